Source: an optimization exercise on an open RTL-to-GDS flow (aim: small area and a short achievable clock period). Production flows keep margins and buffers that such runs may drop. RTL that was checked went through simulation tests only; none was proved equivalent to the original. Order is by start time. A run may have started before the one above it ended, and the first run may already hold edits. The series may have gaps, and a smaller design here may also do less where the tests do not look. For runs 2 to 5, 12 to 18, 21, 22, 28, 29, 33, 36, 37, 39 and 49, only the layout was checked, not whether the RTL still works.

## config.mk

```make
export PLATFORM = sky130hd
export DESIGN_NAME = ham
export DESIGN_NICKNAME = ham
export VERILOG_FILES = /design/flow/design.v
export SDC_FILE = /design/flow/constraint.sdc
export NUM_CORES = 4
export LEC_CHECK = 0
export CAP_MARGIN = 20
export CORE_MARGIN = 2
export CORE_UTILIZATION = 40
export SLEW_MARGIN = 20
```

## constraint.sdc

```tcl
create_clock -name core_clock -period 12.5 [get_ports {clk}]
set_input_delay 2.5000 -clock core_clock [delete_from_list [all_inputs] [get_ports {clk}]]
set_output_delay 2.5000 -clock core_clock [all_outputs]
set_load 0.01 [all_outputs]
```

## design.v

```verilog
`timescale 1ns / 1ps
module hd_calcu_4m(input [33:0] a,
                   output reg [5:0] hd
                  );
  always @(a)
  begin
   hd <= (a[33]+a[32]+a[31]+a[30]+a[29]+a[28]+a[27]+
	a[26]+a[25]+a[24]+a[23]+a[22]+a[21]+a[20]+a[19]+a[18]
	+a[17]+a[16]+a[15]+a[14]+a[13]+a[12]+a[11]+a[10]+a[9]+
	a[8]+a[7]+a[6]+a[5]+a[4]+a[3]+a[2]+a[1]+a[0]);
  end
endmodule
`timescale 1ns / 1ps
module ham(data_in, data_out,clk,resetn);
input [31:0] data_in;
input clk,resetn;
reg [33:0] temp; 
output reg [33:0] data_out;
reg [33:0] invert,swap,i_e_l,i_o_l;
reg [33:0] invert_xor,swap_xor,i_e_l_xor,i_o_l_xor;
wire [5:0] hd_invert,hd_swap,hd_i_e_l,hd_i_o_l;
reg [5:0] hd_sel_i_s,hd_sel_el_ol;
reg [5:0] hd_sel1;
parameter Invert = 2'b00;
parameter Swap = 2'b01;
parameter Invert_even_line = 2'b10;
parameter Invert_odd_line = 2'b11;
always @(posedge clk,negedge resetn)
begin
if(!resetn)
 data_out<=0;
 else 
 data_out<=temp;
end 
always @(*)
 begin
 invert={~(data_in),Invert};
 swap ={data_in[30],data_in[31],data_in[28],data_in[29],data_in[26],data_in[27],data_in[24],data_in[25],data_in[22],
       data_in[23],data_in[20],data_in[21],data_in[18],data_in[19],data_in[16],data_in[17],data_in[14],
       data_in[15],data_in[12],data_in[13],data_in[10],data_in[11],data_in[8],data_in[9],data_in[6],
       data_in[7],data_in[4],data_in[5],data_in[2],data_in[3],data_in[0],data_in[1],Swap};
 i_e_l={data_in[31],~data_in[30],data_in[29],~data_in[28],
       data_in[27],~data_in[26],data_in[25],~data_in[24],data_in[23],~data_in[22],data_in[21],~data_in[20],
       data_in[19],~data_in[18],data_in[17],~data_in[16],data_in[15],~data_in[14],data_in[13],~data_in[12],
       data_in[11],~data_in[10],data_in[9],~data_in[8],data_in[7],~data_in[6],data_in[5],~data_in[4],
       data_in[3],~data_in[2],data_in[1],~data_in[0],Invert_even_line};
 i_o_l={~data_in[31],data_in[30],~data_in[29],data_in[28],
       ~data_in[27],data_in[26],~data_in[25],data_in[24],~data_in[23],data_in[22],~data_in[21],data_in[20],
       ~data_in[19],data_in[18],~data_in[17],data_in[16],~data_in[15],data_in[14],~data_in[13],data_in[12],
       ~data_in[11],data_in[10],~data_in[9],data_in[8],~data_in[7],data_in[6],~data_in[5],data_in[4],
       ~data_in[3],data_in[2],~data_in[1],data_in[0],Invert_odd_line};
invert_xor= invert^data_out;
 swap_xor = swap^data_out;
 i_e_l_xor= i_e_l^data_out;
 i_o_l_xor= i_o_l^data_out;
end
 hd_calcu_4m h1(invert_xor, hd_invert);
 hd_calcu_4m h2(swap_xor, hd_swap);
 hd_calcu_4m h3(i_e_l_xor, hd_i_e_l);
 hd_calcu_4m h4(i_o_l_xor, hd_i_o_l); 
always @(*)
 begin
   if(hd_invert<hd_swap)
      hd_sel_i_s=hd_invert;
   else if(hd_invert>hd_swap)
      hd_sel_i_s=hd_swap;
	else
	hd_sel_i_s=hd_invert;
	if(hd_i_e_l<hd_i_o_l)
      hd_sel_el_ol=hd_i_e_l;
   else if(hd_i_e_l>hd_i_o_l)
      hd_sel_el_ol=hd_i_o_l;
	else
	hd_sel_el_ol=hd_i_e_l;
end
always @(*)
	begin
		if(hd_sel_i_s<hd_sel_el_ol)
		      hd_sel1=hd_sel_i_s;
		else if (hd_sel_i_s>hd_sel_el_ol)
		      hd_sel1=hd_sel_el_ol;
		else
		hd_sel1=hd_sel_el_ol;
		end
	always@(*)		
			begin
			case(hd_sel1)
			 hd_invert:temp<=invert;
			 hd_swap:temp<=swap;
			 hd_i_e_l:temp<=i_e_l;
          hd_i_o_l:temp<=i_o_l;		
          default: temp<=~invert;
			 endcase
		end
		endmodule
```

## run.sh

```bash
#!/bin/bash
# synth_recipe.tcl (not shown) runs the flow's synth.tcl, then flattens the netlist and writes it again
# the make line also repeats each setting of config.mk as NAME=value (left out here)
make -C /OpenROAD-flow-scripts/flow DESIGN_CONFIG=/design/flow/config.mk WORK_HOME=/design/flow/orfs CLKGATE_MAP_FILE= SYNTH_SCRIPT=/design/flow/synth_recipe.tcl finish
```

==> results.toml, run 1 <==
[run_status]
status = "timing/DRC/antenna clean"

[finish]
area.growth.synth_to_final_pct = 27.70
fillers = 1550
antenna_cells = 0
regMostFlops = "data_out"
nNetsFinal = 1019
top_regs = "data_out (34)"
fin_area_um2 = 8682
largest_reg_flops = 34
drive_above_1_share_pct = 15.93

[timing]
fmax_mhz = 82.58
hold_viol = 0
finalClockSkew_ns = 0.004383
maxSlewHeadroom_pct = 42.57
setup_viol_count_final = 0
fin_crit_ns = 12.11
fin_ws_ns = 0.3908
tns_ns = 0
fin_crit_sh_pct = 96.87
worst_pin_slew_ns = 0.8614
drv_slew = 0

[detailed_routing]
wl_per_cell_um = 17.99
drc = 0
drt_first_iter_violations = 225
totalWireLength_um = 19090
via_count = 5303
firstDrtPassIters = 5
postRouteAntennaNets = 0
avgViaCountPerCell = 4.998

[job]
max_cap_viol_count = 0

[critical_path]
cpMostUsedCell = "fa_1"
cp_max_fo = 24
slowest_stage = "clkdlybuf4s50_1"
path_delay_family = "adder cells"
rrSetupSlack_ns = 2.39
cpPeakStageDelay_ns = 0.53
start_kind = "input port"
crit_start = "data_in[18]"
critical_path_buf_inv_count = 10
r2r-start = "data_out[32]"
arrival_ns = 12.28
cp_data_required_time_ns = 12.67
crit_type = "input port to flop"
endpoint_kind = "flop"

[hold_path]
hp-start = "data_out[1]"
hold_class = "flop to flop"

[synthesis]
syn_inst = 719
synth_area_um2 = 6799
ys_seq_elements = 34
async_reset_ff_share_pct = 100.0
syn_nets = 897
synthFlopType = "dfrtp_1"
synth.yosys.warnings = 2
ys_types = 51
ys_seq_area_share_pct = 12.51
synth_edf_count = 0
avgSynthCellArea_um2 = 9.456

[clock_network]
clockRootBuffer = "clkbuf_16"
cts_tree = "done"
cts_buffers = 5
cts_buffer_depth = 2
ctsHoldBuffers = 0
clkSinkCount = 34
htree_levels = 2
clkLatencyLatePin_ns = 0.28
clkSlewWorstSetupHoldPaths_ns = 0.06

[place]
place_area_um2 = 8215
gp_congestion = 0.8555
preCtsSetupSlack_ns = -0.3259
dp.final_hpwl_um = 15540
portBuffers = 67

[global_route]
grt_max_degree = 49
grt_pass1_vias = 5732
overflow = 0
antenna_found_initial = 0
grt_pass1_wl_um = 30000
grt_use_total_pct = 21.65

[die]
io_pins = 68
die_w_um = 134.4
dieArea_um2 = 18060
row_count = 47
start_util_pct = 41.00
coreArea_um2 = 16580
dieHeight_um = 134.4
==> tightest hold or removal path, cell delays in order, from the launching register on <==
cell and delay, ns:
dfrtp_1 0.60, fa_1 0.30, xnor2_1 0.21, o31ai_1 0.10, buf_4 0.14, inv_1 0.04
==> path summary, 6_finish.rpt <==
| check | to | cells after the start |
|---|---|---|
| min in group asynchronous | data_out[16] | 1 |
| min | data_out[1] | 5 |
| max in group asynchronous | data_out[4] | 1 |
| max reg2reg | data_out[10] | 39 |
| min reg2reg | data_out[1] | 5 |
| max | data_out[10] | 39 |
==> cells in the final DEF (no fill, tap or decap), drive strengths merged <==
cell           count
bufbuf             1
a211oi            18
nand3              3
nand4             21
nor3              35
o211a             16
nor2              22
xnor2             77
a22o               2
nand2              6
inv              173
a31oi              3
fa               100
a21oi             13
dfrtp             34
o31ai              2
nor2b              5
mux2i             31
a311oi             1
nand3b             1
and2               2
a221oi             1
o21ai              7
a311o              1
and3               2
and4               3
or3                2
bufinv             1
a21o              15
a21boi             1
ha                44
clkbuf             7
o41ai              1
xor2              37
o21bai             1
buf               85
dlymetal6s2s       6
clkdlybuf4s50     59
a211o              2
==> kinds of logic (layout without fill, tap and decap cells) <==
family          after synthesis  count (layout)  synth area share [%]
compound gates               84              84                 9.956
fa+ha+maj                   144             144                 37.54
buf+inv                     210             332                 12.18
flops                        34              34                 12.51
mux                          31              31                 4.987
simple gates                102             102                 8.134
xor+xnor                    114             114                 14.69
==> layer usage <==
metal	up-vias	part of all wire (%)	track usage [%]
met1	2659	44	28.86
li1	2504	-	-
met3	19	3.5	2.116
met4	0	2.1	5.906
met2	121	50	37.64
met5	-	0	0
==> cell usage after synthesis, drive strengths merged, types with 5 or more instances <==
cell,count,area share (%)
a21o,15,1.8
fa,100,29
a21oi,13,1.0
dfrtp,34,13
nor3,35,2.7
inv,173,9.6
ha,44,8.1
xor2,37,4.8
xnor2,77,9.9
mux2i,31,5.0
nor2,22,1.2
clkbuf,24,1.3
nand2,6,0.33
o21ai,7,0.52
a211oi,18,2.1
nand4,21,2.0
o211a,16,2.4
buf,13,1.3
nor2b,5,0.46
==> repair_timing <==
action,CTS,global route
gates resized for setup,1,37
endpoints found under the setup margin,21,34
cloned,1,0
pin swaps,2,13
setup buffers,1,5
==> final cells by class <==
class	instances	area, um^2	area share (%)
clock buffer	6	138.9	1.600
clock inverter	1	30.03	0.3459
inverter	173	649.4	7.479
multi-input combinational	475	5320	61.28
sequential	34	850.8	9.800
tap	220	275.3	3.170
timing repair buffer	152	1418	16.33
==> through the flow <==
| stage | hold WS [ns] | cells | utilization (%) |
|---|---|---|---|
| 2_1_floorplan | 1.068 | 719 | - |
| 3_3_place_gp | 1.449 | 1047 | 49.54 |
| 3_5_place_dp | 1.418 | 1047 | 49.54 |
| 4_1_cts | 1.454 | 1056 | 50.92 |
| 5_1_grt | 1.506 | 1061 | 52.35 |
| 6_report | 1.429 | 1061 | 52.35 |
Power of run 1 is left out: the tool's default activity adds up to more than one toggle a clock period on the data nets, which glitch-free logic cannot reach.
==> inputs of run 2 (changes only) <==
==> design.v (replaced) <==
module hd_calcu_4m(input [15:0] a,
                   output [4:0] hd
                  );
  assign hd = a[0] + a[1] + a[2] + a[3] + a[4] + a[5] + a[6] + a[7] +
              a[8] + a[9] + a[10] + a[11] + a[12] + a[13] + a[14] + a[15];
endmodule
module ham(data_in, data_out, clk, resetn);
input [31:0] data_in;
input clk, resetn;
output reg [33:0] data_out;
wire p1 = data_out[1];
wire p0 = data_out[0];
wire [15:0] va, vb, vw;
genvar k;
generate
  for (k = 0; k < 16; k = k + 1) begin : pr
    wire d1 = data_in[2*k+1];
    wire d0 = data_in[2*k];
    wire q1 = data_out[2*k+3];
    wire q0 = data_out[2*k+2];
    wire x  = d1 ^ d0;
    assign va[k] = d1 ^ q1;
    assign vb[k] = d0 ^ q0;
    assign vw[k] = x ? ~va[k] : vb[k];
  end
endgenerate
wire [4:0] A, B, W;
hd_calcu_4m ca(va, A);
hd_calcu_4m cb(vb, B);
hd_calcu_4m cw(vw, W);
wire [5:0] M = A + W;
wire ie = A >= 5'd8 + p1;
wire io = B >= 5'd7 + p1 + p0;
wire is = M >= 6'd16 + p0;
wire se = W <= 5'd8 - p1 + p0;
wire so = M <= B + 6'd8 - p1;
wire eo = A + p0 <= B;
wire sel_i = ie & io & is;
wire sel_s = ~is & se & so;
wire sel_e = ~ie & ~se & eo;
wire c1 = ~sel_i & ~sel_s;
wire c0 = ~sel_i & ~sel_e;
wire inv1 = ~(c1 & ~c0);    
wire inv0 = ~(c1 & c0);     
reg [33:0] nxt;
integer i;
always @(*) begin
  nxt[1:0] = {c1, c0};
  for (i = 0; i < 16; i = i + 1) begin
    nxt[2*i+3] = sel_s ? data_in[2*i]   : data_in[2*i+1] ^ inv1;
    nxt[2*i+2] = sel_s ? data_in[2*i+1] : data_in[2*i]   ^ inv0;
  end
end
always @(posedge clk, negedge resetn)
begin
  if (!resetn)
    data_out <= 34'd0;
  else
    data_out <= nxt;
end
endmodule
==> results.toml, run 2 <==
[die]
io_pins = 68
dieArea_um2 = 12730
dieHeight_um = 112.8
coreArea_um2 = 11470
row_count = 39
start_util_pct = 41.30
die_w_um = 112.8

[global_route]
grt_pass1_vias = 3484
antenna_found_initial = 0
grt_max_degree = 35
overflow = 0
grt_pass1_wl_um = 16790
grt_use_total_pct = 16.55

[critical_path]
reg2reg_depth = 21
r2r-start = "data_out[3]"
crit_start = "data_in[1]"
endpoint_kind = "flop"
endpoint = "data_out[23]"
crit_type = "input port to flop"
cp_max_fo = 33
arrival_ns = 10.44
start_kind = "input port"
rrSetupSlack_ns = 4.55
reg2reg_to = "data_out[23]"
cp_data_required_time_ns = 12.66

[timing]
maxSlewHeadroom_pct = 28.86
fin_crit_sh_pct = 82.23
hold_viol = 0
fmax_mhz = 97.29
fin_crit_ns = 10.28
setup_viol_count_final = 0
rsz0062_at_grt = "false"
drv_slew = 0
worst_pin_slew_ns = 1.067
finalClockSkew_ns = 0.003551
tns_ns = 0

[finish]
final_cell_mix = "clkdlybuf4s50_1, inv_1, ha_1"
fin_area_um2 = 5401
nNetsFinal = 625
layout_commonest_cell = "clkdlybuf4s50_1"
largest_reg_flops = 34
area.growth.synth_to_final_pct = 14.06
fillers = 1072
top_regs = "data_out (34)"
antenna_cells = 0
drive_above_1_share_pct = 9.180
regMostFlops = "data_out"

[synthesis]
syn_nets = 590
synth.yosys.warnings = 1
syn_inst = 476
yosys-top-cells-area = "dfrtp_1, fa_1, ha_1"
synth_common_cells = "inv_1, ha_1, xnor2_1"
yosys.area.top_type_share_pct = 17.97
ys_seq_elements = 34
ys_seq_area_share_pct = 17.97
yosysMostFrequentCell = "inv_1"
async_reset_ff_share_pct = 100.0
synthFlopType = "dfrtp_1"
avgSynthCellArea_um2 = 9.949
synth_edf_count = 0
synth_area_leader_cell = "dfrtp_1"
synth_area_um2 = 4736
ys_types = 44

[detailed_routing]
drt_first_iter_violations = 56
firstDrtPassIters = 4
via_count = 3211
wl_per_cell_um = 15.27
avgViaCountPerCell = 4.902
postRouteAntennaNets = 0
drc = 0
totalWireLength_um = 9999

[clock_network]
post_cts_resize_count = 0
cts_buffer_depth = 2
ctsHoldBuffers = 0
htree_levels = 2
clkLatencyLatePin_ns = 0.28
clkSinkCount = 34
cts_buffers = 5
clockRootBuffer = "clkbuf_16"
post_cts_buffers = 0
clkSlewWorstSetupHoldPaths_ns = 0.06
cts_tree = "done"

[place]
place_area_um2 = 5254
dp.final_hpwl_um = 8165
portBuffers = 67
gp_congestion = 0.8885

[run_status]
status = "timing/DRC/antenna clean"

[job]
max_cap_viol_count = 0

[hold_path]
hold_class = "flop to flop"
## run 2: cell count changes in the layout (fill, tap and decap cells not counted), sizes merged, moves of 28 or more
| cell | delta |
|---|---|
| buf | -83 |
| fa | -68 |
| inv | -110 |
| mux2 | +28 |
| nor3 | -34 |
| xnor2 | -36 |
## run 2: worst max-delay path, stage by stage
cell and delay, ns:
clkdlybuf4s50_1 0.58, mux2i_1 0.10, o21ai_0 0.23, ha_1 0.29
fa_1 0.57, fa_1 0.45, fa_1 0.55, inv_1 0.06
fa_1 0.51, fa_1 0.47, fa_1 0.42, xnor2_1 0.35
ha_1 0.38, a21oi_1 0.24, xnor2_1 0.17, ha_1 0.27
a21o_1 0.18, a2111oi_0 0.40, o21ai_0 0.15, or4_2 1.07
mux2_4 0.47
## run 2: per-layer routing
layer	global-route usage [%]	wire [um]	up-vias
met4	4.553	144	0
li1	-	-	1601
met2	30.94	5245	45
met1	19.76	4297	1554
met3	2.303	311	11
met5	0	0	-
## run 2: stage by stage
step | setup slack [ns] | util (%) | hold slack (ns) | instances
finish | 2.222 | 47.10 | 1.264 | 655
global route | 1.890 | 47.10 | 1.394 | 655
CTS | 2.196 | 47.10 | 1.266 | 655
detailed placement | 1.937 | 45.82 | 1.241 | 647
global placement | 1.962 | 45.82 | 1.242 | 647
floorplan | 3.591 | - | 1.076 | 476
## run 2: final cells by class
type	count	area, um^2	area share (%)
multi-input cells	338	3302	61.13
flip-flops and latches	34	850.8	15.75
repair buffers	69	685.7	12.69
inverters	63	236.5	4.378
well taps	143	178.9	3.312
clock buffers	7	142.6	2.641
clock inverters	1	5.005	0.09266
## run 2: how the worst min path moves through the flow
stage,cells past startpoint,end,from
floorplan,6,data_out[1],data_out[1]
global placement,6,data_out[1],data_out[1]
detailed placement,6,data_out[1],data_out[1]
CTS,6,data_out[1],data_out[1]
global route,6,data_out[1],data_out[1]
finish,6,data_out[1],data_out[1]
## run 2: cells by family (layout without fill, tap and decap cells)
logic type | after synthesis | in the layout | share of synthesized area (%)
compound gates | 65 | 65 | 8.507
flops | 34 | 34 | 17.97
fa+ha+maj | 80 | 80 | 26.21
xor+xnor | 76 | 76 | 14.21
simple gates | 62 | 62 | 6.420
buf+inv | 104 | 140 | 12.34
mux | 55 | 55 | 14.35
Power of run 2 is left out for the same reason.
==> inputs of run 3 (changes only) <==
--- a/config.mk
+++ b/config.mk
@@ -5,6 +5,7 @@
 export SDC_FILE = /design/flow/constraint.sdc
 export NUM_CORES = 4
 export LEC_CHECK = 0
+export ABC_AREA = 1
 export CAP_MARGIN = 20
 export CORE_MARGIN = 2
 export CORE_UTILIZATION = 40
==> results.toml, run 3 <==
[synthesis]
syn_nets = 710
synth_area_leader_cell = "dfrtp_1"
synth_edf_count = 0
synth.yosys.warnings = 1
yosys-top-cells-area = "dfrtp_1, fa_1, ha_1"
synth_common_cells = "nand2_1, inv_1, ha_1"
async_reset_ff_share_pct = 100.0
ys_seq_elements = 34
ys_seq_area_share_pct = 18.23
yosysMostFrequentCell = "nand2_1"
ys_types = 32
synth_area_um2 = 4667
synthFlopType = "dfrtp_1"
yosys.area.top_type_share_pct = 18.23
avgSynthCellArea_um2 = 7.830
syn_inst = 596

[clock_network]
ctsHoldBuffers = 0
clkSinkCount = 34
cts_buffer_depth = 2
clockRootBuffer = "clkbuf_16"
post_cts_buffers = 0
clkSlewWorstSetupHoldPaths_ns = 0.06
post_cts_resize_count = 0
cts_tree = "done"
cts_buffers = 5
clkLatencyLatePin_ns = 0.29
htree_levels = 2

[critical_path]
path_delay_family = "adder cells"
cp_max_fo = 33
critical_path_depth = 28
cpPeakStageDelay_ns = 0.79
cpMostUsedCell = "fa_1"
critical_path_buf_inv_count = 4
reg2reg_depth = 27
slowest_stage = "inv_2"
endpoint_kind = "flop"
crit_type = "input port to flop"
start_kind = "input port"
arrival_ns = 10.59
cp_data_required_time_ns = 12.70

[global_route]
antenna_found_initial = 0
grt_pass1_vias = 3669
overflow = 0
grt_max_degree = 50
grt_pass1_wl_um = 17750
grt_use_total_pct = 17.39

[detailed_routing]
avgViaCountPerCell = 4.692
drc = 0
drt_first_iter_violations = 149
firstDrtPassIters = 5
wl_per_cell_um = 13.71
postRouteAntennaNets = 0
totalWireLength_um = 10520
via_count = 3599

[timing]
fmax_mhz = 96.22
drv_slew = 0
fin_crit_ns = 10.39
rsz0062_at_grt = "false"
hold_viol = 0
maxSlewHeadroom_pct = 42.70
whs_ns = 1.095
finalClockSkew_ns = 0.008127
fin_crit_sh_pct = 83.14
worst_pin_slew_ns = 0.8595
setup_viol_count_final = 0
tns_ns = 0

[finish]
final_cell_mix = "nand2_1, inv_1, clkdlybuf4s50_1"
post-route-util_pct = 46.43
largest_reg_flops = 34
regMostFlops = "data_out"
layout_commonest_cell = "nand2_1"
antenna_cells = 0
top_regs = "data_out (34)"
stdcell_count = 767
nNetsFinal = 737
drive_above_1_share_pct = 5.288
area.growth.synth_to_final_pct = 13.59

[hold_path]
min_path_cells = 8
hold_class = "flop to flop"

[die]
io_pins = 68
die_w_um = 112.0
coreArea_um2 = 11420
dieHeight_um = 112.0
row_count = 39
dieArea_um2 = 12550
start_util_pct = 40.87

[place]
dp.final_hpwl_um = 8170
post-place-cells = 759
gp_congestion = 0.8670
portBuffers = 67

[run_status]
status = "timing/DRC/antenna clean"

[job]
max_cap_viol_count = 0
[run 3: cell types whose count changed after synthesis, sizes merged, moves of 4 or more]
cell,change
a21o,-7
buf,+6
inv,+30
mux2,-25
mux2i,-23
nand2,+124
nand3,+37
nor2,+21
nor2b,-4
xor2,-19
[run 3: per-stage QoR]
step	instance area (um^2)	worst slack, ns
after floorplan	4667	3.930
after global placement	5154	1.999
after global routing	5301	1.633
after CTS	5301	2.091
after detailed placement	5154	1.797
final	5301	2.107
[run 3: cell type report]
class,count,area (um^2)
well taps,143,178.9
repair buffers,67,665.6
clock buffers,7,142.6
inverters,93,349.1
multi-input cells,422,3109
fillers,1141,6117
flip-flops and latches,34,850.8
clock inverters,1,5.005
[run 3: final timing paths]
kind | start | to | slack, ns
setup / recovery | data_in[0] | data_out[5] | 2.11
hold / removal | data_out[0] | data_out[1] | 1.09
setup reg to reg | data_out[3] | data_out[5] | 4.56
hold reg to reg | data_out[0] | data_out[1] | 1.09
max in group asynchronous | resetn | data_out[2] | 9.63
min in group asynchronous | resetn | data_out[26] | 2.31
[run 3: cell families after synthesis]
logic type,after synthesis,share of synthesized area (%)
simple gates,231,22.06
buf+inv,140,15.15
fa+ha+maj,80,26.60
xor+xnor,59,11.23
compound gates,45,5.147
flops,34,18.23
mux,7,1.582
[run 3: metal layers]
layer | routed length [um] | global-route usage (%) | share of wire [%]
met1 | 4698 | 21.56 | 45
met2 | 5325 | 31.43 | 51
met3 | 259 | 2.430 | 2.5
met4 | 233 | 5.366 | 2.2
met5 | 0 | 0 | 0
[run 3: worst reg2reg max path: stages (launching register included)]
cell and delay (ns):
dfrtp_1 0.39, xnor2_1 0.18, mux2_2 0.29, ha_1 0.33, fa_1 0.57, fa_1 0.45, fa_1 0.55, inv_1 0.05
fa_1 0.51, fa_1 0.48, fa_1 0.43, xnor2_1 0.22, ha_1 0.34, a21oi_2 0.20, o21ai_0 0.12, nor2_2 0.20
inv_1 0.08, ha_1 0.30, nand2_1 0.07, nor2_1 0.13, nand2_1 0.06, nor2_1 0.08, a31oi_1 0.05, nor2_1 0.12
nand3_2 0.62, inv_2 0.79, nand2_1 0.12, o21ai_1 0.12
Power of run 3 is left out for the same reason.
==> inputs of run 4 (changes only) <==
--- a/config.mk
+++ b/config.mk
@@ -5,8 +5,8 @@
 export SDC_FILE = /design/flow/constraint.sdc
 export NUM_CORES = 4
 export LEC_CHECK = 0
-export ABC_AREA = 1
 export CAP_MARGIN = 20
 export CORE_MARGIN = 2
 export CORE_UTILIZATION = 40
+export SETUP_SLACK_MARGIN = 3
 export SLEW_MARGIN = 20
==> results.toml, run 4 <==
[synthesis]
yosys-top-cells-area = "dfrtp_1, fa_1, ha_1"
synth_common_cells = "inv_1, ha_1, xnor2_1"
synth.yosys.warnings = 1
ys_seq_area_share_pct = 17.97
ys_types = 44
syn_nets = 590
avgSynthCellArea_um2 = 9.949
synth_area_leader_cell = "dfrtp_1"
synth_area_um2 = 4736
synth_edf_count = 0
ys_seq_elements = 34
synthFlopType = "dfrtp_1"
async_reset_ff_share_pct = 100.0
yosysMostFrequentCell = "inv_1"
syn_inst = 476
yosys.area.top_type_share_pct = 17.97

[die]
dieArea_um2 = 12730
start_util_pct = 41.30
io_pins = 68
dieHeight_um = 112.8
coreArea_um2 = 11470
die_w_um = 112.8
row_count = 39

[finish]
area.growth.synth_to_final_pct = 17.94
top_regs = "data_out (34)"
post-route-util_pct = 48.71
final_cell_mix = "inv_1, clkdlybuf4s50_1, ha_1"
regMostFlops = "data_out"
layout_commonest_cell = "inv_1"
antenna_cells = 0
drive_above_1_share_pct = 14.31
fillers = 1059
largest_reg_flops = 34
nNetsFinal = 630

[timing]
fin_crit_sh_pct = 74.39
rsz0062_at_grt = "false"
setup_viol_count_final = 0
fin_ws_ns = 3.202
worst_pin_slew_ns = 0.7928
drv_slew = 0
fmax_mhz = 107.5
maxSlewHeadroom_pct = 46.59
finalClockSkew_ns = 0.004869
hold_viol = 0
tns_ns = 0
fin_crit_ns = 9.298

[clock_network]
cts_buffer_depth = 2
cts_buffers = 5
clkSlewWorstSetupHoldPaths_ns = 0.05
clkLatencyLatePin_ns = 0.28
cts_tree = "done"
clockRootBuffer = "clkbuf_16"
clkSinkCount = 34
ctsHoldBuffers = 0
htree_levels = 2

[place]
preCtsSetupSlack_ns = 1.937
dp.final_hpwl_um = 8165
gp_congestion = 0.8885
portBuffers = 67

[global_route]
overflow = 0
antenna_found_initial = 0
grt_use_met2_pct = 31.66
grt_max_degree = 35
top_usage_layer = "met2"
grt_pass1_vias = 3503
grt.met1_usage_pct = 20.50
grt_util_met3_pct = 2.303
grt_use_total_pct = 16.98
grt_pass1_wl_um = 17130

[detailed_routing]
totalWireLength_um = 10510
postRouteAntennaNets = 0
drt_first_iter_violations = 70
firstDrtPassIters = 4
wl_per_cell_um = 15.92
via_count = 3298
avgViaCountPerCell = 4.997
drc = 0

[critical_path]
crit_start = "data_in[3]"
cpMostUsedCell = "fa_1"
slowest_stage = "or4_4"
rrSetupSlack_ns = 5.24
arrival_ns = 9.46
crit_type = "input port to flop"
start_kind = "input port"
path_delay_family = "adder cells"
r2r-start = "data_out[3]"
cp_data_required_time_ns = 12.66
cp_cell_sequence = "clkdlybuf4s15_1 > xnor2_2 > xor2_1 > fa_1 > inv_1 > fa_1 > fa_1 > fa_1 > fa_1 > fa_2 > inv_1 > ha_1 > a21o_1 > a21oi_2 > xnor2_1 > ha_1 > a21o_1 > a2111oi_2 > o21ai_1 > buf_4 > or4_4 > mux2_4"
critical_path_buf_inv_count = 4
cp_max_fo = 16
endpoint_kind = "flop"
cpPeakStageDelay_ns = 0.61

[job]
max_cap_viol_count = 0

[hold_path]
hold_class = "flop to flop"
hp-start = "data_out[1]"

[run_status]
status = "timing/DRC/antenna clean"
## run 4: changes by cell type in the layout (fill, tap and decap cells not counted), sizes merged, moves of 11 or more
cell / previous run / this run
nand2: 148 / 24
mux2: 3 / 28
nand3: 44 / 7
nor2: 34 / 13
inv: 93 / 63
mux2i: 4 / 27
clkdlybuf4s50: 66 / 55
xor2: 16 / 35
## run 4: kinds of logic (layout without fill, tap and decap cells)
| kind of cell | count (synthesis) | after routing | share of synthesized area [%] |
|---|---|---|---|
| buf+inv | 104 | 144 | 12.34 |
| fa+ha+maj | 80 | 80 | 26.21 |
| xor+xnor | 76 | 76 | 14.21 |
| compound gates | 65 | 65 | 8.507 |
| simple gates | 62 | 63 | 6.420 |
| mux | 55 | 55 | 14.35 |
| flops | 34 | 34 | 17.97 |
## run 4: worst min-delay path: stages (launching register included)
cell and delay, ns:
dfrtp_1 0.43, ha_1 0.18, nand2_1 0.05, nor3_1 0.19, o31ai_2 0.13, o311ai_2 0.09, and2_1 0.15
## run 4: repair_timing
| item | CTS | global route |
|---|---|---|
| resized for setup | 15 | 30 |
| setup buffers | 1 | 2 |
| pin swaps | 2 | 4 |
| endpoints found under the setup margin | 33 | 33 |
| endpoints found under the hold margin | 0 | 0 |
| gates cloned | 1 | 1 |
## run 4: routing by layer
layer	part of all wire, %	up-vias
li1	-	1610
met1	43	1620
met2	52	56
met3	3.4	12
met4	1.4	0
met5	0	-
## run 4: final timing paths
kind / cells past startpoint / to
worst max-delay path: 22 / data_out[20]
worst min-delay path: 6 / data_out[1]
worst max register to register: 23 / data_out[20]
worst min register to register: 6 / data_out[1]
max in group asynchronous: 2 / data_out[1]
min in group asynchronous: 2 / data_out[22]
## run 4: cell type report
class,instances,area [um^2],share of cell area (%)
Clock buffer,7,142.6,2.554
Clock inverter,1,5.005,0.08961
Inverter,63,236.5,4.234
Multi-Input combinational cell,339,3417,61.18
Sequential cell,34,850.8,15.23
Tap cell,143,178.9,3.203
Timing Repair Buffer,73,754.5,13.51
## run 4: through the flow
step / std cells / hold WS [ns] / area [um^2]
after floorplan: 476 / 1.076 / 4736
after global placement: 647 / 1.242 / 5254
after detailed placement: 647 / 1.241 / 5254
after CTS: 657 / 1.266 / 5451
after global routing: 660 / 1.394 / 5585
final: 660 / 1.273 / 5585
Power of run 4 is left out for the same reason.
==> inputs of run 5 (changes only) <==
--- a/config.mk
+++ b/config.mk
@@ -8,5 +8,5 @@
 export CAP_MARGIN = 20
 export CORE_MARGIN = 2
 export CORE_UTILIZATION = 40
-export SETUP_SLACK_MARGIN = 3
+export SETUP_SLACK_MARGIN = 5
 export SLEW_MARGIN = 20
==> results.toml, run 5 <==
[critical_path]
crit_start = "data_in[0]"
cp_data_required_time_ns = 12.67
crit_type = "input port to flop"
arrival_ns = 8.89
start_kind = "input port"
r2r-start = "data_out[3]"
rrSetupSlack_ns = 5.52
endpoint_kind = "flop"
cp_max_fo = 6
reg2reg_to = "data_out[4]"
reg2reg_depth = 25

[finish]
top_regs = "data_out (34)"
area.growth.synth_to_final_pct = 27.87
layout_commonest_cell = "inv_1"
final_cell_mix = "inv_1, clkdlybuf4s50_1, ha_1"
nNetsFinal = 659
antenna_cells = 0
drive_above_1_share_pct = 24.18
fillers = 1022
regMostFlops = "data_out"
largest_reg_flops = 34

[synthesis]
synthFlopType = "dfrtp_1"
synth_common_cells = "inv_1, ha_1, xnor2_1"
synth.yosys.warnings = 1
syn_inst = 476
syn_nets = 590
yosys.area.top_type_share_pct = 17.97
ys_types = 44
synth_area_um2 = 4736
avgSynthCellArea_um2 = 9.949
synth_area_leader_cell = "dfrtp_1"
async_reset_ff_share_pct = 100.0
yosys-top-cells-area = "dfrtp_1, fa_1, ha_1"
synth_edf_count = 0
ys_seq_area_share_pct = 17.97
ys_seq_elements = 34
yosysMostFrequentCell = "inv_1"

[detailed_routing]
drc = 0
wl_per_cell_um = 16.42
totalWireLength_um = 11310
drt_first_iter_violations = 86
firstDrtPassIters = 4
via_count = 3427
avgViaCountPerCell = 4.974
postRouteAntennaNets = 0

[die]
dieHeight_um = 112.8
coreArea_um2 = 11470
dieArea_um2 = 12730
die_w_um = 112.8
start_util_pct = 41.30
row_count = 39
io_pins = 68

[global_route]
top_usage_layer = "met2"
grt_pass1_wl_um = 18080
grt.met1_usage_pct = 22.38
grt_use_total_pct = 18.10
antenna_found_initial = 0
grt_util_met3_pct = 2.410
grt_max_degree = 35
overflow = 0
grt_pass1_vias = 3627
grt_use_met2_pct = 31.98

[hold_path]
hp-start = "data_out[1]"
hold_class = "flop to flop"
min_path_cells = 7
hold_path_end = "data_out[1]"

[clock_network]
ctsHoldBuffers = 0
cts_buffers = 5
cts_tree = "done"
htree_levels = 2
clockRootBuffer = "clkbuf_16"
clkSinkCount = 34
clkSlewWorstSetupHoldPaths_ns = 0.06
clkLatencyLatePin_ns = 0.28
cts_buffer_depth = 2

[timing]
fmax_mhz = 114.6
worst_pin_slew_ns = 0.6572
fin_crit_ns = 8.728
rsz0062_at_grt = "true"
finalClockSkew_ns = 0.005839
hold_viol = 0
setup_viol_count_final = 0
fin_crit_sh_pct = 69.83
drv_slew = 0
tns_ns = 0
maxSlewHeadroom_pct = 55.72

[place]
gp_congestion = 0.8513
dp.final_hpwl_um = 8034
portBuffers = 67

[run_status]
status = "timing/DRC/antenna clean"

[job]
max_cap_viol_count = 0
[run 5: logic make-up after synthesis]
group	Yosys count	share of synthesized area, %
mux	55	14.35
compound gates	65	8.507
simple gates	62	6.420
flops	34	17.97
xor+xnor	76	14.21
fa+ha+maj	80	26.21
buf+inv	104	12.34
[run 5: repair_timing]
item	CTS	global route
resized for setup	66	32
setup buffers	19	13
pin swaps	25	21
gates cloned	3	0
endpoints found under the setup margin	34	34
[run 5: layout make-up]
class	instances	area [um^2]	share of cell area [%]
timing repair buffer	102	1051	17.36
inverter	63	239.0	3.946
clock buffer	7	142.6	2.355
clock inverter	1	5.005	0.08264
multi-input combinational	339	3588	59.26
sequential	34	850.8	14.05
tap	143	178.9	2.955
[run 5: routing by layer]
layer / vias to the layer above / wire length, um
li1: 1679 / -
met1: 1669 / 4964
met2: 62 / 5765
met3: 17 / 281
met4: 0 / 303
met5: - / 0
[run 5: critical path: stages]
cell and delay, ns:
buf_8 0.10, buf_4 0.13, xor2_1 0.14, ha_1 0.29, inv_2 0.04, fa_1 0.52
inv_1 0.05, fa_1 0.47, inv_1 0.05, fa_1 0.50, fa_1 0.42, inv_1 0.10
fa_2 0.21, inv_2 0.04, fa_2 0.38, xnor2_2 0.25, inv_2 0.09, ha_1 0.28
a21o_1 0.17, a21oi_2 0.14, xnor2_1 0.10, ha_1 0.40, a2111oi_4 0.38, o21ai_2 0.12
or4_4 0.54, buf_8 0.18, mux2_4 0.29
[run 5: how the worst max path moves through the flow]
| stage | endpoint | cells past startpoint | slack (ns) |
|---|---|---|---|
| 6_report | data_out[4] | 27 | 3.77 |
| 5_1_grt | data_out[4] | 26 | 3.50 |
| 4_1_cts | data_out[8] | 24 | 3.51 |
| 3_5_place_dp | data_out[19] | 24 | 2.22 |
| 3_3_place_gp | data_out[7] | 24 | 2.29 |
| 2_1_floorplan | data_out[10] | 23 | 3.89 |
[run 5: through the flow]
step	worst slack [ns]	cell area [um^2]	instances	hold WS, ns	utilization, %
4_1_cts	3.511	5832	676	1.399	50.86
5_1_grt	3.502	6056	689	1.483	52.81
3_3_place_gp	2.291	5341	646	1.290	46.58
6_report	3.772	6056	689	1.419	52.81
3_5_place_dp	2.219	5341	646	1.301	46.58
2_1_floorplan	3.891	4831	476	1.118	-
Power of run 5 is left out for the same reason.
==> inputs of run 6 (changes only) <==
--- a/design.v
+++ b/design.v
@@ -1,8 +1,32 @@
 module hd_calcu_4m(input [15:0] a,
                    output [4:0] hd
                   );
-  assign hd = a[0] + a[1] + a[2] + a[3] + a[4] + a[5] + a[6] + a[7] +
-              a[8] + a[9] + a[10] + a[11] + a[12] + a[13] + a[14] + a[15];
+  wire [4:0] s1, c1;
+  wire [1:0] s2, c2;
+  wire t, u, t2, u2, t3, u3, u4, h, v, y, y2;
+  ham_fa f0 (a[0],  a[1],  a[2],  c1[0], s1[0]);
+  ham_fa f1 (a[3],  a[4],  a[5],  c1[1], s1[1]);
+  ham_fa f2 (a[6],  a[7],  a[8],  c1[2], s1[2]);
+  ham_fa f3 (a[9],  a[10], a[11], c1[3], s1[3]);
+  ham_fa f4 (a[12], a[13], a[14], c1[4], s1[4]);
+  ham_fa f5 (s1[0], s1[1], s1[2], c2[0], s2[0]);
+  ham_fa f6 (s1[3], s1[4], a[15], c2[1], s2[1]);
+  ham_ha h0 (s2[0], s2[1], h, hd[0]);
+  ham_fa f7 (c1[0], c1[1], c1[2], u,  t);
+  ham_fa f8 (t,     c1[3], c1[4], u2, t2);
+  ham_fa f9 (t2,    c2[0], c2[1], u3, t3);
+  ham_ha h1 (t3,    h,            u4, hd[1]);
+  ham_fa f10 (u, u2, u3, y, v);
+  ham_ha h2 (v, u4, y2, hd[2]);
+  ham_ha h3 (y, y2, hd[4], hd[3]);
+endmodule
+module ham_fa(input a, input b, input c, output co, output s);
+  assign s  = a ^ b ^ c;
+  assign co = (a & b) | (a & c) | (b & c);
+endmodule
+module ham_ha(input a, input b, output co, output s);
+  assign s  = a ^ b;
+  assign co = a & b;
 endmodule
 module ham(data_in, data_out, clk, resetn);
 input [31:0] data_in;
@@ -10,7 +34,7 @@
 output reg [33:0] data_out;
 wire p1 = data_out[1];
 wire p0 = data_out[0];
-wire [15:0] va, vb, vw;
+wire [15:0] va, vb, vn, vz;
 genvar k;
 generate
   for (k = 0; k < 16; k = k + 1) begin : pr
@@ -21,20 +45,35 @@
     wire x  = d1 ^ d0;
     assign va[k] = d1 ^ q1;
     assign vb[k] = d0 ^ q0;
-    assign vw[k] = x ? ~va[k] : vb[k];
+    assign vn[k] = x ? va[k] : ~vb[k];
+    assign vz[k] = x ? ~vb[k] : va[k];
   end
 endgenerate
-wire [4:0] A, B, W;
+wire [4:0] A, B, N, Z;
 hd_calcu_4m ca(va, A);
 hd_calcu_4m cb(vb, B);
-hd_calcu_4m cw(vw, W);
-wire [5:0] M = A + W;
-wire ie = A >= 5'd8 + p1;
-wire io = B >= 5'd7 + p1 + p0;
-wire is = M >= 6'd16 + p0;
-wire se = W <= 5'd8 - p1 + p0;
-wire so = M <= B + 6'd8 - p1;
-wire eo = A + p0 <= B;
+hd_calcu_4m cn(vn, N);
+hd_calcu_4m cz(vz, Z);
+function geq;
+  input [4:0] u, v;
+  input c;
+  reg cy;
+  integer j;
+  begin
+    cy = ~c;
+    for (j = 0; j < 5; j = j + 1)
+      cy = (u[j] & ~v[j]) | (u[j] & cy) | (~v[j] & cy);
+    geq = cy;
+  end
+endfunction
+wire ie = A[4] | (A[3] & (~p1 | A[2] | A[1] | A[0]));
+wire io = B[4] | (B[3] & (~(p1 & p0) | B[2] | B[1] | B[0])) |
+          (~p1 & ~p0 & B[2] & B[1] & B[0]);
+wire se = N[4] | (N[3] & (p0 | ~p1 | N[2] | N[1] | N[0])) |
+          (p0 & ~p1 & N[2] & N[1] & N[0]);
+wire so = ~Z[4] & (~Z[3] | (~p1 & ~Z[2] & ~Z[1] & ~Z[0]));
+wire is = geq(A, N, p0);
+wire eo = geq(B, A, p0);
 wire sel_i = ie & io & is;
 wire sel_s = ~is & se & so;
 wire sel_e = ~ie & ~se & eo;
--- a/config.mk
+++ b/config.mk
@@ -8,5 +8,5 @@
 export CAP_MARGIN = 20
 export CORE_MARGIN = 2
 export CORE_UTILIZATION = 40
-export SETUP_SLACK_MARGIN = 5
+export SETUP_SLACK_MARGIN = 3
 export SLEW_MARGIN = 20
==> results.toml, run 6 <==
[run_status]
status = "timing/DRC/antenna clean"

[hold_path]
hold_class = "flop to flop"

[timing]
whs_ns = 1.442
rsz0062_at_grt = "false"
fin_crit_ns = 8.624
tns_ns = 0
drv_slew = 0
fin_ws_ns = 3.876
finalClockSkew_ns = 0.003744
worst_pin_slew_ns = 0.8389
maxSlewHeadroom_pct = 44.01
fin_crit_sh_pct = 68.99
setup_viol_count_final = 0
fmax_mhz = 116.0
hold_viol = 0

[critical_path]
cp_max_fo = 18
start_kind = "input port"
crit_type = "input port to flop"
arrival_ns = 8.79
endpoint_kind = "flop"
cp_data_required_time_ns = 12.66

[synthesis]
syn_nets = 643
synth_area_um2 = 4743
synth_edf_count = 0
synth.yosys.warnings = 1
async_reset_ff_share_pct = 100.0
synth_common_cells = "a21oi_1, inv_1, clkbuf_1"
synthFlopType = "dfrtp_1"
synth_area_leader_cell = "dfrtp_1"
yosys-top-cells-area = "dfrtp_1, fa_1, a21oi_1"
ys_types = 49
avgSynthCellArea_um2 = 8.624
syn_inst = 550
yosys.area.top_type_share_pct = 17.94
ys_seq_area_share_pct = 17.94
ys_seq_elements = 34
yosysMostFrequentCell = "a21oi_1"

[clock_network]
htree_levels = 2
cts_tree = "done"
clkSinkCount = 34
ctsHoldBuffers = 0
post_cts_resize_count = 0
clkLatencyLatePin_ns = 0.28
cts_buffers = 5
clkSlewWorstSetupHoldPaths_ns = 0.06
clockRootBuffer = "clkbuf_16"
post_cts_buffers = 0
cts_buffer_depth = 2

[global_route]
grt_use_total_pct = 18.22
antenna_found_initial = 0
overflow = 0
grt_max_degree = 35
grt_pass1_wl_um = 18770
grt_pass1_vias = 3727

[detailed_routing]
drc = 0
routed.top_layer = "met4"
drt-met1-wl_um = 5169
firstDrtPassIters = 15
met2_length_um = 5284
postRouteAntennaNets = 0
drt_first_iter_violations = 201
dr_wl_met3_um = 395
avgViaCountPerCell = 5.386
wl_per_cell_um = 16.15
via_count = 3695
totalWireLength_um = 11080

[finish]
drive_above_1_share_pct = 5.525
antenna_cells = 0
largest_reg_flops = 34
nNetsFinal = 635
layout_commonest_cell = "clkdlybuf4s50_1"
area.growth.synth_to_final_pct = 11.34
final_cell_mix = "clkdlybuf4s50_1, a21oi_1, inv_1"
post-route-util_pct = 45.86
regMostFlops = "data_out"
top_regs = "data_out (34)"

[place]
dp.final_hpwl_um = 8432
preCtsSetupSlack_ns = 3.593
gp_congestion = 0.8341
portBuffers = 67

[die]
coreArea_um2 = 11520
die_w_um = 112.9
dieArea_um2 = 12750
row_count = 39
start_util_pct = 41.19
io_pins = 68
dieHeight_um = 112.9

[job]
max_cap_viol_count = 0
[run 6: changes by cell type in the layout (fill, tap and decap cells not counted), sizes merged, moves of 15 or more]
cell    change
a21oi      +37
buf        -37
ha         -30
a211oi     +27
nor3       +27
nor2       +18
o21a       +15
[run 6: final timing paths]
kind | depth (start not counted) | slack, ns | start | endpoint
max | 18 | 3.88 | data_in[0] | data_out[33]
min in group asynchronous | 1 | 2.32 | resetn | data_out[19]
max in group asynchronous | 1 | 9.64 | resetn | data_out[32]
min reg2reg | 3 | 1.44 | data_out[1] | data_out[1]
min | 3 | 1.44 | data_out[1] | data_out[1]
max reg2reg | 17 | 6.32 | data_out[9] | data_out[33]
[run 6: critical path, stage by stage]
cell	delay (ns)
clkdlybuf4s50_1	0.67
nor2_1	0.09
a211oi_1	0.24
a21oi_1	0.10
fa_1	0.46
fa_1	0.54
inv_1	0.05
fa_1	0.50
fa_1	0.43
inv_1	0.08
fa_1	0.42
ha_1	0.22
ha_1	0.35
a41oi_1	0.06
o211ai_1	0.37
and3b_1	0.77
nand2_2	0.50
mux2_2	0.42
[run 6: area by class of cell]
type	instances	area (um^2)
repair buffers	68	673.1
well taps	143	178.9
flip-flops and latches	34	850.8
clock buffers	7	142.6
fillers	1130	6235
inverters	52	195.2
multi-input cells	381	3236
clock inverters	1	5.005
[run 6: layer usage]
metal	up-vias	GRT usage [%]
met5	-	0
met4	0	4.797
met3	24	2.464
met2	86	30.04
met1	1792	25.40
li1	1793	-
[run 6: cells by family after synthesis]
family	share of synthesized area, %
AND/OR/NAND/NOR	10.95
adder cells (fa/ha/maj)	22.47
XOR/XNOR	9.602
AO/OA/AOI/OAI	18.02
multiplexers	7.175
buffers and inverters	13.85
flip-flops	17.94
[run 6: through the flow]
step                      cell area (um^2)  instances
final                                 5281        686
after global routing                  5281        686
after CTS                             5281        686
after detailed placement              5134        678
after global placement                5134        678
after floorplan                       4743        550
Power of run 6 is left out for the same reason.
==> inputs of run 7 (changes only) <==
--- a/config.mk
+++ b/config.mk
@@ -8,5 +8,5 @@
 export CAP_MARGIN = 20
 export CORE_MARGIN = 2
 export CORE_UTILIZATION = 40
-export SETUP_SLACK_MARGIN = 3
+export SETUP_SLACK_MARGIN = 0
 export SLEW_MARGIN = 20
==> results.toml, run 7 <==
[timing]
maxSlewHeadroom_pct = 44.01
worst_pin_slew_ns = 0.8389
fmax_mhz = 116.0
rsz0062_at_grt = "false"
fin_crit_sh_pct = 68.99
drv_slew = 0
fin_crit_ns = 8.624
finalClockSkew_ns = 0.003744
tns_ns = 0
fin_ws_ns = 3.876
setup_viol_count_final = 0
hold_viol = 0

[detailed_routing]
via_count = 3695
firstDrtPassIters = 15
totalWireLength_um = 11080
avgViaCountPerCell = 5.386
drt_first_iter_violations = 201
drc = 0
postRouteAntennaNets = 0
wl_per_cell_um = 16.15

[die]
start_util_pct = 41.19
die_w_um = 112.9
dieHeight_um = 112.9
row_count = 39
dieArea_um2 = 12750
io_pins = 68
coreArea_um2 = 11520

[synthesis]
synth_compound_area_share_pct = 18.02
async_reset_ff_share_pct = 100.0
synthFlopType = "dfrtp_1"
syn_inst = 550
synthXorXnorAreaFrac_pct = 9.602
synth_common_cells = "a21oi_1, inv_1, clkbuf_1"
ys_seq_area_share_pct = 17.94
yosys-top-cells-area = "dfrtp_1, fa_1, a21oi_1"
synthAdderAreaFrac_pct = 22.47
ys_types = 49
synth-simple-area-share_pct = 10.95
syn_nets = 643
synth_area_um2 = 4743
synth_top_family_by_area = "adder cells"
synth_mux_area_share_pct = 7.175
yosysMostFrequentCell = "a21oi_1"
synth.yosys.warnings = 1
yosys.area.top_type_share_pct = 17.94
synth_area_leader_cell = "dfrtp_1"
synth_edf_count = 0
avgSynthCellArea_um2 = 8.624
ys_seq_elements = 34

[finish]
fillers = 1130
antenna_cells = 0
top_regs = "data_out (34)"
largest_reg_flops = 34
layout_commonest_cell = "clkdlybuf4s50_1"
drive_above_1_share_pct = 5.525
area.growth.synth_to_final_pct = 11.34
nNetsFinal = 635
final_cell_mix = "clkdlybuf4s50_1, a21oi_1, inv_1"
regMostFlops = "data_out"

[global_route]
grt_max_degree = 35
grt_use_total_pct = 18.22
antenna_found_initial = 0
overflow = 0
grt_pass1_vias = 3727
grt_pass1_wl_um = 18770

[clock_network]
clkSinkCount = 34
htree_levels = 2
cts_buffers = 5
post_cts_buffers = 0
clkSlewWorstSetupHoldPaths_ns = 0.06
clockRootBuffer = "clkbuf_16"
cts_tree = "done"
cts_buffer_depth = 2
clkLatencyLatePin_ns = 0.28
post_cts_resize_count = 0
ctsHoldBuffers = 0

[run_status]
status = "timing/DRC/antenna clean"

[critical_path]
endpoint_kind = "flop"
cp_cell_sequence = "clkdlybuf4s50_1 > nor2_1 > a211oi_1 > a21oi_1 > fa_1 > fa_1 > inv_1 > fa_1 > fa_1 > inv_1 > fa_1 > ha_1 > ha_1 > a41oi_1 > o211ai_1 > and3b_1 > nand2_2 > mux2_2"
crit_type = "input port to flop"
arrival_ns = 8.79
start_kind = "input port"
slowest_stage = "and3b_1"
cp_data_required_time_ns = 12.66
cpMostUsedCell = "fa_1"
cpPeakStageDelay_ns = 0.77
cp_max_fo = 18

[hold_path]
hold_class = "flop to flop"

[place]
portBuffers = 67
dp.final_hpwl_um = 8432
gp_congestion = 0.8341
preCtsSetupSlack_ns = 3.593

[job]
max_cap_viol_count = 0
## run 7: cell counts in the layout (fill, tap and decap cells not counted)
No cell type changed its count.
## run 7: layout make-up
class / count / area [um^2] / area share (%)
clock inverters: 1 / 5.005 / 0.09476
clock buffers: 7 / 142.6 / 2.701
flip-flops and latches: 34 / 850.8 / 16.11
well taps: 143 / 178.9 / 3.388
repair buffers: 68 / 673.1 / 12.75
inverters: 52 / 195.2 / 3.696
multi-input cells: 381 / 3236 / 61.26
## run 7: logic make-up (layout without fill, tap and decap cells)
logic type      count (synthesis)  in the layout
compound gates                134            134
xor+xnor                       52             52
fa+ha+maj                      61             61
buf+inv                       135            128
flops                          34             34
mux                            32             32
simple gates                  102            102
## run 7: critical path: cells and delay by family
| family | cells | cell delay, ns |
|---|---|---|
| AO/OA/AOI/OAI | 4 | 0.77 |
| adder cells (fa/ha/maj) | 7 | 2.92 |
| buffers and inverters | 3 | 0.80 |
| multiplexers | 1 | 0.42 |
| AND/OR/NAND/NOR | 3 | 1.36 |
## run 7: stage by stage
| step | std cells | hold WS (ns) | util [%] | area (um^2) |
|---|---|---|---|---|
| 2_1_floorplan | 550 | 0.9722 | - | 4743 |
| 3_3_place_gp | 678 | 1.397 | 44.58 | 5134 |
| 3_5_place_dp | 678 | 1.390 | 44.58 | 5134 |
| 4_1_cts | 686 | 1.414 | 45.86 | 5281 |
| 5_1_grt | 686 | 1.500 | 45.86 | 5281 |
| 6_report | 686 | 1.442 | 45.86 | 5281 |
## run 7: per-layer routing
metal	GRT usage (%)	routed length [um]	vias to the layer above
li1	-	-	1793
met5	0	0	-
met2	30.04	5284	86
met4	4.797	226	0
met1	25.40	5169	1792
met3	2.464	395	24
## run 7: final timing paths
path                             start            to  slack, ns  cells after the start
setup / recovery            data_in[0]  data_out[33]       3.88                     18
setup reg to reg           data_out[9]  data_out[33]       6.32                     17
min in group asynchronous       resetn  data_out[19]       2.32                      1
max in group asynchronous       resetn  data_out[32]       9.64                      1
hold reg to reg            data_out[1]   data_out[1]       1.44                      3
hold / removal             data_out[1]   data_out[1]       1.44                      3
Power of run 7 is left out for the same reason.
==> inputs of run 8 (changes only) <==
==> flow/run.sh (new file) <==
#!/bin/bash
set -euo pipefail
export BUFFER_PORTS_ARGS="-buffer_cell sky130_fd_sc_hd__buf_1"
bash standard.sh > standard.log 2>&1
==> standard.sh (new file) <==
#!/bin/bash
# synth_recipe.tcl (not shown) runs the flow's synth.tcl, then flattens the netlist and writes it again
# the make line also repeats each setting of config.mk as NAME=value (left out here)
make -C /OpenROAD-flow-scripts/flow DESIGN_CONFIG=/design/flow/config.mk WORK_HOME=/design/flow/orfs CLKGATE_MAP_FILE= SYNTH_SCRIPT=/design/flow/synth_recipe.tcl "${@:-finish}"
removed: run.sh
==> results.toml, run 8 <==
[synthesis]
syn_nets = 643
avgSynthCellArea_um2 = 8.624
yosys.area.top_type_share_pct = 17.94
async_reset_ff_share_pct = 100.0
ys_seq_elements = 34
ys_seq_area_share_pct = 17.94
synth-simple-area-share_pct = 10.95
synth_area_um2 = 4743
synth_common_cells = "a21oi_1, inv_1, clkbuf_1"
synthAdderAreaFrac_pct = 22.47
synthXorXnorAreaFrac_pct = 9.602
synth_compound_area_share_pct = 18.02
synth_top_family_by_area = "adder cells"
ys_types = 49
synth_mux_area_share_pct = 7.175
syn_inst = 550
yosys-top-cells-area = "dfrtp_1, fa_1, a21oi_1"
synth.yosys.warnings = 1
synthFlopType = "dfrtp_1"
yosysMostFrequentCell = "a21oi_1"
synth_edf_count = 0
synth_area_leader_cell = "dfrtp_1"

[job]
max_cap_viol_count = 0

[critical_path]
start_kind = "input port"
crit_type = "input port to flop"
cp_max_fo = 18
endpoint_kind = "flop"
cp_data_required_time_ns = 12.66
arrival_ns = 8.44

[detailed_routing]
firstDrtPassIters = 15
wl_per_cell_um = 16.35
drt_first_iter_violations = 179
avgViaCountPerCell = 5.417
totalWireLength_um = 11220
drt-met1-wl_um = 5237
routed.top_layer = "met4"
drc = 0
postRouteAntennaNets = 0
via_count = 3716
met2_length_um = 5176
dr_wl_met3_um = 489

[place]
place_area_um2 = 4721
portBuffers = 67
gp_congestion = 0.8237
dp.final_hpwl_um = 8520

[clock_network]
clkSinkCount = 34
cts_tree = "done"
cts_buffer_depth = 2
clkSlewWorstSetupHoldPaths_ns = 0.05
post_cts_buffers = 0
cts_buffers = 5
clkLatencyLatePin_ns = 0.28
post_cts_resize_count = 0
htree_levels = 2
ctsHoldBuffers = 0
clockRootBuffer = "clkbuf_16"

[finish]
area.growth.synth_to_final_pct = 2.638
nNetsFinal = 635
layout_commonest_cell = "buf_1"
largest_reg_flops = 34
fin_area_um2 = 4868
drive_above_1_share_pct = 5.525
final_cell_mix = "buf_1, a21oi_1, inv_1"
regMostFlops = "data_out"
antenna_cells = 0
top_regs = "data_out (34)"

[die]
row_count = 39
dieArea_um2 = 12750
dieHeight_um = 112.9
die_w_um = 112.9
io_pins = 68
coreArea_um2 = 11520
start_util_pct = 41.19

[timing]
fin_crit_sh_pct = 66.24
fmax_mhz = 120.8
fin_crit_ns = 8.280
drv_slew = 0
finalClockSkew_ns = 0.004484
worst_pin_slew_ns = 0.9387
whs_ns = 1.431
maxSlewHeadroom_pct = 37.42
setup_viol_count_final = 0
tns_ns = 0
hold_viol = 0
rsz0062_at_grt = "false"

[hold_path]
hold_class = "flop to flop"

[global_route]
grt_pass1_vias = 3623
overflow = 0
grt_use_total_pct = 18.04
grt_pass1_wl_um = 18370
grt_max_degree = 35
antenna_found_initial = 0

[run_status]
status = "timing/DRC/antenna clean"
## run 8: worst paths after layout
| kind | from | cells past startpoint | end | slack (ns) |
|---|---|---|---|---|
| min in group asynchronous | resetn | 1 | data_out[19] | 2.35 |
| max in group asynchronous | resetn | 1 | data_out[33] | 9.56 |
| worst min-delay path | data_out[1] | 3 | data_out[1] | 1.43 |
| worst min register to register | data_out[1] | 3 | data_out[1] | 1.43 |
| worst max-delay path | data_in[2] | 18 | data_out[19] | 4.22 |
| worst max register to register | data_out[9] | 17 | data_out[19] | 6.32 |
## run 8: kinds of logic (layout without fill, tap and decap cells)
logic type | Yosys count | in the layout
xor+xnor | 52 | 52
fa+ha+maj | 61 | 61
flops | 34 | 34
compound gates | 134 | 134
mux | 32 | 32
simple gates | 102 | 102
buf+inv | 135 | 128
## run 8: metrics by stage
stage	util [%]	std cells	setup slack, ns
2_1_floorplan	-	550	4.965
3_3_place_gp	40.99	678	4.097
3_5_place_dp	40.99	678	3.949
4_1_cts	42.28	686	4.220
5_1_grt	42.28	686	3.764
6_report	42.28	686	4.220
## run 8: area by class of cell
type / count / area (um^2)
Inverter: 52 / 195.2
Timing Repair Buffer: 68 / 260.3
Clock buffer: 7 / 142.6
Clock inverter: 1 / 5.005
Sequential cell: 34 / 850.8
Tap cell: 143 / 178.9
Multi-Input combinational cell: 381 / 3236
Fill cell: 1161 / 6648
## run 8: per-layer routing
metal  track usage [%]  vias up
met5                 0        -
met4             6.179        0
met3             2.410       21
met2             29.12      104
met1             25.11     1796
li1                  -     1795
## run 8: worst max-delay path, stage by stage
cell and delay (ns):
buf_1 0.33, nor2_1 0.10, a211oi_1 0.26, a21oi_1 0.10
fa_1 0.44, fa_1 0.54, inv_1 0.06, fa_1 0.51
fa_1 0.42, inv_1 0.08, fa_1 0.42, ha_1 0.22
ha_1 0.35, a41oi_1 0.06, o211ai_1 0.36, and3b_1 0.76
nand2_2 0.50, mux2_2 0.42
Power of run 8 is left out for the same reason.
==> inputs of run 9 (changes only) <==
--- a/config.mk
+++ b/config.mk
@@ -8,5 +8,5 @@
 export CAP_MARGIN = 20
 export CORE_MARGIN = 2
 export CORE_UTILIZATION = 40
-export SETUP_SLACK_MARGIN = 0
+export SETUP_SLACK_MARGIN = 5
 export SLEW_MARGIN = 20
==> results.toml, run 9 <==
[clock_network]
htree_levels = 2
clockRootBuffer = "clkbuf_16"
cts_buffers = 5
clkLatencyLatePin_ns = 0.29
cts_buffer_depth = 2
cts_tree = "done"
clkSinkCount = 34
clkSlewWorstSetupHoldPaths_ns = 0.06

[finish]
largest_reg_flops = 34
fillers = 1132
final_cell_mix = "buf_1, a21oi_1, inv_1"
layout_commonest_cell = "buf_1"
antenna_cells = 0
regMostFlops = "data_out"
nNetsFinal = 659
area.growth.synth_to_final_pct = 10.31
top_regs = "data_out (34)"
drive_above_1_share_pct = 13.23

[synthesis]
avgSynthCellArea_um2 = 8.624
synth-simple-area-share_pct = 10.95
synth_top_family_by_area = "adder cells"
synth_compound_area_share_pct = 18.02
yosys-top-cells-area = "dfrtp_1, fa_1, a21oi_1"
synthFlopType = "dfrtp_1"
synth_common_cells = "a21oi_1, inv_1, clkbuf_1"
synth_area_um2 = 4743
yosys.area.top_type_share_pct = 17.94
synth.yosys.warnings = 1
synth_mux_area_share_pct = 7.175
ys_types = 49
ys_seq_elements = 34
ys_seq_area_share_pct = 17.94
yosysMostFrequentCell = "a21oi_1"
async_reset_ff_share_pct = 100.0
synth_edf_count = 0
syn_inst = 550
synthXorXnorAreaFrac_pct = 9.602
syn_nets = 643
synthAdderAreaFrac_pct = 22.47
synth_area_leader_cell = "dfrtp_1"

[detailed_routing]
drt_first_iter_violations = 184
dr_wl_met3_um = 560
avgViaCountPerCell = 5.432
met2_length_um = 5758
postRouteAntennaNets = 0
wl_per_cell_um = 17.11
via_count = 3857
totalWireLength_um = 12150
drc = 0
routed.top_layer = "met4"
drt-met1-wl_um = 5544
firstDrtPassIters = 15

[timing]
whs_ns = 1.221
worst_pin_slew_ns = 0.9430
maxSlewHeadroom_pct = 37.13
tns_ns = 0
drv_slew = 0
fin_crit_ns = 7.339
rsz0062_at_grt = "true"
setup_viol_count_final = 0
finalClockSkew_ns = 0.006412
hold_viol = 0
fin_crit_sh_pct = 58.72
fmax_mhz = 136.2

[die]
coreArea_um2 = 11520
io_pins = 68
start_util_pct = 41.19
die_w_um = 112.9
row_count = 39
dieHeight_um = 112.9
dieArea_um2 = 12750

[hold_path]
hold_class = "flop to flop"
hp-start = "data_out[1]"
min_path_cells = 4
hold_path_end = "data_out[28]"

[critical_path]
arrival_ns = 7.51
reg2reg_depth = 18
rrSetupSlack_ns = 7.03
reg2reg_to = "data_out[13]"
cp_max_fo = 10
cp_data_required_time_ns = 12.67
crit_type = "input port to flop"
endpoint_kind = "flop"
start_kind = "input port"
r2r-start = "data_out[9]"

[run_status]
status = "timing/DRC/antenna clean"

[global_route]
grt_use_total_pct = 18.49
grt_max_degree = 35
antenna_found_initial = 0
grt_pass1_vias = 3735
grt_pass1_wl_um = 18870
overflow = 0

[place]
dp.final_hpwl_um = 8470
portBuffers = 67
gp_congestion = 0.8279

[job]
max_cap_viol_count = 0
==> run 9: cell types whose count changed in the layout (fill, tap and decap cells not counted), moves of 2 or more <==
cell	delta
buf_4	+17
buf_2	+2
buf_12	+5
buf_1	-10
clkbuf_2	+7
==> run 9: cell families after synthesis <==
logic type	after synthesis
DFF	34
muxes	32
adders and majority gates	61
AOI/OAI and AO/OA	134
xor gates and xnor gates	52
and+or+nand+nor	102
buffers and inverters	135
==> run 9: area by class of cell <==
cell class	count	area, um^2	share of cell area (%)
Multi-Input combinational cell	382	3337	63.77
Tap cell	143	178.9	3.419
Sequential cell	34	850.8	16.26
Clock inverter	2	13.76	0.2630
Clock buffer	6	128.9	2.463
Timing Repair Buffer	91	528.0	10.09
Inverter	52	195.2	3.730
==> run 9: per-layer routing <==
metal / vias to the layer above / track usage, %
met5: - / 0
met4: 0 / 5.610
met3: 29 / 2.839
met2: 114 / 30.36
met1: 1871 / 25.37
li1: 1843 / -
==> run 9: worst max path at each step <==
| stage | slack (ns) | cells past startpoint | to | startpoint |
|---|---|---|---|---|
| 2_1_floorplan | 5.07 | 20 | data_out[11] | data_in[10] |
| 3_3_place_gp | 4.06 | 18 | data_out[7] | data_in[0] |
| 3_5_place_dp | 3.88 | 18 | data_out[13] | data_in[0] |
| 4_1_cts | 5.02 | 18 | data_out[8] | data_in[6] |
| 5_1_grt | 4.98 | 19 | data_out[32] | data_in[6] |
| 6_report | 5.16 | 19 | data_out[13] | data_in[9] |
==> run 9: timing repair <==
action,CTS,global route
pin swaps,3,4
resized for setup,17,18
gates cloned,0,2
setup endpoints to repair,34,34
hold buffers,0,0
setup buffers,10,12
==> run 9: worst max-delay path, cell delays in order <==
cell and delay, ns:
buf_1 0.26, nor2b_1 0.08, nor3_1 0.13, a21oi_1 0.09
fa_1 0.47, fa_1 0.53, inv_1 0.06, fa_1 0.51
fa_1 0.45, inv_1 0.08, fa_1 0.41, ha_1 0.37
o41ai_2 0.36, o211ai_1 0.25, a211oi_4 0.29, buf_12 0.19
buf_12 0.13, xnor2_1 0.06, mux2_2 0.27
==> run 9: stage by stage <==
stage	setup WS (ns)	util (%)	std cells	area, um^2
after global placement	4.064	40.99	678	4721
final	5.161	45.44	710	5233
after global routing	4.980	45.44	710	5233
after floorplan	5.072	-	550	4747
after CTS	5.023	43.46	696	5005
after detailed placement	3.879	40.99	678	4721
Power of run 9 is left out for the same reason.
==> inputs of run 10 (changes only) <==
==> flow/run.sh (replaced) <==
#!/bin/bash
set -euo pipefail
export BUFFER_PORTS_ARGS="-buffer_cell sky130_fd_sc_hd__buf_1"
bash standard.sh SETUP_SLACK_MARGIN=6 finish > standard.log 2>&1
--- a/config.mk
+++ b/config.mk
@@ -8,5 +8,4 @@
 export CAP_MARGIN = 20
 export CORE_MARGIN = 2
 export CORE_UTILIZATION = 40
-export SETUP_SLACK_MARGIN = 5
 export SLEW_MARGIN = 20
==> results.toml, run 10 <==
[finish]
seqCellArea_um2 = 850.8
final_cell_mix = "a21oi_1, inv_1, buf_1"
largest_reg_flops = 34
multiInputGateArea_um2 = 3881
drive_above_1_share_pct = 33.73
area.growth.synth_to_final_pct = 29.86
fillers = 1005
layout_commonest_cell = "a21oi_1"
antenna_cells = 0
top_regs = "data_out (34)"
nNetsFinal = 673
fin_area_um2 = 6160
regMostFlops = "data_out"

[timing]
worst_pin_slew_ns = 0.9642
hold_viol = 0
drv_slew = 0
setup_viol_count_final = 0
tns_ns = 0
fin_crit_sh_pct = 54.73
fmax_mhz = 146.2
finalClockSkew_ns = 0.003892
fin_crit_ns = 6.841
maxSlewHeadroom_pct = 35.72
rsz0062_at_grt = "true"

[detailed_routing]
drt_first_iter_violations = 159
avgViaCountPerCell = 5.532
wl_per_cell_um = 19.00
drc = 0
firstDrtPassIters = 15
postRouteAntennaNets = 0
via_count = 4005
totalWireLength_um = 13750

[critical_path]
cp_data_required_time_ns = 12.68
start_kind = "input port"
crit_type = "input port to flop"
arrival_ns = 7.02
cpPeakStageDelay_ns = 0.53
cp_max_fo = 7
reg2reg_to = "data_out[22]"
crit_start = "data_in[9]"
endpoint = "data_out[22]"
cp_cell_sequence = "buf_12 > nor2b_4 > nor3_2 > a21oi_2 > fa_2 > fa_1 > inv_2 > fa_1 > fa_2 > inv_2 > fa_1 > ha_4 > ha_4 > a41oi_2 > o211ai_1 > buf_4 > a211oi_4 > buf_6 > buf_6 > buf_16 > buf_6 > o21a_1 > a211oi_2"
rrSetupSlack_ns = 7.26
reg2reg_depth = 21
r2r-start = "data_out[11]"
slowest_stage = "fa_1"
endpoint_kind = "flop"

[place]
portBuffers = 67
dp.final_hpwl_um = 8722
gp_congestion = 0.8097
place_area_um2 = 4938

[synthesis]
synthAdderAreaFrac_pct = 22.47
synth_edf_count = 0
synth_top_family_by_area = "adder cells"
synthFlopType = "dfrtp_1"
synthXorXnorAreaFrac_pct = 9.602
avgSynthCellArea_um2 = 8.624
synth_mux_area_share_pct = 7.175
yosys.area.top_type_share_pct = 17.94
syn_nets = 643
ys_seq_area_share_pct = 17.94
synth_common_cells = "a21oi_1, inv_1, clkbuf_1"
synth.yosys.warnings = 1
async_reset_ff_share_pct = 100.0
yosys-top-cells-area = "dfrtp_1, fa_1, a21oi_1"
ys_types = 49
syn_inst = 550
yosysMostFrequentCell = "a21oi_1"
synth_area_leader_cell = "dfrtp_1"
synth-simple-area-share_pct = 10.95
ys_seq_elements = 34
synth_compound_area_share_pct = 18.02
synth_area_um2 = 4743

[global_route]
antenna_found_initial = 0
grt_pass1_vias = 3962
grt_use_total_pct = 21.26
grt_pass1_wl_um = 20980
overflow = 0
grt_max_degree = 35

[clock_network]
clkLatencyLatePin_ns = 0.29
ctsHoldBuffers = 0
cts_buffers = 5
clkSlewWorstSetupHoldPaths_ns = 0.06
clkSinkCount = 34
clockRootBuffer = "clkbuf_16"
htree_levels = 2
cts_tree = "done"
cts_buffer_depth = 2

[die]
start_util_pct = 41.19
dieHeight_um = 112.9
io_pins = 68
dieArea_um2 = 12750
coreArea_um2 = 11520
die_w_um = 112.9
row_count = 39

[job]
max_cap_viol_count = 0

[run_status]
status = "timing/DRC/antenna clean"

[hold_path]
hold_class = "flop to flop"
run 10: cell counts after synthesis:
No cell type changed its count.
run 10: stage by stage:
| step | hold slack, ns | util (%) | instances | setup slack (ns) |
|---|---|---|---|---|
| final | 1.272 | 53.49 | 724 | 5.659 |
| after global routing | 1.313 | 53.49 | 724 | 5.528 |
| after detailed placement | 1.237 | 42.88 | 680 | 4.225 |
| after global placement | 1.239 | 42.88 | 680 | 4.343 |
| after CTS | 1.192 | 51.26 | 716 | 5.698 |
| after floorplan | 0.9724 | - | 550 | 5.496 |
run 10: final cells by class:
type	instances	share of cell area (%)
Multi-Input combinational cell	383	63.01
Timing Repair Buffer	104	14.65
Sequential cell	34	13.81
Inverter	52	3.169
Tap cell	143	2.905
Clock buffer	6	2.255
Clock inverter	2	0.2031
run 10: worst min path at each step:
stage	end	start	cells after the start	slack, ns
after floorplan	data_out[22]	data_out[1]	4	0.97
after global placement	data_out[1]	data_out[1]	4	1.24
after detailed placement	data_out[1]	data_out[1]	4	1.24
after CTS	data_out[30]	data_out[1]	5	1.19
after global routing	data_out[8]	data_out[1]	5	1.31
final	data_out[8]	data_out[1]	5	1.27
run 10: cells by family after synthesis:
group | after synthesis
buffers and inverters | 135
AO/OA/AOI/OAI | 134
AND/OR/NAND/NOR | 102
adder cells (fa/ha/maj) | 61
XOR/XNOR | 52
flip-flops | 34
multiplexers | 32
run 10: metal layers:
layer	GRT usage [%]	up-vias	part of all wire, %
met5	0	-	0
met4	6.341	0	2.4
met3	3.107	22	5.6
met2	36.06	138	49
met1	28.35	1970	43
li1	-	1875	-
run 10: worst max-delay path, delay by kind of cell:
family,cells,cell delay (ns)
adders and majority gates,7,2.68
AOI/OAI and AO/OA,6,0.74
buffers and inverters,8,0.88
and+or+nand+nor,2,0.20
run 10: timing repair:
item,4_1_cts,5_1_grt
buffers inserted,25,6
cloned,3,2
resized for setup,141,42
setup endpoints to repair,34,34
pin swaps,29,16
Power of run 10 is left out for the same reason.
==> inputs of run 11 (changes only) <==
==> flow/run.sh (replaced) <==
#!/bin/bash
set -euo pipefail
export BUFFER_PORTS_ARGS="-buffer_cell sky130_fd_sc_hd__buf_1"
bash standard.sh SETUP_SLACK_MARGIN=7 finish > standard.log 2>&1
==> results.toml, run 11 <==
[synthesis]
synth_mux_area_share_pct = 7.175
synth-simple-area-share_pct = 10.95
synth_area_leader_cell = "dfrtp_1"
ys_seq_elements = 34
synth_area_um2 = 4743
synth_edf_count = 0
ys_types = 49
yosys-top-cells-area = "dfrtp_1, fa_1, a21oi_1"
syn_inst = 550
synthFlopType = "dfrtp_1"
syn_nets = 643
yosys.area.top_type_share_pct = 17.94
synth_common_cells = "a21oi_1, inv_1, clkbuf_1"
ys_seq_area_share_pct = 17.94
synth.yosys.warnings = 1
yosysMostFrequentCell = "a21oi_1"
synth_top_family_by_area = "adder cells"
async_reset_ff_share_pct = 100.0
synthAdderAreaFrac_pct = 22.47
synthXorXnorAreaFrac_pct = 9.602
avgSynthCellArea_um2 = 8.624
synth_compound_area_share_pct = 18.02

[clock_network]
clkSlewWorstSetupHoldPaths_ns = 0.06
clkLatencyLatePin_ns = 0.29
cts_tree = "done"
cts_buffers = 5
cts_buffer_depth = 2
clkSinkCount = 34
clockRootBuffer = "clkbuf_16"
htree_levels = 2

[run_status]
status = "timing/DRC/antenna clean"

[critical_path]
arrival_ns = 7.02
cpPeakStageDelay_ns = 0.53
rrSetupSlack_ns = 7.26
cp_data_required_time_ns = 12.68
start_kind = "input port"
critical_path_buf_inv_count = 8
endpoint_kind = "flop"
reg2reg_depth = 21
cp_cell_sequence = "buf_12 > nor2b_4 > nor3_2 > a21oi_2 > fa_2 > fa_1 > inv_2 > fa_1 > fa_2 > inv_2 > fa_1 > ha_4 > ha_4 > a41oi_2 > o211ai_1 > buf_4 > a211oi_4 > buf_6 > buf_6 > buf_16 > buf_6 > o21a_1 > a211oi_2"
r2r-start = "data_out[11]"
slowest_stage = "fa_1"
reg2reg_to = "data_out[22]"
path_delay_family = "adder cells"
crit_type = "input port to flop"
cp_max_fo = 7

[global_route]
overflow = 0
grt_max_degree = 35
grt_pass1_vias = 3964
antenna_found_initial = 0
grt_use_total_pct = 21.26
grt_pass1_wl_um = 20980

[die]
start_util_pct = 41.19
dieArea_um2 = 12750
io_pins = 68
die_w_um = 112.9
dieHeight_um = 112.9
row_count = 39
coreArea_um2 = 11520

[detailed_routing]
wl_per_cell_um = 19.04
firstDrtPassIters = 17
drt_first_iter_violations = 176
drc = 0
via_count = 3977
avgViaCountPerCell = 5.493
totalWireLength_um = 13790
postRouteAntennaNets = 0

[place]
dp.final_hpwl_um = 8722
gp_congestion = 0.8097
portBuffers = 67

[timing]
worst_pin_slew_ns = 0.9798
setup_viol_count_final = 0
rsz0062_at_grt = "true"
fmax_mhz = 146.3
tns_ns = 0
finalClockSkew_ns = 0.003356
drv_slew = 0
hold_viol = 0
maxSlewHeadroom_pct = 34.68
fin_crit_sh_pct = 54.68
fin_crit_ns = 6.835

[hold_path]
hp-start = "data_out[1]"
hold_path_end = "data_out[8]"
min_path_cells = 5
hold_class = "flop to flop"

[finish]
regMostFlops = "data_out"
seqCellArea_um2 = 850.8
fillers = 1005
area.growth.synth_to_final_pct = 29.86
nNetsFinal = 673
largest_reg_flops = 34
drive_above_1_share_pct = 33.73
final_cell_mix = "a21oi_1, inv_1, buf_1"
top_regs = "data_out (34)"
antenna_cells = 0
multiInputGateArea_um2 = 3881
layout_commonest_cell = "a21oi_1"

[job]
max_cap_viol_count = 0
[run 11: cell counts after synthesis]
Identical to the previous run, type by type.
[run 11: layer usage]
layer,routed length [um],GRT usage (%),share of wire [%]
met5,0,0,0
met4,348,6.341,2.5
met3,637,3.107,4.6
met2,6842,36.06,50
met1,5960,28.35,43
[run 11: cell families (layout without fill, tap and decap cells)]
| group | Yosys count | count (layout) |
|---|---|---|
| AO/OA/AOI/OAI | 134 | 134 |
| XOR/XNOR | 52 | 52 |
| AND/OR/NAND/NOR | 102 | 104 |
| adder cells (fa/ha/maj) | 61 | 61 |
| flip-flops | 34 | 34 |
| multiplexers | 32 | 32 |
| buffers and inverters | 135 | 164 |
[run 11: what timing repair did]
| item | in CTS | in global routing |
|---|---|---|
| hold buffers | 0 | 0 |
| setup endpoints to repair | 34 | 34 |
| resized for setup | 141 | 42 |
| cloned | 3 | 2 |
| pin swaps | 29 | 16 |
| buffers inserted | 25 | 6 |
[run 11: final cells by class]
cell class              instances  share of cell area, %
multi-input cells             383                  63.01
repair buffers                104                  14.65
flip-flops and latches         34                  13.81
inverters                      52                  3.169
well taps                     143                  2.905
clock buffers                   6                  2.255
clock inverters                 2                 0.2031
[run 11: worst max path at each step]
| stage | start | end | cells after the start |
|---|---|---|---|
| finish | data_in[9] | data_out[22] | 23 |
| detailed placement | data_in[10] | data_out[26] | 19 |
| floorplan | data_in[7] | data_out[27] | 18 |
| global placement | data_in[10] | data_out[16] | 18 |
| global route | data_in[6] | data_out[12] | 21 |
| CTS | data_in[1] | data_out[17] | 21 |
[run 11: per-stage QoR]
| step | util [%] | hold slack, ns | worst slack (ns) | cell area [um^2] | cells |
|---|---|---|---|---|---|
| detailed placement | 42.88 | 1.237 | 4.225 | 4938 | 680 |
| global placement | 42.88 | 1.239 | 4.343 | 4938 | 680 |
| finish | 53.49 | 1.272 | 5.665 | 6160 | 724 |
| global route | 53.49 | 1.313 | 5.528 | 6160 | 724 |
| CTS | 51.26 | 1.192 | 5.698 | 5903 | 716 |
| floorplan | - | 0.9724 | 5.496 | 5161 | 550 |
[run 11: worst register-to-register path: stages (launching register included)]
cell	delay, ns
dfrtp_1	0.59
mux2i_4	0.30
a21oi_2	0.09
fa_2	0.42
fa_1	0.53
inv_2	0.04
fa_1	0.45
fa_2	0.35
inv_2	0.06
fa_1	0.44
ha_4	0.18
ha_4	0.31
a41oi_2	0.05
o211ai_1	0.17
buf_4	0.17
a211oi_4	0.04
buf_6	0.14
buf_6	0.12
buf_16	0.13
buf_6	0.11
o21a_1	0.17
a211oi_2	0.25
Power of run 11 is left out for the same reason.
==> inputs of run 12 (changes only) <==
--- a/design.v
+++ b/design.v
@@ -1,24 +1,27 @@
 module hd_calcu_4m(input [15:0] a,
                    output [4:0] hd
                   );
-  wire [4:0] s1, c1;
-  wire [1:0] s2, c2;
-  wire t, u, t2, u2, t3, u3, u4, h, v, y, y2;
-  ham_fa f0 (a[0],  a[1],  a[2],  c1[0], s1[0]);
-  ham_fa f1 (a[3],  a[4],  a[5],  c1[1], s1[1]);
-  ham_fa f2 (a[6],  a[7],  a[8],  c1[2], s1[2]);
-  ham_fa f3 (a[9],  a[10], a[11], c1[3], s1[3]);
-  ham_fa f4 (a[12], a[13], a[14], c1[4], s1[4]);
-  ham_fa f5 (s1[0], s1[1], s1[2], c2[0], s2[0]);
-  ham_fa f6 (s1[3], s1[4], a[15], c2[1], s2[1]);
-  ham_ha h0 (s2[0], s2[1], h, hd[0]);
-  ham_fa f7 (c1[0], c1[1], c1[2], u,  t);
-  ham_fa f8 (t,     c1[3], c1[4], u2, t2);
-  ham_fa f9 (t2,    c2[0], c2[1], u3, t3);
-  ham_ha h1 (t3,    h,            u4, hd[1]);
-  ham_fa f10 (u, u2, u3, y, v);
-  ham_ha h2 (v, u4, y2, hd[2]);
-  ham_ha h3 (y, y2, hd[4], hd[3]);
+  wire c0, s0, c1, s1, c2, s2, c3, s3, c4, s4, c5, s5, c6, s6, c7, s7, c8, s8, c9, s9, c10, s10, c11, s11, c12, s12, c13, s13, c14, s14;
+  ham_fa f0 (a[0], a[10], a[11], c0, s0);
+  ham_fa f1 (a[12], a[13], a[14], c1, s1);
+  ham_fa f2 (a[15], a[1], a[2], c2, s2);
+  ham_fa f3 (a[3], a[4], a[5], c3, s3);
+  ham_fa f4 (a[6], a[7], a[8], c4, s4);
+  ham_fa f5 (a[9], s0, s1, c5, s5);
+  ham_fa f6 (s2, s3, s4, c6, s6);
+  ham_ha h7 (s5, s6, c7, s7);
+  ham_fa f8 (c0, c1, c2, c8, s8);
+  ham_fa f9 (c3, c4, c5, c9, s9);
+  ham_fa f10 (c6, s8, c7, c10, s10);
+  ham_ha h11 (s9, s10, c11, s11);
+  ham_fa f12 (c8, c9, c10, c12, s12);
+  ham_ha h13 (c11, s12, c13, s13);
+  ham_ha h14 (c12, c13, c14, s14);
+  assign hd[0] = s7;
+  assign hd[1] = s11;
+  assign hd[2] = s13;
+  assign hd[3] = s14;
+  assign hd[4] = c14;
 endmodule
 module ham_fa(input a, input b, input c, output co, output s);
   assign s  = a ^ b ^ c;
==> flow/run.sh (replaced) <==
#!/bin/bash
set -euo pipefail
export BUFFER_PORTS_ARGS="-buffer_cell sky130_fd_sc_hd__buf_1"
bash standard.sh > standard.log 2>&1
--- a/config.mk
+++ b/config.mk
@@ -8,4 +8,5 @@
 export CAP_MARGIN = 20
 export CORE_MARGIN = 2
 export CORE_UTILIZATION = 40
+export SETUP_SLACK_MARGIN = 4
 export SLEW_MARGIN = 20
==> results.toml, run 12 <==
[global_route]
grt_pass1_wl_um = 17330
grt_use_total_pct = 17.34
overflow = 0
grt_max_degree = 49
antenna_found_initial = 0
grt_pass1_vias = 3384

[clock_network]
post_cts_buffers = 0
clkSlewWorstSetupHoldPaths_ns = 0.06
cts_buffers = 5
clkSinkCount = 34
cts_buffer_depth = 2
cts_tree = "done"
htree_levels = 2
ctsHoldBuffers = 0
clockRootBuffer = "clkbuf_16"
post_cts_resize_count = 0
clkLatencyLatePin_ns = 0.28

[detailed_routing]
avgViaCountPerCell = 5.307
drc = 0
drt_first_iter_violations = 174
postRouteAntennaNets = 0
wl_per_cell_um = 15.77
totalWireLength_um = 10670
via_count = 3593
firstDrtPassIters = 4

[finish]
area.growth.synth_to_final_pct = 2.914
seqCellArea_um2 = 850.8
antenna_cells = 0
final_cell_mix = "buf_1, a21oi_1, inv_1"
top_regs = "data_out (34)"
drive_above_1_share_pct = 3.558
nNetsFinal = 624
multiInputGateArea_um2 = 3088
regMostFlops = "data_out"
layout_commonest_cell = "buf_1"
largest_reg_flops = 34
fin_area_um2 = 4728
fillers = 1144

[synthesis]
syn_nets = 631
ys_seq_elements = 34
ys_seq_area_share_pct = 18.52
synth_area_leader_cell = "dfrtp_1"
synth.yosys.warnings = 1
synthFlopType = "dfrtp_1"
avgSynthCellArea_um2 = 8.508
syn_inst = 540
ys_types = 48
yosys.area.top_type_share_pct = 18.52
yosys-top-cells-area = "dfrtp_1, fa_1, xnor2_1"
synth_common_cells = "a21oi_1, inv_1, nor2_1"
async_reset_ff_share_pct = 100.0
synth_area_um2 = 4594
yosysMostFrequentCell = "a21oi_1"
synth_edf_count = 0

[critical_path]
start_kind = "input port"
cp_max_fo = 16
crit_type = "input port to flop"
cp_data_required_time_ns = 12.62
endpoint_kind = "flop"
arrival_ns = 8.02

[timing]
fin_crit_ns = 7.896
fmax_mhz = 126.6
worst_pin_slew_ns = 1.120
finalClockSkew_ns = 0.007559
rsz0062_at_grt = "false"
setup_viol_count_final = 0
fin_crit_sh_pct = 63.17
drv_slew = 0
maxSlewHeadroom_pct = 25.17
hold_viol = 0
tns_ns = 0

[run_status]
status = "timing/DRC/antenna clean"

[die]
start_util_pct = 40.58
dieHeight_um = 111.2
io_pins = 68
coreArea_um2 = 11320
die_w_um = 111.2
row_count = 39
dieArea_um2 = 12360

[job]
max_cap_viol_count = 0

[place]
dp.final_hpwl_um = 8163
place_area_um2 = 4581
portBuffers = 67
gp_congestion = 0.8867

[hold_path]
hold_class = "flop to flop"
-- run 12: changes by cell type after synthesis, moves of 4 or more --
cell,before,now
o21ai_0,13,24
a211oi_1,28,14
xnor2_1,28,40
o221a_1,0,16
xor2_1,24,16
nor3_1,28,9
mux2_2,16,0
o21a_1,16,0
nand2_1,9,15
nor2_1,30,49
nand2b_1,9,5
-- run 12: critical path, stage by stage --
cell      delay, ns
buf_1          0.34
nor2_1         0.10
a211oi_1       0.23
a21oi_1        0.10
fa_1           0.55
fa_1           0.54
ha_1           0.15
inv_1          0.05
fa_1           0.35
inv_1          0.07
fa_1           0.41
ha_1           0.34
or4_4          0.53
a221oi_2       0.32
and2_2         0.20
nand2_1        0.65
xnor2_1        0.45
a21oi_1        0.12
-- run 12: cell type report --
type,instances,area share (%)
clock buffers,7,3.017
clock inverters,1,0.1058
repair buffers,68,5.504
flip-flops and latches,34,17.99
well taps,143,3.784
inverters,54,4.287
multi-input cells,370,65.31
-- run 12: final timing paths --
kind                        startpoint      endpoint  slack (ns)  cells past startpoint
hold reg to reg            data_out[1]   data_out[1]        1.01                      4
hold / removal             data_out[1]   data_out[1]        1.01                      4
max in group asynchronous       resetn  data_out[31]        9.57                      1
setup / recovery            data_in[6]  data_out[17]        4.60                     18
min in group asynchronous       resetn  data_out[13]        2.34                      1
setup reg to reg           data_out[3]  data_out[17]        6.60                     19
-- run 12: cell families (layout without fill, tap and decap cells) --
family / Yosys count / count (layout) / share of synthesized area [%]
AND/OR/NAND/NOR: 105 / 105 / 11.19
AO/OA/AOI/OAI: 133 / 133 / 19.20
multiplexers: 16 / 16 / 3.486
flip-flops: 34 / 34 / 18.52
buffers and inverters: 136 / 130 / 14.38
XOR/XNOR: 56 / 56 / 10.68
adder cells (fa/ha/maj): 60 / 60 / 22.55
-- run 12: routing by layer --
metal	track usage (%)	up-vias	part of all wire, %
met5	0	-	0
met4	3.621	0	1.1
met3	2.788	16	3.8
met2	28.82	85	47
met1	24.00	1740	48
li1	-	1752	-
-- run 12: metrics by stage --
stage,instances,utilization [%],hold WS [ns],setup slack [ns]
CTS,677,41.77,1.003,4.605
detailed placement,669,40.46,0.9862,4.306
global placement,669,40.46,0.9448,4.399
finish,677,41.77,1.009,4.604
floorplan,540,-,0.8080,4.991
global route,677,41.77,1.059,4.308
Power of run 12 is left out for the same reason.
==> inputs of run 13 (changes only) <==
--- a/config.mk
+++ b/config.mk
@@ -8,5 +8,5 @@
 export CAP_MARGIN = 20
 export CORE_MARGIN = 2
 export CORE_UTILIZATION = 40
-export SETUP_SLACK_MARGIN = 4
+export SETUP_SLACK_MARGIN = 5
 export SLEW_MARGIN = 20
==> results.toml, run 13 <==
[run_status]
status = "timing/DRC/antenna clean"

[place]
gp_congestion = 0.8422
place_area_um2 = 4579
dp.final_hpwl_um = 8142
portBuffers = 67

[detailed_routing]
firstDrtPassIters = 5
met2_length_um = 5254
totalWireLength_um = 10880
drc = 0
avgViaCountPerCell = 5.331
drt-met1-wl_um = 5043
via_count = 3620
routed.top_layer = "met4"
wl_per_cell_um = 16.02
dr_wl_met3_um = 462
drt_first_iter_violations = 183
postRouteAntennaNets = 0

[critical_path]
path_delay_family = "adder cells"
slowest_stage = "fa_1"
critical_path_depth = 18
endpoint_kind = "flop"
cp_max_fo = 10
reg2reg_depth = 19
start_kind = "input port"
cpMostUsedCell = "fa_1"
critical_path_buf_inv_count = 3
rrSetupSlack_ns = 7.05
cp_cell_sequence = "buf_2 > nor2_1 > a211oi_1 > a21oi_1 > fa_1 > fa_1 > ha_1 > inv_1 > fa_1 > inv_1 > fa_1 > ha_1 > or4_4 > a221oi_4 > a211oi_2 > and3_4 > or3_4 > o221a_1"
reg2reg_to = "data_out[30]"
crit_type = "input port to flop"
cpPeakStageDelay_ns = 0.57
arrival_ns = 7.49
r2r-start = "data_out[3]"
endpoint = "data_out[30]"
crit_start = "data_in[2]"
cp_data_required_time_ns = 12.67

[synthesis]
ys_types = 48
synth.yosys.warnings = 1
yosys-top-cells-area = "dfrtp_1, fa_1, xnor2_1"
synth_edf_count = 0
syn_nets = 631
syn_inst = 540
yosys.area.top_type_share_pct = 18.52
avgSynthCellArea_um2 = 8.508
ys_seq_elements = 34
async_reset_ff_share_pct = 100.0
synth_area_um2 = 4594
yosysMostFrequentCell = "a21oi_1"
synth_area_leader_cell = "dfrtp_1"
ys_seq_area_share_pct = 18.52
synth_common_cells = "a21oi_1, inv_1, nor2_1"
synthFlopType = "dfrtp_1"

[finish]
drive_above_1_share_pct = 8.769
nNetsFinal = 626
regMostFlops = "data_out"
multiInputGateArea_um2 = 3162
seqCellArea_um2 = 850.8
antenna_cells = 0
final_cell_mix = "inv_1, a21oi_1, nor2_1"
layout_commonest_cell = "inv_1"
fillers = 1132
top_regs = "data_out (34)"
area.growth.synth_to_final_pct = 5.065
fin_area_um2 = 4827
largest_reg_flops = 34

[die]
die_w_um = 111.2
row_count = 39
coreArea_um2 = 11320
start_util_pct = 40.58
dieArea_um2 = 12360
io_pins = 68
dieHeight_um = 111.2

[global_route]
grt_pass1_vias = 3455
grt_pass1_wl_um = 17500
grt_use_total_pct = 17.55
antenna_found_initial = 0
overflow = 0
grt_max_degree = 35

[hold_path]
hold_class = "flop to flop"

[clock_network]
htree_levels = 2
cts_tree = "done"
clkLatencyLatePin_ns = 0.28
clkSlewWorstSetupHoldPaths_ns = 0.06
clkSinkCount = 34
cts_buffer_depth = 2
post_cts_buffers = 0
clockRootBuffer = "clkbuf_16"
cts_buffers = 5

[timing]
tns_ns = 0
maxSlewHeadroom_pct = 40.36
setup_viol_count_final = 0
finalClockSkew_ns = 0.006757
rsz0062_at_grt = "false"
fin_crit_ns = 7.321
drv_slew = 0
hold_viol = 0
fin_crit_sh_pct = 58.57
worst_pin_slew_ns = 0.8946
fmax_mhz = 136.6

[job]
max_cap_viol_count = 0
run 13: cells by family after synthesis:
logic type,count (synthesis),share of synthesized area (%)
fa+ha+maj,60,22.55
xor+xnor,56,10.68
simple gates,105,11.19
flops,34,18.52
compound gates,133,19.20
mux,16,3.486
buf+inv,136,14.38
run 13: per-stage QoR:
step	util (%)	hold slack, ns	cells	setup WS [ns]
after detailed placement	40.45	1.002	669	4.359
after CTS	42.08	1.061	677	5.004
after floorplan	-	0.8080	540	5.015
after global routing	42.64	1.126	679	4.993
final	42.64	1.070	679	5.179
after global placement	40.45	0.9756	669	4.419
run 13: worst register-to-register path, cell delays in order, from the launching register on:
cell and delay, ns:
dfrtp_1 0.46, nor2b_1 0.17, nor3_1 0.17, a21oi_1 0.09, fa_1 0.56, inv_1 0.06
fa_1 0.44, inv_1 0.08, ha_1 0.15, inv_1 0.05, fa_1 0.36, inv_1 0.07
fa_1 0.44, ha_1 0.35, or4_4 0.54, a221oi_4 0.34, a211oi_2 0.11, and3_4 0.21
or3_4 0.43, o221a_1 0.26
run 13: layout make-up:
class	instances	area share (%)
sequential	34	17.63
timing repair buffer	68	5.910
tap	143	3.707
multi-input combinational	372	65.50
clock buffer	7	2.955
inverter	54	4.199
clock inverter	1	0.1037
run 13: repair_timing:
item	CTS	global route
resized for setup	15	17
hold buffers	0	0
pin swaps	0	1
cloned	0	2
setup endpoints to repair	32	32
run 13: how the worst min path moves through the flow:
stage,start,to,cells past startpoint
after floorplan,data_out[1],data_out[1],4
after global placement,data_out[1],data_out[1],4
after detailed placement,data_out[1],data_out[1],4
after CTS,data_out[1],data_out[1],4
after global routing,data_out[1],data_out[1],4
final,data_out[1],data_out[1],4
run 13: metal layers:
metal / track usage, % / up-vias
met1: 24.29 / 1765
met5: 0 / -
li1: - / 1752
met3: 2.570 / 13
met4: 3.457 / 0
met2: 29.43 / 90
Power of run 13 is left out for the same reason.
==> inputs of run 14 (changes only) <==
--- a/config.mk
+++ b/config.mk
@@ -10,3 +10,5 @@
 export CORE_UTILIZATION = 40
 export SETUP_SLACK_MARGIN = 5
 export SLEW_MARGIN = 20
+export SYNTH_HIERARCHICAL = 1
+export SYNTH_MINIMUM_KEEP_SIZE = 0
==> results.toml, run 14 <==
[synthesis]
ys_seq_elements = 34
syn_inst = 528
yosysMostFrequentCell = "buf_4"
synth_area_um2 = 4633
synth.yosys.warnings = 7
ys_seq_area_share_pct = 18.36
async_reset_ff_share_pct = 100.0
synth_area_leader_cell = "fa_1"
synth_edf_count = 0
yosys-top-cells-area = "fa_1, dfrtp_1, buf_4"
syn_nets = 622
synthFlopType = "dfrtp_1"
yosys.area.top_type_share_pct = 19.01
ys_types = 41
avgSynthCellArea_um2 = 8.775
synth_common_cells = "buf_4, clkbuf_1, nor2_1"

[timing]
fmax_mhz = 137.6
fin_crit_sh_pct = 58.13
tns_ns = 0
maxSlewHeadroom_pct = 37.01
rsz0062_at_grt = "false"
setup_viol_count_final = 0
drv_slew = 0
finalClockSkew_ns = 0.004943
fin_ws_ns = 5.234
worst_pin_slew_ns = 0.9448
hold_viol = 0
fin_crit_ns = 7.266

[place]
gp_congestion = 0.9123
portBuffers = 67
preCtsSetupSlack_ns = 4.163
dp.final_hpwl_um = 8154

[detailed_routing]
avgViaCountPerCell = 5.495
met2_length_um = 5215
totalWireLength_um = 10970
drt_first_iter_violations = 189
wl_per_cell_um = 17.17
drt-met1-wl_um = 5133
drc = 0
postRouteAntennaNets = 0
firstDrtPassIters = 5
dr_wl_met3_um = 476
via_count = 3511
routed.top_layer = "met4"

[finish]
nNetsFinal = 589
top_regs = "data_out (34)"
post-route-util_pct = 40.87
fillers = 1121
final_cell_mix = "buf_1, nor2_1, xor2_1"
largest_reg_flops = 34
area.growth.synth_to_final_pct = 0.2971
antenna_cells = 0
regMostFlops = "data_out"
drive_above_1_share_pct = 8.065
layout_commonest_cell = "buf_1"

[clock_network]
cts_tree = "done"
clockRootBuffer = "clkbuf_16"
htree_levels = 2
clkSinkCount = 34
cts_buffer_depth = 2
cts_buffers = 5
clkLatencyLatePin_ns = 0.28
clkSlewWorstSetupHoldPaths_ns = 0.06

[die]
die_w_um = 111.6
coreArea_um2 = 11370
io_pins = 68
row_count = 39
dieArea_um2 = 12460
dieHeight_um = 111.6
start_util_pct = 40.75

[critical_path]
cpMostUsedCell = "fa_1"
path_delay_family = "adder cells"
start_kind = "input port"
critical_path_buf_inv_count = 1
cp_cell_sequence = "buf_1 > nand2b_1 > a31oi_1 > fa_1 > fa_1 > ha_1 > fa_1 > fa_1 > ha_1 > ha_1 > nand2b_1 > nand2_1 > o31ai_2 > o21a_4 > or2_4 > a211oi_1"
cpPeakStageDelay_ns = 0.64
cp_data_required_time_ns = 12.64
slowest_stage = "o31ai_2"
cp_max_fo = 19
endpoint_kind = "flop"
arrival_ns = 7.41
crit_type = "input port to flop"

[global_route]
grt_use_total_pct = 17.20
grt_pass1_wl_um = 17190
grt_max_degree = 35
overflow = 0
antenna_found_initial = 0
grt_pass1_vias = 3254

[job]
max_cap_viol_count = 0

[run_status]
status = "timing/DRC/antenna clean"

[hold_path]
hold_class = "flop to flop"
run 14: changes by cell type in the layout (fill, tap and decap cells not counted), sizes merged, moves of 14 or more:
cell and change:
inv -47, xor2 +32, o221a -16, nor2b -14
xnor2 -40, nor4 +16, nand2 +21, a21oi -37
a31oi +14
run 14: kinds of logic after synthesis:
| family | synth area share [%] |
|---|---|
| DFF | 18.36 |
| AOI/OAI and AO/OA | 16.42 |
| adders and majority gates | 23.55 |
| and+or+nand+nor | 13.50 |
| muxes | 3.457 |
| buffers and inverters | 15.64 |
| xor gates and xnor gates | 9.074 |
run 14: modules after synthesis, one instance, submodules excluded:
module       cell area, um^2  flip-flops and latches  times used  cells
ham                     3402                      34           1    448
ham_fa                 20.02                       0          44      1
ham_ha                 12.51                       0          16      1
hd_calcu_4m            37.54                       0           4      5
run 14: metrics by stage:
stage                     instance area, um^2  hold WS, ns  std cells
after floorplan                          4633       0.9385        528
after global placement                   4389        1.015        625
after detailed placement                 4389        1.018        625
after CTS                                4553        1.037        633
after global routing                     4647        1.172        639
final                                    4647        1.089        639
run 14: routing by layer:
metal | up-vias | GRT usage, %
met5 | - | 0
met4 | 0 | 4.033
li1 | 1676 | -
met1 | 1726 | 24.38
met2 | 98 | 28.16
met3 | 11 | 2.232
run 14: final cells by class:
class                      instances  area, um^2  area share (%)
tap                              143       178.9           3.850
timing repair buffer              74       319.1           6.866
multi-input combinational        373        3120           67.15
inverter                           7       26.28          0.5654
clock inverter                     2       12.51          0.2693
clock buffer                       6       138.9           2.989
sequential                        34       850.8           18.31
run 14: worst min-delay path: cells and delay by family, from the launching register on:
kind	cells	cell delay, ns
and+or+nand+nor	1	0.11
buffers and inverters	1	0.10
DFF	1	0.44
AOI/OAI and AO/OA	3	0.39
run 14: worst paths after layout:
kind	startpoint	to	slack, ns	cells past startpoint
min reg2reg	data_out[1]	data_out[1]	1.09	5
max reg2reg	data_out[5]	data_out[22]	7.10	16
max in group asynchronous	resetn	data_out[20]	9.55	1
min	data_out[1]	data_out[1]	1.09	5
min in group asynchronous	resetn	data_out[11]	2.35	1
max	data_in[3]	data_out[22]	5.23	16
run 14: repair_timing:
item                       4_1_cts  5_1_grt
setup endpoints to repair       26       26
hold buffers                     0        0
cloned                           0        2
pin swaps                        0        4
gates resized for setup          6       13
buffers inserted                 0        4
Power of run 14 is left out for the same reason.
==> inputs of run 15 (changes only) <==
--- a/config.mk
+++ b/config.mk
@@ -8,7 +8,6 @@
 export CAP_MARGIN = 20
 export CORE_MARGIN = 2
 export CORE_UTILIZATION = 40
+export CTS_BUF_LIST = sky130_fd_sc_hd__clkbuf_4
 export SETUP_SLACK_MARGIN = 5
 export SLEW_MARGIN = 20
-export SYNTH_HIERARCHICAL = 1
-export SYNTH_MINIMUM_KEEP_SIZE = 0
==> results.toml, run 15 <==
[finish]
regMostFlops = "data_out"
top_regs = "data_out (34)"
area.growth.synth_to_final_pct = 2.151
stdcell_count = 678
final_cell_mix = "buf_1, inv_1, a21oi_1"
antenna_cells = 0
largest_reg_flops = 34
drive_above_1_share_pct = 6.542
nNetsFinal = 625
layout_commonest_cell = "buf_1"

[global_route]
grt_use_total_pct = 17.38
antenna_found_initial = 0
overflow = 0
grt_pass1_vias = 3456
grt_max_degree = 35
grt_pass1_wl_um = 17360

[place]
gp_congestion = 0.8422
post-place-cells = 669
dp.final_hpwl_um = 8142
preCtsSetupSlack_ns = 4.359
portBuffers = 67

[timing]
fin_ws_ns = 5.172
worst_pin_slew_ns = 0.8873
rsz0062_at_grt = "true"
drv_slew = 0
finalClockSkew_ns = 0.01113
setup_viol_count_final = 0
hold_viol = 0
tns_ns = 0
maxSlewHeadroom_pct = 40.85
fin_crit_sh_pct = 58.62
fmax_mhz = 136.5
fin_crit_ns = 7.328

[die]
dieArea_um2 = 12360
io_pins = 68
coreArea_um2 = 11320
dieHeight_um = 111.2
die_w_um = 111.2
row_count = 39
start_util_pct = 40.58

[detailed_routing]
via_count = 3626
totalWireLength_um = 10680
postRouteAntennaNets = 0
avgViaCountPerCell = 5.348
drt_first_iter_violations = 175
wl_per_cell_um = 15.74
drc = 0
firstDrtPassIters = 4

[synthesis]
syn_inst = 540
synth_area_leader_cell = "dfrtp_1"
yosys-top-cells-area = "dfrtp_1, fa_1, xnor2_1"
ys_seq_area_share_pct = 18.52
ys_types = 48
yosysMostFrequentCell = "a21oi_1"
synthFlopType = "dfrtp_1"
yosys.area.top_type_share_pct = 18.52
synth_common_cells = "a21oi_1, inv_1, nor2_1"
async_reset_ff_share_pct = 100.0
synth.yosys.warnings = 1
ys_seq_elements = 34
avgSynthCellArea_um2 = 8.508
synth_edf_count = 0
synth_area_um2 = 4594
syn_nets = 631

[clock_network]
cts_buffer_depth = 2
clockRootBuffer = "clkbuf_4"
ctsHoldBuffers = 0
htree_levels = 2
cts_tree = "done"
clkLatencyLatePin_ns = 0.34
cts_buffers = 5
post_cts_buffers = 0
clkSinkCount = 34
clkSlewWorstSetupHoldPaths_ns = 0.12

[critical_path]
r2r-start = "data_out[3]"
reg2reg_depth = 19
crit_type = "input port to flop"
cp_data_required_time_ns = 12.73
cpPeakStageDelay_ns = 0.56
start_kind = "input port"
arrival_ns = 7.56
reg2reg_to = "data_out[32]"
path_delay_family = "adder cells"
cp_max_fo = 8
slowest_stage = "fa_1"
critical_path_buf_inv_count = 5
rrSetupSlack_ns = 7.03
critical_path_depth = 20
endpoint_kind = "flop"
cp_cell_sequence = "buf_1 > nor2_1 > nor3_1 > a21oi_1 > fa_1 > inv_1 > fa_1 > inv_1 > ha_1 > inv_1 > fa_1 > inv_1 > fa_1 > ha_1 > or4_4 > a221oi_2 > a211oi_2 > and3_4 > or3_4 > o221a_1"

[hold_path]
hp-start = "data_out[1]"
hold_path_end = "data_out[1]"
hold_class = "flop to flop"
min_path_cells = 4

[job]
max_cap_viol_count = 0

[run_status]
status = "timing/DRC/antenna clean"
## run 15: cell count changes after synthesis, moves of 10 or more
cell      change
a21oi_1      +36
a31oi_1      -14
buf_4        -25
inv_1        +47
nand2_1      -21
nand2b_1     -13
nor2b_1      +14
nor4_1       -16
o211ai_1     -13
o21ai_0      -10
o221a_1      +16
xnor2_1      +40
xor2_1       -32
## run 15: worst reg2reg max path: cells and delay by family, from the launching register on
| family | cells | cell delay (ns) |
|---|---|---|
| and+or+nand+nor | 5 | 1.52 |
| adders and majority gates | 6 | 2.27 |
| AOI/OAI and AO/OA | 4 | 0.85 |
| buffers and inverters | 4 | 0.26 |
| DFF | 1 | 0.48 |
## run 15: worst max-delay path by stage
stage                              end        start
after global routing      data_out[24]  data_in[30]
after floorplan           data_out[10]   data_in[2]
final                     data_out[32]   data_in[0]
after global placement    data_out[32]  data_in[30]
after detailed placement  data_out[24]   data_in[2]
after CTS                 data_out[24]  data_in[30]
## run 15: logic make-up after synthesis
kind of cell / synth area share (%)
adders and majority gates: 22.55
buffers and inverters: 14.38
muxes: 3.486
xor gates and xnor gates: 10.68
and+or+nand+nor: 11.19
DFF: 18.52
AOI/OAI and AO/OA: 19.20
## run 15: area by class of cell
class | instances | area, um^2
clock buffer | 6 | 45.04
sequential | 34 | 850.8
timing repair buffer | 68 | 274.0
inverter | 54 | 202.7
multi-input combinational | 371 | 3133
clock inverter | 2 | 8.758
tap | 143 | 178.9
fill | 1157 | 6628
## run 15: routing by layer
| layer | wire (um) | GRT usage, % | vias up |
|---|---|---|---|
| li1 | - | - | 1754 |
| met5 | 0 | 0 | - |
| met1 | 5030 | 24.15 | 1781 |
| met2 | 5142 | 29.19 | 87 |
| met4 | 76 | 3.292 | 0 |
| met3 | 425 | 2.406 | 4 |
## run 15: repair_timing
item,in CTS,in global routing
gates resized for setup,5,15
setup endpoints to repair,32,32
gates cloned,0,1
pin swaps,0,1
hold endpoints to repair,0,0
## run 15: metrics by stage
stage | hold WS, ns | instance area (um^2) | util, %
3_3_place_gp | 0.9756 | 4579 | 40.45
4_1_cts | 1.050 | 4651 | 41.08
2_1_floorplan | 0.8080 | 4596 | -
3_5_place_dp | 1.002 | 4579 | 40.45
6_report | 1.075 | 4693 | 41.46
5_1_grt | 1.143 | 4693 | 41.46
Power of run 15 is left out for the same reason.
==> inputs of run 16 (changes only) <==
--- a/config.mk
+++ b/config.mk
@@ -8,6 +8,8 @@
 export CAP_MARGIN = 20
 export CORE_MARGIN = 2
 export CORE_UTILIZATION = 40
-export CTS_BUF_LIST = sky130_fd_sc_hd__clkbuf_4
+export CTS_BUF_LIST = sky130_fd_sc_hd__clkbuf_8
 export SETUP_SLACK_MARGIN = 5
 export SLEW_MARGIN = 20
+export SYNTH_HIERARCHICAL = 1
+export SYNTH_MINIMUM_KEEP_SIZE = 0
==> results.toml, run 16 <==
[clock_network]
cts_tree = "done"
clkSlewWorstSetupHoldPaths_ns = 0.08
htree_levels = 2
clockRootBuffer = "clkbuf_8"
clkSinkCount = 34
cts_buffer_depth = 2
clkLatencyLatePin_ns = 0.30
cts_buffers = 5
ctsHoldBuffers = 0

[detailed_routing]
drt_first_iter_violations = 156
wl_per_cell_um = 16.92
drc = 0
via_count = 3471
totalWireLength_um = 10780
firstDrtPassIters = 5
avgViaCountPerCell = 5.449
postRouteAntennaNets = 0

[finish]
top_regs = "data_out (34)"
fillers = 1135
post-route-util_pct = 40.31
area.growth.synth_to_final_pct = -1.080
final_cell_mix = "buf_1, nor2_1, xor2_1"
antenna_cells = 0
drive_above_1_share_pct = 7.085
layout_commonest_cell = "buf_1"
stdcell_count = 637
largest_reg_flops = 34
regMostFlops = "data_out"
nNetsFinal = 587

[timing]
fin_crit_sh_pct = 58.18
drv_slew = 0
setup_viol_count_final = 0
fin_ws_ns = 5.228
tns_ns = 0
fin_crit_ns = 7.272
hold_viol = 0
fmax_mhz = 137.5
worst_pin_slew_ns = 0.9441
rsz0062_at_grt = "false"
maxSlewHeadroom_pct = 37.06
finalClockSkew_ns = 0.009529

[global_route]
grt_pass1_wl_um = 17010
grt_pass1_vias = 3233
antenna_found_initial = 0
overflow = 0
grt_max_degree = 35
grt_use_total_pct = 17.06

[job]
max_cap_viol_count = 0

[synthesis]
synth.yosys.warnings = 7
yosysMostFrequentCell = "buf_4"
synth_area_leader_cell = "fa_1"
ys_seq_area_share_pct = 18.36
synth_edf_count = 0
synth_common_cells = "buf_4, clkbuf_1, nor2_1"
yosys-top-cells-area = "fa_1, dfrtp_1, buf_4"
synthFlopType = "dfrtp_1"
synth_area_um2 = 4633
syn_inst = 528
async_reset_ff_share_pct = 100.0
avgSynthCellArea_um2 = 8.775
yosys.area.top_type_share_pct = 19.01
ys_types = 41
ys_seq_elements = 34
syn_nets = 622

[critical_path]
critical_path_buf_inv_count = 3
cp_max_fo = 33
endpoint_kind = "flop"
cp_cell_sequence = "buf_1 > nand2b_1 > a31oi_1 > fa_1 > fa_1 > ha_1 > fa_1 > fa_1 > ha_1 > or4_1 > a221oi_2 > o311a_1 > buf_6 > or2_4 > buf_12 > a211oi_1"
cpMostUsedCell = "fa_1"
crit_type = "input port to flop"
cp_data_required_time_ns = 12.66
slowest_stage = "or4_1"
path_delay_family = "adder cells"
cpPeakStageDelay_ns = 0.54
reg2reg_depth = 16
arrival_ns = 7.44
critical_path_depth = 16
start_kind = "input port"

[die]
start_util_pct = 40.75
dieHeight_um = 111.6
row_count = 39
io_pins = 68
dieArea_um2 = 12460
coreArea_um2 = 11370
die_w_um = 111.6

[place]
preCtsSetupSlack_ns = 4.163
post-place-cells = 625
portBuffers = 67
gp_congestion = 0.9123
dp.final_hpwl_um = 8154

[run_status]
status = "timing/DRC/antenna clean"

[hold_path]
min_path_cells = 5
hold_class = "flop to flop"
[run 16: cell count changes after synthesis, sizes merged, moves of 21 or more]
cell and delta:
xor2 +32, xnor2 -40, buf +25, inv -47, nand2 +21, a21oi -36
[run 16: per-stage QoR]
stage / area (um^2) / hold slack, ns
finish: 4583 / 1.090
global route: 4583 / 1.168
CTS: 4493 / 1.038
detailed placement: 4389 / 1.018
global placement: 4389 / 1.015
floorplan: 4633 / 0.9385
[run 16: repair_timing]
action                                  4_1_cts  5_1_grt
resized for setup                             5       11
pin swaps                                     0        2
endpoints found under the hold margin         0        0
gates cloned                                  0        1
buffers inserted                              0        3
endpoints found under the setup margin       26       29
[run 16: per-layer routing]
metal | track usage [%] | up-vias | share of wire, %
met5 | 0 | - | 0
met4 | 4.774 | 0 | 2.1
met3 | 2.395 | 19 | 4.1
met2 | 27.39 | 101 | 47
met1 | 24.20 | 1689 | 47
li1 | - | 1662 | -
[run 16: worst paths after layout]
check / startpoint / end / slack, ns
setup / recovery: data_in[3] / data_out[30] / 5.23
max in group asynchronous: resetn / data_out[23] / 9.57
setup reg to reg: data_out[5] / data_out[30] / 7.08
hold / removal: data_out[1] / data_out[1] / 1.09
hold reg to reg: data_out[1] / data_out[1] / 1.09
min in group asynchronous: resetn / data_out[15] / 2.32
[run 16: worst min-delay path, delay by kind of cell (launching register included)]
kind	cells	cell delay (ns)
buf+inv	1	0.10
simple gates	1	0.11
flops	1	0.44
compound gates	3	0.39
[run 16: area by class of cell]
class | count | area [um^2] | area share [%]
multi-input cells | 372 | 3112 | 67.90
flip-flops and latches | 34 | 850.8 | 18.56
repair buffers | 73 | 320.3 | 6.989
well taps | 143 | 178.9 | 3.904
clock buffers | 6 | 82.58 | 1.802
inverters | 7 | 26.28 | 0.5733
clock inverters | 2 | 12.51 | 0.2730
[run 16: per-module statistics from Yosys, one instance, submodules excluded]
module | cells inside | flops+latches | times used
ham_fa | 1 | 0 | 44
ham_ha | 1 | 0 | 16
hd_calcu_4m | 5 | 0 | 4
ham | 448 | 34 | 1
[run 16: cells by family after synthesis]
| group | Yosys count | synth area share (%) |
|---|---|---|
| adders and majority gates | 61 | 23.55 |
| xor gates and xnor gates | 48 | 9.074 |
| and+or+nand+nor | 132 | 13.50 |
| muxes | 16 | 3.457 |
| AOI/OAI and AO/OA | 114 | 16.42 |
| buffers and inverters | 123 | 15.64 |
| DFF | 34 | 18.36 |
Power of run 16 is left out for the same reason.
==> inputs of run 17 (changes only) <==
--- a/config.mk
+++ b/config.mk
@@ -7,8 +7,7 @@
 export LEC_CHECK = 0
 export CAP_MARGIN = 20
 export CORE_MARGIN = 2
-export CORE_UTILIZATION = 40
-export CTS_BUF_LIST = sky130_fd_sc_hd__clkbuf_8
+export CORE_UTILIZATION = 60
 export SETUP_SLACK_MARGIN = 5
 export SLEW_MARGIN = 20
 export SYNTH_HIERARCHICAL = 1
==> results.toml, run 17 <==
[detailed_routing]
postRouteAntennaNets = 0
avgViaCountPerCell = 5.744
wl_per_cell_um = 17.69
drc = 0
totalWireLength_um = 10490
drt_first_iter_violations = 177
via_count = 3406
firstDrtPassIters = 4

[global_route]
grt_use_total_pct = 25.65
overflow = 0
grt_pass1_vias = 3248
grt_pass1_wl_um = 16960
grt_max_degree = 35
antenna_found_initial = 0

[synthesis]
yosys.area.top_type_share_pct = 19.01
async_reset_ff_share_pct = 100.0
ys_seq_elements = 34
ys_seq_area_share_pct = 18.36
synth.yosys.warnings = 7
synth_area_leader_cell = "fa_1"
yosys-top-cells-area = "fa_1, dfrtp_1, buf_4"
syn_inst = 528
avgSynthCellArea_um2 = 8.775
syn_nets = 622
synth_edf_count = 0
yosysMostFrequentCell = "buf_4"
synth_common_cells = "buf_4, clkbuf_1, nor2_1"
synth_area_um2 = 4633
synthFlopType = "dfrtp_1"
ys_types = 41

[place]
portBuffers = 67
dp.final_hpwl_um = 7804
gp_congestion = 0.9556
place_area_um2 = 4338

[timing]
hold_viol = 0
finalClockSkew_ns = 0.009878
fin_crit_ns = 7.328
maxSlewHeadroom_pct = 36.76
fmax_mhz = 136.5
tns_ns = 0
drv_slew = 0
fin_crit_sh_pct = 58.63
worst_pin_slew_ns = 0.9485
rsz0062_at_grt = "true"
setup_viol_count_final = 0

[die]
start_util_pct = 60.90
dieArea_um2 = 8441
row_count = 32
io_pins = 68
die_w_um = 91.88
dieHeight_um = 91.88
coreArea_um2 = 7607

[critical_path]
cp_data_required_time_ns = 12.65
endpoint_kind = "flop"
slowest_stage = "o31ai_2"
cp_max_fo = 18
cpPeakStageDelay_ns = 0.59
cpMostUsedCell = "fa_1"
start_kind = "input port"
path_delay_family = "adder cells"
cp_cell_sequence = "buf_1 > nand2_1 > a31oi_1 > fa_1 > fa_1 > ha_1 > fa_1 > fa_1 > ha_1 > ha_1 > nand2b_1 > nand2_1 > o31ai_2 > o21a_4 > or2_4 > a211oi_1"
critical_path_buf_inv_count = 1
crit_type = "input port to flop"
arrival_ns = 7.48

[job]
max_cap_viol_count = 0

[clock_network]
clkSinkCount = 34
cts_buffer_depth = 2
cts_buffers = 5
ctsHoldBuffers = 0
htree_levels = 2
post_cts_buffers = 0
clockRootBuffer = "clkbuf_8"
clkSlewWorstSetupHoldPaths_ns = 0.07
clkLatencyLatePin_ns = 0.29
cts_tree = "done"

[finish]
fin_area_um2 = 4499
drive_above_1_share_pct = 6.314
layout_commonest_cell = "buf_1"
area.growth.synth_to_final_pct = -2.889
top_regs = "data_out (34)"
final_cell_mix = "buf_1, nor2_1, xor2_1"
antenna_cells = 0
largest_reg_flops = 34
regMostFlops = "data_out"
nNetsFinal = 584

[hold_path]
hold_class = "flop to flop"

[run_status]
status = "timing/DRC/antenna clean"
run 17: cell counts after synthesis:
Identical to the previous run, type by type.
run 17: area by class of cell:
class / count / area (um^2)
clock buffers: 7 / 76.32
inverters: 7 / 26.28
multi-input cells: 372 / 3105
clock inverters: 1 / 30.03
fillers: 709 / 3108
well taps: 102 / 127.6
repair buffers: 70 / 282.8
flip-flops and latches: 34 / 850.8
run 17: modules after synthesis (local to each module, per instance):
module / cell area, um^2 / cells inside / times used / flip-flops and latches
hd_calcu_4m: 37.54 / 5 / 4 / 0
ham: 3402 / 448 / 1 / 34
ham_fa: 20.02 / 1 / 44 / 0
ham_ha: 12.51 / 1 / 16 / 0
run 17: cell families (layout without fill, tap and decap cells):
| group | after synthesis | after routing | share of synthesized area, % |
|---|---|---|---|
| AOI/OAI and AO/OA | 114 | 114 | 16.42 |
| DFF | 34 | 34 | 18.36 |
| and+or+nand+nor | 132 | 133 | 13.50 |
| muxes | 16 | 16 | 3.457 |
| buffers and inverters | 123 | 85 | 15.64 |
| adders and majority gates | 61 | 61 | 23.55 |
| xor gates and xnor gates | 48 | 48 | 9.074 |
run 17: per-layer routing:
metal	vias to the layer above	GRT usage, %	wire [um]	part of all wire [%]
met5	-	0	0	0
li1	1670	-	-	-
met4	0	4.726	112	1.1
met3	8	2.794	448	4.3
met1	1648	37.90	4906	47
met2	80	41.54	5024	48
run 17: path summary, 6_finish.rpt:
| check | start | endpoint | slack [ns] | depth (start not counted) |
|---|---|---|---|---|
| max in group asynchronous | resetn | data_out[0] | 9.56 | 1 |
| hold / removal | data_out[1] | data_out[1] | 1.07 | 5 |
| setup / recovery | data_in[4] | data_out[20] | 5.17 | 16 |
| hold reg to reg | data_out[1] | data_out[1] | 1.07 | 5 |
| min in group asynchronous | resetn | data_out[11] | 2.34 | 1 |
| setup reg to reg | data_out[5] | data_out[20] | 7.04 | 16 |
run 17: worst min-delay path, cell delays in order, from the launching register on:
cell and delay (ns):
dfrtp_1 0.43, inv_1 0.09, o21ai_0 0.08, a21oi_1 0.10, o21a_4 0.21, nor2_1 0.11
run 17: what timing repair did:
item	in CTS	in global routing
setup endpoints to repair	26	33
cloned	0	1
gates resized for setup	4	10
run 17: per-stage QoR:
stage | hold slack (ns) | instances | util, % | worst slack (ns)
final | 1.066 | 593 | 59.14 | 5.172
after global routing | 1.142 | 593 | 59.14 | 4.975
after CTS | 1.127 | 592 | 58.50 | 5.065
after detailed placement | 1.121 | 584 | 57.02 | 4.232
after global placement | 1.104 | 584 | 57.02 | 4.367
after floorplan | 0.9385 | 528 | - | 5.391
Power of run 17 is left out for the same reason.
==> inputs of run 18 (changes only) <==
--- a/config.mk
+++ b/config.mk
@@ -5,9 +5,11 @@
 export SDC_FILE = /design/flow/constraint.sdc
 export NUM_CORES = 4
 export LEC_CHECK = 0
+export ABC_AREA = 1
 export CAP_MARGIN = 20
 export CORE_MARGIN = 2
 export CORE_UTILIZATION = 60
+export CTS_BUF_LIST = sky130_fd_sc_hd__clkbuf_8
 export SETUP_SLACK_MARGIN = 5
 export SLEW_MARGIN = 20
 export SYNTH_HIERARCHICAL = 1
==> results.toml, run 18 <==
[run_status]
status = "timing/DRC/antenna clean"

[finish]
nNetsFinal = 626
fillers = 648
final_cell_mix = "nand2_1, buf_1, fa_1"
layout_commonest_cell = "nand2_1"
fin_area_um2 = 4215
antenna_cells = 0
top_regs = "data_out (34)"
largest_reg_flops = 34
drive_above_1_share_pct = 4.128
stdcell_count = 629
area.growth.synth_to_final_pct = -1.173
regMostFlops = "data_out"

[timing]
rsz0062_at_grt = "false"
maxSlewHeadroom_pct = 37.19
drv_slew = 0
fmax_mhz = 140.5
fin_crit_sh_pct = 56.93
tns_ns = 0
fin_crit_ns = 7.117
setup_viol_count_final = 0
worst_pin_slew_ns = 0.9421
whs_ns = 1.194
finalClockSkew_ns = 0.008712
hold_viol = 0

[synthesis]
synth.yosys.warnings = 7
syn_inst = 525
yosys-top-cells-area = "fa_1, dfrtp_1, nand2_1"
synth_common_cells = "nand2_1, buf_4, fa_1"
ys_seq_area_share_pct = 19.95
ys_seq_elements = 34
yosys.area.top_type_share_pct = 20.65
syn_nets = 619
yosysMostFrequentCell = "nand2_1"
ys_types = 26
synthFlopType = "dfrtp_1"
synth_area_um2 = 4265
synth_area_leader_cell = "fa_1"
synth_edf_count = 0
async_reset_ff_share_pct = 100.0
avgSynthCellArea_um2 = 8.124

[detailed_routing]
firstDrtPassIters = 6
totalWireLength_um = 9144
via_count = 3238
avgViaCountPerCell = 5.148
routed.top_layer = "met4"
postRouteAntennaNets = 0
met2_length_um = 4222
dr_wl_met3_um = 446
drt-met1-wl_um = 4291
wl_per_cell_um = 14.54
drt_first_iter_violations = 115
drc = 0

[clock_network]
cts_buffers = 5
post_cts_buffers = 0
post_cts_resize_count = 0
ctsHoldBuffers = 0
cts_buffer_depth = 2
clockRootBuffer = "clkbuf_8"
cts_tree = "done"
htree_levels = 2
clkLatencyLatePin_ns = 0.29
clkSinkCount = 34
clkSlewWorstSetupHoldPaths_ns = 0.08

[hold_path]
min_path_cells = 6
hold_class = "flop to flop"

[critical_path]
rrSetupSlack_ns = 7.41
arrival_ns = 7.33
cp_data_required_time_ns = 12.72
cp_max_fo = 34
start_kind = "input port"
reg2reg_depth = 22
crit_type = "input port to flop"
endpoint_kind = "flop"

[die]
coreArea_um2 = 6832
dieHeight_um = 88.32
start_util_pct = 62.44
row_count = 30
die_w_um = 88.32
io_pins = 68
dieArea_um2 = 7800

[global_route]
overflow = 0
grt_pass1_vias = 3020
grt_pass1_wl_um = 14960
grt_use_total_pct = 25.29
grt_max_degree = 50
antenna_found_initial = 0

[place]
dp.final_hpwl_um = 7084
post-place-cells = 621
portBuffers = 67
gp_congestion = 0.8856
place_area_um2 = 4120

[job]
max_cap_viol_count = 0
==> run 18: worst max-delay path: stages <==
cell	delay [ns]
buf_1	0.20
xor2_1	0.37
nor2_1	0.07
a21oi_1	0.23
fa_1	0.51
fa_1	0.50
ha_1	0.20
fa_1	0.39
fa_1	0.44
ha_1	0.19
ha_1	0.30
inv_1	0.07
nand2_1	0.06
o21ai_0	0.08
inv_1	0.06
nand2_1	0.05
nand2_1	0.06
nand2_1	0.09
inv_1	0.11
nand2_4	0.24
inv_4	0.40
nand2_1	0.09
o21ai_1	0.10
==> run 18: per-module statistics from Yosys (local to each module, per instance) <==
module / flip-flops and latches / cell area, um^2 / copies in the design
ham: 34 / 3034 / 1
hd_calcu_4m: 0 / 37.54 / 4
ham_fa: 0 / 20.02 / 44
ham_ha: 0 / 12.51 / 16
==> run 18: per-layer routing <==
metal	vias to the layer above	GRT usage [%]
li1	1614	-
met1	1508	36.40
met2	101	39.37
met3	15	4.851
met4	0	7.025
met5	-	0
==> run 18: path summary, 6_finish.rpt <==
path | startpoint | end
worst max-delay path | data_in[3] | data_out[5]
worst min-delay path | data_out[1] | data_out[1]
worst min register to register | data_out[1] | data_out[1]
worst max register to register | data_out[5] | data_out[5]
min in group asynchronous | resetn | data_out[0]
max in group asynchronous | resetn | data_out[23]
==> run 18: cell type report <==
type | count | area (um^2) | share of cell area [%]
multi-input cells | 384 | 2744 | 65.09
repair buffers | 67 | 252.7 | 5.996
inverters | 40 | 152.6 | 3.621
clock buffers | 6 | 82.58 | 1.959
clock inverters | 2 | 12.51 | 0.2968
well taps | 96 | 120.1 | 2.850
flip-flops and latches | 34 | 850.8 | 20.18
==> run 18: cells by family after synthesis <==
group / Yosys count / share of synthesized area (%)
flops: 34 / 19.95
fa+ha+maj: 60 / 25.34
simple gates: 216 / 21.88
buf+inv: 107 / 15.72
xor+xnor: 48 / 9.856
compound gates: 60 / 7.246
==> run 18: metrics by stage <==
stage | util [%] | worst slack (ns)
2_1_floorplan | - | 6.011
3_3_place_gp | 60.31 | 5.213
3_5_place_dp | 60.31 | 5.033
4_1_cts | 61.70 | 5.363
5_1_grt | 61.70 | 5.023
6_report | 61.70 | 5.383
Power of run 18 is left out for the same reason.
==> inputs of run 19 (changes only) <==
--- a/design.v
+++ b/design.v
@@ -37,7 +37,7 @@
 output reg [33:0] data_out;
 wire p1 = data_out[1];
 wire p0 = data_out[0];
-wire [15:0] va, vb, vn, vz;
+wire [15:0] va, vb, vn;
 genvar k;
 generate
   for (k = 0; k < 16; k = k + 1) begin : pr
@@ -45,38 +45,44 @@
     wire d0 = data_in[2*k];
     wire q1 = data_out[2*k+3];
     wire q0 = data_out[2*k+2];
-    wire x  = d1 ^ d0;
+    wire y  = q1 ^ q0;
     assign va[k] = d1 ^ q1;
     assign vb[k] = d0 ^ q0;
-    assign vn[k] = x ? va[k] : ~vb[k];
-    assign vz[k] = x ? ~vb[k] : va[k];
+    assign vn[k] = y ? va[k] : ~vb[k];
   end
 endgenerate
-wire [4:0] A, B, N, Z;
+wire [4:0] A, B, N;
 hd_calcu_4m ca(va, A);
 hd_calcu_4m cb(vb, B);
 hd_calcu_4m cn(vn, N);
-hd_calcu_4m cz(vz, Z);
-function geq;
+function cout5;
   input [4:0] u, v;
   input c;
   reg cy;
   integer j;
   begin
-    cy = ~c;
+    cy = c;
     for (j = 0; j < 5; j = j + 1)
-      cy = (u[j] & ~v[j]) | (u[j] & cy) | (~v[j] & cy);
-    geq = cy;
+      cy = (u[j] & v[j]) | (u[j] & cy) | (v[j] & cy);
+    cout5 = cy;
   end
 endfunction
+wire [4:0] a8n = ~{A[4] | A[3], ~A[3], A[2:0]};
+wire [4:0] rs, rc;
+genvar m;
+generate
+  for (m = 0; m < 5; m = m + 1) begin : rw
+    ham_fa f(B[m], N[m], a8n[m], rc[m], rs[m]);
+  end
+endgenerate
 wire ie = A[4] | (A[3] & (~p1 | A[2] | A[1] | A[0]));
 wire io = B[4] | (B[3] & (~(p1 & p0) | B[2] | B[1] | B[0])) |
           (~p1 & ~p0 & B[2] & B[1] & B[0]);
 wire se = N[4] | (N[3] & (p0 | ~p1 | N[2] | N[1] | N[0])) |
           (p0 & ~p1 & N[2] & N[1] & N[0]);
-wire so = ~Z[4] & (~Z[3] | (~p1 & ~Z[2] & ~Z[1] & ~Z[0]));
-wire is = geq(A, N, p0);
-wire eo = geq(B, A, p0);
+wire so = rc[4] | cout5(rs, {rc[3:0], 1'b0}, ~p1);
+wire is = cout5(A, ~N, ~p0);
+wire eo = cout5(B, ~A, ~p0);
 wire sel_i = ie & io & is;
 wire sel_s = ~is & se & so;
 wire sel_e = ~ie & ~se & eo;
--- a/config.mk
+++ b/config.mk
@@ -5,7 +5,6 @@
 export SDC_FILE = /design/flow/constraint.sdc
 export NUM_CORES = 4
 export LEC_CHECK = 0
-export ABC_AREA = 1
 export CAP_MARGIN = 20
 export CORE_MARGIN = 2
 export CORE_UTILIZATION = 60
==> results.toml, run 19 <==
[finish]
area.growth.synth_to_final_pct = 2.373
top_regs = "data_out (34)"
final_cell_mix = "fa_1, buf_1, dfrtp_1"
drive_above_1_share_pct = 20.24
antenna_cells = 0
nNetsFinal = 493
regMostFlops = "data_out"
largest_reg_flops = 34

[hold_path]
hold_class = "flop to flop"
hp-start = "data_out[1]"

[critical_path]
arrival_ns = 7.46
cp_max_fo = 18
start_kind = "input port"
endpoint_kind = "flop"
cp_data_required_time_ns = 12.70
crit_type = "input port to flop"
r2r-start = "data_out[13]"
crit_start = "data_in[29]"

[global_route]
grt_pass1_wl_um = 14860
grt_use_total_pct = 25.96
overflow = 0
antenna_found_initial = 0
grt_max_degree = 50
grt_pass1_vias = 2768

[detailed_routing]
firstDrtPassIters = 4
wl_per_cell_um = 18.54
drt_first_iter_violations = 91
drc = 0
postRouteAntennaNets = 0
totalWireLength_um = 9083
avgViaCountPerCell = 5.859
via_count = 2871

[timing]
finalClockSkew_ns = 0.008185
setup_viol_count_final = 0
fin_crit_ns = 7.260
maxSlewHeadroom_pct = 35.05
tns_ns = 0
worst_pin_slew_ns = 0.9742
fin_crit_sh_pct = 58.08
hold_viol = 0
rsz0062_at_grt = "false"
fmax_mhz = 137.7
drv_slew = 0

[synthesis]
synth_area_leader_cell = "dfrtp_1"
avgSynthCellArea_um2 = 10.39
ys_types = 47
synth_edf_count = 0
synth.yosys.warnings = 7
syn_nets = 480
ys_seq_area_share_pct = 20.69
syn_inst = 396
ys_seq_elements = 34
synthFlopType = "dfrtp_1"
synth_common_cells = "buf_4, fa_1, dfrtp_1"
async_reset_ff_share_pct = 100.0
synth_area_um2 = 4113
yosysMostFrequentCell = "buf_4"
yosys-top-cells-area = "dfrtp_1, fa_1, buf_4"
yosys.area.top_type_share_pct = 20.69

[clock_network]
clkLatencyLatePin_ns = 0.29
cts_buffers = 5
clkSinkCount = 34
clockRootBuffer = "clkbuf_8"
post_cts_buffers = 0
cts_buffer_depth = 2
htree_levels = 2
ctsHoldBuffers = 0
cts_tree = "done"
clkSlewWorstSetupHoldPaths_ns = 0.08

[job]
max_cap_viol_count = 0

[die]
start_util_pct = 61.21
dieArea_um2 = 7533
row_count = 30
coreArea_um2 = 6719
die_w_um = 86.79
dieHeight_um = 86.79
io_pins = 68

[run_status]
status = "timing/DRC/antenna clean"

[place]
gp_congestion = 0.8494
dp.final_hpwl_um = 6655
portBuffers = 67
-- run 19: cell types whose count changed after synthesis, moves of 6 or more --
cell / delta
nand2_1: -130
mux2i_1: +32
inv_1: -30
o21ai_1: -18
o21a_1: +17
mux2_2: +16
nor3_1: +16
o21ai_0: -15
nand3_1: -14
nor2_1: -14
o31ai_2: +9
o31ai_1: +8
buf_4: -7
fa_1: -6
-- run 19: critical path, stage by stage --
cell and delay [ns]:
clkbuf_2 0.14, xor2_1 0.24, fa_1 0.50, fa_1 0.47, ha_1 0.23, fa_1 0.37
fa_1 0.46, ha_1 0.20, ha_1 0.41, fa_1 0.47, or2_1 0.22, maj3_1 0.36
nor2_2 0.10, a211oi_2 0.07, buf_6 0.19, and2_4 0.23, o31ai_1 0.28
-- run 19: per-layer routing --
layer  wire length [um]  share of wire [%]  GRT usage [%]
met5                  0                  0              0
met4                127                1.4          5.824
met3                364                4.0          3.524
met2               4369                 48          40.74
met1               4221                 46          38.36
-- run 19: cells by family (layout without fill, tap and decap cells) --
logic type,count (synthesis),in the layout,synth area share (%)
AO/OA/AOI/OAI,73,73,13.72
XOR/XNOR,48,48,10.22
adder cells (fa/ha/maj),51,51,22.39
buffers and inverters,73,86,12.66
flip-flops,34,34,20.69
multiplexers,48,48,12.17
AND/OR/NAND/NOR,69,70,8.154
-- run 19: metrics by stage --
| stage | setup slack (ns) | instances | util (%) | hold slack, ns | cell area [um^2] |
|---|---|---|---|---|---|
| global route | 5.023 | 490 | 62.66 | 1.133 | 4210 |
| floorplan | 5.085 | 396 | - | 0.8173 | 4113 |
| CTS | 5.005 | 490 | 61.28 | 1.135 | 4118 |
| global placement | 4.406 | 481 | 59.46 | 1.094 | 3995 |
| finish | 5.240 | 490 | 62.66 | 1.046 | 4210 |
| detailed placement | 4.281 | 481 | 59.46 | 1.114 | 3995 |
-- run 19: area by class of cell --
cell class | instances | area (um^2)
Sequential cell | 34 | 850.8
Inverter | 9 | 33.78
Tap cell | 80 | 100.1
Clock buffer | 6 | 82.58
Multi-Input combinational cell | 290 | 2824
Clock inverter | 2 | 12.51
Fill cell | 562 | 2509
Timing Repair Buffer | 69 | 306.5
-- run 19: timing repair --
action                     CTS  global route
gates resized for setup     10            37
setup endpoints to repair   33            33
gates cloned                 1             0
pin swaps                    0             2
-- run 19: final timing paths --
path                                end  slack [ns]  depth (start not counted)
min                         data_out[1]        1.05                          4
max reg2reg                data_out[26]        7.08                         18
max in group asynchronous  data_out[18]        9.54                          1
max                        data_out[26]        5.24                         17
min in group asynchronous  data_out[28]        2.35                          1
min reg2reg                 data_out[1]        1.05                          4
Power of run 19 is left out for the same reason.
==> inputs of run 20 (changes only) <==
--- a/config.mk
+++ b/config.mk
@@ -5,6 +5,7 @@
 export SDC_FILE = /design/flow/constraint.sdc
 export NUM_CORES = 4
 export LEC_CHECK = 0
+export ABC_AREA = 1
 export CAP_MARGIN = 20
 export CORE_MARGIN = 2
 export CORE_UTILIZATION = 60
==> results.toml, run 20 <==
[clock_network]
htree_levels = 2
clkLatencyLatePin_ns = 0.29
cts_buffers = 5
clkSinkCount = 34
clkSlewWorstSetupHoldPaths_ns = 0.08
clockRootBuffer = "clkbuf_8"
cts_tree = "done"
cts_buffer_depth = 2

[global_route]
antenna_found_initial = 0
grt_use_total_pct = 25.75
grt_max_degree = 50
overflow = 0
grt_pass1_vias = 2994
grt_pass1_wl_um = 14920

[timing]
tns_ns = 0
worst_pin_slew_ns = 0.9628
maxSlewHeadroom_pct = 35.81
hold_viol = 0
finalClockSkew_ns = 0.005470
drv_slew = 0
fin_crit_ns = 7.194
fmax_mhz = 139.0
rsz0062_at_grt = "false"
fin_crit_sh_pct = 57.55
setup_viol_count_final = 0

[run_status]
status = "timing/DRC/antenna clean"

[synthesis]
synth_area_um2 = 4114
yosys.area.top_type_share_pct = 20.68
syn_nets = 594
synth_area_leader_cell = "dfrtp_1"
ys_seq_elements = 34
synth_common_cells = "nand2_1, inv_1, buf_4"
ys_seq_area_share_pct = 20.68
async_reset_ff_share_pct = 100.0
synthFlopType = "dfrtp_1"
yosys-top-cells-area = "dfrtp_1, fa_1, nand2_1"
yosysMostFrequentCell = "nand2_1"
synth.yosys.warnings = 7
synth_edf_count = 0
avgSynthCellArea_um2 = 8.067
ys_types = 27
syn_inst = 510

[finish]
multiInputGateArea_um2 = 2535
largest_reg_flops = 34
layout_commonest_cell = "nand2_1"
area.growth.synth_to_final_pct = 0.9731
drive_above_1_share_pct = 7.780
final_cell_mix = "nand2_1, inv_1, buf_1"
top_regs = "data_out (34)"
seqCellArea_um2 = 850.8
nNetsFinal = 610
regMostFlops = "data_out"
antenna_cells = 0
fillers = 629

[die]
row_count = 30
io_pins = 68
die_w_um = 86.81
dieHeight_um = 86.81
coreArea_um2 = 6719
dieArea_um2 = 7535
start_util_pct = 61.23

[detailed_routing]
met2_length_um = 4500
totalWireLength_um = 9173
avgViaCountPerCell = 5.114
wl_per_cell_um = 15.11
drt_first_iter_violations = 144
via_count = 3104
postRouteAntennaNets = 0
drc = 0
drt-met1-wl_um = 4198
routed.top_layer = "met4"
firstDrtPassIters = 4
dr_wl_met3_um = 431

[critical_path]
cp_data_required_time_ns = 12.73
endpoint_kind = "flop"
crit_type = "input port to flop"
cp_max_fo = 49
start_kind = "input port"
arrival_ns = 7.43

[place]
dp.final_hpwl_um = 6703
gp_congestion = 0.8902
portBuffers = 67

[hold_path]
hold_class = "flop to flop"

[job]
max_cap_viol_count = 0
-- run 20: cell count changes in the layout (fill, tap and decap cells not counted), sizes merged, moves of 17 or more --
cell and change:
o21ai +18, clkbuf -22, nand2 +124, o31ai -17, nand3 +36, inv +67
mux2i -32, buf +24, o21a -17
-- run 20: worst paths after layout --
path | cells after the start | start | to | slack (ns)
max | 19 | data_in[31] | data_out[22] | 5.31
min | 6 | data_out[1] | data_out[1] | 0.90
max reg2reg | 18 | data_out[6] | data_out[22] | 7.13
min reg2reg | 6 | data_out[1] | data_out[1] | 0.90
max in group asynchronous | 1 | resetn | data_out[2] | 9.56
min in group asynchronous | 1 | resetn | data_out[1] | 2.32
-- run 20: through the flow --
step	hold slack, ns	area [um^2]	util, %	std cells	setup WS (ns)
after CTS	0.9145	4113	61.21	603	5.181
final	0.8978	4154	61.82	607	5.306
after global placement	0.8884	4010	59.68	595	4.559
after floorplan	0.8210	4114	-	510	5.573
after global routing	1.024	4154	61.82	607	5.032
after detailed placement	0.8888	4010	59.68	595	4.470
-- run 20: critical path: stages --
cell	delay (ns)
buf_1	0.12
xor2_1	0.18
mux2_2	0.30
fa_1	0.53
fa_1	0.52
ha_1	0.21
fa_1	0.39
fa_1	0.44
ha_1	0.20
ha_1	0.35
fa_1	0.55
nand2_1	0.06
nand3_1	0.07
nand2_1	0.07
a21boi_2	0.26
nand2_8	0.24
inv_6	0.25
nand2_1	0.07
nand2_1	0.07
-- run 20: per-layer routing --
metal / vias to the layer above / track usage (%)
met5: - / 0
met4: 0 / 5.256
met3: 4 / 4.571
met2: 71 / 42.68
met1: 1472 / 35.54
li1: 1557 / -
-- run 20: Yosys stat by module, one instance, submodules excluded --
module | times used | cell area, um^2
ham | 1 | 3090
hd_calcu_4m | 3 | 37.54
ham_fa | 38 | 20.02
ham_ha | 12 | 12.51
-- run 20: logic make-up after synthesis --
| group | share of synthesized area (%) |
|---|---|
| buffers and inverters | 18.04 |
| AO/OA/AOI/OAI | 4.319 |
| AND/OR/NAND/NOR | 20.22 |
| adder cells (fa/ha/maj) | 22.14 |
| flip-flops | 20.68 |
| XOR/XNOR | 10.22 |
| multiplexers | 4.379 |
-- run 20: timing repair --
| item | in CTS | in global routing |
|---|---|---|
| endpoints found under the setup margin | 17 | 17 |
| hold buffers | 0 | 0 |
| endpoints found under the hold margin | 0 | 0 |
| pin swaps | 0 | 1 |
| gates resized for setup | 2 | 2 |
| buffers inserted | 0 | 4 |
-- run 20: cell type report --
cell class / instances / area share, %
clock buffer: 6 / 1.988
sequential: 34 / 20.48
clock inverter: 2 / 0.3012
timing repair buffer: 71 / 6.807
inverter: 76 / 6.988
multi-input combinational: 338 / 61.02
tap: 80 / 2.410
Power of run 20 is left out for the same reason.
==> inputs of run 21 (changes only) <==
--- a/design.v
+++ b/design.v
@@ -90,15 +90,14 @@
 wire c0 = ~sel_i & ~sel_e;
 wire inv1 = ~(c1 & ~c0);    
 wire inv0 = ~(c1 & c0);     
-reg [33:0] nxt;
-integer i;
-always @(*) begin
-  nxt[1:0] = {c1, c0};
-  for (i = 0; i < 16; i = i + 1) begin
-    nxt[2*i+3] = sel_s ? data_in[2*i]   : data_in[2*i+1] ^ inv1;
-    nxt[2*i+2] = sel_s ? data_in[2*i+1] : data_in[2*i]   ^ inv0;
+wire [33:0] nxt;
+assign nxt[1:0] = {c1, c0};
+generate
+  for (k = 0; k < 16; k = k + 1) begin : ob
+    ham_obit o1(sel_s, data_in[2*k],   data_in[2*k+1], inv1, nxt[2*k+3]);
+    ham_obit o0(sel_s, data_in[2*k+1], data_in[2*k],   inv0, nxt[2*k+2]);
   end
-end
+endgenerate
 always @(posedge clk, negedge resetn)
 begin
   if (!resetn)
@@ -107,3 +106,6 @@
     data_out <= nxt;
 end
 endmodule
+module ham_obit(input s, input u, input v, input inv, output o);
+  assign o = s ? u : v ^ inv;
+endmodule
--- a/config.mk
+++ b/config.mk
@@ -5,7 +5,6 @@
 export SDC_FILE = /design/flow/constraint.sdc
 export NUM_CORES = 4
 export LEC_CHECK = 0
-export ABC_AREA = 1
 export CAP_MARGIN = 20
 export CORE_MARGIN = 2
 export CORE_UTILIZATION = 60
==> results.toml, run 21 <==
[synthesis]
synthXorXnorAreaFrac_pct = 14.67
synth_edf_count = 0
yosys-top-cells-area = "dfrtp_1, fa_1, buf_4"
syn_inst = 381
avgSynthCellArea_um2 = 10.03
synth_area_um2 = 3821
yosysMostFrequentCell = "buf_4"
yosys.area.top_type_share_pct = 22.27
synth_compound_area_share_pct = 11.62
synth_common_cells = "buf_4, fa_1, dfrtp_1, nand2_1, mux2i_1"
synthFlopType = "dfrtp_1"
ys_seq_area_share_pct = 22.27
synth_mux_area_share_pct = 8.644
async_reset_ff_share_pct = 100.0
synth_top_family_by_area = "adder cells"
ys_types = 38
ys_seq_elements = 34
synthAdderAreaFrac_pct = 24.36
synth_area_leader_cell = "dfrtp_1"
synth-simple-area-share_pct = 7.924
synth.yosys.warnings = 7
syn_nets = 465

[finish]
final_cell_mix = "buf_1, fa_1, dfrtp_1"
antenna_cells = 0
largest_reg_flops = 34
layout_commonest_cell = "buf_1"
nNetsFinal = 503
regMostFlops = "data_out"
top_regs = "data_out (34)"
drive_above_1_share_pct = 14.05
area.growth.synth_to_final_pct = 8.743

[die]
coreArea_um2 = 6241
row_count = 29
die_w_um = 83.81
io_pins = 68
dieHeight_um = 83.81
start_util_pct = 61.23
dieArea_um2 = 7023

[critical_path]
start_kind = "input port"
arrival_ns = 7.49
cp_data_required_time_ns = 12.68
endpoint_kind = "flop"
cp_max_fo = 9
crit_type = "input port to flop"

[global_route]
grt_pass1_wl_um = 14500
overflow = 0
grt_use_total_pct = 26.60
grt_max_degree = 35
grt_pass1_vias = 2752
antenna_found_initial = 0

[place]
dp.final_hpwl_um = 5877
gp_congestion = 0.8773
portBuffers = 67

[timing]
maxSlewHeadroom_pct = 36.06
hold_viol = 0
setup_viol_count_final = 0
drv_slew = 0
worst_pin_slew_ns = 0.9591
fin_crit_ns = 7.310
fin_crit_sh_pct = 58.48
tns_ns = 0
rsz0062_at_grt = "false"
fmax_mhz = 136.8
finalClockSkew_ns = 0.009131

[clock_network]
cts_buffers = 5
htree_levels = 2
cts_buffer_depth = 2
clkSlewWorstSetupHoldPaths_ns = 0.08
clkLatencyLatePin_ns = 0.30
clockRootBuffer = "clkbuf_8"
clkSinkCount = 34
cts_tree = "done"
ctsHoldBuffers = 0

[detailed_routing]
drt_first_iter_violations = 132
postRouteAntennaNets = 0
via_count = 2795
totalWireLength_um = 9294
firstDrtPassIters = 4
drc = 0
wl_per_cell_um = 18.70
avgViaCountPerCell = 5.624

[job]
max_cap_viol_count = 0

[hold_path]
hold_class = "flop to flop"

[run_status]
status = "timing/DRC/antenna clean"
-- run 21: cell types whose count changed after synthesis, moves of 16 or more --
| cell | delta |
|---|---|
| inv_1 | -65 |
| mux2i_1 | +33 |
| mux2_2 | -16 |
| nand2_1 | -89 |
| nor2_1 | +16 |
| nand3_1 | -52 |
| xor2_1 | +16 |
-- run 21: critical path: stages --
cell and delay (ns):
buf_2 0.15, xor2_1 0.23, fa_1 0.51, fa_1 0.51, ha_1 0.21, fa_1 0.38, fa_1 0.45, ha_1 0.21
ha_1 0.44, nor2_1 0.09, fa_1 0.54, o22ai_1 0.09, or3_4 0.35, a32oi_4 0.28, a21bo_4 0.20, buf_12 0.15
xnor2_1 0.13, o21ai_1 0.07
-- run 21: path summary, 6_finish.rpt --
path	slack, ns	depth (start not counted)	startpoint	to
setup / recovery	5.19	18	data_in[3]	data_out[18]
hold / removal	0.90	3	data_out[0]	data_out[1]
setup reg to reg	7.13	17	data_out[5]	data_out[18]
hold reg to reg	0.90	3	data_out[0]	data_out[1]
max in group asynchronous	9.56	1	resetn	data_out[22]
min in group asynchronous	2.34	1	resetn	data_out[9]
-- run 21: layout make-up --
class,count,area [um^2]
clock inverter,2,12.51
inverter,9,33.78
timing repair buffer,73,352.8
clock buffer,6,82.58
fill,533,2086
tap,77,96.34
sequential,34,850.8
multi-input combinational,296,2726
-- run 21: modules after synthesis (local to each module, per instance) --
module	flip-flops and latches	cells	copies in the design	cell area, um^2
hd_calcu_4m	0	5	3	37.54
ham	34	220	1	2237
ham_fa	0	1	38	20.02
ham_obit	0	3	32	17.52
ham_ha	0	1	12	12.51
-- run 21: cell families after synthesis --
family                   count (synthesis)
adder cells (fa/ha/maj)                 52
flip-flops                              34
multiplexers                            33
AND/OR/NAND/NOR                         68
AO/OA/AOI/OAI                           72
buffers and inverters                   58
XOR/XNOR                                64
-- run 21: metrics by stage --
stage               hold WS (ns)  cells  util [%]  instance area [um^2]  setup WS (ns)
global placement          0.8597    476     60.97                  3805          4.229
CTS                       0.8905    492     64.43                  4021          5.010
floorplan                 0.7452    381         -                  3824          5.001
finish                    0.9031    497     66.58                  4155          5.190
global route              0.9606    497     66.58                  4155          4.959
detailed placement        0.8694    476     60.97                  3805          4.180
-- run 21: metal layers --
layer / GRT usage, % / share of wire (%) / vias to the layer above
met1: 38.42 / 47 / 1379
met4: 5.425 / 0.86 / 0
met5: 0 / 0 / -
li1: - / - / 1326
met2: 44.00 / 48 / 84
met3: 2.770 / 4.6 / 6
-- run 21: repair_timing --
item | 4_1_cts | 5_1_grt
cloned | 4 | 3
setup endpoints to repair | 32 | 32
resized for setup | 12 | 37
pin swaps | 4 | 8
setup buffers | 4 | 2
Power of run 21 is left out for the same reason.
==> inputs of run 22 (changes only) <==
--- a/design.v
+++ b/design.v
@@ -41,14 +41,8 @@
 genvar k;
 generate
   for (k = 0; k < 16; k = k + 1) begin : pr
-    wire d1 = data_in[2*k+1];
-    wire d0 = data_in[2*k];
-    wire q1 = data_out[2*k+3];
-    wire q0 = data_out[2*k+2];
-    wire y  = q1 ^ q0;
-    assign va[k] = d1 ^ q1;
-    assign vb[k] = d0 ^ q0;
-    assign vn[k] = y ? va[k] : ~vb[k];
+    ham_pair pp(data_in[2*k+1], data_in[2*k], data_out[2*k+3], data_out[2*k+2],
+                va[k], vb[k], vn[k]);
   end
 endgenerate
 wire [4:0] A, B, N;
@@ -109,3 +103,17 @@
 module ham_obit(input s, input u, input v, input inv, output o);
   assign o = s ? u : v ^ inv;
 endmodule
+module ham_pair(input d1, input d0, input q1, input q0,
+                output a, output b, output n);
+  wire y;
+  ham_xor xa(d1, q1, a);
+  ham_xor xb(d0, q0, b);
+  ham_xor xy(q1, q0, y);
+  ham_mxn mn(y, a, b, n);
+endmodule
+module ham_xor(input u, input v, output o);
+  assign o = u ^ v;
+endmodule
+module ham_mxn(input s, input u, input v, output o);
+  assign o = s ? u : ~v;
+endmodule
==> results.toml, run 22 <==
[global_route]
grt_max_degree = 35
grt_pass1_wl_um = 13110
grt_use_total_pct = 27.57
overflow = 0
grt_pass1_vias = 2682
antenna_found_initial = 0

[synthesis]
synth_common_cells = "nand2_1, o21ai_1, xor2_1"
synth_area_leader_cell = "dfrtp_1"
yosys.area.top_type_share_pct = 25.02
yosysMostFrequentCell = "nand2_1"
synth_edf_count = 0
avgSynthCellArea_um2 = 10.21
syn_nets = 417
async_reset_ff_share_pct = 100.0
synthFlopType = "dfrtp_1"
syn_inst = 333
ys_seq_elements = 34
yosys-top-cells-area = "dfrtp_1, fa_1, xor2_1"
synth.yosys.warnings = 7
ys_seq_area_share_pct = 25.02
ys_types = 38
synth_area_um2 = 3401

[die]
dieArea_um2 = 6286
io_pins = 68
start_util_pct = 61.76
die_w_um = 79.29
coreArea_um2 = 5507
row_count = 27
dieHeight_um = 79.29

[place]
preCtsSetupSlack_ns = 4.454
dp.final_hpwl_um = 5607
portBuffers = 67
gp_congestion = 0.8973

[critical_path]
cpMostUsedCell = "fa_1"
arrival_ns = 7.60
slowest_stage = "fa_1"
cp_max_fo = 8
start_kind = "input port"
cp_cell_sequence = "clkbuf_2 > xor2_2 > buf_4 > fa_1 > fa_1 > ha_1 > fa_1 > fa_1 > ha_1 > ha_4 > nor2_1 > fa_1 > o22ai_1 > or3_1 > a32oi_4 > buf_12 > and2_2 > nand2_1 > o21ai_1"
critical_path_buf_inv_count = 3
crit_type = "input port to flop"
cpPeakStageDelay_ns = 0.57
path_delay_family = "adder cells"
endpoint_kind = "flop"
cp_data_required_time_ns = 12.72

[clock_network]
cts_buffers = 5
cts_buffer_depth = 2
ctsHoldBuffers = 0
clkLatencyLatePin_ns = 0.30
htree_levels = 2
clockRootBuffer = "clkbuf_8"
clkSlewWorstSetupHoldPaths_ns = 0.08
cts_tree = "done"
clkSinkCount = 34

[detailed_routing]
firstDrtPassIters = 7
drc = 0
postRouteAntennaNets = 0
avgViaCountPerCell = 5.483
totalWireLength_um = 8388
drt_first_iter_violations = 113
wl_per_cell_um = 17.77
via_count = 2588

[timing]
maxSlewHeadroom_pct = 39.66
worst_pin_slew_ns = 0.9051
tns_ns = 0
fin_crit_sh_pct = 59.00
finalClockSkew_ns = 0.008843
rsz0062_at_grt = "false"
fin_crit_ns = 7.376
setup_viol_count_final = 0
fmax_mhz = 135.6
fin_ws_ns = 5.124
drv_slew = 0
hold_viol = 0

[finish]
post-route-util_pct = 74.46
multiInputGateArea_um2 = 2685
layout_commonest_cell = "nand2_1"
nNetsFinal = 483
top_regs = "data_out (34)"
final_cell_mix = "nand2_1, o21ai_1, buf_1"
regMostFlops = "data_out"
drive_above_1_share_pct = 19.00
fillers = 411
seqCellArea_um2 = 850.8
largest_reg_flops = 34
area.growth.synth_to_final_pct = 20.57
antenna_cells = 0

[hold_path]
hold_class = "flop to flop"

[run_status]
status = "timing/DRC/antenna clean"

[job]
max_cap_viol_count = 0
[run 22: cell count changes after synthesis]
cell,previous run,this run
a21oi_1,18,2
nand2_1,34,50
xor2_1,32,48
o21ai_1,32,48
buf_4,49,17
mux2i_1,33,1
nor2_1,22,6
[run 22: worst reg2reg max path: stages (launching register included)]
cell and delay (ns):
dfrtp_1 0.43, xor2_2 0.17, buf_4 0.15, fa_1 0.57, fa_1 0.44, ha_1 0.21, fa_1 0.39, fa_1 0.48
ha_1 0.23, ha_4 0.33, nor2_1 0.07, fa_1 0.54, o22ai_1 0.10, or3_1 0.36, a32oi_4 0.32, buf_12 0.16
and2_2 0.30, nand2_1 0.08, o21ai_1 0.07
[run 22: modules after synthesis (local to each module, per instance), a selection]
| module | copies in the design | cells inside |
|---|---|---|
| ham | 1 | 92 |
| hd_calcu_4m | 3 | 5 |
| ham_fa | 38 | 1 |
| ham_obit | 32 | 3 |
| ham_ha | 12 | 1 |
| ham_mxn | 16 | 2 |
| ham_xor | 48 | 1 |
[run 22: what timing repair did]
action                                  CTS  global route
pin swaps                                 3             3
setup buffers                             2             2
cloned                                    3             2
endpoints found under the setup margin   32            32
resized for setup                         8            50
[run 22: worst paths after layout]
kind	from	to	slack [ns]	cells past startpoint
setup / recovery	data_in[7]	data_out[6]	5.12	19
hold / removal	data_out[0]	data_out[1]	0.88	3
setup reg to reg	data_out[9]	data_out[6]	7.05	18
hold reg to reg	data_out[0]	data_out[1]	0.88	3
max in group asynchronous	resetn	data_out[15]	9.62	1
min in group asynchronous	resetn	data_out[23]	2.32	1
[run 22: per-stage QoR]
step | area [um^2] | cells | hold slack, ns
after floorplan | 3403 | 333 | 0.7452
after global placement | 3618 | 455 | 0.8652
after detailed placement | 3618 | 455 | 0.8525
after CTS | 3820 | 468 | 0.8817
after global routing | 4100 | 472 | 0.9689
final | 4100 | 472 | 0.8810
[run 22: layout make-up]
| cell class | instances | share of cell area [%] |
|---|---|---|
| well taps | 72 | 2.197 |
| clock buffers | 6 | 2.014 |
| clock inverters | 2 | 0.3052 |
| repair buffers | 71 | 8.422 |
| multi-input cells | 278 | 65.49 |
| flip-flops and latches | 34 | 20.75 |
| inverters | 9 | 0.8239 |
[run 22: cell families after synthesis]
kind of cell / after synthesis / synth area share (%)
muxes: 1 / 0.2943
buffers and inverters: 26 / 4.746
DFF: 34 / 25.02
xor gates and xnor gates: 80 / 20.60
AOI/OAI and AO/OA: 72 / 13.06
adders and majority gates: 52 / 27.37
and+or+nand+nor: 68 / 8.904
[run 22: per-layer routing]
| metal | routed length (um) | GRT usage (%) |
|---|---|---|
| met1 | 3649 | 37.91 |
| met2 | 4326 | 46.10 |
| met3 | 337 | 3.068 |
| met4 | 75 | 8.621 |
| met5 | 0 | 0 |
Power of run 22 is left out for the same reason.
==> inputs of run 23 (changes only) <==
--- a/design.v
+++ b/design.v
@@ -82,8 +82,8 @@
 wire sel_e = ~ie & ~se & eo;
 wire c1 = ~sel_i & ~sel_s;
 wire c0 = ~sel_i & ~sel_e;
-wire inv1 = ~(c1 & ~c0);    
-wire inv0 = ~(c1 & c0);     
+wire inv1 = ~sel_e;           
+wire inv0 = sel_i | sel_e;    
 wire [33:0] nxt;
 assign nxt[1:0] = {c1, c0};
 generate
==> results.toml, run 23 <==
[run_status]
status = "timing/DRC/antenna clean"

[timing]
fin_crit_ns = 7.340
maxSlewHeadroom_pct = 39.57
drv_slew = 0
rsz0062_at_grt = "false"
fmax_mhz = 136.2
finalClockSkew_ns = 0.003887
fin_ws_ns = 5.160
worst_pin_slew_ns = 0.9065
setup_viol_count_final = 0
tns_ns = 0
whs_ns = 0.9348
fin_crit_sh_pct = 58.72
hold_viol = 0

[global_route]
grt_pass1_wl_um = 13230
grt_pass1_vias = 2668
grt_max_degree = 35
antenna_found_initial = 0
overflow = 0
grt_use_total_pct = 28.11

[synthesis]
async_reset_ff_share_pct = 100.0
syn_inst = 331
synthFlopType = "dfrtp_1"
ys_types = 35
yosys.area.top_type_share_pct = 25.37
synth_common_cells = "nand2_1, o21ai_1, xor2_1"
synth_area_um2 = 3353
syn_nets = 415
yosysMostFrequentCell = "nand2_1"
ys_seq_area_share_pct = 25.37
avgSynthCellArea_um2 = 10.13
yosys-top-cells-area = "dfrtp_1, fa_1, xor2_1"
synth.yosys.warnings = 7
synth_area_leader_cell = "dfrtp_1"
ys_seq_elements = 34
synth_edf_count = 0

[detailed_routing]
totalWireLength_um = 8501
wl_per_cell_um = 18.01
firstDrtPassIters = 5
via_count = 2588
drc = 0
postRouteAntennaNets = 0
drt_first_iter_violations = 113
avgViaCountPerCell = 5.483

[hold_path]
min_path_cells = 3
hold_path_end = "data_out[0]"
hold_class = "flop to flop"
hp-start = "data_out[0]"

[place]
post-place-cells = 454
place_area_um2 = 3596
dp.final_hpwl_um = 5544
gp_congestion = 0.9102
portBuffers = 67
preCtsSetupSlack_ns = 4.441

[clock_network]
cts_buffer_depth = 2
clkSlewWorstSetupHoldPaths_ns = 0.07
cts_buffers = 5
clkLatencyLatePin_ns = 0.29
clockRootBuffer = "clkbuf_8"
htree_levels = 2
clkSinkCount = 34
cts_tree = "done"

[finish]
seqCellArea_um2 = 850.8
area.growth.synth_to_final_pct = 19.96
largest_reg_flops = 34
stdcell_count = 472
post-route-util_pct = 73.96
final_cell_mix = "nand2_1, o21ai_1, buf_1"
drive_above_1_share_pct = 17.00
layout_commonest_cell = "nand2_1"
antenna_cells = 0
fin_area_um2 = 4023
fillers = 431
nNetsFinal = 483
regMostFlops = "data_out"
multiInputGateArea_um2 = 2640
top_regs = "data_out (34)"

[critical_path]
cpMostUsedCell = "fa_1"
cp_data_required_time_ns = 12.67
crit_type = "input port to flop"
path_delay_family = "adder cells"
arrival_ns = 7.51
start_kind = "input port"
cp_cell_sequence = "buf_1 > xor2_2 > nand2_1 > o21ai_1 > fa_1 > fa_1 > ha_1 > fa_1 > fa_1 > ha_1 > ha_1 > fa_1 > o22ai_1 > or3_1 > a31oi_4 > clkbuf_2 > and2_4 > o21ai_1"
reg2reg_to = "data_out[31]"
rrSetupSlack_ns = 7.06
endpoint_kind = "flop"
slowest_stage = "fa_1"
critical_path_buf_inv_count = 2
reg2reg_depth = 17
r2r-start = "data_out[8]"
cpPeakStageDelay_ns = 0.58
cp_max_fo = 8

[die]
start_util_pct = 61.65
coreArea_um2 = 5439
die_w_um = 78.76
dieArea_um2 = 6202
dieHeight_um = 78.76
io_pins = 68
row_count = 27

[job]
max_cap_viol_count = 0
[run 23: cell count changes in the layout (fill, tap and decap cells not counted), sizes merged, moves of 2 or more]
cell	change
buf	+2
inv	+2
nor2	-2
a32oi	-2
clkbuf	-3
and2	+3
[run 23: repair_timing]
action | 4_1_cts | 5_1_grt
buffers inserted | 0 | 3
pin swaps | 2 | 3
hold endpoints to repair | 0 | 0
hold buffers | 0 | 0
setup endpoints to repair | 32 | 32
gates resized for setup | 7 | 47
gates cloned | 4 | 3
[run 23: per-module statistics from Yosys (local to each module, per instance), excerpt]
module       cell area (um^2)  cells inside  copies in the design  flip-flops and latches
ham                      1209            90                     1                      34
hd_calcu_4m             37.54             5                     3                       0
ham_fa                  20.02             1                    38                       0
ham_obit                17.52             3                    32                       0
ham_ha                  12.51             1                    12                       0
ham_mxn                 8.758             2                    16                       0
ham_xor                 8.758             1                    48                       0
[run 23: cell families (layout without fill, tap and decap cells)]
group | after synthesis | count (layout) | share of synthesized area, %
xor+xnor | 80 | 80 | 20.90
compound gates | 70 | 70 | 12.09
simple gates | 68 | 75 | 8.731
fa+ha+maj | 53 | 53 | 28.10
flops | 34 | 34 | 25.37
buf+inv | 26 | 88 | 4.813
[run 23: per-layer routing]
layer	GRT usage, %	vias up	part of all wire, %
met3	3.977	12	5.7
met1	38.96	1281	41
met4	7.719	0	1.7
met2	46.75	82	51
li1	-	1213	-
met5	0	-	0
[run 23: worst max path at each step]
stage | depth (start not counted) | slack, ns | start | to
2_1_floorplan | 15 | 5.03 | data_in[3] | data_out[10]
3_3_place_gp | 16 | 4.60 | data_in[8] | data_out[23]
3_5_place_dp | 18 | 4.44 | data_in[9] | data_out[6]
4_1_cts | 17 | 5.01 | data_in[9] | data_out[8]
5_1_grt | 19 | 4.97 | data_in[1] | data_out[28]
6_report | 18 | 5.16 | data_in[1] | data_out[31]
[run 23: worst register-to-register path, cell delays in order, from the launching register on]
cell      delay (ns)
dfrtp_1         0.44
xor2_1          0.25
nand2_1         0.09
o21ai_1         0.13
fa_1            0.46
fa_1            0.50
ha_1            0.22
fa_1            0.41
fa_1            0.46
ha_1            0.20
ha_1            0.38
fa_1            0.58
o22ai_1         0.08
or3_1           0.40
a31oi_4         0.20
clkbuf_2        0.20
and2_4          0.25
o21ai_1         0.09
[run 23: cell type report]
type	instances	area share (%)
sequential	34	21.15
inverter	9	0.8398
timing repair buffer	71	7.496
clock inverter	3	0.9331
tap	72	2.240
multi-input combinational	278	65.63
clock buffer	5	1.711
Power of run 23 is left out for the same reason.
==> inputs of run 24 (changes only) <==
--- a/config.mk
+++ b/config.mk
@@ -9,7 +9,7 @@
 export CORE_MARGIN = 2
 export CORE_UTILIZATION = 60
 export CTS_BUF_LIST = sky130_fd_sc_hd__clkbuf_8
-export SETUP_SLACK_MARGIN = 5
+export SETUP_SLACK_MARGIN = 4
 export SLEW_MARGIN = 20
 export SYNTH_HIERARCHICAL = 1
 export SYNTH_MINIMUM_KEEP_SIZE = 0
==> results.toml, run 24 <==
[detailed_routing]
totalWireLength_um = 6786
postRouteAntennaNets = 0
via_count = 2424
avgViaCountPerCell = 5.258
drc = 0
firstDrtPassIters = 4
wl_per_cell_um = 14.72
drt_first_iter_violations = 83

[global_route]
antenna_found_initial = 0
overflow = 0
grt_pass1_wl_um = 11770
grt_max_degree = 65
grt_use_total_pct = 24.75
grt_pass1_vias = 2497

[finish]
drive_above_1_share_pct = 3.599
top_regs = "data_out (34)"
regMostFlops = "data_out"
final_cell_mix = "buf_1, nand2_1, o21ai_1"
antenna_cells = 0
layout_commonest_cell = "buf_1"
area.growth.synth_to_final_pct = 10.60
nNetsFinal = 473
stdcell_count = 461
largest_reg_flops = 34

[critical_path]
crit_type = "input port to flop"
cp_data_required_time_ns = 12.66
cpPeakStageDelay_ns = 0.79
endpoint_kind = "flop"
start_kind = "input port"
cp_cell_sequence = "buf_1 > xor2_1 > nand2_1 > o21ai_1 > fa_1 > fa_1 > ha_1 > fa_1 > fa_1 > ha_1 > ha_1 > a41o_1 > a221oi_2 > o311ai_4 > buf_4 > nand2_1 > xnor2_1 > o21ai_1"
cp_max_fo = 18
cpMostUsedCell = "fa_1"
arrival_ns = 7.91
slowest_stage = "nand2_1"

[clock_network]
cts_buffer_depth = 2
post_cts_resize_count = 0
cts_tree = "done"
clkLatencyLatePin_ns = 0.29
htree_levels = 2
clkSlewWorstSetupHoldPaths_ns = 0.07
ctsHoldBuffers = 0
clockRootBuffer = "clkbuf_8"
clkSinkCount = 34
cts_buffers = 5
post_cts_buffers = 0

[place]
preCtsSetupSlack_ns = 4.258
portBuffers = 67
dp.final_hpwl_um = 5361
gp_congestion = 0.8732
post-place-cells = 454

[timing]
fmax_mhz = 128.9
whs_ns = 0.8731
setup_viol_count_final = 0
tns_ns = 0
finalClockSkew_ns = 0.003537
fin_crit_ns = 7.757
fin_crit_sh_pct = 62.05
worst_pin_slew_ns = 1.012
hold_viol = 0
fin_ws_ns = 4.743
maxSlewHeadroom_pct = 32.35
rsz0062_at_grt = "false"
drv_slew = 0

[run_status]
status = "timing/DRC/antenna clean"

[synthesis]
syn_nets = 415
synth_area_um2 = 3353
avgSynthCellArea_um2 = 10.13
async_reset_ff_share_pct = 100.0
synth_edf_count = 0
ys_seq_elements = 34
synthFlopType = "dfrtp_1"
synth_common_cells = "nand2_1, o21ai_1, xor2_1"
synth.yosys.warnings = 7
synth_area_leader_cell = "dfrtp_1"
ys_seq_area_share_pct = 25.37
yosys.area.top_type_share_pct = 25.37
yosys-top-cells-area = "dfrtp_1, fa_1, xor2_1"
ys_types = 35
syn_inst = 331
yosysMostFrequentCell = "nand2_1"

[die]
start_util_pct = 61.65
die_w_um = 78.76
dieArea_um2 = 6202
coreArea_um2 = 5439
io_pins = 68
dieHeight_um = 78.76
row_count = 27

[hold_path]
hold_class = "flop to flop"

[job]
max_cap_viol_count = 0
## run 24: cell count changes in the layout (fill, tap and decap cells not counted)
cell | before | now
a31oi_4 | 1 | 0
and2_4 | 8 | 1
nand2_1 | 50 | 51
a31oi_1 | 1 | 2
nand2_4 | 1 | 0
buf_1 | 49 | 66
clkbuf_8 | 5 | 6
xor2_1 | 22 | 48
inv_1 | 11 | 9
xor2_2 | 26 | 0
buf_4 | 3 | 1
clkbuf_2 | 19 | 1
## run 24: routing by layer
layer / GRT usage (%) / share of wire [%]
met2: 41.11 / 49
met1: 33.82 / 46
met3: 3.977 / 3.8
met4: 7.193 / 1.4
met5: 0 / 0
## run 24: path summary, 6_finish.rpt
kind                       slack, ns   startpoint           end  cells after the start
min reg2reg                     0.87  data_out[0]   data_out[0]                      3
min in group asynchronous       2.30       resetn   data_out[1]                      1
max in group asynchronous       9.65       resetn  data_out[14]                      1
max                             4.74   data_in[7]  data_out[24]                     18
max reg2reg                     6.72  data_out[8]  data_out[24]                     16
min                             0.87  data_out[0]   data_out[0]                      3
## run 24: kinds of logic (layout without fill, tap and decap cells)
kind of cell / count (synthesis) / in the layout / synth area share, %
compound gates: 70 / 70 / 12.09
simple gates: 68 / 68 / 8.731
xor+xnor: 80 / 80 / 20.90
flops: 34 / 34 / 25.37
buf+inv: 26 / 84 / 4.813
fa+ha+maj: 53 / 53 / 28.10
## run 24: worst max-delay path: cells and delay by family
family	cells	cell delay, ns
AOI/OAI and AO/OA	5	1.00
xor gates and xnor gates	2	0.51
adders and majority gates	7	2.57
buffers and inverters	2	0.45
and+or+nand+nor	2	0.87
## run 24: per-module statistics from Yosys (local to each module, per instance), excerpt
module       area, um^2  cells inside  copies in the design  flops+latches
ham_obit          17.52             3                    32              0
ham_xor           8.758             1                    48              0
ham_fa            20.02             1                    38              0
hd_calcu_4m       37.54             5                     3              0
ham                1209            90                     1             34
ham_mxn           8.758             2                    16              0
ham_ha            12.51             1                    12              0
## run 24: layout make-up
| type | count | area [um^2] |
|---|---|---|
| timing repair buffer | 68 | 260.3 |
| inverter | 9 | 33.78 |
| sequential | 34 | 850.8 |
| clock buffer | 6 | 82.58 |
| clock inverter | 1 | 30.03 |
| fill | 452 | 1730 |
| multi-input combinational | 271 | 2361 |
| tap | 72 | 90.09 |
## run 24: metrics by stage
step	utilization, %	cell area (um^2)
final	68.19	3709
after global routing	68.19	3709
after floorplan	-	3361
after CTS	68.16	3707
after detailed placement	66.09	3595
after global placement	66.09	3595
Power of run 24 is left out for the same reason.
==> inputs of run 25 (changes only) <==
--- a/config.mk
+++ b/config.mk
@@ -9,7 +9,7 @@
 export CORE_MARGIN = 2
 export CORE_UTILIZATION = 60
 export CTS_BUF_LIST = sky130_fd_sc_hd__clkbuf_8
-export SETUP_SLACK_MARGIN = 4
+export SETUP_SLACK_MARGIN = 3
 export SLEW_MARGIN = 20
 export SYNTH_HIERARCHICAL = 1
 export SYNTH_MINIMUM_KEEP_SIZE = 0
==> results.toml, run 25 <==
[critical_path]
arrival_ns = 7.88
endpoint_kind = "flop"
cp_data_required_time_ns = 12.64
crit_type = "input port to flop"
cp_max_fo = 18
start_kind = "input port"

[timing]
worst_pin_slew_ns = 1.005
fmax_mhz = 129.2
maxSlewHeadroom_pct = 32.86
fin_crit_ns = 7.739
rsz0062_at_grt = "false"
finalClockSkew_ns = 0.008284
tns_ns = 0
hold_viol = 0
drv_slew = 0
fin_crit_sh_pct = 61.91
setup_viol_count_final = 0

[place]
dp.final_hpwl_um = 5583
gp_congestion = 0.8880
portBuffers = 67

[detailed_routing]
wl_per_cell_um = 15.34
totalWireLength_um = 7089
avgViaCountPerCell = 5.372
postRouteAntennaNets = 0
drt_first_iter_violations = 91
firstDrtPassIters = 4
via_count = 2482
drc = 0

[synthesis]
yosys-top-cells-area = "dfrtp_1, fa_1, xor2_1"
syn_nets = 415
synthXorXnorAreaFrac_pct = 20.90
avgSynthCellArea_um2 = 10.13
synth-simple-area-share_pct = 8.731
synthAdderAreaFrac_pct = 28.10
synth_mux_area_share_pct = 0
ys_seq_elements = 34
synth_common_cells = "nand2_1, o21ai_1, xor2_1"
synth_area_um2 = 3353
synth_top_family_by_area = "adder cells"
synth_edf_count = 0
yosys.area.top_type_share_pct = 25.37
syn_inst = 331
ys_seq_area_share_pct = 25.37
synthFlopType = "dfrtp_1"
yosysMostFrequentCell = "nand2_1"
synth_compound_area_share_pct = 12.09
synth.yosys.warnings = 7
ys_types = 35
async_reset_ff_share_pct = 100.0
synth_area_leader_cell = "dfrtp_1"

[global_route]
grt_max_degree = 65
antenna_found_initial = 0
grt_pass1_vias = 2569
overflow = 0
grt_pass1_wl_um = 12270
grt_use_total_pct = 25.80

[clock_network]
cts_tree = "done"
post_cts_buffers = 0
cts_buffers = 5
ctsHoldBuffers = 0
cts_buffer_depth = 2
htree_levels = 2
post_cts_resize_count = 0
clkSlewWorstSetupHoldPaths_ns = 0.08
clkSinkCount = 34
clockRootBuffer = "clkbuf_8"
clkLatencyLatePin_ns = 0.29

[finish]
drive_above_1_share_pct = 3.846
fillers = 463
antenna_cells = 0
nNetsFinal = 473
top_regs = "data_out (34)"
largest_reg_flops = 34
area.growth.synth_to_final_pct = 10.07
final_cell_mix = "buf_1, nand2_1, o21ai_1"
seqCellArea_um2 = 850.8
layout_commonest_cell = "buf_1"
regMostFlops = "data_out"
multiInputGateArea_um2 = 2361

[run_status]
status = "timing/DRC/antenna clean"

[die]
start_util_pct = 61.65
coreArea_um2 = 5439
die_w_um = 78.76
dieHeight_um = 78.76
io_pins = 68
dieArea_um2 = 6202
row_count = 27

[job]
max_cap_viol_count = 0

[hold_path]
hold_class = "flop to flop"
## run 25: changes by cell type in the layout (fill, tap and decap cells not counted), sizes merged
cell / before / now
bufinv: 1 / 0
clkinvlp: 0 / 1
clkinv: 0 / 1
## run 25: cell families after synthesis
| logic type | after synthesis |
|---|---|
| buf+inv | 26 |
| xor+xnor | 80 |
| compound gates | 70 |
| simple gates | 68 |
| flops | 34 |
| fa+ha+maj | 53 |
## run 25: cell type report
type | count | share of cell area, %
flip-flops and latches | 34 | 23.05
inverters | 9 | 0.9153
clock inverters | 2 | 0.3390
well taps | 72 | 2.441
multi-input cells | 271 | 63.97
clock buffers | 6 | 2.237
repair buffers | 68 | 7.051
## run 25: metal layers
metal | GRT usage, % | vias to the layer above | share of wire (%)
met1 | 34.59 | 1199 | 44
li1 | - | 1209 | -
met3 | 5.341 | 10 | 4.5
met5 | 0 | - | 0
met2 | 42.56 | 64 | 50
met4 | 7.895 | 0 | 1.7
## run 25: final timing paths
path                         startpoint           end  slack, ns  cells past startpoint
max                         data_in[30]   data_out[4]       4.76                     17
max in group asynchronous        resetn  data_out[33]       9.64                      1
min                         data_out[0]   data_out[0]       0.91                      3
min reg2reg                 data_out[0]   data_out[0]       0.91                      3
max reg2reg                data_out[32]   data_out[4]       6.69                     16
min in group asynchronous        resetn   data_out[1]       2.31                      1
## run 25: Yosys stat by module, one instance, submodules excluded, excerpt
module,cells inside,cell area (um^2),flip-flops and latches,times used
ham_obit,3,17.52,0,32
ham,90,1209,34,1
ham_ha,1,12.51,0,12
hd_calcu_4m,5,37.54,0,3
ham_fa,1,20.02,0,38
ham_mxn,2,8.758,0,16
ham_xor,1,8.758,0,48
## run 25: critical path: stages
cell	delay, ns
buf_1	0.14
xor2_1	0.30
o21ai_1	0.15
fa_1	0.55
fa_1	0.52
ha_1	0.21
fa_1	0.39
fa_1	0.45
ha_1	0.19
ha_1	0.37
a41o_1	0.24
a221oi_2	0.36
o311ai_4	0.15
buf_4	0.26
nand2_1	0.78
xnor2_1	0.19
o21ai_1	0.09
## run 25: per-stage QoR
step | cells | cell area, um^2 | hold slack (ns) | setup slack (ns) | util, %
6_report | 462 | 3691 | 0.9140 | 4.761 | 67.86
4_1_cts | 462 | 3690 | 0.9058 | 4.522 | 67.84
5_1_grt | 462 | 3691 | 0.9861 | 4.425 | 67.86
3_5_place_dp | 454 | 3595 | 0.8841 | 4.200 | 66.09
3_3_place_gp | 454 | 3595 | 0.8841 | 4.336 | 66.09
2_1_floorplan | 331 | 3353 | 0.7106 | 3.437 | -
Power of run 25 is left out for the same reason.
==> inputs of run 26 (changes only) <==
--- a/config.mk
+++ b/config.mk
@@ -9,7 +9,7 @@
 export CORE_MARGIN = 2
 export CORE_UTILIZATION = 60
 export CTS_BUF_LIST = sky130_fd_sc_hd__clkbuf_8
-export SETUP_SLACK_MARGIN = 3
+export SETUP_SLACK_MARGIN = 4.5
 export SLEW_MARGIN = 20
 export SYNTH_HIERARCHICAL = 1
 export SYNTH_MINIMUM_KEEP_SIZE = 0
==> results.toml, run 26 <==
[hold_path]
hold_class = "flop to flop"
hold_path_end = "data_out[0]"
hp-start = "data_out[0]"
min_path_cells = 3

[critical_path]
reg2reg_depth = 15
r2r-start = "data_out[32]"
cpMostUsedCell = "fa_1"
crit_start = "data_in[9]"
arrival_ns = 7.78
cpPeakStageDelay_ns = 0.57
endpoint_kind = "flop"
slowest_stage = "fa_1"
crit_type = "input port to flop"
cp_max_fo = 64
reg2reg_to = "data_out[9]"
rrSetupSlack_ns = 6.82
start_kind = "input port"
cp_data_required_time_ns = 12.65
cp_cell_sequence = "buf_1 > xor2_1 > nand2_1 > o21ai_1 > fa_1 > fa_1 > ha_1 > fa_1 > fa_1 > ha_1 > ha_1 > fa_1 > o22ai_1 > or3_1 > a31oi_1 > and2_4 > o21ai_1"

[finish]
regMostFlops = "data_out"
area.growth.synth_to_final_pct = 10.15
antenna_cells = 0
fin_area_um2 = 3694
layout_commonest_cell = "buf_1"
final_cell_mix = "buf_1, nand2_1, o21ai_1"
stdcell_count = 462
top_regs = "data_out (34)"
largest_reg_flops = 34
drive_above_1_share_pct = 4.103
nNetsFinal = 473

[clock_network]
post_cts_buffers = 0
clockRootBuffer = "clkbuf_8"
htree_levels = 2
clkLatencyLatePin_ns = 0.29
cts_buffers = 5
cts_buffer_depth = 2
clkSinkCount = 34
clkSlewWorstSetupHoldPaths_ns = 0.07
cts_tree = "done"

[global_route]
overflow = 0
grt_pass1_wl_um = 11660
grt_use_total_pct = 24.47
antenna_found_initial = 0
grt_max_degree = 65
grt_pass1_vias = 2408

[synthesis]
synth.yosys.warnings = 7
yosys.area.top_type_share_pct = 25.37
synthXorXnorAreaFrac_pct = 20.90
synthAdderAreaFrac_pct = 28.10
yosys-top-cells-area = "dfrtp_1, fa_1, xor2_1"
synth-simple-area-share_pct = 8.731
synth_area_leader_cell = "dfrtp_1"
synth_compound_area_share_pct = 12.09
async_reset_ff_share_pct = 100.0
synthFlopType = "dfrtp_1"
yosysMostFrequentCell = "nand2_1"
avgSynthCellArea_um2 = 10.13
syn_inst = 331
synth_mux_area_share_pct = 0
ys_seq_area_share_pct = 25.37
ys_types = 35
synth_common_cells = "nand2_1, o21ai_1, xor2_1"
ys_seq_elements = 34
synth_edf_count = 0
synth_area_um2 = 3353
syn_nets = 415
synth_top_family_by_area = "adder cells"

[detailed_routing]
postRouteAntennaNets = 0
avgViaCountPerCell = 5.234
drc = 0
drt_first_iter_violations = 90
firstDrtPassIters = 4
wl_per_cell_um = 14.98
via_count = 2418
totalWireLength_um = 6922

[place]
dp.final_hpwl_um = 5550
post-place-cells = 454
portBuffers = 67
gp_congestion = 0.8773
place_area_um2 = 3595

[timing]
hold_viol = 0
rsz0062_at_grt = "false"
finalClockSkew_ns = 0.003749
worst_pin_slew_ns = 0.8705
fmax_mhz = 131.1
maxSlewHeadroom_pct = 41.96
tns_ns = 0
setup_viol_count_final = 0
drv_slew = 0
fin_crit_sh_pct = 61.02
fin_crit_ns = 7.627

[die]
die_w_um = 78.76
dieHeight_um = 78.76
io_pins = 68
dieArea_um2 = 6202
start_util_pct = 61.65
coreArea_um2 = 5439
row_count = 27

[run_status]
status = "timing/DRC/antenna clean"

[job]
max_cap_viol_count = 0
run 26: worst max path at each step:
stage,depth (start not counted),slack [ns],to
after floorplan,16,4.93,data_out[10]
after global placement,17,4.34,data_out[20]
after detailed placement,17,4.20,data_out[9]
after CTS,18,4.72,data_out[8]
after global routing,18,4.54,data_out[33]
final,17,4.87,data_out[9]
run 26: metrics by stage:
stage	hold WS [ns]	util, %	setup WS (ns)
after floorplan	0.7109	-	4.933
after global placement	0.8644	66.09	4.343
after detailed placement	0.8554	66.09	4.200
after CTS	0.8788	67.86	4.716
after global routing	0.9787	67.91	4.544
final	0.8986	67.91	4.873
run 26: layer usage:
| metal | track usage (%) | vias up | share of wire [%] |
|---|---|---|---|
| met5 | 0 | - | 0 |
| met4 | 6.842 | 0 | 1.1 |
| met3 | 2.727 | 7 | 3.0 |
| met2 | 40.34 | 52 | 49 |
| met1 | 34.66 | 1152 | 47 |
| li1 | - | 1207 | - |
run 26: cell families (layout without fill, tap and decap cells):
logic type / count (synthesis) / count (layout)
AND/OR/NAND/NOR: 68 / 68
adder cells (fa/ha/maj): 53 / 53
flip-flops: 34 / 34
AO/OA/AOI/OAI: 70 / 70
XOR/XNOR: 80 / 80
buffers and inverters: 26 / 85
run 26: worst max-delay path, delay by kind of cell:
family | cells | cell delay (ns)
compound gates | 4 | 0.66
xor+xnor | 1 | 0.27
fa+ha+maj | 8 | 3.15
buf+inv | 1 | 0.17
simple gates | 3 | 0.98
run 26: modules after synthesis (local to each module, per instance), excerpt:
module / cell area (um^2) / flops+latches / times used / cells
ham_obit: 17.52 / 0 / 32 / 3
ham_xor: 8.758 / 0 / 48 / 1
hd_calcu_4m: 37.54 / 0 / 3 / 5
ham_fa: 20.02 / 0 / 38 / 1
ham_mxn: 8.758 / 0 / 16 / 2
ham: 1209 / 34 / 1 / 90
ham_ha: 12.51 / 0 / 12 / 1
run 26: timing repair:
| action | in CTS | in global routing |
|---|---|---|
| pin swaps | 0 | 0 |
| hold buffers | 0 | 0 |
| resized for setup | 1 | 1 |
| setup endpoints to repair | 1 | 1 |
| gates cloned | 0 | 0 |
run 26: cell type report:
type                            instances  area (um^2)
Multi-Input combinational cell        271         2364
Fill cell                             467         1745
Sequential cell                        34        850.8
Timing Repair Buffer                   68        260.3
Tap cell                               72        90.09
Clock buffer                            6        82.58
Inverter                                9        33.78
Clock inverter                          2        12.51
Power of run 26 is left out for the same reason.
==> inputs of run 27 (changes only) <==
--- a/config.mk
+++ b/config.mk
@@ -8,7 +8,7 @@
 export CAP_MARGIN = 20
 export CORE_MARGIN = 2
 export CORE_UTILIZATION = 60
-export CTS_BUF_LIST = sky130_fd_sc_hd__clkbuf_8
+export CTS_BUF_LIST = sky130_fd_sc_hd__clkbuf_4
 export SETUP_SLACK_MARGIN = 4.5
 export SLEW_MARGIN = 20
 export SYNTH_HIERARCHICAL = 1
==> results.toml, run 27 <==
[run_status]
status = "timing/DRC/antenna clean"

[die]
row_count = 27
die_w_um = 78.76
io_pins = 68
coreArea_um2 = 5439
start_util_pct = 61.65
dieHeight_um = 78.76
dieArea_um2 = 6202

[detailed_routing]
firstDrtPassIters = 4
wl_per_cell_um = 15.01
totalWireLength_um = 6933
avgViaCountPerCell = 5.297
postRouteAntennaNets = 0
drt_first_iter_violations = 109
drc = 0
via_count = 2447

[clock_network]
cts_buffers = 5
post_cts_resize_count = 0
cts_buffer_depth = 2
clockRootBuffer = "clkbuf_4"
ctsHoldBuffers = 0
clkSlewWorstSetupHoldPaths_ns = 0.11
post_cts_buffers = 0
cts_tree = "done"
clkLatencyLatePin_ns = 0.35
htree_levels = 2
clkSinkCount = 34

[timing]
drv_slew = 0
fin_ws_ns = 4.821
setup_viol_count_final = 0
rsz0062_at_grt = "false"
fmax_mhz = 130.2
tns_ns = 0
fin_crit_ns = 7.679
finalClockSkew_ns = 0.006592
hold_viol = 0
fin_crit_sh_pct = 61.43
worst_pin_slew_ns = 1.048
maxSlewHeadroom_pct = 29.98

[synthesis]
avgSynthCellArea_um2 = 10.13
ys_types = 35
synthFlopType = "dfrtp_1"
ys_seq_area_share_pct = 25.37
yosys.area.top_type_share_pct = 25.37
yosys-top-cells-area = "dfrtp_1, fa_1, xor2_1"
synth_area_um2 = 3353
async_reset_ff_share_pct = 100.0
synth_edf_count = 0
synth_common_cells = "nand2_1, o21ai_1, xor2_1"
synth_area_leader_cell = "dfrtp_1"
synth.yosys.warnings = 7
syn_nets = 415
ys_seq_elements = 34
syn_inst = 331
yosysMostFrequentCell = "nand2_1"

[global_route]
overflow = 0
grt_pass1_wl_um = 11630
grt_max_degree = 65
grt_use_total_pct = 24.39
antenna_found_initial = 0
grt_pass1_vias = 2406

[finish]
fillers = 472
area.growth.synth_to_final_pct = 8.843
regMostFlops = "data_out"
top_regs = "data_out (34)"
drive_above_1_share_pct = 3.590
largest_reg_flops = 34
antenna_cells = 0
nNetsFinal = 473
layout_commonest_cell = "buf_1"
stdcell_count = 462
final_cell_mix = "buf_1, nand2_1, o21ai_1"
post-route-util_pct = 67.10

[critical_path]
crit_type = "input port to flop"
start_kind = "input port"
endpoint_kind = "flop"
rrSetupSlack_ns = 6.69
cp_data_required_time_ns = 12.72
crit_start = "data_in[30]"
arrival_ns = 7.90
cp_max_fo = 18
r2r-start = "data_out[32]"

[hold_path]
hold_class = "flop to flop"
hp-start = "data_out[0]"

[place]
dp.final_hpwl_um = 5550
portBuffers = 67
preCtsSetupSlack_ns = 4.200
post-place-cells = 454
gp_congestion = 0.8773

[job]
max_cap_viol_count = 0
[run 27: cell types whose count changed in the layout (fill, tap and decap cells not counted)]
cell / before / now
clkbuf_4: 0 / 5
clkinv_1: 0 / 1
nand2_1: 50 / 51
clkbuf_8: 6 / 0
nand2_2: 1 / 0
[run 27: cell type report]
type | instances | area, um^2 | area share, %
Sequential cell | 34 | 850.8 | 23.31
Inverter | 9 | 33.78 | 0.9256
Tap cell | 72 | 90.09 | 2.468
Multi-Input combinational cell | 271 | 2361 | 64.69
Timing Repair Buffer | 68 | 260.3 | 7.131
Clock buffer | 5 | 37.54 | 1.028
Clock inverter | 3 | 16.27 | 0.4457
[run 27: per-stage QoR]
stage          cell area [um^2]  hold WS [ns]
2_1_floorplan              3372        0.7109
3_3_place_gp               3595        0.8644
3_5_place_dp               3595        0.8554
4_1_cts                    3649        0.8884
5_1_grt                    3650        0.9682
6_report                   3650        0.8838
[run 27: routing by layer]
layer,share of wire [%],GRT usage [%],up-vias
met5,0,0,-
met1,45,34.20,1175
met4,0.94,6.316,0
li1,-,-,1211
met2,50,40.60,56
met3,3.8,3.068,5
[run 27: cell families (layout without fill, tap and decap cells)]
family | after synthesis | count (layout) | synth area share (%)
xor+xnor | 80 | 80 | 20.90
compound gates | 70 | 70 | 12.09
simple gates | 68 | 68 | 8.731
fa+ha+maj | 53 | 53 | 28.10
flops | 34 | 34 | 25.37
buf+inv | 26 | 85 | 4.813
[run 27: per-module statistics from Yosys, one instance, submodules excluded, a selection]
module | cells inside | flip-flops and latches
hd_calcu_4m | 5 | 0
ham_fa | 1 | 0
ham_obit | 3 | 0
ham_ha | 1 | 0
ham_mxn | 2 | 0
ham_xor | 1 | 0
[run 27: worst paths after layout]
path | to | depth (start not counted)
max in group asynchronous | data_out[28] | 1
worst max-delay path | data_out[8] | 17
worst max register to register | data_out[8] | 16
worst min-delay path | data_out[0] | 3
min in group asynchronous | data_out[1] | 1
worst min register to register | data_out[0] | 3
[run 27: critical path, cell delays in order]
cell	delay [ns]
buf_1	0.15
xor2_1	0.29
o21ai_1	0.15
fa_1	0.54
fa_1	0.51
ha_1	0.21
fa_1	0.38
fa_1	0.44
ha_1	0.19
ha_1	0.38
a41o_1	0.25
a221oi_2	0.38
o311ai_4	0.15
buf_4	0.26
nand2_1	0.81
xnor2_1	0.21
o21ai_1	0.08
Power of run 27 is left out for the same reason.
==> inputs of run 28 (changes only) <==
--- a/design.v
+++ b/design.v
@@ -37,18 +37,19 @@
 output reg [33:0] data_out;
 wire p1 = data_out[1];
 wire p0 = data_out[0];
-wire [15:0] va, vb, vn;
+wire [15:0] va, vb, vn, vz;
 genvar k;
 generate
   for (k = 0; k < 16; k = k + 1) begin : pr
     ham_pair pp(data_in[2*k+1], data_in[2*k], data_out[2*k+3], data_out[2*k+2],
-                va[k], vb[k], vn[k]);
+                va[k], vb[k], vn[k], vz[k]);
   end
 endgenerate
-wire [4:0] A, B, N;
+wire [4:0] A, B, N, Z;
 hd_calcu_4m ca(va, A);
 hd_calcu_4m cb(vb, B);
 hd_calcu_4m cn(vn, N);
+hd_calcu_4m cz(vz, Z);
 function cout5;
   input [4:0] u, v;
   input c;
@@ -61,20 +62,12 @@
     cout5 = cy;
   end
 endfunction
-wire [4:0] a8n = ~{A[4] | A[3], ~A[3], A[2:0]};
-wire [4:0] rs, rc;
-genvar m;
-generate
-  for (m = 0; m < 5; m = m + 1) begin : rw
-    ham_fa f(B[m], N[m], a8n[m], rc[m], rs[m]);
-  end
-endgenerate
 wire ie = A[4] | (A[3] & (~p1 | A[2] | A[1] | A[0]));
 wire io = B[4] | (B[3] & (~(p1 & p0) | B[2] | B[1] | B[0])) |
           (~p1 & ~p0 & B[2] & B[1] & B[0]);
 wire se = N[4] | (N[3] & (p0 | ~p1 | N[2] | N[1] | N[0])) |
           (p0 & ~p1 & N[2] & N[1] & N[0]);
-wire so = rc[4] | cout5(rs, {rc[3:0], 1'b0}, ~p1);
+wire so = Z[4] | (Z[3] & (~p1 | Z[2] | Z[1] | Z[0]));
 wire is = cout5(A, ~N, ~p0);
 wire eo = cout5(B, ~A, ~p0);
 wire sel_i = ie & io & is;
@@ -104,12 +97,13 @@
   assign o = s ? u : v ^ inv;
 endmodule
 module ham_pair(input d1, input d0, input q1, input q0,
-                output a, output b, output n);
+                output a, output b, output n, output z);
   wire y;
   ham_xor xa(d1, q1, a);
   ham_xor xb(d0, q0, b);
   ham_xor xy(q1, q0, y);
   ham_mxn mn(y, a, b, n);
+  ham_mxn mz(y, b, a, z);
 endmodule
 module ham_xor(input u, input v, output o);
   assign o = u ^ v;
--- a/config.mk
+++ b/config.mk
@@ -8,7 +8,7 @@
 export CAP_MARGIN = 20
 export CORE_MARGIN = 2
 export CORE_UTILIZATION = 60
-export CTS_BUF_LIST = sky130_fd_sc_hd__clkbuf_4
+export CTS_BUF_LIST = sky130_fd_sc_hd__clkbuf_8
 export SETUP_SLACK_MARGIN = 4.5
 export SLEW_MARGIN = 20
 export SYNTH_HIERARCHICAL = 1
==> results.toml, run 28 <==
[run_status]
status = "timing/DRC/antenna clean"

[synthesis]
yosys.area.top_type_share_pct = 24.06
ys_types = 36
synth.yosys.warnings = 7
synth_area_leader_cell = "fa_1"
synth_edf_count = 0
async_reset_ff_share_pct = 100.0
synthFlopType = "dfrtp_1"
syn_nets = 465
synth_common_cells = "nand2_1, o21ai_1, xor2_1"
ys_seq_area_share_pct = 23.24
avgSynthCellArea_um2 = 9.868
yosys-top-cells-area = "fa_1, dfrtp_1, xor2_1"
syn_inst = 371
ys_seq_elements = 34
synth_area_um2 = 3661

[finish]
fin_area_um2 = 3959
layout_commonest_cell = "buf_1"
largest_reg_flops = 34
area.growth.synth_to_final_pct = 8.134
antenna_cells = 0
stdcell_count = 500
final_cell_mix = "buf_1, nand2_1, o21ai_1"
regMostFlops = "data_out"
top_regs = "data_out (34)"
drive_above_1_share_pct = 3.059
nNetsFinal = 518
fillers = 500

[timing]
rsz0062_at_grt = "false"
drv_slew = 0
fin_crit_sh_pct = 60.78
setup_viol_count_final = 0
hold_viol = 0
tns_ns = 0
fin_crit_ns = 7.598
maxSlewHeadroom_pct = 31.41
fmax_mhz = 131.6
finalClockSkew_ns = 0.003733
worst_pin_slew_ns = 1.029

[detailed_routing]
drt_first_iter_violations = 96
postRouteAntennaNets = 0
firstDrtPassIters = 5
totalWireLength_um = 7577
avgViaCountPerCell = 5.348
wl_per_cell_um = 15.15
via_count = 2674
drc = 0

[clock_network]
post_cts_buffers = 0
cts_tree = "done"
post_cts_resize_count = 0
cts_buffers = 5
clkSinkCount = 34
htree_levels = 2
clockRootBuffer = "clkbuf_8"
clkSlewWorstSetupHoldPaths_ns = 0.08
ctsHoldBuffers = 0
clkLatencyLatePin_ns = 0.29
cts_buffer_depth = 2

[critical_path]
cpMostUsedCell = "fa_1"
cp_max_fo = 16
cpPeakStageDelay_ns = 0.83
cp_cell_sequence = "buf_1 > xor2_1 > nand2_1 > o21ai_1 > fa_1 > fa_1 > ha_1 > fa_1 > fa_1 > ha_1 > ha_1 > a41o_1 > a221o_1 > a211oi_2 > or2_1 > xnor2_1 > o21ai_1"
slowest_stage = "or2_1"
start_kind = "input port"
crit_type = "input port to flop"
cp_data_required_time_ns = 12.66
arrival_ns = 7.76
endpoint_kind = "flop"

[global_route]
grt_use_total_pct = 24.04
antenna_found_initial = 0
grt_max_degree = 65
grt_use_met2_pct = 39.27
grt.met1_usage_pct = 34.10
grt_pass1_vias = 2479
grt_pass1_wl_um = 12010
overflow = 0
grt_util_met3_pct = 3.913
top_usage_layer = "met2"

[die]
dieHeight_um = 82.12
dieArea_um2 = 6743
coreArea_um2 = 5921
io_pins = 68
start_util_pct = 61.83
die_w_um = 82.12
row_count = 28

[place]
gp_congestion = 0.9067
place_area_um2 = 3844
dp.final_hpwl_um = 6067
portBuffers = 67
post-place-cells = 491

[job]
max_cap_viol_count = 0

[hold_path]
hold_class = "flop to flop"
-- run 28: cell types whose count changed after synthesis, moves of 3 or more --
cell,previous run,this run
ha_1,12,16
o21ai_1,49,65
nand2_1,51,65
buf_4,17,22
and2_1,3,0
fa_1,38,44
-- run 28: cell type report --
cell class	count	area [um^2]	share of cell area, %
Timing Repair Buffer	68	272.8	6.890
Inverter	8	30.03	0.7585
Sequential cell	34	850.8	21.49
Multi-Input combinational cell	307	2616	66.09
Clock inverter	2	12.51	0.3161
Tap cell	75	93.84	2.370
Clock buffer	6	82.58	2.086
-- run 28: worst max-delay path: cells and delay by family --
family / cells / cell delay (ns)
xor gates and xnor gates: 2 / 0.51
buffers and inverters: 1 / 0.16
AOI/OAI and AO/OA: 5 / 1.10
and+or+nand+nor: 2 / 0.91
adders and majority gates: 7 / 2.57
-- run 28: logic make-up after synthesis --
logic type / share of synthesized area [%]
xor+xnor: 19.14
compound gates: 12.78
flops: 23.24
simple gates: 9.706
buf+inv: 5.332
fa+ha+maj: 29.80
-- run 28: through the flow --
step           util (%)  worst slack (ns)  hold slack [ns]
2_1_floorplan         -             5.156           0.7313
3_3_place_gp      64.92             4.651           0.8325
3_5_place_dp      64.92             4.546           0.8492
4_1_cts           66.53             4.840           0.8609
5_1_grt           66.86             4.547           0.9139
6_report          66.86             4.902           0.8600
-- run 28: metal layers --
layer | part of all wire, % | wire length [um] | vias up
met1 | 45 | 3438 | 1268
li1 | - | - | 1328
met2 | 49 | 3745 | 69
met4 | 1.2 | 92 | 0
met3 | 4.0 | 301 | 9
met5 | 0 | 0 | -
-- run 28: worst paths after layout --
path,start,endpoint,slack [ns],cells after the start
worst max-delay path,data_in[5],data_out[8],4.90,17
worst min-delay path,data_out[1],data_out[1],0.86,3
worst max register to register,data_out[10],data_out[8],6.86,16
worst min register to register,data_out[1],data_out[1],0.86,3
max in group asynchronous,resetn,data_out[30],9.64,1
min in group asynchronous,resetn,data_out[1],2.32,1
-- run 28: modules after synthesis, one instance, submodules excluded, excerpt --
module       cells inside  cell area, um^2  flip-flops and latches
ham                    83             1169                      34
hd_calcu_4m             5            37.54                       0
ham_fa                  1            20.02                       0
ham_obit                3            17.52                       0
ham_ha                  1            12.51                       0
ham_mxn                 2            8.758                       0
ham_xor                 1            8.758                       0
Power of run 28 is left out for the same reason.
==> inputs of run 29 (changes only) <==
--- a/config.mk
+++ b/config.mk
@@ -9,7 +9,7 @@
 export CORE_MARGIN = 2
 export CORE_UTILIZATION = 60
 export CTS_BUF_LIST = sky130_fd_sc_hd__clkbuf_8
-export SETUP_SLACK_MARGIN = 4.5
+export SETUP_SLACK_MARGIN = 5
 export SLEW_MARGIN = 20
 export SYNTH_HIERARCHICAL = 1
 export SYNTH_MINIMUM_KEEP_SIZE = 0
==> results.toml, run 29 <==
[synthesis]
synth_mux_area_share_pct = 0
synth_common_cells = "nand2_1, o21ai_1, xor2_1"
synth.yosys.warnings = 7
synthFlopType = "dfrtp_1"
ys_seq_area_share_pct = 23.24
async_reset_ff_share_pct = 100.0
synth_compound_area_share_pct = 12.78
synth_area_um2 = 3661
synthXorXnorAreaFrac_pct = 19.14
yosys-top-cells-area = "fa_1, dfrtp_1, xor2_1"
synth_area_leader_cell = "fa_1"
synth-simple-area-share_pct = 9.706
synthAdderAreaFrac_pct = 29.80
synth_top_family_by_area = "adder cells"
ys_types = 36
avgSynthCellArea_um2 = 9.868
yosys.area.top_type_share_pct = 24.06
syn_inst = 371
syn_nets = 465
ys_seq_elements = 34
synth_edf_count = 0

[clock_network]
cts_buffers = 5
clkLatencyLatePin_ns = 0.29
clkSlewWorstSetupHoldPaths_ns = 0.08
clkSinkCount = 34
clockRootBuffer = "clkbuf_8"
htree_levels = 2
cts_tree = "done"
cts_buffer_depth = 2

[hold_path]
hold_path_end = "data_out[1]"
min_path_cells = 3
hold_class = "flop to flop"
hp-start = "data_out[1]"

[timing]
worst_pin_slew_ns = 0.8921
finalClockSkew_ns = 0.003477
hold_viol = 0
whs_ns = 0.8530
tns_ns = 0
fmax_mhz = 139.3
setup_viol_count_final = 0
fin_crit_sh_pct = 57.42
maxSlewHeadroom_pct = 40.53
rsz0062_at_grt = "false"
drv_slew = 0
fin_crit_ns = 7.178

[global_route]
grt_pass1_vias = 2479
antenna_found_initial = 0
grt_max_degree = 65
grt_use_total_pct = 24.04
grt_pass1_wl_um = 12010
overflow = 0

[detailed_routing]
totalWireLength_um = 7635
drc = 0
via_count = 2670
postRouteAntennaNets = 0
firstDrtPassIters = 5
drt_first_iter_violations = 55
wl_per_cell_um = 15.15
avgViaCountPerCell = 5.298

[critical_path]
reg2reg_depth = 17
endpoint_kind = "flop"
rrSetupSlack_ns = 7.28
crit_type = "input port to flop"
start_kind = "input port"
cp_max_fo = 7
cp_data_required_time_ns = 12.65
reg2reg_to = "data_out[9]"
arrival_ns = 7.33
r2r-start = "data_out[10]"

[place]
gp_congestion = 0.9067
dp.final_hpwl_um = 6067
portBuffers = 67

[finish]
layout_commonest_cell = "buf_1"
largest_reg_flops = 34
top_regs = "data_out (34)"
drive_above_1_share_pct = 4.429
nNetsFinal = 522
antenna_cells = 0
regMostFlops = "data_out"
area.growth.synth_to_final_pct = 9.809
final_cell_mix = "buf_1, nand2_1, o21ai_1"

[die]
dieArea_um2 = 6743
die_w_um = 82.12
dieHeight_um = 82.12
start_util_pct = 61.83
io_pins = 68
row_count = 28
coreArea_um2 = 5921

[job]
max_cap_viol_count = 0

[run_status]
status = "timing/DRC/antenna clean"
run 29: cell families after synthesis:
| family | Yosys count |
|---|---|
| AO/OA/AOI/OAI | 83 |
| XOR/XNOR | 80 |
| adder cells (fa/ha/maj) | 61 |
| buffers and inverters | 30 |
| flip-flops | 34 |
| AND/OR/NAND/NOR | 83 |
run 29: modules after synthesis (local to each module, per instance), excerpt:
module,cell area [um^2],cells
ham_mxn,8.758,2
ham_xor,8.758,1
ham_ha,12.51,1
ham_fa,20.02,1
hd_calcu_4m,37.54,5
ham,1169,83
ham_obit,17.52,3
run 29: cell type report:
class | count | area (um^2)
repair buffers | 72 | 327.8
fillers | 495 | 1901
clock inverters | 2 | 12.51
inverters | 8 | 33.78
clock buffers | 6 | 82.58
flip-flops and latches | 34 | 850.8
multi-input cells | 307 | 2619
well taps | 75 | 93.84
run 29: worst max-delay path by stage:
stage	to	cells after the start	start	slack, ns
finish	data_out[9]	18	data_in[5]	5.32
global placement	data_out[10]	16	data_in[12]	4.65
CTS	data_out[9]	17	data_in[3]	5.07
floorplan	data_out[10]	16	data_in[0]	5.16
global route	data_out[17]	18	data_in[3]	5.00
detailed placement	data_out[10]	17	data_in[3]	4.55
run 29: what timing repair did:
action | in CTS | in global routing
hold buffers | 0 | 0
pin swaps | 0 | 1
endpoints found under the setup margin | 16 | 32
gates resized for setup | 1 | 2
setup buffers | 0 | 4
run 29: metrics by stage:
step | worst slack [ns] | utilization [%] | area (um^2) | std cells
detailed placement | 4.546 | 64.92 | 3844 | 491
finish | 5.322 | 67.90 | 4020 | 504
global placement | 4.651 | 64.92 | 3844 | 491
floorplan | 5.156 | - | 3661 | 371
CTS | 5.072 | 66.53 | 3939 | 499
global route | 5.003 | 67.90 | 4020 | 504
run 29: critical path, cell delays in order:
cell        delay (ns)
buf_1             0.16
xor2_1            0.31
nand2_1           0.08
o21ai_1           0.14
fa_1              0.49
fa_1              0.53
ha_1              0.22
fa_1              0.38
fa_1              0.44
ha_1              0.19
ha_1              0.32
a41o_1            0.21
a221o_1           0.39
a211oi_2          0.36
clkinvlp_4        0.15
buf_4             0.20
xnor2_1           0.17
o21ai_1           0.09
run 29: metal layers:
metal	up-vias	wire [um]	GRT usage, %
met5	-	0	0
met1	1266	3454	34.10
li1	1336	-	-
met2	61	3745	39.27
met4	0	84	5.167
met3	7	351	3.913
Power of run 29 is left out for the same reason.
==> inputs of run 30 (changes only) <==
--- a/design.v
+++ b/design.v
@@ -37,19 +37,18 @@
 output reg [33:0] data_out;
 wire p1 = data_out[1];
 wire p0 = data_out[0];
-wire [15:0] va, vb, vn, vz;
+wire [15:0] va, vb, vn;
 genvar k;
 generate
   for (k = 0; k < 16; k = k + 1) begin : pr
     ham_pair pp(data_in[2*k+1], data_in[2*k], data_out[2*k+3], data_out[2*k+2],
-                va[k], vb[k], vn[k], vz[k]);
+                va[k], vb[k], vn[k]);
   end
 endgenerate
-wire [4:0] A, B, N, Z;
+wire [4:0] A, B, N;
 hd_calcu_4m ca(va, A);
 hd_calcu_4m cb(vb, B);
 hd_calcu_4m cn(vn, N);
-hd_calcu_4m cz(vz, Z);
 function cout5;
   input [4:0] u, v;
   input c;
@@ -62,12 +61,20 @@
     cout5 = cy;
   end
 endfunction
+wire [4:0] a8n = ~{A[4] | A[3], ~A[3], A[2:0]};
+wire [4:0] rs, rc;
+genvar m;
+generate
+  for (m = 0; m < 5; m = m + 1) begin : rw
+    ham_fa f(B[m], N[m], a8n[m], rc[m], rs[m]);
+  end
+endgenerate
 wire ie = A[4] | (A[3] & (~p1 | A[2] | A[1] | A[0]));
 wire io = B[4] | (B[3] & (~(p1 & p0) | B[2] | B[1] | B[0])) |
           (~p1 & ~p0 & B[2] & B[1] & B[0]);
 wire se = N[4] | (N[3] & (p0 | ~p1 | N[2] | N[1] | N[0])) |
           (p0 & ~p1 & N[2] & N[1] & N[0]);
-wire so = Z[4] | (Z[3] & (~p1 | Z[2] | Z[1] | Z[0]));
+wire so = rc[4] | cout5(rs, {rc[3:0], 1'b0}, ~p1);
 wire is = cout5(A, ~N, ~p0);
 wire eo = cout5(B, ~A, ~p0);
 wire sel_i = ie & io & is;
@@ -97,13 +104,12 @@
   assign o = s ? u : v ^ inv;
 endmodule
 module ham_pair(input d1, input d0, input q1, input q0,
-                output a, output b, output n, output z);
+                output a, output b, output n);
   wire y;
   ham_xor xa(d1, q1, a);
   ham_xor xb(d0, q0, b);
   ham_xor xy(q1, q0, y);
   ham_mxn mn(y, a, b, n);
-  ham_mxn mz(y, b, a, z);
 endmodule
 module ham_xor(input u, input v, output o);
   assign o = u ^ v;
--- a/config.mk
+++ b/config.mk
@@ -9,7 +9,8 @@
 export CORE_MARGIN = 2
 export CORE_UTILIZATION = 60
 export CTS_BUF_LIST = sky130_fd_sc_hd__clkbuf_8
-export SETUP_SLACK_MARGIN = 5
+export GPL_TIMING_DRIVEN = 1
+export SETUP_SLACK_MARGIN = 4.5
 export SLEW_MARGIN = 20
 export SYNTH_HIERARCHICAL = 1
 export SYNTH_MINIMUM_KEEP_SIZE = 0
==> results.toml, run 30 <==
[run_status]
status = "timing/DRC/antenna clean"

[clock_network]
htree_levels = 2
clkSlewWorstSetupHoldPaths_ns = 0.07
cts_buffers = 5
clockRootBuffer = "clkbuf_8"
post_cts_buffers = 0
ctsHoldBuffers = 0
cts_tree = "done"
clkSinkCount = 34
cts_buffer_depth = 2
clkLatencyLatePin_ns = 0.29

[place]
dp.final_hpwl_um = 5550
gp_congestion = 0.8773
portBuffers = 67

[synthesis]
syn_nets = 415
synth_common_cells = "nand2_1, o21ai_1, xor2_1"
yosys-top-cells-area = "dfrtp_1, fa_1, xor2_1"
synth_area_um2 = 3353
synth.yosys.warnings = 7
ys_seq_elements = 34
ys_seq_area_share_pct = 25.37
yosysMostFrequentCell = "nand2_1"
synth_area_leader_cell = "dfrtp_1"
syn_inst = 331
yosys.area.top_type_share_pct = 25.37
synth_edf_count = 0
ys_types = 35
avgSynthCellArea_um2 = 10.13
async_reset_ff_share_pct = 100.0
synthFlopType = "dfrtp_1"

[hold_path]
min_path_cells = 3
hold_class = "flop to flop"
hold_path_end = "data_out[0]"
hp-start = "data_out[0]"

[detailed_routing]
drt_first_iter_violations = 90
wl_per_cell_um = 14.98
via_count = 2418
postRouteAntennaNets = 0
firstDrtPassIters = 4
drc = 0
totalWireLength_um = 6922
avgViaCountPerCell = 5.234

[die]
die_w_um = 78.76
dieHeight_um = 78.76
io_pins = 68
row_count = 27
coreArea_um2 = 5439
dieArea_um2 = 6202
start_util_pct = 61.65

[finish]
seqCellArea_um2 = 850.8
layout_commonest_cell = "buf_1"
multiInputGateArea_um2 = 2364
largest_reg_flops = 34
final_cell_mix = "buf_1, nand2_1, o21ai_1"
fillers = 467
drive_above_1_share_pct = 4.103
top_regs = "data_out (34)"
nNetsFinal = 473
regMostFlops = "data_out"
antenna_cells = 0
area.growth.synth_to_final_pct = 10.15

[timing]
rsz0062_at_grt = "false"
drv_slew = 0
fin_crit_ns = 7.627
fin_crit_sh_pct = 61.02
finalClockSkew_ns = 0.003749
hold_viol = 0
worst_pin_slew_ns = 0.8705
maxSlewHeadroom_pct = 41.96
fmax_mhz = 131.1
setup_viol_count_final = 0
tns_ns = 0

[critical_path]
start_kind = "input port"
reg2reg_depth = 15
reg2reg_to = "data_out[9]"
cp_data_required_time_ns = 12.65
crit_type = "input port to flop"
cp_max_fo = 64
endpoint_kind = "flop"
r2r-start = "data_out[32]"
rrSetupSlack_ns = 6.82
arrival_ns = 7.78
crit_start = "data_in[9]"

[global_route]
grt_max_degree = 65
grt_pass1_wl_um = 11660
antenna_found_initial = 0
overflow = 0
grt_pass1_vias = 2408
grt_use_total_pct = 24.47

[job]
max_cap_viol_count = 0
[run 30: area by class of cell]
cell class	instances	share of cell area [%]
multi-input cells	271	63.99
flip-flops and latches	34	23.04
repair buffers	68	7.046
well taps	72	2.439
clock buffers	6	2.236
inverters	9	0.9146
clock inverters	2	0.3388
[run 30: cells by family (layout without fill, tap and decap cells)]
logic type	after synthesis	count (layout)	synth area share, %
and+or+nand+nor	68	68	8.731
DFF	34	34	25.37
adders and majority gates	53	53	28.10
AOI/OAI and AO/OA	70	70	12.09
xor gates and xnor gates	80	80	20.90
buffers and inverters	26	85	4.813
[run 30: how the worst max path moves through the flow]
stage                        end  slack [ns]  cells after the start
floorplan           data_out[10]        4.93                     16
global placement    data_out[20]        4.34                     17
detailed placement   data_out[9]        4.20                     17
CTS                  data_out[8]        4.72                     18
global route        data_out[33]        4.54                     18
finish               data_out[9]        4.87                     17
[run 30: through the flow]
stage	setup slack [ns]	utilization (%)	instance area [um^2]	std cells	hold slack, ns
after floorplan	4.933	-	3372	331	0.7109
after global placement	4.343	66.09	3595	454	0.8644
after detailed placement	4.200	66.09	3595	454	0.8554
after CTS	4.716	67.86	3691	462	0.8788
after global routing	4.544	67.91	3694	462	0.9787
final	4.873	67.91	3694	462	0.8986
[run 30: repair_timing]
action | 4_1_cts | 5_1_grt
gates resized for setup | 1 | 1
setup endpoints to repair | 1 | 1
pin swaps | 0 | 0
[run 30: metal layers]
| metal | part of all wire, % | global-route usage [%] | vias up |
|---|---|---|---|
| met3 | 3.0 | 2.727 | 7 |
| met4 | 1.1 | 6.842 | 0 |
| met1 | 47 | 34.66 | 1152 |
| met5 | 0 | 0 | - |
| li1 | - | - | 1207 |
| met2 | 49 | 40.34 | 52 |
[run 30: per-module statistics from Yosys, one instance, submodules excluded, excerpt]
module	cell area (um^2)	cells	times used	flip-flops and latches
ham_mxn	8.758	2	16	0
ham_ha	12.51	1	12	0
ham	1209	90	1	34
hd_calcu_4m	37.54	5	3	0
ham_fa	20.02	1	38	0
ham_obit	17.52	3	32	0
ham_xor	8.758	1	48	0
[run 30: worst max-delay path, stage by stage]
cell and delay [ns]:
buf_1 0.17, xor2_1 0.27, nand2_1 0.07, o21ai_1 0.15
fa_1 0.49, fa_1 0.49, ha_1 0.21, fa_1 0.38
fa_1 0.44, ha_1 0.19, ha_1 0.38, fa_1 0.57
o22ai_1 0.09, or3_1 0.34, a31oi_1 0.26, and2_4 0.57
o21ai_1 0.16
Power of run 30 is left out for the same reason.
==> inputs of run 31 (changes only) <==
--- a/config.mk
+++ b/config.mk
@@ -7,9 +7,9 @@
 export LEC_CHECK = 0
 export CAP_MARGIN = 20
 export CORE_MARGIN = 2
-export CORE_UTILIZATION = 60
+export CORE_UTILIZATION = 75
 export CTS_BUF_LIST = sky130_fd_sc_hd__clkbuf_8
-export GPL_TIMING_DRIVEN = 1
+export PLACE_DENSITY = 0.8
 export SETUP_SLACK_MARGIN = 4.5
 export SLEW_MARGIN = 20
 export SYNTH_HIERARCHICAL = 1
==> results.toml, run 31 <==
[clock_network]
htree_levels = 2
clkSlewWorstSetupHoldPaths_ns = 0.07
post_cts_buffers = 0
cts_tree = "done"
clockRootBuffer = "clkbuf_8"
cts_buffers = 5
cts_buffer_depth = 2
clkLatencyLatePin_ns = 0.29
clkSinkCount = 34

[finish]
multiInputGateArea_um2 = 2361
nNetsFinal = 473
seqCellArea_um2 = 850.8
fillers = 270
final_cell_mix = "buf_1, nand2_1, o21ai_1"
layout_commonest_cell = "buf_1"
area.growth.synth_to_final_pct = 8.881
antenna_cells = 0
drive_above_1_share_pct = 3.342
stdcell_count = 441
largest_reg_flops = 34
regMostFlops = "data_out"
top_regs = "data_out (34)"

[place]
portBuffers = 67
post-place-cells = 434
dp.final_hpwl_um = 5712
gp_congestion = 0.8742

[hold_path]
min_path_cells = 3
hp-start = "data_out[0]"
hold_class = "flop to flop"
hold_path_end = "data_out[0]"

[timing]
setup_viol_count_final = 0
fin_crit_ns = 7.746
finalClockSkew_ns = 0.008397
worst_pin_slew_ns = 1.005
fin_crit_sh_pct = 61.97
drv_slew = 0
hold_viol = 0
rsz0062_at_grt = "false"
fmax_mhz = 129.1
tns_ns = 0
whs_ns = 0.9051
maxSlewHeadroom_pct = 32.83

[critical_path]
start_kind = "input port"
cp_data_required_time_ns = 12.71
slowest_stage = "and2_4"
reg2reg_depth = 17
rrSetupSlack_ns = 6.72
cpPeakStageDelay_ns = 0.58
arrival_ns = 7.95
endpoint_kind = "flop"
cp_cell_sequence = "buf_1 > xor2_1 > nand2_1 > o21ai_1 > fa_1 > fa_1 > ha_1 > fa_1 > fa_1 > ha_1 > ha_1 > fa_1 > o22ai_1 > or3_1 > a31oi_1 > and2_4 > nand2_1 > o21ai_1"
crit_type = "input port to flop"
r2r-start = "data_out[23]"
reg2reg_to = "data_out[13]"
cp_max_fo = 64
cpMostUsedCell = "fa_1"

[global_route]
grt.met1_usage_pct = 42.91
grt_use_met2_pct = 52.54
antenna_found_initial = 0
grt_util_met3_pct = 5.128
overflow = 0
grt_use_total_pct = 31.83
top_usage_layer = "met2"
grt_pass1_vias = 2682
grt_max_degree = 65
grt_pass1_wl_um = 12320

[die]
dieArea_um2 = 5022
io_pins = 68
row_count = 24
start_util_pct = 77.55
coreArea_um2 = 4324
dieHeight_um = 70.87
die_w_um = 70.87

[synthesis]
avgSynthCellArea_um2 = 10.13
ys_seq_elements = 34
syn_inst = 331
synth_area_leader_cell = "dfrtp_1"
yosys.area.top_type_share_pct = 25.37
yosysMostFrequentCell = "nand2_1"
async_reset_ff_share_pct = 100.0
synth_area_um2 = 3353
synth.yosys.warnings = 7
yosys-top-cells-area = "dfrtp_1, fa_1, xor2_1"
ys_seq_area_share_pct = 25.37
synth_edf_count = 0
synth_common_cells = "nand2_1, o21ai_1, xor2_1"
ys_types = 35
syn_nets = 415
synthFlopType = "dfrtp_1"

[detailed_routing]
firstDrtPassIters = 4
via_count = 2551
avgViaCountPerCell = 5.785
drc = 0
totalWireLength_um = 7140
postRouteAntennaNets = 0
wl_per_cell_um = 16.19
drt_first_iter_violations = 175

[run_status]
status = "timing/DRC/antenna clean"

[job]
max_cap_viol_count = 0
-- run 31: cell counts after synthesis --
Identical to the previous run, type by type.
-- run 31: per-layer routing --
layer	part of all wire (%)	vias up
met5	0	-
met3	5.1	16
met4	2.5	0
met1	42	1241
met2	50	88
li1	-	1206
-- run 31: area by class of cell --
cell class / instances / area share, %
Inverter: 9 / 0.9253
Tap cell: 52 / 1.782
Sequential cell: 34 / 23.30
Clock inverter: 2 / 0.3084
Timing Repair Buffer: 68 / 7.128
Clock buffer: 5 / 1.885
Multi-Input combinational cell: 271 / 64.67
-- run 31: cell families after synthesis --
group                    synth area share [%]
XOR/XNOR                                20.90
AND/OR/NAND/NOR                         8.731
buffers and inverters                   4.813
flip-flops                              25.37
adder cells (fa/ha/maj)                 28.10
AO/OA/AOI/OAI                           12.09
-- run 31: worst max-delay path: cells and delay by family --
kind | cells | cell delay, ns
and+or+nand+nor | 4 | 1.14
adders and majority gates | 8 | 3.17
AOI/OAI and AO/OA | 4 | 0.64
xor gates and xnor gates | 1 | 0.29
buffers and inverters | 1 | 0.16
-- run 31: what timing repair did --
item                       in CTS  in global routing
hold buffers                    0                  0
resized for setup               1                  0
setup endpoints to repair       1                  0
-- run 31: Yosys stat by module (local to each module, per instance), excerpt --
| module | times used | cell area [um^2] |
|---|---|---|
| ham_xor | 48 | 8.758 |
| hd_calcu_4m | 3 | 37.54 |
| ham | 1 | 1209 |
| ham_fa | 38 | 20.02 |
| ham_obit | 32 | 17.52 |
| ham_mxn | 16 | 8.758 |
| ham_ha | 12 | 12.51 |
-- run 31: through the flow --
stage          worst slack, ns  instance area, um^2  util [%]
6_report                 4.754                 3651     84.43
5_1_grt                  4.525                 3651     84.43
4_1_cts                  4.822                 3651     84.43
3_5_place_dp             4.171                 3570     82.55
3_3_place_gp             4.418                 3570     82.55
2_1_floorplan            4.933                 3372         -
-- run 31: how the worst max path moves through the flow --
stage	slack (ns)	endpoint	start	cells after the start
after detailed placement	4.17	data_out[13]	data_in[21]	18
after CTS	4.82	data_out[13]	data_in[12]	17
final	4.75	data_out[13]	data_in[21]	18
after global routing	4.53	data_out[22]	data_in[21]	18
after global placement	4.42	data_out[21]	data_in[6]	16
after floorplan	4.93	data_out[10]	data_in[0]	16
Power of run 31 is left out for the same reason.
==> inputs of run 32 (changes only) <==
--- a/config.mk
+++ b/config.mk
@@ -7,9 +7,10 @@
 export LEC_CHECK = 0
 export CAP_MARGIN = 20
 export CORE_MARGIN = 2
-export CORE_UTILIZATION = 75
+export CORE_UTILIZATION = 60
 export CTS_BUF_LIST = sky130_fd_sc_hd__clkbuf_8
-export PLACE_DENSITY = 0.8
+export CTS_CLUSTER_DIAMETER = 500
+export CTS_CLUSTER_SIZE = 50
 export SETUP_SLACK_MARGIN = 4.5
 export SLEW_MARGIN = 20
 export SYNTH_HIERARCHICAL = 1
==> results.toml, run 32 <==
[run_status]
status = "timing/DRC/antenna clean"

[synthesis]
synth_common_cells = "nand2_1, o21ai_1, xor2_1"
synth_mux_area_share_pct = 0
avgSynthCellArea_um2 = 10.13
synth_area_um2 = 3353
syn_inst = 331
synth_edf_count = 0
synth_compound_area_share_pct = 12.09
ys_types = 35
synth_top_family_by_area = "adder cells"
async_reset_ff_share_pct = 100.0
synthFlopType = "dfrtp_1"
yosys-top-cells-area = "dfrtp_1, fa_1, xor2_1"
synth.yosys.warnings = 7
yosys.area.top_type_share_pct = 25.37
yosysMostFrequentCell = "nand2_1"
synthXorXnorAreaFrac_pct = 20.90
ys_seq_elements = 34
synth-simple-area-share_pct = 8.731
ys_seq_area_share_pct = 25.37
synth_area_leader_cell = "dfrtp_1"
synthAdderAreaFrac_pct = 28.10
syn_nets = 415

[clock_network]
htree_levels = 2
cts_tree = "done"
cts_buffers = 5
post_cts_buffers = 0
cts_buffer_depth = 2
clockRootBuffer = "clkbuf_8"
clkSlewWorstSetupHoldPaths_ns = 0.07
clkLatencyLatePin_ns = 0.29
clkSinkCount = 34

[job]
max_cap_viol_count = 0

[place]
dp.final_hpwl_um = 5550
portBuffers = 67
gp_congestion = 0.8773

[timing]
tns_ns = 0
fmax_mhz = 131.1
finalClockSkew_ns = 0.003749
drv_slew = 0
setup_viol_count_final = 0
worst_pin_slew_ns = 0.8705
fin_crit_sh_pct = 61.02
maxSlewHeadroom_pct = 41.96
rsz0062_at_grt = "false"
hold_viol = 0
fin_crit_ns = 7.627

[detailed_routing]
drt-met1-wl_um = 3220
met2_length_um = 3417
drc = 0
dr_wl_met3_um = 211
totalWireLength_um = 6922
firstDrtPassIters = 4
postRouteAntennaNets = 0
wl_per_cell_um = 14.98
avgViaCountPerCell = 5.234
routed.top_layer = "met4"
via_count = 2418
drt_first_iter_violations = 90

[global_route]
grt_pass1_wl_um = 11660
overflow = 0
antenna_found_initial = 0
grt_pass1_vias = 2408
grt_max_degree = 65
grt_use_total_pct = 24.47

[critical_path]
arrival_ns = 7.78
cp_data_required_time_ns = 12.65
start_kind = "input port"
crit_type = "input port to flop"
cp_max_fo = 64
endpoint_kind = "flop"

[finish]
nNetsFinal = 473
layout_commonest_cell = "buf_1"
largest_reg_flops = 34
drive_above_1_share_pct = 4.103
top_regs = "data_out (34)"
fillers = 467
final_cell_mix = "buf_1, nand2_1, o21ai_1"
antenna_cells = 0
multiInputGateArea_um2 = 2364
regMostFlops = "data_out"
area.growth.synth_to_final_pct = 10.15
seqCellArea_um2 = 850.8
post-route-util_pct = 67.91

[die]
row_count = 27
coreArea_um2 = 5439
start_util_pct = 61.65
die_w_um = 78.76
dieArea_um2 = 6202
dieHeight_um = 78.76
io_pins = 68

[hold_path]
hold_class = "flop to flop"
## run 32: layout make-up
class | count | area share [%]
Clock inverter | 2 | 0.3388
Tap cell | 72 | 2.439
Timing Repair Buffer | 68 | 7.046
Sequential cell | 34 | 23.04
Multi-Input combinational cell | 271 | 63.99
Clock buffer | 6 | 2.236
Inverter | 9 | 0.9146
## run 32: stage by stage
stage | area, um^2 | hold slack, ns | cells | worst slack [ns]
after floorplan | 3372 | 0.7109 | 331 | 4.933
after global placement | 3595 | 0.8644 | 454 | 4.343
after detailed placement | 3595 | 0.8554 | 454 | 4.200
after CTS | 3691 | 0.8788 | 462 | 4.716
after global routing | 3694 | 0.9787 | 462 | 4.544
final | 3694 | 0.8986 | 462 | 4.873
## run 32: path summary, 6_finish.rpt
path                              start           end  slack [ns]  cells after the start
max                          data_in[9]   data_out[9]        4.87                     17
min                         data_out[0]   data_out[0]        0.90                      3
max reg2reg                data_out[32]   data_out[9]        6.82                     15
min reg2reg                 data_out[0]   data_out[0]        0.90                      3
max in group asynchronous        resetn  data_out[28]        9.65                      1
min in group asynchronous        resetn   data_out[1]        2.31                      1
## run 32: kinds of logic (layout without fill, tap and decap cells)
group           Yosys count  in the layout
xor+xnor                 80             80
simple gates             68             68
buf+inv                  26             85
fa+ha+maj                53             53
flops                    34             34
compound gates           70             70
## run 32: per-layer routing
metal	vias to the layer above	global-route usage (%)
met1	1152	34.66
met4	0	6.842
met2	52	40.34
met5	-	0
li1	1207	-
met3	7	2.727
## run 32: per-module statistics from Yosys, one instance, submodules excluded, a selection
module | times used | area, um^2 | cells
ham_mxn | 16 | 8.758 | 2
ham_fa | 38 | 20.02 | 1
hd_calcu_4m | 3 | 37.54 | 5
ham_obit | 32 | 17.52 | 3
ham | 1 | 1209 | 90
ham_xor | 48 | 8.758 | 1
ham_ha | 12 | 12.51 | 1
## run 32: what timing repair did
item	4_1_cts	5_1_grt
hold buffers	0	0
pin swaps	0	0
endpoints found under the setup margin	1	1
gates resized for setup	1	1
## run 32: worst max-delay path: stages
cell,delay [ns]
buf_1,0.17
xor2_1,0.27
nand2_1,0.07
o21ai_1,0.15
fa_1,0.49
fa_1,0.49
ha_1,0.21
fa_1,0.38
fa_1,0.44
ha_1,0.19
ha_1,0.38
fa_1,0.57
o22ai_1,0.09
or3_1,0.34
a31oi_1,0.26
and2_4,0.57
o21ai_1,0.16
Power of run 32 is left out for the same reason.
==> inputs of run 33 (changes only) <==
--- a/design.v
+++ b/design.v
@@ -82,14 +82,17 @@
 wire sel_e = ~ie & ~se & eo;
 wire c1 = ~sel_i & ~sel_s;
 wire c0 = ~sel_i & ~sel_e;
-wire inv1 = ~sel_e;           
-wire inv0 = sel_i | sel_e;    
 wire [33:0] nxt;
 assign nxt[1:0] = {c1, c0};
+genvar g;
 generate
-  for (k = 0; k < 16; k = k + 1) begin : ob
-    ham_obit o1(sel_s, data_in[2*k],   data_in[2*k+1], inv1, nxt[2*k+3]);
-    ham_obit o0(sel_s, data_in[2*k+1], data_in[2*k],   inv0, nxt[2*k+2]);
+  for (g = 0; g < 4; g = g + 1) begin : og
+    wire gs, gi1, gi0;
+    ham_ctl ct(ie, io, is, se, so, eo, gs, gi1, gi0);
+    for (k = 4*g; k < 4*g + 4; k = k + 1) begin : ob
+      ham_obit o1(gs, data_in[2*k],   data_in[2*k+1], gi1, nxt[2*k+3]);
+      ham_obit o0(gs, data_in[2*k+1], data_in[2*k],   gi0, nxt[2*k+2]);
+    end
   end
 endgenerate
 always @(posedge clk, negedge resetn)
@@ -99,6 +102,14 @@
   else
     data_out <= nxt;
 end
+endmodule
+module ham_ctl(input ie, input io, input is, input se, input so, input eo,
+               output s, output inv1, output inv0);
+  wire sel_i = ie & io & is;
+  wire sel_e = ~ie & ~se & eo;
+  assign s    = ~is & se & so;
+  assign inv1 = ~sel_e;
+  assign inv0 = sel_i | sel_e;
 endmodule
 module ham_obit(input s, input u, input v, input inv, output o);
   assign o = s ? u : v ^ inv;
--- a/config.mk
+++ b/config.mk
@@ -9,8 +9,6 @@
 export CORE_MARGIN = 2
 export CORE_UTILIZATION = 60
 export CTS_BUF_LIST = sky130_fd_sc_hd__clkbuf_8
-export CTS_CLUSTER_DIAMETER = 500
-export CTS_CLUSTER_SIZE = 50
 export SETUP_SLACK_MARGIN = 4.5
 export SLEW_MARGIN = 20
 export SYNTH_HIERARCHICAL = 1
==> results.toml, run 33 <==
[critical_path]
critical_path_depth = 18
cpMostUsedCell = "fa_1"
crit_type = "input port to flop"
cpPeakStageDelay_ns = 0.57
path_delay_family = "adder cells"
critical_path_buf_inv_count = 1
reg2reg_depth = 17
cp_data_required_time_ns = 12.65
cp_cell_sequence = "buf_1 > xor2_1 > nand2_1 > o21ai_1 > fa_1 > fa_1 > ha_1 > fa_1 > fa_1 > ha_1 > ha_1 > fa_1 > o22ai_1 > o31ai_1 > or2_2 > nand2_1 > nor2_2 > o21ai_1"
rrSetupSlack_ns = 6.97
endpoint_kind = "flop"
start_kind = "input port"
slowest_stage = "fa_1"
cp_max_fo = 16
arrival_ns = 7.64

[finish]
largest_reg_flops = 34
fillers = 465
regMostFlops = "data_out"
area.growth.synth_to_final_pct = 9.640
nNetsFinal = 499
final_cell_mix = "buf_1, nand2_1, o21ai_1"
stdcell_count = 487
layout_commonest_cell = "buf_1"
top_regs = "data_out (34)"
post-route-util_pct = 68.93
drive_above_1_share_pct = 5.060
antenna_cells = 0

[die]
dieArea_um2 = 6468
coreArea_um2 = 5574
dieHeight_um = 80.43
row_count = 27
die_w_um = 80.43
start_util_pct = 62.87
io_pins = 68

[timing]
fmax_mhz = 133.6
fin_ws_ns = 5.014
hold_viol = 0
maxSlewHeadroom_pct = 39.31
worst_pin_slew_ns = 0.9089
drv_slew = 0
setup_viol_count_final = 0
rsz0062_at_grt = "false"
finalClockSkew_ns = 0.01086
fin_crit_sh_pct = 59.89
tns_ns = 0
fin_crit_ns = 7.486

[clock_network]
clkLatencyLatePin_ns = 0.29
post_cts_buffers = 0
cts_tree = "done"
clkSinkCount = 34
clkSlewWorstSetupHoldPaths_ns = 0.08
clockRootBuffer = "clkbuf_8"
cts_buffers = 5
cts_buffer_depth = 2
htree_levels = 2

[place]
dp.final_hpwl_um = 6425
portBuffers = 67
preCtsSetupSlack_ns = 4.478
post-place-cells = 480
gp_congestion = 0.9185

[synthesis]
syn_inst = 358
synth.yosys.warnings = 7
synthFlopType = "dfrtp_1"
async_reset_ff_share_pct = 100.0
synth_area_leader_cell = "dfrtp_1"
ys_seq_area_share_pct = 24.28
ys_types = 41
synth_edf_count = 0
avgSynthCellArea_um2 = 9.789
syn_nets = 442
yosys-top-cells-area = "dfrtp_1, fa_1, xor2_1"
ys_seq_elements = 34
yosysMostFrequentCell = "nand2_1"
synth_common_cells = "nand2_1, o21ai_1, xor2_1"
synth_area_um2 = 3505
yosys.area.top_type_share_pct = 24.28

[hold_path]
hold_class = "flop to flop"
min_path_cells = 2

[detailed_routing]
avgViaCountPerCell = 5.559
drc = 0
wl_per_cell_um = 16.49
totalWireLength_um = 8031
postRouteAntennaNets = 0
via_count = 2707
firstDrtPassIters = 5
drt_first_iter_violations = 195

[global_route]
grt_max_degree = 35
grt_pass1_vias = 2656
antenna_found_initial = 0
overflow = 0
grt_use_total_pct = 27.35
grt_pass1_wl_um = 13030

[run_status]
status = "timing/DRC/antenna clean"

[job]
max_cap_viol_count = 0
==> run 33: path summary, 6_finish.rpt <==
check	from	to
max	data_in[5]	data_out[29]
min	data_out[1]	data_out[0]
max reg2reg	data_out[7]	data_out[29]
min reg2reg	data_out[1]	data_out[0]
max in group asynchronous	resetn	data_out[31]
min in group asynchronous	resetn	data_out[1]
==> run 33: final cells by class <==
type / count / area [um^2] / share of cell area [%]
repair buffers: 67 / 252.7 / 6.578
clock buffers: 6 / 82.58 / 2.149
multi-input cells: 297 / 2499 / 65.03
inverters: 10 / 37.54 / 0.9769
clock inverters: 1 / 30.03 / 0.7815
well taps: 72 / 90.09 / 2.345
flip-flops and latches: 34 / 850.8 / 22.14
==> run 33: stage by stage <==
stage	instance area [um^2]	hold slack, ns
after floorplan	3505	0.6771
final	3842	0.9043
after CTS	3832	0.9078
after global placement	3720	0.8939
after detailed placement	3720	0.8902
after global routing	3842	0.9792
==> run 33: metal layers <==
layer  vias up  global-route usage [%]  share of wire (%)
met2       101                   46.25                 49
met3         6                   4.382                6.2
met5         -                       0                  0
met1      1302                   36.59                 44
li1       1298                       -                  -
met4         0                   7.458                1.1
==> run 33: logic make-up (layout without fill, tap and decap cells) <==
| kind of cell | after synthesis | count (layout) | share of synthesized area (%) |
|---|---|---|---|
| AOI/OAI and AO/OA | 79 | 79 | 13.67 |
| xor gates and xnor gates | 80 | 80 | 19.99 |
| adders and majority gates | 53 | 53 | 26.92 |
| buffers and inverters | 27 | 84 | 4.713 |
| DFF | 34 | 34 | 24.28 |
| muxes | 1 | 1 | 0.4283 |
| and+or+nand+nor | 84 | 84 | 9.997 |
==> run 33: timing repair <==
action / 4_1_cts / 5_1_grt
gates resized for setup: 0 / 4
hold buffers: 0 / 0
setup endpoints to repair: 0 / 32
hold endpoints to repair: 0 / 0
==> run 33: tightest hold or removal path, cell delays in order (launching register included) <==
cell	delay, ns
dfrtp_1	0.42
o21ai_1	0.23
a31oi_1	0.21
==> run 33: per-module statistics from Yosys (local to each module, per instance), a selection <==
module	flip-flops and latches	cells	cell area (um^2)	times used
hd_calcu_4m	0	5	37.54	3
ham_xor	0	1	8.758	48
ham	34	93	1245	1
ham_mxn	0	2	8.758	16
ham_ctl	0	6	28.78	4
ham_fa	0	1	20.02	38
ham_obit	0	3	17.52	32
ham_ha	0	1	12.51	12
Power of run 33 is left out for the same reason.
==> inputs of run 34 (changes only) <==
--- a/design.v
+++ b/design.v
@@ -8,14 +8,14 @@
   ham_fa f3 (a[3], a[4], a[5], c3, s3);
   ham_fa f4 (a[6], a[7], a[8], c4, s4);
   ham_fa f5 (a[9], s0, s1, c5, s5);
-  ham_fa f6 (s2, s3, s4, c6, s6);
-  ham_ha h7 (s5, s6, c7, s7);
+  ham_ha h6 (s2, s3, c6, s6);
+  ham_fa f7 (s4, s6, s5, c7, s7);
   ham_fa f8 (c0, c1, c2, c8, s8);
-  ham_fa f9 (c3, c4, c5, c9, s9);
-  ham_fa f10 (c6, s8, c7, c10, s10);
-  ham_ha h11 (s9, s10, c11, s11);
-  ham_fa f12 (c8, c9, c10, c12, s12);
-  ham_ha h13 (c11, s12, c13, s13);
+  ham_fa f9 (c3, c4, c6, c9, s9);
+  ham_ha h10 (c5, s8, c10, s10);
+  ham_fa f11 (s9, s10, c7, c11, s11);
+  ham_fa f12 (c8, c10, c9, c12, s12);
+  ham_ha h13 (s12, c11, c13, s13);
   ham_ha h14 (c12, c13, c14, s14);
   assign hd[0] = s7;
   assign hd[1] = s11;
@@ -82,17 +82,14 @@
 wire sel_e = ~ie & ~se & eo;
 wire c1 = ~sel_i & ~sel_s;
 wire c0 = ~sel_i & ~sel_e;
+wire inv1 = ~sel_e;           
+wire inv0 = sel_i | sel_e;    
 wire [33:0] nxt;
 assign nxt[1:0] = {c1, c0};
-genvar g;
 generate
-  for (g = 0; g < 4; g = g + 1) begin : og
-    wire gs, gi1, gi0;
-    ham_ctl ct(ie, io, is, se, so, eo, gs, gi1, gi0);
-    for (k = 4*g; k < 4*g + 4; k = k + 1) begin : ob
-      ham_obit o1(gs, data_in[2*k],   data_in[2*k+1], gi1, nxt[2*k+3]);
-      ham_obit o0(gs, data_in[2*k+1], data_in[2*k],   gi0, nxt[2*k+2]);
-    end
+  for (k = 0; k < 16; k = k + 1) begin : ob
+    ham_obit o1(sel_s, data_in[2*k],   data_in[2*k+1], inv1, nxt[2*k+3]);
+    ham_obit o0(sel_s, data_in[2*k+1], data_in[2*k],   inv0, nxt[2*k+2]);
   end
 endgenerate
 always @(posedge clk, negedge resetn)
@@ -102,14 +99,6 @@
   else
     data_out <= nxt;
 end
-endmodule
-module ham_ctl(input ie, input io, input is, input se, input so, input eo,
-               output s, output inv1, output inv0);
-  wire sel_i = ie & io & is;
-  wire sel_e = ~ie & ~se & eo;
-  assign s    = ~is & se & so;
-  assign inv1 = ~sel_e;
-  assign inv0 = sel_i | sel_e;
 endmodule
 module ham_obit(input s, input u, input v, input inv, output o);
   assign o = s ? u : v ^ inv;
--- a/config.mk
+++ b/config.mk
@@ -9,7 +9,7 @@
 export CORE_MARGIN = 2
 export CORE_UTILIZATION = 60
 export CTS_BUF_LIST = sky130_fd_sc_hd__clkbuf_8
-export SETUP_SLACK_MARGIN = 4.5
+export SETUP_SLACK_MARGIN = 5
 export SLEW_MARGIN = 20
 export SYNTH_HIERARCHICAL = 1
 export SYNTH_MINIMUM_KEEP_SIZE = 0
==> results.toml, run 34 <==
[finish]
drive_above_1_share_pct = 4.592
regMostFlops = "data_out"
area.growth.synth_to_final_pct = 10.71
largest_reg_flops = 34
seqCellArea_um2 = 850.8
top_regs = "data_out (34)"
antenna_cells = 0
layout_commonest_cell = "buf_1"
final_cell_mix = "buf_1, nand2_1, o21ai_1"
fillers = 460
nNetsFinal = 475
multiInputGateArea_um2 = 2386
stdcell_count = 464
post-route-util_pct = 68.25
fin_area_um2 = 3712

[synthesis]
synth.yosys.warnings = 7
syn_nets = 415
ys_seq_area_share_pct = 25.37
syn_inst = 331
synth_common_cells = "nand2_1, o21ai_1, xor2_1"
synth_area_leader_cell = "dfrtp_1"
ys_types = 35
avgSynthCellArea_um2 = 10.13
async_reset_ff_share_pct = 100.0
ys_seq_elements = 34
yosysMostFrequentCell = "nand2_1"
synth_edf_count = 0
yosys-top-cells-area = "dfrtp_1, fa_1, xor2_1"
synthFlopType = "dfrtp_1"
synth_area_um2 = 3353
yosys.area.top_type_share_pct = 25.37

[global_route]
grt_pass1_wl_um = 11990
antenna_found_initial = 0
grt_pass1_vias = 2547
grt_max_degree = 65
overflow = 0
grt_use_total_pct = 25.31

[timing]
hold_viol = 0
finalClockSkew_ns = 0.006757
tns_ns = 0
worst_pin_slew_ns = 0.8847
rsz0062_at_grt = "false"
drv_slew = 0
fin_crit_sh_pct = 58.39
fmax_mhz = 137.0
maxSlewHeadroom_pct = 41.02
fin_crit_ns = 7.299
setup_viol_count_final = 0

[detailed_routing]
avgViaCountPerCell = 5.386
drt_first_iter_violations = 115
totalWireLength_um = 7440
firstDrtPassIters = 4
drc = 0
postRouteAntennaNets = 0
via_count = 2499
wl_per_cell_um = 16.03

[critical_path]
cp_data_required_time_ns = 12.66
endpoint_kind = "flop"
crit_type = "input port to flop"
cp_max_fo = 32
arrival_ns = 7.46
start_kind = "input port"

[clock_network]
htree_levels = 2
clkSinkCount = 34
cts_buffer_depth = 2
ctsHoldBuffers = 0
cts_tree = "done"
clkLatencyLatePin_ns = 0.29
post_cts_buffers = 0
cts_buffers = 5
clkSlewWorstSetupHoldPaths_ns = 0.07
clockRootBuffer = "clkbuf_8"

[die]
start_util_pct = 61.65
io_pins = 68
dieHeight_um = 78.76
coreArea_um2 = 5439
die_w_um = 78.76
dieArea_um2 = 6202
row_count = 27

[place]
place_area_um2 = 3595
dp.final_hpwl_um = 5578
gp_congestion = 0.8799
portBuffers = 67
post-place-cells = 454

[run_status]
status = "timing/DRC/antenna clean"

[hold_path]
hold_class = "flop to flop"

[job]
max_cap_viol_count = 0
[run 34: critical path, cell delays in order]
cell and delay, ns:
buf_1 0.15, xor2_1 0.28, o21ai_1 0.15, fa_1 0.57, fa_1 0.45, fa_1 0.40
fa_1 0.37, ha_1 0.19, ha_1 0.37, fa_1 0.56, o22ai_1 0.07, or3_1 0.36
a31oi_2 0.42, and2_4 0.48, o21ai_1 0.13
[run 34: cells by family after synthesis]
family / after synthesis / synth area share [%]
simple gates: 68 / 8.731
xor+xnor: 80 / 20.90
fa+ha+maj: 53 / 28.10
compound gates: 70 / 12.09
buf+inv: 26 / 4.813
flops: 34 / 25.37
[run 34: path summary, 6_finish.rpt]
| path | startpoint | endpoint | slack [ns] | depth (start not counted) |
|---|---|---|---|---|
| setup reg to reg | data_out[27] | data_out[12] | 7.15 | 15 |
| setup / recovery | data_in[0] | data_out[12] | 5.20 | 15 |
| max in group asynchronous | resetn | data_out[8] | 9.63 | 1 |
| min in group asynchronous | resetn | data_out[14] | 2.32 | 1 |
| hold / removal | data_out[0] | data_out[0] | 0.89 | 3 |
| hold reg to reg | data_out[0] | data_out[0] | 0.89 | 3 |
[run 34: metrics by stage]
step,setup slack [ns],hold WS (ns)
after detailed placement,4.531,0.8480
after floorplan,5.193,0.7109
after global placement,4.639,0.8409
after CTS,5.087,0.8643
final,5.201,0.8885
after global routing,4.977,0.9783
[run 34: layer usage]
metal / wire, um / part of all wire, % / vias up / GRT usage (%)
met5: 0 / 0 / - / 0
li1: - / - / 1211 / -
met4: 99 / 1.3 / 0 / 6.667
met1: 3438 / 46 / 1213 / 34.33
met3: 255 / 3.4 / 8 / 4.205
met2: 3646 / 49 / 67 / 42.56
[run 34: per-module statistics from Yosys, one instance, submodules excluded, a selection]
module / flip-flops and latches / cells
ham: 34 / 90
ham_fa: 0 / 1
ham_ha: 0 / 1
ham_mxn: 0 / 2
ham_obit: 0 / 3
ham_xor: 0 / 1
hd_calcu_4m: 0 / 5
[run 34: repair_timing]
action | 4_1_cts | 5_1_grt
endpoints found under the hold margin | 0 | 0
cloned | 0 | 2
pin swaps | 0 | 1
resized for setup | 1 | 3
setup endpoints to repair | 32 | 32
[run 34: cell type report]
class                      count  area share (%)
clock buffer                   6           2.224
clock inverter                 2          0.2359
inverter                       9          0.9100
multi-input combinational    273           64.27
sequential                    34           22.92
tap                           72           2.427
timing repair buffer          68           7.010
Power of run 34 is left out for the same reason.
==> inputs of run 35 (changes only) <==
--- a/config.mk
+++ b/config.mk
@@ -9,7 +9,7 @@
 export CORE_MARGIN = 2
 export CORE_UTILIZATION = 60
 export CTS_BUF_LIST = sky130_fd_sc_hd__clkbuf_8
-export SETUP_SLACK_MARGIN = 5
+export SETUP_SLACK_MARGIN = 4.5
 export SLEW_MARGIN = 20
 export SYNTH_HIERARCHICAL = 1
 export SYNTH_MINIMUM_KEEP_SIZE = 0
==> results.toml, run 35 <==
[critical_path]
cpPeakStageDelay_ns = 0.58
endpoint_kind = "flop"
start_kind = "input port"
crit_type = "input port to flop"
arrival_ns = 7.52
cp_data_required_time_ns = 12.71
cp_max_fo = 64
cp_cell_sequence = "buf_1 > xor2_1 > nand2_1 > o21ai_1 > fa_1 > fa_1 > fa_1 > fa_1 > ha_1 > ha_1 > fa_1 > o22ai_1 > or3_1 > a31oi_1 > and2_4 > nand2_1 > o21ai_1"
cpMostUsedCell = "fa_1"
slowest_stage = "and2_4"

[synthesis]
synth_edf_count = 0
avgSynthCellArea_um2 = 10.13
yosys.area.top_type_share_pct = 25.37
syn_inst = 331
ys_types = 35
yosysMostFrequentCell = "nand2_1"
synth_area_leader_cell = "dfrtp_1"
ys_seq_area_share_pct = 25.37
synthFlopType = "dfrtp_1"
syn_nets = 415
ys_seq_elements = 34
yosys-top-cells-area = "dfrtp_1, fa_1, xor2_1"
async_reset_ff_share_pct = 100.0
synth_area_um2 = 3353
synth_common_cells = "nand2_1, o21ai_1, xor2_1"
synth.yosys.warnings = 7

[die]
dieArea_um2 = 6202
io_pins = 68
dieHeight_um = 78.76
start_util_pct = 61.65
coreArea_um2 = 5439
die_w_um = 78.76
row_count = 27

[finish]
drive_above_1_share_pct = 3.846
stdcell_count = 462
final_cell_mix = "buf_1, nand2_1, o21ai_1"
area.growth.synth_to_final_pct = 10.07
antenna_cells = 0
layout_commonest_cell = "buf_1"
multiInputGateArea_um2 = 2361
seqCellArea_um2 = 850.8
nNetsFinal = 473
top_regs = "data_out (34)"
fillers = 457
largest_reg_flops = 34
regMostFlops = "data_out"

[clock_network]
clkSlewWorstSetupHoldPaths_ns = 0.08
clkLatencyLatePin_ns = 0.29
cts_tree = "done"
cts_buffer_depth = 2
post_cts_resize_count = 0
clockRootBuffer = "clkbuf_8"
ctsHoldBuffers = 0
htree_levels = 2
cts_buffers = 5
post_cts_buffers = 0
clkSinkCount = 34

[detailed_routing]
totalWireLength_um = 6668
wl_per_cell_um = 14.43
drt_first_iter_violations = 63
dr_wl_met3_um = 244
routed.top_layer = "met4"
firstDrtPassIters = 4
postRouteAntennaNets = 0
met2_length_um = 3182
drt-met1-wl_um = 3116
via_count = 2390
avgViaCountPerCell = 5.173
drc = 0

[timing]
finalClockSkew_ns = 0.006922
worst_pin_slew_ns = 0.9998
hold_viol = 0
fmax_mhz = 136.9
fin_crit_sh_pct = 58.43
rsz0062_at_grt = "false"
setup_viol_count_final = 0
fin_crit_ns = 7.304
tns_ns = 0
maxSlewHeadroom_pct = 33.19
drv_slew = 0

[global_route]
antenna_found_initial = 0
grt_use_total_pct = 23.99
grt_max_degree = 65
grt_pass1_vias = 2355
overflow = 0
grt_pass1_wl_um = 11350

[run_status]
status = "timing/DRC/antenna clean"

[place]
post-place-cells = 454
dp.final_hpwl_um = 5353
gp_congestion = 0.9344
portBuffers = 67

[hold_path]
hold_class = "flop to flop"

[job]
max_cap_viol_count = 0
-- run 35: worst max-delay path: cells and delay by family --
family	cells	cell delay [ns]
buffers and inverters	1	0.16
AND/OR/NAND/NOR	4	1.12
XOR/XNOR	1	0.28
adder cells (fa/ha/maj)	7	2.84
AO/OA/AOI/OAI	4	0.57
-- run 35: worst paths after layout --
check	startpoint	to	slack, ns	cells past startpoint
max	data_in[23]	data_out[25]	5.20	17
min	data_out[0]	data_out[0]	0.85	3
max reg2reg	data_out[25]	data_out[25]	7.16	16
min reg2reg	data_out[0]	data_out[0]	0.85	3
max in group asynchronous	resetn	data_out[8]	9.62	1
min in group asynchronous	resetn	data_out[19]	2.32	1
-- run 35: Yosys stat by module (local to each module, per instance), excerpt --
module,flops+latches,times used
ham,34,1
ham_fa,0,38
ham_ha,0,12
ham_mxn,0,16
ham_obit,0,32
ham_xor,0,48
hd_calcu_4m,0,3
-- run 35: layer usage --
layer	GRT usage, %	vias to the layer above
li1	-	1206
met3	3.750	9
met5	0	-
met2	38.80	60
met4	7.544	0
met1	33.51	1115
-- run 35: cell families (layout without fill, tap and decap cells) --
kind of cell | count (synthesis) | in the layout | share of synthesized area (%)
xor gates and xnor gates | 80 | 80 | 20.90
and+or+nand+nor | 68 | 68 | 8.731
DFF | 34 | 34 | 25.37
AOI/OAI and AO/OA | 70 | 70 | 12.09
adders and majority gates | 53 | 53 | 28.10
buffers and inverters | 26 | 85 | 4.813
-- run 35: cell type report --
class                           count  share of cell area [%]
Timing Repair Buffer               68                   7.051
Clock buffer                        6                   2.237
Tap cell                           72                   2.441
Sequential cell                    34                   23.05
Inverter                            9                  0.9153
Clock inverter                      2                  0.3390
Multi-Input combinational cell    271                   63.97
-- run 35: through the flow --
step	worst slack [ns]	util (%)	hold WS (ns)	instance area, um^2
5_1_grt	4.826	67.86	0.9230	3691
2_1_floorplan	4.695	-	0.7107	3361
3_3_place_gp	4.700	66.09	0.8392	3595
6_report	5.196	67.86	0.8534	3691
4_1_cts	4.870	67.84	0.8371	3690
3_5_place_dp	4.536	66.09	0.8217	3595
Power of run 35 is left out for the same reason.
==> inputs of run 36 (changes only) <==
--- a/design.v
+++ b/design.v
@@ -66,7 +66,7 @@
 genvar m;
 generate
   for (m = 0; m < 5; m = m + 1) begin : rw
-    ham_fa f(B[m], N[m], a8n[m], rc[m], rs[m]);
+    ham_fa f(B[m], a8n[m], N[m], rc[m], rs[m]);
   end
 endgenerate
 wire ie = A[4] | (A[3] & (~p1 | A[2] | A[1] | A[0]));
==> results.toml, run 36 <==
[global_route]
antenna_found_initial = 0
overflow = 0
grt_pass1_vias = 2531
grt_max_degree = 65
grt_pass1_wl_um = 11840
grt_use_total_pct = 24.59

[clock_network]
ctsHoldBuffers = 0
clkSlewWorstSetupHoldPaths_ns = 0.06
post_cts_buffers = 0
post_cts_resize_count = 0
clkSinkCount = 34
cts_buffer_depth = 2
cts_buffers = 5
cts_tree = "done"
clockRootBuffer = "clkbuf_8"
htree_levels = 2
clkLatencyLatePin_ns = 0.28

[place]
preCtsSetupSlack_ns = 4.510
gp_congestion = 0.9400
dp.final_hpwl_um = 5484
portBuffers = 67

[hold_path]
hold_class = "flop to flop"
min_path_cells = 3

[die]
row_count = 27
die_w_um = 78.76
dieHeight_um = 78.76
dieArea_um2 = 6202
io_pins = 68
coreArea_um2 = 5439
start_util_pct = 61.65

[timing]
fin_crit_sh_pct = 58.41
setup_viol_count_final = 0
drv_slew = 0
fin_crit_ns = 7.302
rsz0062_at_grt = "false"
fmax_mhz = 137.0
fin_ws_ns = 5.198
worst_pin_slew_ns = 0.9927
maxSlewHeadroom_pct = 33.66
tns_ns = 0
finalClockSkew_ns = 0.003053
hold_viol = 0

[detailed_routing]
firstDrtPassIters = 4
postRouteAntennaNets = 0
totalWireLength_um = 6827
routed.top_layer = "met4"
wl_per_cell_um = 14.84
drt-met1-wl_um = 3173
drt_first_iter_violations = 146
dr_wl_met3_um = 249
drc = 0
met2_length_um = 3275
via_count = 2408
avgViaCountPerCell = 5.235

[finish]
seqCellArea_um2 = 850.8
multiInputGateArea_um2 = 2361
largest_reg_flops = 34
post-route-util_pct = 67.63
area.growth.synth_to_final_pct = 9.702
nNetsFinal = 473
antenna_cells = 0
layout_commonest_cell = "buf_1"
fillers = 459
drive_above_1_share_pct = 3.351
regMostFlops = "data_out"
final_cell_mix = "buf_1, nand2_1, o21ai_1"
top_regs = "data_out (34)"

[synthesis]
yosys-top-cells-area = "dfrtp_1, fa_1, xor2_1"
synth_area_um2 = 3353
syn_inst = 331
yosysMostFrequentCell = "nand2_1"
async_reset_ff_share_pct = 100.0
ys_types = 35
synth_common_cells = "nand2_1, o21ai_1, xor2_1"
avgSynthCellArea_um2 = 10.13
yosys.area.top_type_share_pct = 25.37
synth.yosys.warnings = 7
ys_seq_area_share_pct = 25.37
synth_area_leader_cell = "dfrtp_1"
syn_nets = 415
synth_edf_count = 0
synthFlopType = "dfrtp_1"
ys_seq_elements = 34

[critical_path]
crit_type = "input port to flop"
cp_max_fo = 64
critical_path_buf_inv_count = 1
cpMostUsedCell = "fa_1"
cp_data_required_time_ns = 12.63
critical_path_depth = 15
cpPeakStageDelay_ns = 0.58
arrival_ns = 7.44
endpoint_kind = "flop"
path_delay_family = "adder cells"
slowest_stage = "fa_1"
reg2reg_depth = 14
start_kind = "input port"
cp_cell_sequence = "buf_1 > xor2_1 > o21ai_1 > fa_1 > fa_1 > fa_1 > fa_1 > ha_1 > ha_1 > fa_1 > o22ai_1 > or3_1 > a31oi_1 > and2_4 > o21ai_1"

[job]
max_cap_viol_count = 0

[run_status]
status = "timing/DRC/antenna clean"
==> run 36: cell counts after synthesis <==
Identical to the previous run, type by type.
==> run 36: layout make-up <==
cell class | count | area share (%)
Inverter | 9 | 0.9184
Tap cell | 72 | 2.449
Clock buffer | 6 | 2.245
Multi-Input combinational cell | 271 | 64.18
Timing Repair Buffer | 68 | 7.075
Sequential cell | 34 | 23.13
==> run 36: worst min-delay path, stage by stage, from the launching register on <==
cell and delay [ns]:
dfrtp_1 0.47, o21ai_1 0.14, nand4b_1 0.13, and2_1 0.13
==> run 36: worst paths after layout <==
kind / startpoint / to / slack (ns)
worst max-delay path: data_in[24] / data_out[8] / 5.20
worst min-delay path: data_out[0] / data_out[0] / 0.91
worst max register to register: data_out[26] / data_out[8] / 7.16
worst min register to register: data_out[0] / data_out[0] / 0.91
max in group asynchronous: resetn / data_out[1] / 9.63
min in group asynchronous: resetn / data_out[15] / 2.32
==> run 36: Yosys stat by module (local to each module, per instance), excerpt <==
module | copies in the design | cells inside | flops+latches | area [um^2]
ham | 1 | 90 | 34 | 1209
hd_calcu_4m | 3 | 5 | 0 | 37.54
ham_fa | 38 | 1 | 0 | 20.02
ham_obit | 32 | 3 | 0 | 17.52
ham_ha | 12 | 1 | 0 | 12.51
ham_mxn | 16 | 2 | 0 | 8.758
ham_xor | 48 | 1 | 0 | 8.758
==> run 36: through the flow <==
step	cells	hold WS, ns	cell area [um^2]
after detailed placement	454	0.8678	3595
after global placement	454	0.8752	3595
after floorplan	331	0.7107	3361
final	460	0.9061	3679
after global routing	460	0.9976	3679
after CTS	460	0.8847	3677
==> run 36: layer usage <==
layer,global-route usage (%),up-vias
li1,-,1200
met3,3.182,14
met1,34.98,1140
met5,0,-
met2,39.66,54
met4,7.544,0
==> run 36: kinds of logic after synthesis <==
group	after synthesis	share of synthesized area, %
flip-flops	34	25.37
adder cells (fa/ha/maj)	53	28.10
buffers and inverters	26	4.813
AND/OR/NAND/NOR	68	8.731
AO/OA/AOI/OAI	70	12.09
XOR/XNOR	80	20.90
Power of run 36 is left out for the same reason.
==> inputs of run 37 (changes only) <==
--- a/config.mk
+++ b/config.mk
@@ -8,7 +8,7 @@
 export CAP_MARGIN = 20
 export CORE_MARGIN = 2
 export CORE_UTILIZATION = 60
-export CTS_BUF_LIST = sky130_fd_sc_hd__clkbuf_8
+export CTS_BUF_LIST = sky130_fd_sc_hd__clkbuf_4 sky130_fd_sc_hd__clkbuf_8
 export SETUP_SLACK_MARGIN = 4.5
 export SLEW_MARGIN = 20
 export SYNTH_HIERARCHICAL = 1
==> results.toml, run 37 <==
[run_status]
status = "timing/DRC/antenna clean"

[finish]
seqCellArea_um2 = 850.8
drive_above_1_share_pct = 3.351
fillers = 459
nNetsFinal = 473
layout_commonest_cell = "buf_1"
top_regs = "data_out (34)"
regMostFlops = "data_out"
antenna_cells = 0
multiInputGateArea_um2 = 2361
area.growth.synth_to_final_pct = 9.702
largest_reg_flops = 34
final_cell_mix = "buf_1, nand2_1, o21ai_1"

[global_route]
grt_use_total_pct = 24.59
grt_pass1_wl_um = 11840
grt_pass1_vias = 2531
antenna_found_initial = 0
grt_max_degree = 65
overflow = 0

[clock_network]
cts_buffers = 5
htree_levels = 2
clockRootBuffer = "clkbuf_8"
post_cts_resize_count = 0
cts_tree = "done"
clkSinkCount = 34
cts_buffer_depth = 2
clkLatencyLatePin_ns = 0.28
clkSlewWorstSetupHoldPaths_ns = 0.06
post_cts_buffers = 0
ctsHoldBuffers = 0

[critical_path]
slowest_stage = "fa_1"
endpoint_kind = "flop"
path_delay_family = "adder cells"
cpMostUsedCell = "fa_1"
cp_max_fo = 64
cp_data_required_time_ns = 12.63
cpPeakStageDelay_ns = 0.58
critical_path_buf_inv_count = 1
start_kind = "input port"
arrival_ns = 7.44
cp_cell_sequence = "buf_1 > xor2_1 > o21ai_1 > fa_1 > fa_1 > fa_1 > fa_1 > ha_1 > ha_1 > fa_1 > o22ai_1 > or3_1 > a31oi_1 > and2_4 > o21ai_1"
crit_type = "input port to flop"

[synthesis]
async_reset_ff_share_pct = 100.0
synth_area_um2 = 3353
yosys-top-cells-area = "dfrtp_1, fa_1, xor2_1"
synth_common_cells = "nand2_1, o21ai_1, xor2_1"
synth_edf_count = 0
synth.yosys.warnings = 7
ys_seq_area_share_pct = 25.37
ys_seq_elements = 34
syn_nets = 415
yosysMostFrequentCell = "nand2_1"
synth_area_leader_cell = "dfrtp_1"
avgSynthCellArea_um2 = 10.13
yosys.area.top_type_share_pct = 25.37
synthFlopType = "dfrtp_1"
syn_inst = 331
ys_types = 35

[timing]
tns_ns = 0
finalClockSkew_ns = 0.003053
fin_crit_ns = 7.302
rsz0062_at_grt = "false"
fmax_mhz = 137.0
drv_slew = 0
fin_crit_sh_pct = 58.41
worst_pin_slew_ns = 0.9927
maxSlewHeadroom_pct = 33.66
setup_viol_count_final = 0
hold_viol = 0

[detailed_routing]
totalWireLength_um = 6827
drc = 0
avgViaCountPerCell = 5.235
wl_per_cell_um = 14.84
drt_first_iter_violations = 146
postRouteAntennaNets = 0
via_count = 2408
firstDrtPassIters = 4

[die]
row_count = 27
dieArea_um2 = 6202
die_w_um = 78.76
io_pins = 68
dieHeight_um = 78.76
start_util_pct = 61.65
coreArea_um2 = 5439

[job]
max_cap_viol_count = 0

[place]
gp_congestion = 0.9400
dp.final_hpwl_um = 5484
portBuffers = 67

[hold_path]
hold_class = "flop to flop"
## run 37: cell counts in the layout (fill, tap and decap cells not counted)
No cell type changed its count.
## run 37: per-module statistics from Yosys (local to each module, per instance), excerpt
module       copies in the design  cells inside
ham_mxn                        16             2
ham_ha                         12             1
ham                             1            90
ham_fa                         38             1
hd_calcu_4m                     3             5
ham_obit                       32             3
ham_xor                        48             1
## run 37: worst min-delay path: stages, from the launching register on
cell and delay [ns]:
dfrtp_1 0.47, o21ai_1 0.14, nand4b_1 0.13, and2_1 0.13
## run 37: metrics by stage
step	instances	hold slack [ns]	setup slack, ns	util [%]	area [um^2]
global route	460	0.9976	4.896	67.63	3679
CTS	460	0.8847	4.835	67.61	3677
global placement	454	0.8752	4.712	66.09	3595
detailed placement	454	0.8678	4.510	66.09	3595
finish	460	0.9061	5.198	67.63	3679
floorplan	331	0.7107	4.716	-	3361
## run 37: layer usage
| layer | track usage [%] | wire length [um] |
|---|---|---|
| met5 | 0 | 0 |
| met4 | 7.544 | 129 |
| met3 | 3.182 | 249 |
| met2 | 39.66 | 3275 |
| met1 | 34.98 | 3173 |
## run 37: kinds of logic after synthesis
logic type / count (synthesis) / share of synthesized area (%)
XOR/XNOR: 80 / 20.90
flip-flops: 34 / 25.37
AND/OR/NAND/NOR: 68 / 8.731
adder cells (fa/ha/maj): 53 / 28.10
buffers and inverters: 26 / 4.813
AO/OA/AOI/OAI: 70 / 12.09
## run 37: worst paths after layout
check,endpoint,start,slack [ns],depth (start not counted)
min reg2reg,data_out[0],data_out[0],0.91,3
min in group asynchronous,data_out[15],resetn,2.32,1
max,data_out[8],data_in[24],5.20,15
max reg2reg,data_out[8],data_out[26],7.16,14
min,data_out[0],data_out[0],0.91,3
max in group asynchronous,data_out[1],resetn,9.63,1
## run 37: layout make-up
class / count / area share (%)
clock buffers: 6 / 2.245
inverters: 9 / 0.9184
multi-input cells: 271 / 64.18
flip-flops and latches: 34 / 23.13
well taps: 72 / 2.449
repair buffers: 68 / 7.075
Power of run 37 is left out for the same reason.
==> inputs of run 38 (changes only) <==
--- a/design.v
+++ b/design.v
@@ -79,6 +79,9 @@
 wire eo = cout5(B, ~A, ~p0);
 wire sel_i = ie & io & is;
 wire sel_s = ~is & se & so;
+wire sel_s1, sel_s0;
+ham_sel ss1(is, se, so, sel_s1);
+ham_sel ss0(is, se, so, sel_s0);
 wire sel_e = ~ie & ~se & eo;
 wire c1 = ~sel_i & ~sel_s;
 wire c0 = ~sel_i & ~sel_e;
@@ -88,8 +91,8 @@
 assign nxt[1:0] = {c1, c0};
 generate
   for (k = 0; k < 16; k = k + 1) begin : ob
-    ham_obit o1(sel_s, data_in[2*k],   data_in[2*k+1], inv1, nxt[2*k+3]);
-    ham_obit o0(sel_s, data_in[2*k+1], data_in[2*k],   inv0, nxt[2*k+2]);
+    ham_obit o1(sel_s1, data_in[2*k],   data_in[2*k+1], inv1, nxt[2*k+3]);
+    ham_obit o0(sel_s0, data_in[2*k+1], data_in[2*k],   inv0, nxt[2*k+2]);
   end
 endgenerate
 always @(posedge clk, negedge resetn)
@@ -99,6 +102,9 @@
   else
     data_out <= nxt;
 end
+endmodule
+module ham_sel(input is, input se, input so, output s);
+  assign s = ~is & se & so;
 endmodule
 module ham_obit(input s, input u, input v, input inv, output o);
   assign o = s ? u : v ^ inv;
--- a/config.mk
+++ b/config.mk
@@ -8,7 +8,7 @@
 export CAP_MARGIN = 20
 export CORE_MARGIN = 2
 export CORE_UTILIZATION = 60
-export CTS_BUF_LIST = sky130_fd_sc_hd__clkbuf_4 sky130_fd_sc_hd__clkbuf_8
+export CTS_BUF_LIST = sky130_fd_sc_hd__clkbuf_8
 export SETUP_SLACK_MARGIN = 4.5
 export SLEW_MARGIN = 20
 export SYNTH_HIERARCHICAL = 1
==> results.toml, run 38 <==
[run_status]
status = "timing/DRC/antenna clean"

[timing]
hold_viol = 0
fin_crit_sh_pct = 57.01
drv_slew = 0
fin_crit_ns = 7.126
setup_viol_count_final = 0
finalClockSkew_ns = 0.01268
worst_pin_slew_ns = 0.9549
fmax_mhz = 140.3
tns_ns = 0
maxSlewHeadroom_pct = 36.18
rsz0062_at_grt = "false"

[critical_path]
cp_cell_sequence = "buf_1 > xor2_1 > o21ai_1 > fa_1 > fa_1 > fa_1 > fa_1 > ha_1 > ha_1 > a41o_1 > a221oi_4 > o311ai_4 > nand2_1 > xnor2_1 > o21ai_1"
endpoint_kind = "flop"
start_kind = "input port"
arrival_ns = 7.27
cp_max_fo = 16
cp_data_required_time_ns = 12.65
crit_type = "input port to flop"
cpMostUsedCell = "fa_1"
cpPeakStageDelay_ns = 0.72
slowest_stage = "nand2_1"
path_delay_family = "adder cells"
critical_path_buf_inv_count = 1

[synthesis]
synth_area_um2 = 3408
synth_common_cells = "nand2_1, o21ai_1, xor2_1"
syn_nets = 419
ys_seq_elements = 34
synth_edf_count = 0
yosysMostFrequentCell = "nand2_1"
synth_area_leader_cell = "dfrtp_1"
syn_inst = 335
avgSynthCellArea_um2 = 10.17
yosys.area.top_type_share_pct = 24.96
synthFlopType = "dfrtp_1"
yosys-top-cells-area = "dfrtp_1, fa_1, xor2_1"
async_reset_ff_share_pct = 100.0
ys_seq_area_share_pct = 24.96
ys_types = 37
synth.yosys.warnings = 7

[global_route]
grt_pass1_vias = 2389
antenna_found_initial = 0
grt_pass1_wl_um = 11920
grt_max_degree = 35
overflow = 0
grt_use_total_pct = 25.04

[die]
dieArea_um2 = 6300
die_w_um = 79.37
coreArea_um2 = 5507
dieHeight_um = 79.37
io_pins = 68
start_util_pct = 61.90
row_count = 27

[clock_network]
clkSinkCount = 34
clkSlewWorstSetupHoldPaths_ns = 0.08
post_cts_resize_count = 0
cts_buffers = 5
clockRootBuffer = "clkbuf_8"
htree_levels = 2
cts_tree = "done"
post_cts_buffers = 0
cts_buffer_depth = 2
clkLatencyLatePin_ns = 0.29
ctsHoldBuffers = 0

[detailed_routing]
avgViaCountPerCell = 5.228
met2_length_um = 3381
firstDrtPassIters = 5
totalWireLength_um = 6990
drt-met1-wl_um = 3327
via_count = 2431
drt_first_iter_violations = 94
wl_per_cell_um = 15.03
dr_wl_met3_um = 246
drc = 0
routed.top_layer = "met4"
postRouteAntennaNets = 0

[finish]
top_regs = "data_out (34)"
drive_above_1_share_pct = 4.071
fillers = 461
largest_reg_flops = 34
area.growth.synth_to_final_pct = 10.21
antenna_cells = 0
regMostFlops = "data_out"
fin_area_um2 = 3756
nNetsFinal = 477
multiInputGateArea_um2 = 2401
seqCellArea_um2 = 850.8
layout_commonest_cell = "buf_1"
final_cell_mix = "buf_1, nand2_1, o21ai_1, xor2_1, fa_1"

[place]
place_area_um2 = 3641
gp_congestion = 0.9402
dp.final_hpwl_um = 5629
portBuffers = 67

[hold_path]
hold_class = "flop to flop"

[job]
max_cap_viol_count = 0
run 38: kinds of logic (layout without fill, tap and decap cells):
kind of cell | Yosys count | in the layout | share of synthesized area [%]
xor gates and xnor gates | 80 | 80 | 20.56
AOI/OAI and AO/OA | 70 | 70 | 12.56
and+or+nand+nor | 69 | 69 | 9.031
adders and majority gates | 53 | 53 | 27.64
DFF | 34 | 34 | 24.96
buffers and inverters | 28 | 86 | 4.956
muxes | 1 | 1 | 0.2937
run 38: cell type report:
type | instances | area share, %
well taps | 72 | 2.398
clock buffers | 6 | 2.199
clock inverters | 1 | 0.7995
inverters | 11 | 1.099
repair buffers | 68 | 6.929
multi-input cells | 273 | 63.92
flip-flops and latches | 34 | 22.65
run 38: final timing paths:
path	slack [ns]	cells after the start	to	startpoint
hold / removal	0.88	3	data_out[1]	data_out[0]
min in group asynchronous	2.31	1	data_out[0]	resetn
hold reg to reg	0.88	3	data_out[1]	data_out[0]
setup reg to reg	7.33	14	data_out[32]	data_out[2]
max in group asynchronous	9.64	1	data_out[33]	resetn
setup / recovery	5.37	15	data_out[32]	data_in[0]
run 38: metrics by stage:
stage | instances | worst slack [ns] | utilization (%) | hold WS, ns
finish | 465 | 5.374 | 68.21 | 0.8811
floorplan | 335 | 4.736 | - | 0.7449
global placement | 458 | 4.838 | 66.12 | 0.8729
CTS | 465 | 5.036 | 68.17 | 0.8893
detailed placement | 458 | 4.741 | 66.12 | 0.8593
global route | 465 | 5.057 | 68.21 | 0.9539
run 38: Yosys stat by module (local to each module, per instance), a selection:
module	times used	cells inside	cell area, um^2	flip-flops and latches
ham	1	92	1246	34
ham_fa	38	1	20.02	0
ham_mxn	16	2	8.758	0
ham_obit	32	3	17.52	0
ham_xor	48	1	8.758	0
hd_calcu_4m	3	5	37.54	0
run 38: tightest hold or removal path, stage by stage (launching register included):
cell and delay [ns]:
dfrtp_1 0.44, o21bai_1 0.14, a31oi_1 0.12, mux2i_1 0.14
run 38: layer usage:
layer | up-vias | track usage (%)
met4 | 0 | 5.690
met2 | 50 | 39.24
met3 | 2 | 4.072
met5 | - | 0
met1 | 1165 | 36.90
li1 | 1214 | -
Power of run 38 is left out for the same reason.
==> inputs of run 39 (changes only) <==
--- a/design.v
+++ b/design.v
@@ -79,20 +79,20 @@
 wire eo = cout5(B, ~A, ~p0);
 wire sel_i = ie & io & is;
 wire sel_s = ~is & se & so;
-wire sel_s1, sel_s0;
-ham_sel ss1(is, se, so, sel_s1);
-ham_sel ss0(is, se, so, sel_s0);
 wire sel_e = ~ie & ~se & eo;
 wire c1 = ~sel_i & ~sel_s;
 wire c0 = ~sel_i & ~sel_e;
-wire inv1 = ~sel_e;           
-wire inv0 = sel_i | sel_e;    
 wire [33:0] nxt;
 assign nxt[1:0] = {c1, c0};
+genvar g;
 generate
-  for (k = 0; k < 16; k = k + 1) begin : ob
-    ham_obit o1(sel_s1, data_in[2*k],   data_in[2*k+1], inv1, nxt[2*k+3]);
-    ham_obit o0(sel_s0, data_in[2*k+1], data_in[2*k],   inv0, nxt[2*k+2]);
+  for (g = 0; g < 2; g = g + 1) begin : og
+    wire gs, gi1, gi0;
+    ham_ctl ct(ie, io, is, se, so, eo, gs, gi1, gi0);
+    for (k = 8*g; k < 8*g + 8; k = k + 1) begin : ob
+      ham_obit o1(gs, data_in[2*k],   data_in[2*k+1], gi1, nxt[2*k+3]);
+      ham_obit o0(gs, data_in[2*k+1], data_in[2*k],   gi0, nxt[2*k+2]);
+    end
   end
 endgenerate
 always @(posedge clk, negedge resetn)
@@ -103,8 +103,13 @@
     data_out <= nxt;
 end
 endmodule
-module ham_sel(input is, input se, input so, output s);
-  assign s = ~is & se & so;
+module ham_ctl(input ie, input io, input is, input se, input so, input eo,
+               output s, output inv1, output inv0);
+  wire sel_i = ie & io & is;
+  wire sel_e = ~ie & ~se & eo;
+  assign s    = ~is & se & so;
+  assign inv1 = ~sel_e;
+  assign inv0 = sel_i | sel_e;
 endmodule
 module ham_obit(input s, input u, input v, input inv, output o);
   assign o = s ? u : v ^ inv;
==> results.toml, run 39 <==
[die]
coreArea_um2 = 5540
dieArea_um2 = 6367
die_w_um = 79.80
dieHeight_um = 79.80
io_pins = 68
row_count = 27
start_util_pct = 62.22

[finish]
regMostFlops = "data_out"
top_regs = "data_out (34)"
layout_commonest_cell = "buf_1"
fillers = 462
seqCellArea_um2 = 850.8
largest_reg_flops = 34
final_cell_mix = "buf_1, nand2_1, o21ai_1"
area.growth.synth_to_final_pct = 9.945
antenna_cells = 0
nNetsFinal = 487
drive_above_1_share_pct = 4.715
multiInputGateArea_um2 = 2446

[timing]
maxSlewHeadroom_pct = 41.74
tns_ns = 0
fmax_mhz = 139.3
rsz0062_at_grt = "false"
finalClockSkew_ns = 0.005374
drv_slew = 0
setup_viol_count_final = 0
fin_crit_ns = 7.178
worst_pin_slew_ns = 0.8739
fin_crit_sh_pct = 57.43
hold_viol = 0

[critical_path]
cpMostUsedCell = "fa_1"
cp_max_fo = 32
arrival_ns = 7.32
cp_data_required_time_ns = 12.64
crit_type = "input port to flop"
path_delay_family = "adder cells"
endpoint_kind = "flop"
reg2reg_depth = 15
critical_path_buf_inv_count = 1
cp_cell_sequence = "buf_1 > xor2_1 > o21ai_1 > fa_1 > fa_1 > fa_1 > fa_1 > ha_1 > ha_1 > fa_1 > o22ai_1 > o31ai_1 > or2_2 > nand2_1 > nor2_4 > o21ai_1"
start_kind = "input port"
cpPeakStageDelay_ns = 0.58
critical_path_depth = 16
slowest_stage = "fa_1"

[synthesis]
syn_nets = 430
synth.yosys.warnings = 7
synth_area_leader_cell = "dfrtp_1"
avgSynthCellArea_um2 = 9.963
ys_seq_area_share_pct = 24.68
syn_inst = 346
ys_types = 41
synthFlopType = "dfrtp_1"
synth_area_um2 = 3447
yosysMostFrequentCell = "nand2_1"
synth_common_cells = "nand2_1, o21ai_1, xor2_1"
yosys.area.top_type_share_pct = 24.68
ys_seq_elements = 34
synth_edf_count = 0
yosys-top-cells-area = "dfrtp_1, fa_1, xor2_1"
async_reset_ff_share_pct = 100.0

[detailed_routing]
wl_per_cell_um = 15.89
postRouteAntennaNets = 0
totalWireLength_um = 7547
avgViaCountPerCell = 5.518
via_count = 2621
firstDrtPassIters = 4
drt_first_iter_violations = 91
drc = 0

[clock_network]
clkSinkCount = 34
clockRootBuffer = "clkbuf_8"
clkSlewWorstSetupHoldPaths_ns = 0.07
post_cts_resize_count = 0
cts_buffers = 5
clkLatencyLatePin_ns = 0.28
htree_levels = 2
post_cts_buffers = 0
cts_buffer_depth = 2
cts_tree = "done"
ctsHoldBuffers = 0

[global_route]
overflow = 0
grt_pass1_wl_um = 12650
antenna_found_initial = 0
grt_use_total_pct = 26.06
grt_max_degree = 35
grt_pass1_vias = 2639

[job]
max_cap_viol_count = 0

[place]
portBuffers = 67
gp_congestion = 0.9954
dp.final_hpwl_um = 6103

[hold_path]
hold_class = "flop to flop"
min_path_cells = 2

[run_status]
status = "timing/DRC/antenna clean"
## run 39: layout make-up
class	instances	area share, %
Sequential cell	34	22.45
Clock buffer	6	2.179
Inverter	10	0.9904
Tap cell	72	2.377
Timing Repair Buffer	67	6.669
Multi-Input combinational cell	285	64.54
Clock inverter	1	0.7923
## run 39: modules after synthesis (local to each module, per instance), a selection
module,cell area (um^2),flip-flops and latches,times used
ham_obit,17.52,0,32
ham_xor,8.758,0,48
ham_fa,20.02,0,38
ham_ha,12.51,0,12
ham_mxn,8.758,0,16
hd_calcu_4m,37.54,0,3
ham_ctl,28.78,0,2
ham,1245,34,1
## run 39: metrics by stage
stage / utilization (%) / setup WS, ns / cells / hold slack, ns / instance area [um^2]
finish: 68.41 / 5.322 / 475 / 0.7928 / 3790
global route: 68.41 / 4.965 / 475 / 0.8456 / 3790
CTS: 68.22 / 5.017 / 475 / 0.7903 / 3780
detailed placement: 66.19 / 4.677 / 468 / 0.7724 / 3667
global placement: 66.19 / 4.802 / 468 / 0.7532 / 3667
floorplan: - / 5.013 / 346 / 0.6508 / 3447
## run 39: worst paths after layout
check | startpoint | end | slack [ns]
worst min register to register | data_out[1] | data_out[0] | 0.79
min in group asynchronous | resetn | data_out[27] | 2.32
worst min-delay path | data_out[1] | data_out[0] | 0.79
max in group asynchronous | resetn | data_out[17] | 9.64
worst max register to register | data_out[26] | data_out[31] | 7.30
worst max-delay path | data_in[24] | data_out[31] | 5.32
## run 39: worst register-to-register path, cell delays in order, from the launching register on
cell     delay [ns]
dfrtp_1        0.41
xor2_1         0.29
o21ai_1        0.15
fa_1           0.58
fa_1           0.43
fa_1           0.39
fa_1           0.38
ha_1           0.19
ha_1           0.35
fa_1           0.53
o22ai_1        0.08
o31ai_1        0.28
or2_2          0.18
nand2_1        0.08
nor2_4         0.56
o21ai_1        0.19
## run 39: routing by layer
layer | global-route usage (%) | part of all wire [%] | routed length, um
met2 | 44.45 | 49 | 3709
met3 | 2.941 | 4.2 | 319
met1 | 34.98 | 44 | 3357
met5 | 0 | 0 | 0
met4 | 8.305 | 2.1 | 161
## run 39: kinds of logic (layout without fill, tap and decap cells)
family	after synthesis	after routing	synth area share [%]
xor+xnor	80	80	20.33
flops	34	34	24.68
fa+ha+maj	53	53	27.37
buf+inv	27	84	4.791
compound gates	77	77	13.47
simple gates	74	74	8.930
mux	1	1	0.4354
Power of run 39 is left out for the same reason.
==> inputs of run 40 (changes only) <==
--- a/design.v
+++ b/design.v
@@ -79,20 +79,20 @@
 wire eo = cout5(B, ~A, ~p0);
 wire sel_i = ie & io & is;
 wire sel_s = ~is & se & so;
+wire sel_s1, sel_s0;
+ham_sel ss1(is, se, so, sel_s1);
+ham_sel ss0(is, se, so, sel_s0);
 wire sel_e = ~ie & ~se & eo;
 wire c1 = ~sel_i & ~sel_s;
 wire c0 = ~sel_i & ~sel_e;
+wire inv1 = ~sel_e;           
+wire inv0 = sel_i | sel_e;    
 wire [33:0] nxt;
 assign nxt[1:0] = {c1, c0};
-genvar g;
 generate
-  for (g = 0; g < 2; g = g + 1) begin : og
-    wire gs, gi1, gi0;
-    ham_ctl ct(ie, io, is, se, so, eo, gs, gi1, gi0);
-    for (k = 8*g; k < 8*g + 8; k = k + 1) begin : ob
-      ham_obit o1(gs, data_in[2*k],   data_in[2*k+1], gi1, nxt[2*k+3]);
-      ham_obit o0(gs, data_in[2*k+1], data_in[2*k],   gi0, nxt[2*k+2]);
-    end
+  for (k = 0; k < 16; k = k + 1) begin : ob
+    ham_obit o1(sel_s1, data_in[2*k],   data_in[2*k+1], inv1, nxt[2*k+3]);
+    ham_obit o0(sel_s0, data_in[2*k+1], data_in[2*k],   inv0, nxt[2*k+2]);
   end
 endgenerate
 always @(posedge clk, negedge resetn)
@@ -103,13 +103,8 @@
     data_out <= nxt;
 end
 endmodule
-module ham_ctl(input ie, input io, input is, input se, input so, input eo,
-               output s, output inv1, output inv0);
-  wire sel_i = ie & io & is;
-  wire sel_e = ~ie & ~se & eo;
-  assign s    = ~is & se & so;
-  assign inv1 = ~sel_e;
-  assign inv0 = sel_i | sel_e;
+module ham_sel(input is, input se, input so, output s);
+  assign s = ~is & se & so;
 endmodule
 module ham_obit(input s, input u, input v, input inv, output o);
   assign o = s ? u : v ^ inv;
--- a/config.mk
+++ b/config.mk
@@ -9,7 +9,7 @@
 export CORE_MARGIN = 2
 export CORE_UTILIZATION = 60
 export CTS_BUF_LIST = sky130_fd_sc_hd__clkbuf_8
-export SETUP_SLACK_MARGIN = 4.5
+export SETUP_SLACK_MARGIN = 5
 export SLEW_MARGIN = 20
 export SYNTH_HIERARCHICAL = 1
 export SYNTH_MINIMUM_KEEP_SIZE = 0
==> results.toml, run 40 <==
[clock_network]
post_cts_resize_count = 0
clkSinkCount = 34
cts_buffers = 5
post_cts_buffers = 0
clkSlewWorstSetupHoldPaths_ns = 0.07
cts_tree = "done"
cts_buffer_depth = 2
clkLatencyLatePin_ns = 0.29
ctsHoldBuffers = 0
clockRootBuffer = "clkbuf_8"
htree_levels = 2

[timing]
maxSlewHeadroom_pct = 32.82
tns_ns = 0
worst_pin_slew_ns = 1.005
hold_viol = 0
setup_viol_count_final = 0
drv_slew = 0
finalClockSkew_ns = 0.002889
rsz0062_at_grt = "false"
fin_crit_sh_pct = 56.94
fin_crit_ns = 7.118
fmax_mhz = 140.5

[place]
dp.final_hpwl_um = 5819
gp_congestion = 0.8954
portBuffers = 67

[hold_path]
hold_class = "flop to flop"
min_path_cells = 3

[die]
start_util_pct = 61.90
die_w_um = 79.37
dieHeight_um = 79.37
coreArea_um2 = 5507
io_pins = 68
row_count = 27
dieArea_um2 = 6300

[synthesis]
synthFlopType = "dfrtp_1"
avgSynthCellArea_um2 = 10.17
ys_seq_area_share_pct = 24.96
synth_edf_count = 0
synth_common_cells = "nand2_1, o21ai_1, xor2_1"
synth_area_leader_cell = "dfrtp_1"
syn_inst = 335
synth.yosys.warnings = 7
ys_types = 37
async_reset_ff_share_pct = 100.0
yosysMostFrequentCell = "nand2_1"
syn_nets = 419
yosys-top-cells-area = "dfrtp_1, fa_1, xor2_1"
ys_seq_elements = 34
yosys.area.top_type_share_pct = 24.96
synth_area_um2 = 3408

[detailed_routing]
via_count = 2508
drc = 0
wl_per_cell_um = 15.85
firstDrtPassIters = 7
postRouteAntennaNets = 0
totalWireLength_um = 7384
avgViaCountPerCell = 5.382
drt_first_iter_violations = 63

[finish]
seqCellArea_um2 = 850.8
largest_reg_flops = 34
post-route-util_pct = 67.83
top_regs = "data_out (34)"
drive_above_1_share_pct = 4.061
nNetsFinal = 477
final_cell_mix = "buf_1, nand2_1, o21ai_1, xor2_1, fa_1"
fillers = 485
multiInputGateArea_um2 = 2401
antenna_cells = 0
layout_commonest_cell = "buf_1"
area.growth.synth_to_final_pct = 9.581
regMostFlops = "data_out"

[global_route]
grt_use_total_pct = 25.83
grt_pass1_wl_um = 12320
grt_max_degree = 35
grt_pass1_vias = 2595
overflow = 0
antenna_found_initial = 0

[job]
max_cap_viol_count = 0

[critical_path]
cp_max_fo = 16
endpoint_kind = "flop"
reg2reg_depth = 15
cp_data_required_time_ns = 12.65
start_kind = "input port"
crit_type = "input port to flop"
arrival_ns = 7.27

[run_status]
status = "timing/DRC/antenna clean"
==> run 40: cell type report <==
cell class | instances | share of cell area, %
clock buffer | 6 | 2.211
clock inverter | 2 | 0.2345
inverter | 11 | 1.106
multi-input combinational | 273 | 64.29
sequential | 34 | 22.78
tap | 72 | 2.412
timing repair buffer | 68 | 6.968
==> run 40: routing by layer <==
| layer | wire length (um) | up-vias | GRT usage (%) |
|---|---|---|---|
| met5 | 0 | - | 0 |
| met4 | 157 | 0 | 8.448 |
| met3 | 239 | 13 | 4.299 |
| met2 | 3651 | 58 | 44.75 |
| met1 | 3336 | 1211 | 33.06 |
| li1 | - | 1226 | - |
==> run 40: final timing paths <==
path | from | end | slack (ns)
worst max-delay path | data_in[29] | data_out[32] | 5.38
min in group asynchronous | resetn | data_out[15] | 2.31
worst min register to register | data_out[0] | data_out[1] | 0.91
worst max register to register | data_out[31] | data_out[32] | 7.34
max in group asynchronous | resetn | data_out[11] | 9.63
worst min-delay path | data_out[0] | data_out[1] | 0.91
==> run 40: per-module statistics from Yosys (local to each module, per instance), excerpt <==
module,cell area (um^2),cells inside
ham,1246,92
ham_fa,20.02,1
ham_ha,12.51,1
ham_mxn,8.758,2
ham_obit,17.52,3
ham_sel,8.758,1
ham_xor,8.758,1
hd_calcu_4m,37.54,5
==> run 40: logic make-up (layout without fill, tap and decap cells) <==
| kind of cell | Yosys count | count (layout) | share of synthesized area, % |
|---|---|---|---|
| compound gates | 70 | 70 | 12.56 |
| xor+xnor | 80 | 80 | 20.56 |
| fa+ha+maj | 53 | 53 | 27.64 |
| buf+inv | 28 | 87 | 4.956 |
| flops | 34 | 34 | 24.96 |
| mux | 1 | 1 | 0.2937 |
| simple gates | 69 | 69 | 9.031 |
==> run 40: critical path, stage by stage <==
cell      delay (ns)
buf_1           0.16
xor2_1          0.31
nand2_1         0.09
o21ai_1         0.13
fa_1            0.48
fa_1            0.47
fa_1            0.40
fa_1            0.37
ha_1            0.19
ha_1            0.38
a41o_1          0.27
a221oi_4        0.33
o311ai_4        0.15
nand2_1         0.75
xnor2_1         0.21
o21ai_1         0.08
==> run 40: per-stage QoR <==
stage / hold slack (ns) / area (um^2) / setup WS (ns) / cells
2_1_floorplan: 0.7484 / 3418 / 5.272 / 335
5_1_grt: 0.9462 / 3735 / 5.051 / 466
6_report: 0.9065 / 3735 / 5.382 / 466
4_1_cts: 0.8953 / 3732 / 5.056 / 466
3_5_place_dp: 0.8696 / 3641 / 4.722 / 458
3_3_place_gp: 0.8900 / 3641 / 4.834 / 458
Power of run 40 is left out for the same reason.
==> inputs of run 41 (changes only) <==
==> flow/run.sh (replaced) <==
#!/bin/bash
set -euo pipefail
export BUFFER_PORTS_ARGS="-buffer_cell sky130_fd_sc_hd__buf_1"
bash standard.sh RECOVER_POWER=100 finish > standard.log 2>&1
==> results.toml, run 41 <==
[clock_network]
post_cts_resize_count = 0
clkLatencyLatePin_ns = 0.29
clkSinkCount = 34
cts_buffers = 5
htree_levels = 2
ctsHoldBuffers = 0
post_cts_buffers = 0
cts_tree = "done"
cts_buffer_depth = 2
clockRootBuffer = "clkbuf_8"
clkSlewWorstSetupHoldPaths_ns = 0.07

[critical_path]
slowest_stage = "and3b_1"
arrival_ns = 7.58
endpoint_kind = "flop"
cp_max_fo = 32
start_kind = "input port"
crit_type = "input port to flop"
cpPeakStageDelay_ns = 0.89
cp_data_required_time_ns = 12.63
cpMostUsedCell = "fa_1"
cp_cell_sequence = "buf_1 > xor2_1 > nand2_1 > o21ai_0 > fa_1 > fa_1 > fa_1 > fa_1 > ha_1 > ha_1 > fa_1 > o22ai_1 > o31a_1 > nand2_1 > and3b_1 > o21ai_0"

[finish]
final_cell_mix = "buf_1, nand2_1, xor2_1"
nNetsFinal = 477
area.growth.synth_to_final_pct = 8.480
layout_commonest_cell = "buf_1"
stdcell_count = 466
top_regs = "data_out (34)"
regMostFlops = "data_out"
drive_above_1_share_pct = 3.046
antenna_cells = 0
largest_reg_flops = 34

[synthesis]
yosysMostFrequentCell = "nand2_1"
async_reset_ff_share_pct = 100.0
syn_nets = 419
ys_seq_elements = 34
syn_inst = 335
yosys-top-cells-area = "dfrtp_1, fa_1, xor2_1"
synth_edf_count = 0
yosys.area.top_type_share_pct = 24.96
ys_types = 37
avgSynthCellArea_um2 = 10.17
synth.yosys.warnings = 7
synth_area_leader_cell = "dfrtp_1"
ys_seq_area_share_pct = 24.96
synth_common_cells = "nand2_1, o21ai_1, xor2_1"
synth_area_um2 = 3408
synthFlopType = "dfrtp_1"

[timing]
setup_viol_count_final = 0
maxSlewHeadroom_pct = -25.97
rsz0062_at_grt = "false"
whs_ns = 0.8914
fin_ws_ns = 5.042
drv_slew = 35
worst_pin_slew_ns = 1.890
fmax_mhz = 134.1
finalClockSkew_ns = 0.004323
tns_ns = 0
fin_crit_ns = 7.458
hold_viol = 0
fin_crit_sh_pct = 59.66

[place]
dp.final_hpwl_um = 5819
gp_congestion = 0.8954
portBuffers = 67
preCtsSetupSlack_ns = 4.722
post-place-cells = 458

[die]
io_pins = 68
dieHeight_um = 79.37
dieArea_um2 = 6300
coreArea_um2 = 5507
die_w_um = 79.37
start_util_pct = 61.90
row_count = 27

[global_route]
overflow = 0
grt_use_total_pct = 25.83
grt_pass1_vias = 2595
grt_max_degree = 35
antenna_found_initial = 0
grt_pass1_wl_um = 12320

[detailed_routing]
firstDrtPassIters = 4
drc = 0
avgViaCountPerCell = 5.311
postRouteAntennaNets = 0
wl_per_cell_um = 15.93
via_count = 2475
totalWireLength_um = 7422
drt_first_iter_violations = 59

[run_status]
violations = "max-capacitance violations, max-slew violations"
status = "finished with violations"

[job]
max_cap_viol_count = 1

[hold_path]
hold_class = "flop to flop"
run 41: cell counts after synthesis:
Identical to the previous run, type by type.
run 41: cell families (layout without fill, tap and decap cells):
group | count (synthesis) | in the layout | share of synthesized area, %
AOI/OAI and AO/OA | 70 | 70 | 12.56
xor gates and xnor gates | 80 | 80 | 20.56
adders and majority gates | 53 | 53 | 27.64
buffers and inverters | 28 | 87 | 4.956
DFF | 34 | 34 | 24.96
muxes | 1 | 1 | 0.2937
and+or+nand+nor | 69 | 69 | 9.031
run 41: worst paths after layout:
kind / startpoint / end / slack (ns) / cells past startpoint
worst max-delay path: data_in[29] / data_out[21] / 5.04 / 16
worst min-delay path: data_out[0] / data_out[1] / 0.89 / 3
worst max register to register: data_out[31] / data_out[21] / 7.00 / 15
worst min register to register: data_out[0] / data_out[1] / 0.89 / 3
max in group asynchronous: resetn / data_out[0] / 8.69 / 1
min in group asynchronous: resetn / data_out[15] / 2.72 / 1
run 41: area by class of cell:
cell class | instances | area (um^2)
Clock buffer | 6 | 82.58
Clock inverter | 2 | 8.758
Fill cell | 493 | 1809
Inverter | 11 | 41.29
Multi-Input combinational cell | 273 | 2365
Sequential cell | 34 | 850.8
Tap cell | 72 | 90.09
Timing Repair Buffer | 68 | 259.0
run 41: layer usage:
layer	track usage [%]	wire length, um	up-vias
met3	4.299	271	13
met4	8.448	146	0
li1	-	-	1224
met5	0	0	-
met1	33.06	3333	1176
met2	44.75	3671	62
run 41: worst max-delay path, delay by kind of cell:
family | cells | cell delay (ns)
buffers and inverters | 1 | 0.16
AOI/OAI and AO/OA | 4 | 0.73
and+or+nand+nor | 3 | 1.06
xor gates and xnor gates | 1 | 0.31
adders and majority gates | 7 | 2.82
run 41: modules after synthesis, one instance, submodules excluded, excerpt:
module,area (um^2),times used,flops+latches,cells
ham,1246,1,34,92
hd_calcu_4m,37.54,3,0,5
ham_fa,20.02,38,0,1
ham_obit,17.52,32,0,3
ham_ha,12.51,12,0,1
ham_mxn,8.758,16,0,2
run 41: stage by stage:
| step | util [%] | instance area, um^2 |
|---|---|---|
| 6_report | 67.14 | 3697 |
| 5_1_grt | 67.14 | 3697 |
| 4_1_cts | 67.78 | 3732 |
| 3_5_place_dp | 66.12 | 3641 |
| 3_3_place_gp | 66.12 | 3641 |
| 2_1_floorplan | - | 3418 |
Power of run 41 is left out for the same reason.
==> inputs of run 42 (changes only) <==
==> flow/run.sh (replaced) <==
#!/bin/bash
set -euo pipefail
export BUFFER_PORTS_ARGS="-buffer_cell sky130_fd_sc_hd__buf_1"
bash standard.sh > standard.log 2>&1
--- a/config.mk
+++ b/config.mk
@@ -7,7 +7,7 @@
 export LEC_CHECK = 0
 export CAP_MARGIN = 20
 export CORE_MARGIN = 2
-export CORE_UTILIZATION = 60
+export CORE_UTILIZATION = 70
 export CTS_BUF_LIST = sky130_fd_sc_hd__clkbuf_8
 export SETUP_SLACK_MARGIN = 5
 export SLEW_MARGIN = 20
==> results.toml, run 42 <==
[run_status]
status = "timing/DRC/antenna clean"

[detailed_routing]
postRouteAntennaNets = 0
totalWireLength_um = 7253
firstDrtPassIters = 4
drt_first_iter_violations = 141
drc = 0
via_count = 2539
avgViaCountPerCell = 5.520
wl_per_cell_um = 15.77

[clock_network]
clockRootBuffer = "clkbuf_8"
cts_buffers = 5
clkSinkCount = 34
cts_tree = "done"
htree_levels = 2
cts_buffer_depth = 2
ctsHoldBuffers = 0
clkSlewWorstSetupHoldPaths_ns = 0.07
clkLatencyLatePin_ns = 0.29

[finish]
final_cell_mix = "buf_1, nand2_1, o21ai_1, xor2_1, fa_1"
largest_reg_flops = 34
nNetsFinal = 477
antenna_cells = 0
regMostFlops = "data_out"
drive_above_1_share_pct = 4.071
layout_commonest_cell = "buf_1"
fillers = 329
top_regs = "data_out (34)"
area.growth.synth_to_final_pct = 9.141

[timing]
rsz0062_at_grt = "false"
finalClockSkew_ns = 0.005617
fin_crit_sh_pct = 57.34
tns_ns = 0
worst_pin_slew_ns = 0.8727
drv_slew = 0
maxSlewHeadroom_pct = 41.82
hold_viol = 0
setup_viol_count_final = 0
fin_crit_ns = 7.168
fmax_mhz = 139.5

[critical_path]
cp_max_fo = 32
cpMostUsedCell = "fa_1"
cp_cell_sequence = "buf_1 > xor2_1 > nand2_1 > o21ai_1 > fa_1 > fa_1 > fa_1 > fa_1 > ha_1 > ha_1 > fa_1 > o22ai_1 > o31a_1 > nand2_1 > and3b_2 > nand2_1 > o21ai_1"
endpoint_kind = "flop"
reg2reg_depth = 16
cpPeakStageDelay_ns = 0.60
start_kind = "input port"
slowest_stage = "and3b_2"
rrSetupSlack_ns = 7.28
r2r-start = "data_out[29]"
reg2reg_to = "data_out[4]"
arrival_ns = 7.38
crit_type = "input port to flop"
cp_data_required_time_ns = 12.71

[hold_path]
hold_class = "flop to flop"
min_path_cells = 3
hold_path_end = "data_out[1]"
hp-start = "data_out[0]"

[synthesis]
synth_mux_area_share_pct = 0.2937
synth_edf_count = 0
synthAdderAreaFrac_pct = 27.64
synth_common_cells = "nand2_1, o21ai_1, xor2_1"
syn_inst = 335
ys_seq_area_share_pct = 24.96
ys_seq_elements = 34
avgSynthCellArea_um2 = 10.17
yosys.area.top_type_share_pct = 24.96
synth_area_um2 = 3408
yosysMostFrequentCell = "nand2_1"
synthFlopType = "dfrtp_1"
synth_top_family_by_area = "adder cells"
synthXorXnorAreaFrac_pct = 20.56
synth_area_leader_cell = "dfrtp_1"
synth-simple-area-share_pct = 9.031
syn_nets = 419
ys_types = 37
async_reset_ff_share_pct = 100.0
synth.yosys.warnings = 7
synth_compound_area_share_pct = 12.56
yosys-top-cells-area = "dfrtp_1, fa_1, xor2_1"

[die]
dieHeight_um = 73.78
io_pins = 68
die_w_um = 73.78
row_count = 25
start_util_pct = 72.16
coreArea_um2 = 4723
dieArea_um2 = 5443

[global_route]
grt_pass1_vias = 2527
grt_use_total_pct = 29.70
overflow = 0
grt_pass1_wl_um = 11960
grt_max_degree = 35
antenna_found_initial = 0

[place]
portBuffers = 67
gp_congestion = 0.9462
dp.final_hpwl_um = 5830

[job]
max_cap_viol_count = 0
run 42: Yosys stat by module, one instance, submodules excluded, a selection:
module	cells inside	flops+latches	area (um^2)
hd_calcu_4m	5	0	37.54
ham_ha	1	0	12.51
ham	92	34	1246
ham_obit	3	0	17.52
ham_sel	1	0	8.758
ham_fa	1	0	20.02
ham_mxn	2	0	8.758
ham_xor	1	0	8.758
run 42: what timing repair did:
action,CTS,global route
setup buffers,0,0
hold endpoints to repair,0,0
resized for setup,2,1
endpoints found under the setup margin,7,1
run 42: through the flow:
step           utilization [%]  area (um^2)  hold slack (ns)  cells  worst slack (ns)
6_report                 78.76         3720           0.8665    460             5.332
4_1_cts                  78.70         3717           0.8657    460             5.287
3_5_place_dp             76.95         3635           0.8484    453             4.641
3_3_place_gp             76.95         3635           0.8369    453             4.873
2_1_floorplan                -         3418           0.7484    335             5.272
5_1_grt                  78.76         3720           0.9307    460             5.038
run 42: how the worst max path moves through the flow:
| stage | from | endpoint | slack, ns | depth (start not counted) |
|---|---|---|---|---|
| global route | data_in[1] | data_out[4] | 5.04 | 17 |
| detailed placement | data_in[27] | data_out[12] | 4.64 | 16 |
| floorplan | data_in[1] | data_out[10] | 5.27 | 14 |
| finish | data_in[27] | data_out[4] | 5.33 | 17 |
| global placement | data_in[24] | data_out[11] | 4.87 | 15 |
| CTS | data_in[27] | data_out[4] | 5.29 | 16 |
run 42: cell families after synthesis:
family / count (synthesis)
compound gates: 70
flops: 34
mux: 1
fa+ha+maj: 53
xor+xnor: 80
buf+inv: 28
simple gates: 69
run 42: worst max-delay path, delay by kind of cell:
family	cells	cell delay (ns)
xor+xnor	1	0.29
simple gates	4	0.90
fa+ha+maj	7	2.88
compound gates	4	0.63
buf+inv	1	0.16
run 42: layout make-up:
cell class | instances | area [um^2] | share of cell area [%]
Multi-Input combinational cell | 273 | 2404 | 64.61
Tap cell | 67 | 83.83 | 2.254
Inverter | 11 | 41.29 | 1.110
Clock inverter | 2 | 11.26 | 0.3027
Sequential cell | 34 | 850.8 | 22.87
Clock buffer | 5 | 68.82 | 1.850
Timing Repair Buffer | 68 | 260.3 | 6.996
run 42: routing by layer:
metal	vias up	routed length (um)	GRT usage, %
li1	1216	-	-
met1	1232	3122	39.17
met2	77	3665	49.70
met3	14	334	5.350
met4	0	131	9.697
met5	-	0	0
Power of run 42 is left out for the same reason.
==> inputs of run 43 (changes only) <==
--- a/config.mk
+++ b/config.mk
@@ -7,7 +7,7 @@
 export LEC_CHECK = 0
 export CAP_MARGIN = 20
 export CORE_MARGIN = 2
-export CORE_UTILIZATION = 70
+export CORE_UTILIZATION = 50
 export CTS_BUF_LIST = sky130_fd_sc_hd__clkbuf_8
 export SETUP_SLACK_MARGIN = 5
 export SLEW_MARGIN = 20
==> results.toml, run 43 <==
[synthesis]
ys_seq_elements = 34
synth_common_cells = "nand2_1, o21ai_1, xor2_1"
synth_edf_count = 0
synthFlopType = "dfrtp_1"
ys_seq_area_share_pct = 24.96
async_reset_ff_share_pct = 100.0
synth.yosys.warnings = 7
avgSynthCellArea_um2 = 10.17
yosys.area.top_type_share_pct = 24.96
syn_inst = 335
yosysMostFrequentCell = "nand2_1"
yosys-top-cells-area = "dfrtp_1, fa_1, xor2_1"
syn_nets = 419
synth_area_um2 = 3408
synth_area_leader_cell = "dfrtp_1"
ys_types = 37

[timing]
tns_ns = 0
maxSlewHeadroom_pct = 41.28
fmax_mhz = 141.1
drv_slew = 0
hold_viol = 0
worst_pin_slew_ns = 0.8808
setup_viol_count_final = 0
rsz0062_at_grt = "false"
finalClockSkew_ns = 0.009775
fin_crit_sh_pct = 56.71
fin_crit_ns = 7.089

[clock_network]
cts_buffers = 5
cts_tree = "done"
clkSinkCount = 34
clkSlewWorstSetupHoldPaths_ns = 0.07
clockRootBuffer = "clkbuf_8"
cts_buffer_depth = 2
clkLatencyLatePin_ns = 0.30
htree_levels = 2
post_cts_buffers = 0
ctsHoldBuffers = 0
post_cts_resize_count = 0

[finish]
post-route-util_pct = 56.14
area.growth.synth_to_final_pct = 10.06
regMostFlops = "data_out"
antenna_cells = 0
layout_commonest_cell = "buf_1"
drive_above_1_share_pct = 4.569
largest_reg_flops = 34
fillers = 648
final_cell_mix = "buf_1, nand2_1, o21ai_1, xor2_1, fa_1"
top_regs = "data_out (34)"
seqCellArea_um2 = 850.8
multiInputGateArea_um2 = 2404
nNetsFinal = 477

[hold_path]
min_path_cells = 3
hold_class = "flop to flop"
hold_path_end = "data_out[1]"
hp-start = "data_out[0]"

[detailed_routing]
firstDrtPassIters = 4
via_count = 2436
wl_per_cell_um = 15.14
avgViaCountPerCell = 5.139
totalWireLength_um = 7175
postRouteAntennaNets = 0
drc = 0
drt_first_iter_violations = 78

[place]
gp_congestion = 0.8719
dp.final_hpwl_um = 5733
portBuffers = 67

[global_route]
grt_max_degree = 35
overflow = 0
antenna_found_initial = 0
grt_use_total_pct = 21.23
grt_pass1_wl_um = 12210
grt_pass1_vias = 2457

[critical_path]
start_kind = "input port"
r2r-start = "data_out[26]"
cp_max_fo = 18
rrSetupSlack_ns = 7.36
reg2reg_to = "data_out[2]"
reg2reg_depth = 15
cp_data_required_time_ns = 12.66
arrival_ns = 7.25
endpoint_kind = "flop"
crit_type = "input port to flop"

[die]
start_util_pct = 51.01
die_w_um = 86.56
dieArea_um2 = 7493
dieHeight_um = 86.56
io_pins = 68
row_count = 30
coreArea_um2 = 6681

[run_status]
status = "timing/DRC/antenna clean"

[job]
max_cap_viol_count = 0
[run 43: cell count changes in the layout (fill, tap and decap cells not counted)]
cell      before  now
clkbuf_8       5    6
inv_1         12   11
clkinv_2       0    1
[run 43: final cells by class]
cell class | count | area share (%)
Inverter | 11 | 1.101
Tap cell | 80 | 2.668
Timing Repair Buffer | 68 | 6.938
Multi-Input combinational cell | 273 | 64.08
Clock buffer | 6 | 2.201
Clock inverter | 2 | 0.3336
Sequential cell | 34 | 22.68
[run 43: metal layers]
metal	vias up	part of all wire (%)	routed length [um]	global-route usage, %
met5	-	0	0	0
met4	0	1.6	114	6.108
met3	11	3.3	234	3.619
met2	50	48	3450	33.92
met1	1147	47	3377	29.93
li1	1228	-	-	-
[run 43: how the worst max path moves through the flow]
stage,from,end
CTS,data_in[0],data_out[13]
global route,data_in[25],data_out[3]
floorplan,data_in[1],data_out[10]
detailed placement,data_in[0],data_out[9]
global placement,data_in[24],data_out[2]
finish,data_in[24],data_out[2]
[run 43: critical path, cell delays in order]
cell and delay, ns:
buf_1 0.15, xor2_1 0.28, o21ai_1 0.15, fa_1 0.58, fa_1 0.44, fa_1 0.40, fa_1 0.38, ha_1 0.19
ha_1 0.38, a41o_1 0.27, a221oi_4 0.34, o311ai_4 0.15, buf_4 0.26, nand2_2 0.48, xnor2_1 0.19, o21ai_1 0.08
[run 43: metrics by stage]
step / cell area, um^2 / setup WS, ns / hold slack (ns) / std cells
finish: 3751 / 5.411 / 0.9538 / 474
global route: 3751 / 5.106 / 1.048 / 474
CTS: 3746 / 5.039 / 0.9392 / 474
detailed placement: 3651 / 4.714 / 0.9056 / 466
global placement: 3651 / 4.774 / 0.9076 / 466
floorplan: 3418 / 5.272 / 0.7484 / 335
[run 43: logic make-up (layout without fill, tap and decap cells)]
kind of cell | after synthesis | count (layout) | synth area share, %
and+or+nand+nor | 69 | 69 | 9.031
adders and majority gates | 53 | 53 | 27.64
xor gates and xnor gates | 80 | 80 | 20.56
buffers and inverters | 28 | 87 | 4.956
AOI/OAI and AO/OA | 70 | 70 | 12.56
DFF | 34 | 34 | 24.96
muxes | 1 | 1 | 0.2937
[run 43: per-module statistics from Yosys (local to each module, per instance), excerpt]
module	cells inside	flip-flops and latches	cell area, um^2	times used
ham_sel	1	0	8.758	2
ham_xor	1	0	8.758	48
ham_mxn	2	0	8.758	16
ham_obit	3	0	17.52	32
ham_fa	1	0	20.02	38
hd_calcu_4m	5	0	37.54	3
ham	92	34	1246	1
ham_ha	1	0	12.51	12
Power of run 43 is left out for the same reason.
==> inputs of run 44 (changes only) <==
==> flow/run.sh (replaced) <==
#!/bin/bash
set -euo pipefail
export BUFFER_PORTS_ARGS="-buffer_cell sky130_fd_sc_hd__buf_1"
export CTS_ARGS="-sink_clustering_enable -repair_clock_nets -buf_list sky130_fd_sc_hd__clkbuf_8 -dont_use_dummy_load -sink_clustering_size 40 -sink_clustering_max_diameter 300"
bash standard.sh > standard.log 2>&1
--- a/config.mk
+++ b/config.mk
@@ -7,7 +7,7 @@
 export LEC_CHECK = 0
 export CAP_MARGIN = 20
 export CORE_MARGIN = 2
-export CORE_UTILIZATION = 50
+export CORE_UTILIZATION = 60
 export CTS_BUF_LIST = sky130_fd_sc_hd__clkbuf_8
 export SETUP_SLACK_MARGIN = 5
 export SLEW_MARGIN = 20
==> results.toml, run 44 <==
[run_status]
status = "timing/DRC/antenna clean"

[finish]
largest_reg_flops = 34
post-route-util_pct = 67.42
final_cell_mix = "buf_1, nand2_1, o21ai_1, xor2_1, fa_1"
antenna_cells = 0
area.growth.synth_to_final_pct = 8.921
nNetsFinal = 477
fillers = 485
top_regs = "data_out (34)"
layout_commonest_cell = "buf_1"
drive_above_1_share_pct = 3.581
regMostFlops = "data_out"
fin_area_um2 = 3712
seqCellArea_um2 = 850.8
multiInputGateArea_um2 = 2401

[global_route]
grt_pass1_wl_um = 12230
grt_pass1_vias = 2575
antenna_found_initial = 0
grt_use_total_pct = 25.48
grt.met1_usage_pct = 32.78
grt_util_met3_pct = 4.299
grt_use_met2_pct = 44.41
top_usage_layer = "met2"
overflow = 0
grt_max_degree = 35

[hold_path]
hold_class = "flop to flop"

[timing]
drv_slew = 0
fin_crit_sh_pct = 56.94
maxSlewHeadroom_pct = 32.84
fin_ws_ns = 5.382
worst_pin_slew_ns = 1.005
fmax_mhz = 140.5
finalClockSkew_ns = 0.007930
setup_viol_count_final = 0
hold_viol = 0
rsz0062_at_grt = "false"
tns_ns = 0
fin_crit_ns = 7.118

[die]
dieHeight_um = 79.37
io_pins = 68
die_w_um = 79.37
coreArea_um2 = 5507
row_count = 27
start_util_pct = 61.90
dieArea_um2 = 6300

[clock_network]
cts_buffer_depth = 2
clockRootBuffer = "clkbuf_8"
clkSlewWorstSetupHoldPaths_ns = 0.07
cts_buffers = 5
htree_levels = 2
post_cts_resize_count = 0
ctsHoldBuffers = 0
clkSinkCount = 34
clkLatencyLatePin_ns = 0.29
post_cts_buffers = 0
cts_tree = "done"

[detailed_routing]
totalWireLength_um = 7313
via_count = 2507
firstDrtPassIters = 7
wl_per_cell_um = 15.79
avgViaCountPerCell = 5.415
postRouteAntennaNets = 0
drt_first_iter_violations = 67
drc = 0

[synthesis]
async_reset_ff_share_pct = 100.0
synth_edf_count = 0
ys_seq_area_share_pct = 24.96
synth_area_leader_cell = "dfrtp_1"
synth_common_cells = "nand2_1, o21ai_1, xor2_1"
yosys.area.top_type_share_pct = 24.96
syn_nets = 419
syn_inst = 335
yosysMostFrequentCell = "nand2_1"
synth.yosys.warnings = 7
synth_area_um2 = 3408
yosys-top-cells-area = "dfrtp_1, fa_1, xor2_1"
ys_seq_elements = 34
synthFlopType = "dfrtp_1"
ys_types = 37
avgSynthCellArea_um2 = 10.17

[critical_path]
cpMostUsedCell = "fa_1"
cp_data_required_time_ns = 12.65
critical_path_buf_inv_count = 1
crit_type = "input port to flop"
slowest_stage = "nand2_1"
cpPeakStageDelay_ns = 0.75
arrival_ns = 7.26
path_delay_family = "adder cells"
cp_cell_sequence = "buf_1 > xor2_1 > nand2_1 > o21ai_1 > fa_1 > fa_1 > fa_1 > fa_1 > ha_1 > ha_1 > a41o_1 > a221oi_4 > o311ai_4 > nand2_1 > xnor2_1 > o21ai_1"
endpoint_kind = "flop"
start_kind = "input port"
cp_max_fo = 16

[place]
place_area_um2 = 3641
gp_congestion = 0.8954
preCtsSetupSlack_ns = 4.722
dp.final_hpwl_um = 5819
portBuffers = 67

[job]
max_cap_viol_count = 0
-- run 44: cell counts after synthesis --
Identical to the previous run, type by type.
-- run 44: tightest hold or removal path: stages (launching register included) --
cell and delay, ns:
dfrtp_1 0.47, o21bai_1 0.15, a31oi_1 0.10, mux2i_1 0.14
-- run 44: worst paths after layout --
| check | startpoint | end | slack (ns) | depth (start not counted) |
|---|---|---|---|---|
| max in group asynchronous | resetn | data_out[11] | 9.62 | 1 |
| setup / recovery | data_in[29] | data_out[32] | 5.38 | 16 |
| hold reg to reg | data_out[0] | data_out[1] | 0.91 | 3 |
| min in group asynchronous | resetn | data_out[15] | 2.32 | 1 |
| setup reg to reg | data_out[31] | data_out[32] | 7.35 | 15 |
| hold / removal | data_out[0] | data_out[1] | 0.91 | 3 |
-- run 44: cells by family after synthesis --
family | count (synthesis) | synth area share, %
and+or+nand+nor | 69 | 9.031
adders and majority gates | 53 | 27.64
xor gates and xnor gates | 80 | 20.56
buffers and inverters | 28 | 4.956
muxes | 1 | 0.2937
DFF | 34 | 24.96
AOI/OAI and AO/OA | 70 | 12.56
-- run 44: layout make-up --
cell class	count	area share, %
multi-input combinational	273	64.68
sequential	34	22.92
timing repair buffer	68	7.010
tap	72	2.427
clock buffer	5	1.854
inverter	11	1.112
-- run 44: per-module statistics from Yosys (local to each module, per instance), a selection --
module | flip-flops and latches | cells inside
ham_ha | 0 | 1
ham_sel | 0 | 1
ham_fa | 0 | 1
ham_xor | 0 | 1
ham | 34 | 92
ham_obit | 0 | 3
ham_mxn | 0 | 2
hd_calcu_4m | 0 | 5
-- run 44: routing by layer --
layer	wire length [um]	share of wire, %
met1	3317	45
met3	266	3.6
met4	148	2.0
met2	3581	49
met5	0	0
-- run 44: per-stage QoR --
stage / hold WS, ns / instances
after floorplan: 0.7484 / 335
after global placement: 0.8900 / 458
after detailed placement: 0.8696 / 458
after CTS: 0.8934 / 463
after global routing: 0.9441 / 463
final: 0.9065 / 463
Power of run 44 is left out for the same reason.
==> inputs of run 45 (changes only) <==
==> flow/run.sh (replaced) <==
#!/bin/bash
set -euo pipefail
export BUFFER_PORTS_ARGS="-buffer_cell sky130_fd_sc_hd__buf_1"
export CTS_ARGS="-sink_clustering_enable -repair_clock_nets -root_buf sky130_fd_sc_hd__clkbuf_8 -buf_list sky130_fd_sc_hd__clkbuf_4 -dont_use_dummy_load"
bash standard.sh > standard.log 2>&1
==> results.toml, run 45 <==
[run_status]
status = "timing/DRC/antenna clean"

[finish]
nNetsFinal = 477
layout_commonest_cell = "buf_1"
regMostFlops = "data_out"
final_cell_mix = "buf_1, nand2_1, o21ai_1, xor2_1, fa_1"
area.growth.synth_to_final_pct = 8.921
largest_reg_flops = 34
top_regs = "data_out (34)"
drive_above_1_share_pct = 3.581
antenna_cells = 0

[critical_path]
cp_data_required_time_ns = 12.65
cp_max_fo = 16
crit_type = "input port to flop"
arrival_ns = 7.26
start_kind = "input port"
endpoint_kind = "flop"

[die]
dieArea_um2 = 6300
dieHeight_um = 79.37
coreArea_um2 = 5507
die_w_um = 79.37
io_pins = 68
start_util_pct = 61.90
row_count = 27

[timing]
hold_viol = 0
finalClockSkew_ns = 0.007930
fin_crit_sh_pct = 56.94
maxSlewHeadroom_pct = 32.84
rsz0062_at_grt = "false"
fin_crit_ns = 7.118
setup_viol_count_final = 0
drv_slew = 0
worst_pin_slew_ns = 1.005
fmax_mhz = 140.5
tns_ns = 0

[detailed_routing]
wl_per_cell_um = 15.79
drt_first_iter_violations = 67
via_count = 2507
drc = 0
postRouteAntennaNets = 0
firstDrtPassIters = 7
avgViaCountPerCell = 5.415
totalWireLength_um = 7313

[synthesis]
synth.yosys.warnings = 7
yosys-top-cells-area = "dfrtp_1, fa_1, xor2_1"
synth_common_cells = "nand2_1, o21ai_1, xor2_1"
yosysMostFrequentCell = "nand2_1"
synthFlopType = "dfrtp_1"
avgSynthCellArea_um2 = 10.17
syn_nets = 419
synth_edf_count = 0
async_reset_ff_share_pct = 100.0
synth_area_um2 = 3408
syn_inst = 335
ys_types = 37
synth_area_leader_cell = "dfrtp_1"
yosys.area.top_type_share_pct = 24.96
ys_seq_elements = 34
ys_seq_area_share_pct = 24.96

[global_route]
overflow = 0
grt_max_degree = 35
grt_use_total_pct = 25.48
grt_pass1_vias = 2575
grt_pass1_wl_um = 12230
antenna_found_initial = 0

[place]
gp_congestion = 0.8954
dp.final_hpwl_um = 5819
portBuffers = 67

[hold_path]
hold_class = "flop to flop"

[clock_network]
ctsHoldBuffers = 0
cts_buffers = 5
clkSlewWorstSetupHoldPaths_ns = 0.07
clockRootBuffer = "clkbuf_8"
clkLatencyLatePin_ns = 0.29
cts_buffer_depth = 2
htree_levels = 2
post_cts_resize_count = 0
clkSinkCount = 34
post_cts_buffers = 0
cts_tree = "done"

[job]
max_cap_viol_count = 0
## run 45: area by class of cell
cell class,count,area (um^2)
repair buffers,68,260.3
flip-flops and latches,34,850.8
clock buffers,5,68.82
well taps,72,90.09
fillers,485,1794
multi-input cells,273,2401
inverters,11,41.29
## run 45: modules after synthesis, one instance, submodules excluded, excerpt
module / cells / area [um^2]
ham: 92 / 1246
hd_calcu_4m: 5 / 37.54
ham_fa: 1 / 20.02
ham_obit: 3 / 17.52
ham_ha: 1 / 12.51
ham_mxn: 2 / 8.758
ham_sel: 1 / 8.758
ham_xor: 1 / 8.758
## run 45: logic make-up (layout without fill, tap and decap cells)
family	count (synthesis)	in the layout	share of synthesized area [%]
xor gates and xnor gates	80	80	20.56
DFF	34	34	24.96
and+or+nand+nor	69	69	9.031
buffers and inverters	28	84	4.956
muxes	1	1	0.2937
AOI/OAI and AO/OA	70	70	12.56
adders and majority gates	53	53	27.64
## run 45: path summary, 6_finish.rpt
| kind | from | to | slack [ns] | cells past startpoint |
|---|---|---|---|---|
| min in group asynchronous | resetn | data_out[15] | 2.32 | 1 |
| max in group asynchronous | resetn | data_out[11] | 9.62 | 1 |
| setup / recovery | data_in[29] | data_out[32] | 5.38 | 16 |
| setup reg to reg | data_out[31] | data_out[32] | 7.35 | 15 |
| hold / removal | data_out[0] | data_out[1] | 0.91 | 3 |
| hold reg to reg | data_out[0] | data_out[1] | 0.91 | 3 |
## run 45: worst max-delay path, cell delays in order
cell and delay [ns]:
buf_1 0.16, xor2_1 0.31, nand2_1 0.09, o21ai_1 0.13, fa_1 0.48, fa_1 0.47
fa_1 0.39, fa_1 0.37, ha_1 0.19, ha_1 0.38, a41o_1 0.27, a221oi_4 0.33
o311ai_4 0.15, nand2_1 0.75, xnor2_1 0.21, o21ai_1 0.08
## run 45: per-stage QoR
| step | setup slack (ns) | area [um^2] | util [%] | instances | hold WS, ns |
|---|---|---|---|---|---|
| 2_1_floorplan | 5.272 | 3418 | - | 335 | 0.7484 |
| 3_3_place_gp | 4.834 | 3641 | 66.12 | 458 | 0.8900 |
| 3_5_place_dp | 4.722 | 3641 | 66.12 | 458 | 0.8696 |
| 6_report | 5.382 | 3712 | 67.42 | 463 | 0.9065 |
| 5_1_grt | 5.046 | 3712 | 67.42 | 463 | 0.9441 |
| 4_1_cts | 5.044 | 3710 | 67.37 | 463 | 0.8934 |
## run 45: layer usage
metal  GRT usage, %  vias up  routed length (um)
met5              0        -                   0
met4          7.241        0                 148
met3          4.299       12                 266
met2          44.41       60                3581
met1          32.78     1213                3317
li1               -     1222                   -
Power of run 45 is left out for the same reason.
==> inputs of run 46 (changes only) <==
==> flow/run.sh (replaced) <==
#!/bin/bash
set -euo pipefail
export BUFFER_PORTS_ARGS="-buffer_cell sky130_fd_sc_hd__buf_1"
export CTS_ARGS="-sink_clustering_enable -repair_clock_nets -buf_list sky130_fd_sc_hd__clkbuf_8 -dont_use_dummy_load"
bash standard.sh > standard.log 2>&1
==> results.toml, run 46 <==
[timing]
fin_crit_sh_pct = 56.94
maxSlewHeadroom_pct = 32.84
tns_ns = 0
rsz0062_at_grt = "false"
fin_crit_ns = 7.118
finalClockSkew_ns = 0.007930
setup_viol_count_final = 0
hold_viol = 0
drv_slew = 0
fin_ws_ns = 5.382
worst_pin_slew_ns = 1.005
fmax_mhz = 140.5

[run_status]
status = "timing/DRC/antenna clean"

[die]
io_pins = 68
die_w_um = 79.37
dieHeight_um = 79.37
dieArea_um2 = 6300
coreArea_um2 = 5507
start_util_pct = 61.90
row_count = 27

[clock_network]
htree_levels = 2
cts_buffer_depth = 2
clkSinkCount = 34
post_cts_buffers = 0
cts_tree = "done"
cts_buffers = 5
clkSlewWorstSetupHoldPaths_ns = 0.07
ctsHoldBuffers = 0
clkLatencyLatePin_ns = 0.29
post_cts_resize_count = 0
clockRootBuffer = "clkbuf_8"

[critical_path]
cp_max_fo = 16
cp_data_required_time_ns = 12.65
crit_type = "input port to flop"
arrival_ns = 7.26
endpoint_kind = "flop"
start_kind = "input port"
reg2reg_depth = 15

[finish]
top_regs = "data_out (34)"
drive_above_1_share_pct = 3.581
nNetsFinal = 477
fin_area_um2 = 3712
largest_reg_flops = 34
area.growth.synth_to_final_pct = 8.921
regMostFlops = "data_out"
layout_commonest_cell = "buf_1"
antenna_cells = 0
post-route-util_pct = 67.42
fillers = 485
final_cell_mix = "buf_1, nand2_1, o21ai_1, xor2_1, fa_1"

[detailed_routing]
via_count = 2507
totalWireLength_um = 7313
firstDrtPassIters = 7
postRouteAntennaNets = 0
wl_per_cell_um = 15.79
avgViaCountPerCell = 5.415
drc = 0
drt_first_iter_violations = 67

[synthesis]
ys_seq_elements = 34
synth.yosys.warnings = 7
avgSynthCellArea_um2 = 10.17
synthFlopType = "dfrtp_1"
synth_area_leader_cell = "dfrtp_1"
yosys-top-cells-area = "dfrtp_1, fa_1, xor2_1"
ys_types = 37
synth_area_um2 = 3408
yosys.area.top_type_share_pct = 24.96
yosysMostFrequentCell = "nand2_1"
syn_inst = 335
syn_nets = 419
async_reset_ff_share_pct = 100.0
ys_seq_area_share_pct = 24.96
synth_common_cells = "nand2_1, o21ai_1, xor2_1"
synth_edf_count = 0

[place]
dp.final_hpwl_um = 5819
preCtsSetupSlack_ns = 4.722
portBuffers = 67
gp_congestion = 0.8954
place_area_um2 = 3641

[job]
max_cap_viol_count = 0

[global_route]
grt_pass1_vias = 2575
antenna_found_initial = 0
overflow = 0
grt_use_total_pct = 25.48
grt_pass1_wl_um = 12230
grt_max_degree = 35

[hold_path]
hold_class = "flop to flop"
min_path_cells = 3
==> run 46: cell counts after synthesis <==
Identical to the previous run, type by type.
==> run 46: critical path: stages <==
cell	delay [ns]
buf_1	0.16
xor2_1	0.31
nand2_1	0.09
o21ai_1	0.13
fa_1	0.48
fa_1	0.47
fa_1	0.39
fa_1	0.37
ha_1	0.19
ha_1	0.38
a41o_1	0.27
a221oi_4	0.33
o311ai_4	0.15
nand2_1	0.75
xnor2_1	0.21
o21ai_1	0.08
==> run 46: cell type report <==
cell class              count  area (um^2)  share of cell area [%]
multi-input cells         273         2401                   64.68
clock buffers               5        68.82                   1.854
flip-flops and latches     34        850.8                   22.92
inverters                  11        41.29                   1.112
repair buffers             68        260.3                   7.010
well taps                  72        90.09                   2.427
==> run 46: final timing paths <==
path                              start           end  slack, ns
max in group asynchronous        resetn  data_out[11]       9.62
max                         data_in[29]  data_out[32]       5.38
min                         data_out[0]   data_out[1]       0.91
min reg2reg                 data_out[0]   data_out[1]       0.91
min in group asynchronous        resetn  data_out[15]       2.32
max reg2reg                data_out[31]  data_out[32]       7.35
==> run 46: metal layers <==
layer  GRT usage (%)  vias up  wire, um
met5               0        -         0
met3           4.299       12       266
met2           44.41       60      3581
met1           32.78     1213      3317
met4           7.241        0       148
li1                -     1222         -
==> run 46: per-stage QoR <==
step | instances | hold WS [ns]
final | 463 | 0.9065
after detailed placement | 458 | 0.8696
after CTS | 463 | 0.8934
after floorplan | 335 | 0.7484
after global routing | 463 | 0.9441
after global placement | 458 | 0.8900
==> run 46: kinds of logic after synthesis <==
family | count (synthesis) | share of synthesized area, %
xor+xnor | 80 | 20.56
compound gates | 70 | 12.56
buf+inv | 28 | 4.956
flops | 34 | 24.96
fa+ha+maj | 53 | 27.64
mux | 1 | 0.2937
simple gates | 69 | 9.031
==> run 46: per-module statistics from Yosys (local to each module, per instance), excerpt <==
module       copies in the design  cell area [um^2]  flops+latches
ham                             1              1246             34
ham_fa                         38             20.02              0
ham_ha                         12             12.51              0
ham_mxn                        16             8.758              0
ham_obit                       32             17.52              0
ham_sel                         2             8.758              0
ham_xor                        48             8.758              0
hd_calcu_4m                     3             37.54              0
Power of run 46 is left out for the same reason.
==> inputs of run 47 (changes only) <==
==> flow/run.sh (replaced) <==
#!/bin/bash
set -euo pipefail
export BUFFER_PORTS_ARGS="-buffer_cell sky130_fd_sc_hd__buf_1"
export CTS_ARGS="-sink_clustering_enable -repair_clock_nets -buf_list sky130_fd_sc_hd__clkbuf_8 -dont_use_dummy_load"
bash standard.sh SETUP_SLACK_MARGIN=5.5 finish > standard.log 2>&1
==> results.toml, run 47 <==
[finish]
fillers = 448
top_regs = "data_out (34)"
area.growth.synth_to_final_pct = 13.51
nNetsFinal = 483
final_cell_mix = "buf_1, nand2_1, o21ai_1"
layout_commonest_cell = "buf_1"
drive_above_1_share_pct = 9.824
largest_reg_flops = 34
antenna_cells = 0
regMostFlops = "data_out"
stdcell_count = 469

[synthesis]
synth_top_family_by_area = "adder cells"
synth_edf_count = 0
synth_mux_area_share_pct = 0.2937
syn_nets = 419
avgSynthCellArea_um2 = 10.17
synth_area_leader_cell = "dfrtp_1"
ys_seq_area_share_pct = 24.96
synthXorXnorAreaFrac_pct = 20.56
yosys-top-cells-area = "dfrtp_1, fa_1, xor2_1"
ys_seq_elements = 34
yosysMostFrequentCell = "nand2_1"
yosys.area.top_type_share_pct = 24.96
async_reset_ff_share_pct = 100.0
synth_common_cells = "nand2_1, o21ai_1, xor2_1"
synth_area_um2 = 3408
syn_inst = 335
synth_compound_area_share_pct = 12.56
synthAdderAreaFrac_pct = 27.64
synth-simple-area-share_pct = 9.031
synth.yosys.warnings = 7
ys_types = 37
synthFlopType = "dfrtp_1"

[detailed_routing]
routed.top_layer = "met4"
avgViaCountPerCell = 5.386
drc = 0
firstDrtPassIters = 5
totalWireLength_um = 7975
drt-met1-wl_um = 3653
wl_per_cell_um = 17.00
via_count = 2526
met2_length_um = 3807
drt_first_iter_violations = 121
postRouteAntennaNets = 0
dr_wl_met3_um = 334

[timing]
tns_ns = 0
fmax_mhz = 146.0
rsz0062_at_grt = "false"
setup_viol_count_final = 0
finalClockSkew_ns = 0.01002
maxSlewHeadroom_pct = 41.09
drv_slew = 0
worst_pin_slew_ns = 0.8836
fin_crit_ns = 6.851
fin_crit_sh_pct = 54.81
hold_viol = 0

[place]
post-place-cells = 458
portBuffers = 67
dp.final_hpwl_um = 5738
gp_congestion = 0.9270

[global_route]
grt_max_degree = 35
grt.met1_usage_pct = 34.49
grt_util_met3_pct = 3.394
grt_pass1_wl_um = 12220
grt_use_total_pct = 25.39
antenna_found_initial = 0
top_usage_layer = "met2"
overflow = 0
grt_use_met2_pct = 42.37
grt_pass1_vias = 2536

[critical_path]
cpMostUsedCell = "fa_1"
path_delay_family = "adder cells"
start_kind = "input port"
reg2reg_to = "data_out[21]"
crit_type = "input port to flop"
arrival_ns = 7.02
slowest_stage = "fa_1"
cp_data_required_time_ns = 12.67
critical_path_depth = 17
critical_path_buf_inv_count = 3
reg2reg_depth = 16
cpPeakStageDelay_ns = 0.55
endpoint = "data_out[21]"
crit_start = "data_in[1]"
endpoint_kind = "flop"
cp_cell_sequence = "buf_1 > xor2_2 > buf_4 > fa_1 > fa_1 > fa_1 > fa_1 > ha_1 > inv_1 > fa_1 > and2_1 > maj3_1 > o21ai_0 > nand2_2 > and3b_2 > nand2_1 > o21ai_1"
r2r-start = "data_out[3]"
cp_max_fo = 8
rrSetupSlack_ns = 7.51

[clock_network]
htree_levels = 2
ctsHoldBuffers = 0
clockRootBuffer = "clkbuf_8"
cts_buffers = 5
clkSlewWorstSetupHoldPaths_ns = 0.07
cts_tree = "done"
clkSinkCount = 34
clkLatencyLatePin_ns = 0.29
cts_buffer_depth = 2

[die]
io_pins = 68
die_w_um = 79.37
start_util_pct = 61.90
coreArea_um2 = 5507
dieArea_um2 = 6300
row_count = 27
dieHeight_um = 79.37

[hold_path]
hold_class = "flop to flop"
min_path_cells = 3

[run_status]
status = "timing/DRC/antenna clean"

[job]
max_cap_viol_count = 0
==> run 47: changes by cell type in the layout (fill, tap and decap cells not counted) <==
cell	delta
and3b_4	+4
buf_1	-5
buf_4	+2
clkbuf_2	+5
ha_1	-3
ha_2	+3
nand2_1	-2
nand2_2	+1
nand2_4	+1
xor2_1	-9
xor2_2	+9
==> run 47: area by class of cell <==
| class | instances | area [um^2] | share of cell area [%] |
|---|---|---|---|
| sequential | 34 | 850.8 | 21.99 |
| tap | 72 | 90.09 | 2.329 |
| multi-input combinational | 277 | 2536 | 65.56 |
| inverter | 11 | 41.29 | 1.067 |
| clock buffer | 5 | 68.82 | 1.779 |
| timing repair buffer | 70 | 281.5 | 7.277 |
==> run 47: what timing repair did <==
item	4_1_cts	5_1_grt
pin swaps	0	5
endpoints found under the setup margin	32	32
resized for setup	1	26
setup buffers	0	2
cloned	0	4
==> run 47: worst register-to-register path, stage by stage (launching register included) <==
cell and delay (ns):
dfrtp_1 0.45, xor2_2 0.21, buf_4 0.15, fa_1 0.55, fa_1 0.45, fa_1 0.39, fa_1 0.37, ha_1 0.35
inv_1 0.11, fa_1 0.48, and2_1 0.18, maj3_1 0.34, o21ai_0 0.14, nand2_2 0.20, and3b_2 0.34, nand2_1 0.09
o21ai_1 0.06
==> run 47: per-stage QoR <==
stage	hold slack (ns)	utilization [%]	area [um^2]	setup slack, ns
final	0.9054	70.26	3869	5.649
after global routing	0.9544	70.26	3869	5.479
after CTS	0.9069	67.55	3720	5.445
after detailed placement	0.8851	66.21	3646	5.090
after global placement	0.9013	66.21	3646	5.176
after floorplan	0.7484	-	3423	5.535
==> run 47: worst min-delay path by stage <==
stage	from	endpoint	slack [ns]
6_report	data_out[0]	data_out[1]	0.91
5_1_grt	data_out[0]	data_out[1]	0.95
4_1_cts	data_out[0]	data_out[1]	0.91
3_5_place_dp	data_out[0]	data_out[1]	0.89
3_3_place_gp	data_out[0]	data_out[1]	0.90
2_1_floorplan	data_out[0]	data_out[1]	0.75
==> run 47: logic make-up after synthesis <==
group	Yosys count
compound gates	70
mux	1
flops	34
fa+ha+maj	53
xor+xnor	80
simple gates	69
buf+inv	28
==> run 47: Yosys stat by module (local to each module, per instance), a selection <==
| module | flops+latches | times used |
|---|---|---|
| ham_mxn | 0 | 16 |
| ham_fa | 0 | 38 |
| ham_xor | 0 | 48 |
| ham | 34 | 1 |
| ham_sel | 0 | 2 |
| ham_ha | 0 | 12 |
| hd_calcu_4m | 0 | 3 |
| ham_obit | 0 | 32 |
Power of run 47 is left out for the same reason.
==> inputs of run 48 (changes only) <==
==> flow/run.sh (replaced) <==
#!/bin/bash
set -euo pipefail
export BUFFER_PORTS_ARGS="-buffer_cell sky130_fd_sc_hd__buf_1"
export CTS_ARGS="-sink_clustering_enable -repair_clock_nets -buf_list sky130_fd_sc_hd__clkbuf_8 -dont_use_dummy_load"
bash standard.sh SETUP_SLACK_MARGIN=6.0 finish > standard.log 2>&1
==> results.toml, run 48 <==
[synthesis]
synth.yosys.warnings = 7
yosysMostFrequentCell = "nand2_1"
async_reset_ff_share_pct = 100.0
synth_common_cells = "nand2_1, o21ai_1, xor2_1"
synth_area_leader_cell = "dfrtp_1"
yosys.area.top_type_share_pct = 24.96
ys_seq_area_share_pct = 24.96
synth_area_um2 = 3408
syn_inst = 335
syn_nets = 419
synth_edf_count = 0
yosys-top-cells-area = "dfrtp_1, fa_1, xor2_1"
avgSynthCellArea_um2 = 10.17
ys_types = 37
synthFlopType = "dfrtp_1"
ys_seq_elements = 34

[finish]
top_regs = "data_out (34)"
antenna_cells = 0
final_cell_mix = "buf_1, nand2_1, o21ai_1"
drive_above_1_share_pct = 28.57
nNetsFinal = 499
largest_reg_flops = 34
layout_commonest_cell = "buf_1"
regMostFlops = "data_out"
area.growth.synth_to_final_pct = 28.56

[critical_path]
cpPeakStageDelay_ns = 0.57
reg2reg_depth = 19
r2r-start = "data_out[25]"
critical_path_buf_inv_count = 8
crit_type = "input port to flop"
rrSetupSlack_ns = 7.70
slowest_stage = "fa_1"
endpoint_kind = "flop"
arrival_ns = 6.82
path_delay_family = "adder cells"
reg2reg_to = "data_out[1]"
cp_cell_sequence = "buf_8 > xor2_2 > buf_4 > fa_1 > fa_1 > fa_2 > fa_2 > ha_4 > inv_2 > fa_1 > and2_1 > maj3_2 > o21ai_2 > buf_4 > buf_4 > buf_4 > buf_4 > buf_4 > a21oi_1 > mux2i_1"
start_kind = "input port"
cp_max_fo = 3
cp_data_required_time_ns = 12.65
cpMostUsedCell = "buf_4"

[run_status]
status = "timing/DRC/antenna clean"

[die]
dieHeight_um = 79.37
coreArea_um2 = 5507
row_count = 27
io_pins = 68
die_w_um = 79.37
dieArea_um2 = 6300
start_util_pct = 61.90

[detailed_routing]
drc = 0
totalWireLength_um = 8934
postRouteAntennaNets = 0
avgViaCountPerCell = 5.563
wl_per_cell_um = 18.42
via_count = 2698
firstDrtPassIters = 4
drt_first_iter_violations = 135

[hold_path]
hold_path_end = "data_out[1]"
hp-start = "data_out[0]"
hold_class = "flop to flop"
min_path_cells = 3

[global_route]
grt_use_total_pct = 30.48
grt_pass1_wl_um = 14270
grt_max_degree = 35
antenna_found_initial = 0
overflow = 0
grt_pass1_vias = 2930

[timing]
maxSlewHeadroom_pct = 40.99
setup_viol_count_final = 0
whs_ns = 0.9099
hold_viol = 0
rsz0062_at_grt = "true"
fin_crit_ns = 6.669
drv_slew = 0
finalClockSkew_ns = 0.01402
worst_pin_slew_ns = 0.8851
fin_crit_sh_pct = 53.35
tns_ns = 0
fmax_mhz = 149.9

[clock_network]
cts_buffers = 5
clkSlewWorstSetupHoldPaths_ns = 0.06
clockRootBuffer = "clkbuf_8"
cts_tree = "done"
cts_buffer_depth = 2
htree_levels = 2
clkLatencyLatePin_ns = 0.29
clkSinkCount = 34
ctsHoldBuffers = 0

[job]
max_cap_viol_count = 0

[place]
portBuffers = 67
gp_congestion = 0.9517
dp.final_hpwl_um = 5703
run 48: cell types whose count changed in the layout (fill, tap and decap cells not counted), sizes merged:
cell    change
buf        +16
and3b       +1
clkbuf      -1
run 48: cell type report:
class                           instances  area [um^2]
Fill cell                             350         1125
Multi-Input combinational cell        278         2882
Clock buffer                            5        68.82
Tap cell                               72        90.09
Timing Repair Buffer                   85        449.2
Sequential cell                        34        850.8
Inverter                               11        41.29
run 48: worst max path at each step:
stage,end,depth (start not counted),slack [ns],start
after floorplan,data_out[10],14,5.70,data_in[29]
after global placement,data_out[6],15,5.41,data_in[29]
after detailed placement,data_out[8],15,5.32,data_in[29]
after CTS,data_out[20],17,5.99,data_in[1]
after global routing,data_out[1],20,5.74,data_in[1]
final,data_out[1],20,5.83,data_in[1]
run 48: timing repair:
action                                 CTS  global route
cloned                                   5             0
setup endpoints to repair               32            33
setup buffers                           16             1
endpoints found under the hold margin    0             0
pin swaps                               33            17
resized for setup                       48            32
run 48: tightest hold or removal path, cell delays in order (launching register included):
cell and delay, ns:
dfrtp_1 0.43, o21bai_1 0.14, a31oi_1 0.14, mux2i_1 0.15
run 48: cell families after synthesis:
family / synth area share, %
simple gates: 9.031
buf+inv: 4.956
flops: 24.96
mux: 0.2937
xor+xnor: 20.56
fa+ha+maj: 27.64
compound gates: 12.56
run 48: metal layers:
metal | wire (um) | vias to the layer above | part of all wire [%] | track usage (%)
met4 | 172 | 0 | 1.9 | 10.69
li1 | - | 1260 | - | -
met5 | 0 | - | 0 | 0
met2 | 4598 | 90 | 51 | 52.88
met1 | 3753 | 1332 | 42 | 39.74
met3 | 411 | 16 | 4.6 | 3.733
run 48: metrics by stage:
step	utilization [%]	area, um^2	setup slack [ns]	instances
floorplan	-	3608	5.696	335
global placement	69.30	3816	5.414	458
detailed placement	69.30	3816	5.315	458
CTS	76.96	4238	5.992	484
global route	79.57	4382	5.740	485
finish	79.57	4382	5.831	485
run 48: modules after synthesis, one instance, submodules excluded, excerpt:
module       flip-flops and latches  cells inside
ham_sel                           0             1
ham_xor                           0             1
ham                              34            92
ham_mxn                           0             2
ham_fa                            0             1
ham_ha                            0             1
hd_calcu_4m                       0             5
ham_obit                          0             3
Power of run 48 is left out for the same reason.
==> inputs of run 49 (changes only) <==
--- a/design.v
+++ b/design.v
@@ -85,14 +85,17 @@
 wire sel_e = ~ie & ~se & eo;
 wire c1 = ~sel_i & ~sel_s;
 wire c0 = ~sel_i & ~sel_e;
-wire inv1 = ~sel_e;           
-wire inv0 = sel_i | sel_e;    
+wire [1:0] inv1, inv0;
+ham_inv1 i1a(sel_e, inv1[0]);           
+ham_inv1 i1b(sel_e, inv1[1]);
+ham_inv0 i0a(sel_i, sel_e, inv0[0]);    
+ham_inv0 i0b(sel_i, sel_e, inv0[1]);
 wire [33:0] nxt;
 assign nxt[1:0] = {c1, c0};
 generate
   for (k = 0; k < 16; k = k + 1) begin : ob
-    ham_obit o1(sel_s1, data_in[2*k],   data_in[2*k+1], inv1, nxt[2*k+3]);
-    ham_obit o0(sel_s0, data_in[2*k+1], data_in[2*k],   inv0, nxt[2*k+2]);
+    ham_obit o1(sel_s1, data_in[2*k],   data_in[2*k+1], inv1[k/8], nxt[2*k+3]);
+    ham_obit o0(sel_s0, data_in[2*k+1], data_in[2*k],   inv0[k/8], nxt[2*k+2]);
   end
 endgenerate
 always @(posedge clk, negedge resetn)
@@ -105,6 +108,12 @@
 endmodule
 module ham_sel(input is, input se, input so, output s);
   assign s = ~is & se & so;
+endmodule
+module ham_inv1(input sel_e, output inv1);
+  assign inv1 = ~sel_e;
+endmodule
+module ham_inv0(input sel_i, input sel_e, output inv0);
+  assign inv0 = sel_i | sel_e;
 endmodule
 module ham_obit(input s, input u, input v, input inv, output o);
   assign o = s ? u : v ^ inv;
==> flow/run.sh (replaced) <==
#!/bin/bash
set -euo pipefail
export BUFFER_PORTS_ARGS="-buffer_cell sky130_fd_sc_hd__buf_1"
export CTS_ARGS="-sink_clustering_enable -repair_clock_nets -buf_list sky130_fd_sc_hd__clkbuf_8 -dont_use_dummy_load"
bash standard.sh > standard.log 2>&1
==> results.toml, run 49 <==
[die]
start_util_pct = 61.80
dieArea_um2 = 6253
coreArea_um2 = 5473
dieHeight_um = 79.08
die_w_um = 79.08
row_count = 27
io_pins = 68

[global_route]
grt_use_total_pct = 26.80
grt_pass1_vias = 2627
antenna_found_initial = 0
grt_pass1_wl_um = 12540
overflow = 0
grt_max_degree = 35

[place]
gp_congestion = 0.9229
portBuffers = 67
dp.final_hpwl_um = 5780

[synthesis]
avgSynthCellArea_um2 = 10.04
synth_area_leader_cell = "dfrtp_1"
yosys.area.top_type_share_pct = 25.16
synth_common_cells = "nand2_1, o21ai_1, xor2_1"
syn_nets = 421
yosysMostFrequentCell = "nand2_1"
async_reset_ff_share_pct = 100.0
ys_types = 37
synth_edf_count = 0
yosys-top-cells-area = "dfrtp_1, fa_1, xor2_1"
ys_seq_elements = 34
syn_inst = 337
synth_area_um2 = 3382
synthFlopType = "dfrtp_1"
ys_seq_area_share_pct = 25.16
synth.yosys.warnings = 7

[timing]
finalClockSkew_ns = 0.01637
hold_viol = 0
fmax_mhz = 138.8
tns_ns = 0
worst_pin_slew_ns = 0.9019
setup_viol_count_final = 0
fin_crit_sh_pct = 57.63
fin_crit_ns = 7.204
drv_slew = 0
maxSlewHeadroom_pct = 39.88
rsz0062_at_grt = "true"

[detailed_routing]
avgViaCountPerCell = 5.412
drt_first_iter_violations = 123
totalWireLength_um = 7392
firstDrtPassIters = 4
via_count = 2511
wl_per_cell_um = 15.93
drc = 0
postRouteAntennaNets = 0

[finish]
layout_commonest_cell = "buf_1"
nNetsFinal = 478
antenna_cells = 0
top_regs = "data_out (34)"
area.growth.synth_to_final_pct = 8.620
largest_reg_flops = 34
regMostFlops = "data_out"
final_cell_mix = "buf_1, nand2_1, o21ai_1"
drive_above_1_share_pct = 2.806
post-route-util_pct = 67.12

[critical_path]
path_delay_family = "adder cells"
arrival_ns = 7.41
cpPeakStageDelay_ns = 0.58
r2r-start = "data_out[2]"
endpoint_kind = "flop"
critical_path_buf_inv_count = 1
cpMostUsedCell = "fa_1"
crit_type = "input port to flop"
cp_max_fo = 32
cp_data_required_time_ns = 12.70
crit_start = "data_in[0]"
slowest_stage = "o311ai_0"
start_kind = "input port"
cp_cell_sequence = "buf_1 > xor2_1 > o21ai_1 > fa_1 > fa_1 > fa_1 > fa_1 > ha_1 > ha_1 > fa_1 > o22ai_1 > o311ai_0 > and3b_4 > nand2_1 > o21ai_1"

[clock_network]
htree_levels = 2
cts_tree = "done"
cts_buffer_depth = 2
ctsHoldBuffers = 0
clockRootBuffer = "clkbuf_8"
clkSinkCount = 34
clkLatencyLatePin_ns = 0.30
post_cts_buffers = 0
cts_buffers = 5
clkSlewWorstSetupHoldPaths_ns = 0.07

[hold_path]
hp-start = "data_out[1]"
hold_class = "flop to flop"

[run_status]
status = "timing/DRC/antenna clean"

[job]
max_cap_viol_count = 0
run 49: modules after synthesis, one instance, submodules excluded, a selection:
module | copies in the design | area [um^2] | cells inside | flops+latches
ham | 1 | 1200 | 90 | 34
ham_inv0 | 2 | 6.256 | 1 | 0
ham_ha | 12 | 12.51 | 1 | 0
ham_xor | 48 | 8.758 | 1 | 0
ham_obit | 32 | 17.52 | 3 | 0
ham_mxn | 16 | 8.758 | 2 | 0
ham_fa | 38 | 20.02 | 1 | 0
ham_sel | 2 | 8.758 | 1 | 0
ham_inv1 | 2 | 3.754 | 1 | 0
hd_calcu_4m | 3 | 37.54 | 5 | 0
run 49: final timing paths:
| kind | slack, ns | endpoint | depth (start not counted) |
|---|---|---|---|
| min | 0.96 | data_out[1] | 3 |
| min in group asynchronous | 2.32 | data_out[14] | 1 |
| max in group asynchronous | 9.60 | data_out[31] | 1 |
| max | 5.30 | data_out[25] | 15 |
| max reg2reg | 7.22 | data_out[25] | 14 |
| min reg2reg | 0.96 | data_out[1] | 3 |
run 49: cell families after synthesis:
group,count (synthesis),synth area share (%)
flops,34,25.16
simple gates,68,8.805
xor+xnor,80,20.72
fa+ha+maj,53,27.82
buf+inv,33,5.549
compound gates,69,11.95
run 49: metal layers:
metal  track usage (%)  up-vias  routed length (um)
met5                 0        -                   0
met2             42.71       90                3423
met3             4.886       16                 489
met4             10.52        0                 206
li1                  -     1214                   -
met1             36.56     1191                3274
run 49: layout make-up:
cell class	count	area, um^2
Multi-Input combinational cell	270	2351
Fill cell	467	1799
Sequential cell	34	850.8
Timing Repair Buffer	67	252.7
Tap cell	72	90.09
Clock buffer	5	68.82
Inverter	16	60.06
run 49: stage by stage:
step,hold WS (ns),instances,instance area [um^2],setup WS (ns)
after floorplan,0.7832,337,3382,5.357
after global placement,0.9137,459,3597,4.697
after detailed placement,0.9099,459,3597,4.508
after CTS,0.9211,464,3669,5.247
after global routing,0.9992,464,3674,4.988
final,0.9618,464,3674,5.296
run 49: what timing repair did:
item	in CTS	in global routing
gates resized for setup	2	2
pin swaps	0	0
cloned	0	0
endpoints found under the setup margin	32	32
run 49: worst min-delay path, cell delays in order (launching register included):
cell	delay [ns]
dfrtp_1	0.42
nand3_1	0.12
a221o_1	0.27
a31oi_1	0.11
Power of run 49 is left out for the same reason.

## re-timing with driven ports
How much do the figures lean on ideal ports? The routed layouts below were timed once more, with nothing changed but the port constraints. Step 1: set_driving_cell puts a clkbuf_16 on clk and a buf_2 on each other input, an assumption about the parent block. Step 2 times the ports against the registers' clock, not the clock port: input delays grow and output delays shrink by t, the midpoint of the rising clock arrivals with the driver on. Three values: ideal, step 1, step 2; two values: the first two.
run | t (ns) | setup WS [ns] | worst setup path at the end
run 1 | 0.322 | 0.391 / 0.402 / 0.080 | input to register
run 2 | 0.315 | 2.222 / 2.238 / 1.923 | input to register
run 3 | 0.318 | 2.107 / 2.121 / 1.803 | input to register
run 4 | 0.316 | 3.202 / 3.219 / 2.904 | input to register
run 5 | 0.321 | 3.772 / 3.774 / 3.453 | input to register
run 6 | 0.314 | 3.876 / 3.891 / 3.578 | input to register
run 7 | 0.314 | 3.876 / 3.891 / 3.578 | input to register
run 8 | 0.317 | 4.220 / 4.231 / 3.914 | input to register
run 9 | 0.321 | 5.161 / 5.175 / 4.855 | input to register
run 10 | 0.321 | 5.659 / 5.633 / 5.312 | input to register
run 11 | 0.321 | 5.665 / 5.636 / 5.315 | input to register
run 12 | 0.316 | 4.604 / 4.615 / 4.299 | input to register
run 13 | 0.312 | 5.179 / 5.191 / 4.878 | input to register
run 14 | 0.312 | 5.234 / 5.247 / 4.935 | input to register
run 15 | 0.362 | 5.172 / 5.178 / 4.815 | input to register
run 16 | 0.324 | 5.228 / 5.237 / 4.913 | input to register
run 17 | 0.315 | 5.172 / 5.179 / 4.864 | input to register
run 18 | 0.317 | 5.383 / 5.389 / 5.072 | input to register
run 19 | 0.321 | 5.240 / 5.237 / 4.916 | input to register
run 20 | 0.320 | 5.306 / 5.316 / 4.996 | input to register
run 21 | 0.321 | 5.190 / 5.194 / 4.873 | input to register
run 22 | 0.327 | 5.124 / 5.135 / 4.809 | input to register
run 23 | 0.316 | 5.160 / 5.158 / 4.842 | input to register
run 24 | 0.319 | 4.743 / 4.748 / 4.429 | input to register
run 25 | 0.320 | 4.761 / 4.763 / 4.444 | input to register
run 26 | 0.318 | 4.873 / 4.881 / 4.563 | input to register
run 27 | 0.371 | 4.821 / 4.828 / 4.456 | input to register
run 28 | 0.318 | 4.902 / 4.913 / 4.595 | input to register
run 29 | 0.317 | 5.322 / 5.333 / 5.017 | input to register
run 30 | 0.318 | 4.873 / 4.881 / 4.563 | input to register
run 31 | 0.317 | 4.754 / 4.757 / 4.440 | input to register
run 32 | 0.318 | 4.873 / 4.881 / 4.563 | input to register
run 33 | 0.323 | 5.014 / 5.026 / 4.703 | input to register
run 34 | 0.321 | 5.201 / 5.210 / 4.890 | input to register
run 35 | 0.314 | 5.196 / 5.201 / 4.887 | input to register
run 36 | 0.304 | 5.198 / 5.205 / 4.901 | input to register
run 37 | 0.304 | 5.198 / 5.205 / 4.901 | input to register
run 38 | 0.316 | 5.374 / 5.383 / 5.068 | input to register
run 39 | 0.310 | 5.322 / 5.330 / 5.020 | input to register
run 40 | 0.317 | 5.382 / 5.390 / 5.074 | input to register
run 41 | 0.317 | 5.042 / 5.050 / 4.733 | input to register
run 42 | 0.317 | 5.332 / 5.339 / 5.022 | input to register
run 43 | 0.319 | 5.411 / 5.417 / 5.098 | input to register
run 44 | 0.310 | 5.382 / 5.390 / 5.080 | input to register
run 45 | 0.310 | 5.382 / 5.390 / 5.080 | input to register
run 46 | 0.310 | 5.382 / 5.390 / 5.080 | input to register
run 47 | 0.317 | 5.649 / 5.658 / 5.341 | input to register
run 48 | 0.313 | 5.831 / 5.816 / 5.503 | input to register
run 49 | 0.319 | 5.296 / 5.303 / 4.984 | input to register
The setup slack of run 27, which loses most, moves by +0.007 ns with the drivers and by -0.365 ns with both steps.
